This is an optimization exercise on Yosys and OpenROAD, whose aim is small area, not a production implementation. Where RTL was checked, it was by simulation tests only, not by an equivalence proof against the original. The runs stand in the order in which they began. Some may have run side by side, so a run need not build on the results above it, and the first need not be the original design. Not every run is shown, and edits may drop behaviour that the tests do not exercise. No functional check of the RTL was part of runs 8 to 12, 16 and 17. Power is estimated from default activity; no workload was simulated.

### config.mk
export PLATFORM = sky130hd
export DESIGN_NAME = Axi_Lite_Uart
export DESIGN_NICKNAME = Axi_Lite_Uart
export VERILOG_FILES = /design/flow/design.v
export SDC_FILE = /design/flow/constraint.sdc
export NUM_CORES = 4
export LEC_CHECK = 0
export CAP_MARGIN = 20
export CORE_MARGIN = 2
export CORE_UTILIZATION = 40
export SLEW_MARGIN = 20
### constraint.sdc
create_clock -name core_clock -period 6.0 [get_ports {clock}]
set_input_delay 1.2000 -clock core_clock [delete_from_list [all_inputs] [get_ports {clock}]]
set_output_delay 1.2000 -clock core_clock [all_outputs]
set_load 0.01 [all_outputs]
### run.sh
#!/bin/bash
# synth_recipe.tcl (not shown) runs the flow's synth.tcl, then flattens the netlist and writes it again
# the make line also repeats each setting of config.mk as NAME=value (left out here)
make -C /OpenROAD-flow-scripts/flow DESIGN_CONFIG=/design/flow/config.mk WORK_HOME=/design/flow/orfs CLKGATE_MAP_FILE= SYNTH_SCRIPT=/design/flow/synth_recipe.tcl finish
### design.v
    `timescale 1ns / 1ps
    module Baud_Generator 
    (
        input  clock,
        input  reset,
        input  i_clr,
        input [23:0] i_div_num ,
        output o_u_clk,
        output o_u_tick
    );
    wire [23:0] div_num_half = i_div_num >>> 1;
    reg               ro_u_clk;
    reg [23:0] div_cnt;
    assign o_u_clk = ro_u_clk;
    reg               r_u_clk_d;
    assign o_u_tick = ro_u_clk & ~r_u_clk_d;
    always@(posedge clock or posedge reset) begin
        if(reset) begin
            r_u_clk_d <= 1'b0;
        end
        else begin
            r_u_clk_d <= ro_u_clk;
        end
    end
    always@(posedge clock or posedge reset) begin
        if(reset) begin
            div_cnt <= {24{1'b0}};
        end
        else if(i_clr) begin
            div_cnt <= {24{1'b0}};
        end
        else if(div_cnt >= i_div_num - 1'b1) begin
            div_cnt <= {24{1'b0}}; 
        end
        else begin
            div_cnt <= div_cnt + 1'b1;
        end
    end
    always@(posedge clock or posedge reset) begin
        if(reset) begin
            ro_u_clk <= 1'b0;
        end
        else if(i_clr) begin
            ro_u_clk <= 1'b0;
        end
        else if(div_cnt <= div_num_half) begin
            ro_u_clk <= 1'b1;
        end
        else begin
            ro_u_clk <= 1'b0;
        end
    end
    endmodule
    `timescale 1ns / 1ps
    module Uart_Receiver 
    (
        input clock,
        input i_u_en,
        input i_u_rst,
        input i_uart_rx,
        input [3:0] i_data_bit, 
		input [1:0] i_stop_bit ,
		input [1:0] i_check_bit,
        output [7:0] o_uart_rx_data,
        output o_uart_rx_valid
    );
    reg [7:0] ro_uart_rx_data;
    reg                         ro_uart_rx_valid;
    assign o_uart_rx_data = ro_uart_rx_data; 
    assign o_uart_rx_valid = ro_uart_rx_valid;
    reg     [3:0]                       r_cnt;
    reg                                 r_rx_check;
    always @(posedge clock or posedge i_u_rst) begin
        if(i_u_rst) begin
            r_cnt <= 4'd0;
        end
        else if(!i_u_en) begin
        end
        else if(r_cnt == i_data_bit + i_stop_bit && i_check_bit==0) begin
            r_cnt <= 4'd0;
        end
        else if(r_cnt == i_data_bit + 1 + i_stop_bit && i_check_bit >0) begin
            r_cnt <= 4'd0;
        end
        else if(i_uart_rx == 0 || r_cnt>0) begin
            r_cnt <= r_cnt +1'b1;
        end
        else begin
            r_cnt <= r_cnt;
        end
    end
    always @(posedge clock or posedge i_u_rst) begin
        if(i_u_rst) begin
            ro_uart_rx_data <= 'd0;
        end
        else if(!i_u_en) begin
        end
        else if(r_cnt >= 1 && r_cnt <= i_data_bit) begin
            ro_uart_rx_data <= {i_uart_rx,ro_uart_rx_data[7:1]};
        end
        else begin
            ro_uart_rx_data <= ro_uart_rx_data;
        end
    end
    always @(posedge clock or posedge i_u_rst) begin
        if(i_u_rst) begin
            ro_uart_rx_valid <= 1'b0;
        end
        else if(!i_u_en) begin
        end
        else if(r_cnt ==i_data_bit && i_check_bit == 0) begin
            ro_uart_rx_valid <= 1'b1;
        end
        else if(r_cnt == i_data_bit+1 && i_check_bit == 1 && i_uart_rx == ~r_rx_check)begin
            ro_uart_rx_valid <= 1'b1;
        end
        else if(r_cnt == i_data_bit+1 && i_check_bit == 2 && i_uart_rx == r_rx_check) begin
            ro_uart_rx_valid <= 1'b1;
        end
        else begin
            ro_uart_rx_valid <= 1'b0;
        end
    end
    always @(posedge clock or posedge i_u_rst) begin
        if(i_u_rst) begin
            r_rx_check <= 1'b0;
        end
        else if(!i_u_en) begin
        end
        else if(r_cnt >= 1 && r_cnt <= i_data_bit)begin
            r_rx_check <= r_rx_check ^ i_uart_rx;
        end
        else begin
            r_rx_check <= 1'b0;
        end
    end
    endmodule
    `timescale 1ns / 1ps
    module Uart_Transmitter
    (
        input                                     clock           ,
        input                                     i_u_en          ,
        input                                     i_u_rst           ,
        input [3:0]                               i_data_bit, 
        input [1:0]                               i_stop_bit ,
        input [1:0]                               i_check_bit,
        input                                     i_uart_cts,
        output                                    o_uart_tx,
        input         [7:0]                       i_uart_tx_data  ,
        input                                     i_uart_tx_valid ,
        output                                    o_uart_tx_ready 
    );
    reg                             ro_uart_tx;
    reg                             ro_uart_tx_ready;
    assign  o_uart_tx = ro_uart_tx;
    assign  o_uart_tx_ready = ro_uart_tx_ready;
    reg   [3:0]                       r_cnt;
    reg   [7:0]                       r_uart_tx_data;
    reg                               r_tx_check;
    reg                               r_uart_cts;
    assign cts_valid = !r_uart_cts & (!i_uart_cts);
    assign w_tx_active = i_uart_tx_valid & o_uart_tx_ready & cts_valid;
    always @(posedge clock or posedge i_u_rst) begin
        if(i_u_rst) begin
            r_uart_cts <= 1'b1;
        end
        else if(!i_u_en) begin
        end
        else begin
            r_uart_cts <= i_uart_cts;
        end
    end
    always @(posedge clock or posedge i_u_rst) begin
        if(i_u_rst) begin
            ro_uart_tx_ready <= 1'b1;
        end
        else if(!i_u_en) begin
        end
        else if(w_tx_active) begin
            ro_uart_tx_ready <= 1'b0;
        end
        else if(r_cnt==i_data_bit + i_stop_bit - 1&& i_check_bit ==0) begin
            ro_uart_tx_ready <= 1'b1;
        end
        else if(r_cnt==i_data_bit + i_stop_bit && i_check_bit > 0) begin
            ro_uart_tx_ready <= 1'b1;
        end
        else begin
            ro_uart_tx_ready <= ro_uart_tx_ready;
        end
    end
    always @(posedge clock or posedge i_u_rst) begin
        if(i_u_rst) begin
            r_cnt <= 4'd0;
        end
        else if(!i_u_en) begin
        end
        else if(r_cnt == i_data_bit + i_stop_bit && i_check_bit == 0) begin
            r_cnt <= 4'd0;
        end
        else if(r_cnt == i_data_bit + i_stop_bit + 1 && i_check_bit > 0) begin
            r_cnt <= 4'd0;
        end
        else if(!ro_uart_tx_ready) begin
            r_cnt <= r_cnt +1'b1;
        end
        else begin
            r_cnt <= r_cnt;
        end
    end
    always @(posedge clock or posedge i_u_rst) begin
        if(i_u_rst) begin
            r_uart_tx_data <= 'd0;
        end
        else if(!i_u_en) begin
        end
        else if(w_tx_active) begin
            r_uart_tx_data <= i_uart_tx_data;
        end
        else if(!ro_uart_tx_ready) begin
            r_uart_tx_data <= r_uart_tx_data >> 1;
        end
        else begin
            r_uart_tx_data <= r_uart_tx_data;
        end
    end
    always @(posedge clock or posedge i_u_rst) begin
        if(i_u_rst) begin
            ro_uart_tx <= 1'b1;
        end
        else if(!i_u_en) begin
        end
        else if(w_tx_active) begin
            ro_uart_tx <= 1'b0;
        end
        else if(r_cnt == i_data_bit && i_check_bit > 0) begin
            ro_uart_tx <= i_check_bit == 1? ~r_tx_check : r_tx_check;
        end
        else if(r_cnt >= i_data_bit && i_check_bit == 0) begin
            ro_uart_tx <= 1'b1;
        end
        else if(r_cnt >= i_data_bit +1 && i_check_bit >0) begin
            ro_uart_tx <= 1'b1;
        end
        else if(!ro_uart_tx_ready) begin
            ro_uart_tx <= r_uart_tx_data[0];
        end
        else begin
            ro_uart_tx <= 1'b1;
        end
    end
    always @(posedge clock or posedge i_u_rst) begin
        if(i_u_rst) begin
            r_tx_check <= 1'b0;
        end
        else if(!i_u_en) begin
        end
        else if(r_cnt == i_data_bit) begin
            r_tx_check <= 1'b0;
        end
        else begin
            r_tx_check <= r_tx_check ^ r_uart_tx_data[0];
        end
    end
    endmodule
	`timescale 1ns / 1ps
	module Uart_Driver 
	(
	    input                                  clock           ,
	    input                                  reset           ,
	    input                                  i_uart_rx           ,
	    output                                 o_uart_tx           ,
		input                                  i_uart_cts      			,
	    input      [7:0]     i_user_tx_data      ,
	    input                                  i_user_tx_valid     ,
	    output                                 o_user_tx_ready     ,
	    output     [7:0]     o_user_rx_data      ,
	    output                                 o_user_rx_valid     ,
		input		[23:0]						i_div_num,
		input		[3:0]						i_data_bit,
		input 		[1:0]						i_stop_bit,
		input	 	[1:0]						i_check_bit
	);
	wire                            w_uart_baudclk       ; 
	wire                            w_uart_baudclk_rst   ;
	wire							w_uart_rx_clk		 ;
	wire							w_uart_baudtick		 ;
	wire							w_uart_rx_tick		 ;
	wire							w_rx_clk_rst_next	 ;
	reg								r_uart_rx_clk_rst	 ;							
	wire [7:0]    w_user_rx_data;
	wire                            w_user_rx_valid;      
	reg								r_rx_overlock;
	reg  [2:0]                      r_rx_overvaule;
	reg  [2:0]                      r_rx_overvaule_1;
	reg	[7:0]		r_user_rx_data_1;
	reg	[7:0]		r_user_rx_data_2;
	reg								r_user_rx_valid ;
	reg								r_user_rx_valid_1;
	reg								r_user_rx_valid_2;
	assign		o_user_rx_data = r_user_rx_data_2;
	assign		o_user_rx_valid = r_user_rx_valid_2;
	Baud_Generator  u0_Baud_Generator
	(
		.clock 	    ( clock          ),
		.reset     	( reset          ),
		.i_clr      ( 1'b0           ),
		.i_div_num  ( i_div_num       ),
		.o_u_clk   	( w_uart_baudclk     ),
		.o_u_tick   ( w_uart_baudtick    )
	);
	Baud_Generator u1_Baud_Generator
	(
		.clock   	( clock          ) ,
		.reset     	( reset          ),
		.i_clr      ( r_uart_rx_clk_rst | w_rx_clk_rst_next ),
		.i_div_num  ( i_div_num       ),
		.o_u_clk   	( w_uart_rx_clk      ),
		.o_u_tick   ( w_uart_rx_tick     )
	);
	Uart_Receiver u0_Uart_Receiver
	(
		.clock           	( clock              ),
		.i_u_en           	( w_uart_rx_tick     ),
		.i_u_rst           	( reset  ),
		.i_uart_rx       	( i_uart_rx        ),
		.o_uart_rx_data  	( w_user_rx_data   ),
		.o_uart_rx_valid 	( w_user_rx_valid  ),
		.i_data_bit			( i_data_bit ),
		.i_stop_bit			( i_stop_bit ),
		.i_check_bit		( i_check_bit )
	);
	Uart_Transmitter u0_Uart_Transmitter
	(
		.clock           	( clock                     ),
		.i_u_en           	( w_uart_baudtick           ),
		.i_u_rst           	( reset            ),
		.o_uart_tx       	( o_uart_tx        ),
		.i_uart_tx_data  	( i_user_tx_data   ),
		.i_uart_tx_valid 	( i_user_tx_valid  ),
		.o_uart_tx_ready 	( o_user_tx_ready  ),
		.i_data_bit			( i_data_bit ),
		.i_stop_bit			( i_stop_bit ),
		.i_check_bit		( i_check_bit ),
		.i_uart_cts			( i_uart_cts )
	);
	always @(posedge clock or posedge reset) begin
	    if(reset) begin
	        r_rx_overvaule <= 3'd0;
	    end
	    else if (!r_rx_overlock) begin
			r_rx_overvaule <= {r_rx_overvaule[1:0], i_uart_rx};
		end
		else begin
			r_rx_overvaule <= 3'b111;
		end
	end
	always @(posedge clock or posedge reset) begin
		if(reset) begin
			r_rx_overvaule_1 <= 3'd0;
		end
		else begin
			r_rx_overvaule_1 <= r_rx_overvaule;
		end
	end
	always @(posedge clock or posedge reset) begin
		if(reset) begin
			r_rx_overlock <= 1'b0;
		end
		else if(!w_user_rx_valid && r_user_rx_valid) begin
			r_rx_overlock <= 1'b0;
		end
		else if(r_rx_overvaule == 3'b000 && r_rx_overvaule_1 != 3'b000) begin
			r_rx_overlock <= 1'b1;
		end
		else begin
			r_rx_overlock <= r_rx_overlock;
		end
	end
	always @(posedge clock or posedge reset) begin
		if(reset) begin
			r_user_rx_valid <= 1'b0;
		end
		else begin
			r_user_rx_valid <= w_user_rx_valid;
		end
	end
	assign w_rx_clk_rst_next = (!w_user_rx_valid && r_user_rx_valid) ? 1'b1 :
	                           (r_rx_overvaule == 3'b000 && r_rx_overvaule_1 != 3'b000) ? 1'b0 :
	                           r_uart_rx_clk_rst;
	always @(posedge clock or posedge reset) begin
		if(reset) begin
			r_uart_rx_clk_rst <= 1'b1;
		end
		else begin
			r_uart_rx_clk_rst <= w_rx_clk_rst_next;
		end
	end
	always @(posedge clock or posedge reset) begin
		if(reset) begin
			r_user_rx_data_1 <= 'd0;
			r_user_rx_data_2 <= 'd0;
			r_user_rx_valid_1 <= 1'b0;
			r_user_rx_valid_2 <= 1'b0;
		end
		else if(w_uart_baudtick) begin
			r_user_rx_data_1 <= w_user_rx_data;
			r_user_rx_data_2 <= r_user_rx_data_1;
			r_user_rx_valid_1 <= w_user_rx_valid;
			r_user_rx_valid_2 <= r_user_rx_valid_1;
		end
	end
	endmodule   
`timescale 1 ns / 1 ns
module DPRAM #(
        parameter WIDTH = 16,
        parameter DEPTH = 1024
    ) (
        input                       rst_n,
        input                       clka,
        input                       ena,
        input                       wea,
        input [$clog2(DEPTH)-1:0]   addra,
        input [WIDTH-1:0]           dina,
        output reg [WIDTH-1:0]      douta,
        input                       clkb,
        input                       enb,
        input                       web,
        input [$clog2(DEPTH)-1:0]   addrb,
        input [WIDTH-1:0]           dinb,
        output reg [WIDTH-1:0]      doutb
    );
    reg [WIDTH - 1 : 0] ram [DEPTH - 1 : 0];
    always @(posedge clka) begin
        if (ena) begin
            if (wea) begin
                ram[addra] <= dina;
            end
        end
    end
    always @(posedge clka or negedge rst_n) begin
        if (!rst_n) begin
            douta <= 0;
        end
        else if (ena) begin
            douta <= ram[addra];
        end
    end
    always @(posedge clkb or negedge rst_n) begin
        if (!rst_n) begin
            doutb <= 0;
        end
        else if (enb) begin
            doutb <= ram[addrb];
        end
    end
endmodule
`timescale 1 ns / 1 ns
module sync_fifo #(
    parameter        INPUT_WIDTH       = 128,
    parameter        OUTPUT_WIDTH      = 16,
    parameter        WR_DEPTH          = 1024,
    parameter        RD_DEPTH          = 8192,
    parameter        MODE              = "FWFT",
    parameter        DIRECTION         = "MSB",
    parameter        ECC_MODE          = "no_ecc",
    parameter        PROG_EMPTY_THRESH = 10,
    parameter        PROG_FULL_THRESH  = 10,
    parameter [15:0] USE_ADV_FEATURES  = 16'h1F1F
) (
    input                              clock,
    input                              reset,
    input                              wr_en,
    output                             wr_ready,
    input   [INPUT_WIDTH - 1 : 0]      din,
    input                              rd_en,
    output  reg                        valid,
    output  reg [OUTPUT_WIDTH - 1 : 0] dout,
    output                             full,
    output                             empty,
    output  reg [$clog2(WR_DEPTH) : 0] wr_data_count,
    output      [$clog2(WR_DEPTH) : 0] wr_data_space,
    output  reg [$clog2(RD_DEPTH) : 0] rd_data_count,
    output      [$clog2(RD_DEPTH) : 0] rd_data_space,
    output                             almost_full,
    output                             almost_empty,
    output                             prog_full,
    output                             prog_empty,
    output  reg                        overflow,
    output  reg                        underflow,
    output                             wr_ack,
    output                             sbiterr,
    output                             dbiterr
);
localparam DW = INPUT_WIDTH;
localparam PW = $clog2(1+DW+$clog2(1+DW));
localparam RAM_NUM      = (INPUT_WIDTH >= OUTPUT_WIDTH) ? (INPUT_WIDTH/OUTPUT_WIDTH) : (OUTPUT_WIDTH/INPUT_WIDTH);
localparam RAM_WIDTH    = (ECC_MODE == "en_ecc") ? (DW+PW+1) : (INPUT_WIDTH >= OUTPUT_WIDTH) ? OUTPUT_WIDTH : INPUT_WIDTH;
localparam RAM_DEPTH    = (INPUT_WIDTH >= OUTPUT_WIDTH) ? WR_DEPTH : (WR_DEPTH/RAM_NUM);
localparam RAM_WR_WIDTH = (ECC_MODE == "en_ecc") ? (DW+PW+1) : INPUT_WIDTH;
localparam RAM_RD_WIDTH = (ECC_MODE == "en_ecc") ? (DW+PW+1) : (INPUT_WIDTH >= OUTPUT_WIDTH) ? INPUT_WIDTH : OUTPUT_WIDTH;
reg                              rst_d1;          
reg                              rst_d2;          
wire                             sys_rst;
reg  [$clog2(WR_DEPTH) : 0]      wr_ptr;          
reg  [$clog2(WR_DEPTH) - 2 : 0]  wr_ptr_d1;       
reg  [$clog2(RD_DEPTH) : 0]      rd_ptr;          
reg  [$clog2(RD_DEPTH) - 2 : 0]  rd_ptr_d1;       
reg  [$clog2(RD_DEPTH) : 0]      rd_ptr_next;     
reg  [$clog2(RD_DEPTH) : 0]      rd_ptr_next_d1;  
reg  [$clog2(RD_DEPTH) : 0]      rd_ptr_pre;     
reg  [$clog2(RD_DEPTH) : 0]      rd_ptr_fwft;    
wire [RAM_NUM - 1 : 0]           ram_wr_en;      
wire [RAM_NUM - 1 : 0]           ram_rd_en;      
wire [$clog2(RAM_DEPTH)     : 0] ram_wr_addr;    
wire [$clog2(RAM_DEPTH)     : 0] ram_rd_addr;    
wire [RAM_WR_WIDTH      - 1 : 0] ram_wr_data;    
wire [RAM_RD_WIDTH      - 1 : 0] ram_rd_data;    
reg  [$clog2(WR_DEPTH)      : 0] wr_ptr_b;     
reg  [$clog2(RD_DEPTH)      : 0] rd_ptr_b;     
wire [$clog2(RAM_DEPTH)     : 0] ram_wr_addr_b;     
wire [$clog2(RAM_DEPTH)     : 0] ram_rd_addr_b;     
reg                              empty_d1;          
reg                              pre_valid;         
wire                             pre_read;          
assign wr_ready = ~full;
assign wr_data_space = WR_DEPTH - wr_data_count;
assign rd_data_space = RD_DEPTH - rd_data_count;
assign sys_rst = rst_d2;
always @(posedge clock or negedge reset) begin
    if(reset==1'b0)begin
        rst_d1 <= 1'b0;
        rst_d2 <= 1'b0;
    end
    else begin
        rst_d1 <= 1'b1;
        rst_d2 <= rst_d1;
    end
end
always @(posedge clock or negedge sys_rst) begin
    if(sys_rst == 1'b0)begin
        wr_ptr_d1 <= 1'b0;
    end
    else if(wr_en & (~full))begin
        wr_ptr_d1 <= wr_ptr[$clog2(WR_DEPTH) - 2 : 0];
    end
    else begin
        wr_ptr_d1 <= wr_ptr_d1;
    end
end
always @(posedge clock or negedge sys_rst) begin
    if(sys_rst == 1'b0)begin
        wr_ptr <= 1'b0;
    end
    else if(wr_en & (~full))begin
        wr_ptr[0]                  <= (~(wr_ptr_d1[0] ^ wr_ptr[0]))? ~wr_ptr[0] : wr_ptr[0];
        wr_ptr[1]                  <= (~(wr_ptr_d1[1] ^ wr_ptr[1]) & wr_ptr[0]) ? ~wr_ptr[1] : wr_ptr[1];
        wr_ptr[$clog2(WR_DEPTH)-1] <= (wr_ptr[$clog2(WR_DEPTH)-1] ^ wr_ptr[$clog2(WR_DEPTH)-2]) & ~(|wr_ptr[$clog2(WR_DEPTH)-3:0])? ~wr_ptr[$clog2(WR_DEPTH)-1] : wr_ptr[$clog2(WR_DEPTH)-1];
        wr_ptr[$clog2(WR_DEPTH)]   <= (wr_ptr[$clog2(WR_DEPTH)-1] & ~(|wr_ptr[$clog2(WR_DEPTH)-2:0]))? ~wr_ptr[$clog2(WR_DEPTH)] : wr_ptr[$clog2(WR_DEPTH)];
    end
    else begin
        wr_ptr <= wr_ptr;
    end
end
genvar m;
generate for(m=2;m<$clog2(WR_DEPTH)-1;m=m+1)begin : WR_GRAY_COUNTER
    always @(posedge clock or negedge sys_rst)begin
        if(sys_rst == 1'b0)begin
            wr_ptr[m] <= 1'b0;
        end
        else if(wr_en & (~full))begin
            if(~(wr_ptr_d1[m]^wr_ptr[m]) & wr_ptr[m-1] & ~(|wr_ptr[m-2:0]))
                wr_ptr[m] <= ~wr_ptr[m];
            else 
                wr_ptr[m] <= wr_ptr[m];
        end
        else begin
            wr_ptr[m] <= wr_ptr[m];
        end
    end
end
endgenerate
always @(posedge clock or negedge sys_rst) begin
    if(sys_rst == 1'b0)begin
        rd_ptr_d1 <= 1'b0;
    end
    else if(rd_en & (~empty))begin
        rd_ptr_d1 <= rd_ptr[$clog2(RD_DEPTH) - 2 : 0];
    end
    else begin
        rd_ptr_d1 <= rd_ptr_d1;
    end
end
always @(posedge clock or negedge sys_rst) begin
    if(sys_rst == 1'b0)begin
        rd_ptr <= 1'b0;
    end
    else if(rd_en & (~empty))begin
        rd_ptr[0]                  <= (~(rd_ptr_d1[0] ^ rd_ptr[0]))? ~rd_ptr[0] : rd_ptr[0];
        rd_ptr[1]                  <= (~(rd_ptr_d1[1] ^ rd_ptr[1]) & rd_ptr[0]) ? ~rd_ptr[1] : rd_ptr[1];
        rd_ptr[$clog2(RD_DEPTH)-1] <= ((rd_ptr[$clog2(RD_DEPTH)-1] ^ rd_ptr[$clog2(RD_DEPTH)-2]) & (~(|rd_ptr[$clog2(RD_DEPTH)-3:0]))) ? ~rd_ptr[$clog2(RD_DEPTH)-1] : rd_ptr[$clog2(RD_DEPTH)-1];
        rd_ptr[$clog2(RD_DEPTH)]   <= (rd_ptr[$clog2(RD_DEPTH)-1] & ~(|rd_ptr[$clog2(RD_DEPTH)-2:0]))? ~rd_ptr[$clog2(RD_DEPTH)] : rd_ptr[$clog2(RD_DEPTH)];
    end
    else begin
        rd_ptr <= rd_ptr;
    end
end
always @(posedge clock or negedge sys_rst) begin
    if(sys_rst == 1'b0)begin
        rd_ptr_next_d1 <= 1'b0;
    end
    else if((rd_en | pre_read) & (~empty))begin
        rd_ptr_next_d1 <= rd_ptr_next[$clog2(RD_DEPTH) - 2 : 0];
    end
    else begin
        rd_ptr_next_d1 <= rd_ptr_next_d1;
    end
end
always @(posedge clock or negedge sys_rst) begin
    if(sys_rst == 1'b0)begin
        rd_ptr_next                     <= 1'b0;
    end
    else if((rd_en | pre_read) & (~empty))begin
        rd_ptr_next[0]                  <= (~(rd_ptr_next_d1[0] ^ rd_ptr_next[0]))? ~rd_ptr_next[0] : rd_ptr_next[0];
        rd_ptr_next[1]                  <= (~(rd_ptr_next_d1[1] ^ rd_ptr_next[1]) & rd_ptr_next[0]) ? ~rd_ptr_next[1] : rd_ptr_next[1];
        rd_ptr_next[$clog2(RD_DEPTH)-1] <= ((rd_ptr_next[$clog2(RD_DEPTH)-1] ^ rd_ptr_next[$clog2(RD_DEPTH)-2]) & (~(|rd_ptr_next[$clog2(RD_DEPTH)-3:0]))) ? ~rd_ptr_next[$clog2(RD_DEPTH)-1] : rd_ptr_next[$clog2(RD_DEPTH)-1];
        rd_ptr_next[$clog2(RD_DEPTH)]   <= (rd_ptr_next[$clog2(RD_DEPTH)-1] & ~(|rd_ptr_next[$clog2(RD_DEPTH)-2:0]))? ~rd_ptr_next[$clog2(RD_DEPTH)] : rd_ptr_next[$clog2(RD_DEPTH)];
    end
end
genvar j;
generate for(j=2;j<$clog2(RD_DEPTH)-1;j=j+1) begin : RD_GRAY_COUNTER
    always @(posedge clock or negedge sys_rst)begin
        if(sys_rst == 1'b0)begin
            rd_ptr[j] <= 1'b0;
        end
        else if(rd_en & (~empty))begin
            if(~(rd_ptr_d1[j] ^ rd_ptr[j]) & rd_ptr[j-1] & ~(|rd_ptr[j-2:0]))
                rd_ptr[j] <= ~rd_ptr[j];
        end
    end
    always @(posedge clock or negedge sys_rst)begin
        if(sys_rst == 1'b0)begin
            rd_ptr_next[j] <= 1'b0;
        end
        else if((rd_en | pre_read) & (~empty))begin
            if(~(rd_ptr_next_d1[j] ^ rd_ptr_next[j]) & rd_ptr_next[j-1] & ~(|rd_ptr_next[j-2:0]))
                rd_ptr_next[j] <= ~rd_ptr_next[j];
        end
    end
end
endgenerate
always @(posedge clock or negedge sys_rst) begin
    if(sys_rst == 1'b0)begin
        pre_valid <= 1'b0;
    end
    else if(rd_en)begin
        pre_valid <= 1'b0;
    end
    else if(pre_read)begin
        pre_valid <= 1'b1;
    end
    else begin
        pre_valid <= pre_valid;
    end
end
always @(posedge clock or negedge sys_rst) begin
    if(sys_rst == 1'b0)begin
        rd_ptr_pre <= 1'b0;
    end
    else if(pre_read)begin
        rd_ptr_pre <= rd_ptr_next;
    end
    else begin
        rd_ptr_pre <= rd_ptr_pre;
    end
end
always @(*) begin
    if(sys_rst == 1'b0)begin
        rd_ptr_fwft <= 1'b0;
    end
    else if(rd_en)begin
        rd_ptr_fwft <= rd_ptr_next;
    end
    else begin
        if(pre_valid)begin
            rd_ptr_fwft <= rd_ptr_pre;
        end
        else begin
            rd_ptr_fwft <= rd_ptr_next;
        end
    end
end
assign pre_read = (~empty) & empty_d1;
always @(posedge clock or negedge sys_rst) begin
    if(sys_rst == 1'b0)begin
        empty_d1 <= 1'b1;
    end
    else begin
        empty_d1 <= empty;
    end
end
genvar i;
generate if(MODE == "Standard") begin : standard_mode_read
    always @(posedge clock or negedge sys_rst) begin
        if(sys_rst == 1'b0)begin
            valid <= 1'b0;
        end
        else begin
            valid <= rd_en & (~empty);
        end
    end
end
endgenerate
generate if(MODE == "FWFT") begin : fwft_mode_read
    always @(*) begin
        if(sys_rst == 1'b0)begin
            valid <= 1'b0;
        end
        else begin
            valid <= ~empty_d1;
        end
    end
end
endgenerate
generate if(INPUT_WIDTH >= OUTPUT_WIDTH) begin : BIG_TO_SMALL_RAM
    reg  [RAM_NUM - 1 : 0]  ram_sel;     
    wire [DW - 1 : 0]       decode_data; 
    if(RAM_NUM >= 2)begin
        if(MODE == "Standard")begin
            always @(posedge clock or negedge sys_rst) begin
                if(sys_rst == 1'b0)begin
                    ram_sel[RAM_NUM - 1]     <= 1'b1;
                    ram_sel[RAM_NUM - 2 : 0] <= 1'b0;
                end
                else if(rd_en & (~empty))begin
                    ram_sel <= {ram_sel[RAM_NUM - 2 : 0],ram_sel[RAM_NUM - 1]};
                end
                else begin
                    ram_sel <= ram_sel;
                end
            end
        end
        else if(MODE == "FWFT")begin
            always @(posedge clock or negedge sys_rst) begin
                if(sys_rst == 1'b0)begin
                    ram_sel <= 1'b1;
                end
                else if(rd_en & (~empty))begin
                    ram_sel <= {ram_sel[RAM_NUM - 2 : 0],ram_sel[RAM_NUM - 1]};
                end
                else begin
                    ram_sel <= ram_sel;
                end
            end
        end
    end
    assign ram_wr_addr = wr_ptr;
    for(i=0;i<RAM_NUM;i=i+1)begin : B2S_DUAL_PORT_RAM
        assign ram_wr_en[i] = wr_en & (~full);
        if(ECC_MODE == "no_ecc")begin
            assign ram_wr_data = din;
            assign sbiterr     = 1'b0;
            assign dbiterr     = 1'b0;
        end
        else if(ECC_MODE == "en_ecc")begin
            ecc_encode #(
                .DW     (DW),
                .PW     (PW)) 
            u_ecc_encode(
                .data_i (din),
                .data_o (ram_wr_data));
                ecc_decode #(
                    .DW (DW),
                    .PW (PW)) 
                u_ecc_decode(
                    .data_i  (ram_rd_data),
                    .data_o  (decode_data),
                    .sbiterr (sbiterr),
                    .dbiterr (dbiterr));
        end
        if(MODE == "Standard")begin
            assign ram_rd_en[i] = rd_en & (~empty);
        end
        else if(MODE == "FWFT")begin
            assign ram_rd_en[i] = (rd_en | pre_read) & (~empty);  
        end
        if(DIRECTION == "LSB")begin
            DPRAM #(
	            .WIDTH 	( RAM_WIDTH  ),
	            .DEPTH 	( RAM_DEPTH  ))
            u_DPRAM(
	            .rst_n 	( sys_rst     ),
	            .clka  	( clock       ),
	            .ena   	( 1'b1        ),
	            .wea   	( ram_wr_en[i]),
	            .addra 	( ram_wr_addr[$clog2(RAM_DEPTH) - 1 : 0]),
	            .dina  	( ram_wr_data[(i+1) * RAM_WIDTH - 1 : i * RAM_WIDTH]),
	            .douta 	(             ),
	            .clkb  	( clock       ),
	            .enb   	( ram_rd_en[i]),
	            .web   	( 1'b0        ),
	            .addrb 	( ram_rd_addr[$clog2(RAM_DEPTH) - 1 : 0]),
	            .dinb  	( {RAM_WIDTH{1'b1}}),
	            .doutb 	( ram_rd_data[(i+1) * RAM_WIDTH - 1 : i * RAM_WIDTH]));
        end
        else if(DIRECTION == "MSB")begin
            DPRAM #(
	            .WIDTH 	( RAM_WIDTH  ),
	            .DEPTH 	( RAM_DEPTH  ))
            u_DPRAM(
	            .rst_n 	( sys_rst     ),
	            .clka  	( clock       ),
	            .ena   	( 1'b1        ),
	            .wea   	( ram_wr_en[i]),
	            .addra 	( ram_wr_addr[$clog2(RAM_DEPTH) - 1 : 0]),
	            .dina  	( din[(i+1) * RAM_WIDTH - 1 : i * RAM_WIDTH]),
	            .douta 	(             ),
	            .clkb  	( clock       ),
	            .enb   	( ram_rd_en[i]),
	            .web   	( 1'b0        ),
	            .addrb 	( ram_rd_addr[$clog2(RAM_DEPTH) - 1 : 0]),
	            .dinb  	( {RAM_WIDTH{1'b1}}),
	            .doutb 	( ram_rd_data[RAM_RD_WIDTH - i * RAM_WIDTH - 1 : RAM_RD_WIDTH - (i+1) * RAM_WIDTH]));
        end
    end
    if(MODE == "Standard")begin
        assign ram_rd_addr = rd_ptr >> $clog2(RAM_NUM);
    end
    else if(MODE == "FWFT")begin
        assign ram_rd_addr = rd_ptr_fwft >> $clog2(RAM_NUM);
    end
    case(RAM_NUM)
        4'd1:begin
            if(ECC_MODE == "no_ecc")begin
                always @(*) begin
                    if(sys_rst == 1'b0)begin
                        dout <= 1'b0;
                    end
                    else begin
                        dout <= ram_rd_data;
                    end
                end
            end
            else if(ECC_MODE == "en_ecc")begin
                always @(*) begin
                    if(sys_rst == 1'b0)begin
                        dout <= 1'b0;
                    end
                    else begin
                        dout <= decode_data;
                    end
                end
            end
        end
        4'd2:begin
            always @(*) begin
                if(sys_rst == 1'b0)begin
                    dout <= 1'b0;
                end
                else begin
                    case(ram_sel)
                        2'b01 : dout <= ram_rd_data[OUTPUT_WIDTH - 1 : 0];
                        2'b10 : dout <= ram_rd_data[OUTPUT_WIDTH * 2 - 1 : OUTPUT_WIDTH];
                        default:begin
                            dout     <= ram_rd_data[OUTPUT_WIDTH - 1 : 0];
                        end
                    endcase
                end
            end
        end
        4'd4:begin
            always @(*) begin
                if(sys_rst == 1'b0)begin
                    dout <= 1'b0;
                end
                else begin
                    case(ram_sel)
                        4'b0001 : dout <= ram_rd_data[OUTPUT_WIDTH - 1 : 0];
                        4'b0010 : dout <= ram_rd_data[OUTPUT_WIDTH * 2 - 1 : OUTPUT_WIDTH];
                        4'b0100 : dout <= ram_rd_data[OUTPUT_WIDTH * 3 - 1 : OUTPUT_WIDTH * 2];
                        4'b1000 : dout <= ram_rd_data[OUTPUT_WIDTH * 4 - 1 : OUTPUT_WIDTH * 3];
                        default : begin
                            dout       <= ram_rd_data[OUTPUT_WIDTH - 1 : 0];
                        end
                    endcase
                end
            end
        end
        4'd8:begin
            always @(*) begin
                if(sys_rst == 1'b0)begin
                    dout <= 1'b0;
                end
                else begin
                    case(ram_sel)
                        8'b0000_0001 : dout <= ram_rd_data[OUTPUT_WIDTH - 1 : 0];
                        8'b0000_0010 : dout <= ram_rd_data[OUTPUT_WIDTH * 2 - 1 : OUTPUT_WIDTH];
                        8'b0000_0100 : dout <= ram_rd_data[OUTPUT_WIDTH * 3 - 1 : OUTPUT_WIDTH * 2];
                        8'b0000_1000 : dout <= ram_rd_data[OUTPUT_WIDTH * 4 - 1 : OUTPUT_WIDTH * 3];
                        8'b0001_0000 : dout <= ram_rd_data[OUTPUT_WIDTH * 5 - 1 : OUTPUT_WIDTH * 4];
                        8'b0010_0000 : dout <= ram_rd_data[OUTPUT_WIDTH * 6 - 1 : OUTPUT_WIDTH * 5];
                        8'b0100_0000 : dout <= ram_rd_data[OUTPUT_WIDTH * 7 - 1 : OUTPUT_WIDTH * 6];
                        8'b1000_0000 : dout <= ram_rd_data[OUTPUT_WIDTH * 8 - 1 : OUTPUT_WIDTH * 7];
                        default:begin
                            dout            <= ram_rd_data[OUTPUT_WIDTH - 1 : 0];
                        end
                    endcase
                end
            end
        end
    endcase
    always @(*) begin
        if(sys_rst == 1'b0)begin
            wr_data_count <= 1'b0;
        end
        else if(ram_wr_addr[$clog2(RAM_DEPTH)] ^ ram_rd_addr[$clog2(RAM_DEPTH)])begin
            wr_data_count <= {1'b1,ram_wr_addr_b[$clog2(RAM_DEPTH) - 1 : 0]} - {1'b0,ram_rd_addr_b[$clog2(RAM_DEPTH) - 1 : 0]};
        end
        else begin
            wr_data_count <= ram_wr_addr_b - ram_rd_addr_b;
        end
    end
    always @(*) begin
        if(sys_rst == 1'b0)begin
            rd_data_count <= 1'b0;
        end
        else if(ram_wr_addr[$clog2(RAM_DEPTH)] ^ ram_rd_addr[$clog2(RAM_DEPTH)])begin
            rd_data_count <= RAM_NUM * {1'b1,ram_wr_addr_b[$clog2(RAM_DEPTH) - 1 : 0]} - {1'b0,rd_ptr_b[$clog2(RD_DEPTH) - 1 : 0]};
        end
        else begin
            rd_data_count <= RAM_NUM * ram_wr_addr_b - rd_ptr_b;
        end
    end
end
endgenerate
generate if(INPUT_WIDTH < OUTPUT_WIDTH) begin : SMALL_TO_BIG_RAM
    reg  [RAM_NUM - 1 : 0]           wr_en_d1;       
    always @(posedge clock or negedge sys_rst) begin
        if(sys_rst == 1'b0)begin
            wr_en_d1 <= 1'b1;
        end
        else if(wr_en)begin
            wr_en_d1 <= {wr_en_d1[RAM_NUM - 2 : 0],wr_en_d1[RAM_NUM - 1]};
        end
        else begin
            wr_en_d1 <= wr_en_d1;
        end
    end
    assign ram_wr_addr = wr_ptr >> $clog2(RAM_NUM);
    for(i=0;i<RAM_NUM;i=i+1)begin : S2B_DUAL_PORT_RAM
        assign ram_wr_en[i] = wr_en & wr_en_d1[i] & (~full);
        if(MODE == "Standard")begin
            assign ram_rd_en[i] = rd_en & (~empty);
        end
        else if(MODE == "FWFT")begin
            assign ram_rd_en[i] = (rd_en | pre_read) & (~empty);  
        end
        if(DIRECTION == "LSB")begin
            DPRAM #(
	            .WIDTH 	( RAM_WIDTH  ),
	            .DEPTH 	( RAM_DEPTH  ))
            u_DPRAM(
	            .rst_n 	( sys_rst     ),
	            .clka  	( clock       ),
	            .ena   	( 1'b1        ),
	            .wea   	( ram_wr_en[i]),
	            .addra 	( ram_wr_addr[$clog2(RAM_DEPTH) - 1 : 0]),
	            .dina  	( din         ),
	            .douta 	(             ),
	            .clkb  	( clock       ),
	            .enb   	( ram_rd_en[i]),
	            .web   	( 1'b0        ),
	            .addrb 	( ram_rd_addr[$clog2(RAM_DEPTH) - 1 : 0]),
	            .dinb  	( {RAM_WIDTH{1'b1}}),
	            .doutb 	( ram_rd_data[(i+1) * RAM_WIDTH - 1 : i * RAM_WIDTH]));
        end
        else if(DIRECTION == "MSB")begin
            DPRAM #(
	            .WIDTH 	( RAM_WIDTH  ),
	            .DEPTH 	( RAM_DEPTH  ))
            u_DPRAM(
	            .rst_n 	( sys_rst     ),
	            .clka  	( clock       ),
	            .ena   	( 1'b1        ),
	            .wea   	( ram_wr_en[i]),
	            .addra 	( ram_wr_addr[$clog2(RAM_DEPTH) - 1 : 0]),
	            .dina  	( din         ),
	            .douta 	(             ),
	            .clkb  	( clock       ),
	            .enb   	( ram_rd_en[i]),
	            .web   	( 1'b0        ),
	            .addrb 	( ram_rd_addr[$clog2(RAM_DEPTH) - 1 : 0]),
	            .dinb  	( {RAM_WIDTH{1'b1}}),
	            .doutb 	( ram_rd_data[RAM_RD_WIDTH - i * RAM_WIDTH - 1 : RAM_RD_WIDTH - (i+1) * RAM_WIDTH]));
        end
    end
    if(MODE == "Standard")begin
        assign ram_rd_addr = rd_ptr;
    end
    else if(MODE == "FWFT")begin
        assign ram_rd_addr = rd_ptr_fwft;
    end
    always @(*) begin
        if(sys_rst == 1'b0)begin
            dout <= 1'b0;
        end
        else begin
            dout <= ram_rd_data;
        end
    end
    always @(*) begin
        if(sys_rst == 1'b0)begin
            wr_data_count <= 1'b0;
        end
        else if(ram_wr_addr[$clog2(RAM_DEPTH)] ^ ram_rd_addr[$clog2(RAM_DEPTH)])begin
            wr_data_count <= {1'b1,wr_ptr_b[$clog2(WR_DEPTH) - 1 : 0]} - RAM_NUM * {1'b0,ram_rd_addr_b[$clog2(RAM_DEPTH) - 1 : 0]};
        end
        else begin
            wr_data_count <= wr_ptr_b - RAM_NUM * ram_rd_addr_b;
        end
    end
    always @(*) begin
        if(sys_rst == 1'b0)begin
            rd_data_count <= 1'b0;
        end
        else if(ram_wr_addr[$clog2(RAM_DEPTH)] ^ ram_rd_addr[$clog2(RAM_DEPTH)])begin
            rd_data_count <= {1'b1,ram_wr_addr_b[$clog2(RAM_DEPTH) - 1 : 0]} - {1'b0,rd_ptr_b[$clog2(RD_DEPTH) - 1 : 0]};
        end
        else begin
            rd_data_count <= ram_wr_addr_b - rd_ptr_b;
        end
    end
end
endgenerate
integer k;
always @(*) begin
    if(sys_rst == 1'b0)begin
        wr_ptr_b <= 1'b0;
    end
    else begin
        wr_ptr_b[$clog2(WR_DEPTH)]   <= wr_ptr[$clog2(WR_DEPTH)];
        wr_ptr_b[$clog2(WR_DEPTH)-1] <= wr_ptr[$clog2(WR_DEPTH)-1];
        for(k=1;k<=$clog2(WR_DEPTH)-1;k=k+1)begin
            wr_ptr_b[k-1]           <= wr_ptr[k-1] ^ wr_ptr_b[k];
        end
    end
end
generate if(MODE == "Standard") begin : standard_g2b
    always @(*) begin
        if(sys_rst == 1'b0)begin
            rd_ptr_b <= 1'b0;
        end
        else begin
            rd_ptr_b[$clog2(RD_DEPTH)]   <= rd_ptr[$clog2(RD_DEPTH)];
            rd_ptr_b[$clog2(RD_DEPTH)-1] <= rd_ptr[$clog2(RD_DEPTH)-1];
            for(k=1;k<=$clog2(RD_DEPTH)-1;k=k+1)begin
                rd_ptr_b[k-1]           <= rd_ptr[k-1] ^ rd_ptr_b[k];
        end
        end
    end
end
endgenerate
generate if(MODE == "FWFT") begin : fwft_g2b
    always @(*) begin
        if(sys_rst == 1'b0)begin
            rd_ptr_b <= 1'b0;
        end
        else begin
            rd_ptr_b[$clog2(RD_DEPTH)]   <= rd_ptr_fwft[$clog2(RD_DEPTH)];
            rd_ptr_b[$clog2(RD_DEPTH)-1] <= rd_ptr_fwft[$clog2(RD_DEPTH)-1];
            for(k=1;k<=$clog2(RD_DEPTH)-1;k=k+1)begin
                rd_ptr_b[k-1]            <= rd_ptr_fwft[k-1] ^ rd_ptr_b[k];
            end
        end
    end
end
endgenerate
assign ram_wr_addr_b = (INPUT_WIDTH >= OUTPUT_WIDTH) ? wr_ptr_b : wr_ptr_b >> $clog2(RAM_NUM);
assign ram_rd_addr_b = (INPUT_WIDTH >= OUTPUT_WIDTH) ? rd_ptr_b >> $clog2(RAM_NUM) : rd_ptr_b;
assign full  = (ram_wr_addr[$clog2(RAM_DEPTH)]         != ram_rd_addr[$clog2(RAM_DEPTH)]) && 
               (ram_wr_addr[$clog2(RAM_DEPTH) - 1 : 0] == ram_rd_addr[$clog2(RAM_DEPTH) - 1 : 0]) ? 1'b1 : 1'b0;
assign empty = (ram_wr_addr == ram_rd_addr) ? 1'b1 : 1'b0;
generate if(USE_ADV_FEATURES[3] == 1'b1) begin : ALMOST_FULL_ENABLE
    reg almost_full_d1;
    assign almost_full = almost_full_d1;
    if(INPUT_WIDTH >= OUTPUT_WIDTH)begin
        always @(posedge clock or negedge sys_rst) begin
            if(sys_rst == 1'b0)begin
                almost_full_d1 <= 1'b0;
            end
            else if(rd_data_count == RD_DEPTH - 1)begin
                almost_full_d1 <= 1'b1;
            end
            else begin
                almost_full_d1 <= 1'b0;
            end
        end
    end
    else if(INPUT_WIDTH < OUTPUT_WIDTH)begin
        always @(posedge clock or negedge sys_rst) begin
            if(sys_rst == 1'b0)begin
                almost_full_d1 <= 1'b0;
            end
            else if(wr_data_count == WR_DEPTH - 1)begin
                almost_full_d1 <= 1'b1;
            end
            else begin
                almost_full_d1 <= 1'b0;
            end
        end
    end
end
endgenerate
generate if(USE_ADV_FEATURES[3] == 1'b0) begin : ALMOST_FULL_DISABLE
    assign almost_full = 1'b0;
end
endgenerate
generate if(USE_ADV_FEATURES[11] == 1'b1) begin : ALMOST_EMPTY_ENABLE
    if(INPUT_WIDTH >= OUTPUT_WIDTH)begin
        assign almost_empty = (rd_data_count == 1) ? 1'b1 : 1'b0;
    end
    else if(INPUT_WIDTH < OUTPUT_WIDTH)begin
        assign almost_empty = (wr_data_count == 1) ? 1'b1 : 1'b0;
    end
end
endgenerate
generate if(USE_ADV_FEATURES[11] == 1'b0) begin : ALMOST_EMPTY_DISABLE
    assign almost_empty = 1'b0;
end
endgenerate
generate if(USE_ADV_FEATURES[1] == 1'b1) begin : PROG_FULL_ENABLE
    if(INPUT_WIDTH >= OUTPUT_WIDTH)begin
        assign prog_full = (rd_data_count >= PROG_FULL_THRESH) ? 1'b1 : 1'b0;
    end
    else if(INPUT_WIDTH < OUTPUT_WIDTH)begin
        assign prog_full = (wr_data_count >= PROG_FULL_THRESH) ? 1'b1 : 1'b0;
    end
end
endgenerate
generate if(USE_ADV_FEATURES[1] == 1'b0) begin : PROG_FULL_DISABLE
    assign prog_full = 1'b0;
end
endgenerate
generate if(USE_ADV_FEATURES[9] == 1'b1) begin : PROG_EMPTY_ENABLE
    if(INPUT_WIDTH >= OUTPUT_WIDTH)begin
        assign prog_empty = (rd_data_count <= PROG_EMPTY_THRESH) ? 1'b1 : 1'b0;
    end
    else if(INPUT_WIDTH < OUTPUT_WIDTH)begin
        assign prog_empty = (wr_data_count <= PROG_EMPTY_THRESH) ? 1'b1 : 1'b0;
    end
end
endgenerate
generate if(USE_ADV_FEATURES[9] == 1'b0) begin : PROG_EMPTY_DISABLE
    assign prog_empty = 1'b0;
end
endgenerate
generate if(USE_ADV_FEATURES[0] == 1'b1) begin : OVERFLOW_ENABLE
    always @(posedge clock or negedge sys_rst) begin
        if(sys_rst == 1'b0)begin
            overflow <= 1'b0;
        end
        else if(full)begin
            if(wr_en)begin
                overflow <= 1'b1;
            end
            else begin
                overflow <= overflow;
            end
        end
        else begin
            overflow <= 1'b0;
        end
    end
end
endgenerate
generate if(USE_ADV_FEATURES[0] == 1'b0) begin : OVERFLOW_DISABLE
    always @(*) begin
        overflow <= 1'b0;
    end
end
endgenerate
generate if(USE_ADV_FEATURES[8] == 1'b1) begin : UNDERFLOW_ENABLE
    always @(posedge clock or negedge sys_rst) begin
        if(sys_rst == 1'b0)begin
            underflow <= 1'b0;
        end
        else if(empty)begin
            if(rd_en)begin
                underflow <= 1'b1;
            end
            else begin
                underflow <= underflow;
            end
        end
        else begin
            underflow <= 1'b0;
        end
    end
end
endgenerate
generate if(USE_ADV_FEATURES[8] == 1'b0) begin : UNDERFLOW_DISABLE
    always @(*) begin
        underflow <= 1'b0;
    end
end
endgenerate
generate if(USE_ADV_FEATURES[4] == 1'b1) begin : WR_ACK_ENABLE
    assign wr_ack = wr_en & (~full);
end
endgenerate
generate if(USE_ADV_FEATURES[4] == 1'b0) begin : WR_ACK_DISABLE
    assign wr_ack = 1'b0;
end
endgenerate
endmodule   
	`timescale 1ns / 1ps
	module Axi_Lite_Uart #(
	    parameter  P_S_AXI_DATA_WIDTH	= 32,
	    parameter  P_S_AXI_ADDR_WIDTH	= 16,
		parameter  P_FIFO_DEPTH	= 8
	)
	(   
		input   clock,
		input   reset,
		input  [P_S_AXI_ADDR_WIDTH-1:0] s_axi_awaddr,
		input   s_axi_awvalid,
		output   s_axi_awready,
		input  [P_S_AXI_DATA_WIDTH-1:0] s_axi_wdata,
		input   s_axi_wvalid,
		output   s_axi_wready,
		output  [1:0] s_axi_bresp,
		output   s_axi_bvalid,
		input   s_axi_bready,
		input  [P_S_AXI_ADDR_WIDTH-1:0] s_axi_araddr,
		input   s_axi_arvalid,
		output   s_axi_arready,
		output  [P_S_AXI_DATA_WIDTH-1:0] s_axi_rdata,
		output  [1:0] s_axi_rresp,
		output   s_axi_rvalid,
		input   s_axi_rready,
		input		RxD,
		output  	TxD,
		input		CTS,
		output  	RTS
	);
	reg [P_S_AXI_DATA_WIDTH-1:0] r_axi_awaddr;
	reg                          r_axi_wready;
	reg [1:0]                    r_axi_bresp;
	reg                          r_axi_bvalid;
	reg [P_S_AXI_ADDR_WIDTH-1:0] r_axi_araddr;
	reg                          r_axi_arready;
	reg [P_S_AXI_DATA_WIDTH-1:0] r_axi_rdata;
	reg [1:0]                    r_axi_rresp;
	reg                          r_axi_rvalid;
	reg                          r_axi_awready;
	assign s_axi_wready = r_axi_wready;
	assign s_axi_bresp = r_axi_bresp;
	assign s_axi_bvalid = r_axi_bvalid;
	assign s_axi_arready = r_axi_arready;
	assign s_axi_rdata = r_axi_rdata;
	assign s_axi_rresp = r_axi_rresp;
	assign s_axi_rvalid = r_axi_rvalid;
	assign s_axi_awready = r_axi_awready;
	wire 						i_user_rx_valid;
	wire						i_user_tx_ready;
	wire                        user_rx_valid_posedge;
	wire                        user_tx_ready_posedge;
	wire [7:0]					w_user_tx_data;
	wire [7:0]					w_user_rx_data;
	wire [23:0]					w_div_num;
	wire [3:0]					w_data_bit;
	wire [1:0]					w_stop_bit;
	wire [1:0]					w_check_bit;
	wire						tx_fifo_rvalid;
	wire						tx_fifo_wen;
	wire                        tx_fifo_empty;
	wire						tx_fifo_full;
	wire 						rx_fifo_wen;
	wire						rx_fifo_ren;
	wire 						rx_fifo_empty;
	wire 						rx_fifo_full;
	wire [7:0]					rx_fifo_rdata;
	wire 						axi_reg_wren;
	wire 						axi_reg_rden;
	reg                         r_user_rx_valid;
	reg                         r_user_tx_ready;
	reg                         r_user_tx_valid;
	reg						    tx_fifo_ren;
	reg                         tx_fifo_ren_lock;
	reg  					    tx_fifo_empty_1d;
	wire [P_S_AXI_DATA_WIDTH-1:0] w_axi_reg0;
	reg [P_S_AXI_DATA_WIDTH-1:0]  r_axi_reg1;
	reg [P_S_AXI_DATA_WIDTH-1:0]  r_axi_reg2;
	reg [P_S_AXI_DATA_WIDTH-1:0]  r_axi_reg3;
	assign w_div_num = r_axi_reg2[23:0];
	assign w_data_bit = r_axi_reg2[31:28];
	assign w_stop_bit = r_axi_reg2[27:26];
	assign w_check_bit = r_axi_reg2[25:24];
	assign w_axi_reg0 = {{24{1'b0}},rx_fifo_rdata}; 
	assign axi_reg_wren = r_axi_wready & s_axi_wvalid;
	assign axi_reg_rden = r_axi_rvalid & s_axi_rready;
	assign user_rx_valid_posedge = i_user_rx_valid & (~r_user_rx_valid);
	assign user_tx_ready_posedge = i_user_tx_ready & (~r_user_tx_ready);
	assign tx_fifo_wen = r_axi_bvalid & s_axi_bready & (~tx_fifo_full) & (s_axi_awaddr[3:0]==4'h04);
	assign rx_fifo_wen = user_rx_valid_posedge & (~rx_fifo_full);
	assign rx_fifo_ren = r_axi_arready & s_axi_arvalid;
	assign RTS = rx_fifo_full;
	always @(posedge clock) begin
	    if(~reset)
	        r_axi_awready <= 1'b0;   
	    else begin
	        if(~r_axi_awready && s_axi_awvalid )
	            r_axi_awready <= 1'b1;
	        else if(s_axi_bready && r_axi_bvalid) 
	            r_axi_awready <= 1'b0;
	        else
	            r_axi_awready <= 1'b0; 
	    end
	end
	always @(posedge clock) begin
	    if(~reset)
	        r_axi_awaddr <= {P_S_AXI_ADDR_WIDTH{1'b0}};
	    else begin
	        if(r_axi_awready && s_axi_awvalid )
	            r_axi_awaddr <= s_axi_awaddr;
	        else
	            r_axi_awaddr <= r_axi_awaddr;
	    end
	end
	always @(posedge clock) begin
	    if(~reset)
	        r_axi_wready <= 1'b0;
	    else begin
	       if(~r_axi_wready  && s_axi_wvalid )
	            r_axi_wready <= 1'b1;
	        else
	            r_axi_wready <= 1'b0;
	    end
	end
	always @(posedge clock) begin
	    if(~reset)
	        r_axi_bvalid <= 1'b0;
	    else begin
	        if( ~r_axi_bvalid && r_axi_wready && s_axi_wvalid)
	            r_axi_bvalid <= 1'b1;
	        else if (r_axi_bvalid && s_axi_bready)
	            r_axi_bvalid <= 1'b0;
	        else
	            r_axi_bvalid <= r_axi_bvalid;
	    end
	end
	always @(posedge clock) begin
		if(~reset)
			r_axi_bresp <= 2'b00;
		else begin
			if(~r_axi_bvalid && r_axi_wready && s_axi_wvalid && tx_fifo_full)
				r_axi_bresp <= 2'b10;
			else if(r_axi_awready && ~r_axi_bvalid && r_axi_wready && s_axi_wvalid)
				r_axi_bresp <= 2'b00;
			else if(i_user_tx_ready)
				r_axi_bresp <= 2'b00;
			else
				r_axi_bresp <= r_axi_bresp;
		end
	end
	always @(posedge clock) begin
		if(~reset)
		 	r_axi_arready <= 1'b0;
		else begin
			if(~r_axi_arready && s_axi_arvalid)
				r_axi_arready <= 1'b1;
			else
				r_axi_arready <= 1'b0;
		end
	end
	always @(posedge clock) begin
		if(~reset)
			r_axi_araddr <= {P_S_AXI_ADDR_WIDTH{1'b0}};
		else begin
			if(~r_axi_arready && s_axi_arvalid)
				r_axi_araddr <= s_axi_araddr;
			else
				r_axi_araddr <= r_axi_araddr;
		end
	end
	always @(posedge clock) begin
		if(~reset)
			r_axi_rvalid <= 1'b0;
		else begin
			if(~r_axi_rvalid &&  s_axi_arvalid)
				r_axi_rvalid <= 1'b1;
			else if(r_axi_rvalid && s_axi_rready)
				r_axi_rvalid <= 1'b0;
			else
				r_axi_rvalid <= r_axi_rvalid;
		end
	end
	always @(posedge clock) begin
		if(~reset)
			r_axi_rresp <= 2'b00;
		else begin
			if(~r_axi_rvalid && r_axi_arready )
				r_axi_rresp <= 2'b00;
			else
				r_axi_rresp <= 2'b00;
		end
	end
	always @(posedge clock) begin
		if(~reset) begin
			r_axi_reg1 <= {P_S_AXI_DATA_WIDTH{1'b0}};
			r_axi_reg2 <= {P_S_AXI_DATA_WIDTH{1'b0}};
			r_axi_reg3 <= {P_S_AXI_DATA_WIDTH{1'b0}};
		end
		else begin
			if(axi_reg_wren && r_axi_awaddr[P_S_AXI_ADDR_WIDTH-1:4]==0) begin
				case(r_axi_awaddr[3:0]) 
					4'h04: r_axi_reg1 <= s_axi_wdata;
					4'h08: r_axi_reg2 <= s_axi_wdata;
					4'h0c: r_axi_reg3 <= s_axi_wdata;
					default: begin
						r_axi_reg1 <= r_axi_reg1;
						r_axi_reg2 <= r_axi_reg2;
						r_axi_reg3 <= r_axi_reg3;
					end
				endcase
			end
			else begin
				r_axi_reg1 <= r_axi_reg1;
				r_axi_reg2 <= r_axi_reg2;
				r_axi_reg3 <= r_axi_reg3;
			end
		end
	end
	always @(posedge clock) begin
		if(~reset)
			r_axi_rdata <= {P_S_AXI_DATA_WIDTH{1'b0}};
		else begin
			if(axi_reg_rden && r_axi_awaddr[P_S_AXI_ADDR_WIDTH-1:4]==0)
				case(r_axi_araddr[3:0])
				4'h00: r_axi_rdata <= w_axi_reg0;
				4'h04: r_axi_rdata <= r_axi_reg1;
				4'h08: r_axi_rdata <= r_axi_reg2;
				4'h0c: r_axi_rdata <= r_axi_reg3;
				default: r_axi_rdata <= {P_S_AXI_DATA_WIDTH{1'b0}};
				endcase
			else
				r_axi_rdata <= r_axi_rdata;
		end
	end
	always @(posedge clock) begin
	    if(~reset)
	        r_user_rx_valid <= 1'b0;
	    else
	        r_user_rx_valid <= i_user_rx_valid;
	end
	always @(posedge clock) begin
	    if(~reset)
	        r_user_tx_ready <= 1'b1;
	    else
	        r_user_tx_ready <= i_user_tx_ready;
	end
	always @(posedge clock) begin
	    if(~reset)
	        r_user_tx_valid <= 1'b0;
	    else begin
	        if(~tx_fifo_empty_1d && tx_fifo_rvalid)
	            r_user_tx_valid <= 1'b1;
	        else if(user_tx_ready_posedge)
	            r_user_tx_valid <= 1'b0;
	        else
	            r_user_tx_valid <= r_user_tx_valid;
	    end
	end
	always @(posedge clock) begin
		if(~reset)
			tx_fifo_empty_1d <= 1'b1;
		else
			tx_fifo_empty_1d <= tx_fifo_empty;
	end
	always @(posedge clock) begin
		if(~reset)
			tx_fifo_ren <=  1'b0;
		else if(tx_fifo_ren)
			tx_fifo_ren <= 1'b0;
		else if(i_user_tx_ready && (~tx_fifo_empty) && (~tx_fifo_ren_lock))
			tx_fifo_ren <= 1'b1;
		else
			tx_fifo_ren <= tx_fifo_ren;
	end
	always @(posedge clock) begin
		if(~reset)
			tx_fifo_ren_lock <= 1'b0;
		else if(tx_fifo_ren)
			tx_fifo_ren_lock <= 1'b1;
		else if(user_tx_ready_posedge)
			tx_fifo_ren_lock <= 1'b0;
		else
			tx_fifo_ren_lock <= tx_fifo_ren_lock;
	end
	Uart_Driver u_Uart_Driver(
		.clock           	( clock       ),
		.reset           	( ~reset   ),         
		.i_uart_rx       	( RxD        ),
		.o_uart_tx       	( TxD        ),
		.i_uart_cts      	( CTS       ),
		.i_user_tx_data  	( w_user_tx_data   ),
		.i_user_tx_valid 	( r_user_tx_valid  ),
		.o_user_tx_ready 	( i_user_tx_ready  ),
		.o_user_rx_data  	( w_user_rx_data   ),
		.o_user_rx_valid 	( i_user_rx_valid  ),
		.i_div_num       	( w_div_num        ),
		.i_data_bit      	( w_data_bit       ),
		.i_stop_bit      	( w_stop_bit       ),
		.i_check_bit     	( w_check_bit      )
	);
	sync_fifo #(
		.INPUT_WIDTH       	( 8       ),
		.OUTPUT_WIDTH      	( 8        ),
		.WR_DEPTH          	( P_FIFO_DEPTH ),
		.RD_DEPTH          	( P_FIFO_DEPTH ),
		.MODE              	( "Standard"),
		.DIRECTION         	( "MSB"     ),
		.ECC_MODE          	( "no_ecc"  ),
		.PROG_EMPTY_THRESH 	( 0        ),
		.PROG_FULL_THRESH  	( 0        ),
		.USE_ADV_FEATURES  	( 16'h0000  ))
	u0_sync_fifo(
		.clock         	( clock                ),
		.reset         	( reset                ),
		.wr_en         	( tx_fifo_wen ),
		.wr_ready      	(         ),
		.din           	( r_axi_reg1[7:0]      ),
		.rd_en         	( tx_fifo_ren),
		.valid         	( tx_fifo_rvalid       ),
		.dout          	( w_user_tx_data       ),
		.full          	( tx_fifo_full         ),
		.empty         	( tx_fifo_empty        ),
		.almost_full   	(     ),
		.almost_empty  	(    ),
		.prog_full     	(       ),
		.prog_empty    	(      ),
		.overflow      	(        ),
		.underflow     	(       ),
		.wr_ack        	(          ),
		.sbiterr       	(         ),
		.dbiterr       	(         )
	);
	sync_fifo #(
		.INPUT_WIDTH       	( 8       ),
		.OUTPUT_WIDTH      	( 8        ),
		.WR_DEPTH          	( P_FIFO_DEPTH ),
		.RD_DEPTH          	( P_FIFO_DEPTH ),
		.MODE              	( "Standard"),
		.DIRECTION         	( "MSB"     ),
		.ECC_MODE          	( "no_ecc"  ),
		.PROG_EMPTY_THRESH 	( 0        ),
		.PROG_FULL_THRESH  	( 0        ),
		.USE_ADV_FEATURES  	( 16'h0000  ))
	u1_sync_fifo(
		.clock         	( clock          ),
		.reset         	( reset          ),
		.wr_en         	( rx_fifo_wen    ),
		.wr_ready      	(   ),
		.din           	( w_user_rx_data ),
		.rd_en         	( rx_fifo_ren    ),
		.valid         	(                ),
		.dout          	( rx_fifo_rdata),
		.full          	( rx_fifo_full   ),
		.empty         	( rx_fifo_empty  ),
		.almost_full   	(     ),
		.almost_empty  	(    ),
		.prog_full     	(       ),
		.prog_empty    	(      ),
		.overflow      	(        ),
		.underflow     	(       ),
		.wr_ack        	(          ),
		.sbiterr       	(         ),
		.dbiterr       	(         )
	);
	endmodule
==> results of run 1 <==
## cells in the mapped netlist (all sizes together), types with 4 or more instances
| cell | number | share of area [%] |
|---|---|---|
| o21a | 18 | 0.64 |
| ha | 126 | 7.4 |
| and3 | 32 | 0.94 |
| dfxtp | 160 | 15 |
| nand3 | 40 | 0.94 |
| a21boi | 112 | 4.0 |
| a31oi | 16 | 0.47 |
| clkbuf | 89 | 1.6 |
| nor3 | 20 | 0.62 |
| o2111ai | 6 | 0.25 |
| or3 | 4 | 0.14 |
| and2 | 39 | 1.1 |
| o211ai | 6 | 0.21 |
| or4 | 6 | 0.28 |
| a21oi | 63 | 1.5 |
| edfxtp | 128 | 18 |
| or2 | 4 | 0.12 |
| a22oi | 17 | 0.60 |
| dfstp | 4 | 0.49 |
| inv | 56 | 0.99 |
| o21ai | 63 | 1.5 |
| nand4 | 30 | 0.91 |
| mux2i | 23 | 1.1 |
| a211oi | 7 | 0.31 |
| nand4b | 6 | 0.25 |
| nor2b | 33 | 0.97 |
| nor4 | 12 | 0.38 |
| nand2b | 6 | 0.18 |
| a21o | 11 | 0.39 |
| nand2 | 374 | 6.6 |
| a222oi | 24 | 1.1 |
| mux2 | 18 | 0.95 |
| and4 | 5 | 0.21 |
| xor2 | 55 | 2.3 |
| nor3b | 4 | 0.14 |
| mux4 | 32 | 3.4 |
| nor2 | 124 | 2.4 |
| dfrtp | 148 | 17 |
| buf | 15 | 0.51 |
| xnor2 | 51 | 2.1 |
## per-layer routing
layer / routed length [µm] / part of all wire, %
met1: 25070 / 45
met2: 26050 / 47
met3: 3292 / 5.9
met4: 1490 / 2.7
met5: 8 / 0.014
## report_power, final
part           switching [mW]  leakage, nW  total [mW]  internal (mW)
sequential              0.236         4.31        3.57           3.33
combinational           0.495         4.28       0.941          0.446
clock                    1.24        0.816        3.16           1.92
total                    1.97         9.41        7.67           5.70
## cell families (layout without fill, tap and decap cells)
family	after synthesis	in the layout	synth area share, %
multiplexers	73	73	5.429
flip-flops	440	440	51.09
other	2	4	0.03534
XOR/XNOR	107	107	4.475
AND/OR/NAND/NOR	750	750	16.74
adder cells (fa/ha/maj)	128	128	7.608
AO/OA/AOI/OAI	357	357	11.55
buffers and inverters	160	268	3.074
## per-stage QoR
stage          setup WS (ns)  cell area [µm²]  power, mW  hold slack (ns)  instances
3_5_place_dp           1.510            22880      4.584           0.3401       2725
4_1_cts                1.486            24580      7.765           0.3542       2815
5_1_grt                1.139            24580      8.016           0.3681       2815
2_1_floorplan          2.429            21260      4.242           0.3312       2019
3_3_place_gp           1.558            22880      4.546           0.3328       2725
6_report               1.491            24580      7.672           0.3527       2815
## area by class of cell
class | instances | area share (%)
multi-input cells | 1419 | 39.76
flip-flops and latches | 440 | 44.16
repair buffers | 122 | 4.810
clock buffers | 60 | 5.237
clock inverters | 30 | 1.669
well taps | 688 | 3.502
inverters | 56 | 0.8551
## how the worst min path moves through the flow
| stage | end | cells after the start |
|---|---|---|
| 2_1_floorplan | u0_sync_fifo.rst_d2$_DFF_PN0_ | 0 |
| 3_3_place_gp | u0_sync_fifo.rst_d2$_DFF_PN0_ | 0 |
| 3_5_place_dp | u0_sync_fifo.rst_d2$_DFF_PN0_ | 0 |
| 4_1_cts | u0_sync_fifo.rst_d2$_DFF_PN0_ | 0 |
| 5_1_grt | u0_sync_fifo.rst_d2$_DFF_PN0_ | 0 |
| 6_report | u0_sync_fifo.rst_d2$_DFF_PN0_ | 0 |
==> notes.md, run 1 <==
WP data arrival=4.98 ns; post-DP HPWL=approximately 37,000 µm; flop2flop setup slack=approximately 1.5 ns; Most Used Layer, Global Route=met2; first-pass GRT wire length=slightly below 90,000 µm; Mapped Area=21,250 µm²; sequential-to-total area share from yosys stat=51.09%; commonest non-fill, non-tap cell in the layout=nand2_1; Slew Viols, Final=0; FFs w/ async S/R, synth=34.55%; Die Y=234.5 µm; H-tree depth=2; Critical Path Start Type=flop; Util after Layout=46.78%; initial core utilization=40.43%; Final Hold Fails=0; Synth-to-Final Area Change=15.69%; initial drt markers=a little over 1k; Tightest Pin Transition=around 1.1 ns; CP Depth=14; Hold Buf Count CTS=0; worst-path fanout max=18; Power per Cell Area=312.1 nW/µm²; Clk pin slew, worst setup/hold paths=0.06 ns; met1 Use GR=27.81%; antenna fix cells=0; Period minus WS final=4.509 ns; met3 Use GR=roughly 4%; commonest cells after routing, fill and taps aside=nand2_1, dfxtp_1, dfrtp_1; met2 Use GR=34.03%; Setup TNS Final=0 ns; gpl congestion=0.8594; DR pass1 iterations=5; FF-to-FF path depth=14; Clk Latency, worst-skew pair=0.59 ns; Post-Route Skew=0.02821 ns; PortBufs=100; vias per cell=5.412; DR vias=15.24k; worst-path cell chain=or4_4 > nor4_2 > nand2_1 > nor4_1 > xnor2_1 > ha_1 > and3_1 > and3_1 > nand2_1 > nor3_1 > nor2_1 > a211oi_4 > buf_4 > nor2_1; # resized after CTS=0; FF/Latch Area=10,860 µm²; CTS tree=built; EDFF count, synth=128; total of max-cap violations=0; clk root buf=clkbuf_16; initial antenna violation count=1; endpoint type of the worst setup path=flop; crit share post-route=75.15%; fmax=0.2218 GHz; CP max stage cell=nor4_2; Top delay family on crit path=simple AND/OR/NAND/NOR gates; FF+latch count, synth=440; Mapped Cells=2,017; DR WL/cell=19.86 µm; die width=about 230 µm; synthesized area per cell=around 11 µm²; relative slew slack=28.61%; vias in the first global route=15.04k; pin count of the biggest net entering global routing=106; Die Area=roughly 55,000 µm²; Critical Path RT=6.47 ns; CTS max path bufs=3; Ys Warns=9; Lkg Pwr=9.407 nW; Core Area=52,550 µm²; worst r2r dst=u_Uart_Driver.u0_Baud_Generator.div_cnt[23]$_DFF_PN0_; CP endpoint=u_Uart_Driver.u0_Baud_Generator.div_cnt[23]$_DFF_PN0_; GR Overflow Total=0; Hold Crit Class=reg2reg; layout cell share with drive strength beyond 1=9.403%; Bufs and invs on worst path=1; crit path kind=reg2reg; RSZ-0062 raised after global routing=no; Total GRT Usage=about a fifth; Top FF cell, synth=dfxtp_1; Netlist cell types=slightly above 70; Detail Route Antenna Nets=0; # clock sinks=440; Hold Startpoint=u0_sync_fifo.rst_d1$_DFF_PN0_; VDD IR max=0.1851 mV; Final nets=2,288; # fillers=4,855; num rows=84; outcome=no timing/DRC/antenna violations; total CTS buffers=48; I/O pin cnt=between 100 and 150; Largest stage delay, worst path=approximately 0.64 ns; CP startpoint=r_axi_reg2[1]$_SDFFE_PN0P_; multi-input logic area=9774 µm²; DRT Wirelength=55,920 µm; RR Startpoint=r_axi_reg2[1]$_SDFFE_PN0P_; final number of setup-violating endpoints=0; DR DRC count=0; Setup Fix Bufs, Post-CTS=0
==> run 2: changes to the inputs <==
==> design.v (replaced) <==
`timescale 1ns / 1ps
module Baud_Generator (
    input         clock,
    input         reset,
    input         i_clr,
    input  [23:0] i_div_num,
    output        o_u_tick
);
    reg [23:0] div_cnt;
    reg        u_clk, u_clk_d;
    assign o_u_tick = u_clk & ~u_clk_d;
    wire [24:0] c;
    assign c[0] = 1'b1;
    wire [24:0] inc;
    genvar k;
    generate for (k = 0; k < 24; k = k + 1) begin : incr
        assign inc[k] = div_cnt[k] ^ c[k];
        assign c[k+1] = div_cnt[k] & c[k];
    end endgenerate
    assign inc[24] = c[24];
    wire [24:0] lim = {(i_div_num == 24'd0), i_div_num};
    wire [25:0] b;
    wire [24:0] g;
    assign b[0] = 1'b0;
    assign g[0] = 1'b0;
    generate for (k = 0; k < 25; k = k + 1) begin : cmp
        assign b[k+1] = (~inc[k] & lim[k]) | (~inc[k] & b[k]) | (lim[k] & b[k]);
    end
    for (k = 0; k < 24; k = k + 1) begin : cmp2
        wire h = (k < 23) ? i_div_num[k+1] : 1'b0;
        assign g[k+1] = (div_cnt[k] & ~h) | (div_cnt[k] & g[k]) | (~h & g[k]);
    end
    endgenerate
    wire wrap = ~b[25];
    always @(posedge clock or posedge reset) begin
        if (reset) begin
            div_cnt <= 24'd0;
            u_clk   <= 1'b0;
            u_clk_d <= 1'b0;
        end else begin
            u_clk_d <= u_clk;
            if (i_clr | wrap)
                div_cnt <= 24'd0;
            else
                div_cnt <= inc[23:0];
            u_clk <= ~i_clr & ~g[24];
        end
    end
endmodule
`timescale 1ns / 1ps
module fifo8 (
    input            clock,
    input            reset,       
    input            wr_en,
    input      [7:0] din,
    input            rd_en,
    output           full,
    output           empty,
    output reg [7:0] dout,
    output reg       valid
);
    reg rst_d1, rst_d2;
    always @(posedge clock or negedge reset) begin
        if (~reset) begin
            rst_d1 <= 1'b0;
            rst_d2 <= 1'b0;
        end else begin
            rst_d1 <= 1'b1;
            rst_d2 <= rst_d1;
        end
    end
    reg [7:0] mem [0:7];
    reg [3:0] cnt;
    assign full  = cnt[3];
    assign empty = (cnt == 4'd0);
    wire push = wr_en & ~full;
    wire pop  = rd_en & ~empty;
    wire [2:0] rd = cnt[2:0] - 3'd1;
    integer i;
    always @(posedge clock) begin
        if (push) begin
            mem[0] <= din;
            for (i = 1; i < 8; i = i + 1) mem[i] <= mem[i-1];
        end
    end
    always @(posedge clock or negedge rst_d2) begin
        if (~rst_d2) begin
            cnt   <= 4'd0;
            dout  <= 8'h0;
            valid <= 1'b0;
        end else begin
            cnt <= cnt + {3'd0, push} - {3'd0, pop};
            if (pop) dout <= mem[rd];
            valid <= pop;
        end
    end
endmodule
`timescale 1ns / 1ps
module Axi_Lite_Uart (
    input         clock,
    input         reset,           
    input  [15:0] s_axi_awaddr,
    input         s_axi_awvalid,
    output        s_axi_awready,
    input  [31:0] s_axi_wdata,
    input         s_axi_wvalid,
    output        s_axi_wready,
    output [1:0]  s_axi_bresp,
    output        s_axi_bvalid,
    input         s_axi_bready,
    input  [15:0] s_axi_araddr,
    input         s_axi_arvalid,
    output        s_axi_arready,
    output [31:0] s_axi_rdata,
    output [1:0]  s_axi_rresp,
    output        s_axi_rvalid,
    input         s_axi_rready,
    input         RxD,
    output        TxD,
    input         CTS,
    output        RTS
);
    reg        r_awready, r_wready, r_bvalid, r_bresp, r_arready, r_rvalid;
    reg [3:0]  r_awaddr;
    reg        r_awaddr_hz;       
    reg [3:0]  r_araddr;
    reg [31:0] r_reg1, r_reg2, r_reg3, r_rdata;
    reg        r_rx_valid_d, r_tx_ready_d, r_tx_valid, tx_empty_1d, tx_ren, tx_ren_lock;
    wire        tx_ready;         
    wire        rx_valid2;        
    wire [7:0]  rx_hold;          
    wire        tx_full, tx_empty, rx_full, rx_empty;
    wire [7:0]  tx_dout, rx_dout;
    wire        tx_rvalid_w;
    wire        tx_rvalid = tx_rvalid_w;
    assign s_axi_awready = r_awready;
    assign s_axi_wready  = r_wready;
    assign s_axi_bvalid  = r_bvalid;
    assign s_axi_bresp   = {r_bresp, 1'b0};
    assign s_axi_arready = r_arready;
    assign s_axi_rvalid  = r_rvalid;
    assign s_axi_rresp   = 2'b00;
    assign s_axi_rdata   = r_rdata;
    assign RTS           = rx_full;
    wire wen     = r_wready & s_axi_wvalid;
    wire rden    = r_rvalid & s_axi_rready;
    wire tx_wen  = r_bvalid & s_axi_bready & (s_axi_awaddr[3:0] == 4'h4);
    wire rx_wen  = rx_valid2 & ~r_rx_valid_d;
    wire rx_ren  = r_arready & s_axi_arvalid;
    wire tx_ready_pe = tx_ready & ~r_tx_ready_d;
    always @(posedge clock) begin
        if (~reset) begin
            r_awready   <= 1'b0;
            r_awaddr    <= 4'h0;
            r_awaddr_hz <= 1'b1;
            r_wready    <= 1'b0;
            r_bvalid    <= 1'b0;
            r_bresp     <= 1'b0;
            r_arready   <= 1'b0;
            r_araddr    <= 4'h0;
            r_rvalid    <= 1'b0;
            r_reg1      <= 32'h0;
            r_reg2      <= 32'h0;
            r_reg3      <= 32'h0;
            r_rdata     <= 32'h0;
            r_rx_valid_d <= 1'b0;
            r_tx_ready_d <= 1'b1;
            r_tx_valid  <= 1'b0;
            tx_empty_1d <= 1'b1;
            tx_ren      <= 1'b0;
            tx_ren_lock <= 1'b0;
        end else begin
            r_awready <= ~r_awready & s_axi_awvalid;
            if (r_awready & s_axi_awvalid) begin
                r_awaddr    <= s_axi_awaddr[3:0];
                r_awaddr_hz <= (s_axi_awaddr[15:4] == 12'h0);
            end
            r_wready <= ~r_wready & s_axi_wvalid;
            r_bvalid <= r_bvalid ? ~s_axi_bready : wen;
            if (~r_bvalid & wen & tx_full)
                r_bresp <= 1'b1;
            else if ((r_awready & ~r_bvalid & wen) | tx_ready)
                r_bresp <= 1'b0;
            r_arready <= ~r_arready & s_axi_arvalid;
            if (~r_arready & s_axi_arvalid)
                r_araddr <= s_axi_araddr[3:0];
            r_rvalid <= r_rvalid ? ~s_axi_rready : s_axi_arvalid;
            if (wen & r_awaddr_hz) begin
                if (r_awaddr == 4'h4) r_reg1 <= s_axi_wdata;
                if (r_awaddr == 4'h8) r_reg2 <= s_axi_wdata;
                if (r_awaddr == 4'hc) r_reg3 <= s_axi_wdata;
            end
            if (rden & r_awaddr_hz)
                case (r_araddr)
                    4'h0: r_rdata <= {24'h0, rx_dout};
                    4'h4: r_rdata <= r_reg1;
                    4'h8: r_rdata <= r_reg2;
                    4'hc: r_rdata <= r_reg3;
                    default: r_rdata <= 32'h0;
                endcase
            r_rx_valid_d <= rx_valid2;
            r_tx_ready_d <= tx_ready;
            if (~tx_empty_1d & tx_rvalid)
                r_tx_valid <= 1'b1;
            else if (tx_ready_pe)
                r_tx_valid <= 1'b0;
            tx_empty_1d <= tx_empty;
            if (tx_ren)
                tx_ren <= 1'b0;
            else if (tx_ready & ~tx_empty & ~tx_ren_lock)
                tx_ren <= 1'b1;
            if (tx_ren)
                tx_ren_lock <= 1'b1;
            else if (tx_ready_pe)
                tx_ren_lock <= 1'b0;
        end
    end
    fifo8 u_tx_fifo (
        .clock(clock), .reset(reset), .wr_en(tx_wen), .din(r_reg1[7:0]), .rd_en(tx_ren),
        .full(tx_full), .empty(tx_empty), .dout(tx_dout), .valid(tx_rvalid_w)
    );
    fifo8 u_rx_fifo (
        .clock(clock), .reset(reset), .wr_en(rx_wen), .din(rx_hold), .rd_en(rx_ren),
        .full(rx_full), .empty(rx_empty), .dout(rx_dout), .valid()
    );
    wire [23:0] div_num   = r_reg2[23:0];
    wire [3:0]  data_bit  = r_reg2[31:28];
    wire [1:0]  stop_bit  = r_reg2[27:26];
    wire [1:0]  check_bit = r_reg2[25:24];
    wire tx_tick, rx_tick;
    wire rx_valid;                
    wire [7:0] rx_data;           
    reg [2:0] ov;                 
    reg       ov_a;               
    reg       ov_lock;            
    reg       rx_valid_d;
    reg       rx_valid1, rx_valid2_r;
    reg [7:0] rx_hold_r;
    assign rx_valid2 = rx_valid2_r;
    assign rx_hold   = rx_hold_r;
    wire start_edge = (ov == 3'b000) & ov_a;
    wire rx_end     = ~rx_valid & rx_valid_d;
    wire lock_nxt   = rx_end ? 1'b0 : start_edge ? 1'b1 : ov_lock;
    always @(posedge clock or negedge reset) begin
        if (~reset) begin
            ov          <= 3'd0;
            ov_a        <= 1'b0;
            ov_lock     <= 1'b0;
            rx_valid_d  <= 1'b0;
            rx_valid1   <= 1'b0;
            rx_valid2_r <= 1'b0;
            rx_hold_r   <= 8'h0;
        end else begin
            ov          <= ov_lock ? 3'b111 : {ov[1:0], RxD};
            ov_a        <= ov[2];
            ov_lock     <= lock_nxt;
            rx_valid_d  <= rx_valid;
            if (tx_tick) begin
                rx_valid1   <= rx_valid;
                rx_valid2_r <= rx_valid1;
                if (rx_valid & ~rx_valid1) rx_hold_r <= rx_data;
            end
        end
    end
    Baud_Generator u_tx_baud (
        .clock(clock), .reset(~reset), .i_clr(1'b0), .i_div_num(div_num), .o_u_tick(tx_tick)
    );
    Baud_Generator u_rx_baud (
        .clock(clock), .reset(~reset), .i_clr(~ov_lock | ~lock_nxt), .i_div_num(div_num), .o_u_tick(rx_tick)
    );
    reg [3:0] rx_cnt_u;
    reg [7:0] rx_sr;
    reg       rx_vld, rx_chk;
    assign rx_valid = rx_vld;
    assign rx_data  = rx_sr;
    always @(posedge clock or negedge reset) begin
        if (~reset) begin
            rx_cnt_u <= 4'd0;
            rx_sr    <= 8'h0;
            rx_vld   <= 1'b0;
            rx_chk   <= 1'b0;
        end else if (rx_tick) begin
            if (rx_cnt_u == data_bit + stop_bit && check_bit == 0)
                rx_cnt_u <= 4'd0;
            else if (rx_cnt_u == data_bit + 1 + stop_bit && check_bit > 0)
                rx_cnt_u <= 4'd0;
            else if (RxD == 0 || rx_cnt_u > 0)
                rx_cnt_u <= rx_cnt_u + 1'b1;
            if (rx_cnt_u >= 1 && rx_cnt_u <= data_bit)
                rx_sr <= {RxD, rx_sr[7:1]};
            if (rx_cnt_u == data_bit && check_bit == 0)
                rx_vld <= 1'b1;
            else if (rx_cnt_u == data_bit + 1 && check_bit == 1 && RxD == ~rx_chk)
                rx_vld <= 1'b1;
            else if (rx_cnt_u == data_bit + 1 && check_bit == 2 && RxD == rx_chk)
                rx_vld <= 1'b1;
            else
                rx_vld <= 1'b0;
            if (rx_cnt_u >= 1 && rx_cnt_u <= data_bit)
                rx_chk <= rx_chk ^ RxD;
            else
                rx_chk <= 1'b0;
        end
    end
    reg       tx_out, tx_rdy, tx_chk, tx_cts;
    reg [3:0] tx_cnt_u;
    reg [7:0] tx_sr;
    assign TxD      = tx_out;
    assign tx_ready = tx_rdy;
    wire tx_active = r_tx_valid & tx_rdy & ~tx_cts & ~CTS;
    always @(posedge clock or negedge reset) begin
        if (~reset) begin
            tx_cts   <= 1'b1;
            tx_rdy   <= 1'b1;
            tx_cnt_u <= 4'd0;
            tx_sr    <= 8'h0;
            tx_out   <= 1'b1;
            tx_chk   <= 1'b0;
        end else if (tx_tick) begin
            tx_cts <= CTS;
            if (tx_active)
                tx_rdy <= 1'b0;
            else if (tx_cnt_u == data_bit + stop_bit - 1 && check_bit == 0)
                tx_rdy <= 1'b1;
            else if (tx_cnt_u == data_bit + stop_bit && check_bit > 0)
                tx_rdy <= 1'b1;
            if (tx_cnt_u == data_bit + stop_bit && check_bit == 0)
                tx_cnt_u <= 4'd0;
            else if (tx_cnt_u == data_bit + stop_bit + 1 && check_bit > 0)
                tx_cnt_u <= 4'd0;
            else if (!tx_rdy)
                tx_cnt_u <= tx_cnt_u + 1'b1;
            if (tx_active)
                tx_sr <= tx_dout;
            else if (!tx_rdy)
                tx_sr <= tx_sr >> 1;
            if (tx_active)
                tx_out <= 1'b0;
            else if (tx_cnt_u == data_bit && check_bit > 0)
                tx_out <= check_bit == 1 ? ~tx_chk : tx_chk;
            else if (tx_cnt_u >= data_bit && check_bit == 0)
                tx_out <= 1'b1;
            else if (tx_cnt_u >= data_bit + 1 && check_bit > 0)
                tx_out <= 1'b1;
            else if (!tx_rdy)
                tx_out <= tx_sr[0];
            else
                tx_out <= 1'b1;
            if (tx_cnt_u == data_bit)
                tx_chk <= 1'b0;
            else
                tx_chk <= tx_chk ^ tx_sr[0];
        end
    end
endmodule
==> run 2 against run 1 <==
Effect of this change: final cell count down 9.3%; sequential power fell by 3%; non-clock buffer count increased by 25; register-to-register slack worse by 1.3 ns; worst hold slack lost 0.090 ns; clock skew fell by 0.015 ns; still clean; count of clock-buffer cells in the layout rose by 5; combinational power increased by 55%; maximum frequency fell by 22%.
==> notes.md, run 2 <==
DR vias=13.76k (-9.7%); PortBufs=100 (unchanged); final hold slack=0.2623 ns (-0.09039 ns); Largest regs=u_rx_fifo.mem (64), u_tx_fifo.mem (64); num rows=79 (-6.0%); CTS max path bufs=3 (unchanged); worst-path fanout max=6 (-12); sequential-to-total area share from yosys stat=52.61% (+1.5 points); Post-Route Skew=0.01335 ns (-0.01485 ns); DR WL/cell=18.88 µm (-4.9%); Final nets=2,068 (-9.6%); Detail Route Antenna Nets=0 (unchanged); die width=221.5 µm (-5.5%); Largest stage delay, worst path=0.38 ns (-0.26 ns); synthesized area per cell=10.45 µm² (-0.84%); vias in the first global route=13.86k (-7.8%); endpoint type of the worst setup path=flop; Non-Filler Instances=2,554 (-9.3%); # clock sinks=402 (-8.6%); Power per Cell Area=340.5 nW/µm² (+9.1%); Slew Viols, Final=0 (unchanged); Placed Instances=2,457 (-9.8%); Ys Warns=4 (-5); largest area contributor in the synthesized netlist=edfxtp_1; layout cell share with drive strength beyond 1=12.12% (+2.7 points); DRT Wirelength=48,220 µm (-14%); Post-Place Worst Slack=-0.1675 ns (-1.678 ns); crit path kind=reg2reg; Top FF cell, synth=dfxtp_1; clk root buf=clkbuf_16; FF+latch count, synth=402 (-8.6%); Hold Buf Count CTS=0 (unchanged); Setup TNS Final=0 ns (unchanged); total CTS buffers=45 (-6.3%); EDFF count, synth=128 (unchanged); top-area cell type share of the netlist area=20.31% (+2.2 points); Final Hold Fails=0 (unchanged); RR Startpoint=u_rx_baud.div_cnt[0]$_DFF_PN0_; placed inst area=20,620 µm² (-9.9%); crit share post-route=96.01% (+21 points); Power, Total=7.653 mW (-0.24%); vias per cell=5.389 (-0.43%); Mapped Cells=1,812 (-10%); antenna fix cells=0 (unchanged); CP max stage cell=dfrtp_1; DR DRC count=0 (unchanged); Hold Crit Class=reg2async; Netlist cell types=95 (+32%); CTS tree=built; Lkg Pwr=8.364 nW (-11%); VDD IR max=0.2066 mV (+12%); Synth-to-Final Area Change=18.73%; most instantiated cells after synthesis=nand2_1, dfxtp_1, edfxtp_1; H-tree depth=2 (unchanged); Clk Latency, worst-skew pair=0.57 ns (-0.02 ns); commonest non-fill, non-tap cell in the layout=nand2_1; initial core utilization=40.57% (+0.14 points); relative slew slack=30.42% (+1.8 points); Total GRT Usage=19.66% (-1.0 points); Die Area=49,080 µm² (-11%); Period minus WS final=5.761 ns (+1.252 ns); I/O pin cnt=116 (unchanged); Util after Layout=48.17% (+1.4 points); Critical Path Start Type=flop; Clk pin slew, worst setup/hold paths=0.06 ns (about the same); first-pass GRT wire length=77,050 µm (-12%); commonest cells after routing, fill and taps aside=nand2_1, dfxtp_1, edfxtp_1; FFs w/ async S/R, synth=31.09% (-3.5 points); post-DP HPWL=31,960 µm (-14%); Critical Path RT=6.50 ns (+0.03 ns); Final Worst Setup Slack=0.2395 ns (-1.252 ns); fmax=0.1736 GHz (-22%); pin count of the biggest net entering global routing=141 (+33%); initial antenna violation count=1 (unchanged); Mapped Area=18,930 µm² (-11%); Core Area=46,650 µm² (-11%); most frequent cell after synthesis=nand2_1; CP startpoint=u_rx_baud.div_cnt[0]$_DFF_PN0_; final number of setup-violating endpoints=0 (unchanged); Tightest Pin Transition=1.044 ns (-0.01738 ns); WP data arrival=6.26 ns (+1.28 ns); DR pass1 iterations=16 (+11); outcome=no timing/DRC/antenna violations; Synth area leaders=edfxtp_1, dfrtp_1, dfxtp_1, nand2_1, ha_1; Final Instance Area=22,470 µm² (-8.6%); total of max-cap violations=0 (unchanged); GR Overflow Total=0 (unchanged); CP dominant cell by count=ha_2; initial drt markers=898 (-11%); gpl congestion=0.8573 (-0.24%); Die Y=221.5 µm (-5.5%)
==> run 2: area by class of cell <==
cell class / instances / area [µm²]
sequential: 402 / 9958
tap: 607 / 759.5
clock inverter: 19 / 131.4
timing repair buffer: 147 / 1491
clock buffer: 65 / 1335
fill: 4326 / 24180
multi-input combinational: 1243 / 8532
inverter: 71 / 266.5
==> run 2: repair_timing <==
action                     4_1_cts  5_1_grt
resized for setup               16       28
pin swaps                        4        7
setup endpoints to repair       24       48
setup buffers                    4        2
gates cloned                     3        3
==> run 2: report_power, final <==
| part | switching [mW] | internal [mW] |
|---|---|---|
| Sequential | 0.298 | 3.17 |
| Clock | 1.13 | 1.59 |
| Combinational | 0.721 | 0.743 |
| Total | 2.15 | 5.50 |
==> run 2: path summary, 6_finish.rpt <==
kind | endpoint | slack, ns | cells after the start
worst max-delay path | u_rx_baud.div_cnt[23]$_DFF_PN0_ | 0.24 | 30
worst min-delay path | u_tx_fifo.dout[7]$_DFFE_PN0P_ | 0.26 | 1
worst max register to register | u_rx_baud.div_cnt[23]$_DFF_PN0_ | 0.24 | 30
worst min register to register | u_tx_fifo.dout[7]$_DFFE_PN0P_ | 0.26 | 1
max in group asynchronous | u_tx_baud.div_cnt[4]$_DFF_PN0_ | 4.18 | 2
min in group core_clock | u_rx_fifo.rst_d2$_DFF_PN0_ | 0.35 | 0
==> run 2: logic make-up after synthesis <==
logic type / after synthesis / share of synthesized area (%)
other: 2 / 0.03968
adder cells (fa/ha/maj): 107 / 6.954
AO/OA/AOI/OAI: 402 / 14.76
AND/OR/NAND/NOR: 639 / 15.79
buffers and inverters: 169 / 3.583
XOR/XNOR: 31 / 1.705
multiplexers: 60 / 4.554
flip-flops: 402 / 52.61
==> run 2: worst max-delay path, delay by kind of cell (launching register included) <==
family	cells	cell delay, ns
adders and majority gates	23	4.18
AOI/OAI and AO/OA	2	0.47
DFF	1	0.38
buffers and inverters	2	0.38
and+or+nand+nor	3	0.28
==> run 2: metal layers <==
| layer | GRT usage (%) | vias to the layer above | routed length, µm |
|---|---|---|---|
| met5 | 0 | - | 9 |
| li1 | - | 6604 | - |
| met1 | 25.69 | 6748 | 21460 |
| met3 | 3.512 | 75 | 2477 |
| met4 | 5.689 | 2 | 980 |
| met2 | 33.46 | 335 | 23290 |
==> run 3: changes to the inputs <==
==> design.v (replaced) <==
`timescale 1ns / 1ps
module baud_slice (
    input  q,
    input  ci,
    input  z,
    input  nl,
    input  bi,
    input  nh,
    input  gi,
    output d,
    output co,
    output bo,
    output go
);
    wire s = q ^ ci;
    assign co = q & ci;
    assign d  = s & ~z;
    assign bo = (s & nl) | (s & bi) | (nl & bi);
    assign go = (q & nh) | (q & gi) | (nh & gi);
endmodule
module baud_slice0 (
    input  q,
    input  z,
    input  nl,
    input  nh,
    output d,
    output co,
    output bo,
    output go
);
    assign co = q;
    assign d  = ~q & ~z;
    assign bo = ~q | nl;
    assign go = q & nh;
endmodule
`timescale 1ns / 1ps
module Axi_Lite_Uart (
    input         clock,
    input         reset,           
    input  [15:0] s_axi_awaddr,
    input         s_axi_awvalid,
    output        s_axi_awready,
    input  [31:0] s_axi_wdata,
    input         s_axi_wvalid,
    output        s_axi_wready,
    output [1:0]  s_axi_bresp,
    output        s_axi_bvalid,
    input         s_axi_bready,
    input  [15:0] s_axi_araddr,
    input         s_axi_arvalid,
    output        s_axi_arready,
    output [31:0] s_axi_rdata,
    output [1:0]  s_axi_rresp,
    output        s_axi_rvalid,
    input         s_axi_rready,
    input         RxD,
    output        TxD,
    input         CTS,
    output        RTS
);
    genvar k;
    integer i;
    reg        r_awready, r_wready, r_bvalid, r_bresp, r_arready, r_rvalid;
    reg [3:0]  r_awaddr;
    reg        r_awaddr_hz;       
    reg [3:0]  r_araddr;
    reg [31:0] r_reg1, r_reg2, r_reg3, r_rdata;
    reg        r_rx_valid_d, r_tx_ready_d, r_tx_valid, tx_empty_1d, tx_ren, tx_ren_lock;
    wire       tx_ready;          
    reg        rx_valid2;         
    wire       tx_full, tx_empty, rx_full, rx_empty;
    reg        tx_rvalid;
    reg  [7:0] rx_q;              
    assign s_axi_awready = r_awready;
    assign s_axi_wready  = r_wready;
    assign s_axi_bvalid  = r_bvalid;
    assign s_axi_bresp   = {r_bresp, 1'b0};
    assign s_axi_arready = r_arready;
    assign s_axi_rvalid  = r_rvalid;
    assign s_axi_rresp   = 2'b00;
    assign s_axi_rdata   = r_rdata;
    assign RTS           = rx_full;
    wire wen     = r_wready & s_axi_wvalid;
    wire rden    = r_rvalid & s_axi_rready;
    wire tx_wen  = r_bvalid & s_axi_bready & (s_axi_awaddr[3:0] == 4'h4);
    wire rx_wen  = rx_valid2 & ~r_rx_valid_d;
    wire rx_ren  = r_arready & s_axi_arvalid;
    wire tx_ready_pe = tx_ready & ~r_tx_ready_d;
    wire [31:0] wd  = s_axi_wdata & {32{reset}};
    wire        wra = wen & r_awaddr_hz;
    wire        we1 = ~reset | (wra & (r_awaddr == 4'h4));
    wire        we2 = ~reset | (wra & (r_awaddr == 4'h8));
    wire        we3 = ~reset | (wra & (r_awaddr == 4'hc));
    always @(posedge clock) begin
        if (we1) r_reg1 <= wd;
        if (we2) r_reg2 <= wd;
        if (we3) r_reg3 <= wd;
    end
    wire        rde = rden & r_awaddr_hz;
    wire        rs0 = reset & (r_araddr == 4'h0);
    wire        rs1 = reset & (r_araddr == 4'h4);
    wire        rs2 = reset & (r_araddr == 4'h8);
    wire        rs3 = reset & (r_araddr == 4'hc);
    wire [31:0] rd_mux = ({32{rs1}} & r_reg1) | ({32{rs2}} & r_reg2) |
                         ({32{rs3}} & r_reg3) | {24'h0, {8{rs0}} & rx_q};
    always @(posedge clock) begin
        if (~reset | rde) r_rdata <= rd_mux;
    end
    always @(posedge clock) begin
        if (~reset) begin
            r_awready   <= 1'b0;
            r_awaddr    <= 4'h0;
            r_awaddr_hz <= 1'b1;
            r_wready    <= 1'b0;
            r_bvalid    <= 1'b0;
            r_bresp     <= 1'b0;
            r_arready   <= 1'b0;
            r_araddr    <= 4'h0;
            r_rvalid    <= 1'b0;
            r_rx_valid_d <= 1'b0;
            r_tx_ready_d <= 1'b1;
            r_tx_valid  <= 1'b0;
            tx_empty_1d <= 1'b1;
            tx_ren      <= 1'b0;
            tx_ren_lock <= 1'b0;
        end else begin
            r_awready <= ~r_awready & s_axi_awvalid;
            if (r_awready & s_axi_awvalid) begin
                r_awaddr    <= s_axi_awaddr[3:0];
                r_awaddr_hz <= (s_axi_awaddr[15:4] == 12'h0);
            end
            r_wready <= ~r_wready & s_axi_wvalid;
            r_bvalid <= r_bvalid ? ~s_axi_bready : wen;
            if (~r_bvalid & wen & tx_full)
                r_bresp <= 1'b1;
            else if ((r_awready & ~r_bvalid & wen) | tx_ready)
                r_bresp <= 1'b0;
            r_arready <= ~r_arready & s_axi_arvalid;
            if (~r_arready & s_axi_arvalid)
                r_araddr <= s_axi_araddr[3:0];
            r_rvalid <= r_rvalid ? ~s_axi_rready : s_axi_arvalid;
            r_rx_valid_d <= rx_valid2;
            r_tx_ready_d <= tx_ready;
            if (~tx_empty_1d & tx_rvalid)
                r_tx_valid <= 1'b1;
            else if (tx_ready_pe)
                r_tx_valid <= 1'b0;
            tx_empty_1d <= tx_empty;
            if (tx_ren)
                tx_ren <= 1'b0;
            else if (tx_ready & ~tx_empty & ~tx_ren_lock)
                tx_ren <= 1'b1;
            if (tx_ren)
                tx_ren_lock <= 1'b1;
            else if (tx_ready_pe)
                tx_ren_lock <= 1'b0;
        end
    end
    reg rst_d1, rst_d2;
    always @(posedge clock or negedge reset) begin
        if (~reset) begin
            rst_d1 <= 1'b0;
            rst_d2 <= 1'b0;
        end else begin
            rst_d1 <= 1'b1;
            rst_d2 <= rst_d1;
        end
    end
    reg [7:0] tx_mem [0:7];
    reg [7:0] rx_mem [0:7];
    reg [3:0] tx_cnt, rx_cnt;
    reg [7:0] tx_q;               
    reg [7:0] rx_hold;            
    assign tx_full  = tx_cnt[3];
    assign tx_empty = (tx_cnt == 4'd0);
    assign rx_full  = rx_cnt[3];
    assign rx_empty = (rx_cnt == 4'd0);
    wire tx_push = tx_wen & ~tx_full;
    wire tx_pop  = tx_ren & ~tx_empty;
    wire rx_push = rx_wen & ~rx_full;
    wire rx_pop  = rx_ren & ~rx_empty;
    wire [2:0] tx_rd = tx_cnt[2:0] - 3'd1;
    wire [2:0] rx_rd = rx_cnt[2:0] - 3'd1;
    always @(posedge clock) begin
        if (tx_push) begin
            tx_mem[0] <= r_reg1[7:0];
            for (i = 1; i < 8; i = i + 1) tx_mem[i] <= tx_mem[i-1];
        end
        if (rx_push) begin
            rx_mem[0] <= rx_hold;
            for (i = 1; i < 8; i = i + 1) rx_mem[i] <= rx_mem[i-1];
        end
        if (tx_pop) tx_q <= tx_mem[tx_rd];
    end
    always @(posedge clock or negedge rst_d2) begin
        if (~rst_d2) begin
            tx_cnt    <= 4'd0;
            rx_cnt    <= 4'd0;
            rx_q      <= 8'h0;
            tx_rvalid <= 1'b0;
        end else begin
            tx_cnt    <= tx_cnt + {3'd0, tx_push} - {3'd0, tx_pop};
            rx_cnt    <= rx_cnt + {3'd0, rx_push} - {3'd0, rx_pop};
            if (rx_pop) rx_q <= rx_mem[rx_rd];
            tx_rvalid <= tx_pop;
        end
    end
    wire [23:0] div_num   = r_reg2[23:0];
    wire [3:0]  data_bit  = r_reg2[31:28];
    wire [1:0]  stop_bit  = r_reg2[27:26];
    wire [1:0]  check_bit = r_reg2[25:24];
    wire [23:0] nl = ~div_num;
    wire        nl24 = |div_num;
    reg  [23:0] tx_div_cnt, rx_div_cnt;
    reg         tx_u_clk, tx_u_clk_d, rx_u_clk, rx_u_clk_d;
    wire        tx_tick = tx_u_clk & ~tx_u_clk_d;
    wire        rx_tick = rx_u_clk & ~rx_u_clk_d;
    wire        rx_clr;
    wire [23:0] tx_nxt, rx_nxt;
    wire [24:0] tx_c, rx_c, tx_b, rx_b, tx_g, rx_g;
    wire        tx_z, rx_z;
    baud_slice0 u_tx_s0 (.q(tx_div_cnt[0]), .z(tx_z), .nl(nl[0]), .nh(nl[1]),
        .d(tx_nxt[0]), .co(tx_c[1]), .bo(tx_b[1]), .go(tx_g[1]));
    baud_slice0 u_rx_s0 (.q(rx_div_cnt[0]), .z(rx_z), .nl(nl[0]), .nh(nl[1]),
        .d(rx_nxt[0]), .co(rx_c[1]), .bo(rx_b[1]), .go(rx_g[1]));
    generate for (k = 1; k < 24; k = k + 1) begin : slice
        wire nh = (k < 23) ? nl[k+1] : 1'b1;
        baud_slice u_tx (.q(tx_div_cnt[k]), .ci(tx_c[k]), .z(tx_z), .nl(nl[k]), .bi(tx_b[k]),
            .nh(nh), .gi(tx_g[k]), .d(tx_nxt[k]), .co(tx_c[k+1]), .bo(tx_b[k+1]), .go(tx_g[k+1]));
        baud_slice u_rx (.q(rx_div_cnt[k]), .ci(rx_c[k]), .z(rx_z), .nl(nl[k]), .bi(rx_b[k]),
            .nh(nh), .gi(rx_g[k]), .d(rx_nxt[k]), .co(rx_c[k+1]), .bo(rx_b[k+1]), .go(rx_g[k+1]));
    end endgenerate
    wire tx_wrap = (tx_c[24] & nl24) | (tx_c[24] & tx_b[24]) | (nl24 & tx_b[24]);
    wire rx_wrap = (rx_c[24] & nl24) | (rx_c[24] & rx_b[24]) | (nl24 & rx_b[24]);
    assign tx_z = tx_wrap;
    assign rx_z = rx_clr | rx_wrap;
    always @(posedge clock or negedge reset) begin
        if (~reset) begin
            tx_div_cnt <= 24'd0;
            tx_u_clk   <= 1'b0;
            tx_u_clk_d <= 1'b0;
            rx_div_cnt <= 24'd0;
            rx_u_clk   <= 1'b0;
            rx_u_clk_d <= 1'b0;
        end else begin
            tx_div_cnt <= tx_nxt;
            tx_u_clk   <= ~tx_g[24];
            tx_u_clk_d <= tx_u_clk;
            rx_div_cnt <= rx_nxt;
            rx_u_clk   <= ~rx_clr & ~rx_g[24];
            rx_u_clk_d <= rx_u_clk;
        end
    end
    wire       rx_valid;          
    wire [7:0] rx_data;           
    reg [2:0] ov;                 
    reg       ov_a;               
    reg       ov_lock;            
    reg       rx_valid_d;
    reg       rx_valid1;
    wire start_edge = (ov == 3'b000) & ov_a;
    wire rx_end     = ~rx_valid & rx_valid_d;
    wire lock_nxt   = rx_end ? 1'b0 : start_edge ? 1'b1 : ov_lock;
    assign rx_clr   = ~ov_lock | ~lock_nxt;
    always @(posedge clock or negedge reset) begin
        if (~reset) begin
            ov          <= 3'd0;
            ov_a        <= 1'b0;
            ov_lock     <= 1'b0;
            rx_valid_d  <= 1'b0;
            rx_valid1   <= 1'b0;
            rx_valid2   <= 1'b0;
        end else begin
            ov          <= ov_lock ? 3'b111 : {ov[1:0], RxD};
            ov_a        <= ov[2];
            ov_lock     <= lock_nxt;
            rx_valid_d  <= rx_valid;
            if (tx_tick) begin
                rx_valid1 <= rx_valid;
                rx_valid2 <= rx_valid1;
            end
        end
    end
    always @(posedge clock) begin
        if (tx_tick & rx_valid & ~rx_valid1) rx_hold <= rx_data;
    end
    reg [3:0] rx_cnt_u;
    reg [7:0] rx_sr;
    reg       rx_vld, rx_chk;
    assign rx_valid = rx_vld;
    assign rx_data  = rx_sr;
    always @(posedge clock or negedge reset) begin
        if (~reset) begin
            rx_cnt_u <= 4'd0;
            rx_sr    <= 8'h0;
            rx_vld   <= 1'b0;
            rx_chk   <= 1'b0;
        end else if (rx_tick) begin
            if (rx_cnt_u == data_bit + stop_bit && check_bit == 0)
                rx_cnt_u <= 4'd0;
            else if (rx_cnt_u == data_bit + 1 + stop_bit && check_bit > 0)
                rx_cnt_u <= 4'd0;
            else if (RxD == 0 || rx_cnt_u > 0)
                rx_cnt_u <= rx_cnt_u + 1'b1;
            if (rx_cnt_u >= 1 && rx_cnt_u <= data_bit)
                rx_sr <= {RxD, rx_sr[7:1]};
            if (rx_cnt_u == data_bit && check_bit == 0)
                rx_vld <= 1'b1;
            else if (rx_cnt_u == data_bit + 1 && check_bit == 1 && RxD == ~rx_chk)
                rx_vld <= 1'b1;
            else if (rx_cnt_u == data_bit + 1 && check_bit == 2 && RxD == rx_chk)
                rx_vld <= 1'b1;
            else
                rx_vld <= 1'b0;
            if (rx_cnt_u >= 1 && rx_cnt_u <= data_bit)
                rx_chk <= rx_chk ^ RxD;
            else
                rx_chk <= 1'b0;
        end
    end
    reg       tx_out, tx_rdy, tx_chk, tx_cts;
    reg [3:0] tx_cnt_u;
    reg       tx_sr0;             
    reg [7:1] tx_sr_hi;           
    wire [7:0] tx_sr = {tx_sr_hi, tx_sr0};
    assign TxD      = tx_out;
    assign tx_ready = tx_rdy;
    wire tx_active = r_tx_valid & tx_rdy & ~tx_cts & ~CTS;
    always @(posedge clock) begin
        if (tx_tick) begin
            if (tx_active)
                tx_sr_hi <= tx_q[7:1];
            else if (!tx_rdy)
                tx_sr_hi <= {1'b0, tx_sr_hi[7:2]};
        end
    end
    always @(posedge clock or negedge reset) begin
        if (~reset) begin
            tx_cts   <= 1'b1;
            tx_rdy   <= 1'b1;
            tx_cnt_u <= 4'd0;
            tx_sr0   <= 1'b0;
            tx_out   <= 1'b1;
            tx_chk   <= 1'b0;
        end else if (tx_tick) begin
            tx_cts <= CTS;
            if (tx_active)
                tx_rdy <= 1'b0;
            else if (tx_cnt_u == data_bit + stop_bit - 1 && check_bit == 0)
                tx_rdy <= 1'b1;
            else if (tx_cnt_u == data_bit + stop_bit && check_bit > 0)
                tx_rdy <= 1'b1;
            if (tx_cnt_u == data_bit + stop_bit && check_bit == 0)
                tx_cnt_u <= 4'd0;
            else if (tx_cnt_u == data_bit + stop_bit + 1 && check_bit > 0)
                tx_cnt_u <= 4'd0;
            else if (!tx_rdy)
                tx_cnt_u <= tx_cnt_u + 1'b1;
            if (tx_active)
                tx_sr0 <= tx_q[0];
            else if (!tx_rdy)
                tx_sr0 <= tx_sr[1];
            if (tx_active)
                tx_out <= 1'b0;
            else if (tx_cnt_u == data_bit && check_bit > 0)
                tx_out <= check_bit == 1 ? ~tx_chk : tx_chk;
            else if (tx_cnt_u >= data_bit && check_bit == 0)
                tx_out <= 1'b1;
            else if (tx_cnt_u >= data_bit + 1 && check_bit > 0)
                tx_out <= 1'b1;
            else if (!tx_rdy)
                tx_out <= tx_sr0;
            else
                tx_out <= 1'b1;
            if (tx_cnt_u == data_bit)
                tx_chk <= 1'b0;
            else
                tx_chk <= tx_chk ^ tx_sr0;
        end
    end
endmodule
--- a/config.mk
+++ b/config.mk
@@ -10,2 +10,4 @@
 export CORE_UTILIZATION = 40
 export SLEW_MARGIN = 20
+export SYNTH_HIERARCHICAL = 1
+export SYNTH_MINIMUM_KEEP_SIZE = 0
==> run 3 against run 2 <==
Effect of this change: now fails the layout checks on setup timing; maximum frequency shrank 32%; final cell count is 20% lower; synthesized cell count decreased by 29%; register-to-register slack lost 2.7 ns; setup slack worse by 2.7 ns; die area is 5.3% lower; total power shrank 4.8%; global-route usage down 2.9 points; via count is 23% lower; area after synthesis is 5.4% lower; first-iteration DRC count decreased by 21%; critical path type unchanged; critical endpoint is now rx_div_cnt[12]$_DFF_PN0_; largest cell class unchanged.
==> notes.md, run 3 <==
total of max-cap violations=0 (unchanged); vias in the first global route=10.97k (-21%); final hold slack=0.3324 ns (+0.07013 ns); initial antenna violation count=0 (-1); vias per cell=5.141 (-4.6%); # fillers=3,817 (-12%); fmax=0.1181 GHz (-32%); synthesized area per cell=13.89 µm² (+33%); antenna fix cells=0 (unchanged); Clk Latency, worst-skew pair=0.56 ns (about the same); Detail Route Antenna Nets=0 (unchanged); outcome=complete, but fails checks; Netlist cell types=62 (-35%); Largest stage delay, worst path=0.41 ns (+0.03 ns); Top delay family on crit path=adder cells; num rows=77 (-2.5%); CTS tree=built; post-DP HPWL=25,190 µm (-21%); CTS max path bufs=3 (unchanged); Period minus WS final=8.470 ns (+2.709 ns); Largest regs=rx_mem (64), tx_mem (64); FF+latch count, synth=402 (unchanged); DRT Wirelength=38,470 µm (-20%); crit share post-route=141.2% (+45 points); DR DRC count=0 (unchanged); worst-path fanout max=12 (+6); EDFF count, synth=279 (+120%); PortBufs=100 (unchanged); DR WL/cell=18.77 µm (-0.61%); initial core utilization=40.48% (-0.093 points); gpl congestion=0.7814 (-8.9%); RSZ-0062 raised after global routing=yes; commonest non-fill, non-tap cell in the layout=edfxtp_1; Clk pin slew, worst setup/hold paths=0.06 ns (about the same); first-pass GRT wire length=61,470 µm (-20%); Ys Warns=9 (+5); Final Hold Fails=0 (unchanged); CP dominant cell by count=maj3_2; Bufs and invs on worst path=0 (-2); Tightest Pin Transition=1.131 ns (+0.08729 ns); endpoint type of the worst setup path=flop; Top FF cell, synth=edfxtp_1; Power per Cell Area=342.7 nW/µm² (+0.63%); WP data arrival=8.95 ns (+2.69 ns); initial drt markers=713 (-21%); GR Overflow Total=0 (unchanged); top-area cell type share of the netlist area=46.81% (+26 points); H-tree depth=2 (unchanged); VDD IR max=0.1879 mV (-9.1%); FFs w/ async S/R, synth=25.37% (-5.7 points); total CTS buffers=43 (-4.4%); Synth-to-Final Area Change=18.73% (about the same); DR vias=10.54k (-23%); I/O pin cnt=116 (unchanged); commonest cells after routing, fill and taps aside=edfxtp_1, clkdlybuf4s50_1, dfrtp_1; Critical Path Start Type=flop; Post-Route Skew=0.01305 ns (-0.0003037 ns); crit path kind=reg2reg; die width=215.5 µm (-2.7%); Synth area leaders=edfxtp_1, dfrtp_1, maj3_2, ha_1, dfxtp_1; CP max stage cell=dfrtp_1; Core Area=44,220 µm² (-5.2%); Mapped Cells=1,289 (-29%); most instantiated cells after synthesis=edfxtp_1, dfrtp_1, maj3_2; most frequent cell after synthesis=edfxtp_1; Mapped Area=17,900 µm² (-5.4%); layout cell share with drive strength beyond 1=18.52% (+6.4 points); Power, Total=7.283 mW (-4.8%); clk root buf=clkbuf_16; # clock sinks=402 (unchanged); Final Worst Setup Slack=-2.470 ns (-2.709 ns); Lkg Pwr=8.247 nW (-1.4%); Total GRT Usage=16.77% (-2.9 points); pin count of the biggest net entering global routing=80 (-43%); Final nets=1,580 (-24%); Die Area=46,460 µm² (-5.3%); largest area contributor in the synthesized netlist=edfxtp_1; sequential-to-total area share from yosys stat=63.43% (+11 points); SO Viols=setup timing; final number of setup-violating endpoints=50 (+50); Critical Path RT=6.48 ns (-0.02 ns); DR pass1 iterations=5 (-11); Die Y=215.5 µm (-2.7%); Hold Crit Class=reg2async; relative slew slack=24.60% (-5.8 points); Slew Viols, Final=0 (unchanged)
## run 3: area by class of cell
class / count / area (µm²) / share of cell area (%)
clock inverters: 21 / 166.4 / 0.7830
multi-input cells: 775 / 6255 / 29.43
well taps: 592 / 740.7 / 3.485
repair buffers: 142 / 1329 / 6.252
clock buffers: 59 / 1186 / 5.581
flip-flops and latches: 402 / 11350 / 53.43
inverters: 59 / 221.5 / 1.042
## run 3: worst paths after layout
check	slack, ns	startpoint	cells past startpoint	endpoint
hold / removal	0.33	rst_d2$_DFF_PN0_	0	tx_cnt[0]$_DFF_PN0_
setup reg to reg	-2.47	rx_div_cnt[1]$_DFF_PN0_	27	rx_div_cnt[12]$_DFF_PN0_
min in group core_clock	0.35	rst_d1$_DFF_PN0_	0	rst_d2$_DFF_PN0_
hold reg to reg	0.33	rst_d2$_DFF_PN0_	0	tx_cnt[0]$_DFF_PN0_
setup / recovery	-2.47	rx_div_cnt[1]$_DFF_PN0_	27	rx_div_cnt[12]$_DFF_PN0_
max in group asynchronous	4.02	reset	2	rx_sr[1]$_DFFE_PN0P_
## run 3: per-module statistics from Yosys, one instance, submodules excluded
module | flops+latches | cell area [µm²] | cells inside | copies in the design
baud_slice | 0 | 41.29 | 4 | 46
baud_slice0 | 0 | 23.77 | 4 | 2
Axi_Lite_Uart | 402 | 15950 | 1097 | 1
## run 3: what timing repair did
action,4_1_cts,5_1_grt
pin swaps,25,22
hold buffers,0,0
gates resized for setup,4,6
hold endpoints to repair,0,0
gates cloned,1,1
endpoints found under the setup margin,50,50
setup buffers,1,0
## run 3: worst reg2reg max path, stage by stage (launching register included)
cell	delay, ns
dfrtp_1	0.41
ha_4	0.25
maj3_2	0.30
maj3_2	0.31
maj3_2	0.31
maj3_2	0.32
maj3_2	0.32
maj3_2	0.32
maj3_2	0.31
maj3_2	0.31
maj3_2	0.31
maj3_2	0.31
maj3_2	0.31
maj3_2	0.31
maj3_2	0.31
maj3_2	0.31
maj3_2	0.31
maj3_2	0.31
maj3_2	0.31
maj3_2	0.30
maj3_2	0.30
maj3_2	0.30
maj3_2	0.30
maj3_2	0.30
maj3_2	0.36
a21oi_4	0.23
o21bai_4	0.18
nor2b_1	0.17
## run 3: cell families (layout without fill, tap and decap cells)
kind of cell / Yosys count / count (layout) / share of synthesized area, %
flops: 402 / 402 / 63.43
xor+xnor: 30 / 30 / 1.622
buf+inv: 118 / 281 / 2.621
other cells: 2 / 6 / 0.04196
fa+ha+maj: 177 / 178 / 11.88
compound gates: 196 / 197 / 6.990
simple gates: 315 / 315 / 9.528
mux: 49 / 49 / 3.880
## run 3: routing by layer
layer / track usage, % / part of all wire, %
met1: 23.78 / 47
met4: 3.954 / 1.6
met3: 3.270 / 4.6
met5: 0 / 0
met2: 26.71 / 46
## run 3: report_power, final
group          switching (mW)  internal, mW  total (mW)
Clock                    1.09          1.48        2.57
Sequential              0.242          3.20        3.44
Combinational           0.643         0.632        1.27
Total                    1.98          5.31        7.28
## run 3: per-stage QoR
step / setup TNS [ns] / util, % / setup WS (ns) / instances / area [µm²]
floorplan: -107.17 / - / -2.242 / 1293 / 17970
global placement: -117.31 / 44.85 / -2.381 / 1967 / 19830
detailed placement: -119.81 / 44.85 / -2.457 / 1967 / 19830
CTS: -121.36 / 47.98 / -2.483 / 2049 / 21220
global route: -130.72 / 48.06 / -2.707 / 2050 / 21250
finish: -119.92 / 48.06 / -2.470 / 2050 / 21250
==> run 4: changes to the inputs <==
--- a/config.mk
+++ b/config.mk
@@ -8,5 +8,7 @@
 export CAP_MARGIN = 20
 export CORE_MARGIN = 2
-export CORE_UTILIZATION = 40
+export CORE_UTILIZATION = 60
+export CTS_BUF_LIST = sky130_fd_sc_hd__clkbuf_4
+export CTS_CLUSTER_SIZE = 20
 export SLEW_MARGIN = 20
 export SYNTH_HIERARCHICAL = 1
==> run 4 against run 3 <==
Effect of this change: the layout still fails its checks (setup timing); synthesized cell count unchanged; routed wire length down 0.99%; area after synthesis unchanged; critical path depth unchanged; highest routed layer unchanged.
==> notes.md, run 4 <==
vias in the first global route=11.40k (+3.9%); gpl congestion=0.7918 (+1.3%); Slew Viols, Final=0 (unchanged); Period minus WS final=8.428 ns (-0.04243 ns); pin count of the biggest net entering global routing=80 (unchanged); Util after Layout=71.81% (+24 points); Largest regs=rx_mem (64), tx_mem (64); SO Viols=setup timing; initial drt markers=713 (unchanged); crit path kind=reg2reg; CTS max path bufs=3 (unchanged); GR Overflow Total=0 (unchanged); Non-Filler Instances=1,971 (-3.9%); num rows=63 (-18%); commonest cells after routing, fill and taps aside=edfxtp_1, clkbuf_4, clkdlybuf4s50_1, dfrtp_1, maj3_2; outcome=complete, but fails checks; Final Worst Setup Slack=-2.428 ns (+0.04243 ns); Tightest Pin Transition=1.028 ns (-0.1029 ns); final number of setup-violating endpoints=50 (unchanged); total CTS buffers=101 (+130%); die width=176.7 µm (-18%); Post-Route Skew=0.09385 ns (+0.08080 ns); DR vias=11.25k (+6.7%); DR pass1 iterations=5 (unchanged); VDD IR max=0.2626 mV (+40%); fmax=0.1187 GHz (+0.50%); Final Hold Fails=0 (unchanged); most frequent cell after synthesis=edfxtp_1; Hold Buf Count CTS=0 (unchanged); Synth-to-Final Area Change=18.27%; Netlist cell types=62 (unchanged); Power per Cell Area=336.8 nW/µm² (-1.7%); Ys Warns=9 (unchanged); Bufs and invs on worst path=0 (unchanged); crit share post-route=140.5% (-0.71 points); Total GRT Usage=24.89% (+8.1 points); clk root buf=clkbuf_4; relative slew slack=31.22% (+6.6 points); sequential-to-total area share from yosys stat=63.43% (unchanged); CP max stage cell=dfrtp_1; Synth area leaders=edfxtp_1, dfrtp_1, maj3_2, ha_1, dfxtp_1; PortBufs=100 (unchanged); Clk pin slew, worst setup/hold paths=0.07 ns (about the same); CTS tree=built; worst-path fanout max=12 (unchanged); Die Area=31,230 µm² (-33%); RSZ-0062 raised after global routing=yes; vias per cell=5.705 (+11%); FF+latch count, synth=402 (unchanged); CP dominant cell by count=maj3_2; Lkg Pwr=8.475 nW (+2.8%); synthesized area per cell=13.89 µm² (unchanged); DRT Wirelength=38,090 µm (-0.99%); layout cell share with drive strength beyond 1=24.75% (+6.2 points); Top delay family on crit path=adder cells; EDFF count, synth=279 (unchanged); # clock sinks=402 (unchanged); Top FF cell, synth=edfxtp_1; initial core utilization=60.72% (+20 points); Critical Path RT=6.62 ns (+0.14 ns); I/O pin cnt=116 (unchanged); Detail Route Antenna Nets=0 (unchanged); Largest stage delay, worst path=0.41 ns (about the same); first-pass GRT wire length=59,990 µm (-2.4%); # fillers=2,096 (-45%); Placed Instances=1,770 (-10%); final hold slack=0.3198 ns (-0.01261 ns); FFs w/ async S/R, synth=25.37% (unchanged); DR WL/cell=19.33 µm (+3.0%); most instantiated cells after synthesis=edfxtp_1, dfrtp_1, maj3_2; Die Y=176.7 µm (-18%); Final nets=1,649 (+4.4%); Critical Path Start Type=flop; Mapped Cells=1,289 (unchanged); commonest non-fill, non-tap cell in the layout=edfxtp_1; WP data arrival=9.04 ns (+0.09 ns); largest area contributor in the synthesized netlist=edfxtp_1; endpoint type of the worst setup path=flop; top-area cell type share of the netlist area=46.81% (unchanged); Hold Crit Class=reg2async; total of max-cap violations=0 (unchanged); DR DRC count=0 (unchanged); post-DP HPWL=24,350 µm (-3.3%); Clk Latency, worst-skew pair=0.77 ns (+0.21 ns); H-tree depth=3 (+1); Mapped Area=17,900 µm² (unchanged); Core Area=29,480 µm² (-33%); initial antenna violation count=1 (+1)
run 4: report_power, final:
part           internal, mW  leakage, nW  switching, mW
Combinational         0.637         3.50          0.627
Sequential             3.20         4.13          0.240
Clock                  1.32        0.837           1.11
Total                  5.15         8.48           1.98
run 4: worst paths after layout:
| check | start | endpoint | slack [ns] | cells past startpoint |
|---|---|---|---|---|
| max | rx_div_cnt[1]$_DFF_PN0_ | rx_div_cnt[22]$_DFF_PN0_ | -2.43 | 27 |
| min | rst_d2$_DFF_PN0_ | tx_cnt[1]$_DFF_PN0_ | 0.32 | 0 |
| max reg2reg | rx_div_cnt[1]$_DFF_PN0_ | rx_div_cnt[22]$_DFF_PN0_ | -2.43 | 27 |
| min reg2reg | rst_d2$_DFF_PN0_ | tx_cnt[1]$_DFF_PN0_ | 0.32 | 0 |
| max in group asynchronous | reset | rx_div_cnt[21]$_DFF_PN0_ | 4.20 | 2 |
| min in group core_clock | rst_d1$_DFF_PN0_ | rst_d2$_DFF_PN0_ | 0.35 | 0 |
run 4: cells by family after synthesis:
group                      count (synthesis)  synth area share [%]
DFF                                      402                 63.43
adders and majority gates                177                 11.88
AOI/OAI and AO/OA                        196                 6.990
muxes                                     49                 3.880
buffers and inverters                    118                 2.621
other                                      2               0.04196
and+or+nand+nor                          315                 9.528
xor gates and xnor gates                  30                 1.622
run 4: cell type report:
class	count	area, µm²	share of cell area, %
antenna	1	2.502	0.01182
clock buffer	162	1216	5.745
clock inverter	29	187.7	0.8866
inverter	59	221.5	1.046
multi-input combinational	777	6285	29.69
sequential	402	11350	53.64
tap	390	488.0	2.305
timing repair buffer	151	1414	6.679
run 4: stage by stage:
step / power [mW] / area [µm²] / setup WS [ns] / setup TNS, ns
3_3_place_gp: 4.697 / 19620 / -2.293 / -112.56
5_1_grt: 7.492 / 21170 / -2.658 / -129.02
6_report: 7.130 / 21170 / -2.428 / -118.12
2_1_floorplan: 4.303 / 17970 / -2.242 / -107.17
3_5_place_dp: 4.734 / 19620 / -2.454 / -117.84
4_1_cts: 7.202 / 21150 / -2.465 / -119.48
run 4: modules after synthesis, one instance, submodules excluded:
module	flip-flops and latches	times used	cells inside	area, µm²
Axi_Lite_Uart	402	1	1097	15950
baud_slice	0	46	4	41.29
baud_slice0	0	2	4	23.77
run 4: what timing repair did:
action / 4_1_cts / 5_1_grt
buffers inserted: 4 / 1
resized for setup: 6 / 3
gates cloned: 4 / 0
endpoints found under the hold margin: 0 / 0
endpoints found under the setup margin: 50 / 50
pin swaps: 12 / 21
run 4: worst register-to-register path, cell delays in order, from the launching register on:
cell,delay [ns]
dfrtp_1,0.41
ha_4,0.25
maj3_2,0.29
maj3_2,0.31
maj3_2,0.31
maj3_2,0.31
maj3_2,0.31
maj3_2,0.30
maj3_2,0.30
maj3_2,0.31
maj3_2,0.31
maj3_2,0.31
maj3_2,0.30
maj3_2,0.31
maj3_2,0.31
maj3_2,0.30
maj3_2,0.31
maj3_2,0.31
maj3_2,0.31
maj3_2,0.31
maj3_2,0.31
maj3_2,0.31
maj3_2,0.30
maj3_2,0.31
maj3_2,0.36
a21oi_4,0.21
o21bai_4,0.17
nor2b_1,0.15
run 4: metal layers:
metal	vias up	wire length, µm	track usage [%]
met5	-	0	0
met2	350	18230	40.02
met4	0	928	9.642
met3	71	2229	4.553
li1	5268	-	-
met1	5556	16700	34.03
==> run 5: changes to the inputs <==
==> design.v: back to that of run 2 <==
--- a/config.mk
+++ b/config.mk
@@ -9,7 +9,5 @@
 export CORE_MARGIN = 2
 export CORE_UTILIZATION = 60
-export CTS_BUF_LIST = sky130_fd_sc_hd__clkbuf_4
-export CTS_CLUSTER_SIZE = 20
+export CTS_CLUSTER_DIAMETER = 200
+export CTS_CLUSTER_SIZE = 30
 export SLEW_MARGIN = 20
-export SYNTH_HIERARCHICAL = 1
-export SYNTH_MINIMUM_KEEP_SIZE = 0
==> run 5 against run 4 <==
Effect of this change: the run now finishes clean; critical path depth increased by 2; synthesized cell count rose by 41%; global-route usage rose by 3.0 points; first-iteration DRC count is 48% higher.
==> notes.md, run 5 <==
CP dominant cell by count=ha_1; die width=181.6 µm (+2.8%); Clk pin slew, worst setup/hold paths=0.12 ns (+0.05 ns); Power per Cell Area=293.9 nW/µm² (-13%); CTS tree=built; Hold Crit Class=reg2async; I/O pin cnt=116 (unchanged); worst-path fanout max=5 (-7); Util after Layout=67.77% (-4.0 points); most instantiated cells after synthesis=nand2_1, dfxtp_1, edfxtp_1; final hold slack=0.2556 ns (-0.06424 ns); Critical Path Start Type=flop; DR DRC count=0 (unchanged); sequential-to-total area share from yosys stat=52.61% (-11 points); endpoint type of the worst setup path=flop; multi-input logic area=8511 µm² (+35%); FF/Latch Area=9958 µm² (-12%); EDFF count, synth=128 (-54%); Post-Route Skew=0.04080 ns (-0.05305 ns); gpl congestion=0.9003 (+14%); Setup TNS Final=0 ns (+118.12 ns); synthesized area per cell=10.45 µm² (-25%); Die Y=181.6 µm (+2.8%); final number of setup-violating endpoints=0 (-100%); Clk Latency, worst-skew pair=0.55 ns (-0.22 ns); FFs w/ async S/R, synth=31.09% (+5.7 points); Die Area=32,980 µm² (+5.6%); VDD IR max=0.2420 mV (-7.9%); DRT Wirelength=45,290 µm (+19%); CP max stage cell=dfrtp_1; total of max-cap violations=0 (unchanged); initial drt markers=1,058 (+48%); Synth-to-Final Area Change=12.10%; Ys Warns=4 (-5); Post-Place Worst Slack=-0.1713 ns (+2.283 ns); total CTS buffers=17 (-83%); Mapped Area=18,930 µm² (+5.7%); Detail Route Antenna Nets=0 (unchanged); Final nets=2,044 (+24%); Hold Buf Count CTS=0 (unchanged); commonest non-fill, non-tap cell in the layout=nand2_1; H-tree depth=1 (-2); Final Worst Setup Slack=0.2477 ns (+2.675 ns); pin count of the biggest net entering global routing=125 (+56%); Total GRT Usage=27.86% (+3.0 points); Lkg Pwr=7.883 nW (-7.0%); largest area contributor in the synthesized netlist=edfxtp_1; Core Area=31,310 µm² (+6.2%); layout cell share with drive strength beyond 1=10.02% (-15 points); Mapped Cells=1,812 (+41%); CTS max path bufs=3 (unchanged); outcome=no timing/DRC/antenna violations; Top FF cell, synth=dfxtp_1; placed inst area=20,410 µm² (+4.0%); Period minus WS final=5.752 ns (-2.675 ns); Largest regs=u_rx_fifo.mem (64), u_tx_fifo.mem (64); first-pass GRT wire length=73,430 µm (+22%); Power, Total=6.236 mW (-13%); # clock sinks=402 (unchanged); top-area cell type share of the netlist area=20.31% (-26 points); Tightest Pin Transition=0.9598 ns (-0.06831 ns); initial core utilization=60.45% (-0.26 points); vias per cell=5.891 (+3.3%); clk root buf=clkbuf_16; fmax=0.1738 GHz (+47%); Synth area leaders=edfxtp_1, dfrtp_1, dfxtp_1, nand2_1, ha_1; # fillers=2,436 (+16%); commonest cells after routing, fill and taps aside=nand2_1, dfxtp_1, edfxtp_1; WP data arrival=6.22 ns (-2.82 ns); post-DP HPWL=31,410 µm (+29%); relative slew slack=36.02% (+4.8 points); FF+latch count, synth=402 (unchanged); vias in the first global route=13.54k (+19%); DR WL/cell=19.70 µm (+1.9%); DR pass1 iterations=5 (unchanged); most frequent cell after synthesis=nand2_1; Largest stage delay, worst path=0.40 ns (about the same); Slew Viols, Final=0 (unchanged); GR Overflow Total=0 (unchanged); Netlist cell types=95 (+53%); DR vias=13.54k (+20%); Non-Filler Instances=2,299 (+17%); Placed Instances=2,258 (+28%); Final Instance Area=21,220 µm² (+0.24%); crit share post-route=95.87% (-45 points); antenna fix cells=0 (-1); Critical Path RT=6.47 ns (-0.15 ns); PortBufs=100 (unchanged); initial antenna violation count=0 (-1); num rows=65 (+3.2%); Final Hold Fails=0 (unchanged); crit path kind=reg2reg
## run 5: cell count changes after synthesis, sizes merged, moves of 25 or more
cell,previous run,this run
nand3,45,20
nor2,33,86
a21boi,6,101
o21ai,65,32
a21oi,34,95
clkbuf,43,73
and2,39,2
dfxtp,21,149
nand2,64,337
maj3,93,22
edfxtp,279,128
## run 5: final timing paths
kind                                           startpoint                         endpoint  slack (ns)  depth (start not counted)
setup reg to reg           u_tx_baud.div_cnt[0]$_DFF_PN0_  u_tx_baud.div_cnt[18]$_DFF_PN0_        0.25                         29
hold / removal                 u_rx_fifo.rst_d2$_DFF_PN0_       u_tx_fifo.cnt[3]$_DFF_PN0_        0.26                          1
max in group asynchronous                           reset  u_rx_baud.div_cnt[13]$_DFF_PN0_        4.16                          2
setup / recovery           u_tx_baud.div_cnt[0]$_DFF_PN0_  u_tx_baud.div_cnt[18]$_DFF_PN0_        0.25                         29
hold reg to reg                u_rx_fifo.rst_d2$_DFF_PN0_       u_tx_fifo.cnt[3]$_DFF_PN0_        0.26                          1
min in group core_clock        u_rx_fifo.rst_d1$_DFF_PN0_       u_rx_fifo.rst_d2$_DFF_PN0_        0.36                          0
## run 5: critical path, delay by kind of cell, from the launching register on
family                   cells  cell delay (ns)
adder cells (fa/ha/maj)     23             4.57
flip-flops                   1             0.40
AO/OA/AOI/OAI                1             0.17
buffers and inverters        2             0.29
AND/OR/NAND/NOR              3             0.29
## run 5: per-layer routing
layer | up-vias | GRT usage, % | routed length, µm
li1 | 6530 | - | -
met1 | 6617 | 38.04 | 20040
met2 | 327 | 47.28 | 21940
met3 | 70 | 3.590 | 2067
met4 | 0 | 7.512 | 1245
met5 | - | 0 | 0
## run 5: kinds of logic (layout without fill, tap and decap cells)
group	count (synthesis)	count (layout)	share of synthesized area, %
other	2	4	0.03968
multiplexers	60	60	4.554
buffers and inverters	169	252	3.583
flip-flops	402	402	52.61
adder cells (fa/ha/maj)	107	107	6.954
AND/OR/NAND/NOR	639	639	15.79
AO/OA/AOI/OAI	402	402	14.76
XOR/XNOR	31	31	1.705
## run 5: report_power, final
group | internal (mW) | switching, mW
logic | 0.658 | 0.729
clock network | 0.556 | 0.843
registers | 3.16 | 0.289
## run 5: layout make-up
cell class / count / share of cell area (%)
inverter: 71 / 1.256
sequential: 402 / 46.93
multi-input combinational: 1243 / 40.11
clock inverter: 2 / 0.1356
timing repair buffer: 151 / 6.999
tap: 402 / 2.370
clock buffer: 28 / 2.199
## run 5: timing repair
item                       in CTS  in global routing
gates resized for setup        20                 24
pin swaps                       4                  9
setup endpoints to repair      24                 48
buffers inserted                1                  3
cloned                          3                  3
==> run 6: changes to the inputs <==
==> flow/run.sh (new file) <==
#!/bin/bash
# Standard ORFS layout (standard.sh) with two changes:
#  - port buffers use the smallest buffer cell instead of the resizer's pick;
#  - CTS clusters up to 30 sinks within 200 um and inserts no dummy loads.
# make's full output goes to standard.log; ORFS keeps per-step logs in orfs/logs.
set -euo pipefail
bash standard.sh \
  "BUFFER_PORTS_ARGS=-buffer_cell sky130_fd_sc_hd__buf_1" \
  "CTS_ARGS=-sink_clustering_enable -repair_clock_nets -dont_use_dummy_load -sink_clustering_size 30 -sink_clustering_max_diameter 200" \
  finish > standard.log 2>&1
==> standard.sh (new file) <==
#!/bin/bash
# synth_recipe.tcl (not shown) runs the flow's synth.tcl, then flattens the netlist and writes it again
# the make line also repeats each setting of config.mk as NAME=value (left out here)
make -C /OpenROAD-flow-scripts/flow DESIGN_CONFIG=/design/flow/config.mk WORK_HOME=/design/flow/orfs CLKGATE_MAP_FILE= SYNTH_SCRIPT=/design/flow/synth_recipe.tcl "${@:-finish}"
--- a/config.mk
+++ b/config.mk
@@ -9,5 +9,3 @@
 export CORE_MARGIN = 2
 export CORE_UTILIZATION = 60
-export CTS_CLUSTER_DIAMETER = 200
-export CTS_CLUSTER_SIZE = 30
 export SLEW_MARGIN = 20
removed: run.sh
==> run 6 against run 5 <==
Effect of this change: combinational power shrank 3%; non-clock buffer count shrank 6; maximum frequency shrank 0.55%; largest cell class unchanged; largest power group unchanged; highest routed layer is now met5.
==> notes.md, run 6 <==
outcome=no timing/DRC/antenna violations; CTS max path bufs=3 (unchanged); Slew Viols, Final=0 (unchanged); Ys Warns=4 (unchanged); synthesized area per cell=10.45 µm² (unchanged); Total GRT Usage=26.99% (-0.87 points); crit path kind=reg2reg; largest family of logic cells by synthesized area=simple AND/OR/NAND/NOR gates; crit share post-route=96.40% (+0.53 points); initial drt markers=1,000 (-5.5%); Synth-to-Final Area Change=8.091%; GR Overflow Total=0 (unchanged); Final nets=2,038 (-0.29%); commonest non-fill, non-tap cell in the layout=nand2_1; Clk Latency, worst-skew pair=0.54 ns (about the same); Hold Crit Class=reg2async; final number of setup-violating endpoints=0 (unchanged); CP dominant cell by count=ha_2; antenna fix cells=0 (unchanged); Simple-Gate Fraction of Synth Area=15.79% (unchanged); Largest stage delay, worst path=0.40 ns (about the same); DRT Wirelength=44,680 µm (-1.4%); Util after Layout=65.34% (-2.4 points); FF-to-FF path depth=29 (unchanged); VDD IR max=0.1889 mV (-22%); Top delay family on crit path=adder cells; Detail Route Antenna Nets=0 (unchanged); FF+latch count, synth=402 (unchanged); post-synthesis xor/xnor area fraction=1.705% (unchanged); relative slew slack=42.85% (+6.8 points); Bufs and invs on worst path=1 (-1); Post-Synth Adder-Cell Area=6.954% (unchanged); layout cell share with drive strength beyond 1=9.585% (-0.43 points); PortBufs=100 (unchanged); Mapped Area=18,930 µm² (unchanged); Post-Route Skew=0.06197 ns (+0.02117 ns); Lkg Pwr=7.557 nW (-4.1%); WP data arrival=6.23 ns (about the same); CP max stage cell=dfrtp_1; Synth area leaders=edfxtp_1, dfrtp_1, dfxtp_1, nand2_1, ha_1; Core Area=31,310 µm² (unchanged); DR vias=13.45k (-0.71%); top-area cell type share of the netlist area=20.31% (unchanged); Die Y=181.6 µm (unchanged); Tightest Pin Transition=0.8572 ns (-0.1026 ns); most instantiated cells after synthesis=nand2_1, dfxtp_1, edfxtp_1; Synth Area in Compound Gates=14.76% (unchanged); most frequent cell after synthesis=nand2_1; pin count of the biggest net entering global routing=108 (-14%); Top FF cell, synth=dfxtp_1; endpoint type of the worst setup path=flop; first-pass GRT wire length=70,730 µm (-3.7%); Largest regs=u_rx_fifo.mem (64), u_tx_fifo.mem (64); Final Instance Area=20,460 µm² (-3.6%); total CTS buffers=17 (unchanged); initial antenna violation count=1 (+1); CTS tree=built; DR DRC count=0 (unchanged); worst-path fanout max=7 (+2); Final Hold Fails=0 (unchanged); gpl congestion=0.8747 (-2.8%); DR pass1 iterations=5 (unchanged); EDFF count, synth=128 (unchanged); FFs w/ async S/R, synth=31.09% (unchanged); largest area contributor in the synthesized netlist=edfxtp_1; sequential-to-total area share from yosys stat=52.61% (unchanged); vias per cell=5.898 (+0.12%); Critical Path Start Type=flop; Clk pin slew, worst setup/hold paths=0.12 ns (about the same); clk root buf=clkbuf_16; die width=181.6 µm (unchanged); post-DP HPWL=31,280 µm (-0.43%); final hold slack=0.2773 ns (+0.02173 ns); I/O pin cnt=116 (unchanged); Mapped Cells=1,812 (unchanged); Period minus WS final=5.784 ns (+0.03190 ns); fraction of synthesized area in multiplexers=4.554% (unchanged); CP startpoint=u_rx_baud.div_cnt[0]$_DFF_PN0_; fmax=0.1729 GHz (-0.55%); CP Depth=29 (unchanged); CP endpoint=u_rx_baud.div_cnt[18]$_DFF_PN0_; Die Area=32,980 µm² (unchanged); vias in the first global route=12.83k (-5.3%); DR WL/cell=19.59 µm (-0.54%); worst r2r dst=u_rx_baud.div_cnt[18]$_DFF_PN0_; RR Startpoint=u_rx_baud.div_cnt[0]$_DFF_PN0_; Netlist cell types=95 (unchanged); H-tree depth=1 (unchanged); num rows=65 (unchanged); Critical Path RT=6.45 ns (-0.02 ns); placed inst area=19,780 µm² (-3.1%); Power per Cell Area=298.4 nW/µm² (+1.5%); flop2flop setup slack=0.22 ns (-0.03 ns); initial core utilization=60.45% (unchanged); # clock sinks=402 (unchanged); total of max-cap violations=0 (unchanged); commonest cells after routing, fill and taps aside=nand2_1, dfxtp_1, edfxtp_1
run 6: cell counts after synthesis:
Identical to the previous run, type by type.
run 6: report_power, final:
part / switching, mW / internal [mW]
combinational: 0.730 / 0.617
sequential: 0.281 / 3.16
clock: 0.800 / 0.515
total: 1.81 / 4.29
run 6: how the worst min path moves through the flow:
stage / start / end / slack, ns / cells past startpoint
after detailed placement: u_rx_fifo.rst_d1$_DFF_PN0_ / u_rx_fifo.rst_d2$_DFF_PN0_ / 0.35 / 0
after CTS: u_rx_fifo.rst_d1$_DFF_PN0_ / u_rx_fifo.rst_d2$_DFF_PN0_ / 0.37 / 0
after floorplan: u_rx_fifo.rst_d2$_DFF_PN0_ / u_rx_fifo.cnt[0]$_DFF_PN0_ / 0.32 / 0
after global routing: u_rx_fifo.rst_d2$_DFF_PN0_ / u_tx_fifo.dout[0]$_DFFE_PN0P_ / 0.33 / 0
final: u_rx_fifo.rst_d2$_DFF_PN0_ / u_tx_fifo.dout[0]$_DFFE_PN0P_ / 0.28 / 0
after global placement: u_rx_fifo.rst_d1$_DFF_PN0_ / u_rx_fifo.rst_d2$_DFF_PN0_ / 0.33 / 0
run 6: final cells by class:
class / instances / area [µm²]
flip-flops and latches: 402 / 9960
multi-input cells: 1243 / 8508
clock buffers: 17 / 425.4
fillers: 2591 / 10850
inverters: 71 / 266.5
repair buffers: 145 / 797.0
well taps: 402 / 503.0
run 6: timing repair:
item / 4_1_cts / 5_1_grt
hold buffers: 0 / 0
pin swaps: 4 / 11
buffers inserted: 2 / 3
cloned: 2 / 2
setup endpoints to repair: 24 / 48
resized for setup: 14 / 29
run 6: routing by layer:
| layer | track usage [%] | up-vias | share of wire [%] |
|---|---|---|---|
| li1 | - | 6502 | - |
| met1 | 38.22 | 6595 | 45 |
| met2 | 45.27 | 304 | 48 |
| met3 | 2.948 | 45 | 4.4 |
| met4 | 5.951 | 2 | 2.0 |
| met5 | 0 | - | 0.029 |
run 6: logic make-up after synthesis:
kind of cell    count (synthesis)
flops                         402
other cells                     2
mux                            60
buf+inv                       169
simple gates                  639
xor+xnor                       31
compound gates                402
fa+ha+maj                     107
run 6: worst register-to-register path: cells and delay by family (launching register included):
kind                       cells  cell delay, ns
DFF                            1            0.40
and+or+nand+nor                3            0.31
adders and majority gates     23            4.29
buffers and inverters          1            0.17
AOI/OAI and AO/OA              2            0.55
run 6: stage by stage:
step	setup WS (ns)	std cells	setup TNS (ns)	power (mW)
after floorplan	0.09513	1814	0	4.350
after CTS	0.002371	2274	0	6.138
final	0.2158	2280	0	6.105
after global placement	-0.09822	2253	-1.616	4.750
after global routing	-0.02277	2280	-0.03480	6.407
after detailed placement	-0.1424	2253	-2.730	4.792
==> run 7: changes to the inputs <==
--- a/flow/run.sh
+++ b/flow/run.sh
@@ -8,3 +8,4 @@
   "BUFFER_PORTS_ARGS=-buffer_cell sky130_fd_sc_hd__buf_1" \
   "CTS_ARGS=-sink_clustering_enable -repair_clock_nets -dont_use_dummy_load -sink_clustering_size 30 -sink_clustering_max_diameter 200" \
+  "RECOVER_POWER=100" \
   finish > standard.log 2>&1
==> run 7 against run 6 <==
Effect of this change: the layout now fails its checks (capacitance limit, slew limit); routed wire length hardly changed; critical endpoint unchanged; area after synthesis stayed put; core utilization is 0.35 points lower; setup slack worse by 0.0025 ns; synthesized cell count stayed put.
==> notes.md, run 7 <==
outcome=complete, but fails checks; SO Viols=capacitance limit, slew limit; # clock sinks=402 (unchanged); initial antenna violation count=1 (unchanged); CTS max path bufs=3 (unchanged); total of max-cap violations=5 (+5); commonest non-fill, non-tap cell in the layout=nand2_1; clk root buf=clkbuf_16; Largest regs=u_rx_fifo.mem (64), u_tx_fifo.mem (64); vias in the first global route=12.83k (unchanged); Final Hold Fails=0 (unchanged); antenna fix cells=0 (unchanged); DR pass1 iterations=5 (unchanged); CP dominant cell by count=ha_2; Hold Path Depth=0; gpl congestion=0.8747 (unchanged); fmax=0.1728 GHz (about the same); FFs w/ async S/R, synth=31.09% (unchanged); post-DP HPWL=31,280 µm (unchanged); crit path kind=reg2reg; Die Y=181.6 µm (unchanged); Core Area=31,310 µm² (unchanged); Netlist cell types=95 (unchanged); DR WL/cell=19.60 µm (about the same); Synth-to-Final Area Change=7.516%; EDFF count, synth=128 (unchanged); Hold Buf Count CTS=0 (unchanged); Die Area=32,980 µm² (unchanged); Mapped Cells=1,812 (unchanged); Largest stage delay, worst path=0.40 ns (about the same); VDD IR max=0.1891 mV (+0.11%); layout cell share with drive strength beyond 1=8.839% (-0.75 points); Slew Viols, Final=362 (+362); Mapped Area=18,930 µm² (unchanged); initial drt markers=956 (-4.4%); Final nets=2,038 (unchanged); total CTS buffers=17 (unchanged); synthesized area per cell=10.45 µm² (unchanged); top-area cell type share of the netlist area=20.31% (unchanged); PortBufs=100 (unchanged); num rows=65 (unchanged); CP max stage cell=dfrtp_1; Power per Cell Area=299.4 nW/µm² (+0.34%); Tightest Pin Transition=3.448 ns (+2.590 ns); Total GRT Usage=26.99% (unchanged); Critical Path RT=6.45 ns (about the same); Detail Route Antenna Nets=0 (unchanged); Clk Latency, worst-skew pair=0.53 ns (about the same); FF-to-FF path depth=29 (unchanged); WP data arrival=6.24 ns (about the same); sequential-to-total area share from yosys stat=52.61% (unchanged); I/O pin cnt=116 (unchanged); H-tree depth=1 (unchanged); relative slew slack=-129.8% (-170 points); most frequent cell after synthesis=nand2_1; largest area contributor in the synthesized netlist=edfxtp_1; endpoint type of the worst setup path=flop; FF+latch count, synth=402 (unchanged); vias per cell=5.908 (+0.17%); Top FF cell, synth=dfxtp_1; Post-Route Skew=0.06222 ns (+0.0002504 ns); Setup TNS Final=0 ns (unchanged); DRT Wirelength=44,690 µm (about the same); DR vias=13.47k (+0.17%); GR Overflow Total=0 (unchanged); Synth area leaders=edfxtp_1, dfrtp_1, dfxtp_1, nand2_1, ha_1; worst-path fanout max=7 (unchanged); Hold Crit Class=reg2reg; pin count of the biggest net entering global routing=108 (unchanged); commonest cells after routing, fill and taps aside=nand2_1, dfxtp_1, edfxtp_1; crit share post-route=96.45% (about the same); first-pass GRT wire length=70,730 µm (unchanged); Critical Path Start Type=flop; Util after Layout=65.00% (-0.35 points); most instantiated cells after synthesis=nand2_1, dfxtp_1, edfxtp_1; Lkg Pwr=7.497 nW (-0.80%); DR DRC count=0 (unchanged); final number of setup-violating endpoints=0 (unchanged); die width=181.6 µm (unchanged); initial core utilization=60.45% (unchanged); CTS tree=built; Clk pin slew, worst setup/hold paths=0.12 ns (about the same); Period minus WS final=5.787 ns (+0.002543 ns); Ys Warns=4 (unchanged)
==> run 7: metrics by stage <==
stage,cell area (µm²),worst slack (ns),power [mW],hold slack (ns),std cells
3_3_place_gp,19780,-0.09822,4.750,0.3341,2253
6_report,20350,0.2133,6.093,0.3762,2280
4_1_cts,20280,0.002371,6.138,0.3712,2274
3_5_place_dp,19780,-0.1424,4.792,0.3503,2253
2_1_floorplan,18960,0.09513,4.350,0.3206,1814
5_1_grt,20350,-0.02277,6.393,0.3797,2280
==> run 7: per-layer routing <==
layer,wire [µm],GRT usage (%),vias to the layer above
met1,20330,38.22,6604
met3,1894,2.948,51
met5,13,0,-
li1,-,-,6495
met4,949,5.951,2
met2,21500,45.27,319
==> run 7: area by class of cell <==
type | instances | area (µm²)
repair buffers | 145 | 744.5
inverters | 71 | 266.5
fillers | 2607 | 10960
multi-input cells | 1243 | 8453
well taps | 402 | 503.0
flip-flops and latches | 402 | 9958
clock buffers | 17 | 425.4
==> run 7: where the power goes <==
part / switching, mW / internal [mW]
Sequential: 0.278 / 3.17
Combinational: 0.727 / 0.604
Clock: 0.803 / 0.515
Total: 1.81 / 4.29
==> run 7: kinds of logic (layout without fill, tap and decap cells) <==
kind of cell,after synthesis,in the layout,synth area share [%]
other,2,4,0.03968
adder cells (fa/ha/maj),107,107,6.954
flip-flops,402,402,52.61
AND/OR/NAND/NOR,639,639,15.79
AO/OA/AOI/OAI,402,402,14.76
buffers and inverters,169,233,3.583
XOR/XNOR,31,31,1.705
multiplexers,60,60,4.554
==> run 7: critical path, delay by kind of cell, from the launching register on <==
| family | cells | cell delay [ns] |
|---|---|---|
| AO/OA/AOI/OAI | 2 | 0.56 |
| adder cells (fa/ha/maj) | 23 | 4.28 |
| buffers and inverters | 1 | 0.17 |
| flip-flops | 1 | 0.40 |
| AND/OR/NAND/NOR | 3 | 0.31 |
==> run 7: worst paths after layout <==
path                                                start                         endpoint  slack (ns)
setup / recovery           u_rx_baud.div_cnt[0]$_DFF_PN0_  u_rx_baud.div_cnt[18]$_DFF_PN0_        0.21
max in group asynchronous                           reset  u_tx_baud.div_cnt[14]$_DFF_PN0_        1.24
hold reg to reg                u_rx_fifo.rst_d1$_DFF_PN0_       u_rx_fifo.rst_d2$_DFF_PN0_        0.38
setup reg to reg           u_rx_baud.div_cnt[0]$_DFF_PN0_  u_rx_baud.div_cnt[18]$_DFF_PN0_        0.21
min in group asynchronous      u_rx_fifo.rst_d2$_DFF_PN0_    u_tx_fifo.dout[0]$_DFFE_PN0P_        0.45
hold / removal                 u_rx_fifo.rst_d1$_DFF_PN0_       u_rx_fifo.rst_d2$_DFF_PN0_        0.38
==> run 7: repair_timing <==
action / 4_1_cts / 5_1_grt
endpoints found under the setup margin: 24 / 48
resized for setup: 14 / 29
setup buffers: 2 / 3
gates cloned: 2 / 2
pin swaps: 4 / 11
==> run 8: changes to the inputs <==
==> design.v (replaced) <==
`timescale 1ns / 1ps
module g_nand2 (input a, input b, output y); assign y = ~(a & b); endmodule
module g_nor2  (input a, input b, output y); assign y = ~(a | b); endmodule
module g_xnor2 (input a, input b, output y); assign y = ~(a ^ b); endmodule
module g_nor2b (input a, input bn, output y); assign y = ~a & bn; endmodule    
module g_nand2b(input an, input b, output y); assign y = an | ~b; endmodule    
module g_a21oi  (input a1, input a2, input b1, output y); assign y = ~((a1 & a2) | b1); endmodule
module g_o21ai  (input a1, input a2, input b1, output y); assign y = ~((a1 | a2) & b1); endmodule
module slice_p (
    input  q,       
    input  c,       
    input  b,       
    input  g,       
    input  z,       
    input  dv,      
    input  dh,      
    output d,       
    output cn,      
    output bn,      
    output gn       
);
    wire ns, bg, bp, gg, gp;
    g_xnor2 u_s  (.a(q), .b(c), .y(ns));               
    g_nand2 u_c  (.a(q), .b(c), .y(cn));
    g_nor2  u_d  (.a(ns), .b(z), .y(d));
    g_nor2  u_bg (.a(ns), .b(dv), .y(bg));             
    g_nand2 u_bp (.a(ns), .b(dv), .y(bp));             
    g_a21oi u_b  (.a1(bp), .a2(b), .b1(bg), .y(bn));
    g_nor2b  u_gg (.a(dh), .bn(q), .y(gg));            
    g_nand2b u_gp (.an(q), .b(dh), .y(gp));            
    g_a21oi  u_g  (.a1(gp), .a2(g), .b1(gg), .y(gn));
endmodule
module slice_n (
    input  q,
    input  cn,
    input  bn,
    input  gn,
    input  z,
    input  nv,      
    input  nh,      
    output d,
    output c,
    output b,
    output g
);
    wire s, bgn, bpn, ggn, gpn;
    g_xnor2 u_s  (.a(q), .b(cn), .y(s));               
    g_nor2b u_c  (.a(cn), .bn(q), .y(c));
    g_nor2b u_d  (.a(z), .bn(s), .y(d));
    g_nand2 u_bg (.a(s), .b(nv), .y(bgn));
    g_nor2  u_bp (.a(s), .b(nv), .y(bpn));
    g_o21ai u_b  (.a1(bpn), .a2(bn), .b1(bgn), .y(b));
    g_nand2 u_gg (.a(q), .b(nh), .y(ggn));
    g_nor2  u_gp (.a(q), .b(nh), .y(gpn));
    g_o21ai u_g  (.a1(gpn), .a2(gn), .b1(ggn), .y(g));
endmodule
module slice_0 (
    input  q,
    input  z,
    input  nv,
    input  nh,
    output d,
    output c,
    output b,
    output g
);
    assign c = q;
    assign d = ~(q | z);
    assign b = ~q | nv;
    assign g = q & nh;
endmodule
`timescale 1ns / 1ps
module Axi_Lite_Uart (
    input         clock,
    input         reset,           
    input  [15:0] s_axi_awaddr,
    input         s_axi_awvalid,
    output        s_axi_awready,
    input  [31:0] s_axi_wdata,
    input         s_axi_wvalid,
    output        s_axi_wready,
    output [1:0]  s_axi_bresp,
    output        s_axi_bvalid,
    input         s_axi_bready,
    input  [15:0] s_axi_araddr,
    input         s_axi_arvalid,
    output        s_axi_arready,
    output [31:0] s_axi_rdata,
    output [1:0]  s_axi_rresp,
    output        s_axi_rvalid,
    input         s_axi_rready,
    input         RxD,
    output        TxD,
    input         CTS,
    output        RTS
);
    genvar k;
    integer i;
    reg        r_awready, r_wready, r_bvalid, r_bresp, r_arready, r_rvalid;
    reg [3:0]  r_awaddr;
    reg        r_awaddr_hz;       
    reg [3:0]  r_araddr;
    reg [31:0] r_reg1, r_reg2, r_reg3, r_rdata;
    reg        r_rx_valid_d, r_tx_ready_d, r_tx_valid, tx_empty_1d, tx_ren, tx_ren_lock;
    wire       tx_ready;          
    reg        rx_valid2;         
    wire       tx_full, tx_empty, rx_full, rx_empty;
    reg        tx_rvalid;
    reg  [7:0] rx_q;              
    assign s_axi_awready = r_awready;
    assign s_axi_wready  = r_wready;
    assign s_axi_bvalid  = r_bvalid;
    assign s_axi_bresp   = {r_bresp, 1'b0};
    assign s_axi_arready = r_arready;
    assign s_axi_rvalid  = r_rvalid;
    assign s_axi_rresp   = 2'b00;
    assign s_axi_rdata   = r_rdata;
    assign RTS           = rx_full;
    wire wen     = r_wready & s_axi_wvalid;
    wire rden    = r_rvalid & s_axi_rready;
    wire tx_wen  = r_bvalid & s_axi_bready & (s_axi_awaddr[3:0] == 4'h4);
    wire rx_wen  = rx_valid2 & ~r_rx_valid_d;
    wire rx_ren  = r_arready & s_axi_arvalid;
    wire tx_ready_pe = tx_ready & ~r_tx_ready_d;
    wire [31:0] wd  = s_axi_wdata & {32{reset}};
    wire        wra = wen & r_awaddr_hz;
    wire        we1 = ~reset | (wra & (r_awaddr == 4'h4));
    wire        we2 = ~reset | (wra & (r_awaddr == 4'h8));
    wire        we3 = ~reset | (wra & (r_awaddr == 4'hc));
    always @(posedge clock) begin
        if (we1) r_reg1 <= wd;
        if (we2) r_reg2 <= wd;
        if (we3) r_reg3 <= wd;
    end
    wire        rde = rden & r_awaddr_hz;
    wire        rs0 = reset & (r_araddr == 4'h0);
    wire        rs1 = reset & (r_araddr == 4'h4);
    wire        rs2 = reset & (r_araddr == 4'h8);
    wire        rs3 = reset & (r_araddr == 4'hc);
    wire [31:0] rd_mux = ({32{rs1}} & r_reg1) | ({32{rs2}} & r_reg2) |
                         ({32{rs3}} & r_reg3) | {24'h0, {8{rs0}} & rx_q};
    always @(posedge clock) begin
        if (~reset | rde) r_rdata <= rd_mux;
    end
    always @(posedge clock) begin
        if (~reset) begin
            r_awready   <= 1'b0;
            r_awaddr    <= 4'h0;
            r_awaddr_hz <= 1'b1;
            r_wready    <= 1'b0;
            r_bvalid    <= 1'b0;
            r_bresp     <= 1'b0;
            r_arready   <= 1'b0;
            r_araddr    <= 4'h0;
            r_rvalid    <= 1'b0;
            r_rx_valid_d <= 1'b0;
            r_tx_ready_d <= 1'b1;
            r_tx_valid  <= 1'b0;
            tx_empty_1d <= 1'b1;
            tx_ren      <= 1'b0;
            tx_ren_lock <= 1'b0;
        end else begin
            r_awready <= ~r_awready & s_axi_awvalid;
            if (r_awready & s_axi_awvalid) begin
                r_awaddr    <= s_axi_awaddr[3:0];
                r_awaddr_hz <= (s_axi_awaddr[15:4] == 12'h0);
            end
            r_wready <= ~r_wready & s_axi_wvalid;
            r_bvalid <= r_bvalid ? ~s_axi_bready : wen;
            if (~r_bvalid & wen & tx_full)
                r_bresp <= 1'b1;
            else if ((r_awready & ~r_bvalid & wen) | tx_ready)
                r_bresp <= 1'b0;
            r_arready <= ~r_arready & s_axi_arvalid;
            if (~r_arready & s_axi_arvalid)
                r_araddr <= s_axi_araddr[3:0];
            r_rvalid <= r_rvalid ? ~s_axi_rready : s_axi_arvalid;
            r_rx_valid_d <= rx_valid2;
            r_tx_ready_d <= tx_ready;
            if (~tx_empty_1d & tx_rvalid)
                r_tx_valid <= 1'b1;
            else if (tx_ready_pe)
                r_tx_valid <= 1'b0;
            tx_empty_1d <= tx_empty;
            if (tx_ren)
                tx_ren <= 1'b0;
            else if (tx_ready & ~tx_empty & ~tx_ren_lock)
                tx_ren <= 1'b1;
            if (tx_ren)
                tx_ren_lock <= 1'b1;
            else if (tx_ready_pe)
                tx_ren_lock <= 1'b0;
        end
    end
    reg rst_d1, rst_d2;
    always @(posedge clock or negedge reset) begin
        if (~reset) begin
            rst_d1 <= 1'b0;
            rst_d2 <= 1'b0;
        end else begin
            rst_d1 <= 1'b1;
            rst_d2 <= rst_d1;
        end
    end
    reg [7:0] tx_mem [0:7];
    reg [7:0] rx_mem [0:7];
    reg [3:0] tx_cnt, rx_cnt;
    reg [7:0] tx_q;               
    reg [7:0] rx_hold;            
    assign tx_full  = tx_cnt[3];
    assign tx_empty = (tx_cnt == 4'd0);
    assign rx_full  = rx_cnt[3];
    assign rx_empty = (rx_cnt == 4'd0);
    wire tx_push = tx_wen & ~tx_full;
    wire tx_pop  = tx_ren & ~tx_empty;
    wire rx_push = rx_wen & ~rx_full;
    wire rx_pop  = rx_ren & ~rx_empty;
    reg  [7:0] tx_rdata, rx_rdata;
    always @(*) begin
        tx_rdata = 8'h0;
        rx_rdata = 8'h0;
        for (i = 0; i < 8; i = i + 1) begin
            tx_rdata = tx_rdata | ({8{tx_cnt == i + 1}} & tx_mem[i]);
            rx_rdata = rx_rdata | ({8{rx_cnt == i + 1}} & rx_mem[i]);
        end
    end
    always @(posedge clock) begin
        if (tx_push) begin
            tx_mem[0] <= r_reg1[7:0];
            for (i = 1; i < 8; i = i + 1) tx_mem[i] <= tx_mem[i-1];
        end
        if (rx_push) begin
            rx_mem[0] <= rx_hold;
            for (i = 1; i < 8; i = i + 1) rx_mem[i] <= rx_mem[i-1];
        end
        if (tx_pop) tx_q <= tx_rdata;
    end
    always @(posedge clock or negedge rst_d2) begin
        if (~rst_d2) begin
            tx_cnt    <= 4'd0;
            rx_cnt    <= 4'd0;
            rx_q      <= 8'h0;
            tx_rvalid <= 1'b0;
        end else begin
            tx_cnt    <= tx_cnt + {3'd0, tx_push} - {3'd0, tx_pop};
            rx_cnt    <= rx_cnt + {3'd0, rx_push} - {3'd0, rx_pop};
            if (rx_pop) rx_q <= rx_rdata;
            tx_rvalid <= tx_pop;
        end
    end
    wire [23:0] div_num   = r_reg2[23:0];
    wire [3:0]  data_bit  = r_reg2[31:28];
    wire [1:0]  stop_bit  = r_reg2[27:26];
    wire [1:0]  check_bit = r_reg2[25:24];
    wire [23:0] nl = ~div_num;
    wire        div_zero = ~|div_num;
    reg  [23:0] tx_div_cnt, rx_div_cnt;
    reg         tx_u_clk, tx_u_clk_d, rx_u_clk, rx_u_clk_d;
    wire        tx_tick = tx_u_clk & ~tx_u_clk_d;
    wire        rx_tick = rx_u_clk & ~rx_u_clk_d;
    wire        rx_clr;
    wire [23:0] tx_nxt, rx_nxt;
    wire [24:0] tx_c, rx_c, tx_b, rx_b, tx_g, rx_g;
    wire        tx_z, rx_z;
    slice_0 u_tx_s0 (.q(tx_div_cnt[0]), .z(tx_z), .nv(nl[0]), .nh(nl[1]),
        .d(tx_nxt[0]), .c(tx_c[1]), .b(tx_b[1]), .g(tx_g[1]));
    slice_0 u_rx_s0 (.q(rx_div_cnt[0]), .z(rx_z), .nv(nl[0]), .nh(nl[1]),
        .d(rx_nxt[0]), .c(rx_c[1]), .b(rx_b[1]), .g(rx_g[1]));
    generate for (k = 1; k < 24; k = k + 1) begin : slice
        wire dh = (k < 23) ? div_num[k+1] : 1'b0;
        wire nh = (k < 23) ? nl[k+1] : 1'b1;
        if (k % 2 == 1) begin : p
            slice_p u_tx (.q(tx_div_cnt[k]), .c(tx_c[k]), .b(tx_b[k]), .g(tx_g[k]), .z(tx_z),
                .dv(div_num[k]), .dh(dh), .d(tx_nxt[k]), .cn(tx_c[k+1]), .bn(tx_b[k+1]), .gn(tx_g[k+1]));
            slice_p u_rx (.q(rx_div_cnt[k]), .c(rx_c[k]), .b(rx_b[k]), .g(rx_g[k]), .z(rx_z),
                .dv(div_num[k]), .dh(dh), .d(rx_nxt[k]), .cn(rx_c[k+1]), .bn(rx_b[k+1]), .gn(rx_g[k+1]));
        end else begin : n
            slice_n u_tx (.q(tx_div_cnt[k]), .cn(tx_c[k]), .bn(tx_b[k]), .gn(tx_g[k]), .z(tx_z),
                .nv(nl[k]), .nh(nh), .d(tx_nxt[k]), .c(tx_c[k+1]), .b(tx_b[k+1]), .g(tx_g[k+1]));
            slice_n u_rx (.q(rx_div_cnt[k]), .cn(rx_c[k]), .bn(rx_b[k]), .gn(rx_g[k]), .z(rx_z),
                .nv(nl[k]), .nh(nh), .d(rx_nxt[k]), .c(rx_c[k+1]), .b(rx_b[k+1]), .g(rx_g[k+1]));
        end
    end endgenerate
    wire tx_wrap = ~((tx_c[24] & div_zero) | (tx_c[24] & tx_b[24]) | (div_zero & tx_b[24]));
    wire rx_wrap = ~((rx_c[24] & div_zero) | (rx_c[24] & rx_b[24]) | (div_zero & rx_b[24]));
    assign tx_z = tx_wrap;
    assign rx_z = rx_clr | rx_wrap;
    always @(posedge clock or negedge reset) begin
        if (~reset) begin
            tx_div_cnt <= 24'd0;
            tx_u_clk   <= 1'b0;
            tx_u_clk_d <= 1'b0;
            rx_div_cnt <= 24'd0;
            rx_u_clk   <= 1'b0;
            rx_u_clk_d <= 1'b0;
        end else begin
            tx_div_cnt <= tx_nxt;
            tx_u_clk   <= tx_g[24];
            tx_u_clk_d <= tx_u_clk;
            rx_div_cnt <= rx_nxt;
            rx_u_clk   <= ~rx_clr & rx_g[24];
            rx_u_clk_d <= rx_u_clk;
        end
    end
    wire       rx_valid;          
    wire [7:0] rx_data;           
    reg [2:0] ov;                 
    reg       ov_a;               
    reg       ov_lock;            
    reg       rx_valid_d;
    reg       rx_valid1;
    wire start_edge = (ov == 3'b000) & ov_a;
    wire rx_end     = ~rx_valid & rx_valid_d;
    wire lock_nxt   = rx_end ? 1'b0 : start_edge ? 1'b1 : ov_lock;
    assign rx_clr   = ~ov_lock | ~lock_nxt;
    always @(posedge clock or negedge reset) begin
        if (~reset) begin
            ov          <= 3'd0;
            ov_a        <= 1'b0;
            ov_lock     <= 1'b0;
            rx_valid_d  <= 1'b0;
            rx_valid1   <= 1'b0;
            rx_valid2   <= 1'b0;
        end else begin
            ov          <= ov_lock ? 3'b111 : {ov[1:0], RxD};
            ov_a        <= ov[2];
            ov_lock     <= lock_nxt;
            rx_valid_d  <= rx_valid;
            if (tx_tick) begin
                rx_valid1 <= rx_valid;
                rx_valid2 <= rx_valid1;
            end
        end
    end
    always @(posedge clock) begin
        if (tx_tick & rx_valid & ~rx_valid1) rx_hold <= rx_data;
    end
    reg [3:0] rx_cnt_u;
    reg [7:0] rx_sr;
    reg       rx_vld, rx_chk;
    assign rx_valid = rx_vld;
    assign rx_data  = rx_sr;
    always @(posedge clock or negedge reset) begin
        if (~reset) begin
            rx_cnt_u <= 4'd0;
            rx_sr    <= 8'h0;
            rx_vld   <= 1'b0;
            rx_chk   <= 1'b0;
        end else if (rx_tick) begin
            if (rx_cnt_u == data_bit + stop_bit && check_bit == 0)
                rx_cnt_u <= 4'd0;
            else if (rx_cnt_u == data_bit + 1 + stop_bit && check_bit > 0)
                rx_cnt_u <= 4'd0;
            else if (RxD == 0 || rx_cnt_u > 0)
                rx_cnt_u <= rx_cnt_u + 1'b1;
            if (rx_cnt_u >= 1 && rx_cnt_u <= data_bit)
                rx_sr <= {RxD, rx_sr[7:1]};
            if (rx_cnt_u == data_bit && check_bit == 0)
                rx_vld <= 1'b1;
            else if (rx_cnt_u == data_bit + 1 && check_bit == 1 && RxD == ~rx_chk)
                rx_vld <= 1'b1;
            else if (rx_cnt_u == data_bit + 1 && check_bit == 2 && RxD == rx_chk)
                rx_vld <= 1'b1;
            else
                rx_vld <= 1'b0;
            if (rx_cnt_u >= 1 && rx_cnt_u <= data_bit)
                rx_chk <= rx_chk ^ RxD;
            else
                rx_chk <= 1'b0;
        end
    end
    reg       tx_out, tx_rdy, tx_chk, tx_cts;
    reg [3:0] tx_cnt_u;
    reg       tx_sr0;             
    reg [7:1] tx_sr_hi;           
    wire [7:0] tx_sr = {tx_sr_hi, tx_sr0};
    assign TxD      = tx_out;
    assign tx_ready = tx_rdy;
    wire tx_active = r_tx_valid & tx_rdy & ~tx_cts & ~CTS;
    always @(posedge clock) begin
        if (tx_tick) begin
            if (tx_active)
                tx_sr_hi <= tx_q[7:1];
            else if (!tx_rdy)
                tx_sr_hi <= {1'b0, tx_sr_hi[7:2]};
        end
    end
    always @(posedge clock or negedge reset) begin
        if (~reset) begin
            tx_cts   <= 1'b1;
            tx_rdy   <= 1'b1;
            tx_cnt_u <= 4'd0;
            tx_sr0   <= 1'b0;
            tx_out   <= 1'b1;
            tx_chk   <= 1'b0;
        end else if (tx_tick) begin
            tx_cts <= CTS;
            if (tx_active)
                tx_rdy <= 1'b0;
            else if (tx_cnt_u == data_bit + stop_bit - 1 && check_bit == 0)
                tx_rdy <= 1'b1;
            else if (tx_cnt_u == data_bit + stop_bit && check_bit > 0)
                tx_rdy <= 1'b1;
            if (tx_cnt_u == data_bit + stop_bit && check_bit == 0)
                tx_cnt_u <= 4'd0;
            else if (tx_cnt_u == data_bit + stop_bit + 1 && check_bit > 0)
                tx_cnt_u <= 4'd0;
            else if (!tx_rdy)
                tx_cnt_u <= tx_cnt_u + 1'b1;
            if (tx_active)
                tx_sr0 <= tx_q[0];
            else if (!tx_rdy)
                tx_sr0 <= tx_sr[1];
            if (tx_active)
                tx_out <= 1'b0;
            else if (tx_cnt_u == data_bit && check_bit > 0)
                tx_out <= check_bit == 1 ? ~tx_chk : tx_chk;
            else if (tx_cnt_u >= data_bit && check_bit == 0)
                tx_out <= 1'b1;
            else if (tx_cnt_u >= data_bit + 1 && check_bit > 0)
                tx_out <= 1'b1;
            else if (!tx_rdy)
                tx_out <= tx_sr0;
            else
                tx_out <= 1'b1;
            if (tx_cnt_u == data_bit)
                tx_chk <= 1'b0;
            else
                tx_chk <= tx_chk ^ tx_sr0;
        end
    end
endmodule
--- a/config.mk
+++ b/config.mk
@@ -10,2 +10,4 @@
 export CORE_UTILIZATION = 60
 export SLEW_MARGIN = 20
+export SYNTH_HIERARCHICAL = 1
+export SYNTH_MINIMUM_KEEP_SIZE = 0
==> run 8 against run 7 <==
Effect of this change: the layout still fails its checks (capacitance limit, slew limit); final cell count shrank 10%; clock skew shrank 0.0083 ns; maximum frequency grew 8.5%; setup slack gained 0.45 ns; non-clock buffer count shrank 26; global-route usage shrank 3.4 points; critical path type unchanged; largest power group unchanged.
==> notes.md, run 8 <==
Setup Fix Bufs, Post-CTS=0 (-2); worst-path fanout max=14 (+7); worst r2r dst=tx_div_cnt[15]$_DFF_PN0_; H-tree depth=1 (unchanged); Die Area=33,090 µm² (+0.33%); Synth-to-Final Area Change=6.140%; Final nets=1,764 (-13%); RR Startpoint=tx_div_cnt[0]$_DFF_PN0_; Worst Hold End=ov_a$_DFF_PN0_; PortBufs=100 (unchanged); Largest stage delay, worst path=0.47 ns (+0.07 ns); CP dominant cell by count=nand2_1; first-pass GRT wire length=61,550 µm (-13%); Netlist cell types=69 (-27%); post-DP HPWL=25,840 µm (-17%); FF-to-FF path depth=29 (unchanged); flop2flop setup slack=0.67 ns (+0.45 ns); endpoint type of the worst setup path=flop; vias per cell=5.730 (-3.0%); FFs w/ async S/R, synth=25.37% (-5.7 points); Ys Warns=9 (+5); CP max stage cell=inv_1; Die Y=181.9 µm (+0.17%); DR DRC count=0 (unchanged); # fillers=2,466 (-5.4%); Clk Latency, worst-skew pair=0.53 ns (about the same); Post-Place Worst Slack=0.7662 ns (+0.9086 ns); Tightest Pin Transition=3.425 ns (-0.02271 ns); DR WL/cell=18.77 µm (-4.2%); Period minus WS final=5.332 ns (-0.4546 ns); CP Depth=29 (unchanged); FF+latch count, synth=402 (unchanged); Hold Buf Count CTS=0 (unchanged); I/O pin cnt=116 (unchanged); Final Worst Setup Slack=0.6679 ns (+0.4546 ns); most instantiated cells after synthesis=edfxtp_1, nand2_1, nor2_1; most frequent cell after synthesis=edfxtp_1; commonest non-fill, non-tap cell in the layout=edfxtp_1; total CTS buffers=17 (unchanged); die width=181.9 µm (+0.17%); Final Instance Area=20,160 µm² (-0.95%); EDFF count, synth=279 (+120%); SO Viols=capacitance limit, slew limit; vias in the first global route=11.48k (-11%); Slew Viols, Final=408 (+13%); crit share post-route=88.87% (-7.6 points); DR pass1 iterations=5 (unchanged); Power per Cell Area=300.5 nW/µm² (+0.36%); top-area cell type share of the netlist area=44.11% (+24 points); fmax=0.1875 GHz (+8.5%); Mapped Area=18,990 µm² (+0.34%); Post-Route Skew=0.05396 ns (-0.008252 ns); total of max-cap violations=8 (+3); num rows=65 (unchanged); Synth area leaders=edfxtp_1, dfrtp_1, nor2b_4, nand2_1, xnor2_1; initial antenna violation count=2 (+1); clk root buf=clkbuf_16; synthesized area per cell=12.10 µm² (+16%); layout cell share with drive strength beyond 1=10.50% (+1.7 points); DRT Wirelength=38,500 µm (-14%); placed inst area=19,850 µm² (+0.34%); Top FF cell, synth=edfxtp_1; Mapped Cells=1,569 (-13%); largest area contributor in the synthesized netlist=edfxtp_1; initial core utilization=60.50% (about the same); Clk pin slew, worst setup/hold paths=0.11 ns (about the same); Critical Path Start Type=flop; sequential-to-total area share from yosys stat=59.79% (+7.2 points); Setup TNS Final=0 ns (unchanged); DR vias=11.75k (-13%); crit path kind=reg2reg; relative slew slack=-128.3% (+1.5 points); gpl congestion=0.8366 (-4.4%); CTS tree=built; Detail Route Antenna Nets=0 (unchanged); pin count of the biggest net entering global routing=106 (-1.9%); VDD IR max=0.2929 mV (+55%); Top delay family on crit path=simple AND/OR/NAND/NOR gates; outcome=complete, but fails checks; Lkg Pwr=7.124 nW (-5.0%); Critical Path RT=6.41 ns (-0.04 ns); Power, Total=6.057 mW (-0.59%); Core Area=31,390 µm² (+0.26%); Hold Startpoint=ov[2]$_DFF_PN0_; GR Overflow Total=0 (unchanged); Hold Crit Class=reg2reg; commonest cells after routing, fill and taps aside=edfxtp_1, nand2_1, nor2_1; # resized after CTS=0 (-14); # clock sinks=402 (unchanged); WP data arrival=5.74 ns (-0.50 ns); final number of setup-violating endpoints=0 (unchanged); Bufs and invs on worst path=2 (+1); CTS max path bufs=3 (unchanged); Largest regs=rx_mem (64), tx_mem (64); Hold Path Depth=0 (unchanged); Final Hold Fails=0 (unchanged); initial drt markers=950 (-0.63%); Total GRT Usage=23.56% (-3.4 points); RSZ-0062 raised after global routing=no
## run 8: cell count changes after synthesis, moves of 53 or more
cell / before / now
edfxtp_1: 128 / 279
nand2_1: 337 / 195
dfxtp_1: 149 / 21
nor2b_1: 88 / 17
a21boi_0: 73 / 4
nor2b_4: 0 / 68
a21oi_1: 94 / 41
## run 8: stage by stage
step | hold slack, ns | std cells | util [%]
2_1_floorplan | 0.2132 | 1575 | -
3_3_place_gp | 0.3324 | 2032 | 63.24
3_5_place_dp | 0.3515 | 2032 | 63.24
4_1_cts | 0.3837 | 2049 | 64.59
5_1_grt | 0.3877 | 2050 | 64.20
6_report | 0.3833 | 2051 | 64.21
## run 8: cell type report
| cell class | instances | area, µm² | area share [%] |
|---|---|---|---|
| timing repair buffer | 119 | 491.7 | 2.439 |
| sequential | 402 | 11360 | 56.33 |
| antenna | 2 | 5.005 | 0.02483 |
| inverter | 58 | 217.7 | 1.080 |
| tap | 402 | 503.0 | 2.495 |
| multi-input combinational | 1051 | 7159 | 35.52 |
| clock buffer | 17 | 425.4 | 2.110 |
## run 8: worst max-delay path by stage
| stage | from | to |
|---|---|---|
| floorplan | rx_div_cnt[0]$_DFF_PN0_ | rx_div_cnt[11]$_DFF_PN0_ |
| global placement | rx_div_cnt[0]$_DFF_PN0_ | rx_div_cnt[19]$_DFF_PN0_ |
| detailed placement | rx_div_cnt[0]$_DFF_PN0_ | rx_div_cnt[11]$_DFF_PN0_ |
| CTS | rx_div_cnt[0]$_DFF_PN0_ | rx_div_cnt[9]$_DFF_PN0_ |
| global route | rx_div_cnt[0]$_DFF_PN0_ | rx_div_cnt[9]$_DFF_PN0_ |
| finish | tx_div_cnt[0]$_DFF_PN0_ | tx_div_cnt[15]$_DFF_PN0_ |
## run 8: Yosys stat by module, one instance, submodules excluded, a selection
module         flip-flops and latches  cells inside  cell area [µm²]
g_a21oi                             0             1            8.758
g_o21ai                             0             1            5.005
Axi_Lite_Uart                     402          1147            16120
g_nor2b                             0             1            13.76
g_nand2                             0             1            3.754
g_xnor2                             0             1            8.758
g_nand2b                            0             1            6.256
## run 8: worst reg2reg max path: cells and delay by family, from the launching register on
family	cells	cell delay [ns]
buf+inv	2	0.71
compound gates	8	1.26
xor+xnor	1	0.27
simple gates	17	2.20
flops	1	0.43
fa+ha+maj	1	0.33
## run 8: power by group
group	switching, mW	internal [mW]	total, mW
registers	0.196	3.20	3.39
logic	0.811	0.550	1.36
clock network	0.789	0.515	1.30
## run 8: logic make-up after synthesis
logic type	share of synthesized area, %
and+or+nand+nor	16.89
DFF	59.79
AOI/OAI and AO/OA	11.84
buffers and inverters	2.615
xor gates and xnor gates	3.669
adders and majority gates	3.031
muxes	2.128
other	0.03954
## run 8: per-layer routing
layer / vias up / track usage [%] / part of all wire, %
met5: - / 0 / 0
met4: 0 / 5.484 / 1.9
met3: 41 / 2.146 / 3.6
met2: 225 / 39.72 / 49
met1: 5783 / 33.58 / 46
li1: 5704 / - / -
==> run 9: changes to the inputs <==
--- a/flow/run.sh
+++ b/flow/run.sh
@@ -8,4 +8,3 @@
   "BUFFER_PORTS_ARGS=-buffer_cell sky130_fd_sc_hd__buf_1" \
   "CTS_ARGS=-sink_clustering_enable -repair_clock_nets -dont_use_dummy_load -sink_clustering_size 30 -sink_clustering_max_diameter 200" \
-  "RECOVER_POWER=100" \
   finish > standard.log 2>&1
==> run 9 against run 8 <==
Effect of this change: now clean on timing, DRC and antenna; first-iteration DRC count down 6.4%; clock skew up 0.00075 ns; final cell count about the same; setup slack better by 0.10 ns; via count about the same; sequential share of layout area down 0.34 points; critical endpoint is now rx_div_cnt[9]$_DFF_PN0_.
==> notes.md, run 9 <==
total of max-cap violations=0 (-8); met2 wire len=18,680 µm (-0.72%); fmax=0.1912 GHz (+1.9%); GR Overflow Total=0 (unchanged); top-area cell type share of the netlist area=44.11% (unchanged); most frequent cell after synthesis=edfxtp_1; pin count of the biggest net entering global routing=106 (unchanged); commonest non-fill, non-tap cell in the layout=edfxtp_1; initial antenna violation count=1 (-1); sequential-to-total area share from yosys stat=59.79% (unchanged); Total GRT Usage=23.56% (unchanged); most instantiated cells after synthesis=edfxtp_1, nand2_1, nor2_1; CP dominant cell by count=nand2_1; Final nets=1,764 (unchanged); gpl congestion=0.8366 (unchanged); vias in the first global route=11.48k (unchanged); Mapped Area=18,990 µm² (unchanged); Critical Path Start Type=flop; commonest cells after routing, fill and taps aside=edfxtp_1, nand2_1, nor2_1; largest area contributor in the synthesized netlist=edfxtp_1; outcome=no timing/DRC/antenna violations; Final Hold Fails=0 (unchanged); Placed Instances=2,032 (unchanged); post-DP HPWL=25,840 µm (unchanged); initial core utilization=60.50% (unchanged); Die Y=181.9 µm (unchanged); CP max stage cell=dfrtp_1; clk root buf=clkbuf_16; Synth-to-Final Area Change=6.793%; Top FF cell, synth=edfxtp_1; num rows=65 (unchanged); FFs w/ async S/R, synth=25.37% (unchanged); DR DRC count=0 (unchanged); WP data arrival=5.58 ns (-0.16 ns); layout cell share with drive strength beyond 1=11.78% (+1.3 points); FF+latch count, synth=402 (unchanged); Netlist cell types=69 (unchanged); Setup TNS Final=0 ns (unchanged); CTS max path bufs=3 (unchanged); DRT Wirelength=38,470 µm (about the same); DR vias=11.75k (+0.0085%); Non-Filler Instances=2,050 (-0.049%); Final Worst Setup Slack=0.7696 ns (+0.1017 ns); endpoint type of the worst setup path=flop; Synth area leaders=edfxtp_1, dfrtp_1, nor2b_4, nand2_1, xnor2_1; Detail Route Antenna Nets=0 (unchanged); Slew Viols, Final=0 (-100%); Power per Cell Area=299.3 nW/µm² (-0.38%); Internal Pwr Total=4.267 mW (+0.12%); Ys Warns=9 (unchanged); crit share post-route=87.17% (-1.7 points); FF/Latch Area=11,360 µm² (unchanged); Clk pin slew, worst setup/hold paths=0.11 ns (about the same); worst-path fanout max=16 (+2); synthesized area per cell=12.10 µm² (unchanged); total CTS buffers=17 (unchanged); Critical Path RT=6.35 ns (-0.06 ns); DR WL/cell=18.77 µm (about the same); flop2flop setup slack=0.77 ns (+0.10 ns); Largest stage delay, worst path=0.44 ns (-0.03 ns); final number of setup-violating endpoints=0 (unchanged); # fillers=2,438 (-1.1%); Top Metal Used=met4; # resized after CTS=0 (unchanged); Mapped Cells=1,569 (unchanged); die width=181.9 µm (unchanged); PortBufs=100 (unchanged); Hold Buf Count CTS=0 (unchanged); # clock sinks=402 (unchanged); Clk Latency, worst-skew pair=0.53 ns (about the same); Hold Crit Class=reg2reg; I/O pin cnt=116 (unchanged); multi-input logic area=7231 µm² (+1.0%); Post-Route Skew=0.05472 ns (+0.0007519 ns); crit path kind=reg2reg; Post-Place Worst Slack=0.7662 ns (unchanged); VDD IR max=0.2902 mV (-0.91%); Period minus WS final=5.230 ns (-0.1017 ns); RSZ-0062 raised after global routing=no; initial drt markers=889 (-6.4%); CTS tree=built; Clock power frac=21.6% (about the same); Met1 Wirelength=17,630 µm (+0.40%); Tightest Pin Transition=1.041 ns (-2.384 ns); met3 wire length=1385 µm (-0.86%); Setup Fix Bufs, Post-CTS=0 (unchanged); sw frac=29.72% (+0.073 points); Flop pwr share=55.9% (about the same); first-pass GRT wire length=61,550 µm (unchanged); vias per cell=5.734 (about the same); EDFF count, synth=279 (unchanged); Lkg Pwr=7.216 nW (+1.3%); DR pass1 iterations=5 (unchanged); Die Area=33,090 µm² (unchanged); NetSw=1.805 mW (+0.48%); H-tree depth=1 (unchanged); Comb pwr share=22.6% (about the same); Core Area=31,390 µm² (unchanged); relative slew slack=30.34% (+160 points); Largest regs=rx_mem (64), tx_mem (64)
-- run 9: cell counts after synthesis --
No cell type changed its count.
-- run 9: final cells by class --
cell class                      instances  area share (%)
Antenna cell                            1         0.01234
Clock buffer                           17           2.097
Inverter                               58           1.073
Multi-Input combinational cell       1051           35.65
Sequential cell                       402           55.99
Tap cell                              402           2.480
Timing Repair Buffer                  119           2.696
-- run 9: through the flow --
step	util (%)	hold slack [ns]	instance area (µm²)	total power [mW]
after floorplan	-	0.2132	19010	4.431
after global placement	63.24	0.3324	19850	4.791
after detailed placement	63.24	0.3515	19850	4.827
after CTS	64.59	0.3837	20280	6.124
after global routing	64.61	0.3877	20280	6.384
final	64.61	0.3866	20280	6.071
-- run 9: path summary, 6_finish.rpt --
check / to / start / cells past startpoint
min: ov_a$_DFF_PN0_ / ov[2]$_DFF_PN0_ / 0
min in group asynchronous: tx_cnt[0]$_DFF_PN0_ / rst_d2$_DFF_PN0_ / 0
max: rx_div_cnt[9]$_DFF_PN0_ / rx_div_cnt[0]$_DFF_PN0_ / 29
max in group asynchronous: rx_div_cnt[8]$_DFF_PN0_ / reset / 2
max reg2reg: rx_div_cnt[9]$_DFF_PN0_ / rx_div_cnt[0]$_DFF_PN0_ / 29
min reg2reg: ov_a$_DFF_PN0_ / ov[2]$_DFF_PN0_ / 0
-- run 9: per-module statistics from Yosys (local to each module, per instance), a selection --
module,copies in the design,area [µm²],cells
slice_0,2,23.77,4
g_a21oi,48,8.758,1
g_nor2,92,3.754,1
g_nor2b,68,13.76,1
g_o21ai,44,5.005,1
g_xnor2,46,8.758,1
g_nand2,92,3.754,1
g_nand2b,24,6.256,1
Axi_Lite_Uart,1,16120,1147
-- run 9: worst max-delay path, delay by kind of cell (launching register included) --
family                   cells  cell delay (ns)
XOR/XNOR                     1             0.30
AND/OR/NAND/NOR             24             3.26
adder cells (fa/ha/maj)      1             0.35
flip-flops                   1             0.44
AO/OA/AOI/OAI                2             0.26
buffers and inverters        1             0.40
-- run 9: kinds of logic after synthesis --
family | count (synthesis) | synth area share (%)
simple gates | 559 | 16.89
flops | 402 | 59.79
compound gates | 325 | 11.84
buf+inv | 122 | 2.615
xor+xnor | 78 | 3.669
fa+ha+maj | 44 | 3.031
mux | 37 | 2.128
other cells | 2 | 0.03954
-- run 9: layer usage --
| metal | up-vias | global-route usage, % |
|---|---|---|
| met5 | - | 0 |
| met4 | 0 | 5.484 |
| met3 | 41 | 2.146 |
| met2 | 226 | 39.72 |
| met1 | 5777 | 33.58 |
| li1 | 5710 | - |
-- run 9: power by group through the flow --
stage                     clock [mW]  combinational [mW]  sequential (mW)
after floorplan                    0                1.04             3.39
after global placement             0                1.35             3.44
after detailed placement           0                1.38             3.45
after CTS                       1.35                1.38             3.39
after global routing            1.43                1.53             3.42
final                           1.31                1.37             3.39
==> run 10: changes to the inputs <==
--- a/flow/run.sh
+++ b/flow/run.sh
@@ -8,3 +8,4 @@
   "BUFFER_PORTS_ARGS=-buffer_cell sky130_fd_sc_hd__buf_1" \
   "CTS_ARGS=-sink_clustering_enable -repair_clock_nets -dont_use_dummy_load -sink_clustering_size 30 -sink_clustering_max_diameter 200" \
+  "ABC_LOAD_IN_FF=1" \
   finish > standard.log 2>&1
==> run 10 against run 9 <==
Effect of this change: still clean on timing, DRC and antenna; non-clock buffer count decreased by 2; sequential power is 1% higher; register-to-register slack got worse by 0.07 ns; core utilization grew 0.84 points; total power shrank 1.7%; via count fell by 1.5%; critical path type unchanged; largest power group unchanged.
==> notes.md, run 10 <==
outcome=no timing/DRC/antenna violations; vias in the first global route=11.15k (-2.8%); Clk Latency, worst-skew pair=0.54 ns (about the same); post-DP HPWL=24,630 µm (-4.7%); CP endpoint=rx_div_cnt[9]$_DFF_PN0_; Core Area=29,870 µm² (-4.8%); Total GRT Usage=23.36% (-0.20 points); gpl congestion=0.8019 (-4.1%); worst-path fanout max=9 (-7); largest area contributor in the synthesized netlist=edfxtp_1; CTS tree=built; Slew Viols, Final=0 (unchanged); final number of setup-violating endpoints=0 (unchanged); Largest regs=rx_mem (64), tx_mem (64); FFs w/ async S/R, synth=25.37% (unchanged); WP data arrival=5.70 ns (+0.12 ns); Tightest Pin Transition=0.9876 ns (-0.05367 ns); sequential-to-total area share from yosys stat=62.04% (+2.3 points); Hold Buf Count CTS=0 (unchanged); pin count of the biggest net entering global routing=96 (-9.4%); total of max-cap violations=0 (unchanged); # clock sinks=402 (unchanged); synthesized area per cell=11.66 µm² (-3.6%); first-pass GRT wire length=58,410 µm (-5.1%); Setup TNS Final=0 ns (unchanged); GR Overflow Total=0 (unchanged); Detail Route Antenna Nets=0 (unchanged); Post-Place Worst Slack=0.5457 ns (-0.2205 ns); Non-Filler Instances=2,036 (-0.68%); Placed Instances=2,018 (-0.69%); FF+latch count, synth=402 (unchanged); DR DRC count=0 (unchanged); DR pass1 iterations=5 (unchanged); DR WL/cell=18.11 µm (-3.5%); H-tree depth=1 (unchanged); most instantiated cells after synthesis=edfxtp_1, nand2_1, nor2_1; FF-to-FF path depth=29 (unchanged); initial core utilization=61.26% (+0.76 points); RR Startpoint=rx_div_cnt[0]$_DFF_PN0_; num rows=63 (-3.1%); final hold slack=0.3607 ns (-0.02583 ns); Netlist cell types=68 (-1.4%); commonest cells after routing, fill and taps aside=edfxtp_1, nand2_1, nor2_1; Mapped Area=18,300 µm² (-3.6%); clk root buf=clkbuf_16; Final nets=1,762 (-0.11%); Largest stage delay, worst path=0.45 ns (about the same); Synth area leaders=edfxtp_1, dfrtp_1, nand2_1, nor2b_1, xnor2_1; DRT Wirelength=36,870 µm (-4.2%); # fillers=2,333 (-4.3%); die width=178.7 µm (-1.8%); vias per cell=5.685 (-0.85%); Critical Path Start Type=flop; Setup Fix Bufs, Post-CTS=0 (unchanged); VDD IR max=0.2218 mV (-24%); Power per Cell Area=305.3 nW/µm² (+2.0%); RSZ-0062 raised after global routing=no; Clk pin slew, worst setup/hold paths=0.11 ns (about the same); CP startpoint=rx_div_cnt[0]$_DFF_PN0_; PortBufs=100 (unchanged); CP dominant cell by count=nand2_1; total CTS buffers=17 (unchanged); DR vias=11.57k (-1.5%); crit share post-route=88.36% (+1.2 points); EDFF count, synth=279 (unchanged); CTS max path bufs=3 (unchanged); Mapped Cells=1,569 (unchanged); most frequent cell after synthesis=edfxtp_1; Die Y=178.7 µm (-1.8%); Ys Warns=9 (unchanged); Final Worst Setup Slack=0.6984 ns (-0.07121 ns); commonest non-fill, non-tap cell in the layout=edfxtp_1; endpoint type of the worst setup path=flop; Period minus WS final=5.302 ns (+0.07121 ns); top-area cell type share of the netlist area=45.78% (+1.7 points); crit path kind=reg2reg; worst r2r dst=rx_div_cnt[9]$_DFF_PN0_; Die Area=31,920 µm² (-3.6%); fmax=0.1886 GHz (-1.3%); CP max stage cell=dfrtp_1; relative slew slack=33.93% (+3.6 points); Top FF cell, synth=edfxtp_1; Post-Route Skew=0.07897 ns (+0.02425 ns); layout cell share with drive strength beyond 1=4.559% (-7.2 points); Lkg Pwr=7.098 nW (-1.6%); # resized after CTS=0 (unchanged); Final Hold Fails=0 (unchanged); initial drt markers=850 (-4.4%); initial antenna violation count=1 (unchanged); Synth-to-Final Area Change=6.830% (about the same); flop2flop setup slack=0.70 ns (-0.07 ns); Hold Crit Class=reg2async; I/O pin cnt=116 (unchanged); Critical Path RT=6.40 ns (+0.05 ns)
==> run 10: changes by cell type in the layout (fill, tap and decap cells not counted) <==
cell / previous run / this run
nor3b_2: 0 / 1
nor2b_1: 16 / 85
a21oi_2: 48 / 0
and2_1: 40 / 2
buf_4: 17 / 16
nor2b_2: 2 / 1
clkinv_1: 0 / 1
nor3b_1: 1 / 0
nor2b_4: 68 / 0
and2_0: 0 / 38
inv_2: 3 / 2
a21oi_1: 41 / 89
buf_12: 2 / 1
==> run 10: worst min-delay path by stage <==
stage,endpoint,cells after the start,slack (ns),from
floorplan,rx_cnt[0]$_DFF_PN0_,0,0.21,rst_d2$_DFF_PN0_
global placement,rst_d2$_DFF_PN0_,0,0.33,rst_d1$_DFF_PN0_
detailed placement,rst_d2$_DFF_PN0_,0,0.34,rst_d1$_DFF_PN0_
CTS,rst_d2$_DFF_PN0_,0,0.38,rst_d1$_DFF_PN0_
global route,rst_d2$_DFF_PN0_,0,0.39,rst_d1$_DFF_PN0_
finish,rx_q[6]$_DFFE_PN0P_,0,0.36,rst_d2$_DFF_PN0_
==> run 10: cells by family after synthesis <==
family | after synthesis | synth area share (%)
multiplexers | 37 | 2.208
XOR/XNOR | 78 | 3.808
AND/OR/NAND/NOR | 559 | 14.74
other | 2 | 0.04104
buffers and inverters | 122 | 2.714
flip-flops | 402 | 62.04
AO/OA/AOI/OAI | 325 | 11.30
adder cells (fa/ha/maj) | 44 | 3.145
==> run 10: through the flow <==
stage | utilization, % | cell area (µm²) | power [mW]
after global placement | 63.98 | 19110 | 4.695
after floorplan | - | 18320 | 4.359
after CTS | 65.40 | 19540 | 6.020
final | 65.44 | 19550 | 5.970
after global routing | 65.44 | 19550 | 6.283
after detailed placement | 63.98 | 19110 | 4.723
==> run 10: cell type report <==
| type | instances | area (µm²) | share of cell area (%) |
|---|---|---|---|
| inverter | 58 | 217.7 | 1.114 |
| tap | 390 | 488.0 | 2.496 |
| clock buffer | 17 | 425.4 | 2.176 |
| sequential | 402 | 11360 | 58.08 |
| antenna | 1 | 2.502 | 0.01280 |
| timing repair buffer | 117 | 519.2 | 2.656 |
| multi-input combinational | 1051 | 6543 | 33.46 |
==> run 10: modules after synthesis (local to each module, per instance), excerpt <==
module	copies in the design	area [µm²]
slice_0	2	23.77
g_a21oi	48	5.005
g_nor2	92	3.754
g_nand2b	24	6.256
g_o21ai	44	5.005
Axi_Lite_Uart	1	16120
g_xnor2	46	8.758
g_nand2	92	3.754
g_nor2b	68	6.256
==> run 10: metal layers <==
metal	share of wire [%]	track usage [%]	vias to the layer above
met4	2.4	5.759	0
met1	46	33.05	5654
met3	3.0	2.375	42
li1	-	-	5697
met2	48	39.21	181
met5	0	0	-
==> run 10: report_power, final <==
part	switching, mW	total, mW	leakage (nW)	internal, mW
clock network	0.785	1.30	0.209	0.515
logic	0.713	1.23	2.75	0.521
registers	0.243	3.44	4.14	3.19
==> run 10: worst max-delay path, delay by kind of cell, from the launching register on <==
kind,cells,cell delay (ns)
and+or+nand+nor,25,3.93
DFF,1,0.45
buffers and inverters,1,0.27
adders and majority gates,1,0.21
xor gates and xnor gates,1,0.18
AOI/OAI and AO/OA,1,0.15
==> run 11: changes to the inputs <==
--- a/config.mk
+++ b/config.mk
@@ -8,5 +8,5 @@
 export CAP_MARGIN = 20
 export CORE_MARGIN = 2
-export CORE_UTILIZATION = 60
+export CORE_UTILIZATION = 72
 export SLEW_MARGIN = 20
 export SYNTH_HIERARCHICAL = 1
==> run 11 against run 10 <==
Effect of this change: still clean; routed wire length increased by 2.0%; die area decreased by 16%; setup slack got worse by 0.064 ns; total power increased by 0.41%; critical path depth unchanged; maximum frequency decreased by 1.2%; register-to-register slack got worse by 0.06 ns; critical path type unchanged; largest power group unchanged.
==> notes.md, run 11 <==
DRT Wirelength=37,610 µm (+2.0%); Post-Route Skew=0.05058 ns (-0.02839 ns); largest area contributor in the synthesized netlist=edfxtp_1; Detail Route Antenna Nets=0 (unchanged); DR pass1 iterations=6 (+1); commonest non-fill, non-tap cell in the layout=edfxtp_1; vias per cell=6.086 (+7.1%); FFs w/ async S/R, synth=25.37% (unchanged); initial antenna violation count=0 (-1); H-tree depth=1 (unchanged); Clk pin slew, worst setup/hold paths=0.11 ns (about the same); Final nets=1,760 (-0.11%); DR WL/cell=19.06 µm (+5.3%); Power per Cell Area=308.2 nW/µm² (+0.94%); Hold Crit Class=reg2async; WP data arrival=5.72 ns (+0.02 ns); final hold slack=0.3659 ns (+0.005163 ns); VDD IR max=0.2451 mV (+10%); post-DP HPWL=24,930 µm (+1.2%); worst-path fanout max=24 (+15); most instantiated cells after synthesis=edfxtp_1, nand2_1, nor2_1; initial core utilization=73.10% (+12 points); Clk Latency, worst-skew pair=0.52 ns (-0.02 ns); Die Y=163.4 µm (-8.5%); CTS max path bufs=3 (unchanged); largest family of logic cells by synthesized area=simple AND/OR/NAND/NOR gates; Synth-to-Final Area Change=6.269%; GR Overflow Total=0 (unchanged); met3 wire length=2079 µm (+88%); post-synthesis xor/xnor area fraction=3.808% (unchanged); sequential-to-total area share from yosys stat=62.04% (unchanged); Power, Total=5.994 mW (+0.41%); DR vias=12.01k (+3.7%); fmax=0.1864 GHz (-1.2%); Synth Area in Compound Gates=11.30% (unchanged); layout cell share with drive strength beyond 1=4.321% (-0.24 points); pin count of the biggest net entering global routing=105 (+9.4%); Largest regs=rx_mem (64), tx_mem (64); num rows=58 (-7.9%); clk root buf=clkbuf_16; I/O pin cnt=116 (unchanged); FF+latch count, synth=402 (unchanged); antenna fix cells=0 (-1); Simple-Gate Fraction of Synth Area=14.74% (unchanged); DR DRC count=0 (unchanged); synthesized area per cell=11.66 µm² (unchanged); # clock sinks=402 (unchanged); PortBufs=100 (unchanged); Setup TNS Final=0 ns (unchanged); total CTS buffers=17 (unchanged); Slew Viols, Final=0 (unchanged); relative slew slack=33.66% (-0.27 points); placed inst area=19,020 µm² (-0.47%); final number of setup-violating endpoints=0 (unchanged); Top Metal Used=met4; Critical Path RT=6.35 ns (-0.05 ns); crit share post-route=89.43% (+1.1 points); top-area cell type share of the netlist area=45.78% (unchanged); initial drt markers=1,246 (+47%); Post-Synth Adder-Cell Area=3.145% (unchanged); most frequent cell after synthesis=edfxtp_1; CTS tree=built; Top FF cell, synth=edfxtp_1; Final Instance Area=19,450 µm² (-0.52%); endpoint type of the worst setup path=flop; outcome=no timing/DRC/antenna violations; Core Area=25,040 µm² (-16%); Ys Warns=9 (unchanged); Mapped Cells=1,569 (unchanged); first-pass GRT wire length=59,410 µm (+1.7%); gpl congestion=0.8528 (+6.3%); Lkg Pwr=7.086 nW (-0.17%); Period minus WS final=5.366 ns (+0.06433 ns); Tightest Pin Transition=0.9951 ns (+0.007568 ns); Setup Fix Bufs, Post-CTS=0 (unchanged); Hold Buf Count CTS=0 (unchanged); CP max stage cell=dfrtp_1; # resized after CTS=0 (unchanged); Met1 Wirelength=15,860 µm (-7.4%); Total GRT Usage=28.52% (+5.2 points); Critical Path Start Type=flop; vias in the first global route=11.70k (+4.9%); Placed Instances=1,956 (-3.1%); # fillers=1,632 (-30%); CP dominant cell by count=nand2_1; Mapped Area=18,300 µm² (unchanged); Synth area leaders=edfxtp_1, dfrtp_1, nand2_1, nor2b_1, xnor2_1; Die Area=26,710 µm² (-16%); met2 wire len=19,030 µm (+7.2%); FF-to-FF path depth=29 (unchanged); crit path kind=reg2reg; Netlist cell types=68 (unchanged); Final Hold Fails=0 (unchanged); total of max-cap violations=0 (unchanged); die width=163.4 µm (-8.5%); Largest stage delay, worst path=0.43 ns (-0.02 ns); Non-Filler Instances=1,973 (-3.1%); commonest cells after routing, fill and taps aside=edfxtp_1, nand2_1, nor2_1; fraction of synthesized area in multiplexers=2.208% (unchanged); RSZ-0062 raised after global routing=no; EDFF count, synth=279 (unchanged)
run 11: cell counts after synthesis:
Identical to the previous run, type by type.
run 11: path summary, 6_finish.rpt:
check | start | end | slack [ns]
setup / recovery | rx_div_cnt[0]$_DFF_PN0_ | rx_div_cnt[9]$_DFF_PN0_ | 0.63
hold / removal | rst_d2$_DFF_PN0_ | rx_cnt[2]$_DFF_PN0_ | 0.37
setup reg to reg | rx_div_cnt[0]$_DFF_PN0_ | rx_div_cnt[9]$_DFF_PN0_ | 0.63
hold reg to reg | rst_d2$_DFF_PN0_ | rx_cnt[2]$_DFF_PN0_ | 0.37
max in group asynchronous | reset | rx_div_cnt[8]$_DFF_PN0_ | 4.37
min in group core_clock | rst_d1$_DFF_PN0_ | rst_d2$_DFF_PN0_ | 0.37
run 11: cell families (layout without fill, tap and decap cells):
logic type | Yosys count | after routing
AND/OR/NAND/NOR | 559 | 559
multiplexers | 37 | 37
other | 2 | 8
AO/OA/AOI/OAI | 325 | 325
adder cells (fa/ha/maj) | 44 | 44
buffers and inverters | 122 | 190
flip-flops | 402 | 402
XOR/XNOR | 78 | 78
run 11: per-module statistics from Yosys (local to each module, per instance), excerpt:
module / cell area [µm²] / flip-flops and latches
Axi_Lite_Uart: 16120 / 402
slice_0: 23.77 / 0
g_nand2b: 6.256 / 0
g_nor2b: 6.256 / 0
g_o21ai: 5.005 / 0
g_a21oi: 5.005 / 0
g_nor2: 3.754 / 0
g_nand2: 3.754 / 0
run 11: routing by layer:
metal / vias to the layer above / GRT usage [%]
li1: 5696 / -
met1: 5873 / 39.10
met2: 397 / 50.13
met3: 41 / 2.768
met4: 0 / 6.235
met5: - / 0
run 11: layout make-up:
cell class / instances / area [µm²] / share of cell area (%)
clock buffers: 17 / 425.4 / 2.187
inverters: 58 / 217.7 / 1.119
multi-input cells: 1051 / 6533 / 33.59
flip-flops and latches: 402 / 11360 / 58.39
well taps: 330 / 412.9 / 2.123
repair buffers: 115 / 504.2 / 2.593
run 11: metrics by stage:
stage	utilization (%)	worst slack [ns]
2_1_floorplan	-	1.378
3_3_place_gp	75.98	0.8703
3_5_place_dp	75.98	0.7618
4_1_cts	77.68	0.6344
5_1_grt	77.68	0.1248
6_report	77.68	0.6341
run 11: report_power, final:
part,internal (mW),total (mW),switching (mW)
clock network,0.515,1.29,0.774
logic,0.519,1.25,0.735
registers,3.19,3.45,0.257
total,4.23,5.99,1.77
run 11: worst max-delay path: cells and delay by family, from the launching register on:
| kind | cells | cell delay, ns |
|---|---|---|
| DFF | 1 | 0.43 |
| and+or+nand+nor | 25 | 3.92 |
| xor gates and xnor gates | 1 | 0.13 |
| AOI/OAI and AO/OA | 1 | 0.07 |
| adders and majority gates | 1 | 0.34 |
| buffers and inverters | 1 | 0.30 |
==> run 12: changes to the inputs <==
--- a/design.v
+++ b/design.v
@@ -71,4 +71,31 @@
 endmodule
 `timescale 1ns / 1ps
+module g_a222oi (input a1, input a2, input b1, input b2, input c1, input c2, output y);
+    assign y = ~((a1 & a2) | (b1 & b2) | (c1 & c2));
+endmodule
+module g_a22oi (input a1, input a2, input b1, input b2, output y);
+    assign y = ~((a1 & a2) | (b1 & b2));
+endmodule
+module g_nand3 (input a, input b, input c, output y); assign y = ~(a & b & c); endmodule
+module sel9 (input [8:0] s, input [8:0] d, output y);
+    wire n0, n1, n2;
+    g_a222oi u0 (.a1(s[0]), .a2(d[0]), .b1(s[1]), .b2(d[1]), .c1(s[2]), .c2(d[2]), .y(n0));
+    g_a222oi u1 (.a1(s[3]), .a2(d[3]), .b1(s[4]), .b2(d[4]), .c1(s[5]), .c2(d[5]), .y(n1));
+    g_a222oi u2 (.a1(s[6]), .a2(d[6]), .b1(s[7]), .b2(d[7]), .c1(s[8]), .c2(d[8]), .y(n2));
+    g_nand3  u3 (.a(n0), .b(n1), .c(n2), .y(y));
+endmodule
+module sel4 (input [3:0] s, input [3:0] d, output y);
+    wire n0, n1;
+    g_a222oi u0 (.a1(s[0]), .a2(d[0]), .b1(s[1]), .b2(d[1]), .c1(s[2]), .c2(d[2]), .y(n0));
+    g_nand2  u1 (.a(s[3]), .b(d[3]), .y(n1));
+    g_nand2  u2 (.a(n0), .b(n1), .y(y));
+endmodule
+module sel5 (input [4:0] s, input [4:0] d, output y);
+    wire n0, n1;
+    g_a222oi u0 (.a1(s[0]), .a2(d[0]), .b1(s[1]), .b2(d[1]), .c1(s[2]), .c2(d[2]), .y(n0));
+    g_a22oi  u1 (.a1(s[3]), .a2(d[3]), .b1(s[4]), .b2(d[4]), .y(n1));
+    g_nand2  u2 (.a(n0), .b(n1), .y(y));
+endmodule
+`timescale 1ns / 1ps
 module Axi_Lite_Uart (
     input         clock,
@@ -134,13 +161,21 @@
     end
     wire        rde = rden & r_awaddr_hz;
-    wire        rs0 = reset & (r_araddr == 4'h0);
-    wire        rs1 = reset & (r_araddr == 4'h4);
-    wire        rs2 = reset & (r_araddr == 4'h8);
-    wire        rs3 = reset & (r_araddr == 4'hc);
-    wire [31:0] rd_mux = ({32{rs1}} & r_reg1) | ({32{rs2}} & r_reg2) |
-                         ({32{rs3}} & r_reg3) | {24'h0, {8{rs0}} & rx_q};
-    always @(posedge clock) begin
-        if (~reset | rde) r_rdata <= rd_mux;
-    end
+    wire        rse = reset & rde;
+    wire        rs0 = rse & (r_araddr == 4'h0);
+    wire        rs1 = rse & (r_araddr == 4'h4);
+    wire        rs2 = rse & (r_araddr == 4'h8);
+    wire        rs3 = rse & (r_araddr == 4'hc);
+    wire        rsh = reset & ~rde;
+    wire [31:0] rd_nxt;
+    generate for (k = 0; k < 32; k = k + 1) begin : rdmux
+        if (k < 8) begin : lo
+            sel5 u (.s({rsh, rs0, rs3, rs2, rs1}),
+                    .d({r_rdata[k], rx_q[k], r_reg3[k], r_reg2[k], r_reg1[k]}), .y(rd_nxt[k]));
+        end else begin : hi
+            sel4 u (.s({rsh, rs3, rs2, rs1}),
+                    .d({r_rdata[k], r_reg3[k], r_reg2[k], r_reg1[k]}), .y(rd_nxt[k]));
+        end
+    end endgenerate
+    always @(posedge clock) r_rdata <= rd_nxt;
     always @(posedge clock) begin
         if (~reset) begin
@@ -216,13 +251,20 @@
     wire rx_push = rx_wen & ~rx_full;
     wire rx_pop  = rx_ren & ~rx_empty;
-    reg  [7:0] tx_rdata, rx_rdata;
-    always @(*) begin
-        tx_rdata = 8'h0;
-        rx_rdata = 8'h0;
-        for (i = 0; i < 8; i = i + 1) begin
-            tx_rdata = tx_rdata | ({8{tx_cnt == i + 1}} & tx_mem[i]);
-            rx_rdata = rx_rdata | ({8{rx_cnt == i + 1}} & rx_mem[i]);
-        end
-    end
+    wire [8:0] tx_sel, rx_sel;
+    generate for (k = 0; k < 7; k = k + 1) begin : rsel
+        assign tx_sel[k] = tx_pop & (tx_cnt[2:0] == k + 1);
+        assign rx_sel[k] = rx_pop & (rx_cnt[2:0] == k + 1);
+    end endgenerate
+    assign tx_sel[7] = tx_pop & tx_cnt[3];
+    assign rx_sel[7] = rx_pop & rx_cnt[3];
+    assign tx_sel[8] = ~tx_pop;
+    assign rx_sel[8] = ~rx_pop;
+    wire [7:0] tx_q_nxt, rx_q_nxt;
+    generate for (k = 0; k < 8; k = k + 1) begin : rmux
+        sel9 u_tx (.s(tx_sel), .d({tx_q[k], tx_mem[7][k], tx_mem[6][k], tx_mem[5][k], tx_mem[4][k],
+                   tx_mem[3][k], tx_mem[2][k], tx_mem[1][k], tx_mem[0][k]}), .y(tx_q_nxt[k]));
+        sel9 u_rx (.s(rx_sel), .d({rx_q[k], rx_mem[7][k], rx_mem[6][k], rx_mem[5][k], rx_mem[4][k],
+                   rx_mem[3][k], rx_mem[2][k], rx_mem[1][k], rx_mem[0][k]}), .y(rx_q_nxt[k]));
+    end endgenerate
     always @(posedge clock) begin
         if (tx_push) begin
@@ -234,5 +276,5 @@
             for (i = 1; i < 8; i = i + 1) rx_mem[i] <= rx_mem[i-1];
         end
-        if (tx_pop) tx_q <= tx_rdata;
+        tx_q <= tx_q_nxt;
     end
     always @(posedge clock or negedge rst_d2) begin
@@ -245,5 +287,5 @@
             tx_cnt    <= tx_cnt + {3'd0, tx_push} - {3'd0, tx_pop};
             rx_cnt    <= rx_cnt + {3'd0, rx_push} - {3'd0, rx_pop};
-            if (rx_pop) rx_q <= rx_rdata;
+            rx_q      <= rx_q_nxt;
             tx_rvalid <= tx_pop;
         end
--- a/config.mk
+++ b/config.mk
@@ -8,5 +8,5 @@
 export CAP_MARGIN = 20
 export CORE_MARGIN = 2
-export CORE_UTILIZATION = 72
+export CORE_UTILIZATION = 60
 export SLEW_MARGIN = 20
 export SYNTH_HIERARCHICAL = 1
==> run 12 against run 11 <==
Effect of this change: total power decreased by 11%; sequential share of layout area increased by 0.44 points; die area increased by 13%; non-clock buffer count increased by 3; critical path depth unchanged.
==> notes.md, run 12 <==
outcome=no timing/DRC/antenna violations; Lkg Pwr=6.948 nW (-1.9%); Core Area=28,470 µm² (+14%); RR Startpoint=rx_div_cnt[0]$_DFF_PN0_; relative slew slack=25.92% (-7.7 points); I/O pin cnt=116 (unchanged); gpl congestion=0.7997 (-6.2%); most frequent cell after synthesis=edfxtp_1; Largest stage delay, worst path=0.42 ns (about the same); sequential-to-total area share from yosys stat=63.51% (+1.5 points); Post-Route Skew=0.04683 ns (-0.003747 ns); FF-to-FF path depth=29 (unchanged); DR WL/cell=18.85 µm (-1.1%); Synth area leaders=edfxtp_1, dfrtp_1, dfxtp_1, a222oi_1, nand2_1; initial antenna violation count=0 (unchanged); Mapped Area=17,250 µm² (-5.7%); Clk Latency, worst-skew pair=0.53 ns (about the same); DR DRC count=0 (unchanged); Top FF cell, synth=edfxtp_1; worst r2r dst=rx_div_cnt[3]$_DFF_PN0_; Final nets=1,666 (-5.3%); total CTS buffers=17 (unchanged); CP dominant cell by count=nand2_1; Die Y=173.6 µm (+6.2%); post-DP HPWL=25,050 µm (+0.48%); EDFF count, synth=239 (-14%); crit share post-route=87.65% (-1.8 points); Mapped Cells=1,437 (-8.4%); initial drt markers=1,264 (+1.4%); flop2flop setup slack=0.74 ns (+0.11 ns); Largest regs=rx_mem (64), tx_mem (64); Setup Fix Bufs, Post-CTS=0 (unchanged); top-area cell type share of the netlist area=41.61% (-4.2 points); FF+latch count, synth=402 (unchanged); commonest cells after routing, fill and taps aside=edfxtp_1, nand2_1, nor2_1; vias per cell=5.770 (-5.2%); CP max stage cell=dfrtp_1; Period minus WS final=5.259 ns (-0.1066 ns); largest area contributor in the synthesized netlist=edfxtp_1; worst-path fanout max=24 (unchanged); Tightest Pin Transition=1.103 ns (+0.1076 ns); Placed Instances=1,920 (-1.8%); Setup TNS Final=0 ns (unchanged); endpoint type of the worst setup path=flop; fmax=0.1901 GHz (+2.0%); Total GRT Usage=24.59% (-3.9 points); VDD IR max=0.2848 mV (+16%); final hold slack=0.3426 ns (-0.02332 ns); # clock sinks=402 (unchanged); Final Hold Fails=0 (unchanged); initial core utilization=60.59% (-13 points); pin count of the biggest net entering global routing=63 (-40%); Power, Total=5.359 mW (-11%); DR vias=11.18k (-6.9%); Detail Route Antenna Nets=0 (unchanged); GR Overflow Total=0 (unchanged); clk root buf=clkbuf_16; CTS max path bufs=3 (unchanged); Critical Path Start Type=flop; total of max-cap violations=0 (unchanged); Hold Buf Count CTS=0 (unchanged); layout cell share with drive strength beyond 1=4.829% (+0.51 points); antenna fix cells=0 (unchanged); H-tree depth=1 (unchanged); die width=173.6 µm (+6.2%); Ys Warns=9 (unchanged); CP startpoint=rx_div_cnt[0]$_DFF_PN0_; CTS tree=built; DR pass1 iterations=7 (+1); Util after Layout=65.41% (-12 points); FFs w/ async S/R, synth=25.37% (unchanged); crit path kind=reg2reg; RSZ-0062 raised after global routing=no; Synth-to-Final Area Change=7.957%; num rows=62 (+6.9%); final number of setup-violating endpoints=0 (unchanged); PortBufs=100 (unchanged); Die Area=30,120 µm² (+13%); first-pass GRT wire length=58,480 µm (-1.6%); Power per Cell Area=287.8 nW/µm² (-6.6%); Hold Crit Class=reg2async; vias in the first global route=10.86k (-7.2%); WP data arrival=5.62 ns (-0.10 ns); # resized after CTS=0 (unchanged); Non-Filler Instances=1,937 (-1.8%); most instantiated cells after synthesis=edfxtp_1, nand2_1, nor2_1; commonest non-fill, non-tap cell in the layout=edfxtp_1; Critical Path RT=6.37 ns (+0.02 ns); Slew Viols, Final=0 (unchanged); Clk pin slew, worst setup/hold paths=0.11 ns (about the same); synthesized area per cell=12.00 µm² (+2.9%); Netlist cell types=61 (-10%); DRT Wirelength=36,510 µm (-2.9%)
## run 12: worst max-delay path by stage
stage,cells after the start,slack [ns],to
final,29,0.74,rx_div_cnt[3]$_DFF_PN0_
after global placement,29,0.90,tx_div_cnt[9]$_DFF_PN0_
after detailed placement,29,0.82,rx_div_cnt[7]$_DFF_PN0_
after floorplan,29,1.38,rx_div_cnt[10]$_DFF_PN0_
after global routing,29,0.09,rx_div_cnt[3]$_DFF_PN0_
after CTS,29,0.72,rx_div_cnt[1]$_DFF_PN0_
## run 12: through the flow
stage,worst slack (ns),instance area [µm²]
after floorplan,1.378,17270
after global placement,0.9039,18180
after detailed placement,0.8218,18190
after CTS,0.7213,18620
after global routing,0.09078,18620
final,0.7407,18620
## run 12: cells by family (layout without fill, tap and decap cells)
| logic type | count (synthesis) | count (layout) | share of synthesized area, % |
|---|---|---|---|
| other | 2 | 8 | 0.04354 |
| AOI/OAI and AO/OA | 247 | 247 | 10.29 |
| DFF | 402 | 402 | 63.51 |
| and+or+nand+nor | 560 | 560 | 15.63 |
| adders and majority gates | 40 | 40 | 3.047 |
| muxes | 22 | 22 | 1.378 |
| buffers and inverters | 87 | 197 | 2.074 |
| xor gates and xnor gates | 77 | 77 | 4.033 |
## run 12: worst max-delay path: cells and delay by family, from the launching register on
family                     cells  cell delay (ns)
buffers and inverters          1             0.30
DFF                            1             0.42
AOI/OAI and AO/OA              2             0.20
xor gates and xnor gates       1             0.25
adders and majority gates      1             0.32
and+or+nand+nor               24             3.64
## run 12: where the power goes
part / internal (mW) / total, mW / switching [mW] / leakage, nW
logic: 0.334 / 0.736 / 0.402 / 2.66
registers: 3.13 / 3.33 / 0.206 / 4.08
clock network: 0.515 / 1.29 / 0.778 / 0.209
total: 3.97 / 5.36 / 1.39 / 6.95
## run 12: cell type report
cell class                      instances  area, µm²
Timing Repair Buffer                  118      511.7
Inverter                               62      232.7
Tap cell                              384      480.5
Sequential cell                       402      10950
Clock buffer                           17      425.4
Fill cell                            2242       9848
Multi-Input combinational cell        954       6017
## run 12: per-module statistics from Yosys (local to each module, per instance), a selection
module / cells inside / flip-flops and latches
Axi_Lite_Uart: 855 / 402
slice_0: 4 / 0
g_a222oi: 1 / 0
g_xnor2: 1 / 0
g_a22oi: 1 / 0
g_nand2b: 1 / 0
g_nor2b: 1 / 0
g_o21ai: 1 / 0
g_nand2: 1 / 0
g_nor2: 1 / 0
## run 12: metal layers
layer  GRT usage [%]  vias up  share of wire (%)
li1                -     5421                  -
met1           35.41     5481                 45
met2           42.15      250                 49
met3           2.171       24                4.1
met4           3.602        0                1.1
met5               0        -                  0
==> run 13: changes to the inputs <==
--- a/design.v
+++ b/design.v
@@ -295,4 +295,8 @@
     wire [1:0]  stop_bit  = r_reg2[27:26];
     wire [1:0]  check_bit = r_reg2[25:24];
+    wire [4:0]  sum_ds   = {1'b0, data_bit} + {3'b0, stop_bit};    
+    wire [4:0]  sum_ds1  = sum_ds + 5'd1;                          
+    wire [4:0]  db1      = {1'b0, data_bit} + 5'd1;                
+    wire        par_none = (check_bit == 2'd0);
     wire [23:0] nl = ~div_num;
     wire        div_zero = ~|div_num;
@@ -381,4 +385,9 @@
     reg [7:0] rx_sr;
     reg       rx_vld, rx_chk;
+    wire [4:0] rx_cnt_inc  = {1'b0, rx_cnt_u} + 5'd1;
+    wire       rx_end_frame = par_none ? (rx_cnt_u == sum_ds[3:0]) : ({1'b0, rx_cnt_u} == sum_ds1);
+    wire       rx_in_data   = (rx_cnt_u != 4'd0) & (rx_cnt_u <= data_bit);
+    wire       rx_at_db     = (rx_cnt_u == data_bit);
+    wire       rx_at_db1    = ({1'b0, rx_cnt_u} == db1);
     assign rx_valid = rx_vld;
     assign rx_data  = rx_sr;
@@ -390,24 +399,14 @@
             rx_chk   <= 1'b0;
         end else if (rx_tick) begin
-            if (rx_cnt_u == data_bit + stop_bit && check_bit == 0)
+            if (rx_end_frame)
                 rx_cnt_u <= 4'd0;
-            else if (rx_cnt_u == data_bit + 1 + stop_bit && check_bit > 0)
-                rx_cnt_u <= 4'd0;
-            else if (RxD == 0 || rx_cnt_u > 0)
-                rx_cnt_u <= rx_cnt_u + 1'b1;
-            if (rx_cnt_u >= 1 && rx_cnt_u <= data_bit)
+            else if (RxD == 0 || rx_cnt_u != 4'd0)
+                rx_cnt_u <= rx_cnt_inc[3:0];
+            if (rx_in_data)
                 rx_sr <= {RxD, rx_sr[7:1]};
-            if (rx_cnt_u == data_bit && check_bit == 0)
-                rx_vld <= 1'b1;
-            else if (rx_cnt_u == data_bit + 1 && check_bit == 1 && RxD == ~rx_chk)
-                rx_vld <= 1'b1;
-            else if (rx_cnt_u == data_bit + 1 && check_bit == 2 && RxD == rx_chk)
-                rx_vld <= 1'b1;
-            else
-                rx_vld <= 1'b0;
-            if (rx_cnt_u >= 1 && rx_cnt_u <= data_bit)
-                rx_chk <= rx_chk ^ RxD;
-            else
-                rx_chk <= 1'b0;
+            rx_vld <= (rx_at_db & par_none) |
+                      (rx_at_db1 & (check_bit == 2'd1) & (RxD != rx_chk)) |
+                      (rx_at_db1 & (check_bit == 2'd2) & (RxD == rx_chk));
+            rx_chk <= rx_in_data & (rx_chk ^ RxD);
         end
     end
@@ -420,4 +419,7 @@
     assign tx_ready = tx_rdy;
     wire tx_active = r_tx_valid & tx_rdy & ~tx_cts & ~CTS;
+    wire [4:0] tx_cnt_inc = {1'b0, tx_cnt_u} + 5'd1;
+    wire       tx_at_db   = (tx_cnt_u == data_bit);
+    wire       tx_ge_db   = (tx_cnt_u >= data_bit);
     always @(posedge clock) begin
         if (tx_tick) begin
@@ -440,14 +442,10 @@
             if (tx_active)
                 tx_rdy <= 1'b0;
-            else if (tx_cnt_u == data_bit + stop_bit - 1 && check_bit == 0)
+            else if (par_none ? (tx_cnt_inc == sum_ds) : (tx_cnt_u == sum_ds[3:0]))
                 tx_rdy <= 1'b1;
-            else if (tx_cnt_u == data_bit + stop_bit && check_bit > 0)
-                tx_rdy <= 1'b1;
-            if (tx_cnt_u == data_bit + stop_bit && check_bit == 0)
-                tx_cnt_u <= 4'd0;
-            else if (tx_cnt_u == data_bit + stop_bit + 1 && check_bit > 0)
+            if (par_none ? (tx_cnt_u == sum_ds[3:0]) : ({1'b0, tx_cnt_u} == sum_ds1))
                 tx_cnt_u <= 4'd0;
             else if (!tx_rdy)
-                tx_cnt_u <= tx_cnt_u + 1'b1;
+                tx_cnt_u <= tx_cnt_inc[3:0];
             if (tx_active)
                 tx_sr0 <= tx_q[0];
@@ -456,18 +454,11 @@
             if (tx_active)
                 tx_out <= 1'b0;
-            else if (tx_cnt_u == data_bit && check_bit > 0)
-                tx_out <= check_bit == 1 ? ~tx_chk : tx_chk;
-            else if (tx_cnt_u >= data_bit && check_bit == 0)
-                tx_out <= 1'b1;
-            else if (tx_cnt_u >= data_bit + 1 && check_bit > 0)
-                tx_out <= 1'b1;
-            else if (!tx_rdy)
-                tx_out <= tx_sr0;
+            else if (tx_at_db & ~par_none)
+                tx_out <= (check_bit == 2'd1) ? ~tx_chk : tx_chk;
+            else if (tx_ge_db | ~tx_rdy)
+                tx_out <= tx_ge_db | tx_sr0;
             else
                 tx_out <= 1'b1;
-            if (tx_cnt_u == data_bit)
-                tx_chk <= 1'b0;
-            else
-                tx_chk <= tx_chk ^ tx_sr0;
+            tx_chk <= ~tx_at_db & (tx_chk ^ tx_sr0);
         end
     end
--- a/config.mk
+++ b/config.mk
@@ -8,5 +8,5 @@
 export CAP_MARGIN = 20
 export CORE_MARGIN = 2
-export CORE_UTILIZATION = 60
+export CORE_UTILIZATION = 65
 export SLEW_MARGIN = 20
 export SYNTH_HIERARCHICAL = 1
==> run 13 against run 12 <==
Effect of this change: maximum frequency decreased by 3.5%; first-iteration DRC count down 4.3%; setup slack worse by 0.19 ns; clock power hardly changed; sequential share of layout area is 0.96 points higher; combinational power up 3.7%; final cell count decreased by 4.0%; routed wire length decreased by 3.7%; critical path type unchanged; highest routed layer unchanged.
==> notes.md, run 13 <==
CP max stage cell=dfrtp_1; Ys Warns=9 (unchanged); endpoint type of the worst setup path=flop; crit share post-route=90.80% (+3.1 points); relative slew slack=21.68% (-4.2 points); worst-path fanout max=10 (-58%); Synth-to-Final Area Change=7.661%; Placed Instances=1,840 (-4.2%); initial antenna violation count=1 (+1); initial core utilization=65.68% (+5.1 points); num rows=59 (-4.8%); first-pass GRT wire length=55,880 µm (-4.5%); CP dominant cell by count=nand2_1; # clock sinks=402 (unchanged); Final Instance Area=18,320 µm² (-1.6%); clk root buf=clkbuf_16; Final nets=1,626 (-2.4%); vias in the first global route=10.96k (+0.98%); Total GRT Usage=25.19% (+0.60 points); final number of setup-violating endpoints=0 (unchanged); Power per Cell Area=294.3 nW/µm² (+2.2%); Lkg Pwr=6.795 nW (-2.2%); Non-Filler Instances=1,859 (-4.0%); Hold Crit Class=reg2async; gpl congestion=0.8218 (+2.8%); Mapped Cells=1,407 (-2.1%); Critical Path Start Type=flop; RSZ-0062 raised after global routing=no; flop2flop setup slack=0.55 ns (-0.19 ns); met3 wire length=1899 µm (+28%); Hold Buf Count CTS=0 (unchanged); Slew Viols, Final=0 (unchanged); commonest cells after routing, fill and taps aside=edfxtp_1, nand2_1, nor2_1; Period minus WS final=5.448 ns (+0.1884 ns); Detail Route Antenna Nets=0 (unchanged); FF+latch count, synth=402 (unchanged); Critical Path RT=6.35 ns (-0.02 ns); Final Hold Fails=0 (unchanged); DRT Wirelength=35,150 µm (-3.7%); Tightest Pin Transition=1.166 ns (+0.06303 ns); outcome=no timing/DRC/antenna violations; pin count of the biggest net entering global routing=67 (+6.3%); Synth area leaders=edfxtp_1, dfrtp_1, dfxtp_1, a222oi_1, nand2_1; Power, Total=5.391 mW (+0.60%); total of max-cap violations=0 (unchanged); DR vias=11.12k (-0.53%); most instantiated cells after synthesis=edfxtp_1, nand2_1, nor2_1; DR pass1 iterations=8 (+1); top-area cell type share of the netlist area=42.17% (+0.57 points); Largest regs=rx_mem (64), tx_mem (64); Core Area=25,910 µm² (-9.0%); Post-Route Skew=0.05662 ns (+0.009793 ns); Die Area=27,490 µm² (-8.7%); total CTS buffers=17 (unchanged); RR Startpoint=rx_div_cnt[0]$_DFF_PN0_; post-DP HPWL=23,950 µm (-4.4%); EDFF count, synth=239 (unchanged); DR WL/cell=18.91 µm (+0.32%); fmax=0.1836 GHz (-3.5%); Top Metal Used=met4; WP data arrival=5.80 ns (+0.18 ns); largest area contributor in the synthesized netlist=edfxtp_1; most frequent cell after synthesis=edfxtp_1; placed inst area=17,860 µm² (-1.8%); Netlist cell types=63 (+3.3%); Top FF cell, synth=edfxtp_1; PortBufs=100 (unchanged); DR DRC count=0 (unchanged); synthesized area per cell=12.09 µm² (+0.76%); Die Y=165.8 µm (-4.5%); GR Overflow Total=0 (unchanged); CTS max path bufs=3 (unchanged); layout cell share with drive strength beyond 1=4.859% (+0.029 points); Clk pin slew, worst setup/hold paths=0.11 ns (about the same); CTS tree=built; FFs w/ async S/R, synth=25.37% (unchanged); Setup TNS Final=0 ns (unchanged); Met1 Wirelength=14,880 µm (-10%); H-tree depth=1 (unchanged); Largest stage delay, worst path=0.44 ns (+0.02 ns); met2 wire len=17,710 µm (-1.8%); die width=165.8 µm (-4.5%); initial drt markers=1,210 (-4.3%); final hold slack=0.3606 ns (+0.01805 ns); Mapped Area=17,020 µm² (-1.3%); VDD IR max=0.3324 mV (+17%); vias per cell=5.980 (+3.6%); commonest non-fill, non-tap cell in the layout=edfxtp_1; crit path kind=reg2reg; worst r2r dst=rx_div_cnt[9]$_DFF_PN0_; FF-to-FF path depth=29 (unchanged); sequential-to-total area share from yosys stat=64.37% (+0.86 points); Clk Latency, worst-skew pair=0.52 ns (about the same); I/O pin cnt=116 (unchanged)
-- run 13: cell types whose count changed after synthesis, moves of 4 or more --
| cell | change |
|---|---|
| inv_1 | -12 |
| ha_1 | -9 |
| xnor2_1 | -6 |
| nor2b_1 | +5 |
| nor3_1 | +4 |
-- run 13: per-stage QoR --
stage / util (%) / worst slack (ns)
floorplan: - / 1.378
global route: 70.71 / 0.04105
detailed placement: 68.94 / 0.4530
CTS: 70.58 / 0.3121
global placement: 68.94 / 0.5688
finish: 70.71 / 0.5523
-- run 13: worst max path at each step --
stage	start	end	slack, ns
floorplan	rx_div_cnt[0]$_DFF_PN0_	rx_div_cnt[10]$_DFF_PN0_	1.38
global placement	rx_div_cnt[0]$_DFF_PN0_	rx_div_cnt[9]$_DFF_PN0_	0.57
detailed placement	rx_div_cnt[0]$_DFF_PN0_	rx_div_cnt[7]$_DFF_PN0_	0.45
CTS	rx_div_cnt[0]$_DFF_PN0_	rx_div_cnt[7]$_DFF_PN0_	0.31
global route	rx_div_cnt[0]$_DFF_PN0_	rx_div_cnt[9]$_DFF_PN0_	0.04
finish	rx_div_cnt[0]$_DFF_PN0_	rx_div_cnt[9]$_DFF_PN0_	0.55
-- run 13: metal layers --
| layer | track usage [%] | vias up |
|---|---|---|
| met4 | 5.482 | 0 |
| met1 | 34.43 | 5445 |
| met3 | 2.908 | 38 |
| met2 | 44.11 | 311 |
| met5 | 0 | - |
| li1 | - | 5323 |
-- run 13: layout make-up --
class	instances	area [µm²]
Antenna cell	1	2.502
Inverter	50	187.7
Tap cell	335	419.2
Timing Repair Buffer	116	496.7
Sequential cell	402	10950
Fill cell	1923	7590
Multi-Input combinational cell	938	5836
Clock buffer	17	425.4
-- run 13: kinds of logic (layout without fill, tap and decap cells) --
group | Yosys count | count (layout) | synth area share, %
AO/OA/AOI/OAI | 242 | 242 | 10.32
XOR/XNOR | 72 | 72 | 3.831
adder cells (fa/ha/maj) | 30 | 30 | 2.309
buffers and inverters | 73 | 183 | 1.794
flip-flops | 402 | 402 | 64.37
multiplexers | 22 | 22 | 1.404
other | 2 | 9 | 0.04413
AND/OR/NAND/NOR | 564 | 564 | 15.93
-- run 13: modules after synthesis (local to each module, per instance), a selection --
module	cells inside	copies in the design
g_nand3	1	16
g_a22oi	1	8
g_o21ai	1	44
g_a222oi	1	80
g_nand2b	1	24
g_a21oi	1	48
g_nor2	1	92
g_xnor2	1	46
g_nand2	1	148
slice_0	4	2
Axi_Lite_Uart	825	1
g_nor2b	1	68
-- run 13: power breakdown --
group | total (mW) | switching (mW) | internal (mW)
Combinational | 0.763 | 0.422 | 0.341
Clock | 1.28 | 0.768 | 0.514
Sequential | 3.35 | 0.214 | 3.13
Total | 5.39 | 1.40 | 3.99
-- run 13: what timing repair did --
item	CTS	global route
buffers inserted	0	0
endpoints found under the setup margin	0	18
hold endpoints to repair	0	0
gates resized for setup	0	3
-- run 13: critical path, delay by kind of cell, from the launching register on --
family | cells | cell delay (ns)
and+or+nand+nor | 24 | 3.75
DFF | 1 | 0.44
adders and majority gates | 1 | 0.34
AOI/OAI and AO/OA | 2 | 0.26
xor gates and xnor gates | 1 | 0.24
buffers and inverters | 1 | 0.23
==> run 14: changes to the inputs <==
--- a/design.v
+++ b/design.v
@@ -97,4 +97,24 @@
     g_nand2  u2 (.a(n0), .b(n1), .y(y));
 endmodule
+module g_inv (input a, output y); assign y = ~a; endmodule
+module sel3 (input [2:0] s, input [2:0] d, output y);
+    wire n0;
+    g_a222oi u0 (.a1(s[0]), .a2(d[0]), .b1(s[1]), .b2(d[1]), .c1(s[2]), .c2(d[2]), .y(n0));
+    g_inv    u1 (.a(n0), .y(y));
+endmodule
+module sel2 (input [1:0] s, input [1:0] d, output y);
+    wire n0;
+    g_a22oi u0 (.a1(s[0]), .a2(d[0]), .b1(s[1]), .b2(d[1]), .y(n0));
+    g_inv   u1 (.a(n0), .y(y));
+endmodule
+module g_nand4 (input a, input b, input c, input d, output y); assign y = ~(a & b & c & d); endmodule
+module sel10 (input [9:0] s, input [9:0] d, output y);
+    wire n0, n1, n2, n3;
+    g_a222oi u0 (.a1(s[0]), .a2(d[0]), .b1(s[1]), .b2(d[1]), .c1(s[2]), .c2(d[2]), .y(n0));
+    g_a222oi u1 (.a1(s[3]), .a2(d[3]), .b1(s[4]), .b2(d[4]), .c1(s[5]), .c2(d[5]), .y(n1));
+    g_a222oi u2 (.a1(s[6]), .a2(d[6]), .b1(s[7]), .b2(d[7]), .c1(s[8]), .c2(d[8]), .y(n2));
+    g_nand2  u3 (.a(s[9]), .b(d[9]), .y(n3));
+    g_nand4  u4 (.a(n0), .b(n1), .c(n2), .d(n3), .y(y));
+endmodule
 `timescale 1ns / 1ps
 module Axi_Lite_Uart (
@@ -241,5 +261,5 @@
     reg [7:0] rx_mem [0:7];
     reg [3:0] tx_cnt, rx_cnt;
-    reg [7:0] tx_q;               
+    reg       tx_q0;              
     reg [7:0] rx_hold;            
     assign tx_full  = tx_cnt[3];
@@ -254,14 +274,15 @@
     generate for (k = 0; k < 7; k = k + 1) begin : rsel
         assign tx_sel[k] = tx_pop & (tx_cnt[2:0] == k + 1);
-        assign rx_sel[k] = rx_pop & (rx_cnt[2:0] == k + 1);
+        assign rx_sel[k] = rx_pop & (rx_cnt[2:0] == k + 1);    
     end endgenerate
     assign tx_sel[7] = tx_pop & tx_cnt[3];
     assign rx_sel[7] = rx_pop & rx_cnt[3];
     assign tx_sel[8] = ~tx_pop;
-    assign rx_sel[8] = ~rx_pop;
-    wire [7:0] tx_q_nxt, rx_q_nxt;
+    assign rx_sel[8] = ~rx_pop & rst_d2;
+    wire       tx_q0_nxt;
+    wire [7:0] rx_q_nxt;
+    sel9 u_tx_q0 (.s(tx_sel), .d({tx_q0, tx_mem[7][0], tx_mem[6][0], tx_mem[5][0], tx_mem[4][0],
+                  tx_mem[3][0], tx_mem[2][0], tx_mem[1][0], tx_mem[0][0]}), .y(tx_q0_nxt));
     generate for (k = 0; k < 8; k = k + 1) begin : rmux
-        sel9 u_tx (.s(tx_sel), .d({tx_q[k], tx_mem[7][k], tx_mem[6][k], tx_mem[5][k], tx_mem[4][k],
-                   tx_mem[3][k], tx_mem[2][k], tx_mem[1][k], tx_mem[0][k]}), .y(tx_q_nxt[k]));
         sel9 u_rx (.s(rx_sel), .d({rx_q[k], rx_mem[7][k], rx_mem[6][k], rx_mem[5][k], rx_mem[4][k],
                    rx_mem[3][k], rx_mem[2][k], rx_mem[1][k], rx_mem[0][k]}), .y(rx_q_nxt[k]));
@@ -276,5 +297,6 @@
             for (i = 1; i < 8; i = i + 1) rx_mem[i] <= rx_mem[i-1];
         end
-        tx_q <= tx_q_nxt;
+        tx_q0 <= tx_q0_nxt;
+        rx_q <= rx_q_nxt;
     end
     always @(posedge clock or negedge rst_d2) begin
@@ -282,10 +304,8 @@
             tx_cnt    <= 4'd0;
             rx_cnt    <= 4'd0;
-            rx_q      <= 8'h0;
             tx_rvalid <= 1'b0;
         end else begin
             tx_cnt    <= tx_cnt + {3'd0, tx_push} - {3'd0, tx_pop};
             rx_cnt    <= rx_cnt + {3'd0, rx_push} - {3'd0, rx_pop};
-            rx_q      <= rx_q_nxt;
             tx_rvalid <= tx_pop;
         end
@@ -330,19 +350,19 @@
     wire tx_wrap = ~((tx_c[24] & div_zero) | (tx_c[24] & tx_b[24]) | (div_zero & tx_b[24]));
     wire rx_wrap = ~((rx_c[24] & div_zero) | (rx_c[24] & rx_b[24]) | (div_zero & rx_b[24]));
-    assign tx_z = tx_wrap;
-    assign rx_z = rx_clr | rx_wrap;
+    assign tx_z = tx_wrap | ~reset;
+    assign rx_z = rx_clr | rx_wrap | ~reset;
+    always @(posedge clock) begin
+        tx_div_cnt <= tx_nxt;
+        rx_div_cnt <= rx_nxt;
+    end
     always @(posedge clock or negedge reset) begin
         if (~reset) begin
-            tx_div_cnt <= 24'd0;
             tx_u_clk   <= 1'b0;
             tx_u_clk_d <= 1'b0;
-            rx_div_cnt <= 24'd0;
             rx_u_clk   <= 1'b0;
             rx_u_clk_d <= 1'b0;
         end else begin
-            tx_div_cnt <= tx_nxt;
             tx_u_clk   <= tx_g[24];
             tx_u_clk_d <= tx_u_clk;
-            rx_div_cnt <= rx_nxt;
             rx_u_clk   <= ~rx_clr & rx_g[24];
             rx_u_clk_d <= rx_u_clk;
@@ -392,8 +412,15 @@
     assign rx_valid = rx_vld;
     assign rx_data  = rx_sr;
+    wire       rsr_sh = reset & rx_tick & rx_in_data;
+    wire       rsr_hd = reset & ~(rx_tick & rx_in_data);
+    wire [7:0] rsr_nxt;
+    wire [8:0] rsr_in = {RxD, rx_sr};
+    generate for (k = 0; k < 8; k = k + 1) begin : rsr
+        sel2 u (.s({rsr_hd, rsr_sh}), .d({rx_sr[k], rsr_in[k+1]}), .y(rsr_nxt[k]));
+    end endgenerate
+    always @(posedge clock) rx_sr <= rsr_nxt;
     always @(posedge clock or negedge reset) begin
         if (~reset) begin
             rx_cnt_u <= 4'd0;
-            rx_sr    <= 8'h0;
             rx_vld   <= 1'b0;
             rx_chk   <= 1'b0;
@@ -403,6 +430,4 @@
             else if (RxD == 0 || rx_cnt_u != 4'd0)
                 rx_cnt_u <= rx_cnt_inc[3:0];
-            if (rx_in_data)
-                rx_sr <= {RxD, rx_sr[7:1]};
             rx_vld <= (rx_at_db & par_none) |
                       (rx_at_db1 & (check_bit == 2'd1) & (RxD != rx_chk)) |
@@ -422,12 +447,19 @@
     wire       tx_at_db   = (tx_cnt_u == data_bit);
     wire       tx_ge_db   = (tx_cnt_u >= data_bit);
-    always @(posedge clock) begin
-        if (tx_tick) begin
-            if (tx_active)
-                tx_sr_hi <= tx_q[7:1];
-            else if (!tx_rdy)
-                tx_sr_hi <= {1'b0, tx_sr_hi[7:2]};
+    wire       tsr_sh = tx_tick & ~tx_active & ~tx_rdy & ~tx_pop;
+    wire       tsr_hd = ~tx_pop & ~(tx_tick & ~tx_active & ~tx_rdy);
+    wire [7:1] tsr_nxt;
+    generate for (k = 1; k < 8; k = k + 1) begin : tsr
+        if (k < 7) begin : m
+            sel10 u (.s({tsr_hd, tsr_sh, tx_sel[7:0]}),
+                     .d({tx_sr_hi[k], tx_sr_hi[k+1], tx_mem[7][k], tx_mem[6][k], tx_mem[5][k], tx_mem[4][k],
+                         tx_mem[3][k], tx_mem[2][k], tx_mem[1][k], tx_mem[0][k]}), .y(tsr_nxt[k]));
+        end else begin : t
+            sel9 u (.s({tsr_hd, tx_sel[7:0]}),
+                    .d({tx_sr_hi[k], tx_mem[7][k], tx_mem[6][k], tx_mem[5][k], tx_mem[4][k],
+                        tx_mem[3][k], tx_mem[2][k], tx_mem[1][k], tx_mem[0][k]}), .y(tsr_nxt[k]));
         end
-    end
+    end endgenerate
+    always @(posedge clock) tx_sr_hi <= tsr_nxt;
     always @(posedge clock or negedge reset) begin
         if (~reset) begin
@@ -449,5 +481,5 @@
                 tx_cnt_u <= tx_cnt_inc[3:0];
             if (tx_active)
-                tx_sr0 <= tx_q[0];
+                tx_sr0 <= tx_q0;
             else if (!tx_rdy)
                 tx_sr0 <= tx_sr[1];
==> run 14 against run 13 <==
Effect of this change: highest routed layer unchanged; core utilization grew 0.24 points; worst hold slack lost 0.18 ns; register-to-register slack gained 0.24 ns; total power shrank 7.2%; non-clock buffer count shrank 1; largest power group unchanged; first-iteration DRC count grew 3.3%; maximum frequency grew 4.7%; clock power is essentially flat.
==> notes.md, run 14 <==
outcome=no timing/DRC/antenna violations; initial core utilization=65.77% (+0.096 points); CTS max path bufs=3 (unchanged); Die Area=26,550 µm² (-3.4%); FFs w/ async S/R, synth=9.620% (-16 points); CP dominant cell by count=nand2_1; Detail Route Antenna Nets=0 (unchanged); VDD IR max=0.2623 mV (-21%); DRT Wirelength=33,910 µm (-3.5%); DR DRC count=0 (unchanged); GR Overflow Total=0 (unchanged); Tightest Pin Transition=1.127 ns (-0.03851 ns); Hold Crit Class=reg2async; Die Y=162.9 µm (-1.7%); Post-Place Worst Slack=0.3931 ns (-0.05993 ns); endpoint type of the worst setup path=flop; DR WL/cell=18.34 µm (-3.0%); initial antenna violation count=0 (-1); fmax=0.1921 GHz (+4.7%); largest area contributor in the synthesized netlist=edfxtp_1; vias per cell=5.923 (-0.96%); EDFF count, synth=232 (-2.9%); Comb pwr share=11.5% (-2.7 points); placed inst area=17,280 µm² (-3.3%); Largest stage delay, worst path=0.42 ns (-0.02 ns); Critical Path Start Type=flop; FF+latch count, synth=395 (-1.7%); most instantiated cells after synthesis=edfxtp_1, nand2_1, dfxtp_1; Slew Viols, Final=0 (unchanged); NetSw=1.239 mW (-12%); Ys Warns=9 (unchanged); crit path kind=reg2reg; commonest non-fill, non-tap cell in the layout=edfxtp_1; # clock sinks=395 (-1.7%); Final nets=1,622 (-0.25%); worst-path fanout max=8 (-2); Final Instance Area=17,710 µm² (-3.3%); PortBufs=100 (unchanged); antenna fix cells=0 (-1); total of max-cap violations=0 (unchanged); Clock power frac=25.4% (+1.6 points); Flop pwr share=63.1% (+1.0 points); Largest regs=rx_mem (64), tx_mem (64); initial drt markers=1,250 (+3.3%); Core Area=24,960 µm² (-3.7%); Clk pin slew, worst setup/hold paths=0.11 ns (about the same); final hold slack=0.1854 ns (-0.1752 ns); num rows=58 (-1.7%); Total GRT Usage=25.60% (+0.42 points); CP max stage cell=dfxtp_1; Setup TNS Final=0 ns (unchanged); die width=162.9 µm (-1.7%); Power, Total=5.004 mW (-7.2%); RSZ-0062 raised after global routing=no; total CTS buffers=17 (unchanged); Internal Pwr Total=3.765 mW (-5.6%); Mapped Area=16,420 µm² (-3.5%); gpl congestion=0.8299 (+0.99%); Synth area leaders=edfxtp_1, dfxtp_1, dfrtp_1, a222oi_1, nand2_1; commonest cells after routing, fill and taps aside=edfxtp_1, nand2_1, dfxtp_1; crit share post-route=86.75% (-4.0 points); Top FF cell, synth=edfxtp_1; sw frac=24.76% (-1.3 points); Final Worst Setup Slack=0.7952 ns (+0.2429 ns); CTS tree=built; top-area cell type share of the netlist area=42.43% (+0.26 points); sequential-to-total area share from yosys stat=63.48% (-0.89 points); H-tree depth=1 (unchanged); relative slew slack=24.27% (+2.6 points); synthesized area per cell=11.71 µm² (-3.2%); first-pass GRT wire length=53,570 µm (-4.1%); Critical Path RT=6.45 ns (+0.10 ns); Power per Cell Area=282.5 nW/µm² (-4.0%); Lkg Pwr=6.378 nW (-6.1%); Netlist cell types=58 (-7.9%); Clk Latency, worst-skew pair=0.53 ns (about the same); I/O pin cnt=116 (unchanged); final number of setup-violating endpoints=0 (unchanged); Post-Route Skew=0.09106 ns (+0.03443 ns); vias in the first global route=10.57k (-3.6%); pin count of the biggest net entering global routing=65 (-3.0%); Synth-to-Final Area Change=7.864%; layout cell share with drive strength beyond 1=3.292% (-1.6 points); most frequent cell after synthesis=edfxtp_1; WP data arrival=5.65 ns (-0.15 ns); post-DP HPWL=23,860 µm (-0.37%); clk root buf=clkbuf_16; Mapped Cells=1,402 (-0.36%); DR vias=10.95k (-1.5%); Final Hold Fails=0 (unchanged); DR pass1 iterations=7 (-1); Period minus WS final=5.205 ns (-0.2429 ns)
-- run 14: cell types whose count changed in the layout (fill, tap and decap cells not counted), sizes merged, moves of 4 or more --
cell,before,now
dfrtp,99,35
dfxtp,61,125
mux2,15,0
a22oi,8,16
inv,50,58
edfxtp,239,232
nand4,5,11
nor2,128,122
o21ai,58,63
a21o,3,7
xor2,10,14
-- run 14: cell families after synthesis --
group	count (synthesis)	synth area share, %
compound gates	256	11.26
xor+xnor	75	4.176
fa+ha+maj	30	2.393
buf+inv	79	1.958
flops	395	63.48
mux	6	0.3658
other cells	2	0.04574
simple gates	559	16.32
-- run 14: power by group through the flow --
stage | combinational [mW] | clock [mW] | sequential [mW]
6_report | 0.577 | 1.27 | 3.16
5_1_grt | 0.655 | 1.39 | 3.18
2_1_floorplan | 0.443 | 0 | 3.16
3_3_place_gp | 0.549 | 0 | 3.21
4_1_cts | 0.578 | 1.30 | 3.15
3_5_place_dp | 0.572 | 0 | 3.21
-- run 14: layer usage --
layer	vias up	global-route usage, %	wire length [µm]	share of wire [%]
li1	5300	-	-	-
met4	0	5.270	610	1.8
met2	304	44.80	16910	50
met1	5304	35.02	14690	43
met3	43	2.827	1704	5.0
met5	-	0	0	0
-- run 14: path summary, 6_finish.rpt --
path,from,end,slack [ns],cells after the start
max,rx_div_cnt[0]$_DFF_P_,rx_div_cnt[1]$_DFF_P_,0.80,29
min in group core_clock,rst_d1$_DFF_PN0_,rst_d2$_DFF_PN0_,0.38,0
max reg2reg,rx_div_cnt[0]$_DFF_P_,rx_div_cnt[1]$_DFF_P_,0.80,29
max in group asynchronous,reset,ov_lock$_DFF_PN0_,4.40,2
min,rst_d2$_DFF_PN0_,tx_rvalid$_DFF_PN0_,0.19,0
min reg2reg,rst_d2$_DFF_PN0_,tx_rvalid$_DFF_PN0_,0.19,0
-- run 14: cell type report --
| cell class | count | area, µm² |
|---|---|---|
| repair buffers | 115 | 504.2 |
| well taps | 330 | 412.9 |
| multi-input cells | 934 | 5727 |
| fillers | 1844 | 7253 |
| flip-flops and latches | 395 | 10420 |
| inverters | 58 | 217.7 |
| clock buffers | 17 | 425.4 |
-- run 14: per-stage QoR --
step / std cells / utilization (%)
finish: 1849 / 70.95
floorplan: 1408 / -
CTS: 1848 / 70.92
global placement: 1831 / 69.21
detailed placement: 1831 / 69.21
global route: 1849 / 70.95
-- run 14: worst max-delay path: cells and delay by family (launching register included) --
| family | cells | cell delay (ns) |
|---|---|---|
| and+or+nand+nor | 25 | 3.94 |
| DFF | 1 | 0.42 |
| buffers and inverters | 1 | 0.26 |
| xor gates and xnor gates | 1 | 0.19 |
| adders and majority gates | 1 | 0.18 |
| AOI/OAI and AO/OA | 1 | 0.15 |
-- run 14: repair_timing --
item / CTS / global route
endpoints found under the setup margin: 0 / 16
endpoints found under the hold margin: 0 / 0
hold buffers: 0 / 0
resized for setup: 0 / 0
setup buffers: 0 / 1
-- run 14: modules after synthesis (local to each module, per instance), a selection --
module / flops+latches / cells / copies in the design
g_a22oi: 0 / 1 / 16
g_o21ai: 0 / 1 / 44
Axi_Lite_Uart: 395 / 798 / 1
g_nand2: 0 / 1 / 154
g_nor2b: 0 / 1 / 68
g_nand2b: 0 / 1 / 24
==> run 15: changes to the inputs <==
--- a/flow/run.sh
+++ b/flow/run.sh
@@ -7,5 +7,5 @@
 bash standard.sh \
   "BUFFER_PORTS_ARGS=-buffer_cell sky130_fd_sc_hd__buf_1" \
-  "CTS_ARGS=-sink_clustering_enable -repair_clock_nets -dont_use_dummy_load -sink_clustering_size 30 -sink_clustering_max_diameter 200" \
+  "CTS_ARGS=-sink_clustering_enable -repair_clock_nets -dont_use_dummy_load -sink_clustering_size 20 -sink_clustering_max_diameter 120 -buf_list sky130_fd_sc_hd__clkbuf_8" \
   "ABC_LOAD_IN_FF=1" \
   finish > standard.log 2>&1
==> run 15 against run 14 <==
Effect of this change: final cell count is 0.32% higher; via count is 0.47% higher; routed wire length is 0.46% lower; die area stayed put; register-to-register slack worse by 0.03 ns; sequential power hardly changed; synthesized cell count stayed put; highest routed layer unchanged.
==> notes.md, run 15 <==
fmax=0.1911 GHz (-0.55%); Ys Warns=9 (unchanged); pin count of the biggest net entering global routing=65 (unchanged); Largest regs=rx_mem (64), tx_mem (64); Clk pin slew, worst setup/hold paths=0.12 ns (about the same); Util after Layout=70.51% (-0.44 points); Top FF cell, synth=edfxtp_1; initial drt markers=1,147 (-8.2%); initial antenna violation count=0 (unchanged); total of max-cap violations=0 (unchanged); Setup Fix Bufs, Post-CTS=0 (unchanged); Mapped Cells=1,402 (unchanged); Hold Crit Class=reg2async; Detail Route Antenna Nets=0 (unchanged); first-pass GRT wire length=53,140 µm (-0.81%); final hold slack=0.1852 ns (-0.0001740 ns); CP dominant cell by count=nand2_1; CTS tree=built; Power per Cell Area=273.6 nW/µm² (-3.2%); H-tree depth=1 (unchanged); Tightest Pin Transition=1.080 ns (-0.04771 ns); Synth-to-Final Area Change=7.201%; # clock sinks=395 (unchanged); top-area cell type share of the netlist area=42.43% (unchanged); Lkg Pwr=6.334 nW (-0.69%); I/O pin cnt=116 (unchanged); sequential-to-total area share from yosys stat=63.48% (unchanged); Synth area leaders=edfxtp_1, dfxtp_1, dfrtp_1, a222oi_1, nand2_1; num rows=58 (unchanged); Final nets=1,628 (+0.37%); clk root buf=clkbuf_8; Die Area=26,550 µm² (unchanged); final number of setup-violating endpoints=0 (unchanged); fraction of synthesized area in multiplexers=0.3658% (unchanged); DR DRC count=0 (unchanged); worst-path fanout max=19 (+11); Slew Viols, Final=0 (unchanged); Period minus WS final=5.234 ns (+0.02891 ns); antenna fix cells=0 (unchanged); gpl congestion=0.8299 (unchanged); total CTS buffers=23 (+6); relative slew slack=27.95% (+3.7 points); Total GRT Usage=25.41% (-0.20 points); endpoint type of the worst setup path=flop; synthesized area per cell=11.71 µm² (unchanged); Hold Buf Count CTS=0 (unchanged); Clk Latency, worst-skew pair=0.58 ns (+0.05 ns); VDD IR max=0.2768 mV (+5.5%); commonest cells after routing, fill and taps aside=edfxtp_1, nand2_1, dfxtp_1; CP max stage cell=dfxtp_1; PortBufs=100 (unchanged); crit share post-route=87.23% (+0.48 points); die width=162.9 µm (unchanged); Post-Route Skew=0.04175 ns (-0.04931 ns); DRT Wirelength=33,750 µm (-0.46%); Synth Area in Compound Gates=11.26% (unchanged); Core Area=24,960 µm² (unchanged); crit path kind=reg2reg; FFs w/ async S/R, synth=9.620% (unchanged); Netlist cell types=58 (unchanged); WP data arrival=5.67 ns (+0.02 ns); commonest non-fill, non-tap cell in the layout=edfxtp_1; most instantiated cells after synthesis=edfxtp_1, nand2_1, dfxtp_1; Critical Path RT=6.43 ns (-0.02 ns); FF+latch count, synth=395 (unchanged); Simple-Gate Fraction of Synth Area=16.32% (unchanged); most frequent cell after synthesis=edfxtp_1; EDFF count, synth=232 (unchanged); post-synthesis xor/xnor area fraction=4.176% (unchanged); initial core utilization=65.77% (unchanged); Largest stage delay, worst path=0.43 ns (about the same); largest family of logic cells by synthesized area=simple AND/OR/NAND/NOR gates; largest area contributor in the synthesized netlist=edfxtp_1; vias in the first global route=10.51k (-0.58%); Mapped Area=16,420 µm² (unchanged); DR pass1 iterations=6 (-1); RSZ-0062 raised after global routing=no; CTS max path bufs=3 (unchanged); DR vias=11.00k (+0.47%); vias per cell=5.932 (+0.15%); outcome=no timing/DRC/antenna violations; Die Y=162.9 µm (unchanged); GR Overflow Total=0 (unchanged); Final Hold Fails=0 (unchanged); Critical Path Start Type=flop; Setup TNS Final=0 ns (unchanged); Post-Synth Adder-Cell Area=2.393% (unchanged); layout cell share with drive strength beyond 1=3.672% (+0.38 points); post-DP HPWL=23,860 µm (unchanged); # resized after CTS=0 (unchanged); DR WL/cell=18.20 µm (-0.78%)
==> run 15: cell count changes in the layout (fill, tap and decap cells not counted), sizes merged <==
| cell | change |
|---|---|
| clkbuf | +6 |
==> run 15: cell families after synthesis <==
| logic type | Yosys count |
|---|---|
| AOI/OAI and AO/OA | 256 |
| other | 2 |
| xor gates and xnor gates | 75 |
| and+or+nand+nor | 559 |
| muxes | 6 |
| DFF | 395 |
| buffers and inverters | 79 |
| adders and majority gates | 30 |
==> run 15: final timing paths <==
kind,from,endpoint,slack (ns),cells after the start
min in group core_clock,rst_d1$_DFF_PN0_,rst_d2$_DFF_PN0_,0.38,0
max in group asynchronous,reset,ov_a$_DFF_PN0_,4.45,2
worst min-delay path,rst_d2$_DFF_PN0_,tx_rvalid$_DFF_PN0_,0.19,0
worst max-delay path,tx_div_cnt[0]$_DFF_P_,tx_div_cnt[11]$_DFF_P_,0.77,29
worst max register to register,tx_div_cnt[0]$_DFF_P_,tx_div_cnt[11]$_DFF_P_,0.77,29
worst min register to register,rst_d2$_DFF_PN0_,tx_rvalid$_DFF_PN0_,0.19,0
==> run 15: where the power goes <==
| part | internal (mW) | total [mW] | switching [mW] |
|---|---|---|---|
| combinational | 0.244 | 0.573 | 0.329 |
| clock | 0.348 | 1.09 | 0.740 |
| sequential | 3.01 | 3.16 | 0.147 |
| total | 3.60 | 4.82 | 1.22 |
==> run 15: cell type report <==
| cell class | count | area (µm²) |
|---|---|---|
| Timing Repair Buffer | 115 | 504.2 |
| Tap cell | 330 | 412.9 |
| Clock buffer | 23 | 316.6 |
| Inverter | 58 | 217.7 |
| Multi-Input combinational cell | 934 | 5727 |
| Fill cell | 1867 | 7362 |
| Sequential cell | 395 | 10420 |
==> run 15: Yosys stat by module (local to each module, per instance), excerpt <==
module | flip-flops and latches | times used | cells | cell area, µm²
g_o21ai | 0 | 44 | 1 | 5.005
g_a22oi | 0 | 16 | 1 | 7.507
g_nand2 | 0 | 154 | 1 | 3.754
g_nor2b | 0 | 68 | 1 | 6.256
g_nand4 | 0 | 6 | 1 | 6.256
g_nor2 | 0 | 92 | 1 | 3.754
==> run 15: worst max-delay path, delay by kind of cell, from the launching register on <==
| kind | cells | cell delay [ns] |
|---|---|---|
| flip-flops | 1 | 0.43 |
| AND/OR/NAND/NOR | 24 | 3.62 |
| buffers and inverters | 1 | 0.28 |
| adder cells (fa/ha/maj) | 1 | 0.32 |
| XOR/XNOR | 1 | 0.25 |
| AO/OA/AOI/OAI | 2 | 0.21 |
==> run 15: stage by stage <==
step	worst slack (ns)	power, mW	instance area (µm²)	cells
after floorplan	1.285	3.601	16440	1408
after global placement	0.5014	3.755	17280	1831
after detailed placement	0.3931	3.785	17280	1831
after CTS	0.3279	4.855	17590	1854
after global routing	0.1814	5.039	17600	1855
final	0.7663	4.816	17600	1855
==> run 15: per-layer routing <==
layer	GRT usage [%]	wire [µm]	vias up
met3	2.903	1785	47
met1	34.71	14510	5337
met5	0	0	-
met4	5.752	680	0
met2	44.16	16780	315
li1	-	-	5304
==> run 16: changes to the inputs <==
--- a/design.v
+++ b/design.v
@@ -145,9 +145,9 @@
     integer i;
     reg        r_awready, r_wready, r_bvalid, r_bresp, r_arready, r_rvalid;
-    reg [3:0]  r_awaddr;
+    reg [1:0]  r_awsel;           
     reg        r_awaddr_hz;       
-    reg [3:0]  r_araddr;
+    reg [2:0]  r_arsel;           
     reg [31:0] r_reg1, r_reg2, r_reg3, r_rdata;
-    reg        r_rx_valid_d, r_tx_ready_d, r_tx_valid, tx_empty_1d, tx_ren, tx_ren_lock;
+    reg        r_rx_valid_d, r_tx_ready_d, tx_ren, tx_ren_lock;
     wire       tx_ready;          
     reg        rx_valid2;         
@@ -170,9 +170,10 @@
     wire rx_ren  = r_arready & s_axi_arvalid;
     wire tx_ready_pe = tx_ready & ~r_tx_ready_d;
+    wire r_tx_valid = tx_ren_lock & ~tx_ren & ~tx_rvalid;
     wire [31:0] wd  = s_axi_wdata & {32{reset}};
     wire        wra = wen & r_awaddr_hz;
-    wire        we1 = ~reset | (wra & (r_awaddr == 4'h4));
-    wire        we2 = ~reset | (wra & (r_awaddr == 4'h8));
-    wire        we3 = ~reset | (wra & (r_awaddr == 4'hc));
+    wire        we1 = ~reset | (wra & (r_awsel == 2'd1));
+    wire        we2 = ~reset | (wra & (r_awsel == 2'd2));
+    wire        we3 = ~reset | (wra & (r_awsel == 2'd3));
     always @(posedge clock) begin
         if (we1) r_reg1 <= wd;
@@ -182,8 +183,8 @@
     wire        rde = rden & r_awaddr_hz;
     wire        rse = reset & rde;
-    wire        rs0 = rse & (r_araddr == 4'h0);
-    wire        rs1 = rse & (r_araddr == 4'h4);
-    wire        rs2 = rse & (r_araddr == 4'h8);
-    wire        rs3 = rse & (r_araddr == 4'hc);
+    wire        rs0 = rse & r_arsel[2];
+    wire        rs1 = rse & (r_arsel == 3'd1);
+    wire        rs2 = rse & (r_arsel == 3'd2);
+    wire        rs3 = rse & (r_arsel == 3'd3);
     wire        rsh = reset & ~rde;
     wire [31:0] rd_nxt;
@@ -201,5 +202,5 @@
         if (~reset) begin
             r_awready   <= 1'b0;
-            r_awaddr    <= 4'h0;
+            r_awsel     <= 2'd0;
             r_awaddr_hz <= 1'b1;
             r_wready    <= 1'b0;
@@ -207,10 +208,8 @@
             r_bresp     <= 1'b0;
             r_arready   <= 1'b0;
-            r_araddr    <= 4'h0;
+            r_arsel     <= 3'd4;
             r_rvalid    <= 1'b0;
             r_rx_valid_d <= 1'b0;
             r_tx_ready_d <= 1'b1;
-            r_tx_valid  <= 1'b0;
-            tx_empty_1d <= 1'b1;
             tx_ren      <= 1'b0;
             tx_ren_lock <= 1'b0;
@@ -218,5 +217,7 @@
             r_awready <= ~r_awready & s_axi_awvalid;
             if (r_awready & s_axi_awvalid) begin
-                r_awaddr    <= s_axi_awaddr[3:0];
+                r_awsel     <= (s_axi_awaddr[3:0] == 4'h4) ? 2'd1 :
+                               (s_axi_awaddr[3:0] == 4'h8) ? 2'd2 :
+                               (s_axi_awaddr[3:0] == 4'hc) ? 2'd3 : 2'd0;
                 r_awaddr_hz <= (s_axi_awaddr[15:4] == 12'h0);
             end
@@ -229,13 +230,11 @@
             r_arready <= ~r_arready & s_axi_arvalid;
             if (~r_arready & s_axi_arvalid)
-                r_araddr <= s_axi_araddr[3:0];
+                r_arsel  <= (s_axi_araddr[3:0] == 4'h0) ? 3'd4 :
+                            (s_axi_araddr[3:0] == 4'h4) ? 3'd1 :
+                            (s_axi_araddr[3:0] == 4'h8) ? 3'd2 :
+                            (s_axi_araddr[3:0] == 4'hc) ? 3'd3 : 3'd0;
             r_rvalid <= r_rvalid ? ~s_axi_rready : s_axi_arvalid;
             r_rx_valid_d <= rx_valid2;
             r_tx_ready_d <= tx_ready;
-            if (~tx_empty_1d & tx_rvalid)
-                r_tx_valid <= 1'b1;
-            else if (tx_ready_pe)
-                r_tx_valid <= 1'b0;
-            tx_empty_1d <= tx_empty;
             if (tx_ren)
                 tx_ren <= 1'b0;
==> run 16 against run 15 <==
Effect of this change: still clean on timing, DRC and antenna; final cell count decreased by 0.65%; maximum frequency decreased by 0.49%; critical path depth unchanged; via count increased by 0.39%; non-clock buffer count decreased by 2; combinational power increased by 34%; sequential share of layout area decreased by 0.20 points; worst hold slack improved by 0.025 ns; flip-flop and latch count decreased by 5; area after synthesis decreased by 0.69%; highest routed layer unchanged.
==> notes.md, run 16 <==
final number of setup-violating endpoints=0 (unchanged); DR pass1 iterations=8 (+2); num rows=57 (-1.7%); first-pass GRT wire length=54,310 µm (+2.2%); CTS tree=built; Power per Cell Area=290.6 nW/µm² (+6.2%); synthesized area per cell=11.66 µm² (-0.40%); Critical Path Start Type=flop; RSZ-0062 raised after global routing=no; largest area contributor in the synthesized netlist=edfxtp_1; Top FF cell, synth=edfxtp_1; clk root buf=clkbuf_8; DR DRC count=0 (unchanged); Die Y=162.4 µm (-0.33%); layout cell share with drive strength beyond 1=4.082% (+0.41 points); Post-Place Worst Slack=0.5630 ns (+0.1699 ns); endpoint type of the worst setup path=flop; CTS max path bufs=3 (unchanged); Largest regs=rx_mem (64), tx_mem (64); sequential-to-total area share from yosys stat=63.31% (-0.18 points); post-DP HPWL=23,700 µm (-0.68%); Synth area leaders=edfxtp_1, dfxtp_1, dfrtp_1, a222oi_1, nand2_1; PortBufs=100 (unchanged); DRT Wirelength=34,130 µm (+1.1%); initial drt markers=1,262 (+10%); initial antenna violation count=1 (+1); Clk Latency, worst-skew pair=0.58 ns (about the same); Ys Warns=9 (unchanged); CP endpoint=rx_div_cnt[22]$_DFF_P_; CP max stage cell=dfxtp_1; crit share post-route=87.65% (+0.43 points); commonest cells after routing, fill and taps aside=edfxtp_1, nand2_1, nor2_1; vias in the first global route=10.66k (+1.4%); WP data arrival=5.76 ns (+0.09 ns); Critical Path RT=6.50 ns (+0.07 ns); initial core utilization=66.66% (+0.89 points); I/O pin cnt=116 (unchanged); RR Startpoint=rx_div_cnt[0]$_DFF_P_; Period minus WS final=5.259 ns (+0.02553 ns); flop2flop setup slack=0.74 ns (-0.03 ns); FFs w/ async S/R, synth=9.744% (+0.12 points); FF-to-FF path depth=29 (unchanged); crit path kind=reg2reg; fmax=0.1901 GHz (-0.49%); FF+latch count, synth=390 (-1.3%); # clock sinks=390 (-1.3%); most instantiated cells after synthesis=edfxtp_1, nand2_1, nor2_1; outcome=no timing/DRC/antenna violations; Mapped Area=16,310 µm² (-0.69%); total CTS buffers=23 (unchanged); relative slew slack=26.12% (-1.8 points); Clk pin slew, worst setup/hold paths=0.12 ns (about the same); commonest non-fill, non-tap cell in the layout=edfxtp_1; Mapped Cells=1,398 (-0.29%); Placed Instances=1,819 (-0.66%); DR WL/cell=18.52 µm (+1.8%); Total GRT Usage=25.97% (+0.56 points); placed inst area=17,150 µm² (-0.72%); Final Instance Area=17,490 µm² (-0.63%); H-tree depth=1 (unchanged); Power, Total=5.083 mW (+5.6%); worst r2r dst=rx_div_cnt[22]$_DFF_P_; worst-path fanout max=5 (-14); DR vias=11.05k (+0.39%); most frequent cell after synthesis=edfxtp_1; Largest stage delay, worst path=0.44 ns (about the same); Detail Route Antenna Nets=0 (unchanged); Final Hold Fails=0 (unchanged); total of max-cap violations=0 (unchanged); die width=162.4 µm (-0.33%); Tightest Pin Transition=1.100 ns (+0.02013 ns); Hold Crit Class=reg2async; gpl congestion=0.8236 (-0.76%); Final Worst Setup Slack=0.7407 ns (-0.02553 ns); top-area cell type share of the netlist area=42.72% (+0.29 points); final hold slack=0.2105 ns (+0.02531 ns); Setup TNS Final=0 ns (unchanged); VDD IR max=0.2373 mV (-14%); Non-Filler Instances=1,843 (-0.65%); pin count of the biggest net entering global routing=65 (unchanged); Synth-to-Final Area Change=7.266% (about the same); Slew Viols, Final=0 (unchanged); Final nets=1,622 (-0.37%); Core Area=24,460 µm² (-2.0%); Util after Layout=71.51% (+1.0 points); CP startpoint=rx_div_cnt[0]$_DFF_P_; EDFF count, synth=232 (unchanged); Post-Route Skew=0.04910 ns (+0.007348 ns); vias per cell=5.993 (+1.0%); antenna fix cells=0 (unchanged); GR Overflow Total=0 (unchanged); Netlist cell types=58 (unchanged); Lkg Pwr=6.251 nW (-1.3%); Die Area=26,370 µm² (-0.67%)
run 16: cell count changes in the layout (fill, tap and decap cells not counted), moves of 6 or more:
cell,previous run,this run
nand2_1,197,191
nand2b_1,31,37
nand3_1,29,20
nor2b_1,84,77
run 16: area by class of cell:
cell class	count	area, µm²
sequential	390	10320
fill	1779	6970
multi-input combinational	933	5734
timing repair buffer	113	486.7
tap	324	405.4
clock buffer	23	316.6
inverter	60	225.2
run 16: critical path, delay by kind of cell (launching register included):
family,cells,cell delay (ns)
AND/OR/NAND/NOR,25,3.92
flip-flops,1,0.44
buffers and inverters,1,0.23
XOR/XNOR,1,0.20
adder cells (fa/ha/maj),1,0.19
AO/OA/AOI/OAI,1,0.17
run 16: how the worst min path moves through the flow:
stage,from,end,slack [ns],depth (start not counted)
after floorplan,rst_d2$_DFF_PN0_,rx_cnt[0]$_DFF_PN0_,0.11,0
final,rst_d2$_DFF_PN0_,tx_cnt[2]$_DFF_PN0_,0.21,0
after detailed placement,rst_d2$_DFF_PN0_,tx_cnt[1]$_DFF_PN0_,0.21,0
after global routing,rst_d2$_DFF_PN0_,tx_cnt[1]$_DFF_PN0_,0.25,0
after CTS,rst_d2$_DFF_PN0_,tx_cnt[3]$_DFF_PN0_,0.23,0
after global placement,rst_d2$_DFF_PN0_,tx_cnt[3]$_DFF_PN0_,0.22,0
run 16: where the power goes:
part	total (mW)	switching, mW	internal, mW
registers	3.22	0.202	3.02
logic	0.767	0.437	0.331
clock network	1.09	0.746	0.347
total	5.08	1.38	3.70
run 16: Yosys stat by module, one instance, submodules excluded, a selection:
| module | copies in the design | flops+latches | cell area (µm²) |
|---|---|---|---|
| g_a222oi | 80 | 0 | 10.01 |
| g_nand4 | 6 | 0 | 6.256 |
| g_a22oi | 16 | 0 | 7.507 |
| g_a21oi | 48 | 0 | 5.005 |
| g_nand2 | 154 | 0 | 3.754 |
| g_o21ai | 44 | 0 | 5.005 |
| slice_0 | 2 | 0 | 23.77 |
| g_xnor2 | 46 | 0 | 8.758 |
| g_inv | 8 | 0 | 3.754 |
| g_nand3 | 10 | 0 | 5.005 |
| g_nor2 | 92 | 0 | 3.754 |
| g_nor2b | 68 | 0 | 6.256 |
| g_nand2b | 24 | 0 | 6.256 |
| Axi_Lite_Uart | 1 | 390 | 12860 |
run 16: per-layer routing:
| layer | wire length [µm] | track usage (%) |
|---|---|---|
| met5 | 0 | 0 |
| met1 | 14620 | 36.16 |
| met4 | 910 | 7.643 |
| met3 | 1769 | 2.419 |
| met2 | 16830 | 44.12 |
run 16: repair_timing:
action	in CTS	in global routing
resized for setup	0	0
hold buffers	0	0
setup buffers	0	1
endpoints found under the setup margin	0	13
run 16: cell families after synthesis:
kind of cell	Yosys count	synth area share, %
compound gates	258	11.42
xor+xnor	71	3.898
fa+ha+maj	30	2.409
buf+inv	81	2.033
flops	390	63.31
mux	3	0.1995
other cells	2	0.04605
simple gates	563	16.69
==> run 17: changes to the inputs <==
--- a/flow/run.sh
+++ b/flow/run.sh
@@ -7,5 +7,5 @@
 bash standard.sh \
   "BUFFER_PORTS_ARGS=-buffer_cell sky130_fd_sc_hd__buf_1" \
-  "CTS_ARGS=-sink_clustering_enable -repair_clock_nets -dont_use_dummy_load -sink_clustering_size 20 -sink_clustering_max_diameter 120 -buf_list sky130_fd_sc_hd__clkbuf_8" \
+  "CTS_ARGS=-sink_clustering_enable -repair_clock_nets -dont_use_dummy_load -sink_clustering_size 16 -sink_clustering_max_diameter 100 -buf_list sky130_fd_sc_hd__clkbuf_8" \
   "ABC_LOAD_IN_FF=1" \
   finish > standard.log 2>&1
==> run 17 against run 16 <==
Effect of this change: still clean; setup slack worse by 0.033 ns; first-iteration DRC count is 2.5% lower; combinational power hardly changed; final cell count is 0.27% higher; flip-flop and latch count stayed put; worst hold slack hardly changed; die area stayed put; clock power is 9% higher; count of clock-buffer cells in the layout is 5 higher; sequential power hardly changed; non-clock buffer count stayed put; sequential share of layout area is 0.23 points lower; highest routed layer unchanged.
==> notes.md, run 17 <==
outcome=no timing/DRC/antenna violations; total CTS buffers=28 (+22%); EDFF count, synth=232 (unchanged); Total GRT Usage=26.12% (+0.15 points); layout cell share with drive strength beyond 1=4.396% (+0.31 points); die width=162.4 µm (unchanged); Netlist cell types=58 (unchanged); fraction of synthesized area in multiplexers=0.1995% (unchanged); commonest non-fill, non-tap cell in the layout=edfxtp_1; DRT Wirelength=34,450 µm (+0.95%); multi-input logic area=5734 µm² (unchanged); endpoint type of the worst setup path=flop; Tightest Pin Transition=1.101 ns (+0.001757 ns); Ys Warns=9 (unchanged); sequential-to-total area share from yosys stat=63.31% (unchanged); vias per cell=6.009 (+0.26%); initial antenna violation count=1 (unchanged); commonest cells after routing, fill and taps aside=edfxtp_1, nand2_1, nor2_1; crit path kind=reg2reg; Final Instance Area=17,560 µm² (+0.39%); met3 wire length=1886 µm (+6.6%); VDD IR max=0.2056 mV (-13%); Final Hold Fails=0 (unchanged); FFs w/ async S/R, synth=9.744% (unchanged); Final nets=1,627 (+0.31%); clk root buf=clkbuf_8; Setup TNS Final=0 ns (unchanged); vias in the first global route=10.77k (+1.1%); Mapped Area=16,310 µm² (unchanged); Synth area leaders=edfxtp_1, dfxtp_1, dfrtp_1, a222oi_1, nand2_1; total of max-cap violations=0 (unchanged); Post-Synth Adder-Cell Area=2.409% (unchanged); Period minus WS final=5.293 ns (+0.03331 ns); crit share post-route=88.21% (+0.56 points); Top Metal Used=met4; WP data arrival=5.81 ns (+0.05 ns); H-tree depth=1 (unchanged); final number of setup-violating endpoints=0 (unchanged); Largest stage delay, worst path=0.43 ns (about the same); Core Area=24,460 µm² (unchanged); CTS tree=built; DR pass1 iterations=6 (-2); initial drt markers=1,231 (-2.5%); Lkg Pwr=6.287 nW (+0.58%); Power, Total=5.184 mW (+2.0%); Die Area=26,370 µm² (unchanged); largest area contributor in the synthesized netlist=edfxtp_1; Critical Path Start Type=flop; num rows=57 (unchanged); met2 wire len=17,040 µm (+1.3%); Synth Area in Compound Gates=11.42% (unchanged); # fillers=1,776 (-0.17%); gpl congestion=0.8236 (unchanged); Simple-Gate Fraction of Synth Area=16.69% (unchanged); Die Y=162.4 µm (unchanged); Detail Route Antenna Nets=0 (unchanged); DR vias=11.11k (+0.53%); Critical Path RT=6.52 ns (+0.02 ns); relative slew slack=26.00% (-0.12 points); first-pass GRT wire length=54,650 µm (+0.64%); post-synthesis xor/xnor area fraction=3.898% (unchanged); synthesized area per cell=11.66 µm² (unchanged); most instantiated cells after synthesis=edfxtp_1, nand2_1, nor2_1; CP max stage cell=dfxtp_1; GR Overflow Total=0 (unchanged); RSZ-0062 raised after global routing=no; Clk Latency, worst-skew pair=0.60 ns (+0.02 ns); Bufs and invs on worst path=1 (unchanged); DR DRC count=0 (unchanged); worst-path fanout max=5 (unchanged); post-DP HPWL=23,700 µm (unchanged); Slew Viols, Final=0 (unchanged); pin count of the biggest net entering global routing=65 (unchanged); # clock sinks=390 (unchanged); FF/Latch Area=10,320 µm² (unchanged); Clk pin slew, worst setup/hold paths=0.10 ns (-0.02 ns); Top FF cell, synth=edfxtp_1; Hold Crit Class=reg2async; Largest regs=rx_mem (64), tx_mem (64); Synth-to-Final Area Change=7.688%; Mapped Cells=1,398 (unchanged); I/O pin cnt=116 (unchanged); Hold Buf Count CTS=0 (unchanged); FF+latch count, synth=390 (unchanged); CTS max path bufs=3 (unchanged); Top delay family on crit path=simple AND/OR/NAND/NOR gates; fmax=0.1889 GHz (-0.63%); top-area cell type share of the netlist area=42.72% (unchanged); DR WL/cell=18.64 µm (+0.68%); antenna fix cells=0 (unchanged); Power per Cell Area=295.2 nW/µm² (+1.6%); Post-Route Skew=0.04929 ns (+0.0001922 ns); initial core utilization=66.66% (unchanged); most frequent cell after synthesis=edfxtp_1; placed inst area=17,150 µm² (unchanged); largest family of logic cells by synthesized area=simple AND/OR/NAND/NOR gates; PortBufs=100 (unchanged); Met1 Wirelength=14,780 µm (+1.1%)
==> run 17: repair_timing <==
action                                  in CTS  in global routing
setup buffers                                0                  1
endpoints found under the setup margin       0                 13
gates resized for setup                      0                  0
==> run 17: through the flow <==
step	instances	setup slack [ns]	utilization [%]	hold slack, ns
global route	1848	0.1737	71.79	0.2434
CTS	1847	0.4687	71.69	0.2248
global placement	1819	0.7132	70.12	0.2170
finish	1848	0.7074	71.79	0.2107
floorplan	1404	1.285	-	0.1137
detailed placement	1819	0.5630	70.12	0.2128
==> run 17: cells by family (layout without fill, tap and decap cells) <==
family,count (synthesis),in the layout
AO/OA/AOI/OAI,258,258
multiplexers,3,3
flip-flops,390,390
AND/OR/NAND/NOR,563,563
adder cells (fa/ha/maj),30,30
XOR/XNOR,71,71
buffers and inverters,81,201
other,2,8
==> run 17: Yosys stat by module, one instance, submodules excluded, excerpt <==
| module | area (µm²) | flip-flops and latches | times used | cells |
|---|---|---|---|---|
| Axi_Lite_Uart | 12860 | 390 | 1 | 794 |
| g_a21oi | 5.005 | 0 | 48 | 1 |
| g_a222oi | 10.01 | 0 | 80 | 1 |
| g_inv | 3.754 | 0 | 8 | 1 |
| g_nand2 | 3.754 | 0 | 154 | 1 |
| g_nand2b | 6.256 | 0 | 24 | 1 |
| g_nand3 | 5.005 | 0 | 10 | 1 |
| g_nand4 | 6.256 | 0 | 6 | 1 |
| g_nor2 | 3.754 | 0 | 92 | 1 |
| g_nor2b | 6.256 | 0 | 68 | 1 |
| g_o21ai | 5.005 | 0 | 44 | 1 |
| g_xnor2 | 8.758 | 0 | 46 | 1 |
| slice_0 | 23.77 | 0 | 2 | 4 |
==> run 17: area by class of cell <==
type | count | area share, %
multi-input combinational | 933 | 32.65
tap | 324 | 2.309
inverter | 60 | 1.283
sequential | 390 | 58.79
timing repair buffer | 113 | 2.772
clock buffer | 28 | 2.195
==> run 17: worst paths after layout <==
| path | start | to | slack, ns | depth (start not counted) |
|---|---|---|---|---|
| max | rx_div_cnt[0]$_DFF_P_ | rx_div_cnt[22]$_DFF_P_ | 0.71 | 29 |
| min | rst_d2$_DFF_PN0_ | rx_cnt[3]$_DFF_PN0_ | 0.21 | 0 |
| max reg2reg | rx_div_cnt[0]$_DFF_P_ | rx_div_cnt[22]$_DFF_P_ | 0.71 | 29 |
| min reg2reg | rst_d2$_DFF_PN0_ | rx_cnt[3]$_DFF_PN0_ | 0.21 | 0 |
| max in group asynchronous | reset | tx_rdy$_DFFE_PN1P_ | 4.28 | 2 |
| min in group core_clock | rst_d1$_DFF_PN0_ | rst_d2$_DFF_PN0_ | 0.37 | 0 |
==> run 17: report_power, final <==
group	switching, mW	internal (mW)
Clock	0.775	0.417
Combinational	0.439	0.331
Sequential	0.202	3.02
==> run 17: per-layer routing <==
metal,up-vias,global-route usage (%)
met1,5388,35.80
met3,50,2.979
met2,324,44.93
met4,0,6.959
met5,-,0
li1,5343,-
==> run 18: changes to the inputs <==
--- a/design.v
+++ b/design.v
@@ -70,4 +70,70 @@
     assign g = q & nh;
 endmodule
+module slice_p23 (
+    input  q,
+    input  c,
+    input  b,
+    input  g,
+    input  z,
+    input  dv,
+    output d,
+    output cn,
+    output bn,
+    output gn
+);
+    wire ns, bg, bp;
+    g_xnor2 u_s  (.a(q), .b(c), .y(ns));
+    g_nand2 u_c  (.a(q), .b(c), .y(cn));
+    g_nor2  u_d  (.a(ns), .b(z), .y(d));
+    g_nor2  u_bg (.a(ns), .b(dv), .y(bg));
+    g_nand2 u_bp (.a(ns), .b(dv), .y(bp));
+    g_a21oi u_b  (.a1(bp), .a2(b), .b1(bg), .y(bn));
+    g_nor2  u_g  (.a(q), .b(g), .y(gn));
+endmodule
+module g_maj3 (input a, input b, input c, output y); assign y = (a & b) | (a & c) | (b & c); endmodule
+module slice_pm (
+    input  q,
+    input  c,
+    input  b,
+    input  g,
+    input  z,
+    input  dv,
+    input  nh,
+    output d,
+    output cn,
+    output bn,
+    output go
+);
+    wire ns, bg, bp;
+    g_xnor2 u_s  (.a(q), .b(c), .y(ns));
+    g_nand2 u_c  (.a(q), .b(c), .y(cn));
+    g_nor2  u_d  (.a(ns), .b(z), .y(d));
+    g_nor2  u_bg (.a(ns), .b(dv), .y(bg));
+    g_nand2 u_bp (.a(ns), .b(dv), .y(bp));
+    g_a21oi u_b  (.a1(bp), .a2(b), .b1(bg), .y(bn));
+    g_maj3  u_g  (.a(q), .b(nh), .c(g), .y(go));
+endmodule
+module slice_nm (
+    input  q,
+    input  cn,
+    input  bn,
+    input  g,
+    input  z,
+    input  nv,
+    input  nh,
+    output d,
+    output c,
+    output b,
+    output go
+);
+    wire s, bgn, bpn;
+    g_xnor2 u_s  (.a(q), .b(cn), .y(s));
+    g_nor2b u_c  (.a(cn), .bn(q), .y(c));
+    g_nor2b u_d  (.a(z), .bn(s), .y(d));
+    g_nand2 u_bg (.a(s), .b(nv), .y(bgn));
+    g_nor2  u_bp (.a(s), .b(nv), .y(bpn));
+    g_o21ai u_b  (.a1(bpn), .a2(bn), .b1(bgn), .y(b));
+    g_maj3  u_g  (.a(q), .b(nh), .c(g), .y(go));
+endmodule
 `timescale 1ns / 1ps
 module g_a222oi (input a1, input a2, input b1, input b2, input c1, input c2, output y);
@@ -335,5 +401,20 @@
         wire dh = (k < 23) ? div_num[k+1] : 1'b0;
         wire nh = (k < 23) ? nl[k+1] : 1'b1;
-        if (k % 2 == 1) begin : p
+        if (k == 23) begin : p
+            slice_p23 u_tx (.q(tx_div_cnt[k]), .c(tx_c[k]), .b(tx_b[k]), .g(tx_g[k]), .z(tx_z),
+                .dv(div_num[k]), .d(tx_nxt[k]), .cn(tx_c[k+1]), .bn(tx_b[k+1]), .gn(tx_g[k+1]));
+            slice_p23 u_rx (.q(rx_div_cnt[k]), .c(rx_c[k]), .b(rx_b[k]), .g(rx_g[k]), .z(rx_z),
+                .dv(div_num[k]), .d(rx_nxt[k]), .cn(rx_c[k+1]), .bn(rx_b[k+1]), .gn(rx_g[k+1]));
+        end else if (k <= 8 && k % 2 == 1) begin : pm
+            slice_pm u_tx (.q(tx_div_cnt[k]), .c(tx_c[k]), .b(tx_b[k]), .g(tx_g[k]), .z(tx_z),
+                .dv(div_num[k]), .nh(nh), .d(tx_nxt[k]), .cn(tx_c[k+1]), .bn(tx_b[k+1]), .go(tx_g[k+1]));
+            slice_pm u_rx (.q(rx_div_cnt[k]), .c(rx_c[k]), .b(rx_b[k]), .g(rx_g[k]), .z(rx_z),
+                .dv(div_num[k]), .nh(nh), .d(rx_nxt[k]), .cn(rx_c[k+1]), .bn(rx_b[k+1]), .go(rx_g[k+1]));
+        end else if (k <= 8) begin : nm
+            slice_nm u_tx (.q(tx_div_cnt[k]), .cn(tx_c[k]), .bn(tx_b[k]), .g(tx_g[k]), .z(tx_z),
+                .nv(nl[k]), .nh(nh), .d(tx_nxt[k]), .c(tx_c[k+1]), .b(tx_b[k+1]), .go(tx_g[k+1]));
+            slice_nm u_rx (.q(rx_div_cnt[k]), .cn(rx_c[k]), .bn(rx_b[k]), .g(rx_g[k]), .z(rx_z),
+                .nv(nl[k]), .nh(nh), .d(rx_nxt[k]), .c(rx_c[k+1]), .b(rx_b[k+1]), .go(rx_g[k+1]));
+        end else if (k % 2 == 1) begin : p
             slice_p u_tx (.q(tx_div_cnt[k]), .c(tx_c[k]), .b(tx_b[k]), .g(tx_g[k]), .z(tx_z),
                 .dv(div_num[k]), .dh(dh), .d(tx_nxt[k]), .cn(tx_c[k+1]), .bn(tx_b[k+1]), .gn(tx_g[k+1]));
==> run 18 against run 17 <==
Effect of this change: non-clock buffer count up 2; core utilization decreased by 0.077 points; first-iteration DRC count increased by 7.6%; clock skew is 0.0080 ns higher; still clean; maximum frequency up 2.0%; clock power hardly changed; routed wire length down 1.7%; die area decreased by 0.62%; critical path type unchanged; combinational power shrank 2%; highest routed layer unchanged; area after synthesis fell by 0.64%; critical path depth is the same; flip-flop and latch count did not move; largest power group unchanged.
==> notes.md, run 18 <==
RSZ-0062 raised after global routing=no; Total GRT Usage=25.80% (-0.32 points); Ys Warns=9 (unchanged); Clk pin slew, worst setup/hold paths=0.10 ns (about the same); largest area contributor in the synthesized netlist=edfxtp_1; layout cell share with drive strength beyond 1=5.574% (+1.2 points); Final Worst Setup Slack=0.8098 ns (+0.1024 ns); Mapped Area=16,200 µm² (-0.64%); CP max stage cell=dfxtp_1; EDFF count, synth=232 (unchanged); Post-Route Skew=0.05732 ns (+0.008032 ns); vias in the first global route=10.55k (-2.1%); Setup TNS Final=0 ns (unchanged); Hold Buf Count CTS=0 (unchanged); GR Overflow Total=0 (unchanged); CP endpoint=tx_div_cnt[10]$_DFF_P_; fmax=0.1927 GHz (+2.0%); commonest non-fill, non-tap cell in the layout=edfxtp_1; H-tree depth=1 (unchanged); final number of setup-violating endpoints=0 (unchanged); total of max-cap violations=0 (unchanged); total CTS buffers=28 (unchanged); endpoint type of the worst setup path=flop; most instantiated cells after synthesis=edfxtp_1, nand2_1, nor2_1; Lkg Pwr=6.272 nW (-0.24%); sequential-to-total area share from yosys stat=63.71% (+0.41 points); DR vias=10.82k (-2.6%); worst-path fanout max=24 (+19); post-DP HPWL=23,070 µm (-2.7%); Placed Instances=1,782 (-2.0%); Clk Latency, worst-skew pair=0.60 ns (about the same); VDD IR max=0.2190 mV (+6.5%); Mapped Cells=1,365 (-2.4%); Synth-to-Final Area Change=7.946%; # fillers=1,811 (+2.0%); Non-Filler Instances=1,813 (-1.9%); initial core utilization=66.43% (-0.23 points); Final nets=1,592 (-2.2%); die width=161.9 µm (-0.31%); Detail Route Antenna Nets=0 (unchanged); Largest stage delay, worst path=0.42 ns (about the same); Final Hold Fails=0 (unchanged); Post-Place Worst Slack=0.4762 ns (-0.08684 ns); DR pass1 iterations=8 (+2); Netlist cell types=56 (-3.4%); Die Area=26,210 µm² (-0.62%); outcome=no timing/DRC/antenna violations; Die Y=161.9 µm (-0.31%); WP data arrival=5.62 ns (-0.19 ns); Core Area=24,390 µm² (-0.29%); FF+latch count, synth=390 (unchanged); initial drt markers=1,324 (+7.6%); clk root buf=clkbuf_8; PortBufs=100 (unchanged); worst r2r dst=tx_div_cnt[10]$_DFF_P_; DR DRC count=0 (unchanged); initial antenna violation count=0 (-1); crit share post-route=86.50% (-1.7 points); relative slew slack=25.56% (-0.45 points); Largest regs=rx_mem (64), tx_mem (64); Critical Path Start Type=flop; top-area cell type share of the netlist area=43.00% (+0.27 points); CP dominant cell by count=nand2_1; FFs w/ async S/R, synth=9.744% (unchanged); pin count of the biggest net entering global routing=70 (+7.7%); CTS max path bufs=3 (unchanged); # clock sinks=390 (unchanged); RR Startpoint=tx_div_cnt[0]$_DFF_P_; Critical Path RT=6.43 ns (-0.09 ns); Power, Total=5.139 mW (-0.88%); gpl congestion=0.8294 (+0.70%); antenna fix cells=0 (unchanged); Hold Crit Class=reg2async; first-pass GRT wire length=53,540 µm (-2.0%); final hold slack=0.2046 ns (-0.006063 ns); DRT Wirelength=33,850 µm (-1.7%); Period minus WS final=5.190 ns (-0.1024 ns); Top FF cell, synth=edfxtp_1; num rows=57 (unchanged); vias per cell=5.968 (-0.69%); most frequent cell after synthesis=edfxtp_1; crit path kind=reg2reg; FF-to-FF path depth=29 (unchanged); Power per Cell Area=293.8 nW/µm² (-0.49%); Tightest Pin Transition=1.108 ns (+0.006641 ns); Synth area leaders=edfxtp_1, dfxtp_1, dfrtp_1, a222oi_1, nand2_1; CTS tree=built; flop2flop setup slack=0.81 ns (+0.10 ns); commonest cells after routing, fill and taps aside=edfxtp_1, nand2_1, nor2_1; I/O pin cnt=116 (unchanged); CP startpoint=tx_div_cnt[0]$_DFF_P_; DR WL/cell=18.67 µm (+0.16%); synthesized area per cell=11.87 µm² (+1.8%); Slew Viols, Final=0 (unchanged)
run 18: logic make-up (layout without fill, tap and decap cells):
group / after synthesis / in the layout / synth area share, %
adders and majority gates: 46 / 46 / 3.537
other: 2 / 4 / 0.04635
DFF: 390 / 390 / 63.71
and+or+nand+nor: 534 / 534 / 15.74
AOI/OAI and AO/OA: 239 / 239 / 10.84
xor gates and xnor gates: 70 / 70 / 3.923
buffers and inverters: 82 / 204 / 2.062
muxes: 2 / 2 / 0.1390
run 18: final cells by class:
| type | instances | area, µm² | area share (%) |
|---|---|---|---|
| clock buffers | 28 | 385.4 | 2.203 |
| flip-flops and latches | 390 | 10320 | 59.02 |
| repair buffers | 115 | 519.2 | 2.969 |
| well taps | 324 | 405.4 | 2.318 |
| inverters | 61 | 229.0 | 1.309 |
| multi-input cells | 895 | 5628 | 32.18 |
run 18: through the flow:
stage	cell area, µm²	util, %
2_1_floorplan	16210	-
3_3_place_gp	17050	69.90
3_5_place_dp	17050	69.90
4_1_cts	17440	71.48
5_1_grt	17490	71.71
6_report	17490	71.71
run 18: how the worst min path moves through the flow:
stage / start / slack, ns / cells after the start / to
floorplan: rst_d2$_DFF_PN0_ / 0.11 / 0 / rx_cnt[0]$_DFF_PN0_
global placement: rst_d2$_DFF_PN0_ / 0.22 / 0 / rx_cnt[0]$_DFF_PN0_
detailed placement: rst_d2$_DFF_PN0_ / 0.22 / 0 / rx_cnt[0]$_DFF_PN0_
CTS: rst_d2$_DFF_PN0_ / 0.22 / 0 / tx_cnt[2]$_DFF_PN0_
global route: rst_d2$_DFF_PN0_ / 0.23 / 0 / tx_cnt[0]$_DFF_PN0_
finish: rst_d2$_DFF_PN0_ / 0.20 / 0 / tx_cnt[0]$_DFF_PN0_
run 18: worst max-delay path, delay by kind of cell, from the launching register on:
kind,cells,cell delay (ns)
buf+inv,1,0.29
xor+xnor,1,0.25
fa+ha+maj,1,0.32
flops,1,0.42
simple gates,24,3.53
compound gates,2,0.21
run 18: modules after synthesis (local to each module, per instance), excerpt:
module / copies in the design / area (µm²)
g_xnor2: 46 / 8.758
g_nand4: 6 / 6.256
g_inv: 8 / 3.754
g_a22oi: 16 / 7.507
g_nand3: 10 / 5.005
g_nor2b: 58 / 6.256
g_a222oi: 80 / 10.01
Axi_Lite_Uart: 1 / 12840
g_maj3: 16 / 11.26
g_o21ai: 36 / 5.005
g_nand2: 146 / 3.754
g_nand2b: 14 / 6.256
g_a21oi: 38 / 5.005
g_nor2: 86 / 3.754
slice_0: 2 / 23.77
run 18: repair_timing:
action / 4_1_cts / 5_1_grt
gates resized for setup: 0 / 0
endpoints found under the setup margin: 0 / 17
setup buffers: 0 / 1
run 18: power by group:
part / internal (mW) / total (mW) / leakage (nW) / switching, mW
combinational: 0.322 / 0.754 / 2.49 / 0.432
clock: 0.417 / 1.18 / 0.201 / 0.762
sequential: 3.01 / 3.21 / 3.58 / 0.191
run 18: metal layers:
layer,GRT usage [%],share of wire (%),vias to the layer above
li1,-,-,5218
met1,34.38,42,5264
met2,45.63,51,305
met3,3.013,5.1,33
met4,6.436,1.9,0
met5,0,0,-
==> run 19: changes to the inputs <==
--- a/config.mk
+++ b/config.mk
@@ -6,8 +6,8 @@
 export NUM_CORES = 4
 export LEC_CHECK = 0
-export CAP_MARGIN = 20
+export CAP_MARGIN = 5
 export CORE_MARGIN = 2
 export CORE_UTILIZATION = 65
-export SLEW_MARGIN = 20
+export SLEW_MARGIN = 5
 export SYNTH_HIERARCHICAL = 1
 export SYNTH_MINIMUM_KEEP_SIZE = 0
==> run 19 against run 18 <==
Effect of this change: combinational power decreased by 0.8%; routed wire length decreased by 0.32%; via count decreased by 0.16%; flip-flop and latch count unchanged; count of clock-buffer cells in the layout unchanged; maximum frequency decreased by 0.16%; first-iteration DRC count increased by 2.8%; largest cell class unchanged; highest routed layer unchanged.
==> notes.md, run 19 <==
outcome=no timing/DRC/antenna violations; pin count of the biggest net entering global routing=70 (unchanged); Period minus WS final=5.199 ns (+0.008537 ns); Final Instance Area=17,440 µm² (-0.27%); Die Area=26,210 µm² (unchanged); Non-Filler Instances=1,811 (-0.11%); FF-to-FF path depth=29 (unchanged); DR pass1 iterations=6 (-2); flop2flop setup slack=0.80 ns (about the same); GR Overflow Total=0 (unchanged); vias in the first global route=10.55k (unchanged); Critical Path Start Type=flop; crit path kind=reg2reg; Largest stage delay, worst path=0.42 ns (about the same); Detail Route Antenna Nets=0 (unchanged); H-tree depth=1 (unchanged); commonest non-fill, non-tap cell in the layout=edfxtp_1; first-pass GRT wire length=53,540 µm (unchanged); Largest regs=rx_mem (64), tx_mem (64); Lkg Pwr=6.253 nW (-0.30%); WP data arrival=5.63 ns (about the same); num rows=57 (unchanged); DRT Wirelength=33,750 µm (-0.32%); worst r2r dst=tx_div_cnt[10]$_DFF_P_; clk root buf=clkbuf_8; final number of setup-violating endpoints=0 (unchanged); I/O pin cnt=116 (unchanged); Synth-to-Final Area Change=7.653%; relative slew slack=19.44% (-6.1 points); Power per Cell Area=294.2 nW/µm² (+0.12%); commonest cells after routing, fill and taps aside=edfxtp_1, nand2_1, nor2_1; Met1 Wirelength=14,310 µm (-0.41%); Clk Latency, worst-skew pair=0.60 ns (about the same); initial drt markers=1,361 (+2.8%); CP dominant cell by count=nand2_1; largest area contributor in the synthesized netlist=edfxtp_1; CP endpoint=tx_div_cnt[10]$_DFF_P_; met2 wire len=17,070 µm (-0.29%); synthesized area per cell=11.87 µm² (unchanged); crit share post-route=86.65% (+0.14 points); Core Area=24,390 µm² (unchanged); met3 wire length=1629 µm (-5.4%); Synth area leaders=edfxtp_1, dfxtp_1, dfrtp_1, a222oi_1, nand2_1; VDD IR max=0.2158 mV (-1.5%); most instantiated cells after synthesis=edfxtp_1, nand2_1, nor2_1; # resized after CTS=0 (unchanged); vias per cell=5.965 (about the same); sequential-to-total area share from yosys stat=63.71% (unchanged); initial core utilization=66.43% (unchanged); Final nets=1,590 (-0.13%); worst-path fanout max=24 (unchanged); Critical Path RT=6.43 ns (about the same); Total GRT Usage=25.80% (unchanged); DR vias=10.80k (-0.16%); RR Startpoint=tx_div_cnt[0]$_DFF_P_; Die Y=161.9 µm (unchanged); antenna fix cells=0 (unchanged); EDFF count, synth=232 (unchanged); CP startpoint=tx_div_cnt[0]$_DFF_P_; Tightest Pin Transition=1.206 ns (+0.09775 ns); Hold Crit Class=reg2async; placed inst area=17,050 µm² (unchanged); CP Depth=29 (unchanged); Top delay family on crit path=simple AND/OR/NAND/NOR gates; DR DRC count=0 (unchanged); total of max-cap violations=0 (unchanged); Netlist cell types=56 (unchanged); DR WL/cell=18.63 µm (-0.21%); Top FF cell, synth=edfxtp_1; RSZ-0062 raised after global routing=no; Ys Warns=9 (unchanged); endpoint type of the worst setup path=flop; total CTS buffers=28 (unchanged); initial antenna violation count=0 (unchanged); CP max stage cell=dfxtp_1; layout cell share with drive strength beyond 1=5.245% (-0.33 points); Slew Viols, Final=0 (unchanged); Placed Instances=1,782 (unchanged); top-area cell type share of the netlist area=43.00% (unchanged); PortBufs=100 (unchanged); # clock sinks=390 (unchanged); Clk pin slew, worst setup/hold paths=0.10 ns (about the same); Bufs and invs on worst path=1 (unchanged); Mapped Area=16,200 µm² (unchanged); die width=161.9 µm (unchanged); FF+latch count, synth=390 (unchanged); most frequent cell after synthesis=edfxtp_1; Mapped Cells=1,365 (unchanged); CTS max path bufs=3 (unchanged); gpl congestion=0.8294 (unchanged); CTS tree=built; Post-Route Skew=0.05623 ns (-0.001092 ns); Top Metal Used=met4; post-DP HPWL=23,070 µm (unchanged); fmax=0.1924 GHz (-0.16%); Setup TNS Final=0 ns (unchanged); final hold slack=0.2060 ns (+0.001406 ns); Final Hold Fails=0 (unchanged); FFs w/ async S/R, synth=9.744% (unchanged); Util after Layout=71.51% (-0.19 points)
==> run 19: cell families (layout without fill, tap and decap cells) <==
group           count (synthesis)  after routing  synth area share [%]
compound gates                239            239                 10.84
xor+xnor                       70             70                 3.923
fa+ha+maj                      46             46                 3.537
buf+inv                        82            202                 2.062
flops                         390            390                 63.71
mux                             2              2                0.1390
other cells                     2              4               0.04635
simple gates                  534            534                 15.74
==> run 19: what timing repair did <==
| action | in CTS | in global routing |
|---|---|---|
| buffers inserted | 0 | 1 |
| hold buffers | 0 | 0 |
| endpoints found under the setup margin | 0 | 17 |
==> run 19: per-stage QoR <==
step	power, mW	worst slack, ns
floorplan	3.759	1.285
global placement	3.958	0.6146
detailed placement	3.997	0.4762
CTS	5.154	0.3801
global route	5.376	0.1809
finish	5.131	0.8012
==> run 19: worst min-delay path by stage <==
stage | startpoint | to | slack [ns] | cells after the start
after floorplan | rst_d2$_DFF_PN0_ | rx_cnt[0]$_DFF_PN0_ | 0.11 | 0
after global placement | rst_d2$_DFF_PN0_ | rx_cnt[0]$_DFF_PN0_ | 0.22 | 0
after detailed placement | rst_d2$_DFF_PN0_ | rx_cnt[0]$_DFF_PN0_ | 0.22 | 0
after CTS | rst_d2$_DFF_PN0_ | tx_cnt[2]$_DFF_PN0_ | 0.22 | 0
after global routing | rst_d2$_DFF_PN0_ | tx_cnt[0]$_DFF_PN0_ | 0.23 | 0
final | rst_d2$_DFF_PN0_ | tx_cnt[0]$_DFF_PN0_ | 0.21 | 0
==> run 19: Yosys stat by module (local to each module, per instance), a selection <==
| module | copies in the design | flip-flops and latches | area [µm²] | cells |
|---|---|---|---|---|
| Axi_Lite_Uart | 1 | 390 | 12840 | 797 |
| g_maj3 | 16 | 0 | 11.26 | 1 |
| g_a222oi | 80 | 0 | 10.01 | 1 |
| g_xnor2 | 46 | 0 | 8.758 | 1 |
| g_a22oi | 16 | 0 | 7.507 | 1 |
| g_nor2b | 58 | 0 | 6.256 | 1 |
| g_nand4 | 6 | 0 | 6.256 | 1 |
| g_nand3 | 10 | 0 | 5.005 | 1 |
| g_a21oi | 38 | 0 | 5.005 | 1 |
| g_inv | 8 | 0 | 3.754 | 1 |
| g_nor2 | 86 | 0 | 3.754 | 1 |
| g_nand2 | 146 | 0 | 3.754 | 1 |
==> run 19: report_power, final <==
| part | switching (mW) | internal, mW | total [mW] |
|---|---|---|---|
| clock | 0.763 | 0.417 | 1.18 |
| combinational | 0.429 | 0.319 | 0.748 |
| sequential | 0.188 | 3.01 | 3.20 |
==> run 19: area by class of cell <==
type,count,area [µm²]
clock buffers,28,385.4
fillers,1819,6948
inverters,61,229.0
multi-input cells,895,5613
flip-flops and latches,390,10320
well taps,324,405.4
repair buffers,113,486.7
==> run 19: layer usage <==
metal	global-route usage [%]	vias to the layer above
met3	3.013	41
met5	0	-
met4	6.436	0
met1	34.38	5249
met2	45.63	306
li1	-	5207
==> run 20: changes to the inputs <==
--- a/design.v
+++ b/design.v
@@ -384,4 +384,5 @@
     wire [4:0]  db1      = {1'b0, data_bit} + 5'd1;                
     wire        par_none = (check_bit == 2'd0);
+    wire [4:0]  end_cnt  = par_none ? {1'b0, sum_ds[3:0]} : sum_ds1;
     wire [23:0] nl = ~div_num;
     wire        div_zero = ~|div_num;
@@ -486,5 +487,5 @@
     reg       rx_vld, rx_chk;
     wire [4:0] rx_cnt_inc  = {1'b0, rx_cnt_u} + 5'd1;
-    wire       rx_end_frame = par_none ? (rx_cnt_u == sum_ds[3:0]) : ({1'b0, rx_cnt_u} == sum_ds1);
+    wire       rx_end_frame = ({1'b0, rx_cnt_u} == end_cnt);
     wire       rx_in_data   = (rx_cnt_u != 4'd0) & (rx_cnt_u <= data_bit);
     wire       rx_at_db     = (rx_cnt_u == data_bit);
@@ -556,5 +557,5 @@
             else if (par_none ? (tx_cnt_inc == sum_ds) : (tx_cnt_u == sum_ds[3:0]))
                 tx_rdy <= 1'b1;
-            if (par_none ? (tx_cnt_u == sum_ds[3:0]) : ({1'b0, tx_cnt_u} == sum_ds1))
+            if ({1'b0, tx_cnt_u} == end_cnt)
                 tx_cnt_u <= 4'd0;
             else if (!tx_rdy)
--- a/flow/run.sh
+++ b/flow/run.sh
@@ -1,6 +1,9 @@
 #!/bin/bash
-# Standard ORFS layout (standard.sh) with two changes:
+# Standard ORFS layout (standard.sh) with these changes:
+#  - ABC maps with a 1 fF output load, so the one-gate modules of the
+#    hierarchical synthesis come out at drive strength 1;
 #  - port buffers use the smallest buffer cell instead of the resizer's pick;
-#  - CTS clusters up to 30 sinks within 200 um and inserts no dummy loads.
+#  - CTS uses clkbuf_8, clusters up to 16 sinks within 100 um and inserts
+#    no dummy loads.
 # make's full output goes to standard.log; ORFS keeps per-step logs in orfs/logs.
 set -euo pipefail
--- a/config.mk
+++ b/config.mk
@@ -6,8 +6,8 @@
 export NUM_CORES = 4
 export LEC_CHECK = 0
-export CAP_MARGIN = 5
+export CAP_MARGIN = 10
 export CORE_MARGIN = 2
 export CORE_UTILIZATION = 65
-export SLEW_MARGIN = 5
+export SLEW_MARGIN = 10
 export SYNTH_HIERARCHICAL = 1
 export SYNTH_MINIMUM_KEEP_SIZE = 0
==> run 20 against run 19 <==
Effect of this change: still clean; clock skew grew 0.0058 ns; via count shrank 0.73%; area after synthesis shrank 0.56%.
==> notes.md, run 20 <==
initial core utilization=66.26% (-0.18 points); Synth Area in Compound Gates=10.39% (-0.45 points); DR vias=10.72k (-0.73%); post-DP HPWL=23,500 µm (+1.9%); Non-Filler Instances=1,803 (-0.44%); relative slew slack=23.10% (+3.7 points); RSZ-0062 raised after global routing=no; initial antenna violation count=1 (+1); Critical Path RT=6.42 ns (about the same); Die Area=26,060 µm² (-0.54%); worst-path fanout max=24 (unchanged); DRT Wirelength=34,220 µm (+1.4%); outcome=no timing/DRC/antenna violations; VDD IR max=0.2588 mV (+20%); # clock sinks=390 (unchanged); Clk Latency, worst-skew pair=0.60 ns (about the same); GR Overflow Total=0 (unchanged); CTS max path bufs=3 (unchanged); Mapped Cells=1,354 (-0.81%); final number of setup-violating endpoints=0 (unchanged); fmax=0.1895 GHz (-1.5%); Post-Place Worst Slack=0.7263 ns (+0.2501 ns); initial drt markers=1,368 (+0.51%); WP data arrival=5.69 ns (+0.06 ns); first-pass GRT wire length=53,940 µm (+0.76%); sequential-to-total area share from yosys stat=64.07% (+0.36 points); crit path kind=reg2reg; gpl congestion=0.8461 (+2.0%); most frequent cell after synthesis=edfxtp_1; top-area cell type share of the netlist area=43.24% (+0.24 points); Tightest Pin Transition=1.145 ns (-0.06115 ns); worst r2r dst=rx_div_cnt[9]$_DFF_P_; Placed Instances=1,774 (-0.45%); Ys Warns=9 (unchanged); flop2flop setup slack=0.72 ns (-0.08 ns); Final nets=1,581 (-0.57%); Hold Crit Class=reg2async; CP dominant cell by count=nand2_1; Final Hold Fails=0 (unchanged); Setup Fix Bufs, Post-CTS=0 (unchanged); DR pass1 iterations=8 (+2); die width=161.4 µm (-0.27%); Netlist cell types=55 (-1.8%); Clk pin slew, worst setup/hold paths=0.10 ns (about the same); Critical Path Start Type=flop; Mapped Area=16,110 µm² (-0.56%); Lkg Pwr=6.212 nW (-0.65%); largest area contributor in the synthesized netlist=edfxtp_1; Largest stage delay, worst path=0.43 ns (about the same); FF+latch count, synth=390 (unchanged); Final Worst Setup Slack=0.7225 ns (-0.07875 ns); FF-to-FF path depth=29 (unchanged); Slew Viols, Final=0 (unchanged); largest family of logic cells by synthesized area=simple AND/OR/NAND/NOR gates; vias in the first global route=10.35k (-1.8%); Setup TNS Final=0 ns (unchanged); PortBufs=100 (unchanged); most instantiated cells after synthesis=edfxtp_1, nand2_1, nor2_1; Power per Cell Area=296.3 nW/µm² (+0.73%); # resized after CTS=0 (unchanged); commonest cells after routing, fill and taps aside=edfxtp_1, nand2_1, nor2_1; final hold slack=0.1717 ns (-0.03430 ns); commonest non-fill, non-tap cell in the layout=edfxtp_1; Detail Route Antenna Nets=0 (unchanged); Post-Route Skew=0.06204 ns (+0.005815 ns); FFs w/ async S/R, synth=9.744% (unchanged); total CTS buffers=28 (unchanged); Largest regs=rx_mem (64), tx_mem (64); clk root buf=clkbuf_8; Period minus WS final=5.278 ns (+0.07875 ns); DR WL/cell=18.98 µm (+1.9%); pin count of the biggest net entering global routing=65 (-7.1%); num rows=57 (unchanged); Die Y=161.4 µm (-0.27%); H-tree depth=1 (unchanged); Post-Synth Adder-Cell Area=3.556% (+0.020 points); endpoint type of the worst setup path=flop; layout cell share with drive strength beyond 1=5.413% (+0.17 points); total of max-cap violations=0 (unchanged); synthesized area per cell=11.90 µm² (+0.25%); CTS tree=built; DR DRC count=0 (unchanged); Synth-to-Final Area Change=7.695% (about the same); Total GRT Usage=26.28% (+0.48 points); EDFF count, synth=232 (unchanged); RR Startpoint=rx_div_cnt[0]$_DFF_P_; CP max stage cell=dfxtp_1; post-synthesis xor/xnor area fraction=4.154% (+0.23 points); Synth area leaders=edfxtp_1, dfxtp_1, dfrtp_1, a222oi_1, nand2_1; Simple-Gate Fraction of Synth Area=15.55% (-0.18 points); crit share post-route=87.96% (+1.3 points); vias per cell=5.948 (-0.29%); Hold Buf Count CTS=0 (unchanged); Core Area=24,320 µm² (-0.29%); I/O pin cnt=116 (unchanged); fraction of synthesized area in multiplexers=0.1864% (+0.047 points); Top FF cell, synth=edfxtp_1
==> run 20: cell types whose count changed in the layout (fill, tap and decap cells not counted), moves of 3 or more <==
cell / before / now
a211oi_1: 3 / 0
nor2_1: 127 / 123
a22o_1: 5 / 1
mux2i_1: 0 / 3
nand2_1: 183 / 187
and3_1: 5 / 1
nor2b_1: 68 / 65
nand2b_1: 29 / 25
==> run 20: per-layer routing <==
metal  vias to the layer above  part of all wire [%]  track usage, %
li1                       5176                     -               -
met1                      5173                    42           36.24
met2                       327                    49           44.83
met3                        48                   6.2           3.544
met4                         0                   2.1           6.291
met5                         -                     0               0
==> run 20: power breakdown <==
part	internal [mW]	total, mW	switching (mW)
clock network	0.417	1.18	0.764
logic	0.326	0.758	0.432
registers	3.02	3.20	0.186
total	3.76	5.14	1.38
==> run 20: critical path, delay by kind of cell, from the launching register on <==
kind,cells,cell delay [ns]
AND/OR/NAND/NOR,24,3.57
flip-flops,1,0.43
adder cells (fa/ha/maj),1,0.32
buffers and inverters,1,0.32
XOR/XNOR,1,0.24
AO/OA/AOI/OAI,2,0.23
==> run 20: layout make-up <==
| class | count | area (µm²) |
|---|---|---|
| Clock buffer | 28 | 385.4 |
| Tap cell | 324 | 405.4 |
| Inverter | 60 | 225.2 |
| Multi-Input combinational cell | 886 | 5529 |
| Antenna cell | 1 | 2.502 |
| Timing Repair Buffer | 114 | 481.7 |
| Fill cell | 1795 | 6967 |
| Sequential cell | 390 | 10320 |
==> run 20: worst max path at each step <==
| stage | from | to | slack, ns | cells after the start |
|---|---|---|---|---|
| finish | rx_div_cnt[0]$_DFF_P_ | rx_div_cnt[9]$_DFF_P_ | 0.72 | 29 |
| global route | rx_div_cnt[0]$_DFF_P_ | rx_div_cnt[9]$_DFF_P_ | 0.17 | 29 |
| floorplan | rx_div_cnt[0]$_DFF_P_ | rx_div_cnt[10]$_DFF_P_ | 1.29 | 29 |
| global placement | rx_div_cnt[0]$_DFF_P_ | rx_div_cnt[9]$_DFF_P_ | 0.86 | 29 |
| detailed placement | rx_div_cnt[0]$_DFF_P_ | rx_div_cnt[5]$_DFF_P_ | 0.73 | 29 |
| CTS | rx_div_cnt[0]$_DFF_P_ | rx_div_cnt[9]$_DFF_P_ | 0.66 | 29 |
==> run 20: stage by stage <==
step	power, mW	cell area [µm²]	utilization (%)
2_1_floorplan	3.774	16120	-
3_3_place_gp	3.973	16970	69.76
3_5_place_dp	4.011	16970	69.76
4_1_cts	5.171	17350	71.34
5_1_grt	5.382	17350	71.34
6_report	5.142	17350	71.35
==> run 20: kinds of logic after synthesis <==
kind of cell	after synthesis
flops	390
fa+ha+maj	46
buf+inv	80
other cells	2
mux	3
compound gates	231
xor+xnor	73
simple gates	529
==> run 20: Yosys stat by module, one instance, submodules excluded, excerpt <==
module,flip-flops and latches,copies in the design
g_a21oi,0,38
g_a22oi,0,16
g_nand4,0,6
g_o21ai,0,36
g_nand3,0,10
g_nor2b,0,58
g_a222oi,0,80
g_xnor2,0,46
g_nand2,0,146
==> run 21: changes to the inputs <==
--- a/config.mk
+++ b/config.mk
@@ -8,5 +8,5 @@
 export CAP_MARGIN = 10
 export CORE_MARGIN = 2
-export CORE_UTILIZATION = 65
+export CORE_UTILIZATION = 72
 export SLEW_MARGIN = 10
 export SYNTH_HIERARCHICAL = 1
==> run 21 against run 20 <==
Effect of this change: still clean on timing, DRC and antenna; worst hold slack improved by 0.050 ns; maximum frequency decreased by 2.1%; count of clock-buffer cells in the layout unchanged; core utilization increased by 7.6 points; non-clock buffer count decreased by 1; largest power group unchanged.
==> notes.md, run 21 <==
outcome=no timing/DRC/antenna violations; fmax=0.1855 GHz (-2.1%); Critical Path Start Type=flop; # resized after CTS=0 (unchanged); pin count of the biggest net entering global routing=74 (+14%); Flop pwr share=62.2% (about the same); largest area contributor in the synthesized netlist=edfxtp_1; VDD IR max=0.2219 mV (-14%); Clk Latency, worst-skew pair=0.61 ns (about the same); worst-path fanout max=15 (-38%); crit path kind=reg2reg; CP max stage cell=dfxtp_1; Final Hold Fails=0 (unchanged); Hold Crit Class=reg2async; commonest non-fill, non-tap cell in the layout=edfxtp_1; first-pass GRT wire length=54,520 µm (+1.1%); Top FF cell, synth=edfxtp_1; final number of setup-violating endpoints=0 (unchanged); sequential-to-total area share from yosys stat=64.07% (unchanged); CP endpoint=rx_div_cnt[10]$_DFF_P_; Period minus WS final=5.391 ns (+0.1137 ns); Detail Route Antenna Nets=0 (unchanged); Largest stage delay, worst path=0.42 ns (about the same); Util after Layout=78.98% (+7.6 points); WP data arrival=5.81 ns (+0.12 ns); flop2flop setup slack=0.61 ns (-0.11 ns); top-area cell type share of the netlist area=43.24% (unchanged); Clock power frac=22.8% (-0.2 points); Placed Instances=1,729 (-2.5%); Power per Cell Area=298.1 nW/µm² (+0.61%); GR Overflow Total=0 (unchanged); Synth area leaders=edfxtp_1, dfxtp_1, dfrtp_1, a222oi_1, nand2_1; Core Area=21,890 µm² (-10%); Mapped Area=16,110 µm² (unchanged); clk root buf=clkbuf_8; FF+latch count, synth=390 (unchanged); initial antenna violation count=1 (unchanged); initial drt markers=1,089 (-20%); Clk pin slew, worst setup/hold paths=0.10 ns (about the same); commonest cells after routing, fill and taps aside=edfxtp_1, nand2_1, nor2_1; Power, Total=5.154 mW (+0.24%); Total GRT Usage=28.76% (+2.5 points); total of max-cap violations=0 (unchanged); Setup Fix Bufs, Post-CTS=0 (unchanged); Slew Viols, Final=0 (unchanged); # fillers=1,410 (-21%); DRT Wirelength=34,310 µm (+0.25%); relative slew slack=18.73% (-4.4 points); Setup TNS Final=0 ns (unchanged); Mapped Cells=1,354 (unchanged); NetSw=1.391 mW (+0.61%); endpoint type of the worst setup path=flop; total CTS buffers=28 (unchanged); FF-to-FF path depth=29 (unchanged); Ys Warns=9 (unchanged); H-tree depth=1 (unchanged); synthesized area per cell=11.90 µm² (unchanged); most frequent cell after synthesis=edfxtp_1; die width=153.6 µm (-4.9%); Critical Path RT=6.41 ns (about the same); DR DRC count=0 (unchanged); # clock sinks=390 (unchanged); Netlist cell types=55 (unchanged); CTS tree=built; Final nets=1,580 (-0.063%); layout cell share with drive strength beyond 1=5.281% (-0.13 points); Non-Filler Instances=1,758 (-2.5%); FFs w/ async S/R, synth=9.744% (unchanged); Largest regs=rx_mem (64), tx_mem (64); vias per cell=6.240 (+4.9%); PortBufs=100 (unchanged); vias in the first global route=10.92k (+5.4%); num rows=54 (-5.3%); I/O pin cnt=116 (unchanged); DR WL/cell=19.51 µm (+2.8%); crit share post-route=89.85% (+1.9 points); Die Y=153.6 µm (-4.9%); Comb pwr share=15.0% (+0.3 points); gpl congestion=0.8581 (+1.4%); most instantiated cells after synthesis=edfxtp_1, nand2_1, nor2_1; EDFF count, synth=232 (unchanged); DR vias=10.97k (+2.3%); DR pass1 iterations=10 (+2); final hold slack=0.2220 ns (+0.05033 ns); Internal Pwr Total=3.764 mW (+0.11%); Hold Buf Count CTS=0 (unchanged); Synth-to-Final Area Change=7.299%; CP startpoint=rx_div_cnt[0]$_DFF_P_; initial core utilization=73.61% (+7.4 points); worst r2r dst=rx_div_cnt[10]$_DFF_P_; Tightest Pin Transition=1.210 ns (+0.06502 ns); Post-Route Skew=0.08681 ns (+0.02477 ns); post-DP HPWL=23,660 µm (+0.67%); sw frac=26.98% (+0.098 points); RR Startpoint=rx_div_cnt[0]$_DFF_P_; Die Area=23,590 µm² (-9.5%); CTS max path bufs=3 (unchanged); RSZ-0062 raised after global routing=no; Lkg Pwr=6.208 nW (about the same)
==> run 21: cell counts after synthesis <==
No cell type changed its count.
==> run 21: worst max-delay path: cells and delay by family (launching register included) <==
kind	cells	cell delay (ns)
AO/OA/AOI/OAI	2	0.27
flip-flops	1	0.42
XOR/XNOR	1	0.27
adder cells (fa/ha/maj)	1	0.32
AND/OR/NAND/NOR	24	3.68
buffers and inverters	1	0.26
==> run 21: area by class of cell <==
cell class,instances,area [µm²],area share [%]
Multi-Input combinational cell,886,5528,31.97
Sequential cell,390,10320,59.71
Timing Repair Buffer,113,474.2,2.743
Tap cell,280,350.3,2.026
Inverter,60,225.2,1.303
Clock buffer,28,385.4,2.229
Antenna cell,1,2.502,0.01447
==> run 21: through the flow <==
| stage | area [µm²] | worst slack (ns) |
|---|---|---|
| after floorplan | 16120 | 1.285 |
| after global placement | 16900 | 0.8667 |
| after detailed placement | 16900 | 0.7534 |
| after CTS | 17290 | 0.6769 |
| after global routing | 17290 | 0.03241 |
| final | 17290 | 0.6088 |
==> run 21: cells by family after synthesis <==
| group | after synthesis | share of synthesized area (%) |
|---|---|---|
| simple gates | 529 | 15.55 |
| flops | 390 | 64.07 |
| compound gates | 231 | 10.39 |
| buf+inv | 80 | 2.042 |
| xor+xnor | 73 | 4.154 |
| fa+ha+maj | 46 | 3.556 |
| mux | 3 | 0.1864 |
| other cells | 2 | 0.04661 |
==> run 21: modules after synthesis, one instance, submodules excluded, excerpt <==
module,flops+latches,times used
g_nand2,0,146
g_xnor2,0,46
g_a22oi,0,16
Axi_Lite_Uart,390,1
g_nand4,0,6
slice_0,0,2
g_nor2b,0,58
g_nand2b,0,14
g_nor2,0,86
g_a222oi,0,80
g_o21ai,0,36
g_inv,0,8
g_nand3,0,10
==> run 21: per-layer routing <==
| layer | track usage (%) | part of all wire, % |
|---|---|---|
| met1 | 37.01 | 40 |
| met2 | 51.56 | 51 |
| met3 | 3.410 | 6.2 |
| met4 | 8.869 | 2.8 |
| met5 | 0 | 0 |
==> run 21: how the worst min path moves through the flow <==
stage / end / startpoint / slack (ns) / cells past startpoint
final: rx_cnt[3]$_DFF_PN0_ / rst_d2$_DFF_PN0_ / 0.22 / 0
after global routing: tx_cnt[2]$_DFF_PN0_ / rst_d2$_DFF_PN0_ / 0.25 / 0
after CTS: tx_cnt[0]$_DFF_PN0_ / rst_d2$_DFF_PN0_ / 0.24 / 0
after detailed placement: rx_cnt[3]$_DFF_PN0_ / rst_d2$_DFF_PN0_ / 0.23 / 0
after global placement: rx_cnt[3]$_DFF_PN0_ / rst_d2$_DFF_PN0_ / 0.21 / 0
after floorplan: rx_cnt[0]$_DFF_PN0_ / rst_d2$_DFF_PN0_ / 0.11 / 0
==> run 21: power by group through the flow <==
stage	registers (mW)	logic, mW	clock network [mW]
3_5_place_dp	3.26	0.761	0
3_3_place_gp	3.25	0.713	0
5_1_grt	3.23	0.855	1.28
6_report	3.21	0.772	1.18
4_1_cts	3.20	0.769	1.20
2_1_floorplan	3.19	0.588	0
==> run 22: changes to the inputs <==
--- a/flow/run.sh
+++ b/flow/run.sh
@@ -10,5 +10,5 @@
 bash standard.sh \
   "BUFFER_PORTS_ARGS=-buffer_cell sky130_fd_sc_hd__buf_1" \
-  "CTS_ARGS=-sink_clustering_enable -repair_clock_nets -dont_use_dummy_load -sink_clustering_size 16 -sink_clustering_max_diameter 100 -buf_list sky130_fd_sc_hd__clkbuf_8" \
+  "CTS_ARGS=-sink_clustering_enable -repair_clock_nets -dont_use_dummy_load -sink_clustering_size 18 -sink_clustering_max_diameter 110 -buf_list sky130_fd_sc_hd__clkbuf_8" \
   "ABC_LOAD_IN_FF=1" \
   finish > standard.log 2>&1
--- a/config.mk
+++ b/config.mk
@@ -8,5 +8,5 @@
 export CAP_MARGIN = 10
 export CORE_MARGIN = 2
-export CORE_UTILIZATION = 72
+export CORE_UTILIZATION = 65
 export SLEW_MARGIN = 10
 export SYNTH_HIERARCHICAL = 1
==> run 22 against run 21 <==
Effect of this change: worst hold slack lost 0.044 ns; area after synthesis is the same; non-clock buffer count grew 1; die area grew 10%; maximum frequency grew 2.1%; clock skew shrank 0.055 ns; combinational power shrank 2%; largest cell class unchanged.
==> notes.md, run 22 <==
outcome=no timing/DRC/antenna violations; Lkg Pwr=6.191 nW (-0.27%); Internal Pwr Total=3.716 mW (-1.3%); Core Area=24,320 µm² (+11%); pin count of the biggest net entering global routing=65 (-12%); Top FF cell, synth=edfxtp_1; Util after Layout=71.18% (-7.8 points); Hold Crit Class=reg2async; most instantiated cells after synthesis=edfxtp_1, nand2_1, nor2_1; Setup TNS Final=0 ns (unchanged); Die Area=26,060 µm² (+10%); Post-Route Skew=0.03136 ns (-0.05545 ns); Power per Cell Area=293.7 nW/µm² (-1.5%); Period minus WS final=5.279 ns (-0.1122 ns); FF-to-FF path depth=29 (unchanged); worst-path fanout max=24 (+9); CTS max path bufs=3 (unchanged); Mapped Cells=1,354 (unchanged); Largest stage delay, worst path=0.43 ns (about the same); VDD IR max=0.2418 mV (+9.0%); CP max stage cell=dfxtp_1; Die Y=161.4 µm (+5.1%); commonest cells after routing, fill and taps aside=edfxtp_1, nand2_1, nor2_1; worst r2r dst=rx_div_cnt[10]$_DFF_P_; Flop pwr share=63.0% (+0.8 points); Largest regs=rx_mem (64), tx_mem (64); top-area cell type share of the netlist area=43.24% (unchanged); total of max-cap violations=0 (unchanged); num rows=57 (+5.6%); # resized after CTS=0 (unchanged); I/O pin cnt=116 (unchanged); EDFF count, synth=232 (unchanged); CTS tree=built; DRT Wirelength=34,230 µm (-0.22%); initial core utilization=66.26% (-7.4 points); FF+latch count, synth=390 (unchanged); relative slew slack=21.79% (+3.1 points); PortBufs=100 (unchanged); total CTS buffers=25 (-11%); commonest non-fill, non-tap cell in the layout=edfxtp_1; crit share post-route=87.98% (-1.9 points); vias per cell=5.961 (-4.5%); Top delay family on crit path=simple AND/OR/NAND/NOR gates; fmax=0.1894 GHz (+2.1%); DR DRC count=0 (unchanged); Total GRT Usage=26.27% (-2.5 points); Mapped Area=16,110 µm² (unchanged); Comb pwr share=14.9% (about the same); Ys Warns=9 (unchanged); DR WL/cell=19.02 µm (-2.6%); Hold Buf Count CTS=0 (unchanged); die width=161.4 µm (+5.1%); layout cell share with drive strength beyond 1=5.220% (-0.061 points); WP data arrival=5.71 ns (-0.10 ns); DR pass1 iterations=6 (-4); final number of setup-violating endpoints=0 (unchanged); vias in the first global route=10.35k (-5.2%); Clk Latency, worst-skew pair=0.58 ns (-0.03 ns); Bufs and invs on worst path=1 (unchanged); Clk pin slew, worst setup/hold paths=0.11 ns (about the same); endpoint type of the worst setup path=flop; flop2flop setup slack=0.72 ns (+0.11 ns); Detail Route Antenna Nets=0 (unchanged); Critical Path RT=6.43 ns (+0.02 ns); Final Hold Fails=0 (unchanged); most frequent cell after synthesis=edfxtp_1; Slew Viols, Final=0 (unchanged); NetSw=1.368 mW (-1.6%); # clock sinks=390 (unchanged); placed inst area=16,970 µm² (+0.38%); Power, Total=5.084 mW (-1.4%); clk root buf=clkbuf_8; sequential-to-total area share from yosys stat=64.07% (unchanged); sw frac=26.91% (-0.074 points); Tightest Pin Transition=1.164 ns (-0.04553 ns); DR vias=10.73k (-2.2%); crit path kind=reg2reg; Critical Path Start Type=flop; FFs w/ async S/R, synth=9.744% (unchanged); synthesized area per cell=11.90 µm² (unchanged); Final Instance Area=17,310 µm² (+0.13%); Synth area leaders=edfxtp_1, dfxtp_1, dfrtp_1, a222oi_1, nand2_1; RSZ-0062 raised after global routing=no; first-pass GRT wire length=53,950 µm (-1.0%); Netlist cell types=55 (unchanged); H-tree depth=1 (unchanged); Clock power frac=22.1% (-0.7 points); gpl congestion=0.8461 (-1.4%); GR Overflow Total=0 (unchanged); initial antenna violation count=1 (unchanged); RR Startpoint=rx_div_cnt[0]$_DFF_P_; Setup Fix Bufs, Post-CTS=0 (unchanged); largest area contributor in the synthesized netlist=edfxtp_1; post-DP HPWL=23,500 µm (-0.66%); Synth-to-Final Area Change=7.439%; Final nets=1,578 (-0.13%); initial drt markers=1,302 (+20%)
==> run 22: layout make-up <==
type | count | area, µm²
Antenna cell | 1 | 2.502
Clock buffer | 25 | 344.1
Fill cell | 1788 | 7008
Inverter | 60 | 225.2
Multi-Input combinational cell | 886 | 5529
Sequential cell | 390 | 10320
Tap cell | 324 | 405.4
Timing Repair Buffer | 114 | 481.7
==> run 22: worst max-delay path by stage <==
stage | start | endpoint | cells after the start
final | rx_div_cnt[0]$_DFF_P_ | rx_div_cnt[10]$_DFF_P_ | 29
after global routing | rx_div_cnt[0]$_DFF_P_ | rx_div_cnt[10]$_DFF_P_ | 29
after CTS | rx_div_cnt[0]$_DFF_P_ | rx_div_cnt[10]$_DFF_P_ | 29
after detailed placement | rx_div_cnt[0]$_DFF_P_ | rx_div_cnt[5]$_DFF_P_ | 29
after global placement | rx_div_cnt[0]$_DFF_P_ | rx_div_cnt[9]$_DFF_P_ | 29
after floorplan | rx_div_cnt[0]$_DFF_P_ | rx_div_cnt[10]$_DFF_P_ | 29
==> run 22: power groups by stage <==
stage / sequential, mW / clock [mW] / combinational (mW)
after floorplan: 3.19 / 0 / 0.588
after global placement: 3.25 / 0 / 0.721
after detailed placement: 3.26 / 0 / 0.751
after CTS: 3.20 / 1.15 / 0.755
after global routing: 3.23 / 1.24 / 0.852
final: 3.20 / 1.12 / 0.758
==> run 22: layer usage <==
metal / wire [µm] / track usage [%] / part of all wire, %
met4: 675 / 5.966 / 2.0
met1: 14470 / 36.04 / 42
met5: 0 / 0 / 0
met3: 2136 / 3.724 / 6.2
met2: 16950 / 45.01 / 50
==> run 22: kinds of logic (layout without fill, tap and decap cells) <==
| family | count (synthesis) | count (layout) | share of synthesized area [%] |
|---|---|---|---|
| simple gates | 529 | 529 | 15.55 |
| other cells | 2 | 5 | 0.04661 |
| buf+inv | 80 | 199 | 2.042 |
| fa+ha+maj | 46 | 46 | 3.556 |
| flops | 390 | 390 | 64.07 |
| mux | 3 | 3 | 0.1864 |
| xor+xnor | 73 | 73 | 4.154 |
| compound gates | 231 | 231 | 10.39 |
==> run 22: per-module statistics from Yosys (local to each module, per instance), excerpt <==
| module | cells | flops+latches | copies in the design |
|---|---|---|---|
| g_xnor2 | 1 | 0 | 46 |
| g_nand2 | 1 | 0 | 146 |
| g_a222oi | 1 | 0 | 80 |
| g_nand4 | 1 | 0 | 6 |
| g_nand3 | 1 | 0 | 10 |
| g_maj3 | 1 | 0 | 16 |
| g_nand2b | 1 | 0 | 14 |
| g_nor2 | 1 | 0 | 86 |
| g_nor2b | 1 | 0 | 58 |
| g_a21oi | 1 | 0 | 38 |
| slice_0 | 4 | 0 | 2 |
==> run 22: per-stage QoR <==
| step | setup WS, ns | cells | hold slack, ns |
|---|---|---|---|
| floorplan | 1.285 | 1356 | 0.1137 |
| global placement | 0.8589 | 1774 | 0.1998 |
| detailed placement | 0.7263 | 1774 | 0.1913 |
| CTS | 0.6684 | 1799 | 0.1903 |
| global route | 0.1854 | 1799 | 0.2115 |
| finish | 0.7210 | 1800 | 0.1777 |
==> run 23: changes to the inputs <==
--- a/flow/run.sh
+++ b/flow/run.sh
@@ -10,5 +10,5 @@
 bash standard.sh \
   "BUFFER_PORTS_ARGS=-buffer_cell sky130_fd_sc_hd__buf_1" \
-  "CTS_ARGS=-sink_clustering_enable -repair_clock_nets -dont_use_dummy_load -sink_clustering_size 18 -sink_clustering_max_diameter 110 -buf_list sky130_fd_sc_hd__clkbuf_8" \
+  "CTS_ARGS=-sink_clustering_enable -repair_clock_nets -dont_use_dummy_load -sink_clustering_size 20 -sink_clustering_max_diameter 90 -buf_list sky130_fd_sc_hd__clkbuf_8" \
   "ABC_LOAD_IN_FF=1" \
   finish > standard.log 2>&1
==> run 23 against run 22 <==
Effect of this change: clock skew decreased by 0.00096 ns; first-iteration DRC count grew 5.1%; largest power group unchanged; count of clock-buffer cells in the layout down 2; final cell count down 0.11%; worst hold slack improved by 0.0079 ns; highest routed layer unchanged.
==> notes.md, run 23 <==
Slew Viols, Final=0 (unchanged); final number of setup-violating endpoints=0 (unchanged); # fillers=1,792 (+0.22%); Ys Warns=9 (unchanged); # clock sinks=390 (unchanged); endpoint type of the worst setup path=flop; flop2flop setup slack=0.67 ns (-0.05 ns); commonest cells after routing, fill and taps aside=edfxtp_1, nand2_1, nor2_1; vias per cell=5.927 (-0.58%); num rows=57 (unchanged); H-tree depth=1 (unchanged); RR Startpoint=rx_div_cnt[0]$_DFF_P_; top-area cell type share of the netlist area=43.24% (unchanged); Clk Latency, worst-skew pair=0.57 ns (about the same); crit path kind=reg2reg; initial drt markers=1,368 (+5.1%); Hold Crit Class=reg2async; layout cell share with drive strength beyond 1=5.092% (-0.13 points); Netlist cell types=55 (unchanged); DR WL/cell=18.94 µm (-0.42%); Core Area=24,320 µm² (unchanged); commonest non-fill, non-tap cell in the layout=edfxtp_1; # resized after CTS=0 (unchanged); crit share post-route=88.90% (+0.92 points); most frequent cell after synthesis=edfxtp_1; relative slew slack=22.74% (+0.95 points); Mapped Area=16,110 µm² (unchanged); VDD IR max=0.2136 mV (-12%); worst-path fanout max=24 (unchanged); DR DRC count=0 (unchanged); FF/Latch Area=10,320 µm² (unchanged); FF-to-FF path depth=29 (unchanged); Critical Path RT=6.42 ns (about the same); FFs w/ async S/R, synth=9.744% (unchanged); Power per Cell Area=291.8 nW/µm² (-0.65%); EDFF count, synth=232 (unchanged); Total GRT Usage=26.17% (-0.096 points); total of max-cap violations=0 (unchanged); Power, Total=5.043 mW (-0.81%); Setup TNS Final=0 ns (unchanged); Detail Route Antenna Nets=0 (unchanged); Non-Filler Instances=1,798 (-0.11%); PortBufs=100 (unchanged); CTS max path bufs=3 (unchanged); synthesized area per cell=11.90 µm² (unchanged); total CTS buffers=23 (-8.0%); worst r2r dst=rx_div_cnt[10]$_DFF_P_; die width=161.4 µm (unchanged); Post-Route Skew=0.03041 ns (-0.0009580 ns); CTS tree=built; Period minus WS final=5.334 ns (+0.05497 ns); first-pass GRT wire length=53,790 µm (-0.29%); gpl congestion=0.8461 (unchanged); Final nets=1,576 (-0.13%); Hold Buf Count CTS=0 (unchanged); Die Y=161.4 µm (unchanged); pin count of the biggest net entering global routing=65 (unchanged); Tightest Pin Transition=1.150 ns (-0.01411 ns); CP max stage cell=dfxtp_1; WP data arrival=5.76 ns (+0.05 ns); Mapped Cells=1,354 (unchanged); largest area contributor in the synthesized netlist=edfxtp_1; Util after Layout=71.07% (-0.11 points); RSZ-0062 raised after global routing=no; clk root buf=clkbuf_8; I/O pin cnt=116 (unchanged); fmax=0.1875 GHz (-1.0%); Synth area leaders=edfxtp_1, dfxtp_1, dfrtp_1, a222oi_1, nand2_1; DR pass1 iterations=7 (+1); Top FF cell, synth=edfxtp_1; Lkg Pwr=6.176 nW (-0.23%); FF+latch count, synth=390 (unchanged); DRT Wirelength=34,050 µm (-0.53%); Setup Fix Bufs, Post-CTS=0 (unchanged); Die Area=26,060 µm² (unchanged); vias in the first global route=10.33k (-0.19%); sequential-to-total area share from yosys stat=64.07% (unchanged); Largest regs=rx_mem (64), tx_mem (64); multi-input logic area=5529 µm² (unchanged); Critical Path Start Type=flop; outcome=no timing/DRC/antenna violations; GR Overflow Total=0 (unchanged); DR vias=10.66k (-0.69%); initial antenna violation count=1 (unchanged); Largest stage delay, worst path=0.43 ns (about the same); initial core utilization=66.26% (unchanged); post-DP HPWL=23,500 µm (unchanged); Placed Instances=1,774 (unchanged); Final Hold Fails=0 (unchanged); most instantiated cells after synthesis=edfxtp_1, nand2_1, nor2_1; Clk pin slew, worst setup/hold paths=0.12 ns (about the same); Synth-to-Final Area Change=7.268%
## run 23: cell count changes in the layout (fill, tap and decap cells not counted)
cell / delta
clkbuf_8: -2
## run 23: metrics by stage
stage          setup slack [ns]  area, µm²  hold WS (ns)
3_3_place_gp             0.8589      16970        0.1998
6_report                 0.6660      17280        0.1856
4_1_cts                  0.6301      17280        0.1975
5_1_grt                  0.1539      17280        0.2143
2_1_floorplan             1.285      16120        0.1137
3_5_place_dp             0.7263      16970        0.1913
## run 23: cells by family after synthesis
| group | after synthesis | share of synthesized area [%] |
|---|---|---|
| and+or+nand+nor | 529 | 15.55 |
| DFF | 390 | 64.07 |
| AOI/OAI and AO/OA | 231 | 10.39 |
| buffers and inverters | 80 | 2.042 |
| xor gates and xnor gates | 73 | 4.154 |
| adders and majority gates | 46 | 3.556 |
| muxes | 3 | 0.1864 |
| other | 2 | 0.04661 |
## run 23: cell type report
type,instances,area share (%)
sequential,390,59.73
timing repair buffer,114,2.787
clock buffer,23,1.831
multi-input combinational,886,31.99
antenna,1,0.01448
tap,324,2.345
inverter,60,1.303
## run 23: modules after synthesis, one instance, submodules excluded, a selection
module         cells  copies in the design  cell area (µm²)
g_nand3            1                    10            5.005
slice_0            4                     2            23.77
Axi_Lite_Uart    786                     1            12750
g_inv              1                     8            3.754
g_a222oi           1                    80            10.01
g_xnor2            1                    46            8.758
g_nand4            1                     6            6.256
g_maj3             1                    16            11.26
g_o21ai            1                    36            5.005
g_nand2            1                   146            3.754
g_a22oi            1                    16            7.507
g_nor2b            1                    58            6.256
g_nand2b           1                    14            6.256
g_nor2             1                    86            3.754
## run 23: worst max-delay path by stage
| stage | start | endpoint | slack, ns | cells past startpoint |
|---|---|---|---|---|
| after global placement | rx_div_cnt[0]$_DFF_P_ | rx_div_cnt[9]$_DFF_P_ | 0.86 | 29 |
| after CTS | rx_div_cnt[0]$_DFF_P_ | rx_div_cnt[10]$_DFF_P_ | 0.63 | 29 |
| after detailed placement | rx_div_cnt[0]$_DFF_P_ | rx_div_cnt[5]$_DFF_P_ | 0.73 | 29 |
| final | rx_div_cnt[0]$_DFF_P_ | rx_div_cnt[10]$_DFF_P_ | 0.67 | 29 |
| after floorplan | rx_div_cnt[0]$_DFF_P_ | rx_div_cnt[10]$_DFF_P_ | 1.29 | 29 |
| after global routing | rx_div_cnt[0]$_DFF_P_ | rx_div_cnt[10]$_DFF_P_ | 0.15 | 29 |
## run 23: routing by layer
| metal | track usage (%) | up-vias | wire length [µm] |
|---|---|---|---|
| li1 | - | 5159 | - |
| met2 | 45.05 | 325 | 16900 |
| met5 | 0 | - | 0 |
| met4 | 5.641 | 0 | 671 |
| met3 | 3.467 | 46 | 2101 |
| met1 | 36.02 | 5126 | 14380 |
## run 23: worst max-delay path: cells and delay by family, from the launching register on
kind | cells | cell delay [ns]
AOI/OAI and AO/OA | 2 | 0.22
xor gates and xnor gates | 1 | 0.23
adders and majority gates | 1 | 0.32
buffers and inverters | 1 | 0.33
DFF | 1 | 0.43
and+or+nand+nor | 24 | 3.62
## run 23: report_power, final
part / internal [mW] / switching (mW)
logic: 0.325 / 0.430
clock network: 0.347 / 0.737
registers: 3.02 / 0.187
==> run 24: changes to the inputs <==
--- a/design.v
+++ b/design.v
@@ -137,4 +137,979 @@
 endmodule
 `timescale 1ns / 1ps
+module uart_rx_next(tick, rxd, cnt, vld, chk, data_bit, check_bit, end_cnt, db1, cnt_n, vld_n, chk_n, in_data);
+  input tick;
+  wire tick;
+  input rxd;
+  wire rxd;
+  input [3:0] cnt;
+  wire [3:0] cnt;
+  input vld;
+  wire vld;
+  input chk;
+  wire chk;
+  input [3:0] data_bit;
+  wire [3:0] data_bit;
+  input [1:0] check_bit;
+  wire [1:0] check_bit;
+  input [4:0] end_cnt;
+  wire [4:0] end_cnt;
+  input [4:0] db1;
+  wire [4:0] db1;
+  output [3:0] cnt_n;
+  wire [3:0] cnt_n;
+  output vld_n;
+  wire vld_n;
+  output chk_n;
+  wire chk_n;
+  output in_data;
+  wire in_data;
+  wire _00_;
+  wire _01_;
+  wire _02_;
+  wire _03_;
+  wire _04_;
+  wire _05_;
+  wire _06_;
+  wire _07_;
+  wire _08_;
+  wire _09_;
+  wire _10_;
+  wire _11_;
+  wire _12_;
+  wire _13_;
+  wire _14_;
+  wire _15_;
+  wire _16_;
+  wire _17_;
+  wire _18_;
+  wire _19_;
+  wire _20_;
+  wire _21_;
+  wire _22_;
+  wire _23_;
+  wire _24_;
+  wire _25_;
+  wire _26_;
+  wire _27_;
+  wire _28_;
+  wire _29_;
+  wire _30_;
+  wire _31_;
+  wire _32_;
+  wire _33_;
+  wire _34_;
+  wire _35_;
+  wire _36_;
+  wire _37_;
+  wire _38_;
+  wire _39_;
+  wire _40_;
+  wire _41_;
+  wire _42_;
+  wire _43_;
+  wire _44_;
+  wire _45_;
+  gm_clkinv_1 _46_ (
+    .A(cnt[2]),
+    .Y(_00_)
+  );
+  gm_clkinv_1 _47_ (
+    .A(cnt[0]),
+    .Y(_01_)
+  );
+  gm_clkinv_1 _48_ (
+    .A(tick),
+    .Y(_02_)
+  );
+  gm_nor2_1 _49_ (
+    .A(_01_),
+    .B(_02_),
+    .Y(_03_)
+  );
+  gm_nand2_1 _50_ (
+    .A(cnt[1]),
+    .B(_03_),
+    .Y(_04_)
+  );
+  gm_clkinv_1 _51_ (
+    .A(rxd),
+    .Y(_05_)
+  );
+  gm_clkinv_1 _52_ (
+    .A(cnt[1]),
+    .Y(_06_)
+  );
+  gm_clkinv_1 _53_ (
+    .A(cnt[3]),
+    .Y(_07_)
+  );
+  gm_nand4_1 _54_ (
+    .A(_01_),
+    .B(_06_),
+    .C(_07_),
+    .D(_00_),
+    .Y(_08_)
+  );
+  gm_nor2_1 _55_ (
+    .A(_07_),
+    .B(end_cnt[3]),
+    .Y(_09_)
+  );
+  gm_nand2_1 _56_ (
+    .A(_00_),
+    .B(end_cnt[2]),
+    .Y(_10_)
+  );
+  gm_a21oi_1 _57_ (
+    .A1(_07_),
+    .A2(end_cnt[3]),
+    .B1(end_cnt[4]),
+    .Y(_11_)
+  );
+  gm_nand2_1 _58_ (
+    .A(_01_),
+    .B(end_cnt[0]),
+    .Y(_12_)
+  );
+  gm_o221a_1 _59_ (
+    .A1(_06_),
+    .A2(end_cnt[1]),
+    .B1(_01_),
+    .B2(end_cnt[0]),
+    .C1(_12_),
+    .X(_13_)
+  );
+  gm_o2111ai_1 _60_ (
+    .A1(_00_),
+    .A2(end_cnt[2]),
+    .B1(_10_),
+    .C1(_11_),
+    .D1(_13_),
+    .Y(_14_)
+  );
+  gm_a211oi_1 _61_ (
+    .A1(_06_),
+    .A2(end_cnt[1]),
+    .B1(_09_),
+    .C1(_14_),
+    .Y(_15_)
+  );
+  gm_o21bai_1 _62_ (
+    .A1(_05_),
+    .A2(_08_),
+    .B1_N(_15_),
+    .Y(_16_)
+  );
+  gm_nand2_1 _63_ (
+    .A(tick),
+    .B(_16_),
+    .Y(_17_)
+  );
+  gm_o21ai_0 _64_ (
+    .A1(_00_),
+    .A2(_04_),
+    .B1(_17_),
+    .Y(_18_)
+  );
+  gm_a21oi_1 _65_ (
+    .A1(_00_),
+    .A2(_04_),
+    .B1(_18_),
+    .Y(cnt_n[2])
+  );
+  gm_o21ai_0 _66_ (
+    .A1(cnt[1]),
+    .A2(_03_),
+    .B1(_04_),
+    .Y(_19_)
+  );
+  gm_a21oi_1 _67_ (
+    .A1(tick),
+    .A2(_15_),
+    .B1(_19_),
+    .Y(cnt_n[1])
+  );
+  gm_o32ai_1 _68_ (
+    .A1(cnt[0]),
+    .A2(_02_),
+    .A3(_16_),
+    .B1(_01_),
+    .B2(tick),
+    .Y(cnt_n[0])
+  );
+  gm_clkinv_1 _69_ (
+    .A(check_bit[1]),
+    .Y(_20_)
+  );
+  gm_nand2_1 _70_ (
+    .A(_00_),
+    .B(db1[2]),
+    .Y(_21_)
+  );
+  gm_o22ai_1 _71_ (
+    .A1(_07_),
+    .A2(db1[3]),
+    .B1(_06_),
+    .B2(db1[1]),
+    .Y(_22_)
+  );
+  gm_a211oi_1 _72_ (
+    .A1(_01_),
+    .A2(db1[0]),
+    .B1(db1[4]),
+    .C1(_22_),
+    .Y(_23_)
+  );
+  gm_nor2_1 _73_ (
+    .A(_01_),
+    .B(db1[0]),
+    .Y(_24_)
+  );
+  gm_a221oi_1 _74_ (
+    .A1(_06_),
+    .A2(db1[1]),
+    .B1(_07_),
+    .B2(db1[3]),
+    .C1(_24_),
+    .Y(_25_)
+  );
+  gm_o2111ai_1 _75_ (
+    .A1(_00_),
+    .A2(db1[2]),
+    .B1(_21_),
+    .C1(_23_),
+    .D1(_25_),
+    .Y(_26_)
+  );
+  gm_clkinv_1 _76_ (
+    .A(chk),
+    .Y(_27_)
+  );
+  gm_o22ai_1 _77_ (
+    .A1(_05_),
+    .A2(chk),
+    .B1(rxd),
+    .B2(_27_),
+    .Y(_28_)
+  );
+  gm_nor4_1 _78_ (
+    .A(_20_),
+    .B(check_bit[0]),
+    .C(_26_),
+    .D(_28_),
+    .Y(_29_)
+  );
+  gm_nor2_1 _79_ (
+    .A(_01_),
+    .B(data_bit[0]),
+    .Y(_30_)
+  );
+  gm_nor2_1 _80_ (
+    .A(_06_),
+    .B(data_bit[1]),
+    .Y(_31_)
+  );
+  gm_nor2_1 _81_ (
+    .A(_00_),
+    .B(data_bit[2]),
+    .Y(_32_)
+  );
+  gm_nor2_1 _82_ (
+    .A(_07_),
+    .B(data_bit[3]),
+    .Y(_33_)
+  );
+  gm_nor2b_1 _83_ (
+    .A(cnt[3]),
+    .B_N(data_bit[3]),
+    .Y(_34_)
+  );
+  gm_a2111oi_0 _84_ (
+    .A1(_00_),
+    .A2(data_bit[2]),
+    .B1(_32_),
+    .C1(_33_),
+    .D1(_34_),
+    .Y(_35_)
+  );
+  gm_a22oi_1 _85_ (
+    .A1(_01_),
+    .A2(data_bit[0]),
+    .B1(_06_),
+    .B2(data_bit[1]),
+    .Y(_36_)
+  );
+  gm_nor4bb_1 _86_ (
+    .A(_30_),
+    .B(_31_),
+    .C_N(_35_),
+    .D_N(_36_),
+    .Y(_37_)
+  );
+  gm_clkinv_1 _87_ (
+    .A(_28_),
+    .Y(_38_)
+  );
+  gm_o21ai_0 _88_ (
+    .A1(_38_),
+    .A2(_26_),
+    .B1(check_bit[0]),
+    .Y(_39_)
+  );
+  gm_o211a_1 _89_ (
+    .A1(check_bit[0]),
+    .A2(_37_),
+    .B1(_20_),
+    .C1(_39_),
+    .X(_40_)
+  );
+  gm_o32a_1 _90_ (
+    .A1(_02_),
+    .A2(_29_),
+    .A3(_40_),
+    .B1(tick),
+    .B2(vld),
+    .X(vld_n)
+  );
+  gm_or4_1 _91_ (
+    .A(cnt[3]),
+    .B(_04_),
+    .C(_16_),
+    .D(_00_),
+    .X(_41_)
+  );
+  gm_o21ai_0 _92_ (
+    .A1(_07_),
+    .A2(_18_),
+    .B1(_41_),
+    .Y(cnt_n[3])
+  );
+  gm_nor2_1 _93_ (
+    .A(_33_),
+    .B(_32_),
+    .Y(_42_)
+  );
+  gm_o21ai_0 _94_ (
+    .A1(_36_),
+    .A2(_31_),
+    .B1(_35_),
+    .Y(_43_)
+  );
+  gm_o21a_1 _95_ (
+    .A1(_42_),
+    .A2(_34_),
+    .B1(_43_),
+    .X(_44_)
+  );
+  gm_o21ai_0 _96_ (
+    .A1(_37_),
+    .A2(_44_),
+    .B1(_08_),
+    .Y(_45_)
+  );
+  gm_clkinv_1 _97_ (
+    .A(_45_),
+    .Y(in_data)
+  );
+  gm_o32ai_1 _98_ (
+    .A1(_02_),
+    .A2(_38_),
+    .A3(_45_),
+    .B1(tick),
+    .B2(_27_),
+    .Y(chk_n)
+  );
+endmodule
+module gm_a2111oi_0 (input A1, input A2, input B1, input C1, input D1, output Y); assign Y = (~A1&~B1&~C1&~D1) | (~A2&~B1&~C1&~D1); endmodule
+module gm_a211oi_1 (input A1, input A2, input B1, input C1, output Y); assign Y = (~A1&~B1&~C1) | (~A2&~B1&~C1); endmodule
+module gm_a21oi_1 (input A1, input A2, input B1, output Y); assign Y = (~A1&~B1) | (~A2&~B1); endmodule
+module gm_a221oi_1 (input A1, input A2, input B1, input B2, input C1, output Y); assign Y = (~A1&~B1&~C1) | (~A1&~B2&~C1) | (~A2&~B1&~C1) | (~A2&~B2&~C1); endmodule
+module gm_a22oi_1 (input A1, input A2, input B1, input B2, output Y); assign Y = (~A1&~B1) | (~A1&~B2) | (~A2&~B1) | (~A2&~B2); endmodule
+module gm_clkinv_1 (input A, output Y); assign Y = (~A); endmodule
+module gm_nand2_1 (input A, input B, output Y); assign Y = (~A) | (~B); endmodule
+module gm_nand4_1 (input A, input B, input C, input D, output Y); assign Y = (~A) | (~B) | (~C) | (~D); endmodule
+module gm_nor2_1 (input A, input B, output Y); assign Y = (~A&~B); endmodule
+module gm_nor2b_1 (input A, input B_N, output Y); assign Y = (~A&B_N); endmodule
+module gm_nor4_1 (input A, input B, input C, input D, output Y); assign Y = (~A&~B&~C&~D); endmodule
+module gm_nor4bb_1 (input A, input B, input C_N, input D_N, output Y); assign Y = (~A&~B&C_N&D_N); endmodule
+module gm_o2111ai_1 (input A1, input A2, input B1, input C1, input D1, output Y); assign Y = (~A1&~A2) | (~B1) | (~C1) | (~D1); endmodule
+module gm_o211a_1 (input A1, input A2, input B1, input C1, output X); assign X = (A1&B1&C1) | (A2&B1&C1); endmodule
+module gm_o21a_1 (input A1, input A2, input B1, output X); assign X = (A1&B1) | (A2&B1); endmodule
+module gm_o21ai_0 (input A1, input A2, input B1, output Y); assign Y = (~A1&~A2) | (~B1); endmodule
+module gm_o21bai_1 (input A1, input A2, input B1_N, output Y); assign Y = (~A1&~A2) | (B1_N); endmodule
+module gm_o221a_1 (input A1, input A2, input B1, input B2, input C1, output X); assign X = (A1&B1&C1) | (A2&B1&C1) | (A1&B2&C1) | (A2&B2&C1); endmodule
+module gm_o22ai_1 (input A1, input A2, input B1, input B2, output Y); assign Y = (~B1&~B2) | (~A1&~A2); endmodule
+module gm_o32a_1 (input A1, input A2, input A3, input B1, input B2, output X); assign X = (A1&B1) | (A1&B2) | (A2&B1) | (A3&B1) | (A2&B2) | (A3&B2); endmodule
+module gm_o32ai_1 (input A1, input A2, input A3, input B1, input B2, output Y); assign Y = (~A1&~A2&~A3) | (~B1&~B2); endmodule
+module gm_or4_1 (input A, input B, input C, input D, output X); assign X = (A) | (B) | (C) | (D); endmodule
+`timescale 1ns / 1ps
+module uart_tx_next(tick, cts_in, valid, cnt, rdy, chk, sr0, sr1, q0, out, cts, data_bit, check_bit, sum_ds, end_cnt, cnt_n, rdy_n, chk_n, sr0_n, out_n, cts_n
+, active);
+  input tick;
+  wire tick;
+  input cts_in;
+  wire cts_in;
+  input valid;
+  wire valid;
+  input [3:0] cnt;
+  wire [3:0] cnt;
+  input rdy;
+  wire rdy;
+  input chk;
+  wire chk;
+  input sr0;
+  wire sr0;
+  input sr1;
+  wire sr1;
+  input q0;
+  wire q0;
+  input out;
+  wire out;
+  input cts;
+  wire cts;
+  input [3:0] data_bit;
+  wire [3:0] data_bit;
+  input [1:0] check_bit;
+  wire [1:0] check_bit;
+  input [4:0] sum_ds;
+  wire [4:0] sum_ds;
+  input [4:0] end_cnt;
+  wire [4:0] end_cnt;
+  output [3:0] cnt_n;
+  wire [3:0] cnt_n;
+  output rdy_n;
+  wire rdy_n;
+  output chk_n;
+  wire chk_n;
+  output sr0_n;
+  wire sr0_n;
+  output out_n;
+  wire out_n;
+  output cts_n;
+  wire cts_n;
+  output active;
+  wire active;
+  wire _000_;
+  wire _001_;
+  wire _002_;
+  wire _003_;
+  wire _004_;
+  wire _005_;
+  wire _006_;
+  wire _007_;
+  wire _008_;
+  wire _009_;
+  wire _010_;
+  wire _011_;
+  wire _012_;
+  wire _013_;
+  wire _014_;
+  wire _015_;
+  wire _016_;
+  wire _017_;
+  wire _018_;
+  wire _019_;
+  wire _020_;
+  wire _021_;
+  wire _022_;
+  wire _023_;
+  wire _024_;
+  wire _025_;
+  wire _026_;
+  wire _027_;
+  wire _028_;
+  wire _029_;
+  wire _030_;
+  wire _031_;
+  wire _032_;
+  wire _033_;
+  wire _034_;
+  wire _035_;
+  wire _036_;
+  wire _037_;
+  wire _038_;
+  wire _039_;
+  wire _040_;
+  wire _041_;
+  wire _042_;
+  wire _043_;
+  wire _044_;
+  wire _045_;
+  wire _046_;
+  wire _047_;
+  wire _048_;
+  wire _049_;
+  wire _050_;
+  wire _051_;
+  wire _052_;
+  wire _053_;
+  wire _054_;
+  wire _055_;
+  wire _056_;
+  wire _057_;
+  wire _058_;
+  wire _059_;
+  wire _060_;
+  wire _061_;
+  wire _062_;
+  wire _063_;
+  wire _064_;
+  wire _065_;
+  wire _066_;
+  gm_clkinv_1 _067_ (
+    .A(cnt[0]),
+    .Y(_014_)
+  );
+  gm_clkinv_1 _068_ (
+    .A(cnt[1]),
+    .Y(_015_)
+  );
+  gm_nor2_1 _069_ (
+    .A(_014_),
+    .B(_015_),
+    .Y(_016_)
+  );
+  gm_clkinv_1 _070_ (
+    .A(cnt[2]),
+    .Y(_017_)
+  );
+  gm_clkinv_1 _071_ (
+    .A(_016_),
+    .Y(_018_)
+  );
+  gm_nor2_1 _072_ (
+    .A(_017_),
+    .B(_018_),
+    .Y(_019_)
+  );
+  gm_clkinv_1 _073_ (
+    .A(_019_),
+    .Y(_020_)
+  );
+  gm_o21ai_0 _074_ (
+    .A1(cnt[2]),
+    .A2(_016_),
+    .B1(_020_),
+    .Y(_021_)
+  );
+  gm_clkinv_1 _075_ (
+    .A(tick),
+    .Y(_022_)
+  );
+  gm_nor2_1 _076_ (
+    .A(rdy),
+    .B(_022_),
+    .Y(_023_)
+  );
+  gm_clkinv_1 _077_ (
+    .A(_023_),
+    .Y(_024_)
+  );
+  gm_o22ai_1 _078_ (
+    .A1(_017_),
+    .A2(end_cnt[2]),
+    .B1(_015_),
+    .B2(end_cnt[1]),
+    .Y(_025_)
+  );
+  gm_nand2_1 _079_ (
+    .A(_014_),
+    .B(end_cnt[0]),
+    .Y(_026_)
+  );
+  gm_a211oi_1 _080_ (
+    .A1(_017_),
+    .A2(end_cnt[2]),
+    .B1(end_cnt[4]),
+    .C1(_022_),
+    .Y(_027_)
+  );
+  gm_nand2_1 _081_ (
+    .A(end_cnt[3]),
+    .B(cnt[3]),
+    .Y(_028_)
+  );
+  gm_o21ai_0 _082_ (
+    .A1(end_cnt[3]),
+    .A2(cnt[3]),
+    .B1(_028_),
+    .Y(_029_)
+  );
+  gm_o2111ai_1 _083_ (
+    .A1(_014_),
+    .A2(end_cnt[0]),
+    .B1(_026_),
+    .C1(_027_),
+    .D1(_029_),
+    .Y(_030_)
+  );
+  gm_a211oi_1 _084_ (
+    .A1(_015_),
+    .A2(end_cnt[1]),
+    .B1(_025_),
+    .C1(_030_),
+    .Y(_031_)
+  );
+  gm_a221oi_1 _085_ (
+    .A1(_021_),
+    .A2(_023_),
+    .B1(_017_),
+    .B2(_024_),
+    .C1(_031_),
+    .Y(cnt_n[2])
+  );
+  gm_o21ai_0 _086_ (
+    .A1(cnt[0]),
+    .A2(cnt[1]),
+    .B1(_018_),
+    .Y(_032_)
+  );
+  gm_a221oi_1 _087_ (
+    .A1(_015_),
+    .A2(_024_),
+    .B1(_023_),
+    .B2(_032_),
+    .C1(_031_),
+    .Y(cnt_n[1])
+  );
+  gm_a221oi_1 _088_ (
+    .A1(cnt[0]),
+    .A2(_023_),
+    .B1(_014_),
+    .B2(_024_),
+    .C1(_031_),
+    .Y(cnt_n[0])
+  );
+  gm_clkinv_1 _089_ (
+    .A(cts),
+    .Y(_033_)
+  );
+  gm_clkinv_1 _090_ (
+    .A(cts_in),
+    .Y(_034_)
+  );
+  gm_nand4_1 _091_ (
+    .A(rdy),
+    .B(valid),
+    .C(_033_),
+    .D(_034_),
+    .Y(_035_)
+  );
+  gm_clkinv_1 _092_ (
+    .A(_035_),
+    .Y(active)
+  );
+  gm_nor2_1 _093_ (
+    .A(_022_),
+    .B(_035_),
+    .Y(_036_)
+  );
+  gm_clkinv_1 _094_ (
+    .A(sr0),
+    .Y(_037_)
+  );
+  gm_nor3_1 _095_ (
+    .A(_037_),
+    .B(_023_),
+    .C(_036_),
+    .Y(_038_)
+  );
+  gm_a221o_1 _096_ (
+    .A1(q0),
+    .A2(_036_),
+    .B1(sr1),
+    .B2(_023_),
+    .C1(_038_),
+    .X(sr0_n)
+  );
+  gm_clkinv_1 _097_ (
+    .A(chk),
+    .Y(_039_)
+  );
+  gm_a22oi_1 _098_ (
+    .A1(_014_),
+    .A2(data_bit[0]),
+    .B1(_015_),
+    .B2(data_bit[1]),
+    .Y(_040_)
+  );
+  gm_nor2_1 _099_ (
+    .A(_014_),
+    .B(data_bit[0]),
+    .Y(_041_)
+  );
+  gm_nor2_1 _100_ (
+    .A(_015_),
+    .B(data_bit[1]),
+    .Y(_042_)
+  );
+  gm_nor2_1 _101_ (
+    .A(_041_),
+    .B(_042_),
+    .Y(_043_)
+  );
+  gm_clkinv_1 _102_ (
+    .A(cnt[3]),
+    .Y(_044_)
+  );
+  gm_nor2_1 _103_ (
+    .A(_044_),
+    .B(data_bit[3]),
+    .Y(_045_)
+  );
+  gm_a21o_1 _104_ (
+    .A1(_044_),
+    .A2(data_bit[3]),
+    .B1(_045_),
+    .X(_046_)
+  );
+  gm_nor2_1 _105_ (
+    .A(_017_),
+    .B(data_bit[2]),
+    .Y(_047_)
+  );
+  gm_a211oi_1 _106_ (
+    .A1(_017_),
+    .A2(data_bit[2]),
+    .B1(_046_),
+    .C1(_047_),
+    .Y(_048_)
+  );
+  gm_nand3_1 _107_ (
+    .A(_040_),
+    .B(_043_),
+    .C(_048_),
+    .Y(_049_)
+  );
+  gm_o221ai_1 _108_ (
+    .A1(_037_),
+    .A2(_039_),
+    .B1(sr0),
+    .B2(chk),
+    .C1(_049_),
+    .Y(_050_)
+  );
+  gm_o22ai_1 _109_ (
+    .A1(tick),
+    .A2(_039_),
+    .B1(_022_),
+    .B2(_050_),
+    .Y(chk_n)
+  );
+  gm_nor2_1 _110_ (
+    .A(check_bit[0]),
+    .B(check_bit[1]),
+    .Y(_051_)
+  );
+  gm_o21ai_0 _111_ (
+    .A1(_044_),
+    .A2(_020_),
+    .B1(sum_ds[4]),
+    .Y(_052_)
+  );
+  gm_o31ai_1 _112_ (
+    .A1(_044_),
+    .A2(_020_),
+    .A3(sum_ds[4]),
+    .B1(_052_),
+    .Y(_053_)
+  );
+  gm_nand2_1 _113_ (
+    .A(sum_ds[1]),
+    .B(_032_),
+    .Y(_054_)
+  );
+  gm_o21ai_0 _114_ (
+    .A1(sum_ds[1]),
+    .A2(_032_),
+    .B1(_054_),
+    .Y(_055_)
+  );
+  gm_nand2_1 _115_ (
+    .A(sum_ds[2]),
+    .B(_021_),
+    .Y(_056_)
+  );
+  gm_nor2_1 _116_ (
+    .A(_044_),
+    .B(sum_ds[3]),
+    .Y(_057_)
+  );
+  gm_a21oi_1 _117_ (
+    .A1(_044_),
+    .A2(sum_ds[3]),
+    .B1(_057_),
+    .Y(_058_)
+  );
+  gm_nand2_1 _118_ (
+    .A(_020_),
+    .B(_058_),
+    .Y(_059_)
+  );
+  gm_o21ai_0 _119_ (
+    .A1(_020_),
+    .A2(_058_),
+    .B1(_059_),
+    .Y(_060_)
+  );
+  gm_o211ai_1 _120_ (
+    .A1(sum_ds[2]),
+    .A2(_021_),
+    .B1(_056_),
+    .C1(_060_),
+    .Y(_061_)
+  );
+  gm_nor2_1 _121_ (
+    .A(cnt[0]),
+    .B(sum_ds[0]),
+    .Y(_062_)
+  );
+  gm_a21oi_1 _122_ (
+    .A1(cnt[0]),
+    .A2(sum_ds[0]),
+    .B1(_062_),
+    .Y(_063_)
+  );
+  gm_nor4b_1 _123_ (
+    .A(_053_),
+    .B(_055_),
+    .C(_061_),
+    .D_N(_063_),
+    .Y(_064_)
+  );
+  gm_o22ai_1 _124_ (
+    .A1(check_bit[0]),
+    .A2(check_bit[1]),
+    .B1(_017_),
+    .B2(sum_ds[2]),
+    .Y(_065_)
+  );
+  gm_nor2_1 _125_ (
+    .A(cnt[1]),
+    .B(sum_ds[1]),
+    .Y(_066_)
+  );
+  gm_a21oi_1 _126_ (
+    .A1(cnt[1]),
+    .A2(sum_ds[1]),
+    .B1(_066_),
+    .Y(_000_)
+  );
+  gm_a2111oi_0 _127_ (
+    .A1(_017_),
+    .A2(sum_ds[2]),
+    .B1(_065_),
+    .C1(_000_),
+    .D1(_063_),
+    .Y(_001_)
+  );
+  gm_a22oi_1 _128_ (
+    .A1(_051_),
+    .A2(_064_),
+    .B1(_058_),
+    .B2(_001_),
+    .Y(_002_)
+  );
+  gm_nor2_1 _129_ (
+    .A(_022_),
+    .B(_002_),
+    .Y(_003_)
+  );
+  gm_nor2_1 _130_ (
+    .A(rdy),
+    .B(_003_),
+    .Y(_004_)
+  );
+  gm_nor2_1 _131_ (
+    .A(_036_),
+    .B(_004_),
+    .Y(rdy_n)
+  );
+  gm_nor2_1 _132_ (
+    .A(_020_),
+    .B(_024_),
+    .Y(_005_)
+  );
+  gm_nor2_1 _133_ (
+    .A(cnt[3]),
+    .B(_005_),
+    .Y(_006_)
+  );
+  gm_a211oi_1 _134_ (
+    .A1(cnt[3]),
+    .A2(_005_),
+    .B1(_006_),
+    .C1(_031_),
+    .Y(cnt_n[3])
+  );
+  gm_nor2_1 _135_ (
+    .A(chk),
+    .B(check_bit[1]),
+    .Y(_007_)
+  );
+  gm_a2111oi_0 _136_ (
+    .A1(chk),
+    .A2(check_bit[1]),
+    .B1(_051_),
+    .C1(_007_),
+    .D1(_049_),
+    .Y(_008_)
+  );
+  gm_nor3_1 _137_ (
+    .A(_017_),
+    .B(data_bit[2]),
+    .C(_046_),
+    .Y(_009_)
+  );
+  gm_o21a_1 _138_ (
+    .A1(_040_),
+    .A2(_042_),
+    .B1(_048_),
+    .X(_010_)
+  );
+  gm_or3_1 _139_ (
+    .A(sr0),
+    .B(_045_),
+    .C(_010_),
+    .X(_011_)
+  );
+  gm_nor3_1 _140_ (
+    .A(rdy),
+    .B(_009_),
+    .C(_011_),
+    .Y(_012_)
+  );
+  gm_nand2_1 _141_ (
+    .A(_022_),
+    .B(out),
+    .Y(_013_)
+  );
+  gm_o41ai_1 _142_ (
+    .A1(_022_),
+    .A2(active),
+    .A3(_008_),
+    .A4(_012_),
+    .B1(_013_),
+    .Y(out_n)
+  );
+  gm_o22ai_1 _143_ (
+    .A1(_022_),
+    .A2(_034_),
+    .B1(tick),
+    .B2(_033_),
+    .Y(cts_n)
+  );
+endmodule
+module gm_a21o_1 (input A1, input A2, input B1, output X); assign X = (A1&A2) | (B1); endmodule
+module gm_a221o_1 (input A1, input A2, input B1, input B2, input C1, output X); assign X = (B1&B2) | (A1&A2) | (C1); endmodule
+module gm_nand3_1 (input A, input B, input C, output Y); assign Y = (~A) | (~B) | (~C); endmodule
+module gm_nor3_1 (input A, input B, input C, output Y); assign Y = (~A&~B&~C); endmodule
+module gm_nor4b_1 (input A, input B, input C, input D_N, output Y); assign Y = (~A&~B&~C&D_N); endmodule
+module gm_o211ai_1 (input A1, input A2, input B1, input C1, output Y); assign Y = (~A1&~A2) | (~B1) | (~C1); endmodule
+module gm_o221ai_1 (input A1, input A2, input B1, input B2, input C1, output Y); assign Y = (~B1&~B2) | (~A1&~A2) | (~C1); endmodule
+module gm_o31ai_1 (input A1, input A2, input A3, input B1, output Y); assign Y = (~A1&~A2&~A3) | (~B1); endmodule
+module gm_o41ai_1 (input A1, input A2, input A3, input A4, input B1, output Y); assign Y = (~A1&~A2&~A3&~A4) | (~B1); endmodule
+module gm_or3_1 (input A, input B, input C, output X); assign X = (A) | (B) | (C); endmodule
+`timescale 1ns / 1ps
 module g_a222oi (input a1, input a2, input b1, input b2, input c1, input c2, output y);
     assign y = ~((a1 & a2) | (b1 & b2) | (c1 & c2));
@@ -486,9 +1461,9 @@
     reg [7:0] rx_sr;
     reg       rx_vld, rx_chk;
-    wire [4:0] rx_cnt_inc  = {1'b0, rx_cnt_u} + 5'd1;
-    wire       rx_end_frame = ({1'b0, rx_cnt_u} == end_cnt);
-    wire       rx_in_data   = (rx_cnt_u != 4'd0) & (rx_cnt_u <= data_bit);
-    wire       rx_at_db     = (rx_cnt_u == data_bit);
-    wire       rx_at_db1    = ({1'b0, rx_cnt_u} == db1);
+    wire [3:0] rx_cnt_n;
+    wire       rx_vld_n, rx_chk_n, rx_in_data;
+    uart_rx_next u_rx_next (.tick(rx_tick), .rxd(RxD), .cnt(rx_cnt_u), .vld(rx_vld), .chk(rx_chk),
+        .data_bit(data_bit), .check_bit(check_bit), .end_cnt(end_cnt), .db1(db1),
+        .cnt_n(rx_cnt_n), .vld_n(rx_vld_n), .chk_n(rx_chk_n), .in_data(rx_in_data));
     assign rx_valid = rx_vld;
     assign rx_data  = rx_sr;
@@ -506,13 +1481,8 @@
             rx_vld   <= 1'b0;
             rx_chk   <= 1'b0;
-        end else if (rx_tick) begin
-            if (rx_end_frame)
-                rx_cnt_u <= 4'd0;
-            else if (RxD == 0 || rx_cnt_u != 4'd0)
-                rx_cnt_u <= rx_cnt_inc[3:0];
-            rx_vld <= (rx_at_db & par_none) |
-                      (rx_at_db1 & (check_bit == 2'd1) & (RxD != rx_chk)) |
-                      (rx_at_db1 & (check_bit == 2'd2) & (RxD == rx_chk));
-            rx_chk <= rx_in_data & (rx_chk ^ RxD);
+        end else begin
+            rx_cnt_u <= rx_cnt_n;
+            rx_vld   <= rx_vld_n;
+            rx_chk   <= rx_chk_n;
         end
     end
@@ -524,8 +1494,11 @@
     assign TxD      = tx_out;
     assign tx_ready = tx_rdy;
-    wire tx_active = r_tx_valid & tx_rdy & ~tx_cts & ~CTS;
-    wire [4:0] tx_cnt_inc = {1'b0, tx_cnt_u} + 5'd1;
-    wire       tx_at_db   = (tx_cnt_u == data_bit);
-    wire       tx_ge_db   = (tx_cnt_u >= data_bit);
+    wire [3:0] tx_cnt_n;
+    wire       tx_rdy_n, tx_chk_n, tx_sr0_n, tx_out_n, tx_cts_n, tx_active;
+    uart_tx_next u_tx_next (.tick(tx_tick), .cts_in(CTS), .valid(r_tx_valid), .cnt(tx_cnt_u),
+        .rdy(tx_rdy), .chk(tx_chk), .sr0(tx_sr0), .sr1(tx_sr[1]), .q0(tx_q0), .out(tx_out), .cts(tx_cts),
+        .data_bit(data_bit), .check_bit(check_bit), .sum_ds(sum_ds), .end_cnt(end_cnt),
+        .cnt_n(tx_cnt_n), .rdy_n(tx_rdy_n), .chk_n(tx_chk_n), .sr0_n(tx_sr0_n), .out_n(tx_out_n),
+        .cts_n(tx_cts_n), .active(tx_active));
     wire       tsr_sh = tx_tick & ~tx_active & ~tx_rdy & ~tx_pop;
     wire       tsr_hd = ~tx_pop & ~(tx_tick & ~tx_active & ~tx_rdy);
@@ -551,27 +1524,11 @@
             tx_out   <= 1'b1;
             tx_chk   <= 1'b0;
-        end else if (tx_tick) begin
-            tx_cts <= CTS;
-            if (tx_active)
-                tx_rdy <= 1'b0;
-            else if (par_none ? (tx_cnt_inc == sum_ds) : (tx_cnt_u == sum_ds[3:0]))
-                tx_rdy <= 1'b1;
-            if ({1'b0, tx_cnt_u} == end_cnt)
-                tx_cnt_u <= 4'd0;
-            else if (!tx_rdy)
-                tx_cnt_u <= tx_cnt_inc[3:0];
-            if (tx_active)
-                tx_sr0 <= tx_q0;
-            else if (!tx_rdy)
-                tx_sr0 <= tx_sr[1];
-            if (tx_active)
-                tx_out <= 1'b0;
-            else if (tx_at_db & ~par_none)
-                tx_out <= (check_bit == 2'd1) ? ~tx_chk : tx_chk;
-            else if (tx_ge_db | ~tx_rdy)
-                tx_out <= tx_ge_db | tx_sr0;
-            else
-                tx_out <= 1'b1;
-            tx_chk <= ~tx_at_db & (tx_chk ^ tx_sr0);
+        end else begin
+            tx_cts   <= tx_cts_n;
+            tx_rdy   <= tx_rdy_n;
+            tx_cnt_u <= tx_cnt_n;
+            tx_sr0   <= tx_sr0_n;
+            tx_out   <= tx_out_n;
+            tx_chk   <= tx_chk_n;
         end
     end
==> flow/run.sh (replaced) <==
#!/bin/bash
# Standard ORFS layout (standard.sh) with these changes:
#  - ABC maps with a 1 fF output load, so the one-gate modules of the
#    hierarchical synthesis come out at drive strength 1;
#  - port buffers use the smallest buffer cell instead of the resizer's pick;
#  - CTS uses clkbuf_8, clusters up to 18 sinks within 110 um and inserts
#    no dummy loads.
# make's full output goes to standard.log; ORFS keeps per-step logs in orfs/logs.
set -euo pipefail
bash standard.sh \
  "BUFFER_PORTS_ARGS=-buffer_cell sky130_fd_sc_hd__buf_1" \
  "CTS_ARGS=-sink_clustering_enable -repair_clock_nets -dont_use_dummy_load -sink_clustering_size 18 -sink_clustering_max_diameter 110 -buf_list sky130_fd_sc_hd__clkbuf_8" \
  "ABC_LOAD_IN_FF=1" \
  finish > standard.log 2>&1
==> run 24 against run 23 <==
Effect of this change: worst hold slack gained 0.014 ns; highest routed layer unchanged; first-iteration DRC count is 10% lower; count of clock-buffer cells in the layout rose by 2; still clean on timing, DRC and antenna; global-route usage fell by 0.91 points; critical path depth rose by 1.
==> notes.md, run 24 <==
outcome=no timing/DRC/antenna violations; WP data arrival=5.76 ns (about the same); Clk pin slew, worst setup/hold paths=0.12 ns (about the same); DRT Wirelength=32,770 µm (-3.7%); I/O pin cnt=116 (unchanged); initial core utilization=66.01% (-0.25 points); # resized after CTS=0 (unchanged); endpoint type of the worst setup path=flop; vias per cell=5.931 (about the same); worst-path fanout max=15 (-38%); CTS max path bufs=3 (unchanged); Tightest Pin Transition=1.150 ns (+0.0002400 ns); Critical Path RT=6.47 ns (+0.05 ns); total CTS buffers=25 (+8.7%); Detail Route Antenna Nets=0 (unchanged); Final Instance Area=17,230 µm² (-0.30%); commonest non-fill, non-tap cell in the layout=edfxtp_1; # clock sinks=390 (unchanged); DR DRC count=0 (unchanged); Slew Viols, Final=0 (unchanged); crit share post-route=88.05% (-0.85 points); clk root buf=clkbuf_8; Post-Synth Adder-Cell Area=2.603% (-0.95 points); Ys Warns=9 (unchanged); Mapped Cells=1,348 (-0.44%); Period minus WS final=5.283 ns (-0.05101 ns); FF+latch count, synth=390 (unchanged); GR Overflow Total=0 (unchanged); Die Area=25,820 µm² (-0.93%); Simple-Gate Fraction of Synth Area=15.20% (-0.35 points); FFs w/ async S/R, synth=9.744% (unchanged); CTS tree=built; final number of setup-violating endpoints=0 (unchanged); first-pass GRT wire length=51,910 µm (-3.5%); crit path kind=reg2reg; Critical Path Start Type=flop; Die Y=160.7 µm (-0.47%); Synth-to-Final Area Change=7.973%; total of max-cap violations=0 (unchanged); H-tree depth=1 (unchanged); Core Area=24,180 µm² (-0.59%); post-synthesis xor/xnor area fraction=3.128% (-1.0 points); Final nets=1,568 (-0.51%); Hold Crit Class=reg2async; Hold Buf Count CTS=0 (unchanged); Setup TNS Final=0 ns (unchanged); pin count of the biggest net entering global routing=65 (unchanged); Synth Area in Compound Gates=11.74% (+1.3 points); DR WL/cell=18.19 µm (-3.9%); largest area contributor in the synthesized netlist=edfxtp_1; RSZ-0062 raised after global routing=no; Post-Route Skew=0.05157 ns (+0.02116 ns); Top FF cell, synth=edfxtp_1; Total GRT Usage=25.26% (-0.91 points); commonest cells after routing, fill and taps aside=edfxtp_1, nand2_1, nor2_1; placed inst area=16,860 µm² (-0.59%); CP max stage cell=dfxtp_1; post-DP HPWL=22,810 µm (-2.9%); Largest stage delay, worst path=0.43 ns (about the same); Final Hold Fails=0 (unchanged); Netlist cell types=59 (+7.3%); largest family of logic cells by synthesized area=simple AND/OR/NAND/NOR gates; relative slew slack=23.31% (+0.57 points); Synth area leaders=edfxtp_1, dfxtp_1, dfrtp_1, a222oi_1, nand2_1; Clk Latency, worst-skew pair=0.58 ns (about the same); num rows=57 (unchanged); gpl congestion=0.8482 (+0.25%); die width=160.7 µm (-0.47%); Largest regs=rx_mem (64), tx_mem (64); fraction of synthesized area in multiplexers=0.2117% (+0.025 points); VDD IR max=0.2032 mV (-4.9%); initial antenna violation count=2 (+1); Setup Fix Bufs, Post-CTS=0 (unchanged); initial drt markers=1,225 (-10%); sequential-to-total area share from yosys stat=64.69% (+0.62 points); Power per Cell Area=292.0 nW/µm² (about the same); Mapped Area=15,960 µm² (-0.96%); fmax=0.1893 GHz (+0.97%); DR pass1 iterations=9 (+2); CP dominant cell by count=nand2_1; Util after Layout=71.27% (+0.20 points); synthesized area per cell=11.84 µm² (-0.51%); EDFF count, synth=232 (unchanged); layout cell share with drive strength beyond 1=5.556% (+0.46 points); most frequent cell after synthesis=edfxtp_1; Lkg Pwr=6.121 nW (-0.90%); vias in the first global route=10.17k (-1.5%); most instantiated cells after synthesis=edfxtp_1, nand2_1, nor2_1; top-area cell type share of the netlist area=43.65% (+0.42 points); PortBufs=100 (unchanged); DR vias=10.69k (+0.30%)
-- run 24: cell types whose count changed after synthesis, moves of 7 or more --
cell	change
inv_1	+23
nor2_1	+14
nand2_1	-12
o21ai_1	+12
ha_1	-11
o21ai_0	-9
nand3_1	-8
xnor2_1	-8
a211oi_1	+7
-- run 24: per-layer routing --
| metal | GRT usage, % | routed length (µm) | vias to the layer above |
|---|---|---|---|
| li1 | - | - | 5200 |
| met1 | 33.45 | 13770 | 5114 |
| met2 | 44.02 | 16380 | 319 |
| met3 | 3.461 | 1735 | 55 |
| met4 | 7.589 | 891 | 0 |
| met5 | 0 | 0 | - |
-- run 24: cell type report --
type | instances | area [µm²]
Multi-Input combinational cell | 865 | 5368
Tap cell | 324 | 405.4
Clock buffer | 25 | 344.1
Sequential cell | 390 | 10320
Inverter | 83 | 311.5
Antenna cell | 2 | 5.005
Timing Repair Buffer | 113 | 474.2
Fill cell | 1765 | 6945
-- run 24: cells by family (layout without fill, tap and decap cells) --
logic type                 Yosys count  after routing
and+or+nand+nor                    511            511
AOI/OAI and AO/OA                  257            257
other                                2              6
adders and majority gates           33             33
DFF                                390            390
buffers and inverters               95            221
muxes                                3              3
xor gates and xnor gates            57             57
-- run 24: path summary, 6_finish.rpt --
kind / startpoint / end / slack, ns / depth (start not counted)
max: tx_div_cnt[0]$_DFF_P_ / tx_div_cnt[10]$_DFF_P_ / 0.72 / 30
min: rst_d2$_DFF_PN0_ / rx_cnt[0]$_DFF_PN0_ / 0.20 / 0
max reg2reg: tx_div_cnt[0]$_DFF_P_ / tx_div_cnt[10]$_DFF_P_ / 0.72 / 30
min reg2reg: rst_d2$_DFF_PN0_ / rx_cnt[0]$_DFF_PN0_ / 0.20 / 0
max in group asynchronous: reset / ov_lock$_DFF_PN0_ / 4.32 / 2
min in group core_clock: rst_d1$_DFF_PN0_ / rst_d2$_DFF_PN0_ / 0.37 / 0
-- run 24: through the flow --
stage          worst slack (ns)  hold slack, ns  total power, mW  instances
6_report                 0.7170          0.1993            5.031       1802
5_1_grt                 0.02161          0.2434            5.269       1801
4_1_cts                  0.5965          0.2284            5.059       1800
3_5_place_dp             0.6843          0.2150            3.963       1775
3_3_place_gp             0.8336          0.2212            3.916       1775
2_1_floorplan            0.9871          0.1137            3.722       1350
-- run 24: modules after synthesis (local to each module, per instance), excerpt --
module	cells inside	flip-flops and latches
gm_o21ai_0	1	0
gm_o221a_1	1	0
gm_o21a_1	1	0
g_maj3	1	0
g_a21oi	1	0
g_nor2	1	0
gm_a221oi_1	1	0
gm_o31ai_1	1	0
gm_o211ai_1	1	0
gm_a21oi_1	1	0
gm_o221ai_1	1	0
gm_nor4_1	1	0
-- run 24: critical path, delay by kind of cell, from the launching register on --
kind,cells,cell delay (ns)
AOI/OAI and AO/OA,3,0.37
xor gates and xnor gates,1,0.20
buffers and inverters,1,0.23
DFF,1,0.43
and+or+nand+nor,25,3.96
-- run 24: power by group --
group	leakage [nW]	internal (mW)	total (mW)	switching (mW)
Clock	0.180	0.376	1.12	0.744
Sequential	3.56	3.02	3.20	0.180
Combinational	2.38	0.287	0.711	0.424
==> run 25: too many edits to list; what changed since run 24 <==
design.v: 1535 -> 4693 lines; modules unchanged: 59
  gm_and2_0: new, 1 line
  gm_and3_1: new, 1 line
  gm_nand2b_1: new, 1 line
  gm_nor3b_1: new, 1 line
  gm_o311ai_0: new, 1 line
  gm_or2_0: new, 1 line
  Axi_Lite_Uart: edited, 375 -> 3526 lines, shown in part
  code outside the modules changed too, not shown
==> module gm_and2_0 as of run 25 <==
module gm_and2_0 (input A, input B, output X); assign X = (A&B); endmodule
==> module gm_and3_1 as of run 25 <==
module gm_and3_1 (input A, input B, input C, output X); assign X = (A&B&C); endmodule
==> module gm_nand2b_1 as of run 25 <==
module gm_nand2b_1 (input A_N, input B, output Y); assign Y = (A_N) | (~B); endmodule
==> module gm_nor3b_1 as of run 25 <==
module gm_nor3b_1 (input A, input B, input C_N, output Y); assign Y = (~A&~B&C_N); endmodule
==> module gm_o311ai_0 as of run 25 <==
module gm_o311ai_0 (input A1, input A2, input A3, input B1, input C1, output Y); assign Y = (~A1&~A2&~A3) | (~B1) | (~C1); endmodule
==> module gm_or2_0 as of run 25 <==
module gm_or2_0 (input A, input B, output X); assign X = (A) | (B); endmodule
==> module Axi_Lite_Uart as of run 25, first 87 of 3526 lines <==
module Axi_Lite_Uart(clock, reset, s_axi_awaddr, s_axi_awvalid, s_axi_awready, s_axi_wdata, s_axi_wvalid, s_axi_wready, s_axi_bresp, s_axi_bvalid, s_axi_bready, s_axi_araddr, s_axi_arvalid, s_axi_arready, s_axi_rdata, s_axi_rresp, s_axi_rvalid, s_axi_rready, RxD, TxD, CTS
, RTS);
  input clock;
  wire clock;
  input reset;
  wire reset;
  input [15:0] s_axi_awaddr;
  wire [15:0] s_axi_awaddr;
  input s_axi_awvalid;
  wire s_axi_awvalid;
  output s_axi_awready;
  reg s_axi_awready;
  input [31:0] s_axi_wdata;
  wire [31:0] s_axi_wdata;
  input s_axi_wvalid;
  wire s_axi_wvalid;
  output s_axi_wready;
  reg s_axi_wready;
  output [1:0] s_axi_bresp;
  wire [1:0] s_axi_bresp;
  output s_axi_bvalid;
  reg s_axi_bvalid;
  input s_axi_bready;
  wire s_axi_bready;
  input [15:0] s_axi_araddr;
  wire [15:0] s_axi_araddr;
  input s_axi_arvalid;
  wire s_axi_arvalid;
  output s_axi_arready;
  reg s_axi_arready;
  output [31:0] s_axi_rdata;
  reg [31:0] s_axi_rdata;
  output [1:0] s_axi_rresp;
  wire [1:0] s_axi_rresp;
  output s_axi_rvalid;
  reg s_axi_rvalid;
  input s_axi_rready;
  wire s_axi_rready;
  input RxD;
  wire RxD;
  output TxD;
  reg TxD;
  input CTS;
  wire CTS;
  output RTS;
  reg RTS;
  wire [2:0] _000_;
  wire _001_;
  wire _002_;
  wire _003_;
  wire _004_;
  wire _005_;
  wire _006_;
  wire _007_;
  wire _008_;
  wire _009_;
  wire _010_;
  wire _011_;
  wire _012_;
  wire _013_;
  wire _014_;
  wire _015_;
  wire _016_;
  wire _017_;
  wire _018_;
  wire _019_;
  wire _020_;
  wire _021_;
  wire _022_;
  wire _023_;
  wire _024_;
  wire _025_;
  wire _026_;
  wire _027_;
  wire _028_;
  wire _029_;
  wire _030_;
  wire _031_;
  wire _032_;
  wire _033_;
  wire _034_;
  wire _035_;
  wire _036_;
  wire _037_;
  wire _038_;
  wire _039_;
  wire _040_;
==> run 25 against run 24 <==
Effect of this change: critical path type unchanged; count of clock-buffer cells in the layout is the same; clock power barely moved; register-to-register slack gained 0.03 ns; worst hold slack worse by 0.0097 ns; critical endpoint is now rx_div_cnt[2]$_DFF_P_.
==> notes.md, run 25 <==
flop2flop setup slack=0.75 ns (+0.03 ns); largest area contributor in the synthesized netlist=edfxtp_1; DR WL/cell=17.76 µm (-2.3%); Slew Viols, Final=0 (unchanged); Final Instance Area=17,050 µm² (-1.1%); commonest non-fill, non-tap cell in the layout=edfxtp_1; # fillers=1,808 (+2.4%); met2 wire len=15,350 µm (-6.3%); Synth-to-Final Area Change=7.726%; CTS tree=built; Detail Route Antenna Nets=0 (unchanged); DRT Wirelength=32,560 µm (-0.66%); vias in the first global route=10.16k (-0.089%); Total GRT Usage=25.26% (about the same); CP max stage cell=dfxtp_1; Critical Path RT=6.52 ns (+0.05 ns); DR vias=10.69k (+0.047%); Netlist cell types=49 (-17%); DR DRC count=0 (unchanged); WP data arrival=5.77 ns (about the same); Post-Route Skew=0.03402 ns (-0.01755 ns); crit share post-route=87.52% (-0.53 points); Largest regs=rx_mem (64), tx_mem (64); # clock sinks=390 (unchanged); EDFF count, synth=232 (unchanged); crit path kind=reg2reg; RSZ-0062 raised after global routing=no; RR Startpoint=rx_div_cnt[0]$_DFF_P_; relative slew slack=27.63% (+4.3 points); initial drt markers=1,198 (-2.2%); gpl congestion=0.8202 (-3.3%); CP endpoint=rx_div_cnt[2]$_DFF_P_; GR Overflow Total=0 (unchanged); PortBufs=100 (unchanged); CTS max path bufs=3 (unchanged); commonest cells after routing, fill and taps aside=edfxtp_1, nand2_1, nor2_1; initial antenna violation count=0 (-2); clk root buf=clkbuf_8; worst-path fanout max=24 (+9); Top FF cell, synth=edfxtp_1; sequential-to-total area share from yosys stat=65.25% (+0.56 points); Top Metal Used=met4; outcome=no timing/DRC/antenna violations; VDD IR max=0.2767 mV (+36%); Final Hold Fails=0 (unchanged); Hold Crit Class=reg2async; met3 wire length=2044 µm (+18%); Lkg Pwr=6.095 nW (-0.42%); Hold Buf Count CTS=0 (unchanged); Ys Warns=7 (-2); most frequent cell after synthesis=edfxtp_1; CP startpoint=rx_div_cnt[0]$_DFF_P_; # resized after CTS=0 (unchanged); initial core utilization=65.64% (-0.37 points); die width=160.0 µm (-0.42%); synthesized area per cell=11.51 µm² (-2.8%); post-DP HPWL=22,320 µm (-2.2%); Top delay family on crit path=simple AND/OR/NAND/NOR gates; Synth area leaders=edfxtp_1, dfxtp_1, dfrtp_1, a222oi_1, nand2_1; pin count of the biggest net entering global routing=67 (+3.1%); final number of setup-violating endpoints=0 (unchanged); DR pass1 iterations=9 (unchanged); top-area cell type share of the netlist area=44.03% (+0.38 points); Clk Latency, worst-skew pair=0.59 ns (about the same); Tightest Pin Transition=1.077 ns (-0.07299 ns); multi-input logic area=5171 µm² (-3.7%); Mapped Cells=1,375 (+2.0%); fmax=0.1904 GHz (+0.60%); Mapped Area=15,820 µm² (-0.85%); Met1 Wirelength=14,300 µm (+3.9%); placed inst area=16,700 µm² (-0.97%); vias per cell=5.834 (-1.6%); total CTS buffers=25 (unchanged); Period minus WS final=5.251 ns (-0.03162 ns); Setup Fix Bufs, Post-CTS=0 (unchanged); FF-to-FF path depth=29 (-3.3%); first-pass GRT wire length=51,600 µm (-0.60%); Setup TNS Final=0 ns (unchanged); Critical Path Start Type=flop; FF+latch count, synth=390 (unchanged); Final nets=1,584 (+1.0%); Clk pin slew, worst setup/hold paths=0.12 ns (about the same); I/O pin cnt=116 (unchanged); FF/Latch Area=10,320 µm² (unchanged); Core Area=24,110 µm² (-0.29%); Largest stage delay, worst path=0.43 ns (about the same); Die Y=160.0 µm (-0.42%); num rows=57 (unchanged); Die Area=25,610 µm² (-0.83%); endpoint type of the worst setup path=flop; total of max-cap violations=0 (unchanged); most instantiated cells after synthesis=edfxtp_1, nand2_1, nor2_1; worst r2r dst=rx_div_cnt[2]$_DFF_P_; CP Depth=29 (-3.3%); FFs w/ async S/R, synth=9.744% (unchanged); antenna fix cells=0 (-2); layout cell share with drive strength beyond 1=4.506% (-1.0 points); Bufs and invs on worst path=1 (unchanged); Power per Cell Area=285.5 nW/µm² (-2.2%); H-tree depth=1 (unchanged)
## run 25: changes by cell type in the layout (fill, tap and decap cells not counted), sizes merged, moves of 6 or more
| cell | delta |
|---|---|
| nor2b | +43 |
| and2 | -33 |
| nor2 | +32 |
| nand2 | +15 |
| ha | -14 |
| a21oi | +10 |
| nor4 | -10 |
| mux2i | +6 |
| xnor2 | -6 |
## run 25: cell type report
cell class	count	share of cell area, %
sequential	390	60.57
multi-input combinational	894	30.34
timing repair buffer	113	2.782
tap	324	2.378
clock buffer	25	2.019
inverter	87	1.916
## run 25: power by group
part | leakage, nW | internal [mW] | total (mW) | switching, mW
registers | 3.62 | 3.00 | 3.13 | 0.135
clock network | 0.180 | 0.375 | 1.13 | 0.756
logic | 2.29 | 0.220 | 0.601 | 0.381
## run 25: routing by layer
metal	GRT usage, %	vias to the layer above
li1	-	5259
met1	35.10	5066
met2	42.38	325
met3	3.403	43
met4	7.166	0
met5	0	-
## run 25: per-module statistics from Yosys, one instance, submodules excluded, excerpt
| module | cells | flops+latches | area (µm²) | copies in the design |
|---|---|---|---|---|
| gm_nand3_1 | 1 | 0 | 5.005 | 6 |
| gm_o221a_1 | 1 | 0 | 11.26 | 1 |
| g_o21ai | 1 | 0 | 5.005 | 36 |
| g_nand2b | 1 | 0 | 6.256 | 14 |
| g_nor2b | 1 | 0 | 6.256 | 58 |
| gm_a221o_1 | 1 | 0 | 10.01 | 1 |
| g_inv | 1 | 0 | 3.754 | 8 |
| gm_nand2_1 | 1 | 0 | 3.754 | 42 |
## run 25: worst reg2reg max path, delay by kind of cell (launching register included)
| kind | cells | cell delay (ns) |
|---|---|---|
| compound gates | 2 | 0.33 |
| buf+inv | 1 | 0.26 |
| simple gates | 25 | 3.97 |
| xor+xnor | 1 | 0.19 |
| flops | 1 | 0.43 |
## run 25: logic make-up (layout without fill, tap and decap cells)
kind of cell / count (synthesis) / in the layout / synth area share [%]
AO/OA/AOI/OAI: 265 / 265 / 12.07
XOR/XNOR: 46 / 46 / 2.546
adder cells (fa/ha/maj): 16 / 16 / 1.139
buffers and inverters: 93 / 225 / 2.349
flip-flops: 390 / 390 / 65.25
multiplexers: 8 / 8 / 0.5219
other: 2 / 4 / 0.04746
AND/OR/NAND/NOR: 555 / 555 / 16.08
## run 25: worst min-delay path by stage
stage | start | endpoint | slack, ns | cells past startpoint
after global routing | rst_d2$_DFF_PN0_ | rx_cnt_reg[1]$_DFF_PN0_ | 0.22 | 0
after detailed placement | rst_d2$_DFF_PN0_ | tx_cnt_reg[0]$_DFF_PN0_ | 0.18 | 0
after global placement | rst_d2$_DFF_PN0_ | tx_cnt_reg[0]$_DFF_PN0_ | 0.19 | 0
after CTS | rst_d2$_DFF_PN0_ | rx_cnt_reg[2]$_DFF_PN0_ | 0.20 | 0
after floorplan | rst_d2$_DFF_PN0_ | RTS$_DFF_PN0_ | 0.11 | 0
final | rst_d2$_DFF_PN0_ | rx_cnt_reg[1]$_DFF_PN0_ | 0.19 | 0
## run 25: stage by stage
stage / total power [mW] / instances / hold slack, ns / utilization (%) / setup slack, ns
2_1_floorplan: 3.593 / 1377 / 0.1134 / - / 1.031
3_3_place_gp: 3.755 / 1808 / 0.1852 / 69.28 / 0.8676
3_5_place_dp: 3.786 / 1808 / 0.1832 / 69.28 / 0.8170
4_1_cts: 4.891 / 1833 / 0.1985 / 70.71 / 0.7718
5_1_grt: 5.102 / 1833 / 0.2192 / 70.71 / 0.1733
6_report: 4.867 / 1833 / 0.1896 / 70.71 / 0.7486
==> run 26: changes to the inputs <==
--- a/flow/run.sh
+++ b/flow/run.sh
@@ -10,5 +10,5 @@
 bash standard.sh \
   "BUFFER_PORTS_ARGS=-buffer_cell sky130_fd_sc_hd__buf_1" \
-  "CTS_ARGS=-sink_clustering_enable -repair_clock_nets -dont_use_dummy_load -sink_clustering_size 18 -sink_clustering_max_diameter 110 -buf_list sky130_fd_sc_hd__clkbuf_8" \
+  "CTS_ARGS=-sink_clustering_enable -repair_clock_nets -dont_use_dummy_load -sink_clustering_size 18 -sink_clustering_max_diameter 110 -buf_list {sky130_fd_sc_hd__clkbuf_4 sky130_fd_sc_hd__clkbuf_8}" \
   "ABC_LOAD_IN_FF=1" \
   finish > standard.log 2>&1
==> run 26 against run 25 <==
Effect of this change: sequential power is essentially flat; worst hold slack is the same; non-clock buffer count is the same; total power is the same; global-route usage is the same; largest power group unchanged; setup slack is the same; flip-flop and latch count is the same; still clean; clock power is essentially flat; sequential share of layout area is the same; critical path depth is the same; count of clock-buffer cells in the layout is the same.
==> notes.md, run 26 <==
CP endpoint=rx_div_cnt[2]$_DFF_P_; DR WL/cell=17.76 µm (unchanged); Clk Latency, worst-skew pair=0.59 ns (about the same); Core Area=24,110 µm² (unchanged); synthesized area per cell=11.51 µm² (unchanged); Clk pin slew, worst setup/hold paths=0.12 ns (about the same); PortBufs=100 (unchanged); Synth area leaders=edfxtp_1, dfxtp_1, dfrtp_1, a222oi_1, nand2_1; sequential-to-total area share from yosys stat=65.25% (unchanged); Synth-to-Final Area Change=7.726% (unchanged); FFs w/ async S/R, synth=9.744% (unchanged); flop2flop setup slack=0.75 ns (about the same); Slew Viols, Final=0 (unchanged); Lkg Pwr=6.095 nW (unchanged); DR pass1 iterations=9 (unchanged); initial drt markers=1,198 (unchanged); most instantiated cells after synthesis=edfxtp_1, nand2_1, nor2_1; Power per Cell Area=285.5 nW/µm² (unchanged); Hold Crit Class=reg2async; DRT Wirelength=32,560 µm (unchanged); post-DP HPWL=22,320 µm (unchanged); Netlist cell types=49 (unchanged); die width=160.0 µm (unchanged); Largest regs=rx_mem (64), tx_mem (64); Largest stage delay, worst path=0.43 ns (about the same); clk root buf=clkbuf_8; Period minus WS final=5.251 ns (unchanged); FF-to-FF path depth=29 (unchanged); I/O pin cnt=116 (unchanged); top-area cell type share of the netlist area=44.03% (unchanged); num rows=57 (unchanged); worst r2r dst=rx_div_cnt[2]$_DFF_P_; DR DRC count=0 (unchanged); # clock sinks=390 (unchanged); EDFF count, synth=232 (unchanged); VDD IR max=0.2767 mV (unchanged); final hold slack=0.1896 ns (unchanged); H-tree depth=1 (unchanged); Setup TNS Final=0 ns (unchanged); Final nets=1,584 (unchanged); Total GRT Usage=25.26% (unchanged); DR vias=10.69k (unchanged); crit path kind=reg2reg; first-pass GRT wire length=51,600 µm (unchanged); most frequent cell after synthesis=edfxtp_1; total CTS buffers=25 (unchanged); Ys Warns=7 (unchanged); total of max-cap violations=0 (unchanged); commonest cells after routing, fill and taps aside=edfxtp_1, nand2_1, nor2_1; worst-path fanout max=24 (unchanged); RR Startpoint=rx_div_cnt[0]$_DFF_P_; vias in the first global route=10.16k (unchanged); Top FF cell, synth=edfxtp_1; Final Hold Fails=0 (unchanged); CP startpoint=rx_div_cnt[0]$_DFF_P_; fmax=0.1904 GHz (unchanged); Mapped Cells=1,375 (unchanged); final number of setup-violating endpoints=0 (unchanged); Critical Path RT=6.52 ns (about the same); Detail Route Antenna Nets=0 (unchanged); CP max stage cell=dfxtp_1; Post-Route Skew=0.03402 ns (unchanged); Die Area=25,610 µm² (unchanged); Mapped Area=15,820 µm² (unchanged); layout cell share with drive strength beyond 1=4.506% (unchanged); RSZ-0062 raised after global routing=no; Hold Buf Count CTS=0 (unchanged); gpl congestion=0.8202 (unchanged); Power, Total=4.867 mW (unchanged); CTS max path bufs=3 (unchanged); WP data arrival=5.77 ns (about the same); endpoint type of the worst setup path=flop; Critical Path Start Type=flop; crit share post-route=87.52% (unchanged); CTS tree=built; FF+latch count, synth=390 (unchanged); # resized after CTS=0 (unchanged); Tightest Pin Transition=1.077 ns (unchanged); vias per cell=5.834 (unchanged); Die Y=160.0 µm (unchanged); antenna fix cells=0 (unchanged); commonest non-fill, non-tap cell in the layout=edfxtp_1; GR Overflow Total=0 (unchanged); largest area contributor in the synthesized netlist=edfxtp_1; initial antenna violation count=0 (unchanged); outcome=no timing/DRC/antenna violations; pin count of the biggest net entering global routing=67 (unchanged); initial core utilization=65.64% (unchanged); relative slew slack=27.63% (unchanged); Setup Fix Bufs, Post-CTS=0 (unchanged)
[run 26: cell counts after synthesis]
No cell type changed its count.
[run 26: cells by family after synthesis]
kind of cell | count (synthesis) | share of synthesized area [%]
buffers and inverters | 93 | 2.349
adders and majority gates | 16 | 1.139
muxes | 8 | 0.5219
DFF | 390 | 65.25
other | 2 | 0.04746
and+or+nand+nor | 555 | 16.08
xor gates and xnor gates | 46 | 2.546
AOI/OAI and AO/OA | 265 | 12.07
[run 26: critical path, delay by kind of cell, from the launching register on]
| kind | cells | cell delay [ns] |
|---|---|---|
| compound gates | 2 | 0.33 |
| xor+xnor | 1 | 0.19 |
| buf+inv | 1 | 0.26 |
| flops | 1 | 0.43 |
| simple gates | 25 | 3.95 |
[run 26: worst min path at each step]
| stage | end | slack [ns] | from |
|---|---|---|---|
| 2_1_floorplan | RTS$_DFF_PN0_ | 0.11 | rst_d2$_DFF_PN0_ |
| 3_3_place_gp | tx_cnt_reg[0]$_DFF_PN0_ | 0.19 | rst_d2$_DFF_PN0_ |
| 3_5_place_dp | tx_cnt_reg[0]$_DFF_PN0_ | 0.18 | rst_d2$_DFF_PN0_ |
| 4_1_cts | rx_cnt_reg[2]$_DFF_PN0_ | 0.20 | rst_d2$_DFF_PN0_ |
| 5_1_grt | rx_cnt_reg[1]$_DFF_PN0_ | 0.22 | rst_d2$_DFF_PN0_ |
| 6_report | rx_cnt_reg[1]$_DFF_PN0_ | 0.19 | rst_d2$_DFF_PN0_ |
[run 26: Yosys stat by module, one instance, submodules excluded, a selection]
| module | flip-flops and latches | cells |
|---|---|---|
| gm_o31ai_1 | 0 | 1 |
| g_a222oi | 0 | 1 |
| gm_nor2_1 | 0 | 1 |
| gm_a221oi_1 | 0 | 1 |
| g_nor2 | 0 | 1 |
| gm_o211a_1 | 0 | 1 |
| gm_o21bai_1 | 0 | 1 |
| Axi_Lite_Uart | 390 | 411 |
[run 26: cell type report]
type,instances,area [µm²]
clock buffer,25,344.1
fill,1808,7061
inverter,87,326.6
multi-input combinational,894,5171
sequential,390,10320
tap,324,405.4
timing repair buffer,113,474.2
[run 26: per-layer routing]
| metal | global-route usage (%) | wire length (µm) |
|---|---|---|
| met5 | 0 | 0 |
| met2 | 42.38 | 15350 |
| met3 | 3.403 | 2044 |
| met4 | 7.166 | 856 |
| met1 | 35.10 | 14300 |
[run 26: stage by stage]
| stage | area, µm² | setup slack (ns) | util [%] | cells |
|---|---|---|---|---|
| 2_1_floorplan | 15840 | 1.031 | - | 1377 |
| 3_3_place_gp | 16700 | 0.8676 | 69.28 | 1808 |
| 3_5_place_dp | 16700 | 0.8170 | 69.28 | 1808 |
| 4_1_cts | 17050 | 0.7718 | 70.71 | 1833 |
| 5_1_grt | 17050 | 0.1733 | 70.71 | 1833 |
| 6_report | 17050 | 0.7486 | 70.71 | 1833 |
[run 26: power breakdown]
group | total (mW) | leakage, nW | internal [mW] | switching (mW)
Combinational | 0.601 | 2.29 | 0.220 | 0.381
Clock | 1.13 | 0.180 | 0.375 | 0.756
Sequential | 3.13 | 3.62 | 3.00 | 0.135
==> run 27: changes to the inputs <==
--- a/flow/run.sh
+++ b/flow/run.sh
@@ -10,5 +10,5 @@
 bash standard.sh \
   "BUFFER_PORTS_ARGS=-buffer_cell sky130_fd_sc_hd__buf_1" \
-  "CTS_ARGS=-sink_clustering_enable -repair_clock_nets -dont_use_dummy_load -sink_clustering_size 18 -sink_clustering_max_diameter 110 -buf_list {sky130_fd_sc_hd__clkbuf_4 sky130_fd_sc_hd__clkbuf_8}" \
+  "CTS_ARGS=-sink_clustering_enable -repair_clock_nets -dont_use_dummy_load -sink_clustering_size 18 -sink_clustering_max_diameter 110 -buf_list sky130_fd_sc_hd__clkbuf_8" \
   "ABC_LOAD_IN_FF=1" \
   finish > standard.log 2>&1
--- a/config.mk
+++ b/config.mk
@@ -8,5 +8,5 @@
 export CAP_MARGIN = 10
 export CORE_MARGIN = 2
-export CORE_UTILIZATION = 65
+export CORE_UTILIZATION = 72
 export SLEW_MARGIN = 10
 export SYNTH_HIERARCHICAL = 1
==> run 27 against run 26 <==
Effect of this change: final cell count down 2.3%; clock skew grew 0.00096 ns; global-route usage grew 2.4 points; sequential power about the same; highest routed layer unchanged; cell area down 0.28%; critical endpoint is now rx_div_cnt[10]$_DFF_P_; critical path depth did not move; count of clock-buffer cells in the layout stayed put; clock power hardly changed; routed wire length about the same; area after synthesis stayed put.
==> notes.md, run 27 <==
initial drt markers=1,155 (-3.6%); relative slew slack=26.72% (-0.91 points); outcome=no timing/DRC/antenna violations; Synth area leaders=edfxtp_1, dfxtp_1, dfrtp_1, a222oi_1, nand2_1; Critical Path RT=6.51 ns (about the same); Total GRT Usage=27.70% (+2.4 points); post-DP HPWL=22,630 µm (+1.4%); Die Y=152.2 µm (-4.9%); worst-path fanout max=24 (unchanged); Critical Path Start Type=flop; Ys Warns=7 (unchanged); DR WL/cell=18.17 µm (+2.3%); largest family of logic cells by synthesized area=simple AND/OR/NAND/NOR gates; Setup Fix Bufs, Post-CTS=0 (unchanged); flop2flop setup slack=0.57 ns (-0.18 ns); FF/Latch Area=10,320 µm² (unchanged); Period minus WS final=5.433 ns (+0.1813 ns); DR vias=10.95k (+2.4%); DR pass1 iterations=8 (-1); vias per cell=6.119 (+4.9%); total of max-cap violations=0 (unchanged); Netlist cell types=49 (unchanged); Clk Latency, worst-skew pair=0.58 ns (about the same); Lkg Pwr=6.104 nW (+0.15%); vias in the first global route=10.40k (+2.4%); initial core utilization=72.95% (+7.3 points); FFs w/ async S/R, synth=9.744% (unchanged); H-tree depth=1 (unchanged); Power per Cell Area=286.2 nW/µm² (+0.25%); FF-to-FF path depth=29 (unchanged); multi-input logic area=5171 µm² (unchanged); initial antenna violation count=0 (unchanged); crit path kind=reg2reg; commonest cells after routing, fill and taps aside=edfxtp_1, nand2_1, nor2_1; # fillers=1,390 (-23%); commonest non-fill, non-tap cell in the layout=edfxtp_1; GR Overflow Total=0 (unchanged); VDD IR max=0.2068 mV (-25%); Final Hold Fails=0 (unchanged); CTS max path bufs=3 (unchanged); Mapped Area=15,820 µm² (unchanged); sequential-to-total area share from yosys stat=65.25% (unchanged); DR DRC count=0 (unchanged); Simple-Gate Fraction of Synth Area=16.08% (unchanged); DRT Wirelength=32,530 µm (about the same); Core Area=21,690 µm² (-10%); CP Depth=29 (unchanged); pin count of the biggest net entering global routing=67 (unchanged); largest area contributor in the synthesized netlist=edfxtp_1; antenna fix cells=0 (unchanged); num rows=54 (-5.3%); first-pass GRT wire length=51,940 µm (+0.66%); Bufs and invs on worst path=1 (unchanged); RSZ-0062 raised after global routing=no; die width=152.2 µm (-4.9%); top-area cell type share of the netlist area=44.03% (unchanged); gpl congestion=0.9143 (+11%); Post-Synth Adder-Cell Area=1.139% (unchanged); Slew Viols, Final=0 (unchanged); I/O pin cnt=116 (unchanged); most frequent cell after synthesis=edfxtp_1; endpoint type of the worst setup path=flop; Power, Total=4.865 mW (about the same); most instantiated cells after synthesis=edfxtp_1, nand2_1, nor2_1; Mapped Cells=1,375 (unchanged); Tightest Pin Transition=1.091 ns (+0.01348 ns); Clk pin slew, worst setup/hold paths=0.12 ns (about the same); layout cell share with drive strength beyond 1=4.570% (+0.063 points); Top delay family on crit path=simple AND/OR/NAND/NOR gates; Top FF cell, synth=edfxtp_1; Hold Buf Count CTS=0 (unchanged); Post-Route Skew=0.03498 ns (+0.0009634 ns); crit share post-route=90.54% (+3.0 points); Die Area=23,180 µm² (-9.5%); PortBufs=100 (unchanged); Detail Route Antenna Nets=0 (unchanged); clk root buf=clkbuf_8; final number of setup-violating endpoints=0 (unchanged); final hold slack=0.1803 ns (-0.009311 ns); Synth-to-Final Area Change=7.426%; post-synthesis xor/xnor area fraction=2.546% (unchanged); Setup TNS Final=0 ns (unchanged); fmax=0.1841 GHz (-3.3%); Largest stage delay, worst path=0.42 ns (about the same); EDFF count, synth=232 (unchanged); fraction of synthesized area in multiplexers=0.5219% (unchanged); CTS tree=built; WP data arrival=5.94 ns (+0.17 ns); Synth Area in Compound Gates=12.07% (unchanged); Hold Crit Class=reg2async; Util after Layout=78.37% (+7.7 points); Largest regs=rx_mem (64), tx_mem (64); # clock sinks=390 (unchanged); Final nets=1,585 (+0.063%); # resized after CTS=0 (unchanged); CP max stage cell=dfxtp_1; FF+latch count, synth=390 (unchanged); synthesized area per cell=11.51 µm² (unchanged); total CTS buffers=25 (unchanged)
## run 27: cell counts after synthesis
Identical to the previous run, type by type.
## run 27: final cells by class
| type | count | area share (%) |
|---|---|---|
| clock buffers | 25 | 2.024 |
| inverters | 87 | 1.921 |
| multi-input cells | 894 | 30.42 |
| flip-flops and latches | 390 | 60.74 |
| well taps | 280 | 2.061 |
| repair buffers | 114 | 2.834 |
## run 27: worst reg2reg max path, delay by kind of cell (launching register included)
kind	cells	cell delay, ns
xor gates and xnor gates	1	0.21
buffers and inverters	1	0.26
DFF	1	0.42
and+or+nand+nor	25	4.15
AOI/OAI and AO/OA	2	0.34
## run 27: per-stage QoR
| stage | std cells | instance area (µm²) | setup WS, ns |
|---|---|---|---|
| finish | 1790 | 17000 | 0.5673 |
| floorplan | 1377 | 15840 | 1.031 |
| detailed placement | 1765 | 16650 | 0.6897 |
| global placement | 1765 | 16650 | 0.8551 |
| global route | 1790 | 17000 | 0.05721 |
| CTS | 1790 | 17000 | 0.5988 |
## run 27: routing by layer
metal	vias to the layer above	track usage, %	share of wire, %
li1	5259	-	-
met2	388	47.19	49
met4	0	7.477	2.4
met1	5253	38.23	42
met3	53	3.697	6.6
met5	-	0	0
## run 27: worst paths after layout
path / from / endpoint
worst max-delay path: rx_div_cnt[0]$_DFF_P_ / rx_div_cnt[10]$_DFF_P_
worst min-delay path: rst_d2$_DFF_PN0_ / rx_cnt_reg[0]$_DFF_PN0_
min in group core_clock: rst_d1$_DFF_PN0_ / rst_d2$_DFF_PN0_
worst max register to register: rx_div_cnt[0]$_DFF_P_ / rx_div_cnt[10]$_DFF_P_
max in group asynchronous: reset / ov_lock$_DFF_PN0_
worst min register to register: rst_d2$_DFF_PN0_ / rx_cnt_reg[0]$_DFF_PN0_
## run 27: per-module statistics from Yosys (local to each module, per instance), excerpt
module,cell area (µm²),flip-flops and latches,cells inside
g_nor2,3.754,0,1
gm_nor4_1,6.256,0,1
gm_clkinv_1,3.754,0,1
gm_and2_0,6.256,0,1
gm_nor4bb_1,10.01,0,1
g_a21oi,5.005,0,1
gm_a21oi_1,5.005,0,1
gm_o2111ai_1,8.758,0,1
gm_nor2b_1,6.256,0,1
gm_o22ai_1,6.256,0,1
gm_o21ai_0,5.005,0,1
gm_nor3b_1,7.507,0,1
g_inv,3.754,0,1
g_a222oi,10.01,0,1
## run 27: kinds of logic after synthesis
family,Yosys count
buf+inv,93
flops,390
fa+ha+maj,16
simple gates,555
compound gates,265
mux,8
other cells,2
xor+xnor,46
## run 27: power by group
part           internal (mW)  leakage (nW)  total (mW)  switching (mW)
combinational          0.220          2.30       0.605           0.385
sequential              3.00          3.62        3.14           0.139
clock                  0.375         0.180        1.12           0.746
total                   3.59          6.10        4.87            1.27
==> run 28: changes to the inputs <==
--- a/config.mk
+++ b/config.mk
@@ -8,5 +8,6 @@
 export CAP_MARGIN = 10
 export CORE_MARGIN = 2
-export CORE_UTILIZATION = 72
+export CORE_UTILIZATION = 65
+export PLACE_DENSITY = 0.75
 export SLEW_MARGIN = 10
 export SYNTH_HIERARCHICAL = 1
==> run 28 against run 27 <==
Effect of this change: register-to-register slack better by 0.23 ns; maximum frequency up 4.4%; setup slack better by 0.23 ns; critical path type unchanged; clock power about the same; area after synthesis unchanged; non-clock buffer count down 1.
==> notes.md, run 28 <==
outcome=no timing/DRC/antenna violations; WP data arrival=5.70 ns (-0.24 ns); GR Overflow Total=0 (unchanged); top-area cell type share of the netlist area=44.03% (unchanged); vias per cell=5.902 (-3.5%); gpl congestion=0.8322 (-9.0%); clk root buf=clkbuf_8; Core Area=24,110 µm² (+11%); post-synthesis xor/xnor area fraction=2.546% (unchanged); Post-Route Skew=0.04986 ns (+0.01488 ns); CP dominant cell by count=maj3_2; DR WL/cell=17.77 µm (-2.2%); Ys Warns=7 (unchanged); Simple-Gate Fraction of Synth Area=16.08% (unchanged); final number of setup-violating endpoints=0 (unchanged); most frequent cell after synthesis=edfxtp_1; Critical Path Start Type=flop; total of max-cap violations=0 (unchanged); post-DP HPWL=22,310 µm (-1.4%); I/O pin cnt=116 (unchanged); die width=160.0 µm (+5.1%); FFs w/ async S/R, synth=9.744% (unchanged); VDD IR max=0.2433 mV (+18%); Critical Path RT=6.49 ns (-0.02 ns); Mapped Area=15,820 µm² (unchanged); relative slew slack=25.31% (-1.4 points); Post-Synth Adder-Cell Area=1.139% (unchanged); # resized after CTS=0 (unchanged); Top delay family on crit path=adder cells; Power, Total=4.867 mW (about the same); Mapped Cells=1,375 (unchanged); total CTS buffers=25 (unchanged); Total GRT Usage=25.11% (-2.6 points); met2 wire len=15,540 µm (-2.0%); largest area contributor in the synthesized netlist=edfxtp_1; antenna fix cells=0 (unchanged); EDFF count, synth=232 (unchanged); commonest non-fill, non-tap cell in the layout=edfxtp_1; first-pass GRT wire length=51,690 µm (-0.47%); Tightest Pin Transition=1.112 ns (+0.02100 ns); layout cell share with drive strength beyond 1=4.506% (-0.063 points); DR DRC count=0 (unchanged); Bufs and invs on worst path=1 (unchanged); Power per Cell Area=285.5 nW/µm² (-0.24%); Synth-to-Final Area Change=7.726%; most instantiated cells after synthesis=edfxtp_1, nand2_1, nor2_1; FF+latch count, synth=390 (unchanged); RSZ-0062 raised after global routing=no; Largest stage delay, worst path=0.47 ns (+0.05 ns); Clk pin slew, worst setup/hold paths=0.11 ns (about the same); crit share post-route=86.73% (-3.8 points); Final Hold Fails=0 (unchanged); Lkg Pwr=6.095 nW (-0.15%); DR vias=10.82k (-1.2%); Met1 Wirelength=14,360 µm (+4.5%); Synth area leaders=edfxtp_1, dfxtp_1, dfrtp_1, a222oi_1, nand2_1; DR pass1 iterations=6 (-2); fmax=0.1922 GHz (+4.4%); commonest cells after routing, fill and taps aside=edfxtp_1, nand2_1, nor2_1; Die Area=25,610 µm² (+10%); Setup TNS Final=0 ns (unchanged); # clock sinks=390 (unchanged); Period minus WS final=5.204 ns (-0.2291 ns); Top Metal Used=met4; fraction of synthesized area in multiplexers=0.5219% (unchanged); H-tree depth=1 (unchanged); Hold Buf Count CTS=0 (unchanged); vias in the first global route=10.23k (-1.7%); Slew Viols, Final=0 (unchanged); pin count of the biggest net entering global routing=66 (-1.5%); worst-path fanout max=6 (-75%); Hold Crit Class=reg2async; largest family of logic cells by synthesized area=simple AND/OR/NAND/NOR gates; Die Y=160.0 µm (+5.1%); Netlist cell types=49 (unchanged); initial antenna violation count=0 (unchanged); CTS max path bufs=3 (unchanged); PortBufs=100 (unchanged); CP max stage cell=edfxtp_1; Clk Latency, worst-skew pair=0.59 ns (about the same); FF-to-FF path depth=26 (-10%); Largest regs=rx_mem (64), tx_mem (64); initial core utilization=65.64% (-7.3 points); flop2flop setup slack=0.80 ns (+0.23 ns); crit path kind=reg2reg; DRT Wirelength=32,570 µm (+0.13%); RR Startpoint=div_num_reg[1]$_DFFE_PP_; Detail Route Antenna Nets=0 (unchanged); met3 wire length=2064 µm (-3.6%); Final nets=1,584 (-0.063%); worst r2r dst=rx_u_clk$_DFF_PN0_; sequential-to-total area share from yosys stat=65.25% (unchanged); endpoint type of the worst setup path=flop; synthesized area per cell=11.51 µm² (unchanged); # fillers=1,749 (+26%); Top FF cell, synth=edfxtp_1; CTS tree=built; Setup Fix Bufs, Post-CTS=0 (unchanged); initial drt markers=1,271 (+10%); CP startpoint=div_num_reg[1]$_DFFE_PP_; num rows=57 (+5.6%); Synth Area in Compound Gates=12.07% (unchanged)
==> run 28: cell counts after synthesis <==
Identical to the previous run, type by type.
==> run 28: area by class of cell <==
class | count | area [µm²] | area share, %
flip-flops and latches | 390 | 10320 | 60.57
multi-input cells | 894 | 5171 | 30.34
repair buffers | 113 | 474.2 | 2.782
well taps | 324 | 405.4 | 2.378
clock buffers | 25 | 344.1 | 2.019
inverters | 87 | 326.6 | 1.916
==> run 28: per-stage QoR <==
stage          hold WS (ns)  util [%]  setup slack, ns  cell area [µm²]  instances
3_3_place_gp         0.1800     69.28           0.8812            16700       1808
5_1_grt              0.1793     70.71           0.1805            17050       1833
4_1_cts              0.1453     70.71           0.7719            17050       1833
2_1_floorplan        0.1134         -            1.031            15840       1377
3_5_place_dp         0.1696     69.28           0.8870            16700       1808
6_report             0.1428     70.71           0.7964            17050       1833
==> run 28: worst max path at each step <==
stage                     cells past startpoint                endpoint
after global placement                       26      rx_u_clk$_DFF_PN0_
after global routing                         29   tx_div_cnt[2]$_DFF_P_
after detailed placement                     29  rx_div_cnt[22]$_DFF_P_
after CTS                                    29  rx_div_cnt[22]$_DFF_P_
after floorplan                              29  tx_div_cnt[11]$_DFF_P_
final                                        26      rx_u_clk$_DFF_PN0_
==> run 28: logic make-up (layout without fill, tap and decap cells) <==
group | Yosys count | count (layout)
AND/OR/NAND/NOR | 555 | 555
flip-flops | 390 | 390
AO/OA/AOI/OAI | 265 | 265
buffers and inverters | 93 | 225
XOR/XNOR | 46 | 46
adder cells (fa/ha/maj) | 16 | 16
multiplexers | 8 | 8
other | 2 | 4
==> run 28: routing by layer <==
layer  track usage [%]  vias to the layer above
met5                 0                        -
met4             6.388                        0
met3             2.805                       42
met2             42.15                      346
met1             35.59                     5163
li1                  -                     5267
==> run 28: modules after synthesis, one instance, submodules excluded, excerpt <==
module       flip-flops and latches  area, µm²
g_nand4                           0      6.256
g_xnor2                           0      8.758
gm_and3_1                         0      6.256
gm_nand3_1                        0      5.005
g_nand2                           0      3.754
gm_o22ai_1                        0      6.256
gm_nor4b_1                        0      8.758
g_maj3                            0      11.26
gm_o221ai_1                       0      8.758
==> run 28: power breakdown <==
| group | internal (mW) | switching (mW) | total, mW |
|---|---|---|---|
| Sequential | 3.00 | 0.140 | 3.14 |
| Combinational | 0.220 | 0.389 | 0.609 |
| Clock | 0.375 | 0.744 | 1.12 |

-- port drivers added, routing unchanged --
The flow's constraints put no driver on any port. The routed layouts listed below were extracted and timed again, unchanged, in two steps. Step 1 assumes that a clkbuf_16 drives the clock port and a buf_2 every other input. Step 2 also shifts input and output timing later by t, the mid clock arrival at the registers, as if the neighbouring blocks saw the same clock. Three values: ideal ports, drivers, drivers and shift; two values: the first two.
run | t (ns) | slack for setup (ns) | hold slack, ns | clock arrival spread, ns | cell pins on the clock port's net
run 1 | 0.637 | 1.491 / 1.491 / 1.491 | 0.353 / 0.353 / 0.353 | 0.028 / 0.029 | 1
run 2 | 0.618 | 0.239 / 0.239 / 0.239 | 0.262 / 0.262 / 0.262 | 0.016 / 0.016 | 1
run 3 | 0.612 | -2.470 / -2.470 / -2.470 | 0.332 / 0.332 / 0.332 | 0.014 / 0.014 | 1
run 4 | 0.776 | -2.428 / -2.428 / -2.428 | 0.320 / 0.320 / 0.320 | 0.094 / 0.094 | 1
run 5 | 0.584 | 0.248 / 0.248 / 0.248 | 0.256 / 0.256 / 0.256 | 0.044 / 0.043 | 1
run 6 | 0.560 | 0.216 / 0.216 / 0.216 | 0.277 / 0.277 / 0.277 | 0.063 / 0.063 | 1
run 7 | 0.558 | 0.213 / 0.213 / 0.213 | 0.376 / 0.376 / 0.376 | 0.064 / 0.063 | 1
run 8 | 0.551 | 0.668 / 0.668 / 0.587 | 0.383 / 0.383 / 0.383 | 0.054 / 0.055 | 1
run 9 | 0.552 | 0.770 / 0.770 / 0.770 | 0.387 / 0.387 / 0.387 | 0.055 / 0.055 | 1
run 10 | 0.554 | 0.698 / 0.698 / 0.698 | 0.361 / 0.361 / 0.361 | 0.079 / 0.079 | 1
run 11 | 0.547 | 0.634 / 0.634 / 0.634 | 0.366 / 0.366 / 0.366 | 0.051 / 0.050 | 1
run 12 | 0.559 | 0.741 / 0.741 / 0.741 | 0.343 / 0.343 / 0.343 | 0.047 / 0.046 | 1
run 13 | 0.544 | 0.552 / 0.552 / 0.552 | 0.361 / 0.361 / 0.361 | 0.058 / 0.057 | 1
run 14 | 0.537 | 0.795 / 0.795 / 0.795 | 0.185 / 0.185 / 0.185 | 0.091 / 0.091 | 1
run 15 | 0.605 | 0.766 / 0.766 / 0.766 | 0.185 / 0.185 / 0.185 | 0.042 / 0.041 | 1
run 16 | 0.601 | 0.741 / 0.741 / 0.741 | 0.211 / 0.211 / 0.211 | 0.051 / 0.051 | 1
run 17 | 0.619 | 0.707 / 0.707 / 0.707 | 0.211 / 0.211 / 0.211 | 0.049 / 0.050 | 1
run 18 | 0.614 | 0.810 / 0.810 / 0.810 | 0.205 / 0.205 / 0.205 | 0.060 / 0.060 | 1
run 19 | 0.616 | 0.801 / 0.801 / 0.801 | 0.206 / 0.206 / 0.206 | 0.060 / 0.060 | 1
run 20 | 0.615 | 0.723 / 0.723 / 0.723 | 0.172 / 0.172 / 0.172 | 0.062 / 0.062 | 1
run 21 | 0.615 | 0.609 / 0.609 / 0.609 | 0.222 / 0.222 / 0.222 | 0.087 / 0.087 | 1
run 22 | 0.615 | 0.721 / 0.721 / 0.721 | 0.178 / 0.178 / 0.178 | 0.032 / 0.032 | 1
run 23 | 0.604 | 0.666 / 0.666 / 0.666 | 0.186 / 0.186 / 0.186 | 0.031 / 0.030 | 1
run 24 | 0.604 | 0.717 / 0.717 / 0.717 | 0.199 / 0.199 / 0.199 | 0.054 / 0.054 | 1
run 25 | 0.617 | 0.749 / 0.749 / 0.749 | 0.190 / 0.190 / 0.190 | 0.034 / 0.034 | 1
run 26 | 0.617 | 0.749 / 0.749 / 0.749 | 0.190 / 0.190 / 0.190 | 0.034 / 0.034 | 1
run 27 | 0.601 | 0.567 / 0.567 / 0.567 | 0.180 / 0.180 / 0.180 | 0.036 / 0.035 | 1
run 28 | 0.611 | 0.796 / 0.796 / 0.796 | 0.143 / 0.143 / 0.143 | 0.051 / 0.051 | 1
For run 8, which loses most, drivers alone change the setup slack by 0.000 ns; drivers and shift together by -0.081 ns.
